Source: an optimization exercise on an open RTL-to-GDS flow (aim: small area). Production flows keep margins and buffers that such runs may drop. Where RTL was checked, it was by simulation tests only, not by an equivalence proof against the original. The runs stand in the order in which they began. Some may have run side by side, so a run need not build on the results above it, and the first need not be the original design. Some runs may be left out. An edit can pass the tests and still lose a function that they never use. No functional check of the RTL was part of runs 17 to 20 and 23. The clock port is modelled as an ideal driver; clocking choices that lean on that would not hold on a real chip. Power and IR drop assume default switching activity.

==> design.v <==
`timescale 1ns / 1ps
module mac(
    input [7:0] in,
    input [7:0] w,
    input [15:0] b,
    output [15:0] out
    );
assign out = w * in + b;
endmodule
`timescale 1ns / 1ps
module shift_mac_l1
(
  input clk,
  input [15:0] data_in,
  output [15:0] data_out
);
reg [15:0] holding_register;
always @ (posedge clk)
  holding_register <= data_in;
assign data_out = holding_register;
endmodule
`timescale 1ns / 1ps
module shift_row_l1
(
  input clk,
  input [7:0] data_in,
  output [8*DEPTH-1:0] data_out
);
parameter DEPTH = 2412;
reg [8*DEPTH-1:0] holding_register;
always @ (posedge clk)
  holding_register <= {holding_register[8*DEPTH-9:0], data_in};
assign data_out = holding_register;
endmodule
`timescale 1ns / 1ps
module conv_l1(
    	input clk,
    	input reset,
    	input [7:0] pxl_in,
		input [7:0] kernel_00, input [7:0] kernel_01, input [7:0] kernel_02,
		input [7:0] kernel_10, input [7:0] kernel_11, input [7:0] kernel_12,
		input [7:0] kernel_20, input [7:0] kernel_21, input [7:0] kernel_22,
    	output [15:0] pxl_out,
		output valid
    );
	localparam ROW = 1200;	 
	localparam COL = 6;	 
	localparam DEPTH = 2*ROW + 2*COL;	 
	wire [8*DEPTH-1:0] line;
	shift_row_l1 #(.DEPTH(DEPTH)) sr(clk, pxl_in, line);
	wire [7:0] x00 = line[8*(2*ROW+2*COL)-1 -: 8];
	wire [7:0] x01 = line[8*(2*ROW+COL)-1 -: 8];
	wire [7:0] x02 = line[8*(2*ROW)-1 -: 8];
	wire [7:0] x10 = line[8*(ROW+2*COL)-1 -: 8];
	wire [7:0] x11 = line[8*(ROW+COL)-1 -: 8];
	wire [7:0] x12 = line[8*ROW-1 -: 8];
	wire [7:0] x20 = line[8*(2*COL)-1 -: 8];
	wire [7:0] x21 = line[8*COL-1 -: 8];
	wire [7:0] x22 = pxl_in;
	wire [15:0] p00, p01, p02, p10, p11, p12, p20, p21, p22;
	mac m00(x00, kernel_00, 16'd0, p00);
	mac m01(x01, kernel_01, p00, p01);
	mac m02(x02, kernel_02, p01, p02);
	mac m10(x10, kernel_10, p02, p10);
	mac m11(x11, kernel_11, p10, p11);
	mac m12(x12, kernel_12, p11, p12);
	mac m20(x20, kernel_20, p12, p20);
	mac m21(x21, kernel_21, p20, p21);
	mac m22(x22, kernel_22, p21, p22);
	assign pxl_out = p22;
	reg [10:0] counter1;	 
	reg [1:0] counter2;	 
	always @(posedge clk) begin
		if (reset) begin
			counter1 <= 0;
			counter2 <= 0; end
		else if (counter1 == 11'd1199) begin
			counter1 <= 0;
			if (counter2 != 2'd2)
				counter2 <= counter2 + 1; end
		else
			counter1 <= counter1 + 1;
	end
	assign valid = (counter2 == 2'd2) && (counter1 >= 11'd12);
endmodule
==> run.sh <==
#!/bin/bash
# synth_recipe.tcl (not shown) runs the flow's synth.tcl, then flattens the netlist and writes it again
# the make line also repeats each setting of config.mk as NAME=value (left out here)
make -C /OpenROAD-flow-scripts/flow DESIGN_CONFIG=/design/flow/config.mk WORK_HOME=/design/flow/orfs CLKGATE_MAP_FILE= SYNTH_SCRIPT=/design/flow/synth_recipe.tcl finish
==> config.mk <==
export PLATFORM = sky130hd
export DESIGN_NAME = conv_l1
export DESIGN_NICKNAME = conv_l1
export VERILOG_FILES = /design/flow/design.v
export SDC_FILE = /design/flow/constraint.sdc
export NUM_CORES = 8
export LEC_CHECK = 0
export CAP_MARGIN = 20
export CORE_MARGIN = 2
export CORE_UTILIZATION = 50
export PLACE_DENSITY = 0.6
export SLEW_MARGIN = 20
==> constraint.sdc <==
create_clock -name core_clock -period 12.0 [get_ports {clk}]
set_input_delay 2.4000 -clock core_clock [delete_from_list [all_inputs] [get_ports {clk}]]
set_output_delay 2.4000 -clock core_clock [all_outputs]
set_load 0.01 [all_outputs]
==> impl_metrics.tcl, run 1 <==
set metrics [dict create \
    cts_tree "built" \
    netlist-cell-type-count 34 \
    period_needed_ps 11920 \
    finalHoldViolations 0 \
    clk_pin_slew_ps 60 \
    core_sq_mm 0.8113 \
    grt_overflow 0 \
    routed_wl_um 460800 \
    finClkSkew_ps 121.4 \
    p_comb_frac 0.081 \
    pre_cts_ws_ps -1320 \
    status "timing/DRC/antenna clean" \
    drt_pre_antenna_iters 5 \
    vias 138581 \
    grt_antenna_before_repair 45 \
    design_area_sq_mm 0.4835 \
    start_kind "input pin" \
    r2r_slack_ps 10450 \
    crit_path_start "kernel_10[6]" \
    cpMostUsedCell "fa_1" \
    grt_max_degree 24 \
    placed_cell_area_sq_mm 0.4225 \
    synth_cells 21409 \
    cp_max_fo 3 \
    synthToLayoutAreaGrowth_pct 18.97 \
    port_buffers 98 \
    start_util 0.5009 \
    power.share.sequential 0.492 \
    hold_class "flip-flop to flip-flop" \
    crit_type "input pin to output pin" \
    relSlewSlack 0.4087 \
    power.total_mw 130.6 \
    whs_path_depth 0 \
    slew_viol_final 0 \
    slowest_delay_ps 660 \
    powerDensity_mw_per_mm2 270.1 \
    drv_cap 0 \
    fillers 59496 \
    peakVddDrop_v 0.001141 \
    pwr-share-clk 0.428 \
    nNetsFinal 24308 \
    crit_end "pxl_out[15]" \
    num_io_pins 99 \
    dieArea_sq_mm 0.8200 \
    r2r_end "counter2[1]$_SDFFE_PP0P_" \
    ys_warn_count 2 \
    chipHeight_um 905.5 \
    cp.depth 25 \
    rsz0062_at_grt "yes" \
    synth_top_family_by_area "adder cells" \
    crit_family "adder cells" \
    arrival_ps 9520 \
    cp.buffers_inverters 7 \
    rows 331 \
    reg2reg_depth 6 \
    cp.required_ps 9600 \
    avgViaCountPerCell 3.882 \
    holdWs_ps 208.6 \
    clock_latency_ps 1240 \
    hpwlAfterDp_um 239200 \
    intPower_mw 103.3 \
    numCtsBuffers 1757 \
    ys_seq_area_frac 0.9512 \
    netlist_area_sq_mm 0.4064 \
    grt_pass1_vias 143451 \
    syn_area_per_cell_sq_um 18.98 \
    p_sw_mw 27.22 \
    grt.total_usage 0.1149 \
    synthAdderAreaFrac 0.03307 \
    rr_startpoint "counter1[0]$_SDFF_PP0_" \
    synth_seq_cells 19309 \
    cts.sinks 19309 \
    max_freq_mhz 83.90 \
    synth_simple_gate_area_share 0.008270 \
    p_leak_nw 197.5 \
    synth_compound_area_frac 0.0004095 \
    fin_ws_ps 80.96 \
    clockBufferDepth 5 \
    dieWidth_um 905.5 \
    timing.final.crit_share 0.9933 \
    drive_above_1_share 0.1350 \
    synth_mux_area_frac 0 \
    antenna_left 0 \
    htreeDepth 7 \
    drt_iter0_markers 5322 \
    grt_pass1_wl_um 761800 \
    routabilityCongestion 0.7507 \
    route.detailed.wl_per_inst_um 12.91 \
    drc 0 \
    slowest_stage "fa_2" \
    worst_pin_slew_ps 885.8 \
    root_buffer "clkbuf_16" \
    synth_xor_area_frac 0.001035 \
    end_kind "output pin" \
    switching_share 0.2085 \
    setup_viol 0 \
]
[final cells by class]
cell class | instances | area [sq um] | share of cell area
Tap cell | 10822 | 13540 | 0.02801
Timing Repair Buffer | 299 | 2765 | 0.005719
Multi-Input combinational cell | 1453 | 18070 | 0.03738
Clock buffer | 2490 | 51220 | 0.1060
Clock inverter | 666 | 8860 | 0.01833
Inverter | 645 | 2424 | 0.005013
Antenna cell | 15 | 37.54 | 0.00007764
Sequential cell | 19309 | 386600 | 0.7995
[cell usage in the layout, fill, tap and decap left out, types with 16 or more instances in the layout]
master      synthesis  layout
nor2_1             24      21
clkbuf_1            1     302
inv_6               0      27
nand2_1           196     179
clkinv_2            0     330
buf_6               0      51
inv_2               0      60
and2_1            387     347
buf_2               1      24
clkbuf_16           0    1774
ha_1              239     222
clkinvlp_4          0      71
dfxtp_1         19309   19309
clkbuf_8            0     414
buf_12              0      25
bufinv_16           0     195
inv_1             645     584
fa_1              522     442
buf_4               0     143
fa_2                0      80
ha_4                0      16
xnor2_1            39      39
clkinv_4            0      20
and2_4              0      40
[through the flow]
step	TNS (ps)	utilization	std cells
4_1_cts	-104.4	0.5956	35681
6_report	0	0.5959	35699
3_5_place_dp	-9388	0.5208	32495
5_1_grt	-462.7	0.5959	35688
3_3_place_gp	-10470	0.5208	32495
2_1_floorplan	0	-	21409
[power groups by stage]
stage	clock network (mW)	registers (mW)	logic (mW)
after floorplan	0	65.6	4.60
after global placement	0	65.6	9.30
after detailed placement	0	65.6	9.05
after CTS	57.5	64.2	9.81
after global routing	60.2	64.1	11.6
final	55.8	64.2	10.5
[cell usage after synthesis]
library cell / instances / share of area
nor2b_1: 2 / 0.000031
nand2_1: 196 / 0.0018
a21oi_1: 3 / 0.000037
xor2_1: 9 / 0.00019
ha_1: 239 / 0.0074
nand2b_2: 1 / 0.000022
o21bai_1: 1 / 0.000018
dfxtp_1: 19309 / 0.95
nor4_2: 1 / 0.000031
nand4_1: 3 / 0.000046
o21ai_0: 3 / 0.000037
and2_1: 387 / 0.0060
buf_2: 1 / 0.000012
xnor2_1: 39 / 0.00084
or3_1: 1 / 0.000015
clkbuf_1: 1 / 0.0000092
inv_1: 645 / 0.0060
a211oi_1: 1 / 0.000018
a21boi_0: 1 / 0.000018
o41ai_4: 1 / 0.000068
nor4_1: 2 / 0.000031
nand3_1: 3 / 0.000037
nand2b_1: 2 / 0.000031
nor2_1: 24 / 0.00022
o32ai_2: 1 / 0.000040
o31ai_1: 1 / 0.000018
and4_1: 1 / 0.000022
o21a_1: 2 / 0.000037
a21oi_2: 2 / 0.000043
a21o_1: 2 / 0.000037
o21ai_2: 1 / 0.000022
and3_1: 1 / 0.000015
o22ai_1: 1 / 0.000015
fa_1: 522 / 0.026
[worst min path at each step]
stage,start,end,slack [ps]
5_1_grt,sr.holding_register[10439]$_DFF_P_,sr.holding_register[10447]$_DFF_P_,210
3_3_place_gp,sr.holding_register[585]$_DFF_P_,sr.holding_register[593]$_DFF_P_,310
2_1_floorplan,sr.holding_register[9992]$_DFF_P_,sr.holding_register[10000]$_DFF_P_,310
3_5_place_dp,sr.holding_register[10918]$_DFF_P_,sr.holding_register[10926]$_DFF_P_,310
6_report,sr.holding_register[18971]$_DFF_P_,sr.holding_register[18979]$_DFF_P_,210
4_1_cts,sr.holding_register[18971]$_DFF_P_,sr.holding_register[18979]$_DFF_P_,190
[state kept, by name (all words and copies together), names as in the netlist]
name and count:
sr.holding_register 19296, counter1 11, counter2 2
[cell families (layout without fill, tap and decap cells)]
logic type | Yosys count | in the layout
AOI/OAI and AO/OA | 20 | 20
adders and majority gates | 761 | 761
buffers and inverters | 647 | 4100
other | 0 | 15
xor gates and xnor gates | 48 | 48
and+or+nand+nor | 624 | 624
DFF | 19309 | 19309
[per-layer routing]
metal | GRT usage | vias up | routed length, um | share of wire
met5 | 0 | - | 12 | 0.000026
met4 | 0.05431 | 2 | 16760 | 0.036
met3 | 0.03047 | 1435 | 22060 | 0.048
met2 | 0.1455 | 2067 | 167800 | 0.36
met1 | 0.1803 | 65272 | 254200 | 0.55
li1 | - | 69805 | - | -
[worst register-to-register path, delay by kind of cell, from the launching register on]
family	cells	cell delay [ps]
AND/OR/NAND/NOR	4	640
flip-flops	1	400
adder cells (fa/ha/maj)	1	230
AO/OA/AOI/OAI	1	200
[what timing repair did]
action                                  CTS  global route
resized for setup                       462           174
endpoints found under the setup margin   11            10
buffers inserted                         36            14
pin swaps                               164           139
hold buffers                              0             0
--- run 2: outline of the changes from run 1 ---
design.v: 85 -> 2919 lines; modules unchanged: 0
  fa_cell: new, 10 lines
  conv_l1: edited, 50 -> 2905 lines, shown in part
  removed: mac, shift_mac_l1, shift_row_l1
==> module fa_cell as of run 2 <==
module fa_cell(
    input a,
    input b,
    input c,
    output s,
    output co
    );
assign s = a ^ b ^ c;
assign co = (a & b) | (a & c) | (b & c);
endmodule
==> module conv_l1, changes in run 2, first 87 of 2897 lines <==
@@ -11,8 +11,9 @@
 	localparam ROW = 1200;	 
 	localparam COL = 6;	 
 	localparam DEPTH = 2*ROW + 2*COL;	 
-	wire [8*DEPTH-1:0] line;
-	shift_row_l1 #(.DEPTH(DEPTH)) sr(clk, pxl_in, line);
+	reg [8*DEPTH-1:0] line;
+	always @(posedge clk)
+		line <= {line[8*DEPTH-9:0], pxl_in};
 	wire [7:0] x00 = line[8*(2*ROW+2*COL)-1 -: 8];
 	wire [7:0] x01 = line[8*(2*ROW+COL)-1 -: 8];
 	wire [7:0] x02 = line[8*(2*ROW)-1 -: 8];
@@ -21,18 +22,2872 @@
 	wire [7:0] x12 = line[8*ROW-1 -: 8];
 	wire [7:0] x20 = line[8*(2*COL)-1 -: 8];
 	wire [7:0] x21 = line[8*COL-1 -: 8];
-	wire [7:0] x22 = pxl_in;
-	wire [15:0] p00, p01, p02, p10, p11, p12, p20, p21, p22;
-	mac m00(x00, kernel_00, 16'd0, p00);
-	mac m01(x01, kernel_01, p00, p01);
-	mac m02(x02, kernel_02, p01, p02);
-	mac m10(x10, kernel_10, p02, p10);
-	mac m11(x11, kernel_11, p10, p11);
-	mac m12(x12, kernel_12, p11, p12);
-	mac m20(x20, kernel_20, p12, p20);
-	mac m21(x21, kernel_21, p20, p21);
-	mac m22(x22, kernel_22, p21, p22);
-	assign pxl_out = p22;
+	wire [15:0] sum;
+	assign pxl_out = sum;
+	wire pp1;
+	wire pp3;
+	wire pp5;
+	wire pp7;
+	wire pp9;
+	wire pp11;
+	wire pp13;
+	wire pp15;
+	wire pp17;
+	wire pp19;
+	wire pp21;
+	wire pp23;
+	wire pp25;
+	wire pp27;
+	wire pp29;
+	wire pp31;
+	wire pp33;
+	wire pp35;
+	wire pp37;
+	wire pp39;
+	wire pp41;
+	wire pp43;
+	wire pp45;
+	wire pp47;
+	wire pp49;
+	wire pp51;
+	wire pp53;
+	wire pp55;
+	wire pp57;
+	wire pp59;
+	wire pp61;
+	wire pp63;
+	wire pp65;
+	wire pp67;
+	wire pp69;
+	wire pp71;
+	wire pp73;
+	wire pp75;
+	wire pp77;
+	wire pp79;
+	wire pp81;
+	wire pp83;
+	wire pp85;
+	wire pp87;
+	wire pp89;
+	wire pp91;
+	wire pp93;
+	wire pp95;
+	wire pp97;
+	wire pp99;
+	wire pp101;
+	wire pp103;
+	wire pp105;
+	wire pp107;
+	wire pp109;
+	wire pp111;
+	wire pp113;
--- a/config.mk
+++ b/config.mk
@@ -10,3 +10,4 @@
 export CORE_UTILIZATION = 50
 export PLACE_DENSITY = 0.6
 export SLEW_MARGIN = 20
+export SYNTH_HIERARCHICAL = 1
==> impl_metrics.tcl, run 2 <==
set metrics [dict create \
    status "timing/DRC/antenna clean" \
    port_buffers 98 \
    ys_warn_count 7 \
    synth_cells 20694 \
    cts_tree "built" \
    peakVddDrop_v 0.0009538 \
    synthTopCellsByCount "dfxtp_1 (19,309), nand2_1 (581), fa_1 (555)" \
    power.total_mw 129.5 \
    max_freq_mhz 85.02 \
    layout_common_cells "dfxtp_1 (19,309), clkbuf_16 (1,760), nand2_1 (569)" \
    crit_type "input pin to output pin" \
    routabilityCongestion 0.7718 \
    hpwlAfterDp_um 253800 \
    num_io_pins 99 \
    root_buffer "clkbuf_16" \
    synth_flop_cell "dfxtp_1" \
    finalHoldViolations 0 \
    cp.required_ps 9600 \
    core_sq_mm 0.7986 \
    grt.total_usage 0.1195 \
    grt_max_degree 18 \
    period_needed_ps 11760 \
    powerDensity_mw_per_mm2 271.6 \
    numCtsBuffers 1741 \
    drt_pre_antenna_iters 4 \
    vias 134671 \
    grt_antenna_before_repair 47 \
    grt_overflow 0 \
    yosysTopAreaCell "dfxtp_1" \
    routed_wl_um 477000 \
    finClkSkew_ps 118.6 \
    end_kind "output pin" \
    netlist_area_sq_mm 0.4010 \
    syn_area_per_cell_sq_um 19.38 \
    clockBufferDepth 5 \
    drc 0 \
    timing.final.crit_share 0.9802 \
    grt_pass1_vias 137213 \
    netlist-cell-type-count 37 \
    cp_max_fo 7 \
    cts.sinks 19309 \
    final_common_cell "dfxtp_1" \
    worst_pin_slew_ps 818.7 \
    drt_iter0_markers 5558 \
    p_leak_nw 189.4 \
    dieWidth_um 899.6 \
    multiInputGateArea_sq_mm 0.01435 \
    post-route-util 0.5969 \
    fin_setup_tns_ps 0 \
    drive_above_1_share 0.1349 \
    dieArea_sq_mm 0.8093 \
    largest_reg_flops 19296 \
    fillers 58200 \
    yosys.area.top_type_share 0.9639 \
    clock_latency_ps 1230 \
    holdWs_ps 226.5 \
    synthToLayoutAreaGrowth_pct 18.86 \
    start_util 0.5022 \
    synth_area_leaders "dfxtp_1 (96%), fa_1 (2.8%), nand2_1 (0.54%), clkbuf_1 (0.13%), inv_1 (0.029%)" \
    largestRegisters "line (19296), counter1 (11), counter2 (2)" \
    arrival_ps 9360 \
    ys_seq_area_frac 0.9639 \
    slew_viol_final 0 \
    synth_enable_flop_cells 0 \
    antenna_left 0 \
    clk_pin_slew_ps 60 \
    chipHeight_um 899.6 \
    nNetsFinal 23248 \
    route.detailed.wl_per_inst_um 13.81 \
    start_kind "input pin" \
    synthArstFlopShare 0 \
    synth_seq_cells 19309 \
    largest-register "line" \
    grt_pass1_wl_um 762500 \
    htreeDepth 7 \
    rsz0062_at_grt "yes" \
    avgViaCountPerCell 3.900 \
    rows 328 \
    regArea_sq_mm 0.3866 \
    drv_cap 0 \
    synth_most_common_cell "dfxtp_1" \
    hold_class "flip-flop to flip-flop" \
    setup_viol 0 \
    relSlewSlack 0.4534 \
]
-- run 2: kinds of logic (layout without fill, tap and decap cells) --
family / after synthesis / count (layout) / share of synthesized area
XOR/XNOR: 10 / 10 / 0.0002184
flip-flops: 19309 / 19309 / 0.9639
buffers and inverters: 178 / 3440 / 0.001678
AO/OA/AOI/OAI: 16 / 16 / 0.0002777
other: 1 / 18 / 0.000009351
multiplexers: 2 / 2 / 0.00004992
AND/OR/NAND/NOR: 614 / 614 / 0.005915
adder cells (fa/ha/maj): 564 / 564 / 0.02799
-- run 2: routing by layer --
metal	track usage	share of wire	wire, um
met1	0.1870	0.55	262500
met5	0	0.000027	13
met4	0.05300	0.034	16230
met3	0.02980	0.040	19210
met2	0.1551	0.38	179100
-- run 2: power by group --
part           leakage [nW]  switching (mW)  internal, mW  total (mW)
clock                  29.3            21.8          33.5        55.3
sequential              156          0.0314          64.2        64.2
combinational          4.56            5.21          4.79        10.0
total                   189            27.0           102         129
-- run 2: what timing repair did --
action,CTS,global route
resized for setup,366,47
setup buffers,8,1
cloned,0,0
hold buffers,0,0
endpoints found under the setup margin,7,4
pin swaps,130,61
-- run 2: path summary, 6_finish.rpt --
path                                    to  cells after the start  slack [ps]              startpoint
setup / recovery               pxl_out[15]                     23         240               pxl_in[7]
hold / removal          line[9233]$_DFF_P_                      0         230      line[9225]$_DFF_P_
setup reg to reg  counter2[1]$_SDFFE_PP0P_                      4       10350  counter1[8]$_SDFF_PP0_
hold reg to reg         line[9233]$_DFF_P_                      0         230      line[9225]$_DFF_P_
-- run 2: cell type report --
| cell class | count | area share |
|---|---|---|
| Clock buffer | 2509 | 0.1074 |
| Sequential cell | 19309 | 0.8109 |
| Antenna cell | 11 | 0.00005775 |
| Tap cell | 10560 | 0.02772 |
| Inverter | 31 | 0.0002441 |
| Multi-Input combinational cell | 1213 | 0.03011 |
| Timing Repair Buffer | 306 | 0.006620 |
| Clock inverter | 594 | 0.01691 |
-- run 2: Yosys stat by module, one instance, submodules excluded --
module,cells inside,flip-flops and latches,copies in the design
conv_l1,20142,19309,1
fa_cell,1,0,552
-- run 2: critical path, cell delays in order --
cell and delay [ps]:
clkdlybuf4s50_1 470, buf_4 160, buf_4 170, nand2_1 90
fa_1 520, fa_1 530, fa_1 660, fa_1 470
fa_1 540, fa_1 440, fa_1 390, fa_1 480
fa_1 500, inv_1 40, ha_1 280, buf_4 150
o21a_1 190, o31ai_4 70, buf_4 170, a21oi_2 60
xnor2_2 280, buf_6 170, buf_4 110
-- run 2: metrics by stage --
stage               cells  cell area, sq um  worst slack, ps
floorplan           20700            401100            550.4
global placement    31416            416800            -1563
detailed placement  31416            416800            -1515
CTS                 34521            476600           0.6688
global route        34525            476700          -0.5738
finish              34533            476700            238.0
==> inputs of run 3 (changes only) <==
==> flow/run.sh (new file) <==
#!/bin/bash
# The standard layout (standard.sh), with clock tree synthesis told to use
# larger sink clusters of clkbuf_16 and no dummy loads.
set -euo pipefail
export CTS_ARGS="-sink_clustering_enable -repair_clock_nets -dont_use_dummy_load -sink_clustering_size ${CTS_SIZE:-40} -sink_clustering_max_diameter ${CTS_DIAM:-45} -buf_list sky130_fd_sc_hd__clkbuf_16"
bash standard.sh > standard.log 2>&1
==> standard.sh (new file) <==
#!/bin/bash
# synth_recipe.tcl (not shown) runs the flow's synth.tcl, then flattens the netlist and writes it again
# the make line also repeats each setting of config.mk as NAME=value (left out here)
make -C /OpenROAD-flow-scripts/flow DESIGN_CONFIG=/design/flow/config.mk WORK_HOME=/design/flow/orfs CLKGATE_MAP_FILE= SYNTH_SCRIPT=/design/flow/synth_recipe.tcl "${@:-finish}"
removed: run.sh
==> impl_metrics.tcl, run 3 <==
set metrics [dict create \
    cp.required_ps 9600 \
    rr_startpoint "counter1[8]$_SDFF_PP0_" \
    ys_seq_area_frac 0.9639 \
    power.total_mw 113.6 \
    final_common_cell "dfxtp_1" \
    peakVddDrop_v 0.0009532 \
    dieArea_sq_mm 0.8093 \
    finalHoldViolations 0 \
    slew_viol_final 0 \
    numCtsBuffers 1412 \
    root_buffer "clkbuf_16" \
    ys_warn_count 7 \
    cts_tree "built" \
    hpwlAfterDp_um 253800 \
    synthToLayoutAreaGrowth_pct 12.89 \
    worst_hold_path.endpoint "line[1380]$_DFF_P_" \
    worst_pin_slew_ps 835.0 \
    drv_cap 0 \
    drive_above_1_share 0.08334 \
    r2r_slack_ps 10330 \
    grt_antenna_before_repair 54 \
    synth_most_common_cell "dfxtp_1" \
    grt_pass1_wl_um 737300 \
    end_kind "output pin" \
    clk_pin_slew_ps 70 \
    dieWidth_um 899.6 \
    start_kind "input pin" \
    drc 0 \
    post-route-util 0.5669 \
    powerDensity_mw_per_mm2 251.0 \
    finClkSkew_ps 124.8 \
    netlist-cell-type-count 37 \
    drt_iter0_markers 5669 \
    port_buffers 98 \
    synth_seq_cells 19309 \
    netlist_area_sq_mm 0.4010 \
    synthTopCellsByCount "dfxtp_1 (19,309), nand2_1 (581), fa_1 (555)" \
    nNetsFinal 22919 \
    path_cells "clkdlybuf4s50_1, buf_4, buf_4, nand2_1, fa_1, fa_1, fa_1, fa_1, fa_1, fa_2, fa_1, fa_1, fa_1, inv_1, ha_1, o21a_1, o31ai_4, buf_4, a211o_1, nand3_4, buf_4, buf_4" \
    synth_area_leaders "dfxtp_1 (96%), fa_1 (2.8%), nand2_1 (0.54%), clkbuf_1 (0.13%), inv_1 (0.029%)" \
    grt_max_degree 32 \
    slowest_stage "fa_2" \
    rows 328 \
    max_freq_mhz 85.04 \
    syn_area_per_cell_sq_um 19.38 \
    synthArstFlopShare 0 \
    period_needed_ps 11760 \
    routabilityCongestion 0.7718 \
    layout_common_cells "dfxtp_1 (19,309), clkbuf_16 (1,412), nand2_1 (569)" \
    slowest_delay_ps 590 \
    grt.total_usage 0.1162 \
    timing.final.crit_share 0.9799 \
    avgViaCountPerCell 3.964 \
    holdWs_ps 229.6 \
    chipHeight_um 899.6 \
    holdCritStartpoint "line[1372]$_DFF_P_" \
    grt_pass1_vias 131632 \
    route.detailed.wl_per_inst_um 14.10 \
    whs_path_depth 0 \
    largest_reg_flops 19296 \
    pre_cts_ws_ps -1515 \
    drt_pre_antenna_iters 5 \
    p_leak_nw 177.5 \
    cpMostUsedCell "fa_1" \
    largest-register "line" \
    htreeDepth 7 \
    synth_flop_cell "dfxtp_1" \
    vias 130215 \
    fillers 60258 \
    relSlewSlack 0.4426 \
    largestRegisters "line (19296), counter1 (11), counter2 (2)" \
    r2r_end "counter2[1]$_SDFFE_PP0P_" \
    yosys.area.top_type_share 0.9639 \
    reg2reg_depth 4 \
    crit_type "input pin to output pin" \
    fin_ws_ps 241.5 \
    routed_wl_um 463300 \
    core_sq_mm 0.7986 \
    grt_overflow 0 \
    status "timing/DRC/antenna clean" \
    start_util 0.5022 \
    cp_max_fo 7 \
    ctsHoldBuffers 0 \
    rsz0062_at_grt "no" \
    clock_latency_ps 1210 \
    design_area_sq_mm 0.4528 \
    setup_viol 0 \
    placed_cell_area_sq_mm 0.4168 \
    synth_enable_flop_cells 0 \
    cts.sinks 19309 \
    clockBufferDepth 5 \
    arrival_ps 9360 \
    antenna_left 0 \
    synth_cells 20694 \
    yosysTopAreaCell "dfxtp_1" \
    num_io_pins 99 \
    hold_class "flip-flop to flip-flop" \
]
## run 3: layer usage
layer  up-vias  track usage  wire length, um
met4         4      0.05083            17080
met3      1355      0.02937            20290
met2      1893       0.1498           170500
met5         -            0               23
li1      65545            -                -
met1     61418       0.1827           255400
## run 3: Yosys stat by module, one instance, submodules excluded
module | copies in the design | flip-flops and latches | cells | area, sq um
conv_l1 | 1 | 19309 | 20142 | 390000
fa_cell | 552 | 0 | 1 | 20.02
## run 3: worst max-delay path by stage
stage | from | to | slack (ps) | cells past startpoint
3_3_place_gp | kernel_22[0] | pxl_out[12] | -1560 | 26
3_5_place_dp | kernel_22[0] | pxl_out[12] | -1510 | 25
2_1_floorplan | kernel_00[0] | pxl_out[13] | 550 | 22
5_1_grt | kernel_20[2] | pxl_out[13] | 0.5 | 25
6_report | pxl_in[7] | pxl_out[14] | 240 | 22
4_1_cts | kernel_10[7] | pxl_out[14] | 0.7 | 21
## run 3: cell families after synthesis
| family | share of synthesized area |
|---|---|
| other | 0.000009351 |
| buffers and inverters | 0.001678 |
| adders and majority gates | 0.02799 |
| AOI/OAI and AO/OA | 0.0002777 |
| muxes | 0.00004992 |
| xor gates and xnor gates | 0.0002184 |
| DFF | 0.9639 |
| and+or+nand+nor | 0.005915 |
## run 3: repair_timing
action	in CTS	in global routing
setup endpoints to repair	7	4
buffers inserted	8	1
pin swaps	130	55
cloned	0	0
gates resized for setup	366	50
## run 3: worst max-delay path, delay by kind of cell
family,cells,cell delay [ps]
compound gates,3,550
buf+inv,7,1230
simple gates,2,210
fa+ha+maj,10,4940
## run 3: through the flow
stage	TNS [ps]	instances
3_3_place_gp	-7060	31416
4_1_cts	0	32830
2_1_floorplan	0	20700
5_1_grt	0	32835
6_report	0	32846
3_5_place_dp	-6719	31416
## run 3: area by class of cell
cell class                      instances  area (sq um)  share of cell area
Clock buffer                         1412         35330             0.07804
Inverter                               31         116.4           0.0002570
Sequential cell                     19309        386600              0.8538
Timing Repair Buffer                  306          3149            0.006956
Multi-Input combinational cell       1213         14360             0.03171
Antenna cell                           15         37.54          0.00008291
Tap cell                            10560         13210             0.02918
## run 3: power breakdown
part           internal (mW)  switching, mW  leakage [nW]
Sequential              64.1         0.0311           156
Clock                   20.7           18.8          17.4
Combinational           4.79           5.20          4.57
Total                   89.6           24.0           178
==> inputs of run 4 (changes only) <==
==> flow/run.sh (replaced) <==
#!/bin/bash
# The standard layout (standard.sh), with clock tree synthesis told to use
# larger sink clusters of clkbuf_16 and no dummy loads.
set -euo pipefail
export CTS_ARGS="-sink_clustering_enable -repair_clock_nets -dont_use_dummy_load -sink_clustering_size ${CTS_SIZE:-35} -sink_clustering_max_diameter ${CTS_DIAM:-60} -buf_list sky130_fd_sc_hd__clkbuf_16"
bash standard.sh > standard.log 2>&1
==> impl_metrics.tcl, run 4 <==
set metrics [dict create \
    status "timing/DRC/antenna clean" \
    holdCritStartpoint "line[20]$_DFF_P_" \
    rr_startpoint "counter1[8]$_SDFF_PP0_" \
    drt_pre_antenna_iters 5 \
    path_cells "clkdlybuf4s15_2, buf_12, buf_4, nand2_1, fa_1, fa_2, fa_2, fa_1, fa_2, fa_2, fa_2, fa_2, fa_2, inv_2, ha_4, inv_2, fa_2, nor2b_2, o21a_1, nor2_2, fa_2, xnor2_4, buf_6, buf_6" \
    synth_seq_cells 19309 \
    chipHeight_um 899.6 \
    whs_path_depth 0 \
    hold_class "flip-flop to flip-flop" \
    layout_common_cells "dfxtp_1 (19,309), clkbuf_16 (742), nand2_1 (569)" \
    rows 328 \
    grt_max_degree 36 \
    syn_area_per_cell_sq_um 19.38 \
    ctsHoldBuffers 0 \
    root_buffer "clkbuf_16" \
    intPower_mw 80.01 \
    route.detailed.wl_per_inst_um 13.92 \
    pre_cts_ws_ps -1515 \
    end_kind "output pin" \
    netlist_area_sq_mm 0.4010 \
    drive_above_1_share 0.05453 \
    numCtsBuffers 742 \
    synthAdderAreaFrac 0.02799 \
    htreeDepth 6 \
    ys_warn_count 7 \
    largest_reg_flops 19296 \
    ys_seq_area_frac 0.9639 \
    yosys.area.top_type_share 0.9639 \
    drt_iter0_markers 6018 \
    relSlewSlack 0.4461 \
    synth_xor_area_frac 0.0002184 \
    grt_overflow 0 \
    synth_flop_cell "dfxtp_1" \
    fin_ws_ps 234.3 \
    largestRegisters "line (19296), counter1 (11), counter2 (2)" \
    pwr-share-clk 0.274 \
    clock_latency_ps 1110 \
    r2r_slack_ps 10310 \
    r2r_end "counter2[1]$_SDFFE_PP0P_" \
    antenna_left 0 \
    worst_pin_slew_ps 829.7 \
    holdWs_ps 202.7 \
    grt_pass1_vias 123901 \
    largest-register "line" \
    peakVddDrop_v 0.0009525 \
    grt_antenna_before_repair 51 \
    drc 0 \
    crit_type "input pin to output pin" \
    synth_cells 20694 \
    synth_enable_flop_cells 0 \
    grt_pass1_wl_um 707400 \
    synth_most_common_cell "dfxtp_1" \
    setup_viol 0 \
    start_kind "input pin" \
    synth_mux_area_frac 0.00004992 \
    fillers 61746 \
    cp.required_ps 9600 \
    cp_max_fo 5 \
    p_comb_frac 0.098 \
    port_buffers 98 \
    start_util 0.5022 \
    timing.final.crit_share 0.9805 \
    cts_tree "built" \
    dieWidth_um 899.6 \
    synth_simple_gate_area_share 0.005915 \
    worst_hold_path.endpoint "line[28]$_DFF_P_" \
    period_needed_ps 11770 \
    core_sq_mm 0.7986 \
    clockBufferDepth 4 \
    p_sw_mw 22.08 \
    finalHoldViolations 0 \
    grt.total_usage 0.1094 \
    slew_viol_final 0 \
    power.share.sequential 0.628 \
    slowest_delay_ps 650 \
    clk_pin_slew_ps 100 \
    powerDensity_mw_per_mm2 234.2 \
    routabilityCongestion 0.7718 \
    netlist-cell-type-count 37 \
    power.total_mw 102.1 \
    cpMostUsedCell "fa_2" \
    arrival_ps 9370 \
    rsz0062_at_grt "no" \
    reg2reg_depth 4 \
    synthArstFlopShare 0 \
    num_io_pins 99 \
    switching_share 0.2163 \
    vias 126008 \
    yosysTopAreaCell "dfxtp_1" \
    finClkSkew_ps 129.8 \
    p_leak_nw 169.3 \
    drv_cap 0 \
    dieArea_sq_mm 0.8093 \
    hpwlAfterDp_um 253800 \
    post-route-util 0.5459 \
    slowest_stage "fa_2" \
    cts.sinks 19309 \
    synth_compound_area_frac 0.0002777 \
    max_freq_mhz 84.99 \
    synthToLayoutAreaGrowth_pct 8.711 \
    final_common_cell "dfxtp_1" \
    nNetsFinal 22249 \
    synthTopCellsByCount "dfxtp_1 (19,309), nand2_1 (581), fa_1 (555)" \
    avgViaCountPerCell 3.916 \
    synth_top_family_by_area "adder cells" \
    routed_wl_um 447900 \
    synth_area_leaders "dfxtp_1 (96%), fa_1 (2.8%), nand2_1 (0.54%), clkbuf_1 (0.13%), inv_1 (0.029%)" \
]
## run 4: per-layer routing
layer  track usage  part of all wire
met1        0.1815              0.57
met2        0.1445              0.36
met3       0.01941             0.036
met4       0.03125             0.031
met5             0          0.000033
## run 4: final cells by class
cell class	instances	area (sq um)	area share
tap	10560	13210	0.03031
clock buffer	742	18570	0.04259
timing repair buffer	306	3156	0.007238
inverter	31	116.4	0.0002669
antenna	14	35.03	0.00008036
multi-input combinational	1213	14340	0.03289
sequential	19309	386600	0.8866
## run 4: through the flow
step / area (sq um) / setup TNS, ps / std cells
2_1_floorplan: 401100 / 0 / 20700
3_3_place_gp: 416800 / -7060 / 31416
3_5_place_dp: 416800 / -6719 / 31416
4_1_cts: 435900 / 0 / 32160
5_1_grt: 436000 / 0 / 32166
6_report: 436000 / 0 / 32175
## run 4: power groups by stage
| stage | combinational, mW | sequential (mW) | clock [mW] |
|---|---|---|---|
| 4_1_cts | 10.8 | 64.1 | 29.2 |
| 6_report | 10.0 | 64.1 | 27.9 |
| 5_1_grt | 10.9 | 64.2 | 31.4 |
| 2_1_floorplan | 2.62 | 65.6 | 0 |
| 3_3_place_gp | 9.89 | 65.6 | 0 |
| 3_5_place_dp | 9.82 | 65.6 | 0 |
## run 4: worst max path at each step
| stage | from | endpoint | slack (ps) |
|---|---|---|---|
| after floorplan | kernel_00[0] | pxl_out[13] | 550 |
| after global placement | kernel_22[0] | pxl_out[12] | -1560 |
| after detailed placement | kernel_22[0] | pxl_out[12] | -1510 |
| after CTS | kernel_10[7] | pxl_out[14] | 0.7 |
| after global routing | kernel_10[6] | pxl_out[14] | 1 |
| final | kernel_21[1] | pxl_out[13] | 230 |
## run 4: timing repair
action,in CTS,in global routing
resized for setup,366,36
setup buffers,8,1
setup endpoints to repair,7,4
pin swaps,128,44
## run 4: logic make-up after synthesis
kind of cell | after synthesis
fa+ha+maj | 564
mux | 2
simple gates | 614
buf+inv | 178
flops | 19309
compound gates | 16
xor+xnor | 10
other cells | 1
## run 4: Yosys stat by module (local to each module, per instance)
module,cells inside,copies in the design,cell area (sq um)
conv_l1,20142,1,390000
fa_cell,1,552,20.02
## run 4: worst max-delay path, delay by kind of cell
family                   cells  cell delay, ps
adder cells (fa/ha/maj)     12            5410
buffers and inverters        7             830
AND/OR/NAND/NOR              3             280
XOR/XNOR                     1             270
AO/OA/AOI/OAI                1             140
==> inputs of run 5 (changes only) <==
==> flow/run.sh (replaced) <==
#!/bin/bash
# The standard layout (standard.sh), with clock tree synthesis told to use
# larger sink clusters of clkbuf_16 and no dummy loads.
set -euo pipefail
export CTS_ARGS="-sink_clustering_enable -repair_clock_nets -dont_use_dummy_load -sink_clustering_size ${CTS_SIZE:-35} -sink_clustering_max_diameter ${CTS_DIAM:-60} -buf_list sky130_fd_sc_hd__buf_12"
bash standard.sh > standard.log 2>&1
--- a/config.mk
+++ b/config.mk
@@ -7,7 +7,7 @@
 export LEC_CHECK = 0
 export CAP_MARGIN = 20
 export CORE_MARGIN = 2
-export CORE_UTILIZATION = 50
-export PLACE_DENSITY = 0.6
+export CORE_UTILIZATION = 60
+export PLACE_DENSITY = 0.75
 export SLEW_MARGIN = 20
 export SYNTH_HIERARCHICAL = 1
==> impl_metrics.tcl, run 5 <==
set metrics [dict create \
    status "timing/DRC/antenna clean" \
    grt_max_degree 36 \
    cts.sinks 19309 \
    synth_mux_area_frac 0.00004992 \
    port_buffers 98 \
    synth_most_common_cell "dfxtp_1" \
    layout_common_cells "dfxtp_1 (19,309), buf_12 (744), nand2_1 (573)" \
    clockBufferDepth 4 \
    routabilityCongestion 0.7940 \
    nNetsFinal 22203 \
    rows 300 \
    post-route-util 0.6437 \
    core_sq_mm 0.6666 \
    drt_pre_antenna_iters 4 \
    clock_latency_ps 990 \
    slowest_stage "fa_2" \
    max_freq_mhz 84.80 \
    syn_area_per_cell_sq_um 19.38 \
    powerDensity_mw_per_mm2 234.1 \
    peakVddDrop_v 0.0009588 \
    cp.depth 22 \
    synth_enable_flop_cells 0 \
    slowest_delay_ps 670 \
    timing.final.crit_share 0.9827 \
    hold_class "flip-flop to flip-flop" \
    synth_compound_area_frac 0.0002777 \
    cts_tree "built" \
    largest_reg_flops 19296 \
    cpMostUsedCell "fa_1" \
    grt.total_usage 0.1327 \
    p_leak_nw 166.6 \
    vias 125319 \
    dieArea_sq_mm 0.6750 \
    root_buffer "buf_12" \
    cp.buffers_inverters 7 \
    arrival_ps 9390 \
    cp.required_ps 9600 \
    yosysTopAreaCell "dfxtp_1" \
    grt_overflow 0 \
    drc 0 \
    ctsHoldBuffers 0 \
    slew_viol_final 0 \
    largestRegisters "line (19296), counter1 (11), counter2 (2)" \
    grt_antenna_before_repair 35 \
    yosys.area.top_type_share 0.9639 \
    grt_pass1_wl_um 711900 \
    grt_pass1_vias 125660 \
    synth_area_leaders "dfxtp_1 (96%), fa_1 (2.8%), nand2_1 (0.54%), clkbuf_1 (0.13%), inv_1 (0.029%)" \
    period_needed_ps 11790 \
    placed_cells 29770 \
    synth_cells 20694 \
    dieWidth_um 821.6 \
    num_io_pins 99 \
    whs_path_depth 0 \
    netlist_area_sq_mm 0.4010 \
    crit_type "input pin to output pin" \
    finalHoldViolations 0 \
    rsz0062_at_grt "no" \
    relSlewSlack 0.4343 \
    start_util 0.6016 \
    synth_simple_gate_area_share 0.005915 \
    synth_flop_cell "dfxtp_1" \
    ys_warn_count 7 \
    synthAdderAreaFrac 0.02799 \
    clk_pin_slew_ps 80 \
    finClkSkew_ps 88.97 \
    path_cells "clkdlybuf4s50_1, buf_4, nand2_1, fa_1, fa_2, fa_2, fa_1, fa_1, fa_1, fa_1, fa_1, inv_2, ha_4, inv_2, fa_2, nor2b_2, o21a_1, nor2_1, fa_2, inv_2, buf_12, buf_2" \
    avgViaCountPerCell 4.113 \
    synthToLayoutAreaGrowth_pct 7.005 \
    antenna_left 0 \
    route.detailed.wl_per_inst_um 14.86 \
    cp_max_fo 8 \
    netlist-cell-type-count 37 \
    drv_cap 0 \
    synthArstFlopShare 0 \
    start_kind "input pin" \
    hpwlAfterDp_um 257900 \
    largest-register "line" \
    chipHeight_um 821.6 \
    synth_top_family_by_area "adder cells" \
    final_common_cell "dfxtp_1" \
    drive_above_1_share 0.05131 \
    synth_xor_area_frac 0.0002184 \
    setup_viol 0 \
    synthTopCellsByCount "dfxtp_1 (19,309), nand2_1 (581), fa_1 (555)" \
    routed_wl_um 452800 \
    numCtsBuffers 697 \
    end_kind "output pin" \
    crit_family "adder cells" \
    holdWs_ps 246.9 \
    pre_cts_ws_ps -1640 \
    htreeDepth 6 \
    finalNonFillerCells 30472 \
    drt_iter0_markers 5842 \
    reg2reg_depth 4 \
    power.total_mw 100.5 \
    worst_pin_slew_ps 847.4 \
    synth_seq_cells 19309 \
    ys_seq_area_frac 0.9639 \
    fin_ws_ps 208.0 \
]
==> run 5: cell counts after synthesis <==
Identical to the previous run, type by type.
==> run 5: kinds of logic (layout without fill, tap and decap cells) <==
group / after synthesis / after routing
AND/OR/NAND/NOR: 614 / 614
adder cells (fa/ha/maj): 564 / 564
multiplexers: 2 / 2
flip-flops: 19309 / 19309
buffers and inverters: 178 / 1033
XOR/XNOR: 10 / 10
other: 1 / 15
AO/OA/AOI/OAI: 16 / 16
==> run 5: area by class of cell <==
class                      count  area [sq um]
sequential                 19309        386600
fill                       44924        237500
multi-input combinational   1213         14280
clock buffer                 697         13950
tap                         8909         11150
timing repair buffer         305          3072
inverter                      31         116.4
antenna                        8         20.02
==> run 5: worst paths after layout <==
check / startpoint / end / slack [ps]
setup / recovery: pxl_in[6] / pxl_out[12] / 210
hold / removal: line[9755]$_DFF_P_ / line[9763]$_DFF_P_ / 250
setup reg to reg: counter1[8]$_SDFF_PP0_ / counter2[1]$_SDFFE_PP0P_ / 10280
hold reg to reg: line[9755]$_DFF_P_ / line[9763]$_DFF_P_ / 250
==> run 5: routing by layer <==
| layer | vias up | GRT usage | part of all wire | wire [um] |
|---|---|---|---|---|
| li1 | 64067 | - | - | - |
| met1 | 59326 | 0.2179 | 0.56 | 252500 |
| met5 | - | 0 | 0.000057 | 26 |
| met2 | 1136 | 0.1830 | 0.38 | 172900 |
| met3 | 786 | 0.02172 | 0.034 | 15580 |
| met4 | 4 | 0.03428 | 0.026 | 11760 |
==> run 5: power by group <==
group	switching, mW	internal [mW]	leakage [nW]
registers	0.0304	64.1	156
logic	5.35	4.95	4.48
clock network	17.0	9.08	6.55
==> run 5: per-module statistics from Yosys (local to each module, per instance) <==
module	cell area (sq um)	flops+latches	cells inside	copies in the design
fa_cell	20.02	0	1	552
conv_l1	390000	19309	20142	1
==> run 5: timing repair <==
item,in CTS,in global routing
gates resized for setup,343,27
setup buffers,8,0
setup endpoints to repair,6,6
pin swaps,102,51
==> run 5: stage by stage <==
stage | cell area (sq um) | setup TNS [ps]
after floorplan | 401100 | 0
after CTS | 429100 | 0
after detailed placement | 414800 | -8032
after global placement | 414800 | -8049
after global routing | 429100 | 0
final | 429100 | 0
==> inputs of run 6 (changes only) <==
--- a/config.mk
+++ b/config.mk
@@ -7,7 +7,7 @@
 export LEC_CHECK = 0
 export CAP_MARGIN = 20
 export CORE_MARGIN = 2
-export CORE_UTILIZATION = 60
-export PLACE_DENSITY = 0.75
+export CORE_UTILIZATION = 50
+export PLACE_DENSITY = 0.6
 export SLEW_MARGIN = 20
 export SYNTH_HIERARCHICAL = 1
==> impl_metrics.tcl, run 6 <==
set metrics [dict create \
    vias 125939 \
    synth_area_leaders "dfxtp_1 (96%), fa_1 (2.8%), nand2_1 (0.54%), clkbuf_1 (0.13%), inv_1 (0.029%)" \
    numCtsBuffers 742 \
    synth_most_common_cell "dfxtp_1" \
    num_io_pins 99 \
    reg2reg_depth 4 \
    end_kind "output pin" \
    worst_pin_slew_ps 846.5 \
    cp.buffers_inverters 8 \
    crit_type "input pin to output pin" \
    status "timing/DRC/antenna clean" \
    grt_antenna_before_repair 51 \
    rsz0062_at_grt "no" \
    p_leak_nw 167.1 \
    fin_setup_tns_ps 0 \
    netlist_area_sq_mm 0.4010 \
    grt_pass1_wl_um 707000 \
    grt_pass1_vias 123841 \
    cp.depth 23 \
    root_buffer "buf_12" \
    grt.total_usage 0.1094 \
    syn_area_per_cell_sq_um 19.38 \
    grt_max_degree 36 \
    arrival_ps 9370 \
    synthToLayoutAreaGrowth_pct 7.786 \
    synth_seq_cells 19309 \
    clock_latency_ps 1050 \
    grt_overflow 0 \
    routed_wl_um 447100 \
    clockBufferDepth 4 \
    holdWs_ps 189.9 \
    hpwlAfterDp_um 253800 \
    max_freq_mhz 84.98 \
    placed_cells 31416 \
    synth_cells 20694 \
    nNetsFinal 22249 \
    slowest_delay_ps 630 \
    antenna_left 0 \
    yosysTopAreaCell "dfxtp_1" \
    synth_enable_flop_cells 0 \
    peakVddDrop_v 0.0009522 \
    rows 328 \
    core_sq_mm 0.7986 \
    finalNonFillerCells 32177 \
    netlist-cell-type-count 37 \
    cp.required_ps 9600 \
    dieWidth_um 899.6 \
    port_buffers 98 \
    drv_cap 0 \
    hold_class "flip-flop to flip-flop" \
    largestRegisters "line (19296), counter1 (11), counter2 (2)" \
    slowest_stage "fa_2" \
    synth_flop_cell "dfxtp_1" \
    routabilityCongestion 0.7718 \
    route.detailed.wl_per_inst_um 13.90 \
    cp_max_fo 7 \
    ys_seq_area_frac 0.9639 \
    yosys.area.top_type_share 0.9639 \
    timing.final.crit_share 0.9806 \
    start_util 0.5022 \
    ys_warn_count 7 \
    cts_tree "built" \
    start_kind "input pin" \
    crit_family "adder cells" \
    slew_viol_final 0 \
    finClkSkew_ps 142.4 \
    powerDensity_mw_per_mm2 233.5 \
    whs_path_depth 0 \
    final_common_cell "dfxtp_1" \
    placed_cell_area_sq_mm 0.4168 \
    drive_above_1_share 0.05453 \
    largest_reg_flops 19296 \
    period_needed_ps 11770 \
    synthTopCellsByCount "dfxtp_1 (19,309), nand2_1 (581), fa_1 (555)" \
    chipHeight_um 899.6 \
    drt_pre_antenna_iters 5 \
    power.total_mw 100.9 \
    path_cells "clkdlybuf4s50_1, buf_6, nand2_1, fa_2, fa_2, fa_2, fa_1, fa_2, fa_1, fa_1, fa_1, fa_1, inv_1, ha_1, nor2b_2, buf_4, buf_4, o31ai_4, buf_4, a21oi_2, xnor2_2, buf_6, buf_4" \
    dieArea_sq_mm 0.8093 \
    design_area_sq_mm 0.4323 \
    ctsHoldBuffers 0 \
    avgViaCountPerCell 3.914 \
    finalHoldViolations 0 \
    synthArstFlopShare 0 \
    drc 0 \
    layout_common_cells "dfxtp_1 (19,309), buf_12 (788), nand2_1 (569)" \
    setup_viol 0 \
    largest-register "line" \
    cts.sinks 19309 \
    htreeDepth 6 \
    clk_pin_slew_ps 110 \
    cpMostUsedCell "fa_1" \
    drt_iter0_markers 5924 \
    relSlewSlack 0.4349 \
    fillers 62168 \
]
run 6: cell counts after synthesis:
No cell type changed its count.
run 6: area by class of cell:
class / count / area, sq um / share of cell area
diodes: 16 / 40.04 / 0.00009262
clock buffers: 742 / 14850 / 0.03436
inverters: 31 / 116.4 / 0.0002692
multi-input cells: 1213 / 14340 / 0.03317
flip-flops and latches: 19309 / 386600 / 0.8942
well taps: 10560 / 13210 / 0.03057
repair buffers: 306 / 3156 / 0.007300
run 6: routing by layer:
metal  wire [um]  track usage  part of all wire
met5          15            0          0.000034
met4       13300      0.03128             0.030
met3       16210      0.01937             0.036
met2      163000       0.1443              0.36
met1      254500       0.1816              0.57
run 6: worst register-to-register path: stages (launching register included):
cell	delay (ps)
dfxtp_1	380
or4_4	570
nor4_4	340
nor2_1	70
a211oi_1	220
run 6: final timing paths:
check | start | endpoint | slack, ps
worst min-delay path | line[20]$_DFF_P_ | line[28]$_DFF_P_ | 190
worst max-delay path | kernel_10[6] | pxl_out[15] | 230
worst max register to register | counter1[8]$_SDFF_PP0_ | counter2[1]$_SDFFE_PP0P_ | 10310
worst min register to register | line[20]$_DFF_P_ | line[28]$_DFF_P_ | 190
run 6: Yosys stat by module (local to each module, per instance):
module | copies in the design | cells inside
fa_cell | 552 | 1
conv_l1 | 1 | 20142
run 6: what timing repair did:
item | CTS | global route
setup endpoints to repair | 7 | 4
pin swaps | 128 | 44
setup buffers | 8 | 1
resized for setup | 366 | 36
run 6: cells by family (layout without fill, tap and decap cells):
logic type,count (synthesis),in the layout,share of synthesized area
other cells,1,23,0.000009351
fa+ha+maj,564,564,0.02799
flops,19309,19309,0.9639
xor+xnor,10,10,0.0002184
compound gates,16,16,0.0002777
mux,2,2,0.00004992
simple gates,614,614,0.005915
buf+inv,178,1079,0.001678
run 6: stage by stage:
step	worst slack [ps]	utilization
6_report	233.2	0.5413
5_1_grt	0.0008882	0.5412
4_1_cts	0.6688	0.5411
3_5_place_dp	-1515	0.5219
3_3_place_gp	-1563	0.5219
2_1_floorplan	550.4	-
run 6: power breakdown:
group	internal (mW)	leakage, nW	switching [mW]
clock	9.63	6.97	17.1
sequential	64.1	156	0.0313
combinational	4.79	4.56	5.24
==> inputs of run 7 (changes only) <==
==> flow/run.sh (replaced) <==
#!/bin/bash
# The standard layout (standard.sh) with a leaner clock tree: clock tree
# synthesis builds sink clusters of buf_12 without dummy loads, then
# post_cts.tcl resizes each leaf buffer to the smallest that keeps the
# flip-flop clock-pin slew under LEAF_SLEW_PS.
set -euo pipefail
here=$(cd "$(dirname "$0")" && pwd)
export CTS_ARGS="-sink_clustering_enable -repair_clock_nets -dont_use_dummy_load -sink_clustering_size 35 -sink_clustering_max_diameter 60 -buf_list sky130_fd_sc_hd__buf_12"
export POST_CTS_TCL="$here/post_cts.tcl"
export LEAF_SLEW_PS=120
bash standard.sh > standard.log 2>&1
==> flow/leafsize.tcl (new file) <==
# Resize each clock-tree leaf buffer (one that drives only flip-flop clock
# pins) to the smallest of the candidate buffers (listed by rising area) that
# keeps the slew at its flip-flops' clock pins at most target_ps; if none
# does, to the candidate with the lowest slew.
proc leaf_worst_slew {sinks} {
  set w 0
  foreach pin $sinks {
    foreach q {slew_max_rise slew_max_fall} {
      set s [get_property $pin $q]
      if {$s > $w} { set w $s }
    }
  }
  return $w
}

proc leaf_resize {target_ps cands} {
  set target [expr {$target_ps / 1000.0}]
  set block [ord::get_db_block]
  set n 0
  set before 0.0
  set after 0.0
  foreach inst [$block getInsts] {
    if {![string match "clkbuf_*" [$inst getName]]} continue
    set out ""
    foreach it [$inst getITerms] { if {[$it isOutputSignal]} { set out [$it getNet] } }
    if {$out eq "" || $out eq "NULL"} continue
    set leaf 1
    foreach it [$out getITerms] {
      if {[$it isOutputSignal]} continue
      if {![string match "*__df*" [[[$it getInst] getMaster] getName]]} { set leaf 0; break }
    }
    if {!$leaf} continue
    set sinks [get_pins -of_objects [get_nets [$out getName]] -filter "direction==input"]
    if {[llength $sinks] == 0} continue
    set m [$inst getMaster]
    set before [expr {$before + [$m getWidth] * [$m getHeight] / 1e6}]
    set iname [$inst getName]
    set chosen ""
    set best ""
    set bestw 1e9
    foreach c $cands {
      replace_cell [get_cells $iname] $c
      set w [leaf_worst_slew $sinks]
      if {$w <= $target} { set chosen $c; break }
      if {$w < $bestw} { set bestw $w; set best $c }
    }
    if {$chosen eq ""} { set chosen $best; replace_cell [get_cells $iname] $chosen }
    set m [$inst getMaster]
    set after [expr {$after + [$m getWidth] * [$m getHeight] / 1e6}]
    incr n
  }
  puts [format "leaf_resize: %d leaf buffers, area %.1f -> %.1f um2" $n $before $after]
}
==> flow/post_cts.tcl (new file) <==
# Runs at the end of ORFS's CTS step (POST_CTS_TCL): resize the clock-tree
# leaf buffers to the smallest that keeps the flip-flop clock-pin slew low.
source [file join [file dirname [info script]] leafsize.tcl]
set_propagated_clock [all_clocks]
estimate_parasitics -placement
leaf_resize $::env(LEAF_SLEW_PS) {sky130_fd_sc_hd__buf_2 sky130_fd_sc_hd__buf_4 sky130_fd_sc_hd__buf_6 sky130_fd_sc_hd__buf_8 sky130_fd_sc_hd__buf_12 sky130_fd_sc_hd__clkbuf_16 sky130_fd_sc_hd__buf_16}
detailed_placement
check_placement -verbose
--- a/config.mk
+++ b/config.mk
@@ -7,7 +7,7 @@
 export LEC_CHECK = 0
 export CAP_MARGIN = 20
 export CORE_MARGIN = 2
-export CORE_UTILIZATION = 50
-export PLACE_DENSITY = 0.6
+export CORE_UTILIZATION = 60
+export PLACE_DENSITY = 0.75
 export SLEW_MARGIN = 20
 export SYNTH_HIERARCHICAL = 1
==> impl_metrics.tcl, run 7 <==
set metrics [dict create \
    rows 300 \
    drv_cap 0 \
    grt_pass1_wl_um 712600 \
    pwr-share-clk 0.258 \
    worst_pin_slew_ps 853.8 \
    design_area_sq_mm 0.4293 \
    start_kind "input pin" \
    fin_setup_tns_ps 0 \
    route.detailed.wl_per_inst_um 14.87 \
    status "timing/DRC/antenna clean" \
    start_util 0.6016 \
    cts.sinks 19309 \
    yosysTopAreaCell "dfxtp_1" \
    antenna_left 0 \
    synthTopCellsByCount "dfxtp_1 (19,309), nand2_1 (581), fa_1 (555)" \
    final_common_cell "dfxtp_1" \
    largest_reg_flops 19296 \
    cp.required_ps 9600 \
    hold_class "flip-flop to flip-flop" \
    reg2reg_depth 4 \
    placed_cells 29770 \
    drc 0 \
    slew_viol_final 0 \
    dieArea_sq_mm 0.6750 \
    chipHeight_um 821.6 \
    routabilityCongestion 0.7940 \
    synth_enable_flop_cells 0 \
    synth_most_common_cell "dfxtp_1" \
    largestRegisters "line (19296), counter1 (11), counter2 (2)" \
    p_sw_mw 22.23 \
    pre_cts_ws_ps -1640 \
    clk_pin_slew_ps 110 \
    yosys.area.top_type_share 0.9639 \
    port_buffers 98 \
    synthToLayoutAreaGrowth_pct 7.037 \
    dieWidth_um 821.6 \
    timing.final.crit_share 0.9816 \
    cp_max_fo 8 \
    avgViaCountPerCell 4.112 \
    layout_common_cells "dfxtp_1 (19,309), nand2_1 (573), buf_12 (548)" \
    crit_type "input pin to output pin" \
    period_needed_ps 11780 \
    intPower_mw 78.04 \
    top_layer_used "met5" \
    grt.total_usage 0.1328 \
    routed_wl_um 453300 \
    drt_iter0_markers 5859 \
    syn_area_per_cell_sq_um 19.38 \
    finalHoldViolations 0 \
    drive_above_1_share 0.05131 \
    largest-register "line" \
    synth_seq_cells 19309 \
    ys_seq_area_frac 0.9639 \
    core_sq_mm 0.6666 \
    hpwlAfterDp_um 257900 \
    relSlewSlack 0.4300 \
    power.total_mw 100.3 \
    post-route-util 0.6439 \
    grt_pass1_vias 125715 \
    finClkSkew_ps 109.1 \
    arrival_ps 9380 \
    end_kind "output pin" \
    clock_latency_ps 1090 \
    holdWs_ps 224.2 \
    ys_warn_count 7 \
    powerDensity_mw_per_mm2 233.6 \
    cts_tree "built" \
    finalNonFillerCells 30473 \
    wl_met2_um 173100 \
    switching_share 0.2217 \
    grt_overflow 0 \
    wl_met3_um 15780 \
    netlist-cell-type-count 37 \
    p_leak_nw 166.8 \
    synthArstFlopShare 0 \
    p_comb_frac 0.103 \
    grt_antenna_before_repair 35 \
    placed_cell_area_sq_mm 0.4148 \
    vias 125297 \
    power.share.sequential 0.640 \
    synth_flop_cell "dfxtp_1" \
    drt_pre_antenna_iters 5 \
    whs_path_depth 0 \
    num_io_pins 99 \
    max_freq_mhz 84.90 \
    met1_length_um 252700 \
    synth_cells 20694 \
    netlist_area_sq_mm 0.4010 \
    setup_viol 0 \
    synth_area_leaders "dfxtp_1 (96%), fa_1 (2.8%), nand2_1 (0.54%), clkbuf_1 (0.13%), inv_1 (0.029%)" \
    rsz0062_at_grt "no" \
    grt_max_degree 36 \
    fin_ws_ps 221.1 \
    nNetsFinal 22203 \
    peakVddDrop_v 0.0009651 \
]
run 7: path summary, 6_finish.rpt:
check / startpoint / endpoint / slack, ps
worst max register to register: counter1[8]$_SDFF_PP0_ / counter2[1]$_SDFFE_PP0P_ / 10300
worst min register to register: line[13651]$_DFF_P_ / line[13659]$_DFF_P_ / 220
worst max-delay path: pxl_in[6] / pxl_out[12] / 220
worst min-delay path: line[13651]$_DFF_P_ / line[13659]$_DFF_P_ / 220
run 7: modules after synthesis, one instance, submodules excluded:
module / flip-flops and latches / times used / cells inside
fa_cell: 0 / 552 / 1
conv_l1: 19309 / 1 / 20142
run 7: cell families after synthesis:
logic type	synth area share
buf+inv	0.001678
simple gates	0.005915
compound gates	0.0002777
mux	0.00004992
fa+ha+maj	0.02799
flops	0.9639
xor+xnor	0.0002184
other cells	0.000009351
run 7: layout make-up:
type,count,area [sq um]
clock buffer,697,14080
inverter,31,116.4
fill,44912,237400
multi-input combinational,1213,14280
timing repair buffer,305,3072
tap,8909,11150
sequential,19309,386600
antenna,9,22.52
run 7: layer usage:
layer | track usage | vias up
met4 | 0.03418 | 4
met5 | 0 | -
met1 | 0.2180 | 59313
met2 | 0.1833 | 1132
li1 | - | 64068
met3 | 0.02177 | 780
run 7: worst max-delay path, stage by stage:
cell,delay (ps)
clkdlybuf4s50_1,490
buf_4,190
nand2_1,90
fa_1,520
fa_2,680
fa_2,520
fa_1,570
fa_1,440
fa_1,560
fa_1,460
fa_1,510
inv_2,90
ha_4,130
inv_2,30
fa_2,380
nor2b_2,140
o21a_1,130
nor2_1,50
fa_2,640
inv_2,80
buf_12,120
buf_2,130
run 7: power groups by stage:
stage	clock network [mW]	logic, mW	registers (mW)
finish	25.8	10.3	64.1
global route	28.8	11.1	64.2
detailed placement	0	9.60	65.6
global placement	0	9.73	65.6
floorplan	0	2.62	65.6
==> inputs of run 8 (changes only) <==
--- a/flow/run.sh
+++ b/flow/run.sh
@@ -8,4 +8,5 @@
 export CTS_ARGS="-sink_clustering_enable -repair_clock_nets -dont_use_dummy_load -sink_clustering_size 35 -sink_clustering_max_diameter 60 -buf_list sky130_fd_sc_hd__buf_12"
 export POST_CTS_TCL="$here/post_cts.tcl"
 export LEAF_SLEW_PS=120
+export IO_CONSTRAINTS="$here/io.tcl"
 bash standard.sh > standard.log 2>&1
==> flow/io.tcl (new file) <==
# All ports on one stretch of the left edge, next to each other, so the
# adder tree and the pixel taps gather there instead of spreading over the die.
set die [[ord::get_db_block] getDieArea]
set h [expr {[$die dy] / 1000.0}]
set lo [expr {int($h / 2 - 60)}]
set hi [expr {int($h / 2 + 60)}]
set_io_pin_constraint -pin_names [get_ports *] -region left:$lo-$hi
==> impl_metrics.tcl, run 8 <==
set metrics [dict create \
    rows 300 \
    synth_area_leaders "dfxtp_1 (96%), fa_1 (2.8%), nand2_1 (0.54%), clkbuf_1 (0.13%), inv_1 (0.029%)" \
    netlist-cell-type-count 37 \
    start_util 0.6016 \
    synth_seq_cells 19309 \
    status "aborted with a tool error" \
    synth_enable_flop_cells 0 \
    netlist_area_sq_mm 0.4010 \
    synth_flop_cell "dfxtp_1" \
    toolErrorMsg "[ERROR PPL-0111] 1 constraint(s) does not have available slots for the pins." \
    yosysTopAreaCell "dfxtp_1" \
    ys_warn_count 7 \
    synth_cells 20694 \
    yosys.area.top_type_share 0.9639 \
    chipHeight_um 821.6 \
    synthArstFlopShare 0 \
    syn_area_per_cell_sq_um 19.38 \
    dieWidth_um 821.6 \
    ys_seq_area_frac 0.9639 \
    synthTopCellsByCount "dfxtp_1 (19,309), nand2_1 (581), fa_1 (555)" \
    stop_stage "3_2_place_iop" \
    synth_most_common_cell "dfxtp_1" \
]
[run 8: cell counts after synthesis]
Identical to the previous run, type by type.
[run 8: kinds of logic after synthesis]
kind of cell / Yosys count / share of synthesized area
other cells: 1 / 0.000009351
simple gates: 614 / 0.005915
buf+inv: 178 / 0.001678
xor+xnor: 10 / 0.0002184
fa+ha+maj: 564 / 0.02799
compound gates: 16 / 0.0002777
mux: 2 / 0.00004992
flops: 19309 / 0.9639
[run 8: modules after synthesis (local to each module, per instance)]
module	cells inside	flip-flops and latches
fa_cell	1	0
conv_l1	20142	19309
==> inputs of run 9 (changes only) <==
==> flow/io.tcl (replaced) <==
# All ports on one stretch of the left edge, next to each other, so the
# adder tree and the pixel taps gather there instead of spreading over the die.
set die [[ord::get_db_block] getDieArea]
set h [expr {[$die dy] / 1000.0}]
set lo [expr {int($h / 2 - 85)}]
set hi [expr {int($h / 2 + 85)}]
set_io_pin_constraint -pin_names [get_ports *] -region left:$lo-$hi
==> impl_metrics.tcl, run 9 <==
set metrics [dict create \
    clk_pin_slew_ps 110 \
    largest-register "line" \
    cts.sinks 19309 \
    ys_seq_area_frac 0.9639 \
    start_util 0.6016 \
    setup_viol 0 \
    peakVddDrop_v 0.001791 \
    grt_max_degree 36 \
    slew_viol_final 0 \
    layout_common_cells "dfxtp_1 (19,309), nand2_1 (581), buf_12 (531)" \
    synthTopCellsByCount "dfxtp_1 (19,309), nand2_1 (581), fa_1 (555)" \
    slowest_stage "fa_2" \
    dieWidth_um 821.6 \
    synth_area_leaders "dfxtp_1 (96%), fa_1 (2.8%), nand2_1 (0.54%), clkbuf_1 (0.13%), inv_1 (0.029%)" \
    finalHoldViolations 0 \
    drt_pre_antenna_iters 5 \
    status "timing/DRC/antenna clean" \
    relSlewSlack 0.2115 \
    cp.required_ps 9600 \
    routabilityCongestion 0.7794 \
    crit_type "input pin to output pin" \
    synth_seq_cells 19309 \
    synth_most_common_cell "dfxtp_1" \
    synthArstFlopShare 0 \
    finClkSkew_ps 130.5 \
    cp_max_fo 4 \
    power.total_mw 96.15 \
    chipHeight_um 821.6 \
    port_buffers 98 \
    netlist-cell-type-count 37 \
    yosys.area.top_type_share 0.9639 \
    synth_cells 20694 \
    route.detailed.wl_per_inst_um 14.43 \
    num_io_pins 99 \
    start_kind "input pin" \
    synthToLayoutAreaGrowth_pct 6.977 \
    clock_latency_ps 1080 \
    grt_pass1_wl_um 696100 \
    finalNonFillerCells 30476 \
    cpMostUsedCell "fa_1" \
    grt.total_usage 0.1284 \
    core_sq_mm 0.6666 \
    largest_reg_flops 19296 \
    antenna_left 0 \
    placed_cells 29743 \
    crit_family "adder cells" \
    p_leak_nw 166.8 \
    max_freq_mhz 84.37 \
    grt_antenna_before_repair 27 \
    synth_enable_flop_cells 0 \
    routed_wl_um 439900 \
    ys_warn_count 7 \
    timing.final.crit_share 0.9878 \
    powerDensity_mw_per_mm2 224.1 \
    dieArea_sq_mm 0.6750 \
    avgViaCountPerCell 4.097 \
    grt_overflow 0 \
    vias 124865 \
    rsz0062_at_grt "yes" \
    drc 0 \
    drive_above_1_share 0.04924 \
    holdWs_ps 220.9 \
    cp.buffers_inverters 7 \
    drv_cap 0 \
    slowest_delay_ps 620 \
    cts_tree "built" \
    rows 300 \
    largestRegisters "line (19296), counter1 (11), counter2 (2)" \
    worst_pin_slew_ps 1181 \
    drt_iter0_markers 6084 \
    final_common_cell "dfxtp_1" \
    hold_class "flip-flop to flip-flop" \
    nNetsFinal 22194 \
    end_kind "output pin" \
    hpwlAfterDp_um 247500 \
    yosysTopAreaCell "dfxtp_1" \
    synth_flop_cell "dfxtp_1" \
    netlist_area_sq_mm 0.4010 \
    path_cells "clkdlybuf4s50_1, buf_4, buf_6, buf_4, nand2_1, fa_1, fa_2, fa_1, fa_1, fa_1, fa_2, fa_1, fa_2, buf_12, fa_2, inv_1, ha_1, o21a_1, o31ai_2, a21oi_2, xnor2_2, buf_2" \
    arrival_ps 9450 \
    grt_pass1_vias 124103 \
    syn_area_per_cell_sq_um 19.38 \
    period_needed_ps 11850 \
]
-- run 9: metrics by stage --
stage / setup TNS (ps) / setup WS (ps) / util / area [sq um]
2_1_floorplan: 0 / 550.4 / - / 401100
3_3_place_gp: -5433 / -1184 / 0.6215 / 414300
3_5_place_dp: -5491 / -1178 / 0.6215 / 414300
5_1_grt: -64.59 / -29.02 / 0.6435 / 429000
6_report: 0 / 147.0 / 0.6436 / 429000
-- run 9: modules after synthesis, one instance, submodules excluded --
| module | flops+latches | copies in the design |
|---|---|---|
| conv_l1 | 19309 | 1 |
| fa_cell | 0 | 552 |
-- run 9: cell type report --
cell class	instances	area (sq um)
Antenna cell	21	52.55
Timing Repair Buffer	293	2865
Sequential cell	19309	386600
Clock buffer	700	14040
Tap cell	8909	11150
Inverter	31	116.4
Fill cell	45058	237600
Multi-Input combinational cell	1213	14250
-- run 9: kinds of logic (layout without fill, tap and decap cells) --
family	count (synthesis)	in the layout	synth area share
flip-flops	19309	19309	0.9639
AND/OR/NAND/NOR	614	614	0.005915
adder cells (fa/ha/maj)	564	564	0.02799
buffers and inverters	178	1024	0.001678
AO/OA/AOI/OAI	16	16	0.0002777
XOR/XNOR	10	10	0.0002184
multiplexers	2	2	0.00004992
other	1	28	0.000009351
-- run 9: worst paths after layout --
kind	from	endpoint	slack [ps]	depth (start not counted)
worst max-delay path	kernel_02[5]	pxl_out[15]	150	22
worst min-delay path	line[332]$_DFF_P_	line[340]$_DFF_P_	220	0
worst max register to register	counter1[8]$_SDFF_PP0_	counter2[1]$_SDFFE_PP0P_	10360	4
worst min register to register	line[332]$_DFF_P_	line[340]$_DFF_P_	220	0
-- run 9: metal layers --
metal,routed length [um],vias up,track usage
met2,160500,1101,0.1701
met1,252700,58948,0.2181
met5,108,-,0
li1,-,64043,-
met4,10790,16,0.02913
met3,15870,757,0.02222
-- run 9: power breakdown --
group	switching [mW]	internal (mW)
registers	0.0324	64.1
clock network	16.8	8.96
logic	3.13	3.11
==> inputs of run 10 (changes only) <==
--- a/flow/run.sh
+++ b/flow/run.sh
@@ -9,4 +9,5 @@
 export POST_CTS_TCL="$here/post_cts.tcl"
 export LEAF_SLEW_PS=120
 export IO_CONSTRAINTS="$here/io.tcl"
+export BUFFER_PORTS_ARGS="-buffer_cell sky130_fd_sc_hd__buf_2"
 bash standard.sh > standard.log 2>&1
==> impl_metrics.tcl, run 10 <==
set metrics [dict create \
    grt_max_degree 36 \
    timing.final.crit_share 0.9851 \
    synth_simple_gate_area_share 0.005915 \
    switching_share 0.2125 \
    yosysTopAreaCell "dfxtp_1" \
    r2r_slack_ps 10360 \
    grt_pass1_wl_um 707100 \
    slowest_delay_ps 650 \
    netlist_area_sq_mm 0.4010 \
    finalNonFillerCells 30418 \
    power.share.sequential 0.670 \
    synth_cells 20694 \
    clock_latency_ps 1000 \
    cpMostUsedCell "fa_1" \
    placed_cell_area_sq_mm 0.4132 \
    largestRegisters "line (19296), counter1 (11), counter2 (2)" \
    p_sw_mw 20.33 \
    grt_antenna_before_repair 40 \
    dieArea_sq_mm 0.6750 \
    drt_pre_antenna_iters 5 \
    synthAdderAreaFrac 0.02799 \
    cp.depth 23 \
    port_buffers 98 \
    chipHeight_um 821.6 \
    pwr-share-clk 0.270 \
    nNetsFinal 22140 \
    cp_max_fo 4 \
    grt.total_usage 0.1304 \
    finClkSkew_ps 126.9 \
    synthToLayoutAreaGrowth_pct 6.614 \
    synth_top_family_by_area "adder cells" \
    final_common_cell "dfxtp_1" \
    arrival_ps 9420 \
    drv_cap 0 \
    status "timing/DRC/antenna clean" \
    peakVddDrop_v 0.001544 \
    synthTopCellsByCount "dfxtp_1 (19,309), nand2_1 (581), fa_1 (555)" \
    worst_pin_slew_ps 1017 \
    finalHoldViolations 0 \
    synth_mux_area_frac 0.00004992 \
    start_util 0.6016 \
    crit_path_start "kernel_01[1]" \
    routabilityCongestion 0.8155 \
    slew_viol_final 0 \
    layout_common_cells "dfxtp_1 (19,309), nand2_1 (580), fa_1 (526)" \
    hpwlAfterDp_um 250600 \
    synth_area_leaders "dfxtp_1 (96%), fa_1 (2.8%), nand2_1 (0.54%), clkbuf_1 (0.13%), inv_1 (0.029%)" \
    powerDensity_mw_per_mm2 223.8 \
    path_cells "buf_2, buf_4, nand2_1, fa_1, fa_2, fa_1, fa_1, fa_1, fa_1, fa_2, fa_1, fa_1, fa_1, inv_1, ha_2, inv_1, fa_2, nor2b_2, o21a_1, nor2_1, fa_2, xnor2_2, buf_2" \
    placed_cells 29692 \
    synth_seq_cells 19309 \
    cp.required_ps 9600 \
    cp.buffers_inverters 5 \
    synth_flop_cell "dfxtp_1" \
    r2r_end "counter2[1]$_SDFFE_PP0P_" \
    grt_pass1_vias 125086 \
    intPower_mw 75.36 \
    period_needed_ps 11820 \
    ys_seq_area_frac 0.9639 \
    largest_reg_flops 19296 \
    holdWs_ps 211.4 \
    cts.sinks 19309 \
    route.detailed.wl_per_inst_um 14.64 \
    design_area_sq_mm 0.4276 \
    synth_most_common_cell "dfxtp_1" \
    core_sq_mm 0.6666 \
    end_kind "output pin" \
    hold_class "flip-flop to flip-flop" \
    num_io_pins 99 \
    drt_iter0_markers 6120 \
    dieWidth_um 821.6 \
    synth_enable_flop_cells 0 \
    routed_wl_um 445400 \
    crit_family "adder cells" \
    p_comb_frac 0.059 \
    max_freq_mhz 84.59 \
    rr_startpoint "counter1[8]$_SDFF_PP0_" \
    relSlewSlack 0.3209 \
    drive_above_1_share 0.04546 \
    p_leak_nw 166.1 \
    slowest_stage "fa_2" \
    setup_viol 0 \
    post-route-util 0.6414 \
    grt_busiest_layer "met1" \
    fillers 45187 \
    drc 0 \
    start_kind "input pin" \
    largest-register "line" \
    reg2reg_depth 4 \
    syn_area_per_cell_sq_um 19.38 \
    grt.met3_usage 0.02168 \
    grt_overflow 0 \
    rows 300 \
    crit_end "pxl_out[13]" \
    synth_xor_area_frac 0.0002184 \
    cts_tree "built" \
    crit_type "input pin to output pin" \
    avgViaCountPerCell 4.106 \
    vias 124904 \
    clk_pin_slew_ps 120 \
    netlist-cell-type-count 37 \
    yosys.area.top_type_share 0.9639 \
    grt_use_met1 0.2183 \
    synthArstFlopShare 0 \
    use_met2 0.1764 \
    synth_compound_area_frac 0.0002777 \
    antenna_left 0 \
    ys_warn_count 7 \
]
## run 10: cell counts after synthesis
No cell type changed its count.
## run 10: per-stage QoR
stage | TNS [ps] | power, mW | setup slack [ps]
detailed placement | -1941 | 71.03 | -526.1
global placement | -1958 | 71.14 | -500.8
global route | -7.180 | 99.17 | -7.180
finish | 0 | 95.69 | 178.5
floorplan | 0 | 68.22 | 550.4
## run 10: worst register-to-register path, stage by stage, from the launching register on
cell and delay (ps):
dfxtp_1 380, or4_4 570, nor4_4 320, nor2_1 70, a211oi_1 210
## run 10: area by class of cell
class,instances,area [sq um],share of cell area
Inverter,31,116.4,0.0002721
Multi-Input combinational cell,1213,13930,0.03259
Sequential cell,19309,386600,0.9041
Antenna cell,17,42.54,0.00009950
Timing Repair Buffer,230,1633,0.003819
Tap cell,8909,11150,0.02607
Clock buffer,709,14140,0.03308
## run 10: logic make-up (layout without fill, tap and decap cells)
kind of cell,count (synthesis),in the layout
buf+inv,178,970
fa+ha+maj,564,564
compound gates,16,16
other cells,1,24
mux,2,2
flops,19309,19309
xor+xnor,10,10
simple gates,614,614
## run 10: power by group through the flow
| stage | Sequential, mW | Combinational (mW) | Clock, mW |
|---|---|---|---|
| 2_1_floorplan | 65.6 | 2.62 | 0 |
| 3_3_place_gp | 65.6 | 5.51 | 0 |
| 3_5_place_dp | 65.6 | 5.40 | 0 |
| 5_1_grt | 64.2 | 6.15 | 28.9 |
| 6_report | 64.1 | 5.69 | 25.9 |
## run 10: worst min path at each step
stage,startpoint,end,slack (ps),depth (start not counted)
6_report,line[1409]$_DFF_P_,line[1417]$_DFF_P_,210,0
5_1_grt,line[1409]$_DFF_P_,line[1417]$_DFF_P_,200,0
3_5_place_dp,line[10265]$_DFF_P_,line[10273]$_DFF_P_,310,0
3_3_place_gp,line[14779]$_DFF_P_,line[14787]$_DFF_P_,310,0
2_1_floorplan,line[9992]$_DFF_P_,line[10000]$_DFF_P_,310,0
## run 10: metal layers
layer | vias up | share of wire
li1 | 63978 | -
met1 | 59002 | 0.56
met2 | 1111 | 0.37
met3 | 797 | 0.037
met4 | 16 | 0.025
met5 | - | 0.00026
## run 10: modules after synthesis, one instance, submodules excluded
module / area [sq um] / cells inside / flops+latches
conv_l1: 390000 / 20142 / 19309
fa_cell: 20.02 / 1 / 0
==> inputs of run 11 (changes only) <==
--- a/config.mk
+++ b/config.mk
@@ -8,6 +8,7 @@
 export CAP_MARGIN = 20
 export CORE_MARGIN = 2
 export CORE_UTILIZATION = 60
+export GPL_TIMING_DRIVEN = 0
 export PLACE_DENSITY = 0.75
 export SLEW_MARGIN = 20
 export SYNTH_HIERARCHICAL = 1
==> impl_metrics.tcl, run 11 <==
set metrics [dict create \
    status "timing/DRC/antenna clean" \
    fillers 45185 \
    grt_antenna_before_repair 37 \
    pwr-share-clk 0.270 \
    yosys.area.top_type_share 0.9639 \
    power.total_mw 95.72 \
    r2r_slack_ps 10370 \
    largest-register "line" \
    yosysTopAreaCell "dfxtp_1" \
    peakVddDrop_v 0.001340 \
    drt_iter0_markers 6075 \
    r2r_end "counter2[1]$_SDFFE_PP0P_" \
    grt_pass1_wl_um 694800 \
    intPower_mw 75.36 \
    largest_reg_flops 19296 \
    layout_common_cells "dfxtp_1 (19,309), nand2_1 (581), fa_1 (533)" \
    synth_seq_cells 19309 \
    rows 300 \
    largestRegisters "line (19296), counter1 (11), counter2 (2)" \
    rr_startpoint "counter1[8]$_SDFF_PP0_" \
    netlist_area_sq_mm 0.4010 \
    port_buffers 25 \
    rsz0062_at_grt "no" \
    vias 124484 \
    dieWidth_um 821.6 \
    slew_viol_final 0 \
    finalNonFillerCells 30344 \
    synthArstFlopShare 0 \
    ys_warn_count 7 \
    grt_overflow 0 \
    synth_xor_area_frac 0.0002184 \
    final_common_cell "dfxtp_1" \
    routabilityCongestion 0.7906 \
    relSlewSlack 0.2201 \
    num_io_pins 99 \
    holdCritStartpoint "line[18029]$_DFF_P_" \
    hold_class "flip-flop to flip-flop" \
    finClkSkew_ps 114.6 \
    period_needed_ps 11780 \
    clock_latency_ps 1080 \
    switching_share 0.2127 \
    synth_top_family_by_area "adder cells" \
    synth_compound_area_frac 0.0002777 \
    end_kind "output pin" \
    timing.final.crit_share 0.9818 \
    power.share.sequential 0.670 \
    synth_cells 20694 \
    powerDensity_mw_per_mm2 224.3 \
    start_util 0.6016 \
    route.detailed.wl_per_inst_um 14.23 \
    synth_most_common_cell "dfxtp_1" \
    max_freq_mhz 84.88 \
    pre_cts_ws_ps -763.1 \
    synthAdderAreaFrac 0.02799 \
    synth_mux_area_frac 0.00004992 \
    synth_enable_flop_cells 0 \
    core_sq_mm 0.6666 \
    crit_type "input pin to output pin" \
    setup_viol 0 \
    reg2reg_depth 4 \
    finalHoldViolations 0 \
    drt_pre_antenna_iters 5 \
    p_leak_nw 165.5 \
    nNetsFinal 22066 \
    synthTopCellsByCount "dfxtp_1 (19,309), nand2_1 (581), fa_1 (555)" \
    synth_flop_cell "dfxtp_1" \
    drive_above_1_share 0.03815 \
    dieArea_sq_mm 0.6750 \
    synth_area_leaders "dfxtp_1 (96%), fa_1 (2.8%), nand2_1 (0.54%), clkbuf_1 (0.13%), inv_1 (0.029%)" \
    cts.sinks 19309 \
    worst_hold_path.endpoint "line[18037]$_DFF_P_" \
    post-route-util 0.6401 \
    netlist-cell-type-count 37 \
    antenna_left 0 \
    grt_max_degree 36 \
    whs_path_depth 0 \
    worst_pin_slew_ps 1170 \
    synthToLayoutAreaGrowth_pct 6.404 \
    design_area_sq_mm 0.4267 \
    placed_cell_area_sq_mm 0.4123 \
    fin_setup_tns_ps 0 \
    arrival_ps 9380 \
    avgViaCountPerCell 4.102 \
    grt.total_usage 0.1263 \
    ys_seq_area_frac 0.9639 \
    cp.required_ps 9600 \
    synth_simple_gate_area_share 0.005915 \
    holdWs_ps 222.1 \
    clk_pin_slew_ps 110 \
    p_comb_frac 0.060 \
    drv_cap 0 \
    syn_area_per_cell_sq_um 19.38 \
    fin_ws_ps 218.2 \
    cts_tree "built" \
    chipHeight_um 821.6 \
    drc 0 \
    grt_pass1_vias 126293 \
    placed_cells 29634 \
    start_kind "input pin" \
    hpwlAfterDp_um 234900 \
    p_sw_mw 20.35 \
    cp_max_fo 8 \
    routed_wl_um 431900 \
]
-- run 11: power groups by stage --
stage               Combinational (mW)  Clock, mW  Sequential (mW)
finish                            5.77       25.8             64.1
global route                      6.25       28.8             64.2
detailed placement                5.41          0             65.6
global placement                  5.43          0             65.6
floorplan                         2.62          0             65.6
-- run 11: logic make-up after synthesis --
family                     after synthesis
adders and majority gates              564
AOI/OAI and AO/OA                       16
DFF                                  19309
buffers and inverters                  178
muxes                                    2
and+or+nand+nor                        614
other                                    1
xor gates and xnor gates                10
-- run 11: worst max path at each step --
stage,startpoint,end,cells after the start
floorplan,kernel_00[0],pxl_out[13],22
global placement,kernel_02[0],pxl_out[12],23
detailed placement,kernel_02[0],pxl_out[12],23
global route,kernel_02[7],pxl_out[15],19
finish,kernel_02[7],pxl_out[15],20
-- run 11: final cells by class --
class	count	area (sq um)	share of cell area
Sequential cell	19309	386600	0.9059
Timing Repair Buffer	27	147.6	0.0003460
Buffer	140	734.5	0.001721
Inverter	31	116.4	0.0002727
Tap cell	8909	11150	0.02612
Multi-Input combinational cell	1213	13900	0.03258
Antenna cell	17	42.54	0.00009969
Clock buffer	698	14080	0.03300
-- run 11: per-layer routing --
layer	vias to the layer above	wire length (um)	GRT usage
met5	-	170	0
met2	1130	159900	0.1704
met1	58723	242700	0.2084
met4	28	11210	0.03144
li1	63793	-	-
met3	810	17930	0.02488
-- run 11: modules after synthesis, one instance, submodules excluded --
| module | cells | copies in the design |
|---|---|---|
| conv_l1 | 20142 | 1 |
| fa_cell | 1 | 552 |
-- run 11: worst max-delay path, stage by stage --
cell and delay (ps):
clkbuf_1 730, nand2_1 170, fa_1 540, fa_1 620, fa_1 440, fa_1 530
fa_1 540, fa_1 560, fa_1 480, fa_1 530, inv_1 40, ha_1 170
inv_1 150, fa_2 390, nor2b_4 70, buf_4 130, o31ai_1 340, a21oi_1 180
xnor2_1 180, buf_2 160
==> inputs of run 12 (changes only) <==
--- a/flow/run.sh
+++ b/flow/run.sh
@@ -5,7 +5,7 @@
 # flip-flop clock-pin slew under LEAF_SLEW_PS.
 set -euo pipefail
 here=$(cd "$(dirname "$0")" && pwd)
-export CTS_ARGS="-sink_clustering_enable -repair_clock_nets -dont_use_dummy_load -sink_clustering_size 35 -sink_clustering_max_diameter 60 -buf_list sky130_fd_sc_hd__buf_12"
+export CTS_ARGS="-sink_clustering_enable -repair_clock_nets -dont_use_dummy_load -sink_clustering_size 35 -sink_clustering_max_diameter 70 -buf_list sky130_fd_sc_hd__buf_12"
 export POST_CTS_TCL="$here/post_cts.tcl"
 export LEAF_SLEW_PS=120
 export IO_CONSTRAINTS="$here/io.tcl"
--- a/config.mk
+++ b/config.mk
@@ -7,8 +7,8 @@
 export LEC_CHECK = 0
 export CAP_MARGIN = 20
 export CORE_MARGIN = 2
-export CORE_UTILIZATION = 60
+export CORE_UTILIZATION = 70
 export GPL_TIMING_DRIVEN = 0
-export PLACE_DENSITY = 0.75
+export PLACE_DENSITY = 0.85
 export SLEW_MARGIN = 20
 export SYNTH_HIERARCHICAL = 1
==> impl_metrics.tcl, run 12 <==
set metrics [dict create \
    status "aborted with a tool error" \
    stop_stage "4_1_cts" \
    toolErrorMsg "[ERROR DPL-0033] detailed placement checks failed during check placement." \
    synth_area_leaders "dfxtp_1 (96%), fa_1 (2.8%), nand2_1 (0.54%), clkbuf_1 (0.13%), inv_1 (0.029%)" \
    routabilityCongestion 0.8388 \
    placed_cell_area_sq_mm 0.4106 \
    ys_warn_count 7 \
    synth_top_family_by_area "adder cells" \
    synth_xor_area_frac 0.0002184 \
    synthArstFlopShare 0 \
    netlist-cell-type-count 37 \
    synth_cells 20694 \
    netlist_area_sq_mm 0.4010 \
    synthAdderAreaFrac 0.02799 \
    rows 278 \
    yosys.area.top_type_share 0.9639 \
    synth_flop_cell "dfxtp_1" \
    synth_simple_gate_area_share 0.005915 \
    synth_mux_area_frac 0.00004992 \
    synth_seq_cells 19309 \
    ys_seq_area_frac 0.9639 \
    synthTopCellsByCount "dfxtp_1 (19,309), nand2_1 (581), fa_1 (555)" \
    port_buffers 25 \
    synth_enable_flop_cells 0 \
    hpwlAfterDp_um 313300 \
    cts.sinks 19309 \
    dieWidth_um 760.9 \
    num_io_pins 99 \
    yosysTopAreaCell "dfxtp_1" \
    syn_area_per_cell_sq_um 19.38 \
    synth_most_common_cell "dfxtp_1" \
    start_util 0.7013 \
    pre_cts_ws_ps -757.3 \
    placed_cells 28285 \
    synth_compound_area_frac 0.0002777 \
    chipHeight_um 760.9 \
]
==> run 12: cells by family after synthesis <==
group                    Yosys count
flip-flops                     19309
AND/OR/NAND/NOR                  614
adder cells (fa/ha/maj)          564
buffers and inverters            178
AO/OA/AOI/OAI                     16
XOR/XNOR                          10
multiplexers                       2
other                              1
==> run 12: worst max path at each step <==
stage,startpoint,to,slack [ps]
2_1_floorplan,kernel_00[0],pxl_out[13],550
3_3_place_gp,kernel_10[3],pxl_out[13],-710
3_5_place_dp,kernel_10[3],pxl_out[13],-760
==> run 12: modules after synthesis, one instance, submodules excluded <==
module   copies in the design  flops+latches
conv_l1                     1          19309
fa_cell                   552              0
==> run 12: power by group through the flow <==
stage | Clock (mW) | Combinational, mW | Sequential [mW]
global placement | 0 | 5.12 | 65.6
detailed placement | 0 | 5.09 | 65.6
floorplan | 0 | 2.62 | 65.6
==> inputs of run 13 (changes only) <==
==> flow/run.sh (replaced) <==
#!/bin/bash
# The standard layout (standard.sh) with a leaner clock tree: clock tree
# synthesis builds sink clusters of buf_12 without dummy loads, then
# post_cts.tcl resizes each leaf buffer to the smallest that keeps the
# flip-flop clock-pin slew under LEAF_SLEW_PS.
set -euo pipefail
here=$(cd "$(dirname "$0")" && pwd)
export CTS_ARGS="-sink_clustering_enable -repair_clock_nets -dont_use_dummy_load -sink_clustering_size 35 -sink_clustering_max_diameter 70 -buf_list sky130_fd_sc_hd__buf_12 -tree_buf sky130_fd_sc_hd__buf_4"
export POST_CTS_TCL="$here/post_cts.tcl"
export LEAF_SLEW_PS=118
export IO_CONSTRAINTS="$here/io.tcl"
export BUFFER_PORTS_ARGS="-buffer_cell sky130_fd_sc_hd__buf_2"
bash standard.sh > standard.log 2>&1
--- a/config.mk
+++ b/config.mk
@@ -7,8 +7,8 @@
 export LEC_CHECK = 0
 export CAP_MARGIN = 20
 export CORE_MARGIN = 2
-export CORE_UTILIZATION = 70
+export CORE_UTILIZATION = 60
 export GPL_TIMING_DRIVEN = 0
-export PLACE_DENSITY = 0.85
+export PLACE_DENSITY = 0.75
 export SLEW_MARGIN = 20
 export SYNTH_HIERARCHICAL = 1
==> impl_metrics.tcl, run 13 <==
set metrics [dict create \
    grt_max_degree 36 \
    peakVddDrop_v 0.001341 \
    port_buffers 25 \
    synthToLayoutAreaGrowth_pct 6.431 \
    powerDensity_mw_per_mm2 222.2 \
    synth_area_leaders "dfxtp_1 (96%), fa_1 (2.8%), nand2_1 (0.54%), clkbuf_1 (0.13%), inv_1 (0.029%)" \
    grt.total_usage 0.1252 \
    cts.sinks 19309 \
    drv_cap 0 \
    syn_area_per_cell_sq_um 19.38 \
    synth_flop_cell "dfxtp_1" \
    arrival_ps 9380 \
    synth_most_common_cell "dfxtp_1" \
    placed_cell_area_sq_mm 0.4123 \
    yosys.area.top_type_share 0.9639 \
    cp.required_ps 9600 \
    crit_type "input pin to output pin" \
    end_kind "output pin" \
    drc 0 \
    finClkSkew_ps 193.8 \
    timing.final.crit_share 0.9818 \
    dieWidth_um 821.6 \
    p_sw_mw 19.91 \
    final_common_cell "dfxtp_1" \
    period_needed_ps 11780 \
    routed_wl_um 427500 \
    core_sq_mm 0.6666 \
    dieArea_sq_mm 0.6750 \
    largestRegisters "line (19296), counter1 (11), counter2 (2)" \
    start_util 0.6016 \
    worst_pin_slew_ps 1174 \
    cpMostUsedCell "fa_1" \
    slowest_delay_ps 740 \
    antenna_left 0 \
    design_area_sq_mm 0.4268 \
    setup_viol 0 \
    synthArstFlopShare 0 \
    drt_iter0_markers 6394 \
    netlist-cell-type-count 37 \
    ys_seq_area_frac 0.9639 \
    num_io_pins 99 \
    crit_family "adder cells" \
    slew_viol_final 0 \
    cts_tree "built" \
    largest_reg_flops 19296 \
    cp_max_fo 8 \
    start_kind "input pin" \
    finalNonFillerCells 30298 \
    p_leak_nw 165.8 \
    nNetsFinal 22004 \
    power.total_mw 94.84 \
    slowest_stage "clkbuf_1" \
    synth_cells 20694 \
    avgViaCountPerCell 4.104 \
    power.share.sequential 0.677 \
    largest-register "line" \
    grt_pass1_vias 125759 \
    cp.buffers_inverters 3 \
    switching_share 0.2100 \
    yosysTopAreaCell "dfxtp_1" \
    hold_class "flip-flop to flip-flop" \
    relSlewSlack 0.2165 \
    finalHoldViolations 0 \
    netlist_area_sq_mm 0.4010 \
    chipHeight_um 821.6 \
    p_comb_frac 0.061 \
    rsz0062_at_grt "no" \
    pwr-share-clk 0.262 \
    route.detailed.wl_per_inst_um 14.11 \
    layout_common_cells "dfxtp_1 (19,307), nand2_1 (581), fa_1 (533)" \
    intPower_mw 74.92 \
    vias 124330 \
    grt_antenna_before_repair 41 \
    synthTopCellsByCount "dfxtp_1 (19,309), nand2_1 (581), fa_1 (555)" \
    placed_cells 29634 \
    grt_overflow 0 \
    clk_pin_slew_ps 120 \
    status "timing/DRC/antenna clean" \
    clock_latency_ps 1430 \
    synth_seq_cells 19309 \
    path_cells "clkbuf_1, nand2_1, fa_1, fa_1, fa_1, fa_1, fa_1, fa_1, fa_1, fa_1, fa_1, fa_1, inv_1, ha_1, o21a_1, o31ai_1, a211o_1, nand3_1, buf_2" \
    synth_enable_flop_cells 0 \
    holdWs_ps 141.4 \
    hpwlAfterDp_um 234900 \
    rows 300 \
    drt_pre_antenna_iters 5 \
    grt_pass1_wl_um 690500 \
    drive_above_1_share 0.03577 \
    max_freq_mhz 84.88 \
    routabilityCongestion 0.7906 \
    ys_warn_count 7 \
]
[run 13: cell counts after synthesis]
No cell type changed its count.
[run 13: layout make-up]
cell class,instances,area (sq um)
sequential,19309,386600
fill,45167,239800
clock buffer,643,14180
multi-input combinational,1213,13900
tap,8909,11150
buffer,133,704.4
timing repair buffer,27,147.6
inverter,31,116.4
antenna,33,82.58
[run 13: worst paths after layout]
kind                                              from                        to  slack (ps)  cells past startpoint
worst max-delay path                      kernel_02[7]               pxl_out[14]         220                     19
worst min-delay path                line[8759]$_DFF_P_        line[8767]$_DFF_P_         140                      0
worst max register to register  counter1[8]$_SDFF_PP0_  counter2[1]$_SDFFE_PP0P_       10370                      4
worst min register to register      line[8759]$_DFF_P_        line[8767]$_DFF_P_         140                      0
[run 13: per-layer routing]
| metal | global-route usage | part of all wire | vias up |
|---|---|---|---|
| met5 | 0 | 0.00053 | - |
| met4 | 0.02893 | 0.024 | 38 |
| met3 | 0.02434 | 0.041 | 736 |
| met2 | 0.1685 | 0.37 | 1037 |
| met1 | 0.2082 | 0.57 | 58852 |
| li1 | - | - | 63667 |
[run 13: stage by stage]
step | worst slack [ps] | utilization | TNS (ps)
detailed placement | -763.1 | 0.6185 | -3536
global placement | -709.2 | 0.6185 | -3333
floorplan | 550.4 | - | 0
finish | 218.8 | 0.6403 | 0
global route | 6.828 | 0.6402 | 0
[run 13: power groups by stage]
stage	clock network [mW]	registers, mW	logic, mW
after floorplan	0	65.6	2.62
after global routing	27.9	64.2	6.25
after detailed placement	0	65.6	5.41
after global placement	0	65.6	5.43
final	24.9	64.2	5.79
[run 13: per-module statistics from Yosys (local to each module, per instance)]
module   cells  area (sq um)  times used
conv_l1  20142        390000           1
fa_cell      1         20.02         552
[run 13: kinds of logic (layout without fill, tap and decap cells)]
family	Yosys count	in the layout	synth area share
simple gates	614	614	0.005915
buf+inv	178	834	0.001678
other cells	1	40	0.000009351
xor+xnor	10	10	0.0002184
mux	2	2	0.00004992
flops	19309	19309	0.9639
compound gates	16	16	0.0002777
fa+ha+maj	564	564	0.02799
==> inputs of run 14 (changes only) <==
==> flow/run.sh (replaced) <==
#!/bin/bash
# The standard layout (standard.sh) with a leaner clock tree: clock tree
# synthesis builds sink clusters of buf_12 without dummy loads, then
# post_cts.tcl resizes each leaf buffer to the smallest that keeps the
# flip-flop clock-pin slew under LEAF_SLEW_PS.
set -euo pipefail
here=$(cd "$(dirname "$0")" && pwd)
export CTS_ARGS="-sink_clustering_enable -repair_clock_nets -dont_use_dummy_load -sink_clustering_size 35 -sink_clustering_max_diameter 70 -buf_list sky130_fd_sc_hd__buf_12"
export POST_CTS_TCL="$here/post_cts.tcl"
export LEAF_SLEW_PS=120
export IO_CONSTRAINTS="$here/io.tcl"
export BUFFER_PORTS_ARGS="-buffer_cell sky130_fd_sc_hd__buf_2"
bash standard.sh > standard.log 2>&1
==> impl_metrics.tcl, run 14 <==
set metrics [dict create \
    status "timing/DRC/antenna clean" \
    yosys.area.top_type_share 0.9639 \
    top_layer_used "met5" \
    route.detailed.wl_per_inst_um 14.14 \
    fillers 45175 \
    met1_length_um 241900 \
    holdWs_ps 234.5 \
    nNetsFinal 22011 \
    rsz0062_at_grt "no" \
    num_io_pins 99 \
    layout_common_cells "dfxtp_1 (19,309), nand2_1 (581), fa_1 (533)" \
    hpwlAfterDp_um 234900 \
    clock_latency_ps 1060 \
    power.total_mw 95.36 \
    start_util 0.6016 \
    slew_viol_final 0 \
    largest_reg_flops 19296 \
    rows 300 \
    largestRegisters "line (19296), counter1 (11), counter2 (2)" \
    chipHeight_um 821.6 \
    drv_cap 0 \
    end_kind "output pin" \
    grt_overflow 0 \
    vias 124232 \
    final_common_cell "dfxtp_1" \
    drive_above_1_share 0.03567 \
    hold_class "flip-flop to flip-flop" \
    dieArea_sq_mm 0.6750 \
    yosysTopAreaCell "dfxtp_1" \
    clk_pin_slew_ps 120 \
    wl_met2_um 158600 \
    finClkSkew_ps 113.1 \
    synthArstFlopShare 0 \
    worst_pin_slew_ps 1160 \
    largest-register "line" \
    synth_enable_flop_cells 0 \
    period_needed_ps 11850 \
    ys_seq_area_frac 0.9639 \
    finalHoldViolations 0 \
    crit_type "input pin to output pin" \
    powerDensity_mw_per_mm2 223.5 \
    synthTopCellsByCount "dfxtp_1 (19,309), nand2_1 (581), fa_1 (555)" \
    p_leak_nw 165.5 \
    grt.total_usage 0.1254 \
    peakVddDrop_v 0.001340 \
    synth_cells 20694 \
    netlist-cell-type-count 37 \
    drt_iter0_markers 6484 \
    synth_seq_cells 19309 \
    max_freq_mhz 84.36 \
    port_buffers 25 \
    grt_pass1_wl_um 691200 \
    wl_met3_um 17330 \
    arrival_ps 9450 \
    syn_area_per_cell_sq_um 19.38 \
    netlist_area_sq_mm 0.4010 \
    fin_setup_tns_ps 0 \
    routabilityCongestion 0.7906 \
    cts.sinks 19309 \
    synth_most_common_cell "dfxtp_1" \
    drc 0 \
    dieWidth_um 821.6 \
    drt_pre_antenna_iters 7 \
    ys_warn_count 7 \
    routed_wl_um 428300 \
    grt_pass1_vias 125873 \
    grt_max_degree 36 \
    synth_area_leaders "dfxtp_1 (96%), fa_1 (2.8%), nand2_1 (0.54%), clkbuf_1 (0.13%), inv_1 (0.029%)" \
    setup_viol 0 \
    synth_flop_cell "dfxtp_1" \
    relSlewSlack 0.2264 \
    cp_max_fo 8 \
    avgViaCountPerCell 4.101 \
    antenna_left 0 \
    synthToLayoutAreaGrowth_pct 6.383 \
    timing.final.crit_share 0.9879 \
    cp.required_ps 9600 \
    start_kind "input pin" \
    core_sq_mm 0.6666 \
    grt_antenna_before_repair 37 \
    cts_tree "built" \
]
-- run 14: cell types whose count changed in the layout (fill, tap and decap cells not counted), sizes merged --
| cell | previous run | this run |
|---|---|---|
| buf | 211 | 416 |
| clkbuf | 592 | 394 |
| diode | 33 | 19 |
-- run 14: layout make-up --
cell class / count / area [sq um] / area share
Timing Repair Buffer: 27 / 147.6 / 0.0003461
Multi-Input combinational cell: 1213 / 13900 / 0.03259
Buffer: 140 / 734.5 / 0.001721
Clock buffer: 643 / 13990 / 0.03280
Tap cell: 8909 / 11150 / 0.02613
Inverter: 31 / 116.4 / 0.0002727
Sequential cell: 19309 / 386600 / 0.9060
Antenna cell: 19 / 47.55 / 0.0001114
-- run 14: critical path: stages --
cell and delay (ps):
clkbuf_1 780, nand2_1 170, fa_1 510, fa_1 470, fa_1 560, fa_1 460, fa_1 450, fa_1 480
fa_1 470, fa_1 520, fa_1 460, fa_1 610, inv_1 70, ha_1 270, o21a_1 110, o31ai_1 100
a211o_1 300, nand3_1 110, buf_2 150
-- run 14: power by group --
group | internal, mW | switching (mW)
sequential | 64.1 | 0.0202
combinational | 2.28 | 3.52
clock | 8.82 | 16.6
total | 75.2 | 20.1
-- run 14: per-layer routing --
layer  global-route usage  vias up
li1                     -    63683
met1               0.2083    58739
met2               0.1689     1058
met3              0.02471      724
met4              0.02872       28
met5                    0        -
-- run 14: per-module statistics from Yosys, one instance, submodules excluded --
module	times used	cells inside	cell area, sq um
conv_l1	1	20142	390000
fa_cell	552	1	20.02
-- run 14: path summary, 6_finish.rpt --
kind / startpoint / endpoint / slack [ps] / depth (start not counted)
worst max-delay path: kernel_02[7] / pxl_out[14] / 150 / 19
worst max register to register: counter1[8]$_SDFF_PP0_ / counter2[1]$_SDFFE_PP0P_ / 10370 / 4
worst min register to register: line[9000]$_DFF_P_ / line[9008]$_DFF_P_ / 230 / 0
worst min-delay path: line[9000]$_DFF_P_ / line[9008]$_DFF_P_ / 230 / 0
-- run 14: stage by stage --
| stage | cell area (sq um) | instances | utilization | setup slack, ps |
|---|---|---|---|---|
| floorplan | 401100 | 20700 | - | 550.4 |
| global placement | 412300 | 29634 | 0.6185 | -709.2 |
| detailed placement | 412300 | 29634 | 0.6185 | -763.1 |
| global route | 426600 | 30274 | 0.6399 | 6.828 |
| finish | 426600 | 30291 | 0.6400 | 145.6 |
-- run 14: cell families after synthesis --
| kind of cell | synth area share |
|---|---|
| muxes | 0.00004992 |
| xor gates and xnor gates | 0.0002184 |
| and+or+nand+nor | 0.005915 |
| AOI/OAI and AO/OA | 0.0002777 |
| adders and majority gates | 0.02799 |
| other | 0.000009351 |
| DFF | 0.9639 |
| buffers and inverters | 0.001678 |
==> inputs of run 15 (changes only) <==
--- a/flow/run.sh
+++ b/flow/run.sh
@@ -5,7 +5,7 @@
 # flip-flop clock-pin slew under LEAF_SLEW_PS.
 set -euo pipefail
 here=$(cd "$(dirname "$0")" && pwd)
-export CTS_ARGS="-sink_clustering_enable -repair_clock_nets -dont_use_dummy_load -sink_clustering_size 35 -sink_clustering_max_diameter 70 -buf_list sky130_fd_sc_hd__buf_12"
+export CTS_ARGS="-sink_clustering_enable -repair_clock_nets -dont_use_dummy_load -sink_clustering_size 35 -sink_clustering_max_diameter 70 -buf_list sky130_fd_sc_hd__buf_12 -tree_buf sky130_fd_sc_hd__buf_8"
 export POST_CTS_TCL="$here/post_cts.tcl"
 export LEAF_SLEW_PS=120
 export IO_CONSTRAINTS="$here/io.tcl"
==> impl_metrics.tcl, run 15 <==
set metrics [dict create \
    p_sw_mw 20.05 \
    cp_max_fo 8 \
    cts.sinks 19309 \
    largest-register "line" \
    switching_share 0.2110 \
    p_comb_frac 0.061 \
    design_area_sq_mm 0.4264 \
    fillers 45207 \
    synth_flop_cell "dfxtp_1" \
    drv_cap 0 \
    multiInputGateArea_sq_mm 0.01390 \
    netlist-cell-type-count 37 \
    wl_met3_um 17770 \
    cp.required_ps 9600 \
    synth_simple_gate_area_share 0.005915 \
    slowest_stage "clkbuf_1" \
    netlist_area_sq_mm 0.4010 \
    drt_iter0_markers 6364 \
    placed_cell_area_sq_mm 0.4123 \
    peakVddDrop_v 0.001340 \
    grt_pass1_wl_um 690900 \
    clk_pin_slew_ps 120 \
    synth_area_leaders "dfxtp_1 (96%), fa_1 (2.8%), nand2_1 (0.54%), clkbuf_1 (0.13%), inv_1 (0.029%)" \
    whs_path_depth 0 \
    timing.final.crit_share 0.9849 \
    fin_setup_tns_ps 0 \
    grt_max_degree 36 \
    vias 124299 \
    p_leak_nw 165.5 \
    finClkSkew_ps 139.1 \
    power.share.sequential 0.675 \
    grt_antenna_before_repair 37 \
    ys_warn_count 7 \
    synth_seq_cells 19309 \
    crit_type "input pin to output pin" \
    cts_tree "built" \
    yosysTopAreaCell "dfxtp_1" \
    rsz0062_at_grt "no" \
    hold_class "flip-flop to flip-flop" \
    synth_top_family_by_area "adder cells" \
    syn_area_per_cell_sq_um 19.38 \
    ys_seq_area_frac 0.9639 \
    r2r_slack_ps 10370 \
    drive_above_1_share 0.03567 \
    holdCritStartpoint "line[9024]$_DFF_P_" \
    core_sq_mm 0.6666 \
    routabilityCongestion 0.7906 \
    rr_startpoint "counter1[8]$_SDFF_PP0_" \
    period_needed_ps 11820 \
    route.detailed.wl_per_inst_um 14.12 \
    max_freq_mhz 84.61 \
    setup_viol 0 \
    synth_compound_area_frac 0.0002777 \
    start_kind "input pin" \
    largestRegisters "line (19296), counter1 (11), counter2 (2)" \
    synth_enable_flop_cells 0 \
    grt_overflow 0 \
    path_cells "clkbuf_1, nand2_1, fa_1, fa_1, fa_1, fa_1, fa_1, fa_1, fa_1, fa_1, inv_1, ha_1, inv_1, fa_2, nor2b_4, buf_4, o31ai_1, a21oi_1, xnor2_1, buf_2" \
    drc 0 \
    synthToLayoutAreaGrowth_pct 6.331 \
    antenna_left 0 \
    synthAdderAreaFrac 0.02799 \
    arrival_ps 9420 \
    status "timing/DRC/antenna clean" \
    synth_most_common_cell "dfxtp_1" \
    synth_mux_area_frac 0.00004992 \
    relSlewSlack 0.2250 \
    wl_met2_um 158400 \
    rows 300 \
    post-route-util 0.6397 \
    end_kind "output pin" \
    holdWs_ps 206.1 \
    synthArstFlopShare 0 \
    avgViaCountPerCell 4.104 \
    clock_latency_ps 1170 \
    worst_pin_slew_ps 1162 \
    dieArea_sq_mm 0.6750 \
    final_common_cell "dfxtp_1" \
    grt_pass1_vias 125808 \
    met1_length_um 241400 \
    r2r_end "counter2[1]$_SDFFE_PP0P_" \
    slowest_delay_ps 760 \
    synthTopCellsByCount "dfxtp_1 (19,309), nand2_1 (581), fa_1 (555)" \
    yosys.area.top_type_share 0.9639 \
    start_util 0.6016 \
    synth_xor_area_frac 0.0002184 \
    cpMostUsedCell "fa_1" \
    grt.total_usage 0.1253 \
    worst_hold_path.endpoint "line[9032]$_DFF_P_" \
    chipHeight_um 821.6 \
    drt_pre_antenna_iters 6 \
    top_layer_used "met5" \
    routed_wl_um 427800 \
    dieWidth_um 821.6 \
    synth_cells 20694 \
    nNetsFinal 22011 \
    powerDensity_mw_per_mm2 222.7 \
    pwr-share-clk 0.264 \
    hpwlAfterDp_um 234900 \
    layout_common_cells "dfxtp_1 (19,309), nand2_1 (581), fa_1 (533)" \
    finalHoldViolations 0 \
    reg2reg_depth 4 \
    intPower_mw 74.94 \
    port_buffers 25 \
    slew_viol_final 0 \
    largest_reg_flops 19296 \
    regArea_sq_mm 0.3866 \
    num_io_pins 99 \
]
run 15: cell counts after synthesis:
Identical to the previous run, type by type.
run 15: per-stage QoR:
step / total power [mW] / std cells / worst slack, ps
floorplan: 68.22 / 20700 / 550.4
detailed placement: 71.03 / 29634 / -763.1
finish: 94.99 / 30290 / 181.0
global placement: 71.04 / 29634 / -709.2
global route: 98.48 / 30274 / 6.828
run 15: layer usage:
metal,vias up,global-route usage
met5,-,0
met4,32,0.02827
met2,1074,0.1688
met3,726,0.02501
met1,58809,0.2082
li1,63658,-
run 15: cell families after synthesis:
logic type / count (synthesis)
flops: 19309
compound gates: 16
buf+inv: 178
xor+xnor: 10
other cells: 1
fa+ha+maj: 564
mux: 2
simple gates: 614
run 15: worst max path at each step:
stage             endpoint          from
2_1_floorplan  pxl_out[13]  kernel_00[0]
3_3_place_gp   pxl_out[12]  kernel_02[0]
3_5_place_dp   pxl_out[12]  kernel_02[0]
5_1_grt        pxl_out[15]  kernel_02[7]
6_report       pxl_out[15]  kernel_02[7]
run 15: worst max-delay path: cells and delay by family:
| kind | cells | cell delay, ps |
|---|---|---|
| AOI/OAI and AO/OA | 2 | 520 |
| xor gates and xnor gates | 1 | 180 |
| adders and majority gates | 10 | 4800 |
| buffers and inverters | 5 | 1240 |
| and+or+nand+nor | 2 | 240 |
run 15: per-module statistics from Yosys, one instance, submodules excluded:
module / flip-flops and latches / copies in the design / area, sq um / cells inside
fa_cell: 0 / 552 / 20.02 / 1
conv_l1: 19309 / 1 / 390000 / 20142
run 15: power by group through the flow:
stage	combinational (mW)	sequential (mW)	clock [mW]
after floorplan	2.62	65.6	0
after global routing	6.25	64.2	28.1
after global placement	5.43	65.6	0
after detailed placement	5.41	65.6	0
final	5.77	64.1	25.1
run 15: cell type report:
cell class / count / share of cell area
Sequential cell: 19309 / 0.9065
Multi-Input combinational cell: 1213 / 0.03260
Timing Repair Buffer: 27 / 0.0003462
Inverter: 31 / 0.0002729
Buffer: 140 / 0.001722
Antenna cell: 18 / 0.0001056
Clock buffer: 643 / 0.03233
Tap cell: 8909 / 0.02614
==> inputs of run 16 (changes only) <==
--- a/flow/run.sh
+++ b/flow/run.sh
@@ -9,5 +9,6 @@
 export POST_CTS_TCL="$here/post_cts.tcl"
 export LEAF_SLEW_PS=120
 export IO_CONSTRAINTS="$here/io.tcl"
+export POST_GLOBAL_ROUTE_TCL="$here/post_grt.tcl"
 export BUFFER_PORTS_ARGS="-buffer_cell sky130_fd_sc_hd__buf_2"
 bash standard.sh > standard.log 2>&1
--- a/flow/post_cts.tcl
+++ b/flow/post_cts.tcl
@@ -6,3 +6,5 @@
 leaf_resize $::env(LEAF_SLEW_PS) {sky130_fd_sc_hd__buf_2 sky130_fd_sc_hd__buf_4 sky130_fd_sc_hd__buf_6 sky130_fd_sc_hd__buf_8 sky130_fd_sc_hd__buf_12 sky130_fd_sc_hd__clkbuf_16 sky130_fd_sc_hd__buf_16}
 detailed_placement
 check_placement -verbose
+source [file join [file dirname [info script]] report_leaf.tcl]
+report_leaf_slews [file join $::env(LOG_DIR) leaf_cts.txt]
==> flow/post_grt.tcl (new file) <==
source [file join [file dirname [info script]] report_leaf.tcl]
report_leaf_slews [file join $::env(LOG_DIR) leaf_grt.txt]
==> flow/report_leaf.tcl (new file) <==
# Report, per clock-tree leaf net, the worst flip-flop clock-pin slew (ps)
# with the parasitics estimated at this point of the flow.
proc report_leaf_slews {file} {
  set f [open $file w]
  foreach inst [[ord::get_db_block] getInsts] {
    if {![string match "clkbuf_*" [$inst getName]]} continue
    set out ""
    foreach it [$inst getITerms] { if {[$it isOutputSignal]} { set out [$it getNet] } }
    if {$out eq "" || $out eq "NULL"} continue
    set sinks [get_pins -of_objects [get_nets [$out getName]] -filter "direction==input"]
    set w 0
    foreach pin $sinks {
      foreach q {slew_max_rise slew_max_fall} { set s [get_property $pin $q]; if {$s > $w} { set w $s } }
    }
    puts $f "[$out getName] [[$inst getMaster] getName] [llength $sinks] [format %.2f [expr {$w*1000}]]"
  }
  close $f
}
==> impl_metrics.tcl, run 16 <==
set metrics [dict create \
    drv_cap 0 \
    cp.buffers_inverters 5 \
    antenna_left 0 \
    synthToLayoutAreaGrowth_pct 6.331 \
    crit_path_start "kernel_02[7]" \
    nNetsFinal 22011 \
    largestRegisters "line (19296), counter1 (11), counter2 (2)" \
    synth_seq_cells 19309 \
    synth_most_common_cell "dfxtp_1" \
    netlist_area_sq_mm 0.4010 \
    rr_startpoint "counter1[8]$_SDFF_PP0_" \
    grt.total_usage 0.1253 \
    clock_latency_ps 1170 \
    arrival_ps 9420 \
    cts_tree "built" \
    port_buffers 25 \
    finalHoldViolations 0 \
    synth_area_leaders "dfxtp_1 (96%), fa_1 (2.8%), nand2_1 (0.54%), clkbuf_1 (0.13%), inv_1 (0.029%)" \
    vias 124299 \
    yosys.area.top_type_share 0.9639 \
    max_freq_mhz 84.61 \
    drt_iter0_markers 6364 \
    num_io_pins 99 \
    powerDensity_mw_per_mm2 222.7 \
    avgViaCountPerCell 4.104 \
    final_common_cell "dfxtp_1" \
    worst_pin_slew_ps 1162 \
    p_leak_nw 165.5 \
    ys_seq_area_frac 0.9639 \
    end_kind "output pin" \
    finClkSkew_ps 139.1 \
    timing.final.crit_share 0.9849 \
    layout_common_cells "dfxtp_1 (19,309), nand2_1 (581), fa_1 (533)" \
    start_kind "input pin" \
    chipHeight_um 821.6 \
    grt_pass1_wl_um 690900 \
    drt_pre_antenna_iters 6 \
    hold_class "flip-flop to flip-flop" \
    syn_area_per_cell_sq_um 19.38 \
    drive_above_1_share 0.03567 \
    holdWs_ps 206.1 \
    route.detailed.wl_per_inst_um 14.12 \
    synth_flop_cell "dfxtp_1" \
    cp.required_ps 9600 \
    cp_max_fo 8 \
    drc 0 \
    clk_pin_slew_ps 120 \
    netlist-cell-type-count 37 \
    largest-register "line" \
    fin_setup_tns_ps 0 \
    core_sq_mm 0.6666 \
    grt_pass1_vias 125808 \
    dieArea_sq_mm 0.6750 \
    synth_enable_flop_cells 0 \
    wl_met2_um 158400 \
    slowest_stage "clkbuf_1" \
    start_util 0.6016 \
    ys_warn_count 7 \
    slew_viol_final 0 \
    top_layer_used "met5" \
    synth_cells 20694 \
    slowest_delay_ps 760 \
    synthTopCellsByCount "dfxtp_1 (19,309), nand2_1 (581), fa_1 (555)" \
    synthArstFlopShare 0 \
    relSlewSlack 0.2250 \
    grt_max_degree 36 \
    cts.sinks 19309 \
    crit_family "adder cells" \
    dieWidth_um 821.6 \
    period_needed_ps 11820 \
    largest_reg_flops 19296 \
    rows 300 \
    routed_wl_um 427800 \
    peakVddDrop_v 0.001340 \
    path_cells "clkbuf_1, nand2_1, fa_1, fa_1, fa_1, fa_1, fa_1, fa_1, fa_1, fa_1, inv_1, ha_1, inv_1, fa_2, nor2b_4, buf_4, o31ai_1, a21oi_1, xnor2_1, buf_2" \
    hpwlAfterDp_um 234900 \
    routabilityCongestion 0.7906 \
    grt_overflow 0 \
    met1_length_um 241400 \
    grt_antenna_before_repair 37 \
    wl_met3_um 17770 \
    cpMostUsedCell "fa_1" \
    holdCritStartpoint "line[9024]$_DFF_P_" \
    setup_viol 0 \
    yosysTopAreaCell "dfxtp_1" \
    status "timing/DRC/antenna clean" \
    crit_type "input pin to output pin" \
]
[run 16: cell counts after synthesis]
No cell type changed its count.
[run 16: metal layers]
metal  vias to the layer above  GRT usage
met4                        32    0.02827
met5                         -          0
met1                     58809     0.2082
met2                      1074     0.1688
li1                      63658          -
met3                       726    0.02501
[run 16: worst paths after layout]
path                                            endpoint  depth (start not counted)  slack, ps
worst max-delay path                         pxl_out[15]                         20        180
worst min-delay path                  line[9032]$_DFF_P_                          0        210
worst max register to register  counter2[1]$_SDFFE_PP0P_                          4      10370
worst min register to register        line[9032]$_DFF_P_                          0        210
[run 16: through the flow]
step	power (mW)	area [sq um]	worst slack (ps)	std cells	utilization
floorplan	68.22	401100	550.4	20700	-
global placement	71.04	412300	-709.2	29634	0.6185
detailed placement	71.03	412300	-763.1	29634	0.6185
finish	94.99	426400	181.0	30290	0.6397
[run 16: cell families (layout without fill, tap and decap cells)]
| family | count (synthesis) | after routing | share of synthesized area |
|---|---|---|---|
| mux | 2 | 2 | 0.00004992 |
| simple gates | 614 | 614 | 0.005915 |
| buf+inv | 178 | 841 | 0.001678 |
| compound gates | 16 | 16 | 0.0002777 |
| other cells | 1 | 25 | 0.000009351 |
| fa+ha+maj | 564 | 564 | 0.02799 |
| xor+xnor | 10 | 10 | 0.0002184 |
| flops | 19309 | 19309 | 0.9639 |
[run 16: modules after synthesis, one instance, submodules excluded]
module,cell area [sq um],flip-flops and latches,times used,cells
fa_cell,20.02,0,552,1
conv_l1,390000,19309,1,20142
[run 16: area by class of cell]
| type | instances | area [sq um] |
|---|---|---|
| Sequential cell | 19309 | 386600 |
| Multi-Input combinational cell | 1213 | 13900 |
| Fill cell | 45207 | 240200 |
| Inverter | 31 | 116.4 |
| Buffer | 140 | 734.5 |
| Timing Repair Buffer | 27 | 147.6 |
| Antenna cell | 18 | 45.04 |
| Clock buffer | 643 | 13790 |
| Tap cell | 8909 | 11150 |
[run 16: worst register-to-register path, stage by stage (launching register included)]
cell      delay [ps]
dfxtp_1          380
or4_4            580
nor4_4           330
nor2_1            70
a211oi_1         200
[run 16: report_power, final]
| part | switching, mW | internal (mW) |
|---|---|---|
| sequential | 0.0201 | 64.1 |
| combinational | 3.49 | 2.27 |
| clock | 16.5 | 8.54 |
| total | 20.0 | 74.9 |
==> inputs of run 17 (changes only) <==
==> design.v (replaced) <==
`timescale 1ns / 1ps
module fa_cell(
    input a,
    input b,
    input c,
    output s,
    output co
    );
assign s = a ^ b ^ c;
assign co = (a & b) | (a & c) | (b & c);
endmodule
module sel_cell(
    input a,
    input x,
    input b,
    input y,
    input c,
    input z,
    output y_n
    );
assign y_n = ~((a & x) | (b & y) | (c & z));
endmodule
`timescale 1ns / 1ps
`timescale 1ns / 1ps
`timescale 1ns / 1ps
module conv_l1(
    	input clk,
    	input reset,
    	input [7:0] pxl_in,
		input [7:0] kernel_00, input [7:0] kernel_01, input [7:0] kernel_02,
		input [7:0] kernel_10, input [7:0] kernel_11, input [7:0] kernel_12,
		input [7:0] kernel_20, input [7:0] kernel_21, input [7:0] kernel_22,
    	output [15:0] pxl_out,
		output valid
    );
	localparam ROW = 1200;	 
	localparam COL = 6;	 
	localparam DEPTH = 2*ROW + 2*COL;	 
	reg [8*DEPTH-1:0] line;
	always @(posedge clk)
		line <= {line[8*DEPTH-9:0], pxl_in};
	wire [7:0] x00 = line[8*(2*ROW+2*COL)-1 -: 8];
	wire [7:0] x01 = line[8*(2*ROW+COL)-1 -: 8];
	wire [7:0] x02 = line[8*(2*ROW)-1 -: 8];
	wire [7:0] x10 = line[8*(ROW+2*COL)-1 -: 8];
	wire [7:0] x11 = line[8*(ROW+COL)-1 -: 8];
	wire [7:0] x12 = line[8*ROW-1 -: 8];
	wire [7:0] x20 = line[8*(2*COL)-1 -: 8];
	wire [7:0] x21 = line[8*COL-1 -: 8];
	wire [15:0] sum;
	assign pxl_out = sum;
	wire c1;
	wire c2;
	wire c3;
	wire c4;
	wire c5;
	wire c6;
	wire c7;
	wire c8;
	wire sa9;
	wire sb10;
	wire sc11;
	wire pp12;
	wire pp14;
	wire pp16;
	wire pp18;
	wire pp20;
	wire pp22;
	wire pp24;
	wire pp26;
	wire pp28;
	wire sa30;
	wire sb31;
	wire sc32;
	wire pp33;
	wire pp35;
	wire pp37;
	wire pp39;
	wire pp41;
	wire pp43;
	wire pp45;
	wire pp47;
	wire pp49;
	wire sa51;
	wire sb52;
	wire sc53;
	wire pp54;
	wire pp56;
	wire pp58;
	wire pp60;
	wire pp62;
	wire pp64;
	wire pp66;
	wire pp68;
	wire pp70;
	wire sa72;
	wire sb73;
	wire sc74;
	wire pp75;
	wire pp77;
	wire pp79;
	wire pp81;
	wire pp83;
	wire pp85;
	wire pp87;
	wire pp89;
	wire pp91;
	wire sa93;
	wire sb94;
	wire sc95;
	wire pp96;
	wire pp98;
	wire pp100;
	wire pp102;
	wire pp104;
	wire pp106;
	wire pp108;
	wire pp110;
	wire pp112;
	wire sa114;
	wire sb115;
	wire sc116;
	wire pp117;
	wire pp119;
	wire pp121;
	wire pp123;
	wire pp125;
	wire pp127;
	wire pp129;
	wire pp131;
	wire pp133;
	wire sa135;
	wire sb136;
	wire sc137;
	wire pp138;
	wire pp140;
	wire pp142;
	wire pp144;
	wire pp146;
	wire pp148;
	wire pp150;
	wire pp152;
	wire pp154;
	wire sa156;
	wire sb157;
	wire sc158;
	wire pp159;
	wire pp161;
	wire pp163;
	wire pp165;
	wire pp167;
	wire pp169;
	wire pp171;
	wire pp173;
	wire pp175;
	wire c177;
	wire c178;
	wire c179;
	wire c180;
	wire c181;
	wire c182;
	wire c183;
	wire c184;
	wire sa185;
	wire sb186;
	wire sc187;
	wire pp188;
	wire pp190;
	wire pp192;
	wire pp194;
	wire pp196;
	wire pp198;
	wire pp200;
	wire pp202;
	wire pp204;
	wire sa206;
	wire sb207;
	wire sc208;
	wire pp209;
	wire pp211;
	wire pp213;
	wire pp215;
	wire pp217;
	wire pp219;
	wire pp221;
	wire pp223;
	wire pp225;
	wire sa227;
	wire sb228;
	wire sc229;
	wire pp230;
	wire pp232;
	wire pp234;
	wire pp236;
	wire pp238;
	wire pp240;
	wire pp242;
	wire pp244;
	wire pp246;
	wire sa248;
	wire sb249;
	wire sc250;
	wire pp251;
	wire pp253;
	wire pp255;
	wire pp257;
	wire pp259;
	wire pp261;
	wire pp263;
	wire pp265;
	wire pp267;
	wire sa269;
	wire sb270;
	wire sc271;
	wire pp272;
	wire pp274;
	wire pp276;
	wire pp278;
	wire pp280;
	wire pp282;
	wire pp284;
	wire pp286;
	wire pp288;
	wire sa290;
	wire sb291;
	wire sc292;
	wire pp293;
	wire pp295;
	wire pp297;
	wire pp299;
	wire pp301;
	wire pp303;
	wire pp305;
	wire pp307;
	wire pp309;
	wire sa311;
	wire sb312;
	wire sc313;
	wire pp314;
	wire pp316;
	wire pp318;
	wire pp320;
	wire pp322;
	wire pp324;
	wire pp326;
	wire pp328;
	wire pp330;
	wire sa332;
	wire sb333;
	wire sc334;
	wire pp335;
	wire pp337;
	wire pp339;
	wire pp341;
	wire pp343;
	wire pp345;
	wire pp347;
	wire pp349;
	wire pp351;
	wire c353;
	wire c354;
	wire c355;
	wire c356;
	wire c357;
	wire c358;
	wire c359;
	wire c360;
	wire sa361;
	wire sb362;
	wire sc363;
	wire pp364;
	wire pp366;
	wire pp368;
	wire pp370;
	wire pp372;
	wire pp374;
	wire pp376;
	wire pp378;
	wire pp380;
	wire sa382;
	wire sb383;
	wire sc384;
	wire pp385;
	wire pp387;
	wire pp389;
	wire pp391;
	wire pp393;
	wire pp395;
	wire pp397;
	wire pp399;
	wire pp401;
	wire sa403;
	wire sb404;
	wire sc405;
	wire pp406;
	wire pp408;
	wire pp410;
	wire pp412;
	wire pp414;
	wire pp416;
	wire pp418;
	wire pp420;
	wire pp422;
	wire sa424;
	wire sb425;
	wire sc426;
	wire pp427;
	wire pp429;
	wire pp431;
	wire pp433;
	wire pp435;
	wire pp437;
	wire pp439;
	wire pp441;
	wire pp443;
	wire sa445;
	wire sb446;
	wire sc447;
	wire pp448;
	wire pp450;
	wire pp452;
	wire pp454;
	wire pp456;
	wire pp458;
	wire pp460;
	wire pp462;
	wire pp464;
	wire sa466;
	wire sb467;
	wire sc468;
	wire pp469;
	wire pp471;
	wire pp473;
	wire pp475;
	wire pp477;
	wire pp479;
	wire pp481;
	wire pp483;
	wire pp485;
	wire sa487;
	wire sb488;
	wire sc489;
	wire pp490;
	wire pp492;
	wire pp494;
	wire pp496;
	wire pp498;
	wire pp500;
	wire pp502;
	wire pp504;
	wire pp506;
	wire sa508;
	wire sb509;
	wire sc510;
	wire pp511;
	wire pp513;
	wire pp515;
	wire pp517;
	wire pp519;
	wire pp521;
	wire pp523;
	wire pp525;
	wire pp527;
	wire c529;
	wire c530;
	wire c531;
	wire c532;
	wire c533;
	wire c534;
	wire c535;
	wire c536;
	wire sa537;
	wire sb538;
	wire sc539;
	wire pp540;
	wire pp542;
	wire pp544;
	wire pp546;
	wire pp548;
	wire pp550;
	wire pp552;
	wire pp554;
	wire pp556;
	wire sa558;
	wire sb559;
	wire sc560;
	wire pp561;
	wire pp563;
	wire pp565;
	wire pp567;
	wire pp569;
	wire pp571;
	wire pp573;
	wire pp575;
	wire pp577;
	wire sa579;
	wire sb580;
	wire sc581;
	wire pp582;
	wire pp584;
	wire pp586;
	wire pp588;
	wire pp590;
	wire pp592;
	wire pp594;
	wire pp596;
	wire pp598;
	wire sa600;
	wire sb601;
	wire sc602;
	wire pp603;
	wire pp605;
	wire pp607;
	wire pp609;
	wire pp611;
	wire pp613;
	wire pp615;
	wire pp617;
	wire pp619;
	wire sa621;
	wire sb622;
	wire sc623;
	wire pp624;
	wire pp626;
	wire pp628;
	wire pp630;
	wire pp632;
	wire pp634;
	wire pp636;
	wire pp638;
	wire pp640;
	wire sa642;
	wire sb643;
	wire sc644;
	wire pp645;
	wire pp647;
	wire pp649;
	wire pp651;
	wire pp653;
	wire pp655;
	wire pp657;
	wire pp659;
	wire pp661;
	wire sa663;
	wire sb664;
	wire sc665;
	wire pp666;
	wire pp668;
	wire pp670;
	wire pp672;
	wire pp674;
	wire pp676;
	wire pp678;
	wire pp680;
	wire pp682;
	wire sa684;
	wire sb685;
	wire sc686;
	wire pp687;
	wire pp689;
	wire pp691;
	wire pp693;
	wire pp695;
	wire pp697;
	wire pp699;
	wire pp701;
	wire pp703;
	wire pp705;
	wire pp707;
	wire pp709;
	wire pp711;
	wire pp713;
	wire pp715;
	wire pp717;
	wire pp719;
	wire pp721;
	wire pp723;
	wire pp725;
	wire pp727;
	wire pp729;
	wire pp731;
	wire pp733;
	wire pp735;
	wire pp737;
	wire pp739;
	wire pp741;
	wire pp743;
	wire pp745;
	wire pp747;
	wire pp749;
	wire pp751;
	wire pp753;
	wire pp755;
	wire pp757;
	wire pp759;
	wire pp761;
	wire pp763;
	wire pp765;
	wire pp767;
	wire pp769;
	wire pp771;
	wire pp773;
	wire pp775;
	wire pp777;
	wire pp779;
	wire pp781;
	wire pp783;
	wire pp785;
	wire pp787;
	wire pp789;
	wire pp791;
	wire pp793;
	wire pp795;
	wire pp797;
	wire pp799;
	wire pp801;
	wire pp803;
	wire pp805;
	wire pp807;
	wire pp809;
	wire pp811;
	wire pp813;
	wire pp815;
	wire pp817;
	wire pp819;
	wire pp821;
	wire pp823;
	wire pp825;
	wire pp827;
	wire pp829;
	wire pp831;
	wire s833;
	wire c834;
	wire s837;
	wire c838;
	wire s841;
	wire c842;
	wire s845;
	wire c846;
	wire s849;
	wire c850;
	wire s853;
	wire c854;
	wire s857;
	wire c858;
	wire s861;
	wire c862;
	wire s865;
	wire c866;
	wire s869;
	wire c870;
	wire s873;
	wire c874;
	wire s877;
	wire c878;
	wire s881;
	wire c882;
	wire s885;
	wire c886;
	wire s889;
	wire c890;
	wire s893;
	wire c894;
	wire s897;
	wire c898;
	wire s901;
	wire c902;
	wire s905;
	wire c906;
	wire s909;
	wire c910;
	wire s913;
	wire c914;
	wire s917;
	wire c918;
	wire s921;
	wire c922;
	wire s925;
	wire c926;
	wire s929;
	wire c930;
	wire s933;
	wire c934;
	wire s937;
	wire c938;
	wire s941;
	wire c942;
	wire s945;
	wire c946;
	wire s949;
	wire c950;
	wire s953;
	wire c954;
	wire s957;
	wire c958;
	wire s961;
	wire c962;
	wire s965;
	wire c966;
	wire s969;
	wire c970;
	wire s973;
	wire c974;
	wire s977;
	wire c978;
	wire s981;
	wire c982;
	wire s985;
	wire c986;
	wire s989;
	wire c990;
	wire s993;
	wire c994;
	wire s997;
	wire c998;
	wire s1001;
	wire c1002;
	wire s1005;
	wire c1006;
	wire s1009;
	wire c1010;
	wire s1013;
	wire c1014;
	wire s1017;
	wire c1018;
	wire s1021;
	wire c1022;
	wire s1025;
	wire c1026;
	wire s1029;
	wire c1030;
	wire s1033;
	wire c1034;
	wire s1037;
	wire c1038;
	wire s1041;
	wire c1042;
	wire s1045;
	wire c1046;
	wire s1049;
	wire c1050;
	wire s1053;
	wire c1054;
	wire s1057;
	wire c1058;
	wire s1061;
	wire c1062;
	wire s1065;
	wire c1066;
	wire s1069;
	wire c1070;
	wire s1073;
	wire c1074;
	wire s1077;
	wire c1078;
	wire s1081;
	wire c1082;
	wire s1085;
	wire c1086;
	wire s1089;
	wire c1090;
	wire s1093;
	wire c1094;
	wire s1097;
	wire c1098;
	wire s1101;
	wire c1102;
	wire s1105;
	wire c1106;
	wire s1109;
	wire c1110;
	wire s1113;
	wire c1114;
	wire s1117;
	wire c1118;
	wire s1121;
	wire c1122;
	wire s1125;
	wire c1126;
	wire s1129;
	wire c1130;
	wire s1133;
	wire c1134;
	wire s1137;
	wire c1138;
	wire s1141;
	wire c1142;
	wire s1145;
	wire c1146;
	wire s1149;
	wire c1150;
	wire s1153;
	wire c1154;
	wire s1157;
	wire c1158;
	wire s1161;
	wire c1162;
	wire s1165;
	wire c1166;
	wire s1169;
	wire c1170;
	wire s1173;
	wire c1174;
	wire s1177;
	wire c1178;
	wire s1181;
	wire c1182;
	wire s1185;
	wire c1186;
	wire s1189;
	wire c1190;
	wire s1193;
	wire c1194;
	wire s1197;
	wire c1198;
	wire s1201;
	wire c1202;
	wire s1205;
	wire c1206;
	wire s1209;
	wire c1210;
	wire s1213;
	wire c1214;
	wire s1217;
	wire c1218;
	wire s1221;
	wire c1222;
	wire s1225;
	wire c1226;
	wire s1229;
	wire c1230;
	wire s1233;
	wire c1234;
	wire s1237;
	wire c1238;
	wire s1241;
	wire c1242;
	wire s1245;
	wire c1246;
	wire s1249;
	wire c1250;
	wire s1253;
	wire c1254;
	wire s1257;
	wire c1258;
	wire s1261;
	wire c1262;
	wire s1265;
	wire c1266;
	wire s1269;
	wire c1270;
	wire s1273;
	wire c1274;
	wire s1277;
	wire c1278;
	wire s1281;
	wire c1282;
	wire s1285;
	wire c1286;
	wire s1289;
	wire c1290;
	wire s1293;
	wire c1294;
	wire s1297;
	wire c1298;
	wire s1301;
	wire c1302;
	wire s1305;
	wire c1306;
	wire s1309;
	wire c1310;
	wire s1313;
	wire c1314;
	wire s1317;
	wire c1318;
	wire s1321;
	wire c1322;
	wire s1325;
	wire c1326;
	wire s1329;
	wire c1330;
	wire s1333;
	wire c1334;
	wire s1337;
	wire c1338;
	wire s1341;
	wire c1342;
	wire s1345;
	wire c1346;
	wire s1349;
	wire c1350;
	wire s1353;
	wire c1354;
	wire s1357;
	wire c1358;
	wire s1361;
	wire c1362;
	wire s1365;
	wire c1366;
	wire s1369;
	wire c1370;
	wire s1373;
	wire c1374;
	wire s1377;
	wire c1378;
	wire s1381;
	wire c1382;
	wire s1385;
	wire c1386;
	wire s1389;
	wire c1390;
	wire s1393;
	wire c1394;
	wire s1397;
	wire c1398;
	wire s1401;
	wire c1402;
	wire s1405;
	wire c1406;
	wire s1409;
	wire c1410;
	wire s1413;
	wire c1414;
	wire s1417;
	wire c1418;
	wire s1421;
	wire c1422;
	wire s1425;
	wire c1426;
	wire s1429;
	wire c1430;
	wire s1433;
	wire c1434;
	wire s1437;
	wire c1438;
	wire s1441;
	wire c1442;
	wire s1445;
	wire c1446;
	wire s1449;
	wire c1450;
	wire s1453;
	wire c1454;
	wire s1457;
	wire c1458;
	wire s1461;
	wire c1462;
	wire s1465;
	wire c1466;
	wire s1469;
	wire c1470;
	wire s1473;
	wire c1474;
	wire s1477;
	wire c1478;
	wire s1481;
	wire c1482;
	wire s1485;
	wire c1486;
	wire s1489;
	wire c1490;
	wire s1493;
	wire c1494;
	wire s1497;
	wire c1498;
	wire s1501;
	wire c1502;
	wire s1505;
	wire c1506;
	wire s1509;
	wire c1510;
	wire s1513;
	wire c1514;
	wire s1517;
	wire c1518;
	wire s1521;
	wire c1522;
	wire s1525;
	wire c1526;
	wire s1529;
	wire c1530;
	wire s1533;
	wire c1534;
	wire s1537;
	wire c1538;
	wire s1541;
	wire c1542;
	wire s1545;
	wire c1546;
	wire s1549;
	wire c1550;
	wire s1553;
	wire c1554;
	wire s1557;
	wire c1558;
	wire s1561;
	wire c1562;
	wire s1565;
	wire c1566;
	wire s1569;
	wire c1570;
	wire s1573;
	wire c1574;
	wire s1577;
	wire c1578;
	wire s1581;
	wire c1582;
	wire s1585;
	wire c1586;
	wire s1589;
	wire c1590;
	wire s1593;
	wire c1594;
	wire s1597;
	wire c1598;
	wire s1601;
	wire c1602;
	wire s1605;
	wire c1606;
	wire s1609;
	wire c1610;
	wire s1613;
	wire c1614;
	wire s1617;
	wire c1618;
	wire s1621;
	wire c1622;
	wire s1625;
	wire c1626;
	wire s1629;
	wire c1630;
	wire s1633;
	wire c1634;
	wire s1637;
	wire c1638;
	wire s1641;
	wire c1642;
	wire s1645;
	wire c1646;
	wire s1649;
	wire c1650;
	wire s1653;
	wire c1654;
	wire s1657;
	wire c1658;
	wire s1661;
	wire c1662;
	wire s1665;
	wire c1666;
	wire s1669;
	wire c1670;
	wire s1673;
	wire c1674;
	wire s1677;
	wire c1678;
	wire s1681;
	wire c1682;
	wire s1685;
	wire c1686;
	wire s1689;
	wire c1690;
	wire s1693;
	wire c1694;
	wire s1697;
	wire c1698;
	wire s1701;
	wire c1702;
	wire s1705;
	wire c1706;
	wire s1709;
	wire c1710;
	wire s1713;
	wire c1714;
	wire s1717;
	wire c1718;
	wire s1721;
	wire c1722;
	wire s1725;
	wire c1726;
	wire s1729;
	wire c1730;
	wire s1733;
	wire c1734;
	wire s1737;
	wire c1738;
	wire s1741;
	wire c1742;
	wire s1745;
	wire c1746;
	wire s1749;
	wire c1750;
	wire s1753;
	wire c1754;
	wire s1757;
	wire c1758;
	wire s1761;
	wire c1762;
	wire s1765;
	wire c1766;
	wire s1769;
	wire c1770;
	wire s1773;
	wire c1774;
	wire s1777;
	wire c1778;
	wire s1781;
	wire c1782;
	wire s1785;
	wire c1786;
	wire s1789;
	wire c1790;
	wire s1793;
	wire c1794;
	wire s1797;
	wire c1798;
	wire s1801;
	wire c1802;
	wire s1805;
	wire c1806;
	wire s1809;
	wire c1810;
	wire s1813;
	wire c1814;
	wire s1817;
	wire c1818;
	wire s1821;
	wire c1822;
	wire s1825;
	wire c1826;
	wire s1829;
	wire c1830;
	wire s1833;
	wire c1834;
	wire s1837;
	wire c1838;
	wire s1841;
	wire c1842;
	wire s1845;
	wire c1846;
	wire s1849;
	wire c1850;
	wire s1853;
	wire c1854;
	wire s1857;
	wire c1858;
	wire s1861;
	wire c1862;
	wire s1865;
	wire c1866;
	wire s1869;
	wire c1870;
	wire s1873;
	wire c1874;
	wire s1877;
	wire c1878;
	wire s1881;
	wire c1882;
	wire s1885;
	wire c1886;
	wire s1889;
	wire c1890;
	wire s1893;
	wire c1894;
	wire s1897;
	wire c1898;
	wire s1901;
	wire c1902;
	wire s1905;
	wire c1906;
	wire s1909;
	wire c1910;
	wire s1913;
	wire c1914;
	wire s1917;
	wire c1918;
	wire s1921;
	wire c1922;
	wire s1925;
	wire c1926;
	wire s1929;
	wire c1930;
	wire s1933;
	wire c1934;
	wire s1937;
	wire c1938;
	wire s1941;
	wire c1942;
	wire s1945;
	wire c1946;
	wire s1949;
	wire c1950;
	wire s1953;
	wire c1954;
	wire s1957;
	wire c1958;
	wire s1961;
	wire c1962;
	wire s1965;
	wire c1966;
	wire s1969;
	wire c1970;
	wire s1973;
	wire c1974;
	wire s1977;
	wire c1978;
	wire s1981;
	wire c1982;
	wire s1985;
	wire c1986;
	wire s1989;
	wire c1990;
	wire s1993;
	wire c1994;
	wire s1997;
	wire c1998;
	wire s2001;
	wire c2002;
	wire s2005;
	wire c2006;
	wire s2009;
	wire c2010;
	wire s2013;
	wire c2014;
	wire s2017;
	wire c2018;
	wire s2021;
	wire c2022;
	wire s2025;
	wire c2026;
	wire s2029;
	wire c2030;
	wire s2033;
	wire c2034;
	wire s2037;
	wire c2038;
	wire s2041;
	wire c2042;
	wire s2045;
	wire c2046;
	wire s2049;
	wire c2050;
	wire s2053;
	wire c2054;
	wire s2057;
	wire c2058;
	wire s2061;
	wire c2062;
	wire s2065;
	wire c2066;
	wire s2069;
	wire c2070;
	wire s2073;
	wire c2074;
	wire s2077;
	wire c2078;
	wire s2081;
	wire c2082;
	wire s2085;
	wire c2086;
	wire s2089;
	wire c2090;
	wire s2093;
	wire c2094;
	wire s2097;
	wire c2098;
	wire s2101;
	wire c2102;
	wire s2105;
	wire c2106;
	wire s2109;
	wire c2110;
	wire s2113;
	wire c2114;
	wire s2117;
	wire c2118;
	wire s2121;
	wire c2122;
	wire s2125;
	wire c2126;
	wire s2129;
	wire c2130;
	wire s2133;
	wire c2134;
	wire s2137;
	wire c2138;
	wire s2141;
	wire c2142;
	wire s2145;
	wire c2146;
	wire [8:0] s_x00_x01;
	assign s_x00_x01[0] = x00[0] ^ x01[0];
	assign c1 = x00[0] & x01[0];
	fa_cell f2(x00[1], x01[1], c1, s_x00_x01[1], c2);
	fa_cell f3(x00[2], x01[2], c2, s_x00_x01[2], c3);
	fa_cell f4(x00[3], x01[3], c3, s_x00_x01[3], c4);
	fa_cell f5(x00[4], x01[4], c4, s_x00_x01[4], c5);
	fa_cell f6(x00[5], x01[5], c5, s_x00_x01[5], c6);
	fa_cell f7(x00[6], x01[6], c6, s_x00_x01[6], c7);
	fa_cell f8(x00[7], x01[7], c7, s_x00_x01[7], c8);
	assign s_x00_x01[8] = c8;
	assign sa9 = kernel_00[0] & ~kernel_01[0];
	assign sb10 = ~kernel_00[0] & kernel_01[0];
	assign sc11 = kernel_00[0] & kernel_01[0];
	sel_cell m12(sa9, x00[0], sb10, x01[0], sc11, s_x00_x01[0], pp12);
	sel_cell m14(sa9, x00[1], sb10, x01[1], sc11, s_x00_x01[1], pp14);
	sel_cell m16(sa9, x00[2], sb10, x01[2], sc11, s_x00_x01[2], pp16);
	sel_cell m18(sa9, x00[3], sb10, x01[3], sc11, s_x00_x01[3], pp18);
	sel_cell m20(sa9, x00[4], sb10, x01[4], sc11, s_x00_x01[4], pp20);
	sel_cell m22(sa9, x00[5], sb10, x01[5], sc11, s_x00_x01[5], pp22);
	sel_cell m24(sa9, x00[6], sb10, x01[6], sc11, s_x00_x01[6], pp24);
	sel_cell m26(sa9, x00[7], sb10, x01[7], sc11, s_x00_x01[7], pp26);
	assign pp28 = ~(sc11 & s_x00_x01[8]);
	assign sa30 = kernel_00[1] & ~kernel_01[1];
	assign sb31 = ~kernel_00[1] & kernel_01[1];
	assign sc32 = kernel_00[1] & kernel_01[1];
	sel_cell m33(sa30, x00[0], sb31, x01[0], sc32, s_x00_x01[0], pp33);
	sel_cell m35(sa30, x00[1], sb31, x01[1], sc32, s_x00_x01[1], pp35);
	sel_cell m37(sa30, x00[2], sb31, x01[2], sc32, s_x00_x01[2], pp37);
	sel_cell m39(sa30, x00[3], sb31, x01[3], sc32, s_x00_x01[3], pp39);
	sel_cell m41(sa30, x00[4], sb31, x01[4], sc32, s_x00_x01[4], pp41);
	sel_cell m43(sa30, x00[5], sb31, x01[5], sc32, s_x00_x01[5], pp43);
	sel_cell m45(sa30, x00[6], sb31, x01[6], sc32, s_x00_x01[6], pp45);
	sel_cell m47(sa30, x00[7], sb31, x01[7], sc32, s_x00_x01[7], pp47);
	assign pp49 = ~(sc32 & s_x00_x01[8]);
	assign sa51 = kernel_00[2] & ~kernel_01[2];
	assign sb52 = ~kernel_00[2] & kernel_01[2];
	assign sc53 = kernel_00[2] & kernel_01[2];
	sel_cell m54(sa51, x00[0], sb52, x01[0], sc53, s_x00_x01[0], pp54);
	sel_cell m56(sa51, x00[1], sb52, x01[1], sc53, s_x00_x01[1], pp56);
	sel_cell m58(sa51, x00[2], sb52, x01[2], sc53, s_x00_x01[2], pp58);
	sel_cell m60(sa51, x00[3], sb52, x01[3], sc53, s_x00_x01[3], pp60);
	sel_cell m62(sa51, x00[4], sb52, x01[4], sc53, s_x00_x01[4], pp62);
	sel_cell m64(sa51, x00[5], sb52, x01[5], sc53, s_x00_x01[5], pp64);
	sel_cell m66(sa51, x00[6], sb52, x01[6], sc53, s_x00_x01[6], pp66);
	sel_cell m68(sa51, x00[7], sb52, x01[7], sc53, s_x00_x01[7], pp68);
	assign pp70 = ~(sc53 & s_x00_x01[8]);
	assign sa72 = kernel_00[3] & ~kernel_01[3];
	assign sb73 = ~kernel_00[3] & kernel_01[3];
	assign sc74 = kernel_00[3] & kernel_01[3];
	sel_cell m75(sa72, x00[0], sb73, x01[0], sc74, s_x00_x01[0], pp75);
	sel_cell m77(sa72, x00[1], sb73, x01[1], sc74, s_x00_x01[1], pp77);
	sel_cell m79(sa72, x00[2], sb73, x01[2], sc74, s_x00_x01[2], pp79);
	sel_cell m81(sa72, x00[3], sb73, x01[3], sc74, s_x00_x01[3], pp81);
	sel_cell m83(sa72, x00[4], sb73, x01[4], sc74, s_x00_x01[4], pp83);
	sel_cell m85(sa72, x00[5], sb73, x01[5], sc74, s_x00_x01[5], pp85);
	sel_cell m87(sa72, x00[6], sb73, x01[6], sc74, s_x00_x01[6], pp87);
	sel_cell m89(sa72, x00[7], sb73, x01[7], sc74, s_x00_x01[7], pp89);
	assign pp91 = ~(sc74 & s_x00_x01[8]);
	assign sa93 = kernel_00[4] & ~kernel_01[4];
	assign sb94 = ~kernel_00[4] & kernel_01[4];
	assign sc95 = kernel_00[4] & kernel_01[4];
	sel_cell m96(sa93, x00[0], sb94, x01[0], sc95, s_x00_x01[0], pp96);
	sel_cell m98(sa93, x00[1], sb94, x01[1], sc95, s_x00_x01[1], pp98);
	sel_cell m100(sa93, x00[2], sb94, x01[2], sc95, s_x00_x01[2], pp100);
	sel_cell m102(sa93, x00[3], sb94, x01[3], sc95, s_x00_x01[3], pp102);
	sel_cell m104(sa93, x00[4], sb94, x01[4], sc95, s_x00_x01[4], pp104);
	sel_cell m106(sa93, x00[5], sb94, x01[5], sc95, s_x00_x01[5], pp106);
	sel_cell m108(sa93, x00[6], sb94, x01[6], sc95, s_x00_x01[6], pp108);
	sel_cell m110(sa93, x00[7], sb94, x01[7], sc95, s_x00_x01[7], pp110);
	assign pp112 = ~(sc95 & s_x00_x01[8]);
	assign sa114 = kernel_00[5] & ~kernel_01[5];
	assign sb115 = ~kernel_00[5] & kernel_01[5];
	assign sc116 = kernel_00[5] & kernel_01[5];
	sel_cell m117(sa114, x00[0], sb115, x01[0], sc116, s_x00_x01[0], pp117);
	sel_cell m119(sa114, x00[1], sb115, x01[1], sc116, s_x00_x01[1], pp119);
	sel_cell m121(sa114, x00[2], sb115, x01[2], sc116, s_x00_x01[2], pp121);
	sel_cell m123(sa114, x00[3], sb115, x01[3], sc116, s_x00_x01[3], pp123);
	sel_cell m125(sa114, x00[4], sb115, x01[4], sc116, s_x00_x01[4], pp125);
	sel_cell m127(sa114, x00[5], sb115, x01[5], sc116, s_x00_x01[5], pp127);
	sel_cell m129(sa114, x00[6], sb115, x01[6], sc116, s_x00_x01[6], pp129);
	sel_cell m131(sa114, x00[7], sb115, x01[7], sc116, s_x00_x01[7], pp131);
	assign pp133 = ~(sc116 & s_x00_x01[8]);
	assign sa135 = kernel_00[6] & ~kernel_01[6];
	assign sb136 = ~kernel_00[6] & kernel_01[6];
	assign sc137 = kernel_00[6] & kernel_01[6];
	sel_cell m138(sa135, x00[0], sb136, x01[0], sc137, s_x00_x01[0], pp138);
	sel_cell m140(sa135, x00[1], sb136, x01[1], sc137, s_x00_x01[1], pp140);
	sel_cell m142(sa135, x00[2], sb136, x01[2], sc137, s_x00_x01[2], pp142);
	sel_cell m144(sa135, x00[3], sb136, x01[3], sc137, s_x00_x01[3], pp144);
	sel_cell m146(sa135, x00[4], sb136, x01[4], sc137, s_x00_x01[4], pp146);
	sel_cell m148(sa135, x00[5], sb136, x01[5], sc137, s_x00_x01[5], pp148);
	sel_cell m150(sa135, x00[6], sb136, x01[6], sc137, s_x00_x01[6], pp150);
	sel_cell m152(sa135, x00[7], sb136, x01[7], sc137, s_x00_x01[7], pp152);
	assign pp154 = ~(sc137 & s_x00_x01[8]);
	assign sa156 = kernel_00[7] & ~kernel_01[7];
	assign sb157 = ~kernel_00[7] & kernel_01[7];
	assign sc158 = kernel_00[7] & kernel_01[7];
	sel_cell m159(sa156, x00[0], sb157, x01[0], sc158, s_x00_x01[0], pp159);
	sel_cell m161(sa156, x00[1], sb157, x01[1], sc158, s_x00_x01[1], pp161);
	sel_cell m163(sa156, x00[2], sb157, x01[2], sc158, s_x00_x01[2], pp163);
	sel_cell m165(sa156, x00[3], sb157, x01[3], sc158, s_x00_x01[3], pp165);
	sel_cell m167(sa156, x00[4], sb157, x01[4], sc158, s_x00_x01[4], pp167);
	sel_cell m169(sa156, x00[5], sb157, x01[5], sc158, s_x00_x01[5], pp169);
	sel_cell m171(sa156, x00[6], sb157, x01[6], sc158, s_x00_x01[6], pp171);
	sel_cell m173(sa156, x00[7], sb157, x01[7], sc158, s_x00_x01[7], pp173);
	assign pp175 = ~(sc158 & s_x00_x01[8]);
	wire [8:0] s_x02_x10;
	assign s_x02_x10[0] = x02[0] ^ x10[0];
	assign c177 = x02[0] & x10[0];
	fa_cell f178(x02[1], x10[1], c177, s_x02_x10[1], c178);
	fa_cell f179(x02[2], x10[2], c178, s_x02_x10[2], c179);
	fa_cell f180(x02[3], x10[3], c179, s_x02_x10[3], c180);
	fa_cell f181(x02[4], x10[4], c180, s_x02_x10[4], c181);
	fa_cell f182(x02[5], x10[5], c181, s_x02_x10[5], c182);
	fa_cell f183(x02[6], x10[6], c182, s_x02_x10[6], c183);
	fa_cell f184(x02[7], x10[7], c183, s_x02_x10[7], c184);
	assign s_x02_x10[8] = c184;
	assign sa185 = kernel_02[0] & ~kernel_10[0];
	assign sb186 = ~kernel_02[0] & kernel_10[0];
	assign sc187 = kernel_02[0] & kernel_10[0];
	sel_cell m188(sa185, x02[0], sb186, x10[0], sc187, s_x02_x10[0], pp188);
	sel_cell m190(sa185, x02[1], sb186, x10[1], sc187, s_x02_x10[1], pp190);
	sel_cell m192(sa185, x02[2], sb186, x10[2], sc187, s_x02_x10[2], pp192);
	sel_cell m194(sa185, x02[3], sb186, x10[3], sc187, s_x02_x10[3], pp194);
	sel_cell m196(sa185, x02[4], sb186, x10[4], sc187, s_x02_x10[4], pp196);
	sel_cell m198(sa185, x02[5], sb186, x10[5], sc187, s_x02_x10[5], pp198);
	sel_cell m200(sa185, x02[6], sb186, x10[6], sc187, s_x02_x10[6], pp200);
	sel_cell m202(sa185, x02[7], sb186, x10[7], sc187, s_x02_x10[7], pp202);
	assign pp204 = ~(sc187 & s_x02_x10[8]);
	assign sa206 = kernel_02[1] & ~kernel_10[1];
	assign sb207 = ~kernel_02[1] & kernel_10[1];
	assign sc208 = kernel_02[1] & kernel_10[1];
	sel_cell m209(sa206, x02[0], sb207, x10[0], sc208, s_x02_x10[0], pp209);
	sel_cell m211(sa206, x02[1], sb207, x10[1], sc208, s_x02_x10[1], pp211);
	sel_cell m213(sa206, x02[2], sb207, x10[2], sc208, s_x02_x10[2], pp213);
	sel_cell m215(sa206, x02[3], sb207, x10[3], sc208, s_x02_x10[3], pp215);
	sel_cell m217(sa206, x02[4], sb207, x10[4], sc208, s_x02_x10[4], pp217);
	sel_cell m219(sa206, x02[5], sb207, x10[5], sc208, s_x02_x10[5], pp219);
	sel_cell m221(sa206, x02[6], sb207, x10[6], sc208, s_x02_x10[6], pp221);
	sel_cell m223(sa206, x02[7], sb207, x10[7], sc208, s_x02_x10[7], pp223);
	assign pp225 = ~(sc208 & s_x02_x10[8]);
	assign sa227 = kernel_02[2] & ~kernel_10[2];
	assign sb228 = ~kernel_02[2] & kernel_10[2];
	assign sc229 = kernel_02[2] & kernel_10[2];
	sel_cell m230(sa227, x02[0], sb228, x10[0], sc229, s_x02_x10[0], pp230);
	sel_cell m232(sa227, x02[1], sb228, x10[1], sc229, s_x02_x10[1], pp232);
	sel_cell m234(sa227, x02[2], sb228, x10[2], sc229, s_x02_x10[2], pp234);
	sel_cell m236(sa227, x02[3], sb228, x10[3], sc229, s_x02_x10[3], pp236);
	sel_cell m238(sa227, x02[4], sb228, x10[4], sc229, s_x02_x10[4], pp238);
	sel_cell m240(sa227, x02[5], sb228, x10[5], sc229, s_x02_x10[5], pp240);
	sel_cell m242(sa227, x02[6], sb228, x10[6], sc229, s_x02_x10[6], pp242);
	sel_cell m244(sa227, x02[7], sb228, x10[7], sc229, s_x02_x10[7], pp244);
	assign pp246 = ~(sc229 & s_x02_x10[8]);
	assign sa248 = kernel_02[3] & ~kernel_10[3];
	assign sb249 = ~kernel_02[3] & kernel_10[3];
	assign sc250 = kernel_02[3] & kernel_10[3];
	sel_cell m251(sa248, x02[0], sb249, x10[0], sc250, s_x02_x10[0], pp251);
	sel_cell m253(sa248, x02[1], sb249, x10[1], sc250, s_x02_x10[1], pp253);
	sel_cell m255(sa248, x02[2], sb249, x10[2], sc250, s_x02_x10[2], pp255);
	sel_cell m257(sa248, x02[3], sb249, x10[3], sc250, s_x02_x10[3], pp257);
	sel_cell m259(sa248, x02[4], sb249, x10[4], sc250, s_x02_x10[4], pp259);
	sel_cell m261(sa248, x02[5], sb249, x10[5], sc250, s_x02_x10[5], pp261);
	sel_cell m263(sa248, x02[6], sb249, x10[6], sc250, s_x02_x10[6], pp263);
	sel_cell m265(sa248, x02[7], sb249, x10[7], sc250, s_x02_x10[7], pp265);
	assign pp267 = ~(sc250 & s_x02_x10[8]);
	assign sa269 = kernel_02[4] & ~kernel_10[4];
	assign sb270 = ~kernel_02[4] & kernel_10[4];
	assign sc271 = kernel_02[4] & kernel_10[4];
	sel_cell m272(sa269, x02[0], sb270, x10[0], sc271, s_x02_x10[0], pp272);
	sel_cell m274(sa269, x02[1], sb270, x10[1], sc271, s_x02_x10[1], pp274);
	sel_cell m276(sa269, x02[2], sb270, x10[2], sc271, s_x02_x10[2], pp276);
	sel_cell m278(sa269, x02[3], sb270, x10[3], sc271, s_x02_x10[3], pp278);
	sel_cell m280(sa269, x02[4], sb270, x10[4], sc271, s_x02_x10[4], pp280);
	sel_cell m282(sa269, x02[5], sb270, x10[5], sc271, s_x02_x10[5], pp282);
	sel_cell m284(sa269, x02[6], sb270, x10[6], sc271, s_x02_x10[6], pp284);
	sel_cell m286(sa269, x02[7], sb270, x10[7], sc271, s_x02_x10[7], pp286);
	assign pp288 = ~(sc271 & s_x02_x10[8]);
	assign sa290 = kernel_02[5] & ~kernel_10[5];
	assign sb291 = ~kernel_02[5] & kernel_10[5];
	assign sc292 = kernel_02[5] & kernel_10[5];
	sel_cell m293(sa290, x02[0], sb291, x10[0], sc292, s_x02_x10[0], pp293);
	sel_cell m295(sa290, x02[1], sb291, x10[1], sc292, s_x02_x10[1], pp295);
	sel_cell m297(sa290, x02[2], sb291, x10[2], sc292, s_x02_x10[2], pp297);
	sel_cell m299(sa290, x02[3], sb291, x10[3], sc292, s_x02_x10[3], pp299);
	sel_cell m301(sa290, x02[4], sb291, x10[4], sc292, s_x02_x10[4], pp301);
	sel_cell m303(sa290, x02[5], sb291, x10[5], sc292, s_x02_x10[5], pp303);
	sel_cell m305(sa290, x02[6], sb291, x10[6], sc292, s_x02_x10[6], pp305);
	sel_cell m307(sa290, x02[7], sb291, x10[7], sc292, s_x02_x10[7], pp307);
	assign pp309 = ~(sc292 & s_x02_x10[8]);
	assign sa311 = kernel_02[6] & ~kernel_10[6];
	assign sb312 = ~kernel_02[6] & kernel_10[6];
	assign sc313 = kernel_02[6] & kernel_10[6];
	sel_cell m314(sa311, x02[0], sb312, x10[0], sc313, s_x02_x10[0], pp314);
	sel_cell m316(sa311, x02[1], sb312, x10[1], sc313, s_x02_x10[1], pp316);
	sel_cell m318(sa311, x02[2], sb312, x10[2], sc313, s_x02_x10[2], pp318);
	sel_cell m320(sa311, x02[3], sb312, x10[3], sc313, s_x02_x10[3], pp320);
	sel_cell m322(sa311, x02[4], sb312, x10[4], sc313, s_x02_x10[4], pp322);
	sel_cell m324(sa311, x02[5], sb312, x10[5], sc313, s_x02_x10[5], pp324);
	sel_cell m326(sa311, x02[6], sb312, x10[6], sc313, s_x02_x10[6], pp326);
	sel_cell m328(sa311, x02[7], sb312, x10[7], sc313, s_x02_x10[7], pp328);
	assign pp330 = ~(sc313 & s_x02_x10[8]);
	assign sa332 = kernel_02[7] & ~kernel_10[7];
	assign sb333 = ~kernel_02[7] & kernel_10[7];
	assign sc334 = kernel_02[7] & kernel_10[7];
	sel_cell m335(sa332, x02[0], sb333, x10[0], sc334, s_x02_x10[0], pp335);
	sel_cell m337(sa332, x02[1], sb333, x10[1], sc334, s_x02_x10[1], pp337);
	sel_cell m339(sa332, x02[2], sb333, x10[2], sc334, s_x02_x10[2], pp339);
	sel_cell m341(sa332, x02[3], sb333, x10[3], sc334, s_x02_x10[3], pp341);
	sel_cell m343(sa332, x02[4], sb333, x10[4], sc334, s_x02_x10[4], pp343);
	sel_cell m345(sa332, x02[5], sb333, x10[5], sc334, s_x02_x10[5], pp345);
	sel_cell m347(sa332, x02[6], sb333, x10[6], sc334, s_x02_x10[6], pp347);
	sel_cell m349(sa332, x02[7], sb333, x10[7], sc334, s_x02_x10[7], pp349);
	assign pp351 = ~(sc334 & s_x02_x10[8]);
	wire [8:0] s_x11_x12;
	assign s_x11_x12[0] = x11[0] ^ x12[0];
	assign c353 = x11[0] & x12[0];
	fa_cell f354(x11[1], x12[1], c353, s_x11_x12[1], c354);
	fa_cell f355(x11[2], x12[2], c354, s_x11_x12[2], c355);
	fa_cell f356(x11[3], x12[3], c355, s_x11_x12[3], c356);
	fa_cell f357(x11[4], x12[4], c356, s_x11_x12[4], c357);
	fa_cell f358(x11[5], x12[5], c357, s_x11_x12[5], c358);
	fa_cell f359(x11[6], x12[6], c358, s_x11_x12[6], c359);
	fa_cell f360(x11[7], x12[7], c359, s_x11_x12[7], c360);
	assign s_x11_x12[8] = c360;
	assign sa361 = kernel_11[0] & ~kernel_12[0];
	assign sb362 = ~kernel_11[0] & kernel_12[0];
	assign sc363 = kernel_11[0] & kernel_12[0];
	sel_cell m364(sa361, x11[0], sb362, x12[0], sc363, s_x11_x12[0], pp364);
	sel_cell m366(sa361, x11[1], sb362, x12[1], sc363, s_x11_x12[1], pp366);
	sel_cell m368(sa361, x11[2], sb362, x12[2], sc363, s_x11_x12[2], pp368);
	sel_cell m370(sa361, x11[3], sb362, x12[3], sc363, s_x11_x12[3], pp370);
	sel_cell m372(sa361, x11[4], sb362, x12[4], sc363, s_x11_x12[4], pp372);
	sel_cell m374(sa361, x11[5], sb362, x12[5], sc363, s_x11_x12[5], pp374);
	sel_cell m376(sa361, x11[6], sb362, x12[6], sc363, s_x11_x12[6], pp376);
	sel_cell m378(sa361, x11[7], sb362, x12[7], sc363, s_x11_x12[7], pp378);
	assign pp380 = ~(sc363 & s_x11_x12[8]);
	assign sa382 = kernel_11[1] & ~kernel_12[1];
	assign sb383 = ~kernel_11[1] & kernel_12[1];
	assign sc384 = kernel_11[1] & kernel_12[1];
	sel_cell m385(sa382, x11[0], sb383, x12[0], sc384, s_x11_x12[0], pp385);
	sel_cell m387(sa382, x11[1], sb383, x12[1], sc384, s_x11_x12[1], pp387);
	sel_cell m389(sa382, x11[2], sb383, x12[2], sc384, s_x11_x12[2], pp389);
	sel_cell m391(sa382, x11[3], sb383, x12[3], sc384, s_x11_x12[3], pp391);
	sel_cell m393(sa382, x11[4], sb383, x12[4], sc384, s_x11_x12[4], pp393);
	sel_cell m395(sa382, x11[5], sb383, x12[5], sc384, s_x11_x12[5], pp395);
	sel_cell m397(sa382, x11[6], sb383, x12[6], sc384, s_x11_x12[6], pp397);
	sel_cell m399(sa382, x11[7], sb383, x12[7], sc384, s_x11_x12[7], pp399);
	assign pp401 = ~(sc384 & s_x11_x12[8]);
	assign sa403 = kernel_11[2] & ~kernel_12[2];
	assign sb404 = ~kernel_11[2] & kernel_12[2];
	assign sc405 = kernel_11[2] & kernel_12[2];
	sel_cell m406(sa403, x11[0], sb404, x12[0], sc405, s_x11_x12[0], pp406);
	sel_cell m408(sa403, x11[1], sb404, x12[1], sc405, s_x11_x12[1], pp408);
	sel_cell m410(sa403, x11[2], sb404, x12[2], sc405, s_x11_x12[2], pp410);
	sel_cell m412(sa403, x11[3], sb404, x12[3], sc405, s_x11_x12[3], pp412);
	sel_cell m414(sa403, x11[4], sb404, x12[4], sc405, s_x11_x12[4], pp414);
	sel_cell m416(sa403, x11[5], sb404, x12[5], sc405, s_x11_x12[5], pp416);
	sel_cell m418(sa403, x11[6], sb404, x12[6], sc405, s_x11_x12[6], pp418);
	sel_cell m420(sa403, x11[7], sb404, x12[7], sc405, s_x11_x12[7], pp420);
	assign pp422 = ~(sc405 & s_x11_x12[8]);
	assign sa424 = kernel_11[3] & ~kernel_12[3];
	assign sb425 = ~kernel_11[3] & kernel_12[3];
	assign sc426 = kernel_11[3] & kernel_12[3];
	sel_cell m427(sa424, x11[0], sb425, x12[0], sc426, s_x11_x12[0], pp427);
	sel_cell m429(sa424, x11[1], sb425, x12[1], sc426, s_x11_x12[1], pp429);
	sel_cell m431(sa424, x11[2], sb425, x12[2], sc426, s_x11_x12[2], pp431);
	sel_cell m433(sa424, x11[3], sb425, x12[3], sc426, s_x11_x12[3], pp433);
	sel_cell m435(sa424, x11[4], sb425, x12[4], sc426, s_x11_x12[4], pp435);
	sel_cell m437(sa424, x11[5], sb425, x12[5], sc426, s_x11_x12[5], pp437);
	sel_cell m439(sa424, x11[6], sb425, x12[6], sc426, s_x11_x12[6], pp439);
	sel_cell m441(sa424, x11[7], sb425, x12[7], sc426, s_x11_x12[7], pp441);
	assign pp443 = ~(sc426 & s_x11_x12[8]);
	assign sa445 = kernel_11[4] & ~kernel_12[4];
	assign sb446 = ~kernel_11[4] & kernel_12[4];
	assign sc447 = kernel_11[4] & kernel_12[4];
	sel_cell m448(sa445, x11[0], sb446, x12[0], sc447, s_x11_x12[0], pp448);
	sel_cell m450(sa445, x11[1], sb446, x12[1], sc447, s_x11_x12[1], pp450);
	sel_cell m452(sa445, x11[2], sb446, x12[2], sc447, s_x11_x12[2], pp452);
	sel_cell m454(sa445, x11[3], sb446, x12[3], sc447, s_x11_x12[3], pp454);
	sel_cell m456(sa445, x11[4], sb446, x12[4], sc447, s_x11_x12[4], pp456);
	sel_cell m458(sa445, x11[5], sb446, x12[5], sc447, s_x11_x12[5], pp458);
	sel_cell m460(sa445, x11[6], sb446, x12[6], sc447, s_x11_x12[6], pp460);
	sel_cell m462(sa445, x11[7], sb446, x12[7], sc447, s_x11_x12[7], pp462);
	assign pp464 = ~(sc447 & s_x11_x12[8]);
	assign sa466 = kernel_11[5] & ~kernel_12[5];
	assign sb467 = ~kernel_11[5] & kernel_12[5];
	assign sc468 = kernel_11[5] & kernel_12[5];
	sel_cell m469(sa466, x11[0], sb467, x12[0], sc468, s_x11_x12[0], pp469);
	sel_cell m471(sa466, x11[1], sb467, x12[1], sc468, s_x11_x12[1], pp471);
	sel_cell m473(sa466, x11[2], sb467, x12[2], sc468, s_x11_x12[2], pp473);
	sel_cell m475(sa466, x11[3], sb467, x12[3], sc468, s_x11_x12[3], pp475);
	sel_cell m477(sa466, x11[4], sb467, x12[4], sc468, s_x11_x12[4], pp477);
	sel_cell m479(sa466, x11[5], sb467, x12[5], sc468, s_x11_x12[5], pp479);
	sel_cell m481(sa466, x11[6], sb467, x12[6], sc468, s_x11_x12[6], pp481);
	sel_cell m483(sa466, x11[7], sb467, x12[7], sc468, s_x11_x12[7], pp483);
	assign pp485 = ~(sc468 & s_x11_x12[8]);
	assign sa487 = kernel_11[6] & ~kernel_12[6];
	assign sb488 = ~kernel_11[6] & kernel_12[6];
	assign sc489 = kernel_11[6] & kernel_12[6];
	sel_cell m490(sa487, x11[0], sb488, x12[0], sc489, s_x11_x12[0], pp490);
	sel_cell m492(sa487, x11[1], sb488, x12[1], sc489, s_x11_x12[1], pp492);
	sel_cell m494(sa487, x11[2], sb488, x12[2], sc489, s_x11_x12[2], pp494);
	sel_cell m496(sa487, x11[3], sb488, x12[3], sc489, s_x11_x12[3], pp496);
	sel_cell m498(sa487, x11[4], sb488, x12[4], sc489, s_x11_x12[4], pp498);
	sel_cell m500(sa487, x11[5], sb488, x12[5], sc489, s_x11_x12[5], pp500);
	sel_cell m502(sa487, x11[6], sb488, x12[6], sc489, s_x11_x12[6], pp502);
	sel_cell m504(sa487, x11[7], sb488, x12[7], sc489, s_x11_x12[7], pp504);
	assign pp506 = ~(sc489 & s_x11_x12[8]);
	assign sa508 = kernel_11[7] & ~kernel_12[7];
	assign sb509 = ~kernel_11[7] & kernel_12[7];
	assign sc510 = kernel_11[7] & kernel_12[7];
	sel_cell m511(sa508, x11[0], sb509, x12[0], sc510, s_x11_x12[0], pp511);
	sel_cell m513(sa508, x11[1], sb509, x12[1], sc510, s_x11_x12[1], pp513);
	sel_cell m515(sa508, x11[2], sb509, x12[2], sc510, s_x11_x12[2], pp515);
	sel_cell m517(sa508, x11[3], sb509, x12[3], sc510, s_x11_x12[3], pp517);
	sel_cell m519(sa508, x11[4], sb509, x12[4], sc510, s_x11_x12[4], pp519);
	sel_cell m521(sa508, x11[5], sb509, x12[5], sc510, s_x11_x12[5], pp521);
	sel_cell m523(sa508, x11[6], sb509, x12[6], sc510, s_x11_x12[6], pp523);
	sel_cell m525(sa508, x11[7], sb509, x12[7], sc510, s_x11_x12[7], pp525);
	assign pp527 = ~(sc510 & s_x11_x12[8]);
	wire [8:0] s_x20_x21;
	assign s_x20_x21[0] = x20[0] ^ x21[0];
	assign c529 = x20[0] & x21[0];
	fa_cell f530(x20[1], x21[1], c529, s_x20_x21[1], c530);
	fa_cell f531(x20[2], x21[2], c530, s_x20_x21[2], c531);
	fa_cell f532(x20[3], x21[3], c531, s_x20_x21[3], c532);
	fa_cell f533(x20[4], x21[4], c532, s_x20_x21[4], c533);
	fa_cell f534(x20[5], x21[5], c533, s_x20_x21[5], c534);
	fa_cell f535(x20[6], x21[6], c534, s_x20_x21[6], c535);
	fa_cell f536(x20[7], x21[7], c535, s_x20_x21[7], c536);
	assign s_x20_x21[8] = c536;
	assign sa537 = kernel_20[0] & ~kernel_21[0];
	assign sb538 = ~kernel_20[0] & kernel_21[0];
	assign sc539 = kernel_20[0] & kernel_21[0];
	sel_cell m540(sa537, x20[0], sb538, x21[0], sc539, s_x20_x21[0], pp540);
	sel_cell m542(sa537, x20[1], sb538, x21[1], sc539, s_x20_x21[1], pp542);
	sel_cell m544(sa537, x20[2], sb538, x21[2], sc539, s_x20_x21[2], pp544);
	sel_cell m546(sa537, x20[3], sb538, x21[3], sc539, s_x20_x21[3], pp546);
	sel_cell m548(sa537, x20[4], sb538, x21[4], sc539, s_x20_x21[4], pp548);
	sel_cell m550(sa537, x20[5], sb538, x21[5], sc539, s_x20_x21[5], pp550);
	sel_cell m552(sa537, x20[6], sb538, x21[6], sc539, s_x20_x21[6], pp552);
	sel_cell m554(sa537, x20[7], sb538, x21[7], sc539, s_x20_x21[7], pp554);
	assign pp556 = ~(sc539 & s_x20_x21[8]);
	assign sa558 = kernel_20[1] & ~kernel_21[1];
	assign sb559 = ~kernel_20[1] & kernel_21[1];
	assign sc560 = kernel_20[1] & kernel_21[1];
	sel_cell m561(sa558, x20[0], sb559, x21[0], sc560, s_x20_x21[0], pp561);
	sel_cell m563(sa558, x20[1], sb559, x21[1], sc560, s_x20_x21[1], pp563);
	sel_cell m565(sa558, x20[2], sb559, x21[2], sc560, s_x20_x21[2], pp565);
	sel_cell m567(sa558, x20[3], sb559, x21[3], sc560, s_x20_x21[3], pp567);
	sel_cell m569(sa558, x20[4], sb559, x21[4], sc560, s_x20_x21[4], pp569);
	sel_cell m571(sa558, x20[5], sb559, x21[5], sc560, s_x20_x21[5], pp571);
	sel_cell m573(sa558, x20[6], sb559, x21[6], sc560, s_x20_x21[6], pp573);
	sel_cell m575(sa558, x20[7], sb559, x21[7], sc560, s_x20_x21[7], pp575);
	assign pp577 = ~(sc560 & s_x20_x21[8]);
	assign sa579 = kernel_20[2] & ~kernel_21[2];
	assign sb580 = ~kernel_20[2] & kernel_21[2];
	assign sc581 = kernel_20[2] & kernel_21[2];
	sel_cell m582(sa579, x20[0], sb580, x21[0], sc581, s_x20_x21[0], pp582);
	sel_cell m584(sa579, x20[1], sb580, x21[1], sc581, s_x20_x21[1], pp584);
	sel_cell m586(sa579, x20[2], sb580, x21[2], sc581, s_x20_x21[2], pp586);
	sel_cell m588(sa579, x20[3], sb580, x21[3], sc581, s_x20_x21[3], pp588);
	sel_cell m590(sa579, x20[4], sb580, x21[4], sc581, s_x20_x21[4], pp590);
	sel_cell m592(sa579, x20[5], sb580, x21[5], sc581, s_x20_x21[5], pp592);
	sel_cell m594(sa579, x20[6], sb580, x21[6], sc581, s_x20_x21[6], pp594);
	sel_cell m596(sa579, x20[7], sb580, x21[7], sc581, s_x20_x21[7], pp596);
	assign pp598 = ~(sc581 & s_x20_x21[8]);
	assign sa600 = kernel_20[3] & ~kernel_21[3];
	assign sb601 = ~kernel_20[3] & kernel_21[3];
	assign sc602 = kernel_20[3] & kernel_21[3];
	sel_cell m603(sa600, x20[0], sb601, x21[0], sc602, s_x20_x21[0], pp603);
	sel_cell m605(sa600, x20[1], sb601, x21[1], sc602, s_x20_x21[1], pp605);
	sel_cell m607(sa600, x20[2], sb601, x21[2], sc602, s_x20_x21[2], pp607);
	sel_cell m609(sa600, x20[3], sb601, x21[3], sc602, s_x20_x21[3], pp609);
	sel_cell m611(sa600, x20[4], sb601, x21[4], sc602, s_x20_x21[4], pp611);
	sel_cell m613(sa600, x20[5], sb601, x21[5], sc602, s_x20_x21[5], pp613);
	sel_cell m615(sa600, x20[6], sb601, x21[6], sc602, s_x20_x21[6], pp615);
	sel_cell m617(sa600, x20[7], sb601, x21[7], sc602, s_x20_x21[7], pp617);
	assign pp619 = ~(sc602 & s_x20_x21[8]);
	assign sa621 = kernel_20[4] & ~kernel_21[4];
	assign sb622 = ~kernel_20[4] & kernel_21[4];
	assign sc623 = kernel_20[4] & kernel_21[4];
	sel_cell m624(sa621, x20[0], sb622, x21[0], sc623, s_x20_x21[0], pp624);
	sel_cell m626(sa621, x20[1], sb622, x21[1], sc623, s_x20_x21[1], pp626);
	sel_cell m628(sa621, x20[2], sb622, x21[2], sc623, s_x20_x21[2], pp628);
	sel_cell m630(sa621, x20[3], sb622, x21[3], sc623, s_x20_x21[3], pp630);
	sel_cell m632(sa621, x20[4], sb622, x21[4], sc623, s_x20_x21[4], pp632);
	sel_cell m634(sa621, x20[5], sb622, x21[5], sc623, s_x20_x21[5], pp634);
	sel_cell m636(sa621, x20[6], sb622, x21[6], sc623, s_x20_x21[6], pp636);
	sel_cell m638(sa621, x20[7], sb622, x21[7], sc623, s_x20_x21[7], pp638);
	assign pp640 = ~(sc623 & s_x20_x21[8]);
	assign sa642 = kernel_20[5] & ~kernel_21[5];
	assign sb643 = ~kernel_20[5] & kernel_21[5];
	assign sc644 = kernel_20[5] & kernel_21[5];
	sel_cell m645(sa642, x20[0], sb643, x21[0], sc644, s_x20_x21[0], pp645);
	sel_cell m647(sa642, x20[1], sb643, x21[1], sc644, s_x20_x21[1], pp647);
	sel_cell m649(sa642, x20[2], sb643, x21[2], sc644, s_x20_x21[2], pp649);
	sel_cell m651(sa642, x20[3], sb643, x21[3], sc644, s_x20_x21[3], pp651);
	sel_cell m653(sa642, x20[4], sb643, x21[4], sc644, s_x20_x21[4], pp653);
	sel_cell m655(sa642, x20[5], sb643, x21[5], sc644, s_x20_x21[5], pp655);
	sel_cell m657(sa642, x20[6], sb643, x21[6], sc644, s_x20_x21[6], pp657);
	sel_cell m659(sa642, x20[7], sb643, x21[7], sc644, s_x20_x21[7], pp659);
	assign pp661 = ~(sc644 & s_x20_x21[8]);
	assign sa663 = kernel_20[6] & ~kernel_21[6];
	assign sb664 = ~kernel_20[6] & kernel_21[6];
	assign sc665 = kernel_20[6] & kernel_21[6];
	sel_cell m666(sa663, x20[0], sb664, x21[0], sc665, s_x20_x21[0], pp666);
	sel_cell m668(sa663, x20[1], sb664, x21[1], sc665, s_x20_x21[1], pp668);
	sel_cell m670(sa663, x20[2], sb664, x21[2], sc665, s_x20_x21[2], pp670);
	sel_cell m672(sa663, x20[3], sb664, x21[3], sc665, s_x20_x21[3], pp672);
	sel_cell m674(sa663, x20[4], sb664, x21[4], sc665, s_x20_x21[4], pp674);
	sel_cell m676(sa663, x20[5], sb664, x21[5], sc665, s_x20_x21[5], pp676);
	sel_cell m678(sa663, x20[6], sb664, x21[6], sc665, s_x20_x21[6], pp678);
	sel_cell m680(sa663, x20[7], sb664, x21[7], sc665, s_x20_x21[7], pp680);
	assign pp682 = ~(sc665 & s_x20_x21[8]);
	assign sa684 = kernel_20[7] & ~kernel_21[7];
	assign sb685 = ~kernel_20[7] & kernel_21[7];
	assign sc686 = kernel_20[7] & kernel_21[7];
	sel_cell m687(sa684, x20[0], sb685, x21[0], sc686, s_x20_x21[0], pp687);
	sel_cell m689(sa684, x20[1], sb685, x21[1], sc686, s_x20_x21[1], pp689);
	sel_cell m691(sa684, x20[2], sb685, x21[2], sc686, s_x20_x21[2], pp691);
	sel_cell m693(sa684, x20[3], sb685, x21[3], sc686, s_x20_x21[3], pp693);
	sel_cell m695(sa684, x20[4], sb685, x21[4], sc686, s_x20_x21[4], pp695);
	sel_cell m697(sa684, x20[5], sb685, x21[5], sc686, s_x20_x21[5], pp697);
	sel_cell m699(sa684, x20[6], sb685, x21[6], sc686, s_x20_x21[6], pp699);
	sel_cell m701(sa684, x20[7], sb685, x21[7], sc686, s_x20_x21[7], pp701);
	assign pp703 = ~(sc686 & s_x20_x21[8]);
	assign pp705 = ~(kernel_22[0] & pxl_in[0]);
	assign pp707 = ~(kernel_22[0] & pxl_in[1]);
	assign pp709 = ~(kernel_22[0] & pxl_in[2]);
	assign pp711 = ~(kernel_22[0] & pxl_in[3]);
	assign pp713 = ~(kernel_22[0] & pxl_in[4]);
	assign pp715 = ~(kernel_22[0] & pxl_in[5]);
	assign pp717 = ~(kernel_22[0] & pxl_in[6]);
	assign pp719 = ~(kernel_22[0] & pxl_in[7]);
	assign pp721 = ~(kernel_22[1] & pxl_in[0]);
	assign pp723 = ~(kernel_22[1] & pxl_in[1]);
	assign pp725 = ~(kernel_22[1] & pxl_in[2]);
	assign pp727 = ~(kernel_22[1] & pxl_in[3]);
	assign pp729 = ~(kernel_22[1] & pxl_in[4]);
	assign pp731 = ~(kernel_22[1] & pxl_in[5]);
	assign pp733 = ~(kernel_22[1] & pxl_in[6]);
	assign pp735 = ~(kernel_22[1] & pxl_in[7]);
	assign pp737 = ~(kernel_22[2] & pxl_in[0]);
	assign pp739 = ~(kernel_22[2] & pxl_in[1]);
	assign pp741 = ~(kernel_22[2] & pxl_in[2]);
	assign pp743 = ~(kernel_22[2] & pxl_in[3]);
	assign pp745 = ~(kernel_22[2] & pxl_in[4]);
	assign pp747 = ~(kernel_22[2] & pxl_in[5]);
	assign pp749 = ~(kernel_22[2] & pxl_in[6]);
	assign pp751 = ~(kernel_22[2] & pxl_in[7]);
	assign pp753 = ~(kernel_22[3] & pxl_in[0]);
	assign pp755 = ~(kernel_22[3] & pxl_in[1]);
	assign pp757 = ~(kernel_22[3] & pxl_in[2]);
	assign pp759 = ~(kernel_22[3] & pxl_in[3]);
	assign pp761 = ~(kernel_22[3] & pxl_in[4]);
	assign pp763 = ~(kernel_22[3] & pxl_in[5]);
	assign pp765 = ~(kernel_22[3] & pxl_in[6]);
	assign pp767 = ~(kernel_22[3] & pxl_in[7]);
	assign pp769 = ~(kernel_22[4] & pxl_in[0]);
	assign pp771 = ~(kernel_22[4] & pxl_in[1]);
	assign pp773 = ~(kernel_22[4] & pxl_in[2]);
	assign pp775 = ~(kernel_22[4] & pxl_in[3]);
	assign pp777 = ~(kernel_22[4] & pxl_in[4]);
	assign pp779 = ~(kernel_22[4] & pxl_in[5]);
	assign pp781 = ~(kernel_22[4] & pxl_in[6]);
	assign pp783 = ~(kernel_22[4] & pxl_in[7]);
	assign pp785 = ~(kernel_22[5] & pxl_in[0]);
	assign pp787 = ~(kernel_22[5] & pxl_in[1]);
	assign pp789 = ~(kernel_22[5] & pxl_in[2]);
	assign pp791 = ~(kernel_22[5] & pxl_in[3]);
	assign pp793 = ~(kernel_22[5] & pxl_in[4]);
	assign pp795 = ~(kernel_22[5] & pxl_in[5]);
	assign pp797 = ~(kernel_22[5] & pxl_in[6]);
	assign pp799 = ~(kernel_22[5] & pxl_in[7]);
	assign pp801 = ~(kernel_22[6] & pxl_in[0]);
	assign pp803 = ~(kernel_22[6] & pxl_in[1]);
	assign pp805 = ~(kernel_22[6] & pxl_in[2]);
	assign pp807 = ~(kernel_22[6] & pxl_in[3]);
	assign pp809 = ~(kernel_22[6] & pxl_in[4]);
	assign pp811 = ~(kernel_22[6] & pxl_in[5]);
	assign pp813 = ~(kernel_22[6] & pxl_in[6]);
	assign pp815 = ~(kernel_22[6] & pxl_in[7]);
	assign pp817 = ~(kernel_22[7] & pxl_in[0]);
	assign pp819 = ~(kernel_22[7] & pxl_in[1]);
	assign pp821 = ~(kernel_22[7] & pxl_in[2]);
	assign pp823 = ~(kernel_22[7] & pxl_in[3]);
	assign pp825 = ~(kernel_22[7] & pxl_in[4]);
	assign pp827 = ~(kernel_22[7] & pxl_in[5]);
	assign pp829 = ~(kernel_22[7] & pxl_in[6]);
	assign pp831 = ~(kernel_22[7] & pxl_in[7]);
	fa_cell f834(pp705, pp12, pp188, s833, c834);
	fa_cell f838(pp364, pp540, s833, s837, c838);
	fa_cell f842(pp707, pp721, pp14, s841, c842);
	fa_cell f846(pp33, pp190, pp209, s845, c846);
	fa_cell f850(pp366, pp385, pp542, s849, c850);
	fa_cell f854(pp561, c834, s841, s853, c854);
	fa_cell f858(s845, s849, c838, s857, c858);
	fa_cell f862(s853, s857, 1'b1, s861, c862);
	fa_cell f866(pp709, pp723, pp737, s865, c866);
	fa_cell f870(pp16, pp35, pp54, s869, c870);
	fa_cell f874(pp192, pp211, pp230, s873, c874);
	fa_cell f878(pp368, pp387, pp406, s877, c878);
	fa_cell f882(pp544, pp563, pp582, s881, c882);
	fa_cell f886(s865, c842, c846, s885, c886);
	fa_cell f890(c850, s869, s873, s889, c890);
	fa_cell f894(s877, s881, c854, s893, c894);
	fa_cell f898(s885, s889, c858, s897, c898);
	fa_cell f902(s893, c862, s897, s901, c902);
	fa_cell f906(pp711, pp725, pp739, s905, c906);
	fa_cell f910(pp753, pp18, pp37, s909, c910);
	fa_cell f914(pp56, pp75, pp194, s913, c914);
	fa_cell f918(pp213, pp232, pp251, s917, c918);
	fa_cell f922(pp370, pp389, pp408, s921, c922);
	fa_cell f926(pp427, pp546, pp565, s925, c926);
	fa_cell f930(pp584, pp603, c866, s929, c930);
	fa_cell f934(s905, c870, c874, s933, c934);
	fa_cell f938(c878, c882, s909, s937, c938);
	fa_cell f942(s913, s917, s921, s941, c942);
	fa_cell f946(s925, s929, c886, s945, c946);
	fa_cell f950(c890, s933, s937, s949, c950);
	fa_cell f954(s941, c894, s945, s953, c954);
	fa_cell f958(s949, c898, s953, s957, c958);
	fa_cell f962(c902, s957, 1'b1, s961, c962);
	fa_cell f966(pp713, pp727, pp741, s965, c966);
	fa_cell f970(pp755, pp769, pp39, s969, c970);
	fa_cell f974(pp58, pp77, pp96, s973, c974);
	fa_cell f978(pp215, pp234, pp253, s977, c978);
	fa_cell f982(pp272, pp391, pp410, s981, c982);
	fa_cell f986(pp429, pp448, pp567, s985, c986);
	fa_cell f990(pp586, pp605, pp624, s989, c990);
	fa_cell f994(pp20, pp196, pp372, s993, c994);
	fa_cell f998(pp548, c906, s965, s997, c998);
	fa_cell f1002(c910, c914, c918, s1001, c1002);
	fa_cell f1006(c922, c926, s969, s1005, c1006);
	fa_cell f1010(s973, s977, s981, s1009, c1010);
	fa_cell f1014(s985, s989, c930, s1013, c1014);
	fa_cell f1018(s993, s997, c934, s1017, c1018);
	fa_cell f1022(c938, c942, s1001, s1021, c1022);
	fa_cell f1026(s1005, s1009, s1013, s1025, c1026);
	fa_cell f1030(c946, s1017, c950, s1029, c1030);
	fa_cell f1034(s1021, s1025, c954, s1033, c1034);
	fa_cell f1038(s1029, c958, s1033, s1037, c1038);
	fa_cell f1042(c962, s1037, 1'b1, s1041, c1042);
	fa_cell f1046(pp715, pp729, pp743, s1045, c1046);
	fa_cell f1050(pp757, pp771, pp785, s1049, c1050);
	fa_cell f1054(pp60, pp79, pp98, s1053, c1054);
	fa_cell f1058(pp117, pp236, pp255, s1057, c1058);
	fa_cell f1062(pp274, pp293, pp412, s1061, c1062);
	fa_cell f1066(pp431, pp450, pp469, s1065, c1066);
	fa_cell f1070(pp588, pp607, pp626, s1069, c1070);
	fa_cell f1074(pp645, pp41, pp217, s1073, c1074);
	fa_cell f1078(pp393, pp569, c966, s1077, c1078);
	fa_cell f1082(s1045, s1049, c970, s1081, c1082);
	fa_cell f1086(c974, c978, c982, s1085, c1086);
	fa_cell f1090(c986, c990, pp22, s1089, c1090);
	fa_cell f1094(pp198, pp374, pp550, s1093, c1094);
	fa_cell f1098(c994, s1053, s1057, s1097, c1098);
	fa_cell f1102(s1061, s1065, s1069, s1101, c1102);
	fa_cell f1106(s1073, c998, s1077, s1105, c1106);
	fa_cell f1110(c1002, c1006, c1010, s1109, c1110);
	fa_cell f1114(s1081, s1085, c1014, s1113, c1114);
	fa_cell f1118(s1089, s1093, s1097, s1117, c1118);
	fa_cell f1122(s1101, s1105, c1018, s1121, c1122);
	fa_cell f1126(c1022, s1109, c1026, s1125, c1126);
	fa_cell f1130(s1113, s1117, s1121, s1129, c1130);
	fa_cell f1134(c1030, s1125, c1034, s1133, c1134);
	fa_cell f1138(s1129, c1038, s1133, s1137, c1138);
	fa_cell f1142(c1042, s1137, 1'b1, s1141, c1142);
	fa_cell f1146(pp717, pp731, pp745, s1145, c1146);
	fa_cell f1150(pp759, pp773, pp787, s1149, c1150);
	fa_cell f1154(pp801, pp81, pp100, s1153, c1154);
	fa_cell f1158(pp119, pp138, pp257, s1157, c1158);
	fa_cell f1162(pp276, pp295, pp314, s1161, c1162);
	fa_cell f1166(pp433, pp452, pp471, s1165, c1166);
	fa_cell f1170(pp490, pp609, pp628, s1169, c1170);
	fa_cell f1174(pp647, pp666, pp62, s1173, c1174);
	fa_cell f1178(pp238, pp414, pp590, s1177, c1178);
	fa_cell f1182(c1046, c1050, s1145, s1181, c1182);
	fa_cell f1186(s1149, c1054, c1058, s1185, c1186);
	fa_cell f1190(c1062, c1066, c1070, s1189, c1190);
	fa_cell f1194(pp43, pp219, pp395, s1193, c1194);
	fa_cell f1198(pp571, c1074, s1153, s1197, c1198);
	fa_cell f1202(s1157, s1161, s1165, s1201, c1202);
	fa_cell f1206(s1169, c1078, s1173, s1205, c1206);
	fa_cell f1210(s1177, s1181, c1082, s1209, c1210);
	fa_cell f1214(c1086, pp24, pp200, s1213, c1214);
	fa_cell f1218(pp376, pp552, c1090, s1217, c1218);
	fa_cell f1222(c1094, c1098, c1102, s1221, c1222);
	fa_cell f1226(s1185, s1189, s1193, s1225, c1226);
	fa_cell f1230(s1197, s1201, c1106, s1229, c1230);
	fa_cell f1234(s1205, c1110, s1209, s1233, c1234);
	fa_cell f1238(c1114, s1213, s1217, s1237, c1238);
	fa_cell f1242(c1118, s1221, s1225, s1241, c1242);
	fa_cell f1246(s1229, c1122, s1233, s1245, c1246);
	fa_cell f1250(c1126, s1237, s1241, s1249, c1250);
	fa_cell f1254(c1130, s1245, c1134, s1253, c1254);
	fa_cell f1258(s1249, c1138, s1253, s1257, c1258);
	fa_cell f1262(c1142, s1257, 1'b1, s1261, c1262);
	fa_cell f1266(pp719, pp733, pp747, s1265, c1266);
	fa_cell f1270(pp761, pp775, pp789, s1269, c1270);
	fa_cell f1274(pp803, pp817, pp102, s1273, c1274);
	fa_cell f1278(pp121, pp140, pp159, s1277, c1278);
	fa_cell f1282(pp278, pp297, pp316, s1281, c1282);
	fa_cell f1286(pp335, pp454, pp473, s1285, c1286);
	fa_cell f1290(pp492, pp511, pp630, s1289, c1290);
	fa_cell f1294(pp649, pp668, pp687, s1293, c1294);
	fa_cell f1298(pp83, pp259, pp435, s1297, c1298);
	fa_cell f1302(pp611, c1146, c1150, s1301, c1302);
	fa_cell f1306(s1265, s1269, c1154, s1305, c1306);
	fa_cell f1310(c1158, c1162, c1166, s1309, c1310);
	fa_cell f1314(c1170, pp64, pp240, s1313, c1314);
	fa_cell f1318(pp416, pp592, c1174, s1317, c1318);
	fa_cell f1322(c1178, s1273, s1277, s1321, c1322);
	fa_cell f1326(s1281, s1285, s1289, s1325, c1326);
	fa_cell f1330(s1293, s1297, c1182, s1329, c1330);
	fa_cell f1334(s1301, c1186, c1190, s1333, c1334);
	fa_cell f1338(pp45, pp221, pp397, s1337, c1338);
	fa_cell f1342(pp573, c1194, c1198, s1341, c1342);
	fa_cell f1346(c1202, s1305, s1309, s1345, c1346);
	fa_cell f1350(c1206, s1313, s1317, s1349, c1350);
	fa_cell f1354(s1321, s1325, s1329, s1353, c1354);
	fa_cell f1358(c1210, pp26, pp202, s1357, c1358);
	fa_cell f1362(pp378, pp554, c1214, s1361, c1362);
	fa_cell f1366(c1218, c1222, s1333, s1365, c1366);
	fa_cell f1370(c1226, s1337, s1341, s1369, c1370);
	fa_cell f1374(s1345, c1230, s1349, s1373, c1374);
	fa_cell f1378(s1353, c1234, c1238, s1377, c1378);
	fa_cell f1382(s1357, s1361, s1365, s1381, c1382);
	fa_cell f1386(c1242, s1369, s1373, s1385, c1386);
	fa_cell f1390(c1246, s1377, s1381, s1389, c1390);
	fa_cell f1394(c1250, s1385, s1389, s1393, c1394);
	fa_cell f1398(c1254, s1393, c1258, s1397, c1398);
	fa_cell f1402(c1262, s1397, 1'b1, s1401, c1402);
	fa_cell f1406(pp735, pp749, pp763, s1405, c1406);
	fa_cell f1410(pp777, pp791, pp805, s1409, c1410);
	fa_cell f1414(pp819, pp123, pp142, s1413, c1414);
	fa_cell f1418(pp161, pp299, pp318, s1417, c1418);
	fa_cell f1422(pp337, pp475, pp494, s1421, c1422);
	fa_cell f1426(pp513, pp651, pp670, s1425, c1426);
	fa_cell f1430(pp689, pp104, pp280, s1429, c1430);
	fa_cell f1434(pp456, pp632, c1266, s1433, c1434);
	fa_cell f1438(c1270, s1405, s1409, s1437, c1438);
	fa_cell f1442(c1274, c1278, c1282, s1441, c1442);
	fa_cell f1446(c1286, c1290, c1294, s1445, c1446);
	fa_cell f1450(pp85, pp261, pp437, s1449, c1450);
	fa_cell f1454(pp613, c1298, s1413, s1453, c1454);
	fa_cell f1458(s1417, s1421, s1425, s1457, c1458);
	fa_cell f1462(c1302, s1429, s1433, s1461, c1462);
	fa_cell f1466(s1437, c1306, c1310, s1465, c1466);
	fa_cell f1470(pp66, pp242, pp418, s1469, c1470);
	fa_cell f1474(pp594, c1314, c1318, s1473, c1474);
	fa_cell f1478(c1322, c1326, s1441, s1477, c1478);
	fa_cell f1482(s1445, s1449, s1453, s1481, c1482);
	fa_cell f1486(s1457, c1330, s1461, s1485, c1486);
	fa_cell f1490(pp28, pp204, pp380, s1489, c1490);
	fa_cell f1494(pp556, c1334, pp47, s1493, c1494);
	fa_cell f1498(pp223, pp399, pp575, s1497, c1498);
	fa_cell f1502(c1338, c1342, c1346, s1501, c1502);
	fa_cell f1506(s1465, c1350, s1469, s1505, c1506);
	fa_cell f1510(s1473, s1477, s1481, s1509, c1510);
	fa_cell f1514(c1354, s1485, c1358, s1513, c1514);
	fa_cell f1518(c1362, s1489, c1366, s1517, c1518);
	fa_cell f1522(s1493, s1497, c1370, s1521, c1522);
	fa_cell f1526(s1501, c1374, s1505, s1525, c1526);
	fa_cell f1530(s1509, c1378, s1513, s1529, c1530);
	fa_cell f1534(c1382, s1517, s1521, s1533, c1534);
	fa_cell f1538(c1386, s1525, s1529, s1537, c1538);
	fa_cell f1542(c1390, s1533, s1537, s1541, c1542);
	fa_cell f1546(c1394, s1541, c1398, s1545, c1546);
	fa_cell f1550(pp751, pp765, pp779, s1549, c1550);
	fa_cell f1554(pp793, pp807, pp821, s1553, c1554);
	fa_cell f1558(pp144, pp163, pp320, s1557, c1558);
	fa_cell f1562(pp339, pp496, pp515, s1561, c1562);
	fa_cell f1566(pp672, pp691, pp125, s1565, c1566);
	fa_cell f1570(pp301, pp477, pp653, s1569, c1570);
	fa_cell f1574(c1406, c1410, s1549, s1573, c1574);
	fa_cell f1578(s1553, c1414, c1418, s1577, c1578);
	fa_cell f1582(c1422, c1426, pp106, s1581, c1582);
	fa_cell f1586(pp282, pp458, pp634, s1585, c1586);
	fa_cell f1590(c1430, s1557, s1561, s1589, c1590);
	fa_cell f1594(c1434, s1565, s1569, s1593, c1594);
	fa_cell f1598(c1438, s1573, c1442, s1597, c1598);
	fa_cell f1602(c1446, pp87, pp263, s1601, c1602);
	fa_cell f1606(pp439, pp615, c1450, s1605, c1606);
	fa_cell f1610(c1454, c1458, s1577, s1609, c1610);
	fa_cell f1614(s1581, s1585, s1589, s1613, c1614);
	fa_cell f1618(c1462, s1593, pp49, s1617, c1618);
	fa_cell f1622(pp225, pp401, pp577, s1621, c1622);
	fa_cell f1626(c1466, pp68, pp244, s1625, c1626);
	fa_cell f1630(pp420, pp596, c1470, s1629, c1630);
	fa_cell f1634(c1474, c1478, s1597, s1633, c1634);
	fa_cell f1638(s1601, s1605, c1482, s1637, c1638);
	fa_cell f1642(s1609, s1613, c1486, s1641, c1642);
	fa_cell f1646(c1490, c1494, c1498, s1645, c1646);
	fa_cell f1650(s1617, s1621, c1502, s1649, c1650);
	fa_cell f1654(c1506, s1625, s1629, s1653, c1654);
	fa_cell f1658(s1633, c1510, s1637, s1657, c1658);
	fa_cell f1662(s1641, c1514, c1518, s1661, c1662);
	fa_cell f1666(s1645, c1522, s1649, s1665, c1666);
	fa_cell f1670(c1526, s1653, s1657, s1669, c1670);
	fa_cell f1674(c1530, s1661, c1534, s1673, c1674);
	fa_cell f1678(s1665, s1669, c1538, s1677, c1678);
	fa_cell f1682(s1673, c1542, s1677, s1681, c1682);
	fa_cell f1686(pp767, pp781, pp795, s1685, c1686);
	fa_cell f1690(pp809, pp823, pp165, s1689, c1690);
	fa_cell f1694(pp341, pp517, pp693, s1693, c1694);
	fa_cell f1698(pp146, pp322, pp498, s1697, c1698);
	fa_cell f1702(pp674, c1550, c1554, s1701, c1702);
	fa_cell f1706(s1685, c1558, c1562, s1705, c1706);
	fa_cell f1710(pp127, pp303, pp479, s1709, c1710);
	fa_cell f1714(pp655, c1566, c1570, s1713, c1714);
	fa_cell f1718(s1689, s1693, s1697, s1717, c1718);
	fa_cell f1722(c1574, s1701, c1578, s1721, c1722);
	fa_cell f1726(pp108, pp284, pp460, s1725, c1726);
	fa_cell f1730(pp636, c1582, c1586, s1729, c1730);
	fa_cell f1734(c1590, s1705, c1594, s1733, c1734);
	fa_cell f1738(s1709, s1713, s1717, s1737, c1738);
	fa_cell f1742(pp70, pp246, pp422, s1741, c1742);
	fa_cell f1746(pp598, c1598, pp89, s1745, c1746);
	fa_cell f1750(pp265, pp441, pp617, s1749, c1750);
	fa_cell f1754(c1602, c1606, c1610, s1753, c1754);
	fa_cell f1758(s1721, s1725, s1729, s1757, c1758);
	fa_cell f1762(c1614, s1733, c1618, s1761, c1762);
	fa_cell f1766(c1622, s1737, c1626, s1765, c1766);
	fa_cell f1770(c1630, s1741, c1634, s1769, c1770);
	fa_cell f1774(s1745, s1749, c1638, s1773, c1774);
	fa_cell f1778(s1753, s1757, c1642, s1777, c1778);
	fa_cell f1782(c1646, s1761, c1650, s1781, c1782);
	fa_cell f1786(c1654, s1765, s1769, s1785, c1786);
	fa_cell f1790(c1658, s1773, s1777, s1789, c1790);
	fa_cell f1794(c1662, c1666, s1781, s1793, c1794);
	fa_cell f1798(s1785, c1670, s1789, s1797, c1798);
	fa_cell f1802(c1674, s1793, s1797, s1801, c1802);
	fa_cell f1806(c1678, s1801, 1'b1, s1805, c1806);
	fa_cell f1810(pp783, pp797, pp811, s1809, c1810);
	fa_cell f1814(pp825, pp167, pp343, s1813, c1814);
	fa_cell f1818(pp519, pp695, c1686, s1817, c1818);
	fa_cell f1822(s1809, c1690, c1694, s1821, c1822);
	fa_cell f1826(pp148, pp324, pp500, s1825, c1826);
	fa_cell f1830(pp676, c1698, c1702, s1829, c1830);
	fa_cell f1834(s1813, s1817, c1706, s1833, c1834);
	fa_cell f1838(pp129, pp305, pp481, s1837, c1838);
	fa_cell f1842(pp657, c1710, c1714, s1841, c1842);
	fa_cell f1846(s1821, c1718, s1825, s1845, c1846);
	fa_cell f1850(s1829, pp91, pp267, s1849, c1850);
	fa_cell f1854(pp443, pp619, c1722, s1853, c1854);
	fa_cell f1858(pp110, pp286, pp462, s1857, c1858);
	fa_cell f1862(pp638, c1726, c1730, s1861, c1862);
	fa_cell f1866(s1833, c1734, s1837, s1865, c1866);
	fa_cell f1870(s1841, c1738, s1845, s1869, c1870);
	fa_cell f1874(c1742, c1746, c1750, s1873, c1874);
	fa_cell f1878(s1849, c1754, s1853, s1877, c1878);
	fa_cell f1882(c1758, s1857, s1861, s1881, c1882);
	fa_cell f1886(s1865, c1762, s1869, s1885, c1886);
	fa_cell f1890(c1766, c1770, s1873, s1889, c1890);
	fa_cell f1894(c1774, s1877, s1881, s1893, c1894);
	fa_cell f1898(c1778, c1782, s1885, s1897, c1898);
	fa_cell f1902(c1786, s1889, s1893, s1901, c1902);
	fa_cell f1906(c1790, c1794, s1897, s1905, c1906);
	fa_cell f1910(s1901, c1798, s1905, s1909, c1910);
	fa_cell f1914(c1802, s1909, 1'b1, s1913, c1914);
	fa_cell f1918(pp799, pp813, pp827, s1917, c1918);
	fa_cell f1922(c1810, s1917, pp169, s1921, c1922);
	fa_cell f1926(pp345, pp521, pp697, s1925, c1926);
	fa_cell f1930(c1814, c1818, c1822, s1929, c1930);
	fa_cell f1934(pp150, pp326, pp502, s1933, c1934);
	fa_cell f1938(pp678, c1826, c1830, s1937, c1938);
	fa_cell f1942(s1921, s1925, pp112, s1941, c1942);
	fa_cell f1946(pp288, pp464, pp640, s1945, c1946);
	fa_cell f1950(c1834, pp131, pp307, s1949, c1950);
	fa_cell f1954(pp483, pp659, c1838, s1953, c1954);
	fa_cell f1958(c1842, s1929, c1846, s1957, c1958);
	fa_cell f1962(s1933, s1937, c1850, s1961, c1962);
	fa_cell f1966(c1854, c1858, c1862, s1965, c1966);
	fa_cell f1970(s1941, s1945, c1866, s1969, c1970);
	fa_cell f1974(s1949, s1953, c1870, s1973, c1974);
	fa_cell f1978(s1957, c1874, s1961, s1977, c1978);
	fa_cell f1982(c1878, c1882, s1965, s1981, c1982);
	fa_cell f1986(s1969, c1886, s1973, s1985, c1986);
	fa_cell f1990(c1890, s1977, c1894, s1989, c1990);
	fa_cell f1994(s1981, c1898, s1985, s1993, c1994);
	fa_cell f1998(c1902, s1989, c1906, s1997, c1998);
	fa_cell f2002(s1993, c1910, s1997, s2001, c2002);
	fa_cell f2006(pp815, pp829, c1918, s2005, c2006);
	fa_cell f2010(s2005, pp171, pp347, s2009, c2010);
	fa_cell f2014(pp523, pp699, c1922, s2013, c2014);
	fa_cell f2018(c1926, pp133, pp309, s2017, c2018);
	fa_cell f2022(pp485, pp661, c1930, s2021, c2022);
	fa_cell f2026(pp152, pp328, pp504, s2025, c2026);
	fa_cell f2030(pp680, c1934, c1938, s2029, c2030);
	fa_cell f2034(s2009, s2013, c1942, s2033, c2034);
	fa_cell f2038(c1946, c1950, c1954, s2037, c2038);
	fa_cell f2042(s2017, s2021, c1958, s2041, c2042);
	fa_cell f2046(s2025, s2029, c1962, s2045, c2046);
	fa_cell f2050(c1966, s2033, c1970, s2049, c2050);
	fa_cell f2054(s2037, c1974, s2041, s2053, c2054);
	fa_cell f2058(c1978, s2045, c1982, s2057, c2058);
	fa_cell f2062(s2049, c1986, s2053, s2061, c2062);
	fa_cell f2066(c1990, s2057, c1994, s2065, c2066);
	fa_cell f2070(s2061, c1998, s2065, s2069, c2070);
	fa_cell f2074(pp831, c2006, pp154, s2073, c2074);
	fa_cell f2078(pp330, pp506, pp682, s2077, c2078);
	fa_cell f2082(pp173, pp349, pp525, s2081, c2082);
	fa_cell f2086(pp701, c2010, c2014, s2085, c2086);
	fa_cell f2090(c2018, c2022, c2026, s2089, c2090);
	fa_cell f2094(s2073, s2077, c2030, s2093, c2094);
	fa_cell f2098(s2081, s2085, c2034, s2097, c2098);
	fa_cell f2102(c2038, c2042, s2089, s2101, c2102);
	fa_cell f2106(s2093, c2046, s2097, s2105, c2106);
	fa_cell f2110(c2050, c2054, s2101, s2109, c2110);
	fa_cell f2114(c2058, s2105, c2062, s2113, c2114);
	fa_cell f2118(s2109, c2066, s2113, s2117, c2118);
	fa_cell f2122(pp175, pp351, pp527, s2121, c2122);
	fa_cell f2126(pp703, c2074, c2078, s2125, c2126);
	fa_cell f2130(c2082, c2086, s2121, s2129, c2130);
	fa_cell f2134(c2090, s2125, c2094, s2133, c2134);
	fa_cell f2138(s2129, c2098, c2102, s2137, c2138);
	fa_cell f2142(s2133, c2106, c2110, s2141, c2142);
	fa_cell f2146(s2137, c2114, s2141, s2145, c2146);
	wire g8 = ~(c1402 | s1545);
	wire p8 = c1402 ^ s1545;
	wire g9 = ~(s1681 | c1546);
	wire p9 = s1681 ^ c1546;
	wire g10 = ~(c1682 | s1805);
	wire p10 = c1682 ^ s1805;
	wire g11 = ~(c1806 | s1913);
	wire p11 = c1806 ^ s1913;
	wire g12 = ~(c1914 | s2001);
	wire p12 = c1914 ^ s2001;
	wire g13 = ~(c2002 | s2069);
	wire p13 = c2002 ^ s2069;
	wire g14 = ~(c2070 | s2117);
	wire p14 = c2070 ^ s2117;
	wire g15 = ~(c2118 | s2145);
	wire p15 = c2118 ^ s2145;
	wire G0_9 = g9 | (p9 & g8);
	wire P0_9 = p9 & p8;
	wire G0_11 = g11 | (p11 & g10);
	wire P0_11 = p11 & p10;
	wire G0_13 = g13 | (p13 & g12);
	wire P0_13 = p13 & p12;
	wire G0_15 = g15 | (p15 & g14);
	wire P0_15 = p15 & p14;
	wire G1_10 = g10 | (p10 & G0_9);
	wire P1_10 = p10 & P0_9;
	wire G1_11 = G0_11 | (P0_11 & G0_9);
	wire P1_11 = P0_11 & P0_9;
	wire G1_14 = g14 | (p14 & G0_13);
	wire P1_14 = p14 & P0_13;
	wire G1_15 = G0_15 | (P0_15 & G0_13);
	wire P1_15 = P0_15 & P0_13;
	wire G2_12 = g12 | (p12 & G1_11);
	wire P2_12 = p12 & P1_11;
	wire G2_13 = G0_13 | (P0_13 & G1_11);
	wire P2_13 = P0_13 & P1_11;
	wire G2_14 = G1_14 | (P1_14 & G1_11);
	wire P2_14 = P1_14 & P1_11;
	wire G2_15 = G1_15 | (P1_15 & G1_11);
	wire P2_15 = P1_15 & P1_11;
	assign sum[0] = ~s837;
	assign sum[1] = ~s861;
	assign sum[2] = ~s901;
	assign sum[3] = ~s961;
	assign sum[4] = ~s1041;
	assign sum[5] = ~s1141;
	assign sum[6] = ~s1261;
	assign sum[7] = ~s1401;
	assign sum[8] = p8;
	assign sum[9] = p9 ^ g8;
	assign sum[10] = p10 ^ G0_9;
	assign sum[11] = p11 ^ G1_10;
	assign sum[12] = p12 ^ G1_11;
	assign sum[13] = p13 ^ G2_12;
	assign sum[14] = p14 ^ G2_13;
	assign sum[15] = p15 ^ G2_14;
	reg [10:0] counter1;	 
	reg [1:0] counter2;	 
	always @(posedge clk) begin
		if (reset) begin
			counter1 <= 0;
			counter2 <= 0; end
		else if (counter1 == 11'd1199) begin
			counter1 <= 0;
			if (counter2 != 2'd2)
				counter2 <= counter2 + 1; end
		else
			counter1 <= counter1 + 1;
	end
	assign valid = (counter2 == 2'd2) && (counter1 >= 11'd12);
endmodule
--- a/flow/run.sh
+++ b/flow/run.sh
@@ -9,6 +9,5 @@
 export POST_CTS_TCL="$here/post_cts.tcl"
 export LEAF_SLEW_PS=120
 export IO_CONSTRAINTS="$here/io.tcl"
-export POST_GLOBAL_ROUTE_TCL="$here/post_grt.tcl"
 export BUFFER_PORTS_ARGS="-buffer_cell sky130_fd_sc_hd__buf_2"
 bash standard.sh > standard.log 2>&1
--- a/flow/post_cts.tcl
+++ b/flow/post_cts.tcl
@@ -6,5 +6,3 @@
 leaf_resize $::env(LEAF_SLEW_PS) {sky130_fd_sc_hd__buf_2 sky130_fd_sc_hd__buf_4 sky130_fd_sc_hd__buf_6 sky130_fd_sc_hd__buf_8 sky130_fd_sc_hd__buf_12 sky130_fd_sc_hd__clkbuf_16 sky130_fd_sc_hd__buf_16}
 detailed_placement
 check_placement -verbose
-source [file join [file dirname [info script]] report_leaf.tcl]
-report_leaf_slews [file join $::env(LOG_DIR) leaf_cts.txt]
removed: flow/post_grt.tcl
removed: flow/report_leaf.tcl
==> impl_metrics.tcl, run 17 <==
set metrics [dict create \
    num_io_pins 99 \
    synthToLayoutAreaGrowth_pct 6.474 \
    cp_max_fo 8 \
    placed_cell_area_sq_mm 0.4095 \
    crit_type "input pin to output pin" \
    use_met2 0.1772 \
    grt_pass1_wl_um 703400 \
    pwr-share-clk 0.266 \
    p_sw_mw 19.61 \
    intPower_mw 75.03 \
    synthTopCellsByCount "dfxtp_1 (19,309), fa_1 (360), a222oi_1 (256)" \
    largestRegisters "line (19296), counter1 (11), counter2 (2)" \
    peakVddDrop_v 0.001475 \
    p_comb_frac 0.057 \
    drive_above_1_share 0.04157 \
    cpMostUsedCell "fa_1" \
    syn_area_per_cell_sq_um 19.66 \
    vias 125151 \
    synth_enable_flop_cells 0 \
    synth_seq_cells 19309 \
    power.total_mw 94.64 \
    netlist-cell-type-count 32 \
    ys_seq_area_frac 0.9710 \
    max_freq_mhz 80.83 \
    cp.required_ps 9600 \
    chipHeight_um 818.5 \
    grt.total_usage 0.1297 \
    yosysTopAreaCell "dfxtp_1" \
    timing.final.crit_share 1.031 \
    grt.met3_usage 0.02455 \
    finalNonFillerCells 29767 \
    holdCritStartpoint "line[8639]$_DFF_P_" \
    power.share.sequential 0.678 \
    synth_compound_area_frac 0.006717 \
    clk_pin_slew_ps 120 \
    slowest_stage "fa_1" \
    slowest_delay_ps 650 \
    dieArea_sq_mm 0.6700 \
    synth_most_common_cell "dfxtp_1" \
    antenna_left 0 \
    nNetsFinal 21482 \
    failed_checks "negative setup slack" \
    fin_ws_ps -371.4 \
    grt_max_degree 36 \
    holdWs_ps 204.4 \
    yosys.area.top_type_share 0.9710 \
    cts_tree "built" \
    synthAdderAreaFrac 0.01851 \
    end_kind "output pin" \
    r2r_end "counter1[3]$_SDFF_PP0_" \
    netlist_area_sq_mm 0.3981 \
    rsz0062_at_grt "yes" \
    hpwlAfterDp_um 240100 \
    largest-register "line" \
    drt_iter0_markers 8169 \
    synth_area_leaders "dfxtp_1 (97%), fa_1 (1.8%), a222oi_1 (0.64%), nor2b_1 (0.10%), nand2_1 (0.097%)" \
    rr_startpoint "counter1[6]$_SDFF_PP0_" \
    routed_wl_um 441500 \
    start_util 0.6012 \
    layout_common_cells "dfxtp_1 (19,293), clkbuf_16 (291), fa_1 (289)" \
    period_needed_ps 12370 \
    drc 0 \
    grt_antenna_before_repair 35 \
    path_cells "buf_2, nor2b_1, a222oi_1, fa_1, fa_1, fa_1, fa_1, fa_1, fa_1, fa_1, fa_1, fa_1, fa_2, inv_2, ha_4, inv_2, fa_2, nor2b_4, o21a_1, nor2_2, fa_2, inv_2, buf_6" \
    avgViaCountPerCell 4.204 \
    port_buffers 89 \
    rows 299 \
    synth_simple_gate_area_share 0.002977 \
    grt_busiest_layer "met1" \
    largest_reg_flops 19296 \
    design_area_sq_mm 0.4238 \
    finClkSkew_ps 142.3 \
    finalHoldViolations 0 \
    grt_overflow 0 \
    drv_cap 0 \
    synth_flop_cell "dfxtp_1" \
    synth_cells 20251 \
    r2r_slack_ps 10520 \
    synth_top_family_by_area "adder cells" \
    worst_hold_path.endpoint "line[8647]$_DFF_P_" \
    routabilityCongestion 0.8376 \
    worst_pin_slew_ps 1152 \
    final_common_cell "dfxtp_1" \
    p_leak_nw 165.5 \
    hold_class "flip-flop to flip-flop" \
    core_sq_mm 0.6622 \
    grt_pass1_vias 125943 \
    switching_share 0.2072 \
    grt_use_met1 0.2116 \
    reg2reg_depth 4 \
    slew_viol_final 0 \
    fillers 44403 \
    dieWidth_um 818.5 \
    powerDensity_mw_per_mm2 223.3 \
    synth_xor_area_frac 0.0002420 \
    clock_latency_ps 1180 \
    status "complete, but fails checks" \
    setup_viol 6 \
    arrival_ps 9970 \
    synth_mux_area_frac 0 \
    start_kind "input pin" \
    whs_path_depth 0 \
    ys_warn_count 7 \
    synthArstFlopShare 0 \
    route.detailed.wl_per_inst_um 14.83 \
    relSlewSlack 0.2306 \
    drt_pre_antenna_iters 11 \
    placed_cells 29087 \
    cts.sinks 19309 \
]
==> run 17: cell types whose count changed in the layout (fill, tap and decap cells not counted), moves of 53 or more <==
cell / change
a222oi_1: +256
nor2b_1: +63
nand2_1: -478
fa_1: -244
clkbuf_1: -53
buf_2: +69
==> run 17: power by group through the flow <==
stage	Sequential (mW)	Combinational (mW)	Clock, mW
global route	64.2	5.82	28.1
global placement	65.6	4.58	0
floorplan	65.6	2.32	0
finish	64.1	5.35	25.1
detailed placement	65.6	4.53	0
==> run 17: worst max path at each step <==
stage,start,end,slack (ps),cells after the start
after global routing,line[9592]$_DFF_P_,pxl_out[12],-610,24
after floorplan,kernel_01[0],pxl_out[13],660,21
final,kernel_00[1],pxl_out[12],-370,23
after global placement,kernel_12[3],pxl_out[13],-970,22
after detailed placement,kernel_11[4],pxl_out[13],-740,22
==> run 17: critical path, delay by kind of cell <==
family	cells	cell delay (ps)
adder cells (fa/ha/maj)	13	5970
AND/OR/NAND/NOR	3	770
buffers and inverters	5	380
AO/OA/AOI/OAI	2	430
==> run 17: modules after synthesis (local to each module, per instance) <==
module    copies in the design  cells inside
conv_l1                      1         19638
fa_cell                    357             1
sel_cell                   256             1
==> run 17: cell type report <==
type / instances / area [sq um] / share of cell area
Multi-Input combinational cell: 897 / 11600 / 0.02737
Clock buffer: 642 / 13760 / 0.03246
Buffer: 22 / 86.33 / 0.0002037
Antenna cell: 13 / 32.53 / 0.00007675
Sequential cell: 19309 / 386600 / 0.9121
Inverter: 30 / 112.6 / 0.0002657
Timing Repair Buffer: 125 / 743.2 / 0.001753
Tap cell: 8729 / 10920 / 0.02577
==> run 17: through the flow <==
step | setup slack [ps] | util | setup TNS (ps)
2_1_floorplan | 659.6 | - | 0
5_1_grt | -606.2 | 0.6400 | -3285
3_5_place_dp | -735.1 | 0.6185 | -3576
6_report | -371.4 | 0.6401 | -1865
3_3_place_gp | -966.6 | 0.6184 | -4789
==> run 17: cell families (layout without fill, tap and decap cells) <==
group / after synthesis / after routing
simple gates: 235 / 235
xor+xnor: 11 / 11
buf+inv: 52 / 819
other cells: 1 / 21
flops: 19309 / 19309
compound gates: 270 / 270
fa+ha+maj: 373 / 373
==> run 17: metal layers <==
metal	wire, um	up-vias
met4	13210	24
li1	-	63655
met3	19960	797
met5	163	-
met1	242600	59194
met2	165600	1481
==> run 18: too many edits to list; what changed since run 17 <==
design.v: 2081 -> 2262 lines; modules unchanged: 2
  conv_l1: edited, 2056 -> 2237 lines, shown in part
==> module conv_l1, changes in run 18, first 133 of 2676 lines <==
@@ -24,29 +24,36 @@
 	wire [7:0] x21 = line[8*COL-1 -: 8];
 	wire [15:0] sum;
 	assign pxl_out = sum;
-	wire c1;
-	wire c2;
-	wire c3;
-	wire c4;
-	wire c5;
-	wire c6;
-	wire c7;
-	wire c8;
-	wire sa9;
-	wire sb10;
-	wire sc11;
-	wire pp12;
-	wire pp14;
-	wire pp16;
-	wire pp18;
-	wire pp20;
-	wire pp22;
-	wire pp24;
-	wire pp26;
-	wire pp28;
-	wire sa30;
-	wire sb31;
-	wire sc32;
+	wire sa1;
+	wire sb2;
+	wire sc3;
+	wire sa4;
+	wire sb5;
+	wire sc6;
+	wire sa7;
+	wire sb8;
+	wire sc9;
+	wire sa10;
+	wire sb11;
+	wire sc12;
+	wire sa13;
+	wire sb14;
+	wire sc15;
+	wire sa16;
+	wire sb17;
+	wire sc18;
+	wire sa19;
+	wire sb20;
+	wire sc21;
+	wire sa22;
+	wire sb23;
+	wire sc24;
+	wire c25;
+	wire c26;
+	wire c27;
+	wire c28;
+	wire pp29;
+	wire pp31;
 	wire pp33;
 	wire pp35;
 	wire pp37;
@@ -56,21 +63,18 @@
 	wire pp45;
 	wire pp47;
 	wire pp49;
-	wire sa51;
-	wire sb52;
-	wire sc53;
-	wire pp54;
-	wire pp56;
-	wire pp58;
-	wire pp60;
-	wire pp62;
-	wire pp64;
-	wire pp66;
-	wire pp68;
-	wire pp70;
-	wire sa72;
-	wire sb73;
-	wire sc74;
+	wire pp51;
+	wire pp53;
+	wire pp55;
+	wire pp57;
+	wire pp59;
+	wire pp61;
+	wire pp63;
+	wire pp65;
+	wire pp67;
+	wire pp69;
+	wire pp71;
+	wire pp73;
 	wire pp75;
 	wire pp77;
 	wire pp79;
@@ -80,21 +84,20 @@
 	wire pp87;
 	wire pp89;
 	wire pp91;
-	wire sa93;
-	wire sb94;
-	wire sc95;
-	wire pp96;
-	wire pp98;
-	wire pp100;
-	wire pp102;
-	wire pp104;
-	wire pp106;
-	wire pp108;
-	wire pp110;
-	wire pp112;
-	wire sa114;
-	wire sb115;
-	wire sc116;
+	wire pp93;
+	wire pp95;
+	wire pp97;
+	wire pp99;
+	wire pp101;
+	wire pp103;
+	wire pp105;
+	wire pp107;
+	wire c109;
+	wire c110;
+	wire c111;
+	wire c112;
+	wire pp113;
+	wire pp115;
 	wire pp117;
 	wire pp119;
 	wire pp121;
@@ -104,21 +107,18 @@
 	wire pp129;
 	wire pp131;
--- a/flow/run.sh
+++ b/flow/run.sh
@@ -7,7 +7,7 @@
 here=$(cd "$(dirname "$0")" && pwd)
 export CTS_ARGS="-sink_clustering_enable -repair_clock_nets -dont_use_dummy_load -sink_clustering_size 35 -sink_clustering_max_diameter 70 -buf_list sky130_fd_sc_hd__buf_12 -tree_buf sky130_fd_sc_hd__buf_8"
 export POST_CTS_TCL="$here/post_cts.tcl"
-export LEAF_SLEW_PS=120
+export LEAF_SLEW_PS=119
 export IO_CONSTRAINTS="$here/io.tcl"
 export BUFFER_PORTS_ARGS="-buffer_cell sky130_fd_sc_hd__buf_2"
 bash standard.sh > standard.log 2>&1
--- a/config.mk
+++ b/config.mk
@@ -10,5 +10,6 @@
 export CORE_UTILIZATION = 60
 export GPL_TIMING_DRIVEN = 0
 export PLACE_DENSITY = 0.75
+export SETUP_SLACK_MARGIN = 0.2
 export SLEW_MARGIN = 20
 export SYNTH_HIERARCHICAL = 1
==> impl_metrics.tcl, run 18 <==
set metrics [dict create \
    netlist-cell-type-count 36 \
    final_common_cell "dfxtp_1" \
    routabilityCongestion 0.8171 \
    clk_pin_slew_ps 110 \
    synth_flop_cell "dfxtp_1" \
    finalHoldViolations 0 \
    crit_type "input pin to output pin" \
    drive_above_1_share 0.04534 \
    routed_wl_um 430800 \
    drv_cap 0 \
    chipHeight_um 819.4 \
    cts_tree "built" \
    fillers 44469 \
    route.detailed.wl_per_inst_um 14.36 \
    finalNonFillerCells 30006 \
    grt_pass1_vias 125379 \
    grt.total_usage 0.1263 \
    num_io_pins 99 \
    hpwlAfterDp_um 229600 \
    cp.buffers_inverters 3 \
    rsz0062_at_grt "yes" \
    slowest_stage "a222oi_1" \
    status "timing/DRC/antenna clean" \
    start_kind "input pin" \
    slew_viol_final 0 \
    grt_max_degree 36 \
    cts.sinks 19309 \
    powerDensity_mw_per_mm2 221.4 \
    drc 0 \
    setup_viol 0 \
    worst_pin_slew_ps 1103 \
    slowest_delay_ps 990 \
    synth_cells 20330 \
    crit_family "adder cells" \
    avgViaCountPerCell 4.182 \
    grt_pass1_wl_um 693700 \
    placed_cells 29311 \
    rows 299 \
    clock_latency_ps 1170 \
    period_needed_ps 11660 \
    path_cells "buf_2, nor2b_2, a222oi_1, fa_1, fa_2, fa_2, fa_2, fa_2, fa_2, fa_2, fa_1, inv_2, ha_4, nand2_2, o21ai_2, a41oi_2, fa_2, xnor2_2, buf_2" \
    synthArstFlopShare 0 \
    drt_iter0_markers 8403 \
    relSlewSlack 0.2650 \
    finClkSkew_ps 151.1 \
    synth_area_leaders "dfxtp_1 (97%), fa_1 (1.9%), a222oi_1 (0.64%), nand2_1 (0.13%), nor2b_1 (0.10%)" \
    core_sq_mm 0.6625 \
    cpMostUsedCell "fa_2" \
    multiInputGateArea_sq_mm 0.01254 \
    dieWidth_um 819.4 \
    ys_warn_count 7 \
    end_kind "output pin" \
    synthTopCellsByCount "dfxtp_1 (19,309), fa_1 (384), a222oi_1 (256)" \
    start_util 0.6020 \
    regArea_sq_mm 0.3866 \
    fin_ws_ps 339.1 \
    layout_common_cells "dfxtp_1 (19,283), clkbuf_16 (371), fa_1 (301)" \
    antenna_left 0 \
    largest_reg_flops 19296 \
    dieArea_sq_mm 0.6713 \
    grt_antenna_before_repair 39 \
    arrival_ps 9260 \
    largest-register "line" \
    cp.required_ps 9600 \
    largestRegisters "line (19296), counter1 (11), counter2 (2)" \
    p_leak_nw 165.9 \
    nNetsFinal 21594 \
    fin_setup_tns_ps 0 \
    vias 125479 \
    netlist_area_sq_mm 0.3989 \
    synth_enable_flop_cells 0 \
    syn_area_per_cell_sq_um 19.62 \
    hold_class "flip-flop to flip-flop" \
    cp_max_fo 8 \
    timing.final.crit_share 0.9717 \
    grt_overflow 0 \
    yosysTopAreaCell "dfxtp_1" \
    holdWs_ps 186.4 \
    port_buffers 90 \
    synth_most_common_cell "dfxtp_1" \
    max_freq_mhz 85.76 \
    synthToLayoutAreaGrowth_pct 6.667 \
    peakVddDrop_v 0.001856 \
    pre_cts_ws_ps -548.5 \
    yosys.area.top_type_share 0.9691 \
    ys_seq_area_frac 0.9691 \
    power.total_mw 94.22 \
    drt_pre_antenna_iters 12 \
    synth_seq_cells 19309 \
]
==> run 18: changes by cell type in the layout (fill, tap and decap cells not counted), moves of 11 or more <==
cell,previous run,this run
buf_12,261,183
buf_4,32,45
clkbuf_1,21,10
clkbuf_16,291,371
fa_1,289,301
fa_2,71,83
nand2_1,103,134
nor2b_1,63,24
nor2b_2,1,40
==> run 18: layout make-up <==
class | count | share of cell area
Sequential cell | 19309 | 0.9087
Clock buffer | 642 | 0.03322
Multi-Input combinational cell | 967 | 0.02947
Tap cell | 8879 | 0.02611
Timing Repair Buffer | 133 | 0.001867
Inverter | 35 | 0.0003088
Buffer | 19 | 0.0002000
Antenna cell | 22 | 0.0001294
==> run 18: stage by stage <==
stage	utilization	instance area, sq um
floorplan	-	398900
global placement	0.6195	410500
detailed placement	0.6196	410500
global route	0.6421	425400
finish	0.6422	425500
==> run 18: cell families after synthesis <==
kind of cell,share of synthesized area
buffers and inverters,0.0005835
adders and majority gates,0.01993
AOI/OAI and AO/OA,0.006785
xor gates and xnor gates,0.0003513
other,0.000009401
and+or+nand+nor,0.003240
DFF,0.9691
==> run 18: where the power goes <==
part	switching, mW	internal, mW	leakage (nW)
registers	0.0265	64.1	156
clock network	16.5	8.69	6.90
logic	2.59	2.24	3.46
total	19.2	75.1	166
==> run 18: metal layers <==
metal | vias to the layer above | track usage | wire, um
met5 | - | 0 | 191
met4 | 32 | 0.03287 | 11790
met3 | 801 | 0.02455 | 20110
met2 | 1421 | 0.1686 | 158300
met1 | 59294 | 0.2097 | 240500
li1 | 63931 | - | -
==> run 18: path summary, 6_finish.rpt <==
check | from | end | slack [ps] | cells past startpoint
worst max-delay path | kernel_00[6] | pxl_out[13] | 340 | 19
worst min-delay path | line[18259]$_DFF_P_ | line[18267]$_DFF_P_ | 190 | 0
worst max register to register | counter1[0]$_SDFF_PP0_ | counter1[10]$_SDFF_PP0_ | 10400 | 5
worst min register to register | line[18259]$_DFF_P_ | line[18267]$_DFF_P_ | 190 | 0
==> run 18: Yosys stat by module (local to each module, per instance) <==
module / copies in the design / flip-flops and latches / cells
conv_l1: 1 / 19309 / 19694
fa_cell: 380 / 0 / 1
sel_cell: 256 / 0 / 1
==> inputs of run 19 (changes only) <==
--- a/config.mk
+++ b/config.mk
@@ -10,6 +10,6 @@
 export CORE_UTILIZATION = 60
 export GPL_TIMING_DRIVEN = 0
 export PLACE_DENSITY = 0.75
-export SETUP_SLACK_MARGIN = 0.2
+export SETUP_SLACK_MARGIN = 0.1
 export SLEW_MARGIN = 20
 export SYNTH_HIERARCHICAL = 1
==> impl_metrics.tcl, run 19 <==
set metrics [dict create \
    fin_ws_ps 256.1 \
    cts_tree "built" \
    drc 0 \
    period_needed_ps 11740 \
    routed_wl_um 430800 \
    cp.required_ps 9600 \
    drt_pre_antenna_iters 13 \
    peakVddDrop_v 0.001859 \
    port_buffers 90 \
    p_sw_mw 19.12 \
    layout_common_cells "dfxtp_1 (19,286), clkbuf_16 (371), fa_1 (312)" \
    grt_pass1_vias 125379 \
    setup_viol 0 \
    power.total_mw 94.00 \
    netlist_area_sq_mm 0.3989 \
    max_freq_mhz 85.15 \
    chipHeight_um 819.4 \
    yosysTopAreaCell "dfxtp_1" \
    synth_seq_cells 19309 \
    ys_seq_area_frac 0.9691 \
    end_kind "output pin" \
    arrival_ps 9340 \
    largestRegisters "line (19296), counter1 (11), counter2 (2)" \
    route.detailed.wl_per_inst_um 14.36 \
    clock_latency_ps 1170 \
    cts.sinks 19309 \
    start_util 0.6020 \
    synth_flop_cell "dfxtp_1" \
    routabilityCongestion 0.8171 \
    intPower_mw 74.88 \
    dieWidth_um 819.4 \
    start_kind "input pin" \
    yosys.area.top_type_share 0.9691 \
    netlist-cell-type-count 36 \
    synthArstFlopShare 0 \
    num_io_pins 99 \
    clk_pin_slew_ps 110 \
    synthToLayoutAreaGrowth_pct 6.625 \
    power.share.sequential 0.682 \
    pre_cts_ws_ps -548.5 \
    finalHoldViolations 0 \
    pwr-share-clk 0.269 \
    dieArea_sq_mm 0.6713 \
    slew_viol_final 0 \
    nNetsFinal 21587 \
    post-route-util 0.6419 \
    drv_cap 0 \
    syn_area_per_cell_sq_um 19.62 \
    rows 299 \
    vias 125392 \
    largest-register "line" \
    status "timing/DRC/antenna clean" \
    relSlewSlack 0.2617 \
    synth_most_common_cell "dfxtp_1" \
    grt_overflow 0 \
    synth_cells 20330 \
    p_comb_frac 0.049 \
    core_sq_mm 0.6625 \
    ys_warn_count 7 \
    drt_iter0_markers 8276 \
    grt.total_usage 0.1263 \
    p_leak_nw 165.9 \
    grt_antenna_before_repair 39 \
    final_common_cell "dfxtp_1" \
    avgViaCountPerCell 4.180 \
    drive_above_1_share 0.04327 \
    timing.final.crit_share 0.9787 \
    switching_share 0.2034 \
    synthTopCellsByCount "dfxtp_1 (19,309), fa_1 (384), a222oi_1 (256)" \
    rsz0062_at_grt "no" \
    largest_reg_flops 19296 \
    crit_type "input pin to output pin" \
    fillers 44484 \
    grt_pass1_wl_um 693700 \
    powerDensity_mw_per_mm2 221.0 \
    antenna_left 0 \
    synth_area_leaders "dfxtp_1 (97%), fa_1 (1.9%), a222oi_1 (0.64%), nand2_1 (0.13%), nor2b_1 (0.10%)" \
    grt_max_degree 36 \
    hpwlAfterDp_um 229600 \
    worst_pin_slew_ps 1107 \
    synth_enable_flop_cells 0 \
    cp_max_fo 8 \
    finClkSkew_ps 144.8 \
    hold_class "flip-flop to flip-flop" \
]
[run 19: cell counts after synthesis]
Identical to the previous run, type by type.
[run 19: final cells by class]
cell class                 count  area, sq um  area share
inverter                      35        131.4   0.0003089
timing repair buffer         125        721.9    0.001697
multi-input combinational    967        12450     0.02928
sequential                 19309       386600      0.9090
buffer                        20        87.58   0.0002059
clock buffer                 642        14130     0.03323
antenna                       22        55.05   0.0001294
tap                         8879        11110     0.02612
[run 19: final timing paths]
check	from	endpoint	slack, ps	cells past startpoint
worst max-delay path	kernel_02[0]	pxl_out[12]	260	20
worst min-delay path	line[18259]$_DFF_P_	line[18267]$_DFF_P_	190	0
worst max register to register	counter1[0]$_SDFF_PP0_	counter1[10]$_SDFF_PP0_	10410	5
worst min register to register	line[18259]$_DFF_P_	line[18267]$_DFF_P_	190	0
[run 19: cells by family (layout without fill, tap and decap cells)]
logic type      Yosys count  after routing  synth area share
buf+inv                  61            822         0.0005835
simple gates            261            261          0.003240
fa+ha+maj               405            405           0.01993
other cells               1             30       0.000009401
xor+xnor                 16             16         0.0003513
flops                 19309          19309            0.9691
compound gates          277            277          0.006785
[run 19: Yosys stat by module, one instance, submodules excluded]
| module | copies in the design | flip-flops and latches | cell area (sq um) |
|---|---|---|---|
| conv_l1 | 1 | 19309 | 388700 |
| fa_cell | 380 | 0 | 20.02 |
| sel_cell | 256 | 0 | 10.01 |
[run 19: power groups by stage]
stage | Combinational, mW | Clock (mW) | Sequential [mW]
2_1_floorplan | 2.36 | 0 | 65.6
3_3_place_gp | 4.01 | 0 | 65.6
3_5_place_dp | 3.94 | 0 | 65.6
5_1_grt | 5.10 | 28.2 | 64.2
6_report | 4.60 | 25.2 | 64.2
[run 19: routing by layer]
layer | vias up | routed length, um | GRT usage
li1 | 63926 | - | -
met1 | 59209 | 240300 | 0.2097
met2 | 1419 | 158300 | 0.1686
met3 | 806 | 20170 | 0.02455
met4 | 32 | 11860 | 0.03287
met5 | - | 195 | 0
[run 19: metrics by stage]
step           std cells  TNS [ps]  instance area [sq um]  hold WS, ps
3_3_place_gp       29306     -2065                 410500        309.5
2_1_floorplan      20337         0                 398900        309.6
6_report           29999         0                 425300        192.6
3_5_place_dp       29311     -1907                 410500        312.1
5_1_grt            29982         0                 425300        180.2
[run 19: critical path, stage by stage]
cell	delay [ps]
buf_2	100
nor2b_1	710
a222oi_1	320
fa_2	490
fa_1	600
fa_1	480
fa_1	510
fa_2	390
fa_2	390
fa_1	520
fa_2	510
fa_1	530
inv_2	50
ha_4	270
a21oi_4	130
o21ai_2	80
a41oi_2	190
fa_2	480
inv_1	60
buf_2	120
==> inputs of run 20 (changes only) <==
--- a/flow/run.sh
+++ b/flow/run.sh
@@ -5,7 +5,7 @@
 # flip-flop clock-pin slew under LEAF_SLEW_PS.
 set -euo pipefail
 here=$(cd "$(dirname "$0")" && pwd)
-export CTS_ARGS="-sink_clustering_enable -repair_clock_nets -dont_use_dummy_load -sink_clustering_size 35 -sink_clustering_max_diameter 70 -buf_list sky130_fd_sc_hd__buf_12 -tree_buf sky130_fd_sc_hd__buf_8"
+export CTS_ARGS="-sink_clustering_enable -repair_clock_nets -dont_use_dummy_load -sink_clustering_size 33 -sink_clustering_max_diameter 80 -buf_list sky130_fd_sc_hd__buf_12 -tree_buf sky130_fd_sc_hd__buf_4"
 export POST_CTS_TCL="$here/post_cts.tcl"
 export LEAF_SLEW_PS=119
 export IO_CONSTRAINTS="$here/io.tcl"
==> impl_metrics.tcl, run 20 <==
set metrics [dict create \
    finalNonFillerCells 30018 \
    grt_antenna_before_repair 45 \
    synth_top_family_by_area "adder cells" \
    slew_viol_final 0 \
    max_freq_mhz 82.58 \
    start_kind "flip-flop" \
    synthArstFlopShare 0 \
    final_common_cell "dfxtp_1" \
    finClkSkew_ps 253.7 \
    pre_cts_ws_ps -548.5 \
    placed_cell_area_sq_mm 0.4105 \
    synth_simple_gate_area_share 0.003240 \
    grt_max_degree 34 \
    period_needed_ps 12110 \
    yosys.area.top_type_share 0.9691 \
    post-route-util 0.6391 \
    synth_compound_area_frac 0.006785 \
    crit_type "flip-flop to output pin" \
    dieArea_sq_mm 0.6713 \
    fin_ws_ps -109.2 \
    synth_enable_flop_cells 0 \
    ys_seq_area_frac 0.9691 \
    netlist-cell-type-count 36 \
    synth_cells 20330 \
    avgViaCountPerCell 4.181 \
    route.detailed.wl_per_inst_um 14.33 \
    peakVddDrop_v 0.001671 \
    ys_warn_count 7 \
    failed_checks "negative setup slack" \
    hpwlAfterDp_um 229600 \
    drv_cap 0 \
    rows 299 \
    synth_area_leaders "dfxtp_1 (97%), fa_1 (1.9%), a222oi_1 (0.64%), nand2_1 (0.13%), nor2b_1 (0.10%)" \
    synthTopCellsByCount "dfxtp_1 (19,309), fa_1 (384), a222oi_1 (256)" \
    power.share.sequential 0.684 \
    cts_tree "built" \
    routed_wl_um 430200 \
    setup_viol 4 \
    drc 0 \
    switching_share 0.2067 \
    worst_pin_slew_ps 1202 \
    cp.required_ps 9600 \
    fillers 44639 \
    largest_reg_flops 19296 \
    largest-register "line" \
    synth_xor_area_frac 0.0003513 \
    placed_cells 29311 \
    clock_latency_ps 1540 \
    syn_area_per_cell_sq_um 19.62 \
    yosysTopAreaCell "dfxtp_1" \
    start_util 0.6020 \
    p_sw_mw 19.37 \
    p_comb_frac 0.053 \
    dieWidth_um 819.4 \
    finalHoldViolations 0 \
    hold_class "flip-flop to flip-flop" \
    vias 125503 \
    status "complete, but fails checks" \
    antenna_left 0 \
    clk_pin_slew_ps 110 \
    end_kind "output pin" \
    synthToLayoutAreaGrowth_pct 6.156 \
    drt_iter0_markers 7980 \
    grt_pass1_wl_um 693500 \
    nNetsFinal 21599 \
    powerDensity_mw_per_mm2 221.3 \
    grt_pass1_vias 125730 \
    p_leak_nw 164.9 \
    synth_mux_area_frac 0 \
    netlist_area_sq_mm 0.3989 \
    grt.total_usage 0.1265 \
    core_sq_mm 0.6625 \
    drt_pre_antenna_iters 14 \
    num_io_pins 99 \
    cts.sinks 19309 \
    drive_above_1_share 0.04060 \
    synth_flop_cell "dfxtp_1" \
    synth_most_common_cell "dfxtp_1" \
    synthAdderAreaFrac 0.01993 \
    pwr-share-clk 0.263 \
    layout_common_cells "dfxtp_1 (19,293), buf_12 (550), fa_1 (339)" \
    relSlewSlack 0.1988 \
    routabilityCongestion 0.8171 \
    port_buffers 90 \
    design_area_sq_mm 0.4234 \
    arrival_ps 9710 \
    rsz0062_at_grt "yes" \
    synth_seq_cells 19309 \
    chipHeight_um 819.4 \
    grt_overflow 0 \
    largestRegisters "line (19296), counter1 (11), counter2 (2)" \
    cp_max_fo 4 \
    intPower_mw 74.34 \
    timing.final.crit_share 1.009 \
]
-- run 20: changes by cell type in the layout (fill, tap and decap cells not counted), moves of 4 or more --
cell	before	now
fa_1	312	339
dfxtp_1	19286	19293
diode_2	22	29
buf_12	183	550
fa_2	72	45
nor2b_2	23	0
buf_4	39	85
buf_2	98	94
clkbuf_16	371	35
nor2b_1	41	64
clkbuf_1	11	23
dfxtp_4	12	4
clkbuf_2	7	0
buf_8	71	2
-- run 20: layout make-up --
class / count / area (sq um) / area share
buffer: 25 / 97.59 / 0.0002305
timing repair buffer: 113 / 649.4 / 0.001534
antenna: 29 / 72.57 / 0.0001714
clock buffer: 661 / 12470 / 0.02945
sequential: 19309 / 386600 / 0.9130
multi-input combinational: 967 / 12320 / 0.02910
tap: 8879 / 11110 / 0.02624
inverter: 35 / 131.4 / 0.0003103
-- run 20: final timing paths --
| check | cells past startpoint | slack [ps] | start | endpoint |
|---|---|---|---|---|
| hold / removal | 0 | 80 | line[80]$_DFF_P_ | line[88]$_DFF_P_ |
| setup reg to reg | 5 | 10390 | counter1[0]$_SDFF_PP0_ | counter1[10]$_SDFF_PP0_ |
| setup / recovery | 22 | -110 | line[19288]$_DFF_P_ | pxl_out[13] |
| hold reg to reg | 0 | 80 | line[80]$_DFF_P_ | line[88]$_DFF_P_ |
-- run 20: routing by layer --
layer	track usage	up-vias	wire, um
li1	-	63898	-
met1	0.2090	59310	239700
met3	0.02647	844	20310
met2	0.1688	1401	158000
met4	0.03197	50	11940
met5	0	-	312
-- run 20: worst max-delay path, stage by stage, from the launching register on --
cell,delay [ps]
dfxtp_4,370
ha_4,150
fa_2,330
fa_2,360
fa_2,450
buf_6,140
a222oi_1,920
fa_2,650
fa_2,610
fa_2,460
fa_2,520
fa_2,410
fa_2,580
fa_2,490
fa_1,520
inv_2,50
ha_4,280
nand2_2,60
o21ai_2,140
a41oi_2,60
fa_2,400
xnor2_2,180
buf_2,160
-- run 20: metrics by stage --
stage	power (mW)	TNS, ps	hold slack, ps
6_report	93.71	-337.3	75.68
3_5_place_dp	69.56	-1907	312.1
5_1_grt	97.24	-2020	60.00
2_1_floorplan	67.97	0	309.6
3_3_place_gp	69.62	-2065	309.5
-- run 20: cells by family after synthesis --
group / Yosys count
compound gates: 277
xor+xnor: 16
fa+ha+maj: 405
buf+inv: 61
flops: 19309
other cells: 1
simple gates: 261
-- run 20: modules after synthesis, one instance, submodules excluded --
module | cell area (sq um) | cells inside | times used
conv_l1 | 388700 | 19694 | 1
fa_cell | 20.02 | 1 | 380
sel_cell | 10.01 | 1 | 256
-- run 20: power groups by stage --
stage	Combinational [mW]	Clock, mW	Sequential, mW
final	4.96	24.6	64.1
after global routing	5.45	27.6	64.2
after global placement	4.01	0	65.6
after floorplan	2.36	0	65.6
after detailed placement	3.94	0	65.6
==> inputs of run 21 (changes only) <==
--- a/design.v
+++ b/design.v
@@ -1824,347 +1824,347 @@
 	fa_cell f946(pp433, pp609, pp617, s945, c946);
 	fa_cell f950(pp625, c906, c910, s949, c950);
 	fa_cell f954(c914, s933, s937, s953, c954);
-	fa_cell f958(s941, s945, s949, s957, c958);
-	fa_cell f962(c918, s953, c922, s961, c962);
+	fa_cell f958(s941, s945, c918, s957, c958);
+	fa_cell f962(s949, s953, c922, s961, c962);
 	fa_cell f966(s957, s961, c926, s965, c966);
 	fa_cell f970(pp775, pp789, pp803, s969, c970);
 	fa_cell f974(pp817, c930, s969, s973, c974);
-	fa_cell f978(pp35, pp43, pp51, s977, c978);
-	fa_cell f982(pp59, pp227, pp235, s981, c982);
-	fa_cell f986(pp243, pp251, pp419, s985, c986);
-	fa_cell f990(pp427, pp435, pp443, s989, c990);
-	fa_cell f994(pp611, pp619, pp627, s993, c994);
-	fa_cell f998(pp635, s973, c934, s997, c998);
+	fa_cell f978(pp43, pp51, pp59, s977, c978);
+	fa_cell f982(pp235, pp243, pp251, s981, c982);
+	fa_cell f986(pp427, pp435, pp443, s985, c986);
+	fa_cell f990(pp619, pp627, pp635, s989, c990);
+	fa_cell f994(s973, pp35, pp227, s993, c994);
+	fa_cell f998(pp419, pp611, c934, s997, c998);
 	fa_cell f1002(c938, c942, c946, s1001, c1002);
 	fa_cell f1006(s977, s981, s985, s1005, c1006);
 	fa_cell f1010(s989, s993, c950, s1009, c1010);
-	fa_cell f1014(s997, s1001, c954, s1013, c1014);
+	fa_cell f1014(c954, s997, s1001, s1013, c1014);
 	fa_cell f1018(s1005, c958, s1009, s1017, c1018);
 	fa_cell f1022(s1013, c962, s1017, s1021, c1022);
 	fa_cell f1026(c966, s1021, 1'b1, s1025, c1026);
 	fa_cell f1030(pp777, pp791, pp805, s1029, c1030);
 	fa_cell f1034(pp819, pp833, c970, s1033, c1034);
-	fa_cell f1038(s1029, pp37, pp45, s1037, c1038);
+	fa_cell f1038(s1029, s1033, c974, s1037, c1038);
 	fa_cell f1042(pp53, pp61, pp69, s1041, c1042);
-	fa_cell f1046(pp113, pp229, pp237, s1045, c1046);
-	fa_cell f1050(pp245, pp253, pp261, s1049, c1050);
-	fa_cell f1054(pp305, pp421, pp429, s1053, c1054);
-	fa_cell f1058(pp437, pp445, pp453, s1057, c1058);
-	fa_cell f1062(pp497, pp613, pp621, s1061, c1062);
-	fa_cell f1066(pp629, pp637, pp645, s1065, c1066);
-	fa_cell f1070(pp689, s1033, c974, s1069, c1070);
+	fa_cell f1046(pp113, pp245, pp253, s1045, c1046);
+	fa_cell f1050(pp261, pp305, pp437, s1049, c1050);
+	fa_cell f1054(pp445, pp453, pp497, s1053, c1054);
+	fa_cell f1058(pp629, pp637, pp645, s1057, c1058);
+	fa_cell f1062(pp689, pp37, pp229, s1061, c1062);
+	fa_cell f1066(pp421, pp613, pp45, s1065, c1066);
+	fa_cell f1070(pp237, pp429, pp621, s1069, c1070);
 	fa_cell f1074(c978, c982, c986, s1073, c1074);
-	fa_cell f1078(c990, c994, s1037, s1077, c1078);
-	fa_cell f1082(s1041, s1045, s1049, s1081, c1082);
-	fa_cell f1086(s1053, s1057, s1061, s1085, c1086);
+	fa_cell f1078(c990, s1037, s1041, s1077, c1078);
+	fa_cell f1082(s1045, s1049, s1053, s1081, c1082);
+	fa_cell f1086(s1057, s1061, c994, s1085, c1086);
 	fa_cell f1090(s1065, s1069, c998, s1089, c1090);
-	fa_cell f1094(c1002, s1073, c1006, s1093, c1094);
+	fa_cell f1094(c1002, c1006, s1073, s1093, c1094);
 	fa_cell f1098(s1077, s1081, s1085, s1097, c1098);
-	fa_cell f1102(c1010, c1014, s1089, s1101, c1102);
+	fa_cell f1102(c1010, s1089, c1014, s1101, c1102);
 	fa_cell f1106(s1093, s1097, c1018, s1105, c1106);
 	fa_cell f1110(s1101, c1022, s1105, s1109, c1110);
 	fa_cell f1114(pp779, pp793, pp807, s1113, c1114);
 	fa_cell f1118(pp821, pp835, pp849, s1117, c1118);
 	fa_cell f1122(c1030, s1113, s1117, s1121, c1122);
-	fa_cell f1126(pp47, pp55, pp63, s1125, c1126);
-	fa_cell f1130(pp71, pp79, pp115, s1129, c1130);
-	fa_cell f1134(pp123, pp239, pp247, s1133, c1134);
-	fa_cell f1138(pp255, pp263, pp271, s1137, c1138);
-	fa_cell f1142(pp307, pp315, pp431, s1141, c1142);
-	fa_cell f1146(pp439, pp447, pp455, s1145, c1146);
-	fa_cell f1150(pp463, pp499, pp507, s1149, c1150);
-	fa_cell f1154(pp623, pp631, pp639, s1153, c1154);
-	fa_cell f1158(pp647, pp655, pp691, s1157, c1158);
-	fa_cell f1162(pp699, c1034, s1121, s1161, c1162);
+	fa_cell f1126(c1034, pp63, pp71, s1125, c1126);
+	fa_cell f1130(pp79, pp115, pp123, s1129, c1130);
+	fa_cell f1134(pp255, pp263, pp271, s1133, c1134);
+	fa_cell f1138(pp307, pp315, pp447, s1137, c1138);
+	fa_cell f1142(pp455, pp463, pp499, s1141, c1142);
+	fa_cell f1146(pp507, pp639, pp647, s1145, c1146);
+	fa_cell f1150(pp655, pp691, pp699, s1149, c1150);
+	fa_cell f1154(s1121, pp47, pp239, s1153, c1154);
+	fa_cell f1158(pp431, pp623, pp55, s1157, c1158);
+	fa_cell f1162(pp247, pp439, pp631, s1161, c1162);
 	fa_cell f1166(c1038, c1042, c1046, s1165, c1166);
 	fa_cell f1170(c1050, c1054, c1058, s1169, c1170);
-	fa_cell f1174(c1062, c1066, s1125, s1173, c1174);
-	fa_cell f1178(s1129, s1133, s1137, s1177, c1178);
-	fa_cell f1182(s1141, s1145, s1149, s1181, c1182);
-	fa_cell f1186(s1153, s1157, c1070, s1185, c1186);
-	fa_cell f1190(s1161, c1074, s1165, s1189, c1190);
-	fa_cell f1194(s1169, c1078, c1082, s1193, c1194);
-	fa_cell f1198(c1086, s1173, s1177, s1197, c1198);
+	fa_cell f1174(s1125, s1129, s1133, s1173, c1174);
+	fa_cell f1178(s1137, s1141, s1145, s1177, c1178);
+	fa_cell f1182(s1149, c1062, s1153, s1181, c1182);
+	fa_cell f1186(c1066, c1070, s1157, s1185, c1186);
+	fa_cell f1190(s1161, c1074, c1078, s1189, c1190);
+	fa_cell f1194(c1082, s1165, s1169, s1193, c1194);
+	fa_cell f1198(s1173, s1177, c1086, s1197, c1198);
 	fa_cell f1202(s1181, s1185, c1090, s1201, c1202);
-	fa_cell f1206(c1094, s1189, c1098, s1205, c1206);
-	fa_cell f1210(s1193, s1197, s1201, s1209, c1210);
-	fa_cell f1214(c1102, s1205, c1106, s1213, c1214);
+	fa_cell f1206(c1094, s1189, s1193, s1205, c1206);
+	fa_cell f1210(s1197, c1098, c1102, s1209, c1210);
+	fa_cell f1214(s1201, s1205, c1106, s1213, c1214);
 	fa_cell f1218(s1209, s1213, 1'b1, s1217, c1218);
 	fa_cell f1222(pp781, pp795, pp809, s1221, c1222);
 	fa_cell f1226(pp823, pp837, pp851, s1225, c1226);
 	fa_cell f1230(pp865, c1114, c1118, s1229, c1230);
-	fa_cell f1234(s1221, s1225, pp57, s1233, c1234);
-	fa_cell f1238(pp65, pp73, pp81, s1237, c1238);
+	fa_cell f1234(s1221, s1225, s1229, s1233, c1234);
+	fa_cell f1238(c1122, pp73, pp81, s1237, c1238);
 	fa_cell f1242(pp89, pp117, pp125, s1241, c1242);
-	fa_cell f1246(pp133, pp249, pp257, s1245, c1246);
-	fa_cell f1250(pp265, pp273, pp281, s1249, c1250);
-	fa_cell f1254(pp309, pp317, pp325, s1253, c1254);
-	fa_cell f1258(pp441, pp449, pp457, s1257, c1258);
-	fa_cell f1262(pp465, pp473, pp501, s1261, c1262);
-	fa_cell f1266(pp509, pp517, pp633, s1265, c1266);
-	fa_cell f1270(pp641, pp649, pp657, s1269, c1270);
-	fa_cell f1274(pp665, pp693, pp701, s1273, c1274);
-	fa_cell f1278(pp709, s1229, c1122, s1277, c1278);
+	fa_cell f1246(pp133, pp265, pp273, s1245, c1246);
+	fa_cell f1250(pp281, pp309, pp317, s1249, c1250);
+	fa_cell f1254(pp325, pp457, pp465, s1253, c1254);
+	fa_cell f1258(pp473, pp501, pp509, s1257, c1258);
+	fa_cell f1262(pp517, pp649, pp657, s1261, c1262);
+	fa_cell f1266(pp665, pp693, pp701, s1265, c1266);
+	fa_cell f1270(pp709, pp57, pp249, s1269, c1270);
+	fa_cell f1274(pp441, pp633, pp65, s1273, c1274);
+	fa_cell f1278(pp257, pp449, pp641, s1277, c1278);
 	fa_cell f1282(c1126, c1130, c1134, s1281, c1282);
 	fa_cell f1286(c1138, c1142, c1146, s1285, c1286);
-	fa_cell f1290(c1150, c1154, c1158, s1289, c1290);
-	fa_cell f1294(s1233, s1237, s1241, s1293, c1294);
-	fa_cell f1298(s1245, s1249, s1253, s1297, c1298);
-	fa_cell f1302(s1257, s1261, s1265, s1301, c1302);
-	fa_cell f1306(s1269, s1273, c1162, s1305, c1306);
+	fa_cell f1290(c1150, s1233, s1237, s1289, c1290);
+	fa_cell f1294(s1241, s1245, s1249, s1293, c1294);
+	fa_cell f1298(s1253, s1257, s1261, s1297, c1298);
+	fa_cell f1302(s1265, c1154, s1269, s1301, c1302);
+	fa_cell f1306(c1158, c1162, s1273, s1305, c1306);
 	fa_cell f1310(s1277, c1166, c1170, s1309, c1310);
-	fa_cell f1314(s1281, s1285, s1289, s1313, c1314);
-	fa_cell f1318(c1174, c1178, c1182, s1317, c1318);
-	fa_cell f1322(s1293, s1297, s1301, s1321, c1322);
+	fa_cell f1314(c1174, c1178, s1281, s1313, c1314);
+	fa_cell f1318(s1285, s1289, s1293, s1317, c1318);
+	fa_cell f1322(s1297, c1182, s1301, s1321, c1322);
 	fa_cell f1326(c1186, s1305, c1190, s1325, c1326);
-	fa_cell f1330(c1194, s1309, s1313, s1329, c1330);
-	fa_cell f1334(c1198, s1317, s1321, s1333, c1334);
-	fa_cell f1338(c1202, c1206, s1325, s1337, c1338);
+	fa_cell f1330(s1309, c1194, s1313, s1329, c1330);
+	fa_cell f1334(s1317, c1198, s1321, s1333, c1334);
+	fa_cell f1338(c1202, s1325, c1206, s1337, c1338);
 	fa_cell f1342(s1329, s1333, c1210, s1341, c1342);
 	fa_cell f1346(s1337, c1214, s1341, s1345, c1346);
 	fa_cell f1350(pp783, pp797, pp811, s1349, c1350);
 	fa_cell f1354(pp825, pp839, pp853, s1353, c1354);
 	fa_cell f1358(pp867, pp881, c1222, s1357, c1358);
 	fa_cell f1362(c1226, s1349, s1353, s1361, c1362);
-	fa_cell f1366(pp67, pp75, pp83, s1365, c1366);
-	fa_cell f1370(pp91, pp99, pp119, s1369, c1370);
-	fa_cell f1374(pp127, pp135, pp143, s1373, c1374);
-	fa_cell f1378(pp259, pp267, pp275, s1377, c1378);
-	fa_cell f1382(pp283, pp291, pp311, s1381, c1382);
-	fa_cell f1386(pp319, pp327, pp335, s1385, c1386);
-	fa_cell f1390(pp451, pp459, pp467, s1389, c1390);
-	fa_cell f1394(pp475, pp483, pp503, s1393, c1394);
-	fa_cell f1398(pp511, pp519, pp527, s1397, c1398);
-	fa_cell f1402(pp643, pp651, pp659, s1401, c1402);
-	fa_cell f1406(pp667, pp675, pp695, s1405, c1406);
-	fa_cell f1410(pp703, pp711, pp719, s1409, c1410);
-	fa_cell f1414(c1230, s1357, s1361, s1413, c1414);
+	fa_cell f1366(c1230, s1357, pp83, s1365, c1366);
+	fa_cell f1370(pp91, pp99, pp127, s1369, c1370);
+	fa_cell f1374(pp135, pp143, pp275, s1373, c1374);
+	fa_cell f1378(pp283, pp291, pp319, s1377, c1378);
+	fa_cell f1382(pp327, pp335, pp467, s1381, c1382);
+	fa_cell f1386(pp475, pp483, pp511, s1385, c1386);
+	fa_cell f1390(pp519, pp527, pp659, s1389, c1390);
+	fa_cell f1394(pp667, pp675, pp703, s1393, c1394);
+	fa_cell f1398(pp711, pp719, s1361, s1397, c1398);
+	fa_cell f1402(pp67, pp259, pp451, s1401, c1402);
+	fa_cell f1406(pp643, pp75, pp119, s1405, c1406);
+	fa_cell f1410(pp267, pp311, pp459, s1409, c1410);
+	fa_cell f1414(pp503, pp651, pp695, s1413, c1414);
 	fa_cell f1418(c1234, c1238, c1242, s1417, c1418);
 	fa_cell f1422(c1246, c1250, c1254, s1421, c1422);
 	fa_cell f1426(c1258, c1262, c1266, s1425, c1426);
-	fa_cell f1430(c1270, c1274, s1365, s1429, c1430);
-	fa_cell f1434(s1369, s1373, s1377, s1433, c1434);
-	fa_cell f1438(s1381, s1385, s1389, s1437, c1438);
-	fa_cell f1442(s1393, s1397, s1401, s1441, c1442);
-	fa_cell f1446(s1405, s1409, c1278, s1445, c1446);
+	fa_cell f1430(s1365, s1369, s1373, s1429, c1430);
+	fa_cell f1434(s1377, s1381, s1385, s1433, c1434);
+	fa_cell f1438(s1389, s1393, s1397, s1437, c1438);
+	fa_cell f1442(c1270, s1401, c1274, s1441, c1442);
+	fa_cell f1446(c1278, s1405, s1409, s1445, c1446);
 	fa_cell f1450(s1413, c1282, c1286, s1449, c1450);
-	fa_cell f1454(c1290, s1417, s1421, s1453, c1454);
-	fa_cell f1458(s1425, c1294, c1298, s1457, c1458);
-	fa_cell f1462(c1302, s1429, s1433, s1461, c1462);
-	fa_cell f1466(s1437, s1441, c1306, s1465, c1466);
-	fa_cell f1470(s1445, c1310, c1314, s1469, c1470);
-	fa_cell f1474(c1318, s1449, s1453, s1473, c1474);
-	fa_cell f1478(c1322, s1457, s1461, s1477, c1478);
-	fa_cell f1482(s1465, c1326, c1330, s1481, c1482);
-	fa_cell f1486(s1469, s1473, c1334, s1485, c1486);
+	fa_cell f1454(c1290, c1294, c1298, s1453, c1454);
+	fa_cell f1458(s1417, s1421, s1425, s1457, c1458);
+	fa_cell f1462(s1429, s1433, s1437, s1461, c1462);
+	fa_cell f1466(c1302, c1306, s1441, s1465, c1466);
+	fa_cell f1470(s1445, c1310, s1449, s1469, c1470);
+	fa_cell f1474(c1314, c1318, s1453, s1473, c1474);
+	fa_cell f1478(s1457, s1461, c1322, s1477, c1478);
+	fa_cell f1482(s1465, c1326, s1469, s1481, c1482);
+	fa_cell f1486(c1330, s1473, c1334, s1485, c1486);
 	fa_cell f1490(s1477, c1338, s1481, s1489, c1490);
 	fa_cell f1494(s1485, c1342, s1489, s1493, c1494);
 	fa_cell f1498(pp799, pp813, pp827, s1497, c1498);
 	fa_cell f1502(pp841, pp855, pp869, s1501, c1502);
 	fa_cell f1506(pp883, c1350, c1354, s1505, c1506);
-	fa_cell f1510(s1497, s1501, pp77, s1509, c1510);
-	fa_cell f1514(pp85, pp93, pp101, s1513, c1514);
-	fa_cell f1518(pp121, pp129, pp137, s1517, c1518);
-	fa_cell f1522(pp145, pp153, pp269, s1521, c1522);
-	fa_cell f1526(pp277, pp285, pp293, s1525, c1526);
-	fa_cell f1530(pp313, pp321, pp329, s1529, c1530);
-	fa_cell f1534(pp337, pp345, pp461, s1533, c1534);
-	fa_cell f1538(pp469, pp477, pp485, s1537, c1538);
-	fa_cell f1542(pp505, pp513, pp521, s1541, c1542);
-	fa_cell f1546(pp529, pp537, pp653, s1545, c1546);
-	fa_cell f1550(pp661, pp669, pp677, s1549, c1550);
-	fa_cell f1554(pp697, pp705, pp713, s1553, c1554);
-	fa_cell f1558(pp721, pp729, c1358, s1557, c1558);
-	fa_cell f1562(s1505, c1362, c1366, s1561, c1562);
-	fa_cell f1566(c1370, c1374, c1378, s1565, c1566);
-	fa_cell f1570(c1382, c1386, c1390, s1569, c1570);
-	fa_cell f1574(c1394, c1398, c1402, s1573, c1574);
-	fa_cell f1578(c1406, c1410, s1509, s1577, c1578);
-	fa_cell f1582(s1513, s1517, s1521, s1581, c1582);
-	fa_cell f1586(s1525, s1529, s1533, s1585, c1586);
-	fa_cell f1590(s1537, s1541, s1545, s1589, c1590);
-	fa_cell f1594(s1549, s1553, s1557, s1593, c1594);
-	fa_cell f1598(c1414, c1418, c1422, s1597, c1598);
-	fa_cell f1602(c1426, s1561, s1565, s1601, c1602);
-	fa_cell f1606(s1569, s1573, c1430, s1605, c1606);
-	fa_cell f1610(c1434, c1438, c1442, s1609, c1610);
-	fa_cell f1614(s1577, s1581, s1585, s1613, c1614);
-	fa_cell f1618(s1589, c1446, s1593, s1617, c1618);
-	fa_cell f1622(c1450, c1454, c1458, s1621, c1622);
-	fa_cell f1626(s1597, s1601, c1462, s1625, c1626);
-	fa_cell f1630(s1605, s1609, s1613, s1629, c1630);
-	fa_cell f1634(c1466, s1617, c1470, s1633, c1634);
-	fa_cell f1638(c1474, s1621, c1478, s1637, c1638);
-	fa_cell f1642(s1625, s1629, c1482, s1641, c1642);
-	fa_cell f1646(s1633, c1486, s1637, s1645, c1646);
-	fa_cell f1650(s1641, c1490, s1645, s1649, c1650);
+	fa_cell f1510(s1497, s1501, c1358, s1509, c1510);
+	fa_cell f1514(s1505, c1362, pp93, s1513, c1514);
+	fa_cell f1518(pp101, pp137, pp145, s1517, c1518);
+	fa_cell f1522(pp153, pp285, pp293, s1521, c1522);
+	fa_cell f1526(pp329, pp337, pp345, s1525, c1526);
+	fa_cell f1530(pp477, pp485, pp521, s1529, c1530);
+	fa_cell f1534(pp529, pp537, pp669, s1533, c1534);
+	fa_cell f1538(pp677, pp713, pp721, s1537, c1538);
+	fa_cell f1542(pp729, pp77, pp121, s1541, c1542);
+	fa_cell f1546(pp269, pp313, pp461, s1545, c1546);
+	fa_cell f1550(pp505, pp653, pp697, s1549, c1550);
+	fa_cell f1554(pp85, pp129, pp277, s1553, c1554);
+	fa_cell f1558(pp321, pp469, pp513, s1557, c1558);
+	fa_cell f1562(pp661, pp705, s1509, s1561, c1562);
+	fa_cell f1566(c1366, c1370, c1374, s1565, c1566);
+	fa_cell f1570(c1378, c1382, c1386, s1569, c1570);
+	fa_cell f1574(c1390, c1394, c1398, s1573, c1574);
+	fa_cell f1578(s1513, s1517, s1521, s1577, c1578);
+	fa_cell f1582(s1525, s1529, s1533, s1581, c1582);
+	fa_cell f1586(s1537, c1402, s1541, s1585, c1586);
+	fa_cell f1590(s1545, s1549, c1406, s1589, c1590);
+	fa_cell f1594(c1410, c1414, s1553, s1593, c1594);
+	fa_cell f1598(s1557, c1418, c1422, s1597, c1598);
+	fa_cell f1602(c1426, s1561, c1430, s1601, c1602);
+	fa_cell f1606(c1434, s1565, s1569, s1605, c1606);
+	fa_cell f1610(s1573, c1438, s1577, s1609, c1610);
+	fa_cell f1614(s1581, c1442, s1585, s1613, c1614);
+	fa_cell f1618(c1446, s1589, s1593, s1617, c1618);
+	fa_cell f1622(c1450, c1454, s1597, s1621, c1622);
+	fa_cell f1626(c1458, s1601, s1605, s1625, c1626);
+	fa_cell f1630(c1462, s1609, c1466, s1629, c1630);
+	fa_cell f1634(s1613, s1617, c1470, s1633, c1634);
+	fa_cell f1638(s1621, c1474, s1625, s1637, c1638);
+	fa_cell f1642(c1478, s1629, c1482, s1641, c1642);
+	fa_cell f1646(s1633, s1637, c1486, s1645, c1646);
+	fa_cell f1650(c1490, s1641, s1645, s1649, c1650);
 	fa_cell f1654(pp815, pp829, pp843, s1653, c1654);
 	fa_cell f1658(pp857, pp871, pp885, s1657, c1658);
 	fa_cell f1662(c1498, c1502, s1653, s1661, c1662);
-	fa_cell f1666(s1657, pp87, pp95, s1665, c1666);
-	fa_cell f1670(pp103, pp131, pp139, s1669, c1670);
-	fa_cell f1674(pp147, pp155, pp163, s1673, c1674);
-	fa_cell f1678(pp279, pp287, pp295, s1677, c1678);
-	fa_cell f1682(pp323, pp331, pp339, s1681, c1682);
-	fa_cell f1686(pp347, pp355, pp471, s1685, c1686);
-	fa_cell f1690(pp479, pp487, pp515, s1689, c1690);
-	fa_cell f1694(pp523, pp531, pp539, s1693, c1694);
-	fa_cell f1698(pp547, pp663, pp671, s1697, c1698);
-	fa_cell f1702(pp679, pp707, pp715, s1701, c1702);
-	fa_cell f1706(pp723, pp731, pp739, s1705, c1706);
-	fa_cell f1710(c1506, s1661, c1510, s1709, c1710);
+	fa_cell f1666(s1657, c1506, pp103, s1665, c1666);
+	fa_cell f1670(pp147, pp155, pp163, s1669, c1670);
+	fa_cell f1674(pp295, pp339, pp347, s1673, c1674);
+	fa_cell f1678(pp355, pp487, pp531, s1677, c1678);
+	fa_cell f1682(pp539, pp547, pp679, s1681, c1682);
+	fa_cell f1686(pp723, pp731, pp739, s1685, c1686);
+	fa_cell f1690(s1661, pp87, pp131, s1689, c1690);
+	fa_cell f1694(pp279, pp323, pp471, s1693, c1694);
+	fa_cell f1698(pp515, pp663, pp707, s1697, c1698);
+	fa_cell f1702(pp95, pp139, pp287, s1701, c1702);
+	fa_cell f1706(pp331, pp479, pp523, s1705, c1706);
+	fa_cell f1710(pp671, pp715, c1510, s1709, c1710);
 	fa_cell f1714(c1514, c1518, c1522, s1713, c1714);
 	fa_cell f1718(c1526, c1530, c1534, s1717, c1718);
-	fa_cell f1722(c1538, c1542, c1546, s1721, c1722);
-	fa_cell f1726(c1550, c1554, s1665, s1725, c1726);
-	fa_cell f1730(s1669, s1673, s1677, s1729, c1730);
-	fa_cell f1734(s1681, s1685, s1689, s1733, c1734);
-	fa_cell f1738(s1693, s1697, s1701, s1737, c1738);
-	fa_cell f1742(s1705, c1558, c1562, s1741, c1742);
-	fa_cell f1746(c1566, c1570, c1574, s1745, c1746);
-	fa_cell f1750(s1709, s1713, s1717, s1749, c1750);
-	fa_cell f1754(s1721, c1578, c1582, s1753, c1754);
-	fa_cell f1758(c1586, c1590, s1725, s1757, c1758);
-	fa_cell f1762(s1729, s1733, s1737, s1761, c1762);
-	fa_cell f1766(c1594, c1598, c1602, s1765, c1766);
-	fa_cell f1770(c1606, c1610, s1741, s1769, c1770);
-	fa_cell f1774(s1745, s1749, c1614, s1773, c1774);
-	fa_cell f1778(s1753, s1757, s1761, s1777, c1778);
-	fa_cell f1782(c1618, c1622, c1626, s1781, c1782);
-	fa_cell f1786(s1765, s1769, c1630, s1785, c1786);
-	fa_cell f1790(s1773, s1777, c1634, s1789, c1790);
-	fa_cell f1794(c1638, s1781, s1785, s1793, c1794);
-	fa_cell f1798(c1642, s1789, c1646, s1797, c1798);
-	fa_cell f1802(s1793, c1650, 1'b1, s1801, c1802);
+	fa_cell f1722(c1538, s1665, s1669, s1721, c1722);
+	fa_cell f1726(s1673, s1677, s1681, s1725, c1726);
+	fa_cell f1730(s1685, c1542, c1546, s1729, c1730);
+	fa_cell f1734(c1550, s1689, s1693, s1733, c1734);
+	fa_cell f1738(s1697, c1554, c1558, s1737, c1738);
+	fa_cell f1742(s1701, s1705, c1562, s1741, c1742);
+	fa_cell f1746(s1709, c1566, c1570, s1745, c1746);
+	fa_cell f1750(c1574, c1578, c1582, s1749, c1750);
+	fa_cell f1754(s1713, s1717, s1721, s1753, c1754);
+	fa_cell f1758(s1725, c1586, c1590, s1757, c1758);
+	fa_cell f1762(s1729, s1733, c1594, s1761, c1762);
+	fa_cell f1766(s1737, c1598, s1741, s1765, c1766);
+	fa_cell f1770(c1602, s1745, c1606, s1769, c1770);
+	fa_cell f1774(c1610, s1749, s1753, s1773, c1774);
+	fa_cell f1778(c1614, s1757, c1618, s1777, c1778);
+	fa_cell f1782(s1761, c1622, s1765, s1781, c1782);
+	fa_cell f1786(c1626, s1769, s1773, s1785, c1786);
+	fa_cell f1790(c1630, s1777, c1634, s1789, c1790);
+	fa_cell f1794(s1781, c1638, s1785, s1793, c1794);
+	fa_cell f1798(c1642, s1789, s1793, s1797, c1798);
+	fa_cell f1802(c1646, s1797, 1'b1, s1801, c1802);
 	fa_cell f1806(pp831, pp845, pp859, s1805, c1806);
 	fa_cell f1810(pp873, pp887, c1654, s1809, c1810);
-	fa_cell f1814(c1658, s1805, pp97, s1813, c1814);
-	fa_cell f1818(pp105, pp141, pp149, s1817, c1818);
-	fa_cell f1822(pp157, pp165, pp173, s1821, c1822);
-	fa_cell f1826(pp289, pp297, pp333, s1825, c1826);
-	fa_cell f1830(pp341, pp349, pp357, s1829, c1830);
-	fa_cell f1834(pp365, pp481, pp489, s1833, c1834);
-	fa_cell f1838(pp525, pp533, pp541, s1837, c1838);
-	fa_cell f1842(pp549, pp557, pp673, s1841, c1842);
-	fa_cell f1846(pp681, pp717, pp725, s1845, c1846);
-	fa_cell f1850(pp733, pp741, pp749, s1849, c1850);
-	fa_cell f1854(s1809, c1662, c1666, s1853, c1854);
+	fa_cell f1814(c1658, s1805, s1809, s1813, c1814);
+	fa_cell f1818(c1662, pp157, pp165, s1817, c1818);
+	fa_cell f1822(pp173, pp349, pp357, s1821, c1822);
+	fa_cell f1826(pp365, pp541, pp549, s1825, c1826);
+	fa_cell f1830(pp557, pp733, pp741, s1829, c1830);
+	fa_cell f1834(pp749, pp97, pp141, s1833, c1834);
+	fa_cell f1838(pp289, pp333, pp481, s1837, c1838);
+	fa_cell f1842(pp525, pp673, pp717, s1841, c1842);
+	fa_cell f1846(pp105, pp149, pp297, s1845, c1846);
+	fa_cell f1850(pp341, pp489, pp533, s1849, c1850);
+	fa_cell f1854(pp681, pp725, c1666, s1853, c1854);
 	fa_cell f1858(c1670, c1674, c1678, s1857, c1858);
-	fa_cell f1862(c1682, c1686, c1690, s1861, c1862);
-	fa_cell f1866(c1694, c1698, c1702, s1865, c1866);
-	fa_cell f1870(c1706, s1813, s1817, s1869, c1870);
-	fa_cell f1874(s1821, s1825, s1829, s1873, c1874);
-	fa_cell f1878(s1833, s1837, s1841, s1877, c1878);
+	fa_cell f1862(c1682, c1686, s1813, s1861, c1862);
+	fa_cell f1866(s1817, s1821, s1825, s1865, c1866);
+	fa_cell f1870(s1829, c1690, c1694, s1869, c1870);
+	fa_cell f1874(c1698, s1833, s1837, s1873, c1874);
+	fa_cell f1878(s1841, c1702, c1706, s1877, c1878);
 	fa_cell f1882(s1845, s1849, c1710, s1881, c1882);
 	fa_cell f1886(c1714, c1718, c1722, s1885, c1886);
-	fa_cell f1890(s1853, s1857, s1861, s1889, c1890);
-	fa_cell f1894(s1865, c1726, c1730, s1893, c1894);
+	fa_cell f1890(c1726, s1853, s1857, s1889, c1890);
+	fa_cell f1894(s1861, s1865, c1730, s1893, c1894);
 	fa_cell f1898(c1734, c1738, s1869, s1897, c1898);
 	fa_cell f1902(s1873, s1877, c1742, s1901, c1902);
-	fa_cell f1906(c1746, c1750, c1754, s1905, c1906);
-	fa_cell f1910(s1881, s1885, s1889, s1909, c1910);
-	fa_cell f1914(c1758, c1762, s1893, s1913, c1914);
-	fa_cell f1918(s1897, c1766, s1901, s1917, c1918);
-	fa_cell f1922(c1770, c1774, s1905, s1921, c1922);
+	fa_cell f1906(s1881, c1746, c1750, s1905, c1906);
+	fa_cell f1910(c1754, s1885, s1889, s1909, c1910);
+	fa_cell f1914(s1893, c1758, c1762, s1913, c1914);
+	fa_cell f1918(s1897, s1901, c1766, s1917, c1918);
+	fa_cell f1922(c1770, s1905, c1774, s1921, c1922);
 	fa_cell f1926(s1909, c1778, s1913, s1925, c1926);
-	fa_cell f1930(s1917, c1782, c1786, s1929, c1930);
+	fa_cell f1930(c1782, s1917, c1786, s1929, c1930);
 	fa_cell f1934(s1921, s1925, c1790, s1933, c1934);
-	fa_cell f1938(s1929, c1794, s1933, s1937, c1938);
+	fa_cell f1938(c1794, s1929, s1933, s1937, c1938);
 	fa_cell f1942(c1798, s1937, 1'b1, s1941, c1942);
 	fa_cell f1946(pp847, pp861, pp875, s1945, c1946);
 	fa_cell f1950(pp889, c1806, s1945, s1949, c1950);
-	fa_cell f1954(pp107, pp151, pp159, s1953, c1954);
-	fa_cell f1958(pp167, pp175, pp183, s1957, c1958);
-	fa_cell f1962(pp299, pp343, pp351, s1961, c1962);
-	fa_cell f1966(pp359, pp367, pp375, s1965, c1966);
-	fa_cell f1970(pp491, pp535, pp543, s1969, c1970);
-	fa_cell f1974(pp551, pp559, pp567, s1973, c1974);
-	fa_cell f1978(pp683, pp727, pp735, s1977, c1978);
-	fa_cell f1982(pp743, pp751, pp759, s1981, c1982);
-	fa_cell f1986(c1810, s1949, c1814, s1985, c1986);
+	fa_cell f1954(c1810, pp167, pp175, s1953, c1954);
+	fa_cell f1958(pp183, pp359, pp367, s1957, c1958);
+	fa_cell f1962(pp375, pp551, pp559, s1961, c1962);
+	fa_cell f1966(pp567, pp743, pp751, s1965, c1966);
+	fa_cell f1970(pp759, s1949, pp107, s1969, c1970);
+	fa_cell f1974(pp151, pp299, pp343, s1973, c1974);
+	fa_cell f1978(pp491, pp535, pp683, s1977, c1978);
+	fa_cell f1982(pp727, pp159, pp351, s1981, c1982);
+	fa_cell f1986(pp543, pp735, c1814, s1985, c1986);
 	fa_cell f1990(c1818, c1822, c1826, s1989, c1990);
-	fa_cell f1994(c1830, c1834, c1838, s1993, c1994);
-	fa_cell f1998(c1842, c1846, c1850, s1997, c1998);
-	fa_cell f2002(s1953, s1957, s1961, s2001, c2002);
-	fa_cell f2006(s1965, s1969, s1973, s2005, c2006);
-	fa_cell f2010(s1977, s1981, c1854, s2009, c2010);
-	fa_cell f2014(c1858, c1862, c1866, s2013, c2014);
-	fa_cell f2018(s1985, s1989, s1993, s2017, c2018);
-	fa_cell f2022(s1997, c1870, c1874, s2021, c2022);
-	fa_cell f2026(c1878, s2001, s2005, s2025, c2026);
-	fa_cell f2030(c1882, c1886, c1890, s2029, c2030);
-	fa_cell f2034(c1894, s2009, s2013, s2033, c2034);
-	fa_cell f2038(s2017, c1898, s2021, s2037, c2038);
+	fa_cell f1994(c1830, s1953, s1957, s1993, c1994);
+	fa_cell f1998(s1961, s1965, c1834, s1997, c1998);
+	fa_cell f2002(c1838, c1842, s1969, s2001, c2002);
+	fa_cell f2006(s1973, s1977, c1846, s2005, c2006);
+	fa_cell f2010(c1850, s1981, c1854, s2009, c2010);
+	fa_cell f2014(c1858, c1862, s1985, s2013, c2014);
+	fa_cell f2018(c1866, s1989, s1993, s2017, c2018);
+	fa_cell f2022(c1870, c1874, c1878, s2021, c2022);
+	fa_cell f2026(s1997, s2001, s2005, s2025, c2026);
+	fa_cell f2030(c1882, c1886, s2009, s2029, c2030);
+	fa_cell f2034(c1890, s2013, s2017, s2033, c2034);
+	fa_cell f2038(c1894, c1898, s2021, s2037, c2038);
 	fa_cell f2042(s2025, c1902, c1906, s2041, c2042);
-	fa_cell f2046(c1910, s2029, s2033, s2045, c2046);
+	fa_cell f2046(s2029, c1910, s2033, s2045, c2046);
 	fa_cell f2050(c1914, s2037, c1918, s2049, c2050);
-	fa_cell f2054(c1922, s2041, s2045, s2053, c2054);
+	fa_cell f2054(s2041, c1922, s2045, s2053, c2054);
 	fa_cell f2058(c1926, s2049, c1930, s2057, c2058);
 	fa_cell f2062(s2053, c1934, s2057, s2061, c2062);
 	fa_cell f2066(c1938, s2061, 1'b1, s2065, c2066);
 	fa_cell f2070(pp863, pp877, pp891, s2069, c2070);
-	fa_cell f2074(c1946, s2069, pp161, s2073, c2074);
-	fa_cell f2078(pp169, pp177, pp185, s2077, c2078);
-	fa_cell f2082(pp353, pp361, pp369, s2081, c2082);
-	fa_cell f2086(pp377, pp545, pp553, s2085, c2086);
-	fa_cell f2090(pp561, pp569, pp737, s2089, c2090);
-	fa_cell f2094(pp745, pp753, pp761, s2093, c2094);
-	fa_cell f2098(c1950, c1954, c1958, s2097, c2098);
-	fa_cell f2102(c1962, c1966, c1970, s2101, c2102);
-	fa_cell f2106(c1974, c1978, c1982, s2105, c2106);
-	fa_cell f2110(s2073, s2077, s2081, s2109, c2110);
-	fa_cell f2114(s2085, s2089, s2093, s2113, c2114);
+	fa_cell f2074(c1946, s2069, c1950, s2073, c2074);
+	fa_cell f2078(pp177, pp185, pp369, s2077, c2078);
+	fa_cell f2082(pp377, pp561, pp569, s2081, c2082);
+	fa_cell f2086(pp753, pp761, pp161, s2085, c2086);
+	fa_cell f2090(pp353, pp545, pp737, s2089, c2090);
+	fa_cell f2094(pp169, pp361, pp553, s2093, c2094);
+	fa_cell f2098(pp745, c1954, c1958, s2097, c2098);
+	fa_cell f2102(c1962, c1966, s2073, s2101, c2102);
+	fa_cell f2106(s2077, s2081, c1970, s2105, c2106);
+	fa_cell f2110(c1974, c1978, s2085, s2109, c2110);
+	fa_cell f2114(s2089, c1982, s2093, s2113, c2114);
 	fa_cell f2118(c1986, c1990, c1994, s2117, c2118);
-	fa_cell f2122(c1998, s2097, s2101, s2121, c2122);
-	fa_cell f2126(s2105, c2002, c2006, s2125, c2126);
+	fa_cell f2122(s2097, s2101, c1998, s2121, c2122);
+	fa_cell f2126(c2002, c2006, s2105, s2125, c2126);
 	fa_cell f2130(s2109, s2113, c2010, s2129, c2130);
-	fa_cell f2134(c2014, c2018, c2022, s2133, c2134);
-	fa_cell f2138(s2117, s2121, c2026, s2137, c2138);
-	fa_cell f2142(s2125, c2030, s2129, s2141, c2142);
+	fa_cell f2134(c2014, c2018, s2117, s2133, c2134);
+	fa_cell f2138(s2121, c2022, s2125, s2137, c2138);
+	fa_cell f2142(c2026, c2030, s2129, s2141, c2142);
 	fa_cell f2146(c2034, s2133, c2038, s2145, c2146);
 	fa_cell f2150(s2137, c2042, s2141, s2149, c2150);
 	fa_cell f2154(c2046, s2145, c2050, s2153, c2154);
 	fa_cell f2158(s2149, c2054, s2153, s2157, c2158);
 	fa_cell f2162(c2058, s2157, c2062, s2161, c2162);
 	fa_cell f2166(pp879, pp893, c2070, s2165, c2166);
-	fa_cell f2170(pp171, pp179, pp187, s2169, c2170);
-	fa_cell f2174(pp363, pp371, pp379, s2173, c2174);
-	fa_cell f2178(pp555, pp563, pp571, s2177, c2178);
-	fa_cell f2182(pp747, pp755, pp763, s2181, c2182);
-	fa_cell f2186(s2165, c2074, c2078, s2185, c2186);
-	fa_cell f2190(c2082, c2086, c2090, s2189, c2190);
-	fa_cell f2194(c2094, s2169, s2173, s2193, c2194);
-	fa_cell f2198(s2177, s2181, c2098, s2197, c2198);
-	fa_cell f2202(c2102, c2106, s2185, s2201, c2202);
-	fa_cell f2206(s2189, c2110, c2114, s2205, c2206);
-	fa_cell f2210(s2193, c2118, c2122, s2209, c2210);
-	fa_cell f2214(c2126, s2197, s2201, s2213, c2214);
-	fa_cell f2218(s2205, c2130, c2134, s2217, c2218);
-	fa_cell f2222(c2138, s2209, s2213, s2221, c2222);
-	fa_cell f2226(c2142, c2146, s2217, s2225, c2226);
+	fa_cell f2170(s2165, pp187, pp379, s2169, c2170);
+	fa_cell f2174(pp571, pp763, pp171, s2173, c2174);
+	fa_cell f2178(pp363, pp555, pp747, s2177, c2178);
+	fa_cell f2182(pp179, pp371, pp563, s2181, c2182);
+	fa_cell f2186(pp755, c2074, c2078, s2185, c2186);
+	fa_cell f2190(c2082, s2169, c2086, s2189, c2190);
+	fa_cell f2194(c2090, s2173, s2177, s2193, c2194);
+	fa_cell f2198(c2094, s2181, c2098, s2197, c2198);
+	fa_cell f2202(c2102, s2185, c2106, s2201, c2202);
+	fa_cell f2206(c2110, s2189, s2193, s2205, c2206);
+	fa_cell f2210(c2114, c2118, s2197, s2209, c2210);
+	fa_cell f2214(c2122, s2201, c2126, s2213, c2214);
+	fa_cell f2218(s2205, c2130, s2209, s2217, c2218);
+	fa_cell f2222(c2134, c2138, s2213, s2221, c2222);
+	fa_cell f2226(c2142, s2217, c2146, s2225, c2226);
 	fa_cell f2230(s2221, c2150, s2225, s2229, c2230);
 	fa_cell f2234(c2154, s2229, c2158, s2233, c2234);
-	fa_cell f2238(pp895, pp181, pp189, s2237, c2238);
-	fa_cell f2242(pp373, pp381, pp565, s2241, c2242);
-	fa_cell f2246(pp573, pp757, pp765, s2245, c2246);
-	fa_cell f2250(c2166, c2170, c2174, s2249, c2250);
-	fa_cell f2254(c2178, c2182, s2237, s2253, c2254);
-	fa_cell f2258(s2241, s2245, c2186, s2257, c2258);
-	fa_cell f2262(c2190, s2249, c2194, s2261, c2262);
-	fa_cell f2266(s2253, c2198, c2202, s2265, c2266);
-	fa_cell f2270(c2206, s2257, s2261, s2269, c2270);
-	fa_cell f2274(c2210, c2214, s2265, s2273, c2274);
-	fa_cell f2278(s2269, c2218, c2222, s2277, c2278);
-	fa_cell f2282(s2273, c2226, s2277, s2281, c2282);
+	fa_cell f2238(pp895, c2166, pp181, s2237, c2238);
+	fa_cell f2242(pp373, pp565, pp757, s2241, c2242);
+	fa_cell f2246(pp189, pp381, pp573, s2245, c2246);
+	fa_cell f2250(pp765, c2170, c2174, s2249, c2250);
+	fa_cell f2254(c2178, s2237, s2241, s2253, c2254);
+	fa_cell f2258(c2182, s2245, c2186, s2257, c2258);
+	fa_cell f2262(c2190, c2194, s2249, s2261, c2262);
+	fa_cell f2266(s2253, c2198, s2257, s2265, c2266);
+	fa_cell f2270(c2202, c2206, s2261, s2269, c2270);
+	fa_cell f2274(c2210, s2265, c2214, s2273, c2274);
+	fa_cell f2278(s2269, c2218, s2273, s2277, c2278);
+	fa_cell f2282(c2222, c2226, s2277, s2281, c2282);
 	fa_cell f2286(c2230, s2281, 1'b1, s2285, c2286);
 	fa_cell f2290(pp191, pp383, pp575, s2289, c2290);
 	fa_cell f2294(pp767, c2238, c2242, s2293, c2294);
-	fa_cell f2298(c2246, s2289, c2250, s2297, c2298);
-	fa_cell f2302(s2293, c2254, c2258, s2301, c2302);
-	fa_cell f2306(c2262, s2297, c2266, s2305, c2306);
+	fa_cell f2298(s2289, c2246, c2250, s2297, c2298);
+	fa_cell f2302(c2254, s2293, c2258, s2301, c2302);
+	fa_cell f2306(s2297, c2262, c2266, s2305, c2306);
 	fa_cell f2310(s2301, c2270, s2305, s2309, c2310);
-	fa_cell f2314(c2274, c2278, s2309, s2313, c2314);
-	fa_cell f2318(s2313, c2282, 1'b1, s2317, c2318);
+	fa_cell f2314(c2274, s2309, c2278, s2313, c2314);
+	fa_cell f2318(c2282, s2313, 1'b1, s2317, c2318);
 	wire g4 = ~(c1026 | s1109);
 	wire p4 = c1026 ^ s1109;
 	wire g5 = ~(c1110 | s1217);
@@ -2175,8 +2175,8 @@
 	wire p7 = c1346 ^ s1493;
 	wire g8 = ~(c1494 | s1649);
 	wire p8 = c1494 ^ s1649;
-	wire g9 = ~(s1797 | s1801);
-	wire p9 = s1797 ^ s1801;
+	wire g9 = ~(c1650 | s1801);
+	wire p9 = c1650 ^ s1801;
 	wire g10 = ~(c1802 | s1941);
 	wire p10 = c1802 ^ s1941;
 	wire g11 = ~(c1942 | s2065);
--- a/flow/run.sh
+++ b/flow/run.sh
@@ -5,7 +5,7 @@
 # flip-flop clock-pin slew under LEAF_SLEW_PS.
 set -euo pipefail
 here=$(cd "$(dirname "$0")" && pwd)
-export CTS_ARGS="-sink_clustering_enable -repair_clock_nets -dont_use_dummy_load -sink_clustering_size 33 -sink_clustering_max_diameter 80 -buf_list sky130_fd_sc_hd__buf_12 -tree_buf sky130_fd_sc_hd__buf_4"
+export CTS_ARGS="-sink_clustering_enable -repair_clock_nets -dont_use_dummy_load -sink_clustering_size 33 -sink_clustering_max_diameter 80 -buf_list sky130_fd_sc_hd__buf_12 -tree_buf sky130_fd_sc_hd__buf_8"
 export POST_CTS_TCL="$here/post_cts.tcl"
 export LEAF_SLEW_PS=119
 export IO_CONSTRAINTS="$here/io.tcl"
==> impl_metrics.tcl, run 21 <==
set metrics [dict create \
    status "timing/DRC/antenna clean" \
    period_needed_ps 11870 \
    drc 0 \
    switching_share 0.2206 \
    p_comb_frac 0.078 \
    fin_setup_tns_ps 0 \
    worst_pin_slew_ps 1125 \
    largest_reg_flops 19296 \
    finalHoldViolations 0 \
    drv_cap 0 \
    intPower_mw 75.40 \
    grt_pass1_vias 126546 \
    hold_class "flip-flop to flip-flop" \
    relSlewSlack 0.2498 \
    rows 299 \
    largest-register "line" \
    start_util 0.6020 \
    slew_viol_final 0 \
    power.share.sequential 0.663 \
    finalNonFillerCells 30004 \
    syn_area_per_cell_sq_um 19.62 \
    arrival_ps 9470 \
    route.detailed.wl_per_inst_um 14.75 \
    end_kind "output pin" \
    p_leak_nw 165.2 \
    synth_area_leaders "dfxtp_1 (97%), fa_1 (1.9%), a222oi_1 (0.64%), nand2_1 (0.13%), nor2b_1 (0.10%)" \
    grt.total_usage 0.1298 \
    avgViaCountPerCell 4.195 \
    chipHeight_um 819.4 \
    synth_most_common_cell "dfxtp_1" \
    dieWidth_um 819.4 \
    synth_enable_flop_cells 0 \
    finClkSkew_ps 132.2 \
    design_area_sq_mm 0.4243 \
    layout_common_cells "dfxtp_1 (19,286), buf_12 (565), fa_1 (297)" \
    vias 125863 \
    antenna_left 0 \
    drt_pre_antenna_iters 13 \
    timing.final.crit_share 0.9888 \
    drive_above_1_share 0.04530 \
    routed_wl_um 442600 \
    synth_flop_cell "dfxtp_1" \
    post-route-util 0.6404 \
    start_kind "input pin" \
    synthToLayoutAreaGrowth_pct 6.372 \
    synthTopCellsByCount "dfxtp_1 (19,309), fa_1 (384), a222oi_1 (256)" \
    grt_antenna_before_repair 38 \
    core_sq_mm 0.6625 \
    netlist_area_sq_mm 0.3989 \
    port_buffers 90 \
    grt_pass1_wl_um 705700 \
    yosysTopAreaCell "dfxtp_1" \
    largestRegisters "line (19296), counter1 (11), counter2 (2)" \
    clock_latency_ps 1170 \
    synth_seq_cells 19309 \
    netlist-cell-type-count 36 \
    pwr-share-clk 0.259 \
    cp_max_fo 10 \
    synthArstFlopShare 0 \
    yosys.area.top_type_share 0.9691 \
    num_io_pins 99 \
    powerDensity_mw_per_mm2 228.0 \
    max_freq_mhz 84.28 \
    fin_ws_ps 134.7 \
    setup_viol 0 \
    routabilityCongestion 0.8515 \
    placed_cell_area_sq_mm 0.4105 \
    p_sw_mw 21.34 \
    crit_type "input pin to output pin" \
    grt_max_degree 34 \
    synth_cells 20330 \
    cts_tree "built" \
    nNetsFinal 21593 \
    pre_cts_ws_ps -1313 \
    ys_warn_count 7 \
    placed_cells 29307 \
    clk_pin_slew_ps 120 \
    cp.required_ps 9600 \
    cts.sinks 19309 \
    hpwlAfterDp_um 238000 \
    drt_iter0_markers 8220 \
    dieArea_sq_mm 0.6713 \
    ys_seq_area_frac 0.9691 \
    peakVddDrop_v 0.001727 \
    grt_overflow 0 \
    rsz0062_at_grt "yes" \
    final_common_cell "dfxtp_1" \
]
run 21: cell types whose count changed in the layout (fill, tap and decap cells not counted), moves of 8 or more:
cell,delta
buf_12,+15
buf_2,-9
buf_4,-61
buf_8,+72
clkbuf_1,-15
clkbuf_16,-13
diode_2,-8
fa_1,-42
fa_2,+42
nor2b_1,-25
nor2b_2,+22
run 21: final timing paths:
| check | start | to | slack [ps] | cells past startpoint |
|---|---|---|---|---|
| max | kernel_11[3] | pxl_out[12] | 130 | 20 |
| min | line[8763]$_DFF_P_ | line[8771]$_DFF_P_ | 220 | 0 |
| min reg2reg | line[8763]$_DFF_P_ | line[8771]$_DFF_P_ | 220 | 0 |
| max reg2reg | counter1[0]$_SDFF_PP0_ | counter1[8]$_SDFF_PP0_ | 10450 | 4 |
run 21: through the flow:
step	power, mW	hold WS [ps]
3_5_place_dp	71.07	312.1
3_3_place_gp	71.06	309.7
5_1_grt	100.2	207.4
2_1_floorplan	68.15	309.6
6_report	96.74	221.7
run 21: cell families after synthesis:
logic type,count (synthesis),synth area share
adder cells (fa/ha/maj),405,0.01993
buffers and inverters,61,0.0005835
AND/OR/NAND/NOR,261,0.003240
other,1,0.000009401
AO/OA/AOI/OAI,277,0.006785
XOR/XNOR,16,0.0003513
flip-flops,19309,0.9691
run 21: metal layers:
metal  vias up  global-route usage  wire [um]  share of wire
met5         -                   0        126        0.00028
met3       853             0.02338      18520          0.042
met2      1508              0.1771     166100           0.38
li1      63908                   -          -              -
met1     59572              0.2121     244300           0.55
met4        22             0.03661      13500          0.031
run 21: layout make-up:
| type | instances | area, sq um |
|---|---|---|
| flip-flops and latches | 19309 | 386600 |
| multi-input cells | 967 | 12620 |
| fillers | 44561 | 238300 |
| inverters | 35 | 131.4 |
| clock buffers | 666 | 12930 |
| diodes | 21 | 52.55 |
| well taps | 8879 | 11110 |
| repair buffers | 110 | 704.4 |
| plain buffers | 17 | 142.6 |
run 21: critical path, cell delays in order:
cell,delay (ps)
buf_2,150
and2_1,370
a222oi_1,740
fa_1,580
fa_1,470
fa_2,480
fa_1,510
fa_2,370
fa_2,350
fa_1,510
fa_1,450
fa_1,530
inv_2,50
ha_4,300
nand2_4,60
o21ai_2,150
a41oi_2,60
fa_2,740
inv_2,60
buf_6,120
run 21: power groups by stage:
stage,Clock [mW],Sequential [mW],Combinational [mW]
floorplan,0,65.6,2.54
global placement,0,65.6,5.44
detailed placement,0,65.6,5.45
global route,28.1,64.2,7.99
finish,25.1,64.1,7.53
run 21: modules after synthesis, one instance, submodules excluded:
module    flops+latches  copies in the design
sel_cell              0                   256
conv_l1           19309                     1
fa_cell               0                   380
==> inputs of run 22 (changes only) <==
--- a/design.v
+++ b/design.v
@@ -2245,18 +2245,14 @@
 	assign sum[13] = p13 ^ G3_12;
 	assign sum[14] = p14 ^ G3_13;
 	assign sum[15] = p15 ^ G3_14;
-	reg [10:0] counter1;	 
-	reg [1:0] counter2;	 
+	reg [11:0] count;
 	always @(posedge clk) begin
-		if (reset) begin
-			counter1 <= 0;
-			counter2 <= 0; end
-		else if (counter1 == 11'd1199) begin
-			counter1 <= 0;
-			if (counter2 != 2'd2)
-				counter2 <= counter2 + 1; end
+		if (reset)
+			count <= 0;
+		else if (count == 12'd3599)
+			count <= 12'd2400;
 		else
-			counter1 <= counter1 + 1;
+			count <= count + 1;
 	end
-	assign valid = (counter2 == 2'd2) && (counter1 >= 11'd12);
+	assign valid = (count >= 12'd2412);
 endmodule
==> impl_metrics.tcl, run 22 <==
set metrics [dict create \
    routed_wl_um 449800 \
    whs_path_depth 0 \
    synth_enable_flop_cells 0 \
    clock_latency_ps 1170 \
    start_util 0.6019 \
    num_io_pins 99 \
    end_kind "output pin" \
    setup_viol 0 \
    status "timing/DRC/antenna clean" \
    synthTopCellsByCount "dfxtp_1 (19,308), fa_1 (384), a222oi_1 (256)" \
    synth_most_common_cell "dfxtp_1" \
    ys_seq_area_frac 0.9692 \
    drt_iter0_markers 7970 \
    cts_tree "built" \
    final_common_cell "dfxtp_1" \
    max_freq_mhz 84.32 \
    synth_area_leaders "dfxtp_1 (97%), fa_1 (1.9%), a222oi_1 (0.64%), nand2_1 (0.13%), nor2b_1 (0.10%)" \
    drive_above_1_share 0.04578 \
    relSlewSlack 0.2460 \
    worst_pin_slew_ps 1131 \
    slew_viol_final 0 \
    yosys.area.top_type_share 0.9692 \
    cp.required_ps 9600 \
    cp_max_fo 8 \
    grt_antenna_before_repair 33 \
    avgViaCountPerCell 4.196 \
    power.total_mw 94.12 \
    hold_class "flip-flop to flip-flop" \
    powerDensity_mw_per_mm2 221.9 \
    chipHeight_um 819.3 \
    synth_seq_cells 19308 \
    period_needed_ps 11860 \
    netlist-cell-type-count 34 \
    rr_startpoint "count[0]$_SDFF_PP0_" \
    p_leak_nw 165.2 \
    routabilityCongestion 0.8376 \
    finalHoldViolations 0 \
    drv_cap 0 \
    nNetsFinal 21612 \
    largest-register "line" \
    dieWidth_um 819.3 \
    r2r_end "count[4]$_SDFF_PP0_" \
    grt_pass1_wl_um 715400 \
    netlist_area_sq_mm 0.3988 \
    route.detailed.wl_per_inst_um 14.98 \
    timing.final.crit_share 0.9883 \
    vias 125976 \
    grt_overflow 0 \
    synth_flop_cell "dfxtp_1" \
    peakVddDrop_v 0.001075 \
    core_sq_mm 0.6625 \
    arrival_ps 9460 \
    largestRegisters "line (19296), count (12)" \
    drc 0 \
    r2r_slack_ps 10360 \
    reg2reg_depth 5 \
    start_kind "input pin" \
    yosysTopAreaCell "dfxtp_1" \
    synthToLayoutAreaGrowth_pct 6.350 \
    port_buffers 90 \
    worst_hold_path.endpoint "line[13337]$_DFF_P_" \
    holdWs_ps 231.5 \
    largest_reg_flops 19296 \
    grt.total_usage 0.1325 \
    cts.sinks 19308 \
    hpwlAfterDp_um 244400 \
    syn_area_per_cell_sq_um 19.62 \
    rsz0062_at_grt "yes" \
    dieArea_sq_mm 0.6712 \
    finClkSkew_ps 106.8 \
    grt_pass1_vias 125802 \
    synthArstFlopShare 0 \
    grt_max_degree 34 \
    holdCritStartpoint "line[13329]$_DFF_P_" \
    rows 299 \
    crit_type "input pin to output pin" \
    ys_warn_count 7 \
    drt_pre_antenna_iters 10 \
    clk_pin_slew_ps 120 \
    synth_cells 20329 \
    antenna_left 0 \
    layout_common_cells "dfxtp_1 (19,286), buf_12 (568), fa_1 (320)" \
]
run 22: worst max path at each step:
stage,to,start,slack (ps),cells after the start
finish,pxl_out[12],kernel_02[4],140,20
global route,pxl_out[12],line[88]$_DFF_P_,70,20
detailed placement,pxl_out[13],pxl_in[5],-740,22
global placement,pxl_out[15],pxl_in[5],-720,22
floorplan,pxl_out[13],pxl_in[7],510,20
run 22: cell type report:
type / count / area [sq um]
flip-flops and latches: 19308 / 386600
fillers: 44668 / 238400
clock buffers: 669 / 12930
multi-input cells: 971 / 12500
well taps: 8879 / 11110
repair buffers: 127 / 755.7
inverters: 32 / 120.1
plain buffers: 17 / 95.09
diodes: 20 / 50.05
run 22: cells by family (layout without fill, tap and decap cells):
| logic type | count (synthesis) | in the layout | synth area share |
|---|---|---|---|
| AO/OA/AOI/OAI | 277 | 277 | 0.006777 |
| AND/OR/NAND/NOR | 266 | 266 | 0.003209 |
| XOR/XNOR | 16 | 16 | 0.0003514 |
| flip-flops | 19308 | 19308 | 0.9692 |
| other | 1 | 28 | 0.000009403 |
| buffers and inverters | 57 | 845 | 0.0005459 |
| adder cells (fa/ha/maj) | 404 | 404 | 0.01990 |
run 22: modules after synthesis (local to each module, per instance):
module / cells inside / flops+latches
sel_cell: 1 / 0
fa_cell: 1 / 0
conv_l1: 19693 / 19308
run 22: critical path: stages:
cell and delay, ps:
buf_2 150, nor2b_2 650, a222oi_1 260, fa_1 450, fa_1 800, fa_1 500, fa_1 500, fa_2 410
fa_2 390, fa_1 510, fa_2 470, fa_1 540, inv_2 50, ha_4 240, a21oi_4 130, o21ai_1 90
a41oi_1 220, fa_2 490, inv_1 70, buf_2 120
run 22: through the flow:
step | cell area [sq um] | TNS (ps) | utilization | worst slack [ps] | cells
floorplan | 398800 | 0 | - | 505.6 | 20336
global placement | 410400 | -2914 | 0.6194 | -724.3 | 29305
detailed placement | 410500 | -2823 | 0.6196 | -740.7 | 29320
global route | 424100 | 0 | 0.6401 | 72.29 | 30008
finish | 424100 | 0 | 0.6402 | 140.4 | 30023
run 22: layer usage:
layer | global-route usage | up-vias | routed length, um
li1 | - | 63981 | -
met1 | 0.2186 | 59666 | 249500
met2 | 0.1794 | 1450 | 167600
met3 | 0.02341 | 857 | 19170
met4 | 0.03585 | 22 | 13380
met5 | 0 | - | 128
run 22: report_power, final:
group / switching (mW) / leakage [nW] / internal, mW
registers: 0.0292 / 156 / 64.1
logic: 2.80 / 3.53 / 2.11
clock network: 16.8 / 6.12 / 8.28
==> inputs of run 23 (changes only) <==
--- a/design.v
+++ b/design.v
@@ -1273,6 +1273,16 @@
 	wire c2314;
 	wire s2317;
 	wire c2318;
+	wire s2321;
+	wire c2322;
+	wire s2325;
+	wire c2326;
+	wire s2329;
+	wire c2330;
+	wire s2333;
+	wire c2334;
+	wire s2337;
+	wire c2338;
 	assign sa1 = kernel_00[0] & ~kernel_01[0];
 	assign sb2 = ~kernel_00[0] & kernel_01[0];
 	assign sc3 = kernel_00[0] & kernel_01[0];
@@ -1863,336 +1873,329 @@
 	fa_cell f1102(c1010, s1089, c1014, s1101, c1102);
 	fa_cell f1106(s1093, s1097, c1018, s1105, c1106);
 	fa_cell f1110(s1101, c1022, s1105, s1109, c1110);
-	fa_cell f1114(pp779, pp793, pp807, s1113, c1114);
-	fa_cell f1118(pp821, pp835, pp849, s1117, c1118);
-	fa_cell f1122(c1030, s1113, s1117, s1121, c1122);
-	fa_cell f1126(c1034, pp63, pp71, s1125, c1126);
-	fa_cell f1130(pp79, pp115, pp123, s1129, c1130);
-	fa_cell f1134(pp255, pp263, pp271, s1133, c1134);
-	fa_cell f1138(pp307, pp315, pp447, s1137, c1138);
-	fa_cell f1142(pp455, pp463, pp499, s1141, c1142);
-	fa_cell f1146(pp507, pp639, pp647, s1145, c1146);
-	fa_cell f1150(pp655, pp691, pp699, s1149, c1150);
-	fa_cell f1154(s1121, pp47, pp239, s1153, c1154);
-	fa_cell f1158(pp431, pp623, pp55, s1157, c1158);
-	fa_cell f1162(pp247, pp439, pp631, s1161, c1162);
-	fa_cell f1166(c1038, c1042, c1046, s1165, c1166);
-	fa_cell f1170(c1050, c1054, c1058, s1169, c1170);
-	fa_cell f1174(s1125, s1129, s1133, s1173, c1174);
-	fa_cell f1178(s1137, s1141, s1145, s1177, c1178);
-	fa_cell f1182(s1149, c1062, s1153, s1181, c1182);
-	fa_cell f1186(c1066, c1070, s1157, s1185, c1186);
-	fa_cell f1190(s1161, c1074, c1078, s1189, c1190);
-	fa_cell f1194(c1082, s1165, s1169, s1193, c1194);
-	fa_cell f1198(s1173, s1177, c1086, s1197, c1198);
-	fa_cell f1202(s1181, s1185, c1090, s1201, c1202);
-	fa_cell f1206(c1094, s1189, s1193, s1205, c1206);
-	fa_cell f1210(s1197, c1098, c1102, s1209, c1210);
-	fa_cell f1214(s1201, s1205, c1106, s1213, c1214);
-	fa_cell f1218(s1209, s1213, 1'b1, s1217, c1218);
-	fa_cell f1222(pp781, pp795, pp809, s1221, c1222);
-	fa_cell f1226(pp823, pp837, pp851, s1225, c1226);
-	fa_cell f1230(pp865, c1114, c1118, s1229, c1230);
-	fa_cell f1234(s1221, s1225, s1229, s1233, c1234);
-	fa_cell f1238(c1122, pp73, pp81, s1237, c1238);
-	fa_cell f1242(pp89, pp117, pp125, s1241, c1242);
-	fa_cell f1246(pp133, pp265, pp273, s1245, c1246);
-	fa_cell f1250(pp281, pp309, pp317, s1249, c1250);
-	fa_cell f1254(pp325, pp457, pp465, s1253, c1254);
-	fa_cell f1258(pp473, pp501, pp509, s1257, c1258);
-	fa_cell f1262(pp517, pp649, pp657, s1261, c1262);
-	fa_cell f1266(pp665, pp693, pp701, s1265, c1266);
-	fa_cell f1270(pp709, pp57, pp249, s1269, c1270);
-	fa_cell f1274(pp441, pp633, pp65, s1273, c1274);
-	fa_cell f1278(pp257, pp449, pp641, s1277, c1278);
-	fa_cell f1282(c1126, c1130, c1134, s1281, c1282);
-	fa_cell f1286(c1138, c1142, c1146, s1285, c1286);
-	fa_cell f1290(c1150, s1233, s1237, s1289, c1290);
-	fa_cell f1294(s1241, s1245, s1249, s1293, c1294);
-	fa_cell f1298(s1253, s1257, s1261, s1297, c1298);
-	fa_cell f1302(s1265, c1154, s1269, s1301, c1302);
-	fa_cell f1306(c1158, c1162, s1273, s1305, c1306);
-	fa_cell f1310(s1277, c1166, c1170, s1309, c1310);
-	fa_cell f1314(c1174, c1178, s1281, s1313, c1314);
-	fa_cell f1318(s1285, s1289, s1293, s1317, c1318);
-	fa_cell f1322(s1297, c1182, s1301, s1321, c1322);
-	fa_cell f1326(c1186, s1305, c1190, s1325, c1326);
-	fa_cell f1330(s1309, c1194, s1313, s1329, c1330);
-	fa_cell f1334(s1317, c1198, s1321, s1333, c1334);
-	fa_cell f1338(c1202, s1325, c1206, s1337, c1338);
-	fa_cell f1342(s1329, s1333, c1210, s1341, c1342);
-	fa_cell f1346(s1337, c1214, s1341, s1345, c1346);
-	fa_cell f1350(pp783, pp797, pp811, s1349, c1350);
-	fa_cell f1354(pp825, pp839, pp853, s1353, c1354);
-	fa_cell f1358(pp867, pp881, c1222, s1357, c1358);
-	fa_cell f1362(c1226, s1349, s1353, s1361, c1362);
-	fa_cell f1366(c1230, s1357, pp83, s1365, c1366);
-	fa_cell f1370(pp91, pp99, pp127, s1369, c1370);
-	fa_cell f1374(pp135, pp143, pp275, s1373, c1374);
-	fa_cell f1378(pp283, pp291, pp319, s1377, c1378);
-	fa_cell f1382(pp327, pp335, pp467, s1381, c1382);
-	fa_cell f1386(pp475, pp483, pp511, s1385, c1386);
-	fa_cell f1390(pp519, pp527, pp659, s1389, c1390);
-	fa_cell f1394(pp667, pp675, pp703, s1393, c1394);
-	fa_cell f1398(pp711, pp719, s1361, s1397, c1398);
-	fa_cell f1402(pp67, pp259, pp451, s1401, c1402);
-	fa_cell f1406(pp643, pp75, pp119, s1405, c1406);
-	fa_cell f1410(pp267, pp311, pp459, s1409, c1410);
-	fa_cell f1414(pp503, pp651, pp695, s1413, c1414);
-	fa_cell f1418(c1234, c1238, c1242, s1417, c1418);
-	fa_cell f1422(c1246, c1250, c1254, s1421, c1422);
-	fa_cell f1426(c1258, c1262, c1266, s1425, c1426);
-	fa_cell f1430(s1365, s1369, s1373, s1429, c1430);
-	fa_cell f1434(s1377, s1381, s1385, s1433, c1434);
-	fa_cell f1438(s1389, s1393, s1397, s1437, c1438);
-	fa_cell f1442(c1270, s1401, c1274, s1441, c1442);
-	fa_cell f1446(c1278, s1405, s1409, s1445, c1446);
-	fa_cell f1450(s1413, c1282, c1286, s1449, c1450);
-	fa_cell f1454(c1290, c1294, c1298, s1453, c1454);
-	fa_cell f1458(s1417, s1421, s1425, s1457, c1458);
-	fa_cell f1462(s1429, s1433, s1437, s1461, c1462);
-	fa_cell f1466(c1302, c1306, s1441, s1465, c1466);
-	fa_cell f1470(s1445, c1310, s1449, s1469, c1470);
-	fa_cell f1474(c1314, c1318, s1453, s1473, c1474);
-	fa_cell f1478(s1457, s1461, c1322, s1477, c1478);
-	fa_cell f1482(s1465, c1326, s1469, s1481, c1482);
-	fa_cell f1486(c1330, s1473, c1334, s1485, c1486);
-	fa_cell f1490(s1477, c1338, s1481, s1489, c1490);
-	fa_cell f1494(s1485, c1342, s1489, s1493, c1494);
-	fa_cell f1498(pp799, pp813, pp827, s1497, c1498);
-	fa_cell f1502(pp841, pp855, pp869, s1501, c1502);
-	fa_cell f1506(pp883, c1350, c1354, s1505, c1506);
-	fa_cell f1510(s1497, s1501, c1358, s1509, c1510);
-	fa_cell f1514(s1505, c1362, pp93, s1513, c1514);
-	fa_cell f1518(pp101, pp137, pp145, s1517, c1518);
-	fa_cell f1522(pp153, pp285, pp293, s1521, c1522);
-	fa_cell f1526(pp329, pp337, pp345, s1525, c1526);
-	fa_cell f1530(pp477, pp485, pp521, s1529, c1530);
-	fa_cell f1534(pp529, pp537, pp669, s1533, c1534);
-	fa_cell f1538(pp677, pp713, pp721, s1537, c1538);
-	fa_cell f1542(pp729, pp77, pp121, s1541, c1542);
-	fa_cell f1546(pp269, pp313, pp461, s1545, c1546);
-	fa_cell f1550(pp505, pp653, pp697, s1549, c1550);
-	fa_cell f1554(pp85, pp129, pp277, s1553, c1554);
-	fa_cell f1558(pp321, pp469, pp513, s1557, c1558);
-	fa_cell f1562(pp661, pp705, s1509, s1561, c1562);
-	fa_cell f1566(c1366, c1370, c1374, s1565, c1566);
-	fa_cell f1570(c1378, c1382, c1386, s1569, c1570);
-	fa_cell f1574(c1390, c1394, c1398, s1573, c1574);
-	fa_cell f1578(s1513, s1517, s1521, s1577, c1578);
-	fa_cell f1582(s1525, s1529, s1533, s1581, c1582);
-	fa_cell f1586(s1537, c1402, s1541, s1585, c1586);
-	fa_cell f1590(s1545, s1549, c1406, s1589, c1590);
-	fa_cell f1594(c1410, c1414, s1553, s1593, c1594);
-	fa_cell f1598(s1557, c1418, c1422, s1597, c1598);
-	fa_cell f1602(c1426, s1561, c1430, s1601, c1602);
-	fa_cell f1606(c1434, s1565, s1569, s1605, c1606);
-	fa_cell f1610(s1573, c1438, s1577, s1609, c1610);
-	fa_cell f1614(s1581, c1442, s1585, s1613, c1614);
-	fa_cell f1618(c1446, s1589, s1593, s1617, c1618);
-	fa_cell f1622(c1450, c1454, s1597, s1621, c1622);
-	fa_cell f1626(c1458, s1601, s1605, s1625, c1626);
-	fa_cell f1630(c1462, s1609, c1466, s1629, c1630);
-	fa_cell f1634(s1613, s1617, c1470, s1633, c1634);
-	fa_cell f1638(s1621, c1474, s1625, s1637, c1638);
-	fa_cell f1642(c1478, s1629, c1482, s1641, c1642);
-	fa_cell f1646(s1633, s1637, c1486, s1645, c1646);
-	fa_cell f1650(c1490, s1641, s1645, s1649, c1650);
-	fa_cell f1654(pp815, pp829, pp843, s1653, c1654);
-	fa_cell f1658(pp857, pp871, pp885, s1657, c1658);
-	fa_cell f1662(c1498, c1502, s1653, s1661, c1662);
-	fa_cell f1666(s1657, c1506, pp103, s1665, c1666);
-	fa_cell f1670(pp147, pp155, pp163, s1669, c1670);
-	fa_cell f1674(pp295, pp339, pp347, s1673, c1674);
-	fa_cell f1678(pp355, pp487, pp531, s1677, c1678);
-	fa_cell f1682(pp539, pp547, pp679, s1681, c1682);
-	fa_cell f1686(pp723, pp731, pp739, s1685, c1686);
-	fa_cell f1690(s1661, pp87, pp131, s1689, c1690);
-	fa_cell f1694(pp279, pp323, pp471, s1693, c1694);
-	fa_cell f1698(pp515, pp663, pp707, s1697, c1698);
-	fa_cell f1702(pp95, pp139, pp287, s1701, c1702);
-	fa_cell f1706(pp331, pp479, pp523, s1705, c1706);
-	fa_cell f1710(pp671, pp715, c1510, s1709, c1710);
-	fa_cell f1714(c1514, c1518, c1522, s1713, c1714);
-	fa_cell f1718(c1526, c1530, c1534, s1717, c1718);
-	fa_cell f1722(c1538, s1665, s1669, s1721, c1722);
-	fa_cell f1726(s1673, s1677, s1681, s1725, c1726);
-	fa_cell f1730(s1685, c1542, c1546, s1729, c1730);
-	fa_cell f1734(c1550, s1689, s1693, s1733, c1734);
-	fa_cell f1738(s1697, c1554, c1558, s1737, c1738);
-	fa_cell f1742(s1701, s1705, c1562, s1741, c1742);
-	fa_cell f1746(s1709, c1566, c1570, s1745, c1746);
-	fa_cell f1750(c1574, c1578, c1582, s1749, c1750);
-	fa_cell f1754(s1713, s1717, s1721, s1753, c1754);
-	fa_cell f1758(s1725, c1586, c1590, s1757, c1758);
-	fa_cell f1762(s1729, s1733, c1594, s1761, c1762);
-	fa_cell f1766(s1737, c1598, s1741, s1765, c1766);
-	fa_cell f1770(c1602, s1745, c1606, s1769, c1770);
-	fa_cell f1774(c1610, s1749, s1753, s1773, c1774);
-	fa_cell f1778(c1614, s1757, c1618, s1777, c1778);
-	fa_cell f1782(s1761, c1622, s1765, s1781, c1782);
-	fa_cell f1786(c1626, s1769, s1773, s1785, c1786);
-	fa_cell f1790(c1630, s1777, c1634, s1789, c1790);
-	fa_cell f1794(s1781, c1638, s1785, s1793, c1794);
-	fa_cell f1798(c1642, s1789, s1793, s1797, c1798);
-	fa_cell f1802(c1646, s1797, 1'b1, s1801, c1802);
-	fa_cell f1806(pp831, pp845, pp859, s1805, c1806);
-	fa_cell f1810(pp873, pp887, c1654, s1809, c1810);
-	fa_cell f1814(c1658, s1805, s1809, s1813, c1814);
-	fa_cell f1818(c1662, pp157, pp165, s1817, c1818);
-	fa_cell f1822(pp173, pp349, pp357, s1821, c1822);
-	fa_cell f1826(pp365, pp541, pp549, s1825, c1826);
-	fa_cell f1830(pp557, pp733, pp741, s1829, c1830);
-	fa_cell f1834(pp749, pp97, pp141, s1833, c1834);
-	fa_cell f1838(pp289, pp333, pp481, s1837, c1838);
-	fa_cell f1842(pp525, pp673, pp717, s1841, c1842);
-	fa_cell f1846(pp105, pp149, pp297, s1845, c1846);
-	fa_cell f1850(pp341, pp489, pp533, s1849, c1850);
-	fa_cell f1854(pp681, pp725, c1666, s1853, c1854);
-	fa_cell f1858(c1670, c1674, c1678, s1857, c1858);
-	fa_cell f1862(c1682, c1686, s1813, s1861, c1862);
-	fa_cell f1866(s1817, s1821, s1825, s1865, c1866);
-	fa_cell f1870(s1829, c1690, c1694, s1869, c1870);
-	fa_cell f1874(c1698, s1833, s1837, s1873, c1874);
-	fa_cell f1878(s1841, c1702, c1706, s1877, c1878);
-	fa_cell f1882(s1845, s1849, c1710, s1881, c1882);
-	fa_cell f1886(c1714, c1718, c1722, s1885, c1886);
-	fa_cell f1890(c1726, s1853, s1857, s1889, c1890);
-	fa_cell f1894(s1861, s1865, c1730, s1893, c1894);
-	fa_cell f1898(c1734, c1738, s1869, s1897, c1898);
-	fa_cell f1902(s1873, s1877, c1742, s1901, c1902);
-	fa_cell f1906(s1881, c1746, c1750, s1905, c1906);
-	fa_cell f1910(c1754, s1885, s1889, s1909, c1910);
-	fa_cell f1914(s1893, c1758, c1762, s1913, c1914);
-	fa_cell f1918(s1897, s1901, c1766, s1917, c1918);
-	fa_cell f1922(c1770, s1905, c1774, s1921, c1922);
-	fa_cell f1926(s1909, c1778, s1913, s1925, c1926);
-	fa_cell f1930(c1782, s1917, c1786, s1929, c1930);
-	fa_cell f1934(s1921, s1925, c1790, s1933, c1934);
-	fa_cell f1938(c1794, s1929, s1933, s1937, c1938);
-	fa_cell f1942(c1798, s1937, 1'b1, s1941, c1942);
-	fa_cell f1946(pp847, pp861, pp875, s1945, c1946);
-	fa_cell f1950(pp889, c1806, s1945, s1949, c1950);
-	fa_cell f1954(c1810, pp167, pp175, s1953, c1954);
-	fa_cell f1958(pp183, pp359, pp367, s1957, c1958);
-	fa_cell f1962(pp375, pp551, pp559, s1961, c1962);
-	fa_cell f1966(pp567, pp743, pp751, s1965, c1966);
-	fa_cell f1970(pp759, s1949, pp107, s1969, c1970);
-	fa_cell f1974(pp151, pp299, pp343, s1973, c1974);
-	fa_cell f1978(pp491, pp535, pp683, s1977, c1978);
-	fa_cell f1982(pp727, pp159, pp351, s1981, c1982);
-	fa_cell f1986(pp543, pp735, c1814, s1985, c1986);
-	fa_cell f1990(c1818, c1822, c1826, s1989, c1990);
-	fa_cell f1994(c1830, s1953, s1957, s1993, c1994);
-	fa_cell f1998(s1961, s1965, c1834, s1997, c1998);
-	fa_cell f2002(c1838, c1842, s1969, s2001, c2002);
-	fa_cell f2006(s1973, s1977, c1846, s2005, c2006);
-	fa_cell f2010(c1850, s1981, c1854, s2009, c2010);
-	fa_cell f2014(c1858, c1862, s1985, s2013, c2014);
-	fa_cell f2018(c1866, s1989, s1993, s2017, c2018);
-	fa_cell f2022(c1870, c1874, c1878, s2021, c2022);
-	fa_cell f2026(s1997, s2001, s2005, s2025, c2026);
-	fa_cell f2030(c1882, c1886, s2009, s2029, c2030);
-	fa_cell f2034(c1890, s2013, s2017, s2033, c2034);
-	fa_cell f2038(c1894, c1898, s2021, s2037, c2038);
-	fa_cell f2042(s2025, c1902, c1906, s2041, c2042);
-	fa_cell f2046(s2029, c1910, s2033, s2045, c2046);
-	fa_cell f2050(c1914, s2037, c1918, s2049, c2050);
-	fa_cell f2054(s2041, c1922, s2045, s2053, c2054);
-	fa_cell f2058(c1926, s2049, c1930, s2057, c2058);
-	fa_cell f2062(s2053, c1934, s2057, s2061, c2062);
-	fa_cell f2066(c1938, s2061, 1'b1, s2065, c2066);
-	fa_cell f2070(pp863, pp877, pp891, s2069, c2070);
-	fa_cell f2074(c1946, s2069, c1950, s2073, c2074);
-	fa_cell f2078(pp177, pp185, pp369, s2077, c2078);
-	fa_cell f2082(pp377, pp561, pp569, s2081, c2082);
-	fa_cell f2086(pp753, pp761, pp161, s2085, c2086);
-	fa_cell f2090(pp353, pp545, pp737, s2089, c2090);
-	fa_cell f2094(pp169, pp361, pp553, s2093, c2094);
-	fa_cell f2098(pp745, c1954, c1958, s2097, c2098);
-	fa_cell f2102(c1962, c1966, s2073, s2101, c2102);
-	fa_cell f2106(s2077, s2081, c1970, s2105, c2106);
-	fa_cell f2110(c1974, c1978, s2085, s2109, c2110);
-	fa_cell f2114(s2089, c1982, s2093, s2113, c2114);
-	fa_cell f2118(c1986, c1990, c1994, s2117, c2118);
-	fa_cell f2122(s2097, s2101, c1998, s2121, c2122);
-	fa_cell f2126(c2002, c2006, s2105, s2125, c2126);
-	fa_cell f2130(s2109, s2113, c2010, s2129, c2130);
-	fa_cell f2134(c2014, c2018, s2117, s2133, c2134);
-	fa_cell f2138(s2121, c2022, s2125, s2137, c2138);
-	fa_cell f2142(c2026, c2030, s2129, s2141, c2142);
-	fa_cell f2146(c2034, s2133, c2038, s2145, c2146);
-	fa_cell f2150(s2137, c2042, s2141, s2149, c2150);
-	fa_cell f2154(c2046, s2145, c2050, s2153, c2154);
-	fa_cell f2158(s2149, c2054, s2153, s2157, c2158);
-	fa_cell f2162(c2058, s2157, c2062, s2161, c2162);
-	fa_cell f2166(pp879, pp893, c2070, s2165, c2166);
-	fa_cell f2170(s2165, pp187, pp379, s2169, c2170);
-	fa_cell f2174(pp571, pp763, pp171, s2173, c2174);
-	fa_cell f2178(pp363, pp555, pp747, s2177, c2178);
-	fa_cell f2182(pp179, pp371, pp563, s2181, c2182);
-	fa_cell f2186(pp755, c2074, c2078, s2185, c2186);
-	fa_cell f2190(c2082, s2169, c2086, s2189, c2190);
-	fa_cell f2194(c2090, s2173, s2177, s2193, c2194);
-	fa_cell f2198(c2094, s2181, c2098, s2197, c2198);
-	fa_cell f2202(c2102, s2185, c2106, s2201, c2202);
-	fa_cell f2206(c2110, s2189, s2193, s2205, c2206);
-	fa_cell f2210(c2114, c2118, s2197, s2209, c2210);
-	fa_cell f2214(c2122, s2201, c2126, s2213, c2214);
-	fa_cell f2218(s2205, c2130, s2209, s2217, c2218);
-	fa_cell f2222(c2134, c2138, s2213, s2221, c2222);
-	fa_cell f2226(c2142, s2217, c2146, s2225, c2226);
-	fa_cell f2230(s2221, c2150, s2225, s2229, c2230);
-	fa_cell f2234(c2154, s2229, c2158, s2233, c2234);
-	fa_cell f2238(pp895, c2166, pp181, s2237, c2238);
-	fa_cell f2242(pp373, pp565, pp757, s2241, c2242);
-	fa_cell f2246(pp189, pp381, pp573, s2245, c2246);
-	fa_cell f2250(pp765, c2170, c2174, s2249, c2250);
-	fa_cell f2254(c2178, s2237, s2241, s2253, c2254);
-	fa_cell f2258(c2182, s2245, c2186, s2257, c2258);
-	fa_cell f2262(c2190, c2194, s2249, s2261, c2262);
-	fa_cell f2266(s2253, c2198, s2257, s2265, c2266);
-	fa_cell f2270(c2202, c2206, s2261, s2269, c2270);
-	fa_cell f2274(c2210, s2265, c2214, s2273, c2274);
-	fa_cell f2278(s2269, c2218, s2273, s2277, c2278);
-	fa_cell f2282(c2222, c2226, s2277, s2281, c2282);
-	fa_cell f2286(c2230, s2281, 1'b1, s2285, c2286);
-	fa_cell f2290(pp191, pp383, pp575, s2289, c2290);
-	fa_cell f2294(pp767, c2238, c2242, s2293, c2294);
-	fa_cell f2298(s2289, c2246, c2250, s2297, c2298);
-	fa_cell f2302(c2254, s2293, c2258, s2301, c2302);
-	fa_cell f2306(s2297, c2262, c2266, s2305, c2306);
-	fa_cell f2310(s2301, c2270, s2305, s2309, c2310);
-	fa_cell f2314(c2274, s2309, c2278, s2313, c2314);
-	fa_cell f2318(c2282, s2313, 1'b1, s2317, c2318);
-	wire g4 = ~(c1026 | s1109);
-	wire p4 = c1026 ^ s1109;
-	wire g5 = ~(c1110 | s1217);
-	wire p5 = c1110 ^ s1217;
-	wire g6 = ~(c1218 | s1345);
-	wire p6 = c1218 ^ s1345;
-	wire g7 = ~(c1346 | s1493);
-	wire p7 = c1346 ^ s1493;
-	wire g8 = ~(c1494 | s1649);
-	wire p8 = c1494 ^ s1649;
-	wire g9 = ~(c1650 | s1801);
-	wire p9 = c1650 ^ s1801;
-	wire g10 = ~(c1802 | s1941);
-	wire p10 = c1802 ^ s1941;
-	wire g11 = ~(c1942 | s2065);
-	wire p11 = c1942 ^ s2065;
-	wire g12 = ~(c2066 | s2161);
-	wire p12 = c2066 ^ s2161;
-	wire g13 = ~(s2233 | c2162);
-	wire p13 = s2233 ^ c2162;
-	wire g14 = ~(s2285 | c2234);
-	wire p14 = s2285 ^ c2234;
-	wire g15 = ~(c2286 | s2317);
-	wire p15 = c2286 ^ s2317;
-	wire G0_5 = g5 | (p5 & g4);
-	wire P0_5 = p5 & p4;
-	wire G0_7 = g7 | (p7 & g6);
-	wire P0_7 = p7 & p6;
+	fa_cell f1114(c1026, s1109, 1'b1, s1113, c1114);
+	fa_cell f1118(pp779, pp793, pp807, s1117, c1118);
+	fa_cell f1122(pp821, pp835, pp849, s1121, c1122);
+	fa_cell f1126(c1030, s1117, s1121, s1125, c1126);
+	fa_cell f1130(c1034, pp63, pp71, s1129, c1130);
+	fa_cell f1134(pp79, pp115, pp123, s1133, c1134);
+	fa_cell f1138(pp255, pp263, pp271, s1137, c1138);
+	fa_cell f1142(pp307, pp315, pp447, s1141, c1142);
+	fa_cell f1146(pp455, pp463, pp499, s1145, c1146);
+	fa_cell f1150(pp507, pp639, pp647, s1149, c1150);
+	fa_cell f1154(pp655, pp691, pp699, s1153, c1154);
+	fa_cell f1158(s1125, pp47, pp239, s1157, c1158);
+	fa_cell f1162(pp431, pp623, pp55, s1161, c1162);
+	fa_cell f1166(pp247, pp439, pp631, s1165, c1166);
+	fa_cell f1170(c1038, c1042, c1046, s1169, c1170);
+	fa_cell f1174(c1050, c1054, c1058, s1173, c1174);
+	fa_cell f1178(s1129, s1133, s1137, s1177, c1178);
+	fa_cell f1182(s1141, s1145, s1149, s1181, c1182);
+	fa_cell f1186(s1153, c1062, s1157, s1185, c1186);
+	fa_cell f1190(c1066, c1070, s1161, s1189, c1190);
+	fa_cell f1194(s1165, c1074, c1078, s1193, c1194);
+	fa_cell f1198(c1082, s1169, s1173, s1197, c1198);
+	fa_cell f1202(s1177, s1181, c1086, s1201, c1202);
+	fa_cell f1206(s1185, s1189, c1090, s1205, c1206);
+	fa_cell f1210(c1094, s1193, s1197, s1209, c1210);
+	fa_cell f1214(s1201, c1098, c1102, s1213, c1214);
+	fa_cell f1218(s1205, s1209, c1106, s1217, c1218);
+	fa_cell f1222(s1213, s1217, c1110, s1221, c1222);
+	fa_cell f1226(c1114, s1221, 1'b1, s1225, c1226);
+	fa_cell f1230(pp781, pp795, pp809, s1229, c1230);
+	fa_cell f1234(pp823, pp837, pp851, s1233, c1234);
+	fa_cell f1238(pp865, c1118, c1122, s1237, c1238);
+	fa_cell f1242(s1229, s1233, s1237, s1241, c1242);
+	fa_cell f1246(c1126, pp73, pp81, s1245, c1246);
+	fa_cell f1250(pp89, pp117, pp125, s1249, c1250);
+	fa_cell f1254(pp133, pp265, pp273, s1253, c1254);
+	fa_cell f1258(pp281, pp309, pp317, s1257, c1258);
+	fa_cell f1262(pp325, pp457, pp465, s1261, c1262);
+	fa_cell f1266(pp473, pp501, pp509, s1265, c1266);
+	fa_cell f1270(pp517, pp649, pp657, s1269, c1270);
+	fa_cell f1274(pp665, pp693, pp701, s1273, c1274);
+	fa_cell f1278(pp709, pp57, pp249, s1277, c1278);
+	fa_cell f1282(pp441, pp633, pp65, s1281, c1282);
+	fa_cell f1286(pp257, pp449, pp641, s1285, c1286);
+	fa_cell f1290(c1130, c1134, c1138, s1289, c1290);
+	fa_cell f1294(c1142, c1146, c1150, s1293, c1294);
+	fa_cell f1298(c1154, s1241, s1245, s1297, c1298);
+	fa_cell f1302(s1249, s1253, s1257, s1301, c1302);
+	fa_cell f1306(s1261, s1265, s1269, s1305, c1306);
+	fa_cell f1310(s1273, c1158, s1277, s1309, c1310);
+	fa_cell f1314(c1162, c1166, s1281, s1313, c1314);
+	fa_cell f1318(s1285, c1170, c1174, s1317, c1318);
+	fa_cell f1322(c1178, c1182, s1289, s1321, c1322);
+	fa_cell f1326(s1293, s1297, s1301, s1325, c1326);
+	fa_cell f1330(s1305, c1186, s1309, s1329, c1330);
+	fa_cell f1334(c1190, s1313, c1194, s1333, c1334);
+	fa_cell f1338(s1317, c1198, s1321, s1337, c1338);
+	fa_cell f1342(s1325, c1202, s1329, s1341, c1342);
+	fa_cell f1346(c1206, s1333, c1210, s1345, c1346);
+	fa_cell f1350(s1337, s1341, c1214, s1349, c1350);
+	fa_cell f1354(s1345, c1218, s1349, s1353, c1354);
+	fa_cell f1358(c1222, s1353, c1226, s1357, c1358);
+	fa_cell f1362(pp783, pp797, pp811, s1361, c1362);
+	fa_cell f1366(pp825, pp839, pp853, s1365, c1366);
+	fa_cell f1370(pp867, pp881, c1230, s1369, c1370);
+	fa_cell f1374(c1234, s1361, s1365, s1373, c1374);
+	fa_cell f1378(c1238, s1369, pp83, s1377, c1378);
+	fa_cell f1382(pp91, pp99, pp127, s1381, c1382);
+	fa_cell f1386(pp135, pp143, pp275, s1385, c1386);
+	fa_cell f1390(pp283, pp291, pp319, s1389, c1390);
+	fa_cell f1394(pp327, pp335, pp467, s1393, c1394);
+	fa_cell f1398(pp475, pp483, pp511, s1397, c1398);
+	fa_cell f1402(pp519, pp527, pp659, s1401, c1402);
+	fa_cell f1406(pp667, pp675, pp703, s1405, c1406);
+	fa_cell f1410(pp711, pp719, s1373, s1409, c1410);
+	fa_cell f1414(pp67, pp259, pp451, s1413, c1414);
+	fa_cell f1418(pp643, pp75, pp119, s1417, c1418);
+	fa_cell f1422(pp267, pp311, pp459, s1421, c1422);
+	fa_cell f1426(pp503, pp651, pp695, s1425, c1426);
+	fa_cell f1430(c1242, c1246, c1250, s1429, c1430);
+	fa_cell f1434(c1254, c1258, c1262, s1433, c1434);
+	fa_cell f1438(c1266, c1270, c1274, s1437, c1438);
+	fa_cell f1442(s1377, s1381, s1385, s1441, c1442);
+	fa_cell f1446(s1389, s1393, s1397, s1445, c1446);
+	fa_cell f1450(s1401, s1405, s1409, s1449, c1450);
+	fa_cell f1454(c1278, s1413, c1282, s1453, c1454);
+	fa_cell f1458(c1286, s1417, s1421, s1457, c1458);
+	fa_cell f1462(s1425, c1290, c1294, s1461, c1462);
+	fa_cell f1466(c1298, c1302, c1306, s1465, c1466);
+	fa_cell f1470(s1429, s1433, s1437, s1469, c1470);
+	fa_cell f1474(s1441, s1445, s1449, s1473, c1474);
+	fa_cell f1478(c1310, c1314, s1453, s1477, c1478);
+	fa_cell f1482(s1457, c1318, s1461, s1481, c1482);
+	fa_cell f1486(c1322, c1326, s1465, s1485, c1486);
+	fa_cell f1490(s1469, s1473, c1330, s1489, c1490);
+	fa_cell f1494(s1477, c1334, s1481, s1493, c1494);
+	fa_cell f1498(c1338, s1485, c1342, s1497, c1498);
+	fa_cell f1502(s1489, c1346, s1493, s1501, c1502);
+	fa_cell f1506(s1497, c1350, s1501, s1505, c1506);
+	fa_cell f1510(c1354, s1505, c1358, s1509, c1510);
+	fa_cell f1514(pp799, pp813, pp827, s1513, c1514);
+	fa_cell f1518(pp841, pp855, pp869, s1517, c1518);
+	fa_cell f1522(pp883, c1362, c1366, s1521, c1522);
+	fa_cell f1526(s1513, s1517, c1370, s1525, c1526);
+	fa_cell f1530(s1521, c1374, pp93, s1529, c1530);
+	fa_cell f1534(pp101, pp137, pp145, s1533, c1534);
+	fa_cell f1538(pp153, pp285, pp293, s1537, c1538);
+	fa_cell f1542(pp329, pp337, pp345, s1541, c1542);
+	fa_cell f1546(pp477, pp485, pp521, s1545, c1546);
+	fa_cell f1550(pp529, pp537, pp669, s1549, c1550);
+	fa_cell f1554(pp677, pp713, pp721, s1553, c1554);
+	fa_cell f1558(pp729, pp77, pp121, s1557, c1558);
+	fa_cell f1562(pp269, pp313, pp461, s1561, c1562);
+	fa_cell f1566(pp505, pp653, pp697, s1565, c1566);
+	fa_cell f1570(pp85, pp129, pp277, s1569, c1570);
+	fa_cell f1574(pp321, pp469, pp513, s1573, c1574);
+	fa_cell f1578(pp661, pp705, s1525, s1577, c1578);
+	fa_cell f1582(c1378, c1382, c1386, s1581, c1582);
+	fa_cell f1586(c1390, c1394, c1398, s1585, c1586);
+	fa_cell f1590(c1402, c1406, c1410, s1589, c1590);
+	fa_cell f1594(s1529, s1533, s1537, s1593, c1594);
+	fa_cell f1598(s1541, s1545, s1549, s1597, c1598);
+	fa_cell f1602(s1553, c1414, s1557, s1601, c1602);
+	fa_cell f1606(s1561, s1565, c1418, s1605, c1606);
+	fa_cell f1610(c1422, c1426, s1569, s1609, c1610);
+	fa_cell f1614(s1573, c1430, c1434, s1613, c1614);
+	fa_cell f1618(c1438, s1577, c1442, s1617, c1618);
+	fa_cell f1622(c1446, s1581, s1585, s1621, c1622);
+	fa_cell f1626(s1589, c1450, s1593, s1625, c1626);
+	fa_cell f1630(s1597, c1454, s1601, s1629, c1630);
+	fa_cell f1634(c1458, s1605, s1609, s1633, c1634);
+	fa_cell f1638(c1462, c1466, s1613, s1637, c1638);
+	fa_cell f1642(c1470, s1617, s1621, s1641, c1642);
+	fa_cell f1646(c1474, s1625, c1478, s1645, c1646);
+	fa_cell f1650(s1629, s1633, c1482, s1649, c1650);
+	fa_cell f1654(s1637, c1486, s1641, s1653, c1654);
+	fa_cell f1658(c1490, s1645, c1494, s1657, c1658);
+	fa_cell f1662(s1649, s1653, c1498, s1661, c1662);
+	fa_cell f1666(c1502, s1657, s1661, s1665, c1666);
+	fa_cell f1670(c1506, s1665, 1'b1, s1669, c1670);
+	fa_cell f1674(pp815, pp829, pp843, s1673, c1674);
+	fa_cell f1678(pp857, pp871, pp885, s1677, c1678);
+	fa_cell f1682(c1514, c1518, s1673, s1681, c1682);
+	fa_cell f1686(s1677, c1522, pp103, s1685, c1686);
+	fa_cell f1690(pp147, pp155, pp163, s1689, c1690);
+	fa_cell f1694(pp295, pp339, pp347, s1693, c1694);
+	fa_cell f1698(pp355, pp487, pp531, s1697, c1698);
+	fa_cell f1702(pp539, pp547, pp679, s1701, c1702);
+	fa_cell f1706(pp723, pp731, pp739, s1705, c1706);
+	fa_cell f1710(s1681, pp87, pp131, s1709, c1710);
+	fa_cell f1714(pp279, pp323, pp471, s1713, c1714);
+	fa_cell f1718(pp515, pp663, pp707, s1717, c1718);
+	fa_cell f1722(pp95, pp139, pp287, s1721, c1722);
+	fa_cell f1726(pp331, pp479, pp523, s1725, c1726);
+	fa_cell f1730(pp671, pp715, c1526, s1729, c1730);
+	fa_cell f1734(c1530, c1534, c1538, s1733, c1734);
+	fa_cell f1738(c1542, c1546, c1550, s1737, c1738);
+	fa_cell f1742(c1554, s1685, s1689, s1741, c1742);
+	fa_cell f1746(s1693, s1697, s1701, s1745, c1746);
+	fa_cell f1750(s1705, c1558, c1562, s1749, c1750);
+	fa_cell f1754(c1566, s1709, s1713, s1753, c1754);
+	fa_cell f1758(s1717, c1570, c1574, s1757, c1758);
+	fa_cell f1762(s1721, s1725, c1578, s1761, c1762);
+	fa_cell f1766(s1729, c1582, c1586, s1765, c1766);
+	fa_cell f1770(c1590, c1594, c1598, s1769, c1770);
+	fa_cell f1774(s1733, s1737, s1741, s1773, c1774);
+	fa_cell f1778(s1745, c1602, c1606, s1777, c1778);
+	fa_cell f1782(s1749, s1753, c1610, s1781, c1782);
+	fa_cell f1786(s1757, c1614, s1761, s1785, c1786);
+	fa_cell f1790(c1618, s1765, c1622, s1789, c1790);
+	fa_cell f1794(c1626, s1769, s1773, s1793, c1794);
+	fa_cell f1798(c1630, s1777, c1634, s1797, c1798);
+	fa_cell f1802(s1781, c1638, s1785, s1801, c1802);
+	fa_cell f1806(c1642, s1789, s1793, s1805, c1806);
+	fa_cell f1810(c1646, s1797, c1650, s1809, c1810);
+	fa_cell f1814(s1801, c1654, s1805, s1813, c1814);
+	fa_cell f1818(c1658, s1809, s1813, s1817, c1818);
+	fa_cell f1822(c1662, s1817, c1666, s1821, c1822);
+	fa_cell f1826(pp831, pp845, pp859, s1825, c1826);
+	fa_cell f1830(pp873, pp887, c1674, s1829, c1830);
+	fa_cell f1834(c1678, s1825, s1829, s1833, c1834);
+	fa_cell f1838(c1682, pp157, pp165, s1837, c1838);
+	fa_cell f1842(pp173, pp349, pp357, s1841, c1842);
+	fa_cell f1846(pp365, pp541, pp549, s1845, c1846);
+	fa_cell f1850(pp557, pp733, pp741, s1849, c1850);
+	fa_cell f1854(pp749, pp97, pp141, s1853, c1854);
+	fa_cell f1858(pp289, pp333, pp481, s1857, c1858);
+	fa_cell f1862(pp525, pp673, pp717, s1861, c1862);
+	fa_cell f1866(pp105, pp149, pp297, s1865, c1866);
+	fa_cell f1870(pp341, pp489, pp533, s1869, c1870);
+	fa_cell f1874(pp681, pp725, c1686, s1873, c1874);
+	fa_cell f1878(c1690, c1694, c1698, s1877, c1878);
+	fa_cell f1882(c1702, c1706, s1833, s1881, c1882);
+	fa_cell f1886(s1837, s1841, s1845, s1885, c1886);
+	fa_cell f1890(s1849, c1710, c1714, s1889, c1890);
+	fa_cell f1894(c1718, s1853, s1857, s1893, c1894);
+	fa_cell f1898(s1861, c1722, c1726, s1897, c1898);
+	fa_cell f1902(s1865, s1869, c1730, s1901, c1902);
+	fa_cell f1906(c1734, c1738, c1742, s1905, c1906);
+	fa_cell f1910(c1746, s1873, s1877, s1909, c1910);
+	fa_cell f1914(s1881, s1885, c1750, s1913, c1914);
+	fa_cell f1918(c1754, c1758, s1889, s1917, c1918);
+	fa_cell f1922(s1893, s1897, c1762, s1921, c1922);
+	fa_cell f1926(s1901, c1766, c1770, s1925, c1926);
+	fa_cell f1930(c1774, s1905, s1909, s1929, c1930);
+	fa_cell f1934(s1913, c1778, c1782, s1933, c1934);
+	fa_cell f1938(s1917, s1921, c1786, s1937, c1938);
+	fa_cell f1942(c1790, s1925, c1794, s1941, c1942);
+	fa_cell f1946(s1929, c1798, s1933, s1945, c1946);
+	fa_cell f1950(c1802, s1937, c1806, s1949, c1950);
+	fa_cell f1954(s1941, s1945, c1810, s1953, c1954);
+	fa_cell f1958(c1814, s1949, s1953, s1957, c1958);
+	fa_cell f1962(c1818, s1957, 1'b1, s1961, c1962);
+	fa_cell f1966(pp847, pp861, pp875, s1965, c1966);
+	fa_cell f1970(pp889, c1826, s1965, s1969, c1970);
+	fa_cell f1974(c1830, pp167, pp175, s1973, c1974);
+	fa_cell f1978(pp183, pp359, pp367, s1977, c1978);
+	fa_cell f1982(pp375, pp551, pp559, s1981, c1982);
+	fa_cell f1986(pp567, pp743, pp751, s1985, c1986);
+	fa_cell f1990(pp759, s1969, pp107, s1989, c1990);
+	fa_cell f1994(pp151, pp299, pp343, s1993, c1994);
+	fa_cell f1998(pp491, pp535, pp683, s1997, c1998);
+	fa_cell f2002(pp727, pp159, pp351, s2001, c2002);
+	fa_cell f2006(pp543, pp735, c1834, s2005, c2006);
+	fa_cell f2010(c1838, c1842, c1846, s2009, c2010);
+	fa_cell f2014(c1850, s1973, s1977, s2013, c2014);
+	fa_cell f2018(s1981, s1985, c1854, s2017, c2018);
+	fa_cell f2022(c1858, c1862, s1989, s2021, c2022);
+	fa_cell f2026(s1993, s1997, c1866, s2025, c2026);
+	fa_cell f2030(c1870, s2001, c1874, s2029, c2030);
+	fa_cell f2034(c1878, c1882, s2005, s2033, c2034);
+	fa_cell f2038(c1886, s2009, s2013, s2037, c2038);
+	fa_cell f2042(c1890, c1894, c1898, s2041, c2042);
+	fa_cell f2046(s2017, s2021, s2025, s2045, c2046);
+	fa_cell f2050(c1902, c1906, s2029, s2049, c2050);
+	fa_cell f2054(c1910, s2033, s2037, s2053, c2054);
+	fa_cell f2058(c1914, c1918, s2041, s2057, c2058);
+	fa_cell f2062(s2045, c1922, c1926, s2061, c2062);
+	fa_cell f2066(s2049, c1930, s2053, s2065, c2066);
+	fa_cell f2070(c1934, s2057, c1938, s2069, c2070);
+	fa_cell f2074(s2061, c1942, s2065, s2073, c2074);
+	fa_cell f2078(c1946, s2069, c1950, s2077, c2078);
+	fa_cell f2082(s2073, c1954, s2077, s2081, c2082);
+	fa_cell f2086(c1958, s2081, 1'b1, s2085, c2086);
+	fa_cell f2090(pp863, pp877, pp891, s2089, c2090);
+	fa_cell f2094(c1966, s2089, c1970, s2093, c2094);
+	fa_cell f2098(pp177, pp185, pp369, s2097, c2098);
+	fa_cell f2102(pp377, pp561, pp569, s2101, c2102);
+	fa_cell f2106(pp753, pp761, pp161, s2105, c2106);
+	fa_cell f2110(pp353, pp545, pp737, s2109, c2110);
+	fa_cell f2114(pp169, pp361, pp553, s2113, c2114);
+	fa_cell f2118(pp745, c1974, c1978, s2117, c2118);
+	fa_cell f2122(c1982, c1986, s2093, s2121, c2122);
+	fa_cell f2126(s2097, s2101, c1990, s2125, c2126);
+	fa_cell f2130(c1994, c1998, s2105, s2129, c2130);
+	fa_cell f2134(s2109, c2002, s2113, s2133, c2134);
+	fa_cell f2138(c2006, c2010, c2014, s2137, c2138);
+	fa_cell f2142(s2117, s2121, c2018, s2141, c2142);
+	fa_cell f2146(c2022, c2026, s2125, s2145, c2146);
+	fa_cell f2150(s2129, s2133, c2030, s2149, c2150);
+	fa_cell f2154(c2034, c2038, s2137, s2153, c2154);
+	fa_cell f2158(s2141, c2042, s2145, s2157, c2158);
+	fa_cell f2162(c2046, c2050, s2149, s2161, c2162);
+	fa_cell f2166(c2054, s2153, c2058, s2165, c2166);
+	fa_cell f2170(s2157, c2062, s2161, s2169, c2170);
+	fa_cell f2174(c2066, s2165, c2070, s2173, c2174);
+	fa_cell f2178(s2169, c2074, s2173, s2177, c2178);
+	fa_cell f2182(c2078, s2177, c2082, s2181, c2182);
+	fa_cell f2186(pp879, pp893, c2090, s2185, c2186);
+	fa_cell f2190(s2185, pp187, pp379, s2189, c2190);
+	fa_cell f2194(pp571, pp763, pp171, s2193, c2194);
+	fa_cell f2198(pp363, pp555, pp747, s2197, c2198);
+	fa_cell f2202(pp179, pp371, pp563, s2201, c2202);
+	fa_cell f2206(pp755, c2094, c2098, s2205, c2206);
+	fa_cell f2210(c2102, s2189, c2106, s2209, c2210);
+	fa_cell f2214(c2110, s2193, s2197, s2213, c2214);
+	fa_cell f2218(c2114, s2201, c2118, s2217, c2218);
+	fa_cell f2222(c2122, s2205, c2126, s2221, c2222);
+	fa_cell f2226(c2130, s2209, s2213, s2225, c2226);
+	fa_cell f2230(c2134, c2138, s2217, s2229, c2230);
+	fa_cell f2234(c2142, s2221, c2146, s2233, c2234);
+	fa_cell f2238(s2225, c2150, s2229, s2237, c2238);
+	fa_cell f2242(c2154, c2158, s2233, s2241, c2242);
+	fa_cell f2246(c2162, s2237, c2166, s2245, c2246);
+	fa_cell f2250(s2241, c2170, s2245, s2249, c2250);
+	fa_cell f2254(c2174, s2249, c2178, s2253, c2254);
+	fa_cell f2258(pp895, c2186, pp181, s2257, c2258);
+	fa_cell f2262(pp373, pp565, pp757, s2261, c2262);
+	fa_cell f2266(pp189, pp381, pp573, s2265, c2266);
+	fa_cell f2270(pp765, c2190, c2194, s2269, c2270);
+	fa_cell f2274(c2198, s2257, s2261, s2273, c2274);
+	fa_cell f2278(c2202, s2265, c2206, s2277, c2278);
+	fa_cell f2282(c2210, c2214, s2269, s2281, c2282);
+	fa_cell f2286(s2273, c2218, s2277, s2285, c2286);
+	fa_cell f2290(c2222, c2226, s2281, s2289, c2290);
+	fa_cell f2294(c2230, s2285, c2234, s2293, c2294);
+	fa_cell f2298(s2289, c2238, s2293, s2297, c2298);
+	fa_cell f2302(c2242, c2246, s2297, s2301, c2302);
+	fa_cell f2306(c2250, s2301, 1'b1, s2305, c2306);
+	fa_cell f2310(pp191, pp383, pp575, s2309, c2310);
+	fa_cell f2314(pp767, c2258, c2262, s2313, c2314);
+	fa_cell f2318(s2309, c2266, c2270, s2317, c2318);
+	fa_cell f2322(c2274, s2313, c2278, s2321, c2322);
+	fa_cell f2326(s2317, c2282, c2286, s2325, c2326);
+	fa_cell f2330(s2321, c2290, s2325, s2329, c2330);
+	fa_cell f2334(c2294, s2329, c2298, s2333, c2334);
+	fa_cell f2338(c2302, s2333, 1'b1, s2337, c2338);
+	wire g8 = ~(s1669 | c1510);
+	wire p8 = s1669 ^ c1510;
+	wire g9 = ~(c1670 | s1821);
+	wire p9 = c1670 ^ s1821;
+	wire g10 = ~(c1822 | s1961);
+	wire p10 = c1822 ^ s1961;
+	wire g11 = ~(c1962 | s2085);
+	wire p11 = c1962 ^ s2085;
+	wire g12 = ~(c2086 | s2181);
+	wire p12 = c2086 ^ s2181;
+	wire g13 = ~(s2253 | c2182);
+	wire p13 = s2253 ^ c2182;
+	wire g14 = ~(s2305 | c2254);
+	wire p14 = s2305 ^ c2254;
+	wire g15 = ~(c2306 | s2337);
+	wire p15 = c2306 ^ s2337;
 	wire G0_9 = g9 | (p9 & g8);
 	wire P0_9 = p9 & p8;
 	wire G0_11 = g11 | (p11 & g10);
@@ -2201,10 +2204,6 @@
 	wire P0_13 = p13 & p12;
 	wire G0_15 = g15 | (p15 & g14);
 	wire P0_15 = p15 & p14;
-	wire G1_6 = g6 | (p6 & G0_5);
-	wire P1_6 = p6 & P0_5;
-	wire G1_7 = G0_7 | (P0_7 & G0_5);
-	wire P1_7 = P0_7 & P0_5;
 	wire G1_10 = g10 | (p10 & G0_9);
 	wire P1_10 = p10 & P0_9;
 	wire G1_11 = G0_11 | (P0_11 & G0_9);
@@ -2213,38 +2212,30 @@
 	wire P1_14 = p14 & P0_13;
 	wire G1_15 = G0_15 | (P0_15 & G0_13);
 	wire P1_15 = P0_15 & P0_13;
-	wire G2_8 = g8 | (p8 & G1_7);
-	wire P2_8 = p8 & P1_7;
-	wire G2_9 = G0_9 | (P0_9 & G1_7);
-	wire P2_9 = P0_9 & P1_7;
-	wire G2_10 = G1_10 | (P1_10 & G1_7);
-	wire P2_10 = P1_10 & P1_7;
-	wire G2_11 = G1_11 | (P1_11 & G1_7);
-	wire P2_11 = P1_11 & P1_7;
-	wire G3_12 = g12 | (p12 & G2_11);
-	wire P3_12 = p12 & P2_11;
-	wire G3_13 = G0_13 | (P0_13 & G2_11);
-	wire P3_13 = P0_13 & P2_11;
-	wire G3_14 = G1_14 | (P1_14 & G2_11);
-	wire P3_14 = P1_14 & P2_11;
-	wire G3_15 = G1_15 | (P1_15 & G2_11);
-	wire P3_15 = P1_15 & P2_11;
+	wire G2_12 = g12 | (p12 & G1_11);
+	wire P2_12 = p12 & P1_11;
+	wire G2_13 = G0_13 | (P0_13 & G1_11);
+	wire P2_13 = P0_13 & P1_11;
+	wire G2_14 = G1_14 | (P1_14 & G1_11);
+	wire P2_14 = P1_14 & P1_11;
+	wire G2_15 = G1_15 | (P1_15 & G1_11);
+	wire P2_15 = P1_15 & P1_11;
 	assign sum[0] = ~s901;
 	assign sum[1] = ~s925;
 	assign sum[2] = ~s965;
 	assign sum[3] = ~s1025;
-	assign sum[4] = p4;
-	assign sum[5] = p5 ^ g4;
-	assign sum[6] = p6 ^ G0_5;
-	assign sum[7] = p7 ^ G1_6;
-	assign sum[8] = p8 ^ G1_7;
-	assign sum[9] = p9 ^ G2_8;
-	assign sum[10] = p10 ^ G2_9;
-	assign sum[11] = p11 ^ G2_10;
-	assign sum[12] = p12 ^ G2_11;
-	assign sum[13] = p13 ^ G3_12;
-	assign sum[14] = p14 ^ G3_13;
-	assign sum[15] = p15 ^ G3_14;
+	assign sum[4] = ~s1113;
+	assign sum[5] = ~s1225;
+	assign sum[6] = ~s1357;
+	assign sum[7] = ~s1509;
+	assign sum[8] = p8;
+	assign sum[9] = p9 ^ g8;
+	assign sum[10] = p10 ^ G0_9;
+	assign sum[11] = p11 ^ G1_10;
+	assign sum[12] = p12 ^ G1_11;
+	assign sum[13] = p13 ^ G2_12;
+	assign sum[14] = p14 ^ G2_13;
+	assign sum[15] = p15 ^ G2_14;
 	reg [11:0] count;
 	always @(posedge clk) begin
 		if (reset)
==> impl_metrics.tcl, run 23 <==
set metrics [dict create \
    status "timing/DRC/antenna clean" \
    wl_met2_um 166800 \
    final_common_cell "dfxtp_1" \
    routed_wl_um 441200 \
    synthTopCellsByCount "dfxtp_1 (19,308), fa_1 (388), a222oi_1 (256)" \
    slowest_stage "a222oi_1" \
    finalNonFillerCells 30002 \
    layout_common_cells "dfxtp_1 (19,283), buf_12 (575), fa_1 (309)" \
    grt_overflow 0 \
    rows 299 \
    max_freq_mhz 84.03 \
    placed_cells 29298 \
    p_leak_nw 165.4 \
    vias 125866 \
    rsz0062_at_grt "yes" \
    fin_setup_tns_ps 0 \
    synth_flop_cell "dfxtp_1" \
    synth_most_common_cell "dfxtp_1" \
    pre_cts_ws_ps -1107 \
    wl_met3_um 18200 \
    r2r_slack_ps 10450 \
    grt.total_usage 0.1303 \
    grt_antenna_before_repair 30 \
    synthArstFlopShare 0 \
    dieArea_sq_mm 0.6712 \
    met1_length_um 244100 \
    chipHeight_um 819.2 \
    yosys.area.top_type_share 0.9693 \
    ys_seq_area_frac 0.9693 \
    slew_viol_final 0 \
    finalHoldViolations 0 \
    multiInputGateArea_sq_mm 0.01265 \
    hpwlAfterDp_um 236600 \
    fillers 44614 \
    cts_tree "built" \
    drv_cap 0 \
    syn_area_per_cell_sq_um 19.63 \
    synth_enable_flop_cells 0 \
    num_io_pins 99 \
    arrival_ps 9500 \
    drt_iter0_markers 7845 \
    powerDensity_mw_per_mm2 223.6 \
    top_layer_used "met5" \
    synth_area_leaders "dfxtp_1 (97%), fa_1 (1.9%), a222oi_1 (0.64%), nand2_1 (0.12%), nor2b_1 (0.10%)" \
    crit_end "pxl_out[14]" \
    cpMostUsedCell "fa_2" \
    largest_reg_flops 19296 \
    end_kind "output pin" \
    routabilityCongestion 0.8442 \
    cts.sinks 19308 \
    start_kind "input pin" \
    core_sq_mm 0.6625 \
    fin_ws_ps 99.08 \
    netlist_area_sq_mm 0.3988 \
    reg2reg_depth 5 \
    setup_viol 0 \
    netlist-cell-type-count 32 \
    cp.depth 17 \
    drive_above_1_share 0.04859 \
    synthToLayoutAreaGrowth_pct 6.440 \
    drt_pre_antenna_iters 11 \
    antenna_left 0 \
    cp_max_fo 8 \
    rr_startpoint "count[0]$_SDFF_PP0_" \
    r2r_end "count[7]$_SDFF_PP0_" \
    dieWidth_um 819.2 \
    period_needed_ps 11900 \
    route.detailed.wl_per_inst_um 14.70 \
    grt_max_degree 34 \
    path_cells "buf_2, nor2b_2, a222oi_1, fa_1, fa_2, fa_1, fa_1, fa_2, fa_2, fa_2, fa_2, fa_2, nor2b_4, o31a_1, or4_4, nand3_4, buf_6" \
    crit_type "input pin to output pin" \
    clk_pin_slew_ps 110 \
    cp.required_ps 9600 \
    nNetsFinal 21604 \
    grt_pass1_vias 126331 \
    relSlewSlack 0.09399 \
    yosysTopAreaCell "dfxtp_1" \
    largestRegisters "line (19296), count (12)" \
    hold_class "flip-flop to flip-flop" \
    drc 0 \
    largest-register "line" \
    synth_cells 20311 \
    synth_seq_cells 19308 \
    crit_path_start "kernel_20[6]" \
    peakVddDrop_v 0.001183 \
    timing.final.crit_share 0.9917 \
    finClkSkew_ps 125.9 \
    worst_pin_slew_ps 1359 \
    regArea_sq_mm 0.3866 \
    ys_warn_count 7 \
    grt_pass1_wl_um 708400 \
    clock_latency_ps 1140 \
    port_buffers 90 \
    slowest_delay_ps 1050 \
    start_util 0.6019 \
    cp.buffers_inverters 2 \
    avgViaCountPerCell 4.195 \
    crit_family "adder cells" \
]
run 23: cell type report:
type | instances | share of cell area
well taps | 8879 | 0.02617
inverters | 28 | 0.0002535
repair buffers | 144 | 0.002282
flip-flops and latches | 19308 | 0.9108
diodes | 7 | 0.00004127
plain buffers | 18 | 0.0003655
clock buffers | 662 | 0.03029
multi-input cells | 956 | 0.02981
run 23: worst min path at each step:
stage / start / end / slack (ps) / depth (start not counted)
after floorplan: line[9992]$_DFF_P_ / line[10000]$_DFF_P_ / 310 / 0
after global placement: line[38]$_DFF_P_ / line[46]$_DFF_P_ / 310 / 0
after detailed placement: line[10093]$_DFF_P_ / line[10101]$_DFF_P_ / 310 / 0
after global routing: line[8651]$_DFF_P_ / line[8659]$_DFF_P_ / 220 / 0
final: line[11060]$_DFF_P_ / line[11068]$_DFF_P_ / 210 / 0
run 23: where the power goes:
| part | switching, mW | internal, mW |
|---|---|---|
| Clock | 16.7 | 8.25 |
| Combinational | 3.25 | 2.58 |
| Sequential | 0.0271 | 64.1 |
| Total | 20.0 | 74.9 |
run 23: metrics by stage:
step,area [sq um],utilization,hold WS (ps),power [mW]
floorplan,398800,-,309.6,68.12
detailed placement,410400,0.6195,312.1,70.45
global route,424400,0.6406,215.7,98.51
finish,424500,0.6406,213.4,94.91
global placement,410400,0.6194,309.7,70.54
run 23: kinds of logic (layout without fill, tap and decap cells):
logic type      count (synthesis)  in the layout  synth area share
buf+inv                        55            852         0.0005334
other cells                     1             16       0.000009404
fa+ha+maj                     404            404           0.01998
simple gates                  261            261          0.003229
flops                       19308          19308            0.9693
compound gates                268            268          0.006639
xor+xnor                       14             14         0.0003075
run 23: layer usage:
layer / up-vias / track usage
li1: 63920 / -
met1: 59643 / 0.2147
met2: 1448 / 0.1780
met3: 831 / 0.02256
met4: 24 / 0.03378
met5: - / 0
run 23: modules after synthesis (local to each module, per instance):
| module | area (sq um) | cells |
|---|---|---|
| sel_cell | 10.01 | 1 |
| fa_cell | 20.02 | 1 |
| conv_l1 | 388500 | 19670 |
==> inputs of run 24 (changes only) <==
==> design.v: back to that of run 22 <==
--- a/flow/run.sh
+++ b/flow/run.sh
@@ -7,7 +7,8 @@
 here=$(cd "$(dirname "$0")" && pwd)
 export CTS_ARGS="-sink_clustering_enable -repair_clock_nets -dont_use_dummy_load -sink_clustering_size 33 -sink_clustering_max_diameter 80 -buf_list sky130_fd_sc_hd__buf_12 -tree_buf sky130_fd_sc_hd__buf_8"
 export POST_CTS_TCL="$here/post_cts.tcl"
-export LEAF_SLEW_PS=119
+export LEAF_SLEW_PS=118
 export IO_CONSTRAINTS="$here/io.tcl"
+export MIN_CLK_ROUTING_LAYER=met2
 export BUFFER_PORTS_ARGS="-buffer_cell sky130_fd_sc_hd__buf_2"
 bash standard.sh > standard.log 2>&1
--- a/flow/post_cts.tcl
+++ b/flow/post_cts.tcl
@@ -6,3 +6,5 @@
 leaf_resize $::env(LEAF_SLEW_PS) {sky130_fd_sc_hd__buf_2 sky130_fd_sc_hd__buf_4 sky130_fd_sc_hd__buf_6 sky130_fd_sc_hd__buf_8 sky130_fd_sc_hd__buf_12 sky130_fd_sc_hd__clkbuf_16 sky130_fd_sc_hd__buf_16}
 detailed_placement
 check_placement -verbose
+source [file join [file dirname [info script]] report_leaf.tcl]
+report_leaf_slews [file join $::env(LOG_DIR) leaf_cts.txt]
==> flow/report_leaf.tcl (new file) <==
# Report, per clock-tree leaf net, the worst flip-flop clock-pin slew (ps)
# with the parasitics estimated at this point of the flow.
proc report_leaf_slews {file} {
  set f [open $file w]
  foreach inst [[ord::get_db_block] getInsts] {
    if {![string match "clkbuf_*" [$inst getName]]} continue
    set out ""
    foreach it [$inst getITerms] { if {[$it isOutputSignal]} { set out [$it getNet] } }
    if {$out eq "" || $out eq "NULL"} continue
    set sinks [get_pins -of_objects [get_nets [$out getName]] -filter "direction==input"]
    set w 0
    foreach pin $sinks {
      foreach q {slew_max_rise slew_max_fall} { set s [get_property $pin $q]; if {$s > $w} { set w $s } }
    }
    puts $f "[$out getName] [[$inst getMaster] getName] [llength $sinks] [format %.2f [expr {$w*1000}]]"
  }
  close $f
}
==> impl_metrics.tcl, run 24 <==
set metrics [dict create \
    status "timing/DRC/antenna clean" \
    finClkSkew_ps 111.6 \
    final_common_cell "dfxtp_1" \
    finalHoldViolations 0 \
    synth_enable_flop_cells 0 \
    setup_viol 0 \
    synth_cells 20329 \
    core_sq_mm 0.6625 \
    synthArstFlopShare 0 \
    holdWs_ps 237.2 \
    drv_cap 0 \
    fin_setup_tns_ps 0 \
    fillers 44650 \
    clock_latency_ps 1160 \
    layout_common_cells "dfxtp_1 (19,286), buf_12 (551), fa_1 (327)" \
    arrival_ps 9500 \
    netlist_area_sq_mm 0.3988 \
    multiInputGateArea_sq_mm 0.01246 \
    largestRegisters "line (19296), count (12)" \
    reg2reg_depth 5 \
    start_util 0.6019 \
    rsz0062_at_grt "yes" \
    r2r_slack_ps 10360 \
    grt.total_usage 0.1325 \
    grt_pass1_wl_um 715600 \
    dieArea_sq_mm 0.6712 \
    synth_flop_cell "dfxtp_1" \
    drt_pre_antenna_iters 13 \
    synthTopCellsByCount "dfxtp_1 (19,308), fa_1 (384), a222oi_1 (256)" \
    end_kind "output pin" \
    relSlewSlack 0.2149 \
    synth_area_leaders "dfxtp_1 (97%), fa_1 (1.9%), a222oi_1 (0.64%), nand2_1 (0.13%), nor2b_1 (0.10%)" \
    synthAdderAreaFrac 0.01990 \
    grt_overflow 0 \
    intPower_mw 74.56 \
    netlist-cell-type-count 34 \
    power.total_mw 94.15 \
    cp.required_ps 9600 \
    hpwlAfterDp_um 244400 \
    synth_mux_area_frac 0 \
    synth_compound_area_frac 0.006777 \
    drt_iter0_markers 7915 \
    yosys.area.top_type_share 0.9692 \
    p_comb_frac 0.053 \
    largest_reg_flops 19296 \
    grt_max_degree 34 \
    synth_xor_area_frac 0.0003514 \
    power.share.sequential 0.681 \
    slew_viol_final 0 \
    ys_seq_area_frac 0.9692 \
    switching_share 0.2081 \
    synthToLayoutAreaGrowth_pct 6.367 \
    grt_antenna_before_repair 34 \
    peakVddDrop_v 0.001069 \
    cts_tree "built" \
    clk_pin_slew_ps 110 \
    routabilityCongestion 0.8376 \
    crit_end "pxl_out[13]" \
    syn_area_per_cell_sq_um 19.62 \
    route.detailed.wl_per_inst_um 14.97 \
    r2r_end "count[4]$_SDFF_PP0_" \
    max_freq_mhz 84.02 \
    drive_above_1_share 0.04539 \
    crit_path_start "kernel_02[3]" \
    routed_wl_um 449500 \
    vias 125415 \
    yosysTopAreaCell "dfxtp_1" \
    powerDensity_mw_per_mm2 221.9 \
    ys_warn_count 7 \
    synth_most_common_cell "dfxtp_1" \
    regArea_sq_mm 0.3866 \
    port_buffers 90 \
    grt_pass1_vias 124316 \
    avgViaCountPerCell 4.178 \
    rows 299 \
    pwr-share-clk 0.266 \
    synth_top_family_by_area "adder cells" \
    dieWidth_um 819.3 \
    synth_simple_gate_area_share 0.003209 \
    worst_pin_slew_ps 1175 \
    cp_max_fo 8 \
    antenna_left 0 \
    cts.sinks 19308 \
    nNetsFinal 21616 \
    period_needed_ps 11900 \
    timing.final.crit_share 0.9918 \
    p_sw_mw 19.59 \
    num_io_pins 99 \
    p_leak_nw 165.3 \
    synth_seq_cells 19308 \
    rr_startpoint "count[0]$_SDFF_PP0_" \
    drc 0 \
    largest-register "line" \
    start_kind "input pin" \
    chipHeight_um 819.3 \
    hold_class "flip-flop to flip-flop" \
    crit_type "input pin to output pin" \
]
[run 24: cells by family (layout without fill, tap and decap cells)]
logic type,count (synthesis),in the layout
buffers and inverters,57,849
and+or+nand+nor,266,266
DFF,19308,19308
AOI/OAI and AO/OA,277,277
adders and majority gates,404,404
other,1,22
xor gates and xnor gates,16,16
[run 24: worst max-delay path, stage by stage]
cell	delay [ps]
buf_2	200
nor2b_2	640
a222oi_1	270
fa_1	470
fa_1	790
fa_1	500
fa_1	500
fa_2	400
fa_2	380
fa_1	510
fa_2	470
fa_1	540
inv_2	50
ha_4	300
nand2_1	70
o21ai_1	170
a41oi_2	60
fa_2	380
xnor2_2	200
buf_2	160
[run 24: routing by layer]
layer / up-vias / share of wire / routed length (um) / track usage
met1: 59761 / 0.56 / 250100 / 0.2186
met3: 121 / 0.040 / 18150 / 0.02341
met4: 26 / 0.0074 / 3315 / 0.006717
li1: 63989 / - / - / -
met2: 1518 / 0.40 / 177800 / 0.1930
met5: - / 0.00032 / 144 / 0
[run 24: worst min path at each step]
stage                                to  slack, ps  cells after the start           startpoint
floorplan           line[10000]$_DFF_P_        310                      0   line[9992]$_DFF_P_
global placement     line[9685]$_DFF_P_        310                      0   line[9677]$_DFF_P_
detailed placement  line[10366]$_DFF_P_        310                      0  line[10358]$_DFF_P_
global route         line[1147]$_DFF_P_        240                      0   line[1139]$_DFF_P_
finish              line[12970]$_DFF_P_        240                      0  line[12962]$_DFF_P_
[run 24: cell type report]
cell class / count / share of cell area
timing repair buffer: 131 / 0.001870
tap: 8879 / 0.02619
clock buffer: 669 / 0.03067
multi-input combinational: 971 / 0.02938
sequential: 19308 / 0.9113
buffer: 17 / 0.0002153
antenna: 14 / 0.00008259
inverter: 32 / 0.0002832
[run 24: modules after synthesis (local to each module, per instance)]
module | area, sq um | copies in the design | cells
conv_l1 | 388600 | 1 | 19693
fa_cell | 20.02 | 380 | 1
sel_cell | 10.01 | 256 | 1
[run 24: power by group through the flow]
| stage | logic (mW) | clock network, mW | registers (mW) |
|---|---|---|---|
| finish | 4.99 | 25.0 | 64.1 |
| global route | 5.50 | 28.1 | 64.1 |
| detailed placement | 4.44 | 0 | 65.6 |
| global placement | 4.53 | 0 | 65.6 |
| floorplan | 2.61 | 0 | 65.6 |
[run 24: per-stage QoR]
stage	utilization	setup WS, ps	instance area (sq um)	instances
final	0.6403	98.06	424200	30021
after floorplan	-	505.6	398800	20336
after detailed placement	0.6196	-740.7	410500	29320
after global placement	0.6194	-724.3	410400	29305
after global routing	0.6402	45.05	424200	30012
==> inputs of run 25 (changes only) <==
--- a/flow/post_cts.tcl
+++ b/flow/post_cts.tcl
@@ -6,5 +6,3 @@
 leaf_resize $::env(LEAF_SLEW_PS) {sky130_fd_sc_hd__buf_2 sky130_fd_sc_hd__buf_4 sky130_fd_sc_hd__buf_6 sky130_fd_sc_hd__buf_8 sky130_fd_sc_hd__buf_12 sky130_fd_sc_hd__clkbuf_16 sky130_fd_sc_hd__buf_16}
 detailed_placement
 check_placement -verbose
-source [file join [file dirname [info script]] report_leaf.tcl]
-report_leaf_slews [file join $::env(LOG_DIR) leaf_cts.txt]
removed: flow/report_leaf.tcl
==> impl_metrics.tcl, run 25 <==
set metrics [dict create \
    intPower_mw 74.56 \
    syn_area_per_cell_sq_um 19.62 \
    grt_pass1_wl_um 715600 \
    synthArstFlopShare 0 \
    drive_above_1_share 0.04539 \
    pwr-share-clk 0.266 \
    max_freq_mhz 84.02 \
    crit_family "adder cells" \
    drt_iter0_markers 7915 \
    wl_met3_um 18150 \
    cp.buffers_inverters 3 \
    grt_overflow 0 \
    synthToLayoutAreaGrowth_pct 6.367 \
    drc 0 \
    cpMostUsedCell "fa_1" \
    cp.depth 20 \
    wl_met2_um 177800 \
    r2r_slack_ps 10360 \
    antenna_left 0 \
    status "timing/DRC/antenna clean" \
    drt_pre_antenna_iters 13 \
    yosys.area.top_type_share 0.9692 \
    p_leak_nw 165.3 \
    chipHeight_um 819.3 \
    fin_setup_tns_ps 0 \
    holdWs_ps 237.2 \
    placed_cells 29320 \
    grt.total_usage 0.1325 \
    routed_wl_um 449500 \
    timing.final.crit_share 0.9918 \
    start_kind "input pin" \
    p_comb_frac 0.053 \
    route.detailed.wl_per_inst_um 14.97 \
    period_needed_ps 11900 \
    cp.required_ps 9600 \
    synth_enable_flop_cells 0 \
    netlist_area_sq_mm 0.3988 \
    ys_seq_area_frac 0.9692 \
    dieWidth_um 819.3 \
    port_buffers 90 \
    largestRegisters "line (19296), count (12)" \
    grt_max_degree 34 \
    power.share.sequential 0.681 \
    grt_antenna_before_repair 34 \
    routabilityCongestion 0.8376 \
    powerDensity_mw_per_mm2 221.9 \
    rsz0062_at_grt "yes" \
    slowest_stage "fa_1" \
    power.total_mw 94.15 \
    slew_viol_final 0 \
    r2r_end "count[4]$_SDFF_PP0_" \
    setup_viol 0 \
    post-route-util 0.6403 \
    rows 299 \
    num_io_pins 99 \
    worst_pin_slew_ps 1175 \
    fillers 44650 \
    clk_pin_slew_ps 110 \
    drv_cap 0 \
    top_layer_used "met5" \
    hold_class "flip-flop to flip-flop" \
    crit_type "input pin to output pin" \
    reg2reg_depth 5 \
    cts_tree "built" \
    netlist-cell-type-count 34 \
    cp_max_fo 8 \
    synth_seq_cells 19308 \
    synth_flop_cell "dfxtp_1" \
    slowest_delay_ps 790 \
    relSlewSlack 0.2149 \
    finalHoldViolations 0 \
    pre_cts_ws_ps -740.7 \
    hpwlAfterDp_um 244400 \
    final_common_cell "dfxtp_1" \
    yosysTopAreaCell "dfxtp_1" \
    met1_length_um 250100 \
    avgViaCountPerCell 4.178 \
    path_cells "buf_2, nor2b_2, a222oi_1, fa_1, fa_1, fa_1, fa_1, fa_2, fa_2, fa_1, fa_2, fa_1, inv_2, ha_4, nand2_1, o21ai_1, a41oi_2, fa_2, xnor2_2, buf_2" \
    design_area_sq_mm 0.4242 \
    synth_cells 20329 \
    core_sq_mm 0.6625 \
    arrival_ps 9500 \
    crit_end "pxl_out[13]" \
    finalNonFillerCells 30021 \
    largest-register "line" \
    synthTopCellsByCount "dfxtp_1 (19,308), fa_1 (384), a222oi_1 (256)" \
    clock_latency_ps 1160 \
    end_kind "output pin" \
    rr_startpoint "count[0]$_SDFF_PP0_" \
    start_util 0.6019 \
    ys_warn_count 7 \
    finClkSkew_ps 111.6 \
    layout_common_cells "dfxtp_1 (19,286), buf_12 (551), fa_1 (327)" \
    grt_pass1_vias 124316 \
    p_sw_mw 19.59 \
    vias 125415 \
    largest_reg_flops 19296 \
    dieArea_sq_mm 0.6712 \
    nNetsFinal 21616 \
    synth_most_common_cell "dfxtp_1" \
    switching_share 0.2081 \
    fin_ws_ps 98.06 \
    crit_path_start "kernel_02[3]" \
    synth_area_leaders "dfxtp_1 (97%), fa_1 (1.9%), a222oi_1 (0.64%), nand2_1 (0.13%), nor2b_1 (0.10%)" \
    peakVddDrop_v 0.001069 \
    placed_cell_area_sq_mm 0.4105 \
    cts.sinks 19308 \
]
[run 25: cell counts after synthesis]
Identical to the previous run, type by type.
[run 25: power groups by stage]
stage / Clock [mW] / Sequential [mW] / Combinational, mW
floorplan: 0 / 65.6 / 2.61
global placement: 0 / 65.6 / 4.53
detailed placement: 0 / 65.6 / 4.44
global route: 28.1 / 64.1 / 5.50
finish: 25.0 / 64.1 / 4.99
[run 25: area by class of cell]
| type | count | area [sq um] | share of cell area |
|---|---|---|---|
| antenna | 14 | 35.03 | 0.00008259 |
| buffer | 17 | 91.34 | 0.0002153 |
| clock buffer | 669 | 13010 | 0.03067 |
| inverter | 32 | 120.1 | 0.0002832 |
| multi-input combinational | 971 | 12460 | 0.02938 |
| sequential | 19308 | 386600 | 0.9113 |
| tap | 8879 | 11110 | 0.02619 |
| timing repair buffer | 131 | 793.3 | 0.001870 |
[run 25: Yosys stat by module, one instance, submodules excluded]
module / cells inside / copies in the design / flops+latches
conv_l1: 19693 / 1 / 19308
fa_cell: 1 / 380 / 0
sel_cell: 1 / 256 / 0
[run 25: per-layer routing]
metal	global-route usage	vias up
met5	0	-
met4	0.006717	26
met3	0.02341	121
met2	0.1930	1518
met1	0.2186	59761
li1	-	63989
[run 25: worst min path at each step]
stage | start | endpoint | slack [ps] | cells after the start
2_1_floorplan | line[9992]$_DFF_P_ | line[10000]$_DFF_P_ | 310 | 0
3_3_place_gp | line[9677]$_DFF_P_ | line[9685]$_DFF_P_ | 310 | 0
3_5_place_dp | line[10358]$_DFF_P_ | line[10366]$_DFF_P_ | 310 | 0
5_1_grt | line[1139]$_DFF_P_ | line[1147]$_DFF_P_ | 240 | 0
6_report | line[12962]$_DFF_P_ | line[12970]$_DFF_P_ | 240 | 0
[run 25: cells by family (layout without fill, tap and decap cells)]
logic type / after synthesis / after routing / share of synthesized area
AOI/OAI and AO/OA: 277 / 277 / 0.006777
and+or+nand+nor: 266 / 266 / 0.003209
buffers and inverters: 57 / 849 / 0.0005459
xor gates and xnor gates: 16 / 16 / 0.0003514
DFF: 19308 / 19308 / 0.9692
other: 1 / 22 / 0.000009403
adders and majority gates: 404 / 404 / 0.01990
==> inputs of run 26 (changes only) <==
--- a/flow/run.sh
+++ b/flow/run.sh
@@ -10,5 +10,5 @@
 export LEAF_SLEW_PS=118
 export IO_CONSTRAINTS="$here/io.tcl"
 export MIN_CLK_ROUTING_LAYER=met2
-export BUFFER_PORTS_ARGS="-buffer_cell sky130_fd_sc_hd__buf_2"
+export BUFFER_PORTS_ARGS="-buffer_cell sky130_fd_sc_hd__buf_1"
 bash standard.sh > standard.log 2>&1
==> impl_metrics.tcl, run 26 <==
set metrics [dict create \
    clock_latency_ps 1140 \
    max_freq_mhz 84.44 \
    hpwlAfterDp_um 245300 \
    worst_pin_slew_ps 1329 \
    grt_pass1_wl_um 714300 \
    synth_seq_cells 19308 \
    switching_share 0.2089 \
    holdWs_ps 223.4 \
    placed_cells 29325 \
    core_sq_mm 0.6625 \
    crit_family "adder cells" \
    syn_area_per_cell_sq_um 19.62 \
    p_comb_frac 0.056 \
    rsz0062_at_grt "yes" \
    synthTopCellsByCount "dfxtp_1 (19,308), fa_1 (384), a222oi_1 (256)" \
    drc 0 \
    power.total_mw 94.42 \
    vias 125321 \
    p_leak_nw 165.2 \
    route.detailed.wl_per_inst_um 14.97 \
    grt.total_usage 0.1322 \
    ys_warn_count 7 \
    cp.depth 20 \
    yosys.area.top_type_share 0.9692 \
    synth_flop_cell "dfxtp_1" \
    drt_iter0_markers 7587 \
    cp_max_fo 5 \
    antenna_left 0 \
    grt_pass1_vias 124972 \
    routed_wl_um 449600 \
    fin_ws_ps 157.4 \
    nNetsFinal 21632 \
    arrival_ps 9440 \
    ys_seq_area_frac 0.9692 \
    crit_path_start "kernel_01[7]" \
    rr_startpoint "count[0]$_SDFF_PP0_" \
    pwr-share-clk 0.265 \
    cts_tree "built" \
    slowest_delay_ps 880 \
    end_kind "output pin" \
    cts.sinks 19308 \
    finalNonFillerCells 30046 \
    intPower_mw 74.69 \
    grt_antenna_before_repair 32 \
    synth_enable_flop_cells 0 \
    dieArea_sq_mm 0.6712 \
    powerDensity_mw_per_mm2 222.5 \
    slew_viol_final 0 \
    post-route-util 0.6404 \
    drive_above_1_share 0.04266 \
    power.share.sequential 0.679 \
    hold_class "flip-flop to flip-flop" \
    drt_pre_antenna_iters 11 \
    reg2reg_depth 5 \
    avgViaCountPerCell 4.171 \
    period_needed_ps 11840 \
    finalHoldViolations 0 \
    p_sw_mw 19.73 \
    grt_overflow 0 \
    synthToLayoutAreaGrowth_pct 6.396 \
    relSlewSlack 0.1140 \
    final_common_cell "dfxtp_1" \
    peakVddDrop_v 0.001791 \
    drv_cap 0 \
    start_kind "input pin" \
    rows 299 \
    synthArstFlopShare 0 \
    port_buffers 90 \
    r2r_end "count[0]$_SDFF_PP0_" \
    slowest_stage "a222oi_1" \
    largestRegisters "line (19296), count (12)" \
    synth_most_common_cell "dfxtp_1" \
    num_io_pins 99 \
    chipHeight_um 819.3 \
    largest-register "line" \
    dieWidth_um 819.3 \
    timing.final.crit_share 0.9869 \
    placed_cell_area_sq_mm 0.4104 \
    pre_cts_ws_ps -787.7 \
    setup_viol 0 \
    start_util 0.6019 \
    routabilityCongestion 0.8396 \
    crit_end "pxl_out[12]" \
    clk_pin_slew_ps 110 \
    synth_cells 20329 \
    yosysTopAreaCell "dfxtp_1" \
    r2r_slack_ps 10470 \
    cp.buffers_inverters 4 \
    fin_setup_tns_ps 0 \
    largest_reg_flops 19296 \
    crit_type "input pin to output pin" \
    finClkSkew_ps 134.2 \
    layout_common_cells "dfxtp_1 (19,288), buf_12 (545), fa_1 (317)" \
    design_area_sq_mm 0.4243 \
    path_cells "clkbuf_2, and2_4, a222oi_1, fa_1, fa_1, fa_1, fa_1, fa_2, fa_2, fa_2, fa_2, fa_1, inv_2, ha_4, a21oi_4, o21ai_2, a41oi_2, fa_2, inv_2, buf_6" \
    netlist-cell-type-count 34 \
    grt_max_degree 34 \
    cp.required_ps 9600 \
    status "timing/DRC/antenna clean" \
    netlist_area_sq_mm 0.3988 \
    synth_area_leaders "dfxtp_1 (97%), fa_1 (1.9%), a222oi_1 (0.64%), nand2_1 (0.13%), nor2b_1 (0.10%)" \
]
==> run 26: changes by cell type in the layout (fill, tap and decap cells not counted), moves of 10 or more <==
cell     before  now
fa_1        327  317
buf_2        89   21
buf_1         0   71
nor2b_1      18   37
fa_2         57   67
nor2b_2      40   21
==> run 26: power by group through the flow <==
stage | Combinational [mW] | Sequential (mW) | Clock [mW]
after floorplan | 2.61 | 65.6 | 0
after global placement | 4.26 | 65.6 | 0
after detailed placement | 4.20 | 65.6 | 0
after global routing | 5.77 | 64.1 | 28.1
final | 5.26 | 64.1 | 25.0
==> run 26: worst min-delay path by stage <==
stage | cells past startpoint | end | from | slack, ps
floorplan | 0 | line[10000]$_DFF_P_ | line[9992]$_DFF_P_ | 310
global placement | 0 | line[84]$_DFF_P_ | line[76]$_DFF_P_ | 310
detailed placement | 0 | line[10002]$_DFF_P_ | line[9994]$_DFF_P_ | 310
global route | 0 | line[18781]$_DFF_P_ | line[18773]$_DFF_P_ | 220
finish | 0 | line[18781]$_DFF_P_ | line[18773]$_DFF_P_ | 220
==> run 26: cell families (layout without fill, tap and decap cells) <==
group,Yosys count,count (layout),share of synthesized area
flip-flops,19308,19308,0.9692
adder cells (fa/ha/maj),404,404,0.01990
AO/OA/AOI/OAI,277,277,0.006777
XOR/XNOR,16,16,0.0003514
buffers and inverters,57,865,0.0005459
AND/OR/NAND/NOR,266,266,0.003209
other,1,31,0.000009403
==> run 26: worst reg2reg max path, cell delays in order, from the launching register on <==
cell      delay, ps
dfxtp_1         370
ha_1            230
and3_1          240
nand3_1         190
nand2b_1        310
nor2_1           70
==> run 26: layout make-up <==
class	instances	area, sq um
antenna	23	57.56
tap	8879	11110
buffer	25	205.2
clock buffer	669	13010
timing repair buffer	139	765.7
inverter	32	120.1
multi-input combinational	971	12480
fill	44537	238200
sequential	19308	386600
==> run 26: modules after synthesis, one instance, submodules excluded <==
| module | cell area [sq um] | cells | copies in the design |
|---|---|---|---|
| sel_cell | 10.01 | 1 | 256 |
| conv_l1 | 388600 | 19693 | 1 |
| fa_cell | 20.02 | 1 | 380 |
==> run 26: routing by layer <==
layer	track usage	up-vias	share of wire
met5	0	-	0.00033
li1	-	64004	-
met4	0.004809	22	0.0048
met3	0.02446	85	0.041
met1	0.2156	59761	0.55
met2	0.1953	1449	0.40
==> inputs of run 27 (changes only) <==
==> flow/run.sh (replaced) <==
#!/bin/bash
# The standard layout (standard.sh), run with these changes:
# - clock tree synthesis builds sink clusters of 33 flip-flops driven by
#   buf_12, with buf_8 above them and no dummy loads; post_cts.tcl then
#   resizes each leaf buffer to the smallest that keeps the flip-flop
#   clock-pin slew under LEAF_SLEW_PS (estimated after placement);
# - io.tcl puts all ports next to each other on the left edge;
# - every port gets a buf_2 as its port buffer (resized later as needed);
# - clock nets may be routed from met2 up.
# ORFS writes each step's full log under orfs/logs; make's own output goes
# to standard.log.
set -euo pipefail
here=$(cd "$(dirname "$0")" && pwd)
export CTS_ARGS="-sink_clustering_enable -repair_clock_nets -dont_use_dummy_load -sink_clustering_size 33 -sink_clustering_max_diameter 80 -buf_list sky130_fd_sc_hd__buf_12 -tree_buf sky130_fd_sc_hd__buf_8"
export POST_CTS_TCL="$here/post_cts.tcl"
export LEAF_SLEW_PS=118
export IO_CONSTRAINTS="$here/io.tcl"
export MIN_CLK_ROUTING_LAYER=met2
export BUFFER_PORTS_ARGS="-buffer_cell sky130_fd_sc_hd__buf_2"
bash standard.sh > standard.log 2>&1
==> impl_metrics.tcl, run 27 <==
set metrics [dict create \
    status "timing/DRC/antenna clean" \
    netlist_area_sq_mm 0.3988 \
    grt_pass1_wl_um 715600 \
    routabilityCongestion 0.8376 \
    rows 299 \
    start_kind "input pin" \
    drt_pre_antenna_iters 13 \
    largest-register "line" \
    synth_cells 20329 \
    synth_area_leaders "dfxtp_1 (97%), fa_1 (1.9%), a222oi_1 (0.64%), nand2_1 (0.13%), nor2b_1 (0.10%)" \
    p_leak_nw 165.3 \
    relSlewSlack 0.2149 \
    synthToLayoutAreaGrowth_pct 6.367 \
    synth_enable_flop_cells 0 \
    fillers 44650 \
    ys_warn_count 7 \
    layout_common_cells "dfxtp_1 (19,286), buf_12 (551), fa_1 (327)" \
    synth_seq_cells 19308 \
    setup_viol 0 \
    ys_seq_area_frac 0.9692 \
    post-route-util 0.6403 \
    chipHeight_um 819.3 \
    period_needed_ps 11900 \
    port_buffers 90 \
    synthTopCellsByCount "dfxtp_1 (19,308), fa_1 (384), a222oi_1 (256)" \
    finalHoldViolations 0 \
    hpwlAfterDp_um 244400 \
    hold_class "flip-flop to flip-flop" \
    powerDensity_mw_per_mm2 221.9 \
    route.detailed.wl_per_inst_um 14.97 \
    largestRegisters "line (19296), count (12)" \
    synthArstFlopShare 0 \
    holdWs_ps 237.2 \
    max_freq_mhz 84.02 \
    end_kind "output pin" \
    final_common_cell "dfxtp_1" \
    antenna_left 0 \
    grt_antenna_before_repair 34 \
    dieArea_sq_mm 0.6712 \
    drc 0 \
    crit_type "input pin to output pin" \
    cp_max_fo 8 \
    slew_viol_final 0 \
    clock_latency_ps 1160 \
    rsz0062_at_grt "yes" \
    vias 125415 \
    finalNonFillerCells 30021 \
    grt_overflow 0 \
    crit_path_start "kernel_02[3]" \
    rr_startpoint "count[0]$_SDFF_PP0_" \
    timing.final.crit_share 0.9918 \
    grt_max_degree 34 \
    drive_above_1_share 0.04539 \
    syn_area_per_cell_sq_um 19.62 \
    holdCritStartpoint "line[12962]$_DFF_P_" \
    grt_pass1_vias 124316 \
    drt_iter0_markers 7915 \
    cp.required_ps 9600 \
    clk_pin_slew_ps 110 \
    grt.total_usage 0.1325 \
    worst_pin_slew_ps 1175 \
    synth_most_common_cell "dfxtp_1" \
    nNetsFinal 21616 \
    num_io_pins 99 \
    r2r_slack_ps 10360 \
    start_util 0.6019 \
    cts.sinks 19308 \
    finClkSkew_ps 111.6 \
    yosysTopAreaCell "dfxtp_1" \
    largest_reg_flops 19296 \
    synth_flop_cell "dfxtp_1" \
    netlist-cell-type-count 34 \
    yosys.area.top_type_share 0.9692 \
    dieWidth_um 819.3 \
    arrival_ps 9500 \
    routed_wl_um 449500 \
    placed_cells 29320 \
    drv_cap 0 \
    avgViaCountPerCell 4.178 \
    cts_tree "built" \
    peakVddDrop_v 0.001069 \
    core_sq_mm 0.6625 \
]
run 27: cell counts after synthesis:
Identical to the previous run, type by type.
run 27: worst paths after layout:
path	endpoint	cells after the start
setup / recovery	pxl_out[13]	20
hold / removal	line[12970]$_DFF_P_	0
hold reg to reg	line[12970]$_DFF_P_	0
setup reg to reg	count[4]$_SDFF_PP0_	5
run 27: layout make-up:
class | instances | area (sq um) | share of cell area
sequential | 19308 | 386600 | 0.9113
inverter | 32 | 120.1 | 0.0002832
buffer | 17 | 91.34 | 0.0002153
clock buffer | 669 | 13010 | 0.03067
tap | 8879 | 11110 | 0.02619
antenna | 14 | 35.03 | 0.00008259
timing repair buffer | 131 | 793.3 | 0.001870
multi-input combinational | 971 | 12460 | 0.02938
run 27: report_power, final:
group          internal [mW]  switching [mW]  total (mW)
Clock                   8.32            16.7        25.0
Combinational           2.15            2.84        4.99
Sequential              64.1          0.0291        64.1
run 27: metrics by stage:
step                worst slack [ps]  power [mW]  TNS (ps)  instance area [sq um]
global route                   45.05       97.73         0                 424200
global placement              -724.3       70.15     -2914                 410400
floorplan                      505.6       68.21         0                 398800
finish                         98.06       94.15         0                 424200
detailed placement            -740.7       70.07     -2823                 410500
run 27: Yosys stat by module, one instance, submodules excluded:
module	cells	copies in the design	cell area [sq um]
conv_l1	19693	1	388600
fa_cell	1	380	20.02
sel_cell	1	256	10.01
run 27: layer usage:
| metal | up-vias | GRT usage | share of wire |
|---|---|---|---|
| met5 | - | 0 | 0.00032 |
| met4 | 26 | 0.006717 | 0.0074 |
| li1 | 63989 | - | - |
| met1 | 59761 | 0.2186 | 0.56 |
| met2 | 1518 | 0.1930 | 0.40 |
| met3 | 121 | 0.02341 | 0.040 |
run 27: kinds of logic after synthesis:
family                     synth area share
buffers and inverters             0.0005459
and+or+nand+nor                    0.003209
xor gates and xnor gates          0.0003514
adders and majority gates           0.01990
DFF                                  0.9692
other                           0.000009403
AOI/OAI and AO/OA                  0.006777
run 27: worst max-delay path, cell delays in order:
cell and delay [ps]:
buf_2 200, nor2b_2 640, a222oi_1 270, fa_1 470, fa_1 790, fa_1 500, fa_1 500, fa_2 400
fa_2 380, fa_1 510, fa_2 470, fa_1 540, inv_2 50, ha_4 300, nand2_1 70, o21ai_1 170
a41oi_2 60, fa_2 380, xnor2_2 200, buf_2 160
==> inputs of run 28 (changes only) <==
--- a/config.mk
+++ b/config.mk
@@ -7,9 +7,9 @@
 export LEC_CHECK = 0
 export CAP_MARGIN = 20
 export CORE_MARGIN = 2
-export CORE_UTILIZATION = 60
+export CORE_UTILIZATION = 55
 export GPL_TIMING_DRIVEN = 0
-export PLACE_DENSITY = 0.75
+export PLACE_DENSITY = 0.7
 export SETUP_SLACK_MARGIN = 0.1
 export SLEW_MARGIN = 20
 export SYNTH_HIERARCHICAL = 1
==> impl_metrics.tcl, run 28 <==
set metrics [dict create \
    grt_pass1_vias 124272 \
    holdCritStartpoint "line[17681]$_DFF_P_" \
    finalNonFillerCells 30711 \
    port_buffers 90 \
    cts_tree "built" \
    fillers 52740 \
    r2r_end "count[4]$_SDFF_PP0_" \
    drv_cap 0 \
    reg2reg_depth 5 \
    num_io_pins 99 \
    status "timing/DRC/antenna clean" \
    rows 312 \
    intPower_mw 75.04 \
    pwr-share-clk 0.261 \
    largest-register "line" \
    drt_pre_antenna_iters 13 \
    timing.final.crit_share 0.9891 \
    cp.required_ps 9600 \
    regArea_sq_mm 0.3866 \
    crit_type "input pin to output pin" \
    period_needed_ps 11870 \
    clk_pin_slew_ps 120 \
    power.total_mw 95.86 \
    worst_hold_path.endpoint "line[17689]$_DFF_P_" \
    grt_antenna_before_repair 39 \
    synth_most_common_cell "dfxtp_1" \
    antenna_left 0 \
    switching_share 0.2172 \
    layout_common_cells "dfxtp_1 (19,292), buf_12 (529), fa_1 (335)" \
    ys_seq_area_frac 0.9692 \
    end_kind "output pin" \
    vias 125734 \
    setup_viol 0 \
    routabilityCongestion 0.7991 \
    drt_iter0_markers 7881 \
    synthArstFlopShare 0 \
    grt_overflow 0 \
    finClkSkew_ps 165.8 \
    slew_viol_final 0 \
    routed_wl_um 432900 \
    multiInputGateArea_sq_mm 0.01244 \
    synthToLayoutAreaGrowth_pct 6.574 \
    synth_cells 20329 \
    start_kind "input pin" \
    arrival_ps 9470 \
    post-route-util 0.5885 \
    synth_flop_cell "dfxtp_1" \
    p_comb_frac 0.070 \
    largest_reg_flops 19296 \
    syn_area_per_cell_sq_um 19.62 \
    rsz0062_at_grt "yes" \
    start_util 0.5522 \
    grt_pass1_wl_um 696000 \
    finalHoldViolations 0 \
    relSlewSlack 0.1185 \
    synth_seq_cells 19308 \
    synthTopCellsByCount "dfxtp_1 (19,308), fa_1 (384), a222oi_1 (256)" \
    powerDensity_mw_per_mm2 225.5 \
    yosysTopAreaCell "dfxtp_1" \
    nNetsFinal 21598 \
    core_sq_mm 0.7222 \
    yosys.area.top_type_share 0.9692 \
    grt_max_degree 34 \
    ys_warn_count 7 \
    dieWidth_um 855.5 \
    dieArea_sq_mm 0.7319 \
    p_sw_mw 20.82 \
    grt.total_usage 0.1165 \
    drc 0 \
    final_common_cell "dfxtp_1" \
    worst_pin_slew_ps 1322 \
    hpwlAfterDp_um 236100 \
    max_freq_mhz 84.26 \
    r2r_slack_ps 10520 \
    route.detailed.wl_per_inst_um 14.10 \
    clock_latency_ps 1190 \
    placed_cells 30015 \
    hold_class "flip-flop to flip-flop" \
    power.share.sequential 0.669 \
    avgViaCountPerCell 4.094 \
    cp_max_fo 8 \
    rr_startpoint "count[0]$_SDFF_PP0_" \
    synth_area_leaders "dfxtp_1 (97%), fa_1 (1.9%), a222oi_1 (0.64%), nand2_1 (0.13%), nor2b_1 (0.10%)" \
    peakVddDrop_v 0.001912 \
    p_leak_nw 165.2 \
    cts.sinks 19308 \
    chipHeight_um 855.5 \
    netlist-cell-type-count 34 \
    largestRegisters "line (19296), count (12)" \
    holdWs_ps 189.6 \
    drive_above_1_share 0.04330 \
    synth_enable_flop_cells 0 \
    whs_path_depth 0 \
    netlist_area_sq_mm 0.3988 \
]
[run 28: cell counts after synthesis]
No cell type changed its count.
[run 28: worst max-delay path by stage]
stage | slack, ps | end | start
after detailed placement | -1110 | pxl_out[13] | kernel_22[0]
final | 130 | pxl_out[13] | kernel_10[4]
after floorplan | 510 | pxl_out[13] | pxl_in[7]
after global placement | -1160 | pxl_out[13] | kernel_22[0]
after global routing | 70 | pxl_out[13] | kernel_20[7]
[run 28: power by group through the flow]
stage / Combinational [mW] / Clock [mW] / Sequential [mW]
2_1_floorplan: 2.61 / 0 / 65.6
3_3_place_gp: 5.74 / 0 / 65.6
3_5_place_dp: 5.66 / 0 / 65.6
5_1_grt: 7.17 / 28.2 / 64.1
6_report: 6.71 / 25.0 / 64.1
[run 28: cells by family (layout without fill, tap and decap cells)]
| family | Yosys count | after routing | share of synthesized area |
|---|---|---|---|
| flops | 19308 | 19308 | 0.9692 |
| fa+ha+maj | 404 | 404 | 0.01990 |
| compound gates | 277 | 277 | 0.006777 |
| simple gates | 266 | 267 | 0.003209 |
| buf+inv | 57 | 830 | 0.0005459 |
| xor+xnor | 16 | 16 | 0.0003514 |
| other cells | 1 | 32 | 0.000009403 |
[run 28: routing by layer]
metal | routed length [um] | part of all wire | GRT usage
met1 | 242400 | 0.56 | 0.1917
met2 | 168700 | 0.39 | 0.1683
met3 | 19210 | 0.044 | 0.02261
met4 | 2485 | 0.0057 | 0.004731
met5 | 154 | 0.00036 | 0
[run 28: stage by stage]
stage	worst slack (ps)	TNS [ps]	cell area, sq um
6_report	131.3	0	425000
3_5_place_dp	-1113	-4563	411300
3_3_place_gp	-1156	-4908	411300
2_1_floorplan	505.6	0	398800
5_1_grt	70.21	0	425000
[run 28: per-module statistics from Yosys, one instance, submodules excluded]
module    cells  flip-flops and latches
conv_l1   19693                   19308
fa_cell       1                       0
sel_cell      1                       0
[run 28: area by class of cell]
class                           count  share of cell area
Buffer                             17           0.0002414
Antenna cell                       24           0.0001413
Sequential cell                 19308              0.9095
Multi-Input combinational cell    972             0.02927
Timing Repair Buffer              114            0.001528
Inverter                           32           0.0002826
Clock buffer                      667             0.03085
Tap cell                         9577             0.02819
[run 28: worst max-delay path, stage by stage]
cell and delay (ps):
buf_2 100, nor2b_1 830, a222oi_1 230, fa_1 490
fa_1 730, fa_2 540, fa_1 480, fa_2 360
fa_2 350, fa_1 500, fa_1 440, fa_1 560
inv_2 50, ha_4 300, nand2_4 60, o21ai_2 150
a41oi_2 60, fa_2 410, xnor2_4 260, buf_6 160
==> inputs of run 29 (changes only) <==
--- a/config.mk
+++ b/config.mk
@@ -7,9 +7,9 @@
 export LEC_CHECK = 0
 export CAP_MARGIN = 20
 export CORE_MARGIN = 2
-export CORE_UTILIZATION = 55
+export CORE_UTILIZATION = 64
 export GPL_TIMING_DRIVEN = 0
-export PLACE_DENSITY = 0.7
+export PLACE_DENSITY = 0.8
 export SETUP_SLACK_MARGIN = 0.1
 export SLEW_MARGIN = 20
 export SYNTH_HIERARCHICAL = 1
==> impl_metrics.tcl, run 29 <==
set metrics [dict create \
    antenna_left 0 \
    cp.required_ps 9600 \
    netlist_area_sq_mm 0.3988 \
    clock_latency_ps 1180 \
    start_kind "input pin" \
    synth_xor_area_frac 0.0003514 \
    largest-register "line" \
    netlist-cell-type-count 34 \
    grt_overflow 0 \
    grt.total_usage 0.1595 \
    grt_antenna_before_repair 33 \
    synthToLayoutAreaGrowth_pct 6.276 \
    ys_warn_count 7 \
    synthAdderAreaFrac 0.01990 \
    timing.final.crit_share 0.9918 \
    synth_enable_flop_cells 0 \
    route.detailed.wl_per_inst_um 17.11 \
    routabilityCongestion 0.8452 \
    rsz0062_at_grt "no" \
    period_needed_ps 11900 \
    reg2reg_depth 5 \
    hold_class "flip-flop to flip-flop" \
    relSlewSlack 0.2627 \
    cp_max_fo 8 \
    grt_pass1_wl_um 788200 \
    num_io_pins 99 \
    path_cells "buf_2, nor2b_2, a222oi_1, fa_1, fa_2, fa_2, fa_2, fa_2, fa_2, fa_1, fa_2, fa_1, inv_1, ha_4, nand2_1, o21ai_1, a41oi_2, fa_2, inv_1, buf_2" \
    ys_seq_area_frac 0.9692 \
    setup_viol 0 \
    crit_family "adder cells" \
    routed_wl_um 503300 \
    yosysTopAreaCell "dfxtp_1" \
    synth_mux_area_frac 0 \
    drc 0 \
    p_leak_nw 165.5 \
    largestRegisters "line (19296), count (12)" \
    fillers 37517 \
    dieWidth_um 793.4 \
    drive_above_1_share 0.04425 \
    holdCritStartpoint "line[745]$_DFF_P_" \
    avgViaCountPerCell 4.304 \
    start_util 0.6431 \
    synth_cells 20329 \
    worst_hold_path.endpoint "line[753]$_DFF_P_" \
    finClkSkew_ps 161.0 \
    synth_top_family_by_area "adder cells" \
    synth_most_common_cell "dfxtp_1" \
    cts_tree "built" \
    powerDensity_mw_per_mm2 222.9 \
    cts.sinks 19308 \
    r2r_end "count[9]$_SDFF_PP0_" \
    hpwlAfterDp_um 256000 \
    synth_compound_area_frac 0.006777 \
    port_buffers 90 \
    holdWs_ps 181.1 \
    clk_pin_slew_ps 120 \
    slowest_stage "nor2b_2" \
    nNetsFinal 21596 \
    synth_flop_cell "dfxtp_1" \
    r2r_slack_ps 10420 \
    fin_ws_ps 98.38 \
    max_freq_mhz 84.02 \
    grt_pass1_vias 132038 \
    drv_cap 0 \
    pre_cts_ws_ps -770.2 \
    dieArea_sq_mm 0.6295 \
    slew_viol_final 0 \
    core_sq_mm 0.6201 \
    yosys.area.top_type_share 0.9692 \
    slowest_delay_ps 710 \
    rows 289 \
    synthArstFlopShare 0 \
    synth_simple_gate_area_share 0.003209 \
    grt_max_degree 34 \
    drt_pre_antenna_iters 13 \
    arrival_ps 9500 \
    vias 126585 \
    finalHoldViolations 0 \
    chipHeight_um 793.4 \
    largest_reg_flops 19296 \
    end_kind "output pin" \
    worst_pin_slew_ps 1106 \
    synth_area_leaders "dfxtp_1 (97%), fa_1 (1.9%), a222oi_1 (0.64%), nand2_1 (0.13%), nor2b_1 (0.10%)" \
    final_common_cell "dfxtp_1" \
    drt_iter0_markers 8433 \
    rr_startpoint "count[0]$_SDFF_PP0_" \
    synthTopCellsByCount "dfxtp_1 (19,308), fa_1 (384), a222oi_1 (256)" \
    cpMostUsedCell "fa_2" \
    status "timing/DRC/antenna clean" \
    peakVddDrop_v 0.001783 \
    layout_common_cells "dfxtp_1 (19,286), buf_12 (434), fa_1 (323)" \
    syn_area_per_cell_sq_um 19.62 \
    whs_path_depth 0 \
    crit_type "input pin to output pin" \
    cp.buffers_inverters 4 \
    synth_seq_cells 19308 \
]
-- run 29: cell types whose count changed in the layout (fill, tap and decap cells not counted), sizes merged --
cell / previous run / this run
clkbuf: 65 / 165
diode: 24 / 8
and2: 33 / 32
buf: 733 / 632
-- run 29: through the flow --
step	TNS [ps]	utilization	area (sq um)	std cells	power (mW)
2_1_floorplan	0	-	398800	20336	68.21
3_3_place_gp	-3409	0.6606	409700	28719	70.06
3_5_place_dp	-3001	0.6608	409800	28735	70.01
5_1_grt	0	0.6834	423800	29405	97.65
6_report	0	0.6835	423800	29409	94.48
-- run 29: kinds of logic after synthesis --
| logic type | after synthesis |
|---|---|
| adder cells (fa/ha/maj) | 404 |
| flip-flops | 19308 |
| XOR/XNOR | 16 |
| other | 1 |
| AO/OA/AOI/OAI | 277 |
| AND/OR/NAND/NOR | 266 |
| buffers and inverters | 57 |
-- run 29: final cells by class --
cell class / count / area (sq um) / area share
antenna: 8 / 20.02 / 0.00004723
buffer: 17 / 105.1 / 0.0002480
clock buffer: 666 / 13560 / 0.03200
inverter: 32 / 120.1 / 0.0002834
multi-input combinational: 971 / 12430 / 0.02933
sequential: 19308 / 386600 / 0.9121
tap: 8293 / 10380 / 0.02448
timing repair buffer: 114 / 649.4 / 0.001532
-- run 29: power breakdown --
part	leakage (nW)	internal, mW	switching, mW
registers	156	64.1	0.0292
clock network	6.50	8.56	17.0
logic	3.45	1.99	2.77
total	166	74.6	19.8
-- run 29: layer usage --
layer,up-vias,part of all wire,track usage
met2,1478,0.45,0.2579
met4,36,0.0056,0.006807
met5,-,0.00044,0
li1,63923,-,-
met3,141,0.034,0.02342
met1,61007,0.51,0.2448
-- run 29: modules after synthesis, one instance, submodules excluded --
| module | cells inside | flops+latches | copies in the design | cell area [sq um] |
|---|---|---|---|---|
| conv_l1 | 19693 | 19308 | 1 | 388600 |
| fa_cell | 1 | 0 | 380 | 20.02 |
| sel_cell | 1 | 0 | 256 | 10.01 |
-- run 29: how the worst max path moves through the flow --
stage / from / to / slack (ps) / depth (start not counted)
3_5_place_dp: pxl_in[5] / pxl_out[12] / -770 / 22
5_1_grt: kernel_22[1] / pxl_out[12] / 100 / 20
3_3_place_gp: kernel_01[7] / pxl_out[12] / -850 / 20
2_1_floorplan: pxl_in[7] / pxl_out[13] / 510 / 20
6_report: kernel_02[5] / pxl_out[12] / 100 / 20
-- run 29: worst register-to-register path, cell delays in order, from the launching register on --
cell and delay (ps):
dfxtp_1 390, ha_1 240, and3_1 250, nand3_1 200, nand2b_1 310, nor2_1 90
==> inputs of run 30 (changes only) <==
--- a/config.mk
+++ b/config.mk
@@ -7,9 +7,10 @@
 export LEC_CHECK = 0
 export CAP_MARGIN = 20
 export CORE_MARGIN = 2
-export CORE_UTILIZATION = 64
+export CORE_UTILIZATION = 60
 export GPL_TIMING_DRIVEN = 0
-export PLACE_DENSITY = 0.8
+export PLACE_DENSITY = 0.75
 export SETUP_SLACK_MARGIN = 0.1
 export SLEW_MARGIN = 20
 export SYNTH_HIERARCHICAL = 1
+export TNS_END_PERCENT = 10
==> impl_metrics.tcl, run 30 <==
set metrics [dict create \
    rr_startpoint "count[0]$_SDFF_PP0_" \
    synthArstFlopShare 0 \
    rows 299 \
    pre_cts_ws_ps -740.7 \
    fin_ws_ps -50.56 \
    cp.required_ps 9600 \
    syn_area_per_cell_sq_um 19.62 \
    synth_area_leaders "dfxtp_1 (97%), fa_1 (1.9%), a222oi_1 (0.64%), nand2_1 (0.13%), nor2b_1 (0.10%)" \
    num_io_pins 99 \
    hold_class "flip-flop to flip-flop" \
    arrival_ps 9650 \
    crit_type "input pin to output pin" \
    ys_warn_count 7 \
    cp.buffers_inverters 4 \
    drt_iter0_markers 8009 \
    nNetsFinal 21603 \
    drv_cap 0 \
    finalHoldViolations 0 \
    vias 125346 \
    timing.final.crit_share 1.004 \
    worst_pin_slew_ps 1260 \
    ys_seq_area_frac 0.9692 \
    reg2reg_depth 5 \
    grt_max_degree 34 \
    crit_path_start "kernel_10[7]" \
    yosysTopAreaCell "dfxtp_1" \
    post-route-util 0.6400 \
    period_needed_ps 12050 \
    cts.sinks 19308 \
    drt_pre_antenna_iters 12 \
    synth_top_family_by_area "adder cells" \
    slowest_delay_ps 910 \
    dieWidth_um 819.3 \
    design_area_sq_mm 0.4240 \
    failed_checks "negative setup slack" \
    slew_viol_final 0 \
    finClkSkew_ps 114.0 \
    r2r_slack_ps 10360 \
    crit_end "pxl_out[12]" \
    synth_enable_flop_cells 0 \
    placed_cell_area_sq_mm 0.4105 \
    final_common_cell "dfxtp_1" \
    largestRegisters "line (19296), count (12)" \
    layout_common_cells "dfxtp_1 (19,287), buf_12 (551), fa_1 (331)" \
    routed_wl_um 449200 \
    rsz0062_at_grt "yes" \
    peakVddDrop_v 0.001039 \
    cts_tree "built" \
    netlist-cell-type-count 34 \
    route.detailed.wl_per_inst_um 14.97 \
    grt.total_usage 0.1324 \
    synth_mux_area_frac 0 \
    p_leak_nw 165.2 \
    met1_length_um 250300 \
    cp_max_fo 8 \
    synth_xor_area_frac 0.0003514 \
    powerDensity_mw_per_mm2 221.7 \
    clk_pin_slew_ps 110 \
    synth_simple_gate_area_share 0.003209 \
    drive_above_1_share 0.04414 \
    setup_viol 2 \
    largest_reg_flops 19296 \
    grt_pass1_wl_um 715100 \
    dieArea_sq_mm 0.6712 \
    r2r_end "count[4]$_SDFF_PP0_" \
    synth_compound_area_frac 0.006777 \
    start_kind "input pin" \
    synth_most_common_cell "dfxtp_1" \
    synthTopCellsByCount "dfxtp_1 (19,308), fa_1 (384), a222oi_1 (256)" \
    largest-register "line" \
    chipHeight_um 819.3 \
    clock_latency_ps 1160 \
    port_buffers 90 \
    routabilityCongestion 0.8376 \
    top_layer_used "met5" \
    slowest_stage "nor2b_1" \
    hpwlAfterDp_um 244400 \
    crit_family "adder cells" \
    wl_met2_um 177700 \
    synth_cells 20329 \
    max_freq_mhz 82.98 \
    synth_flop_cell "dfxtp_1" \
    antenna_left 0 \
    wl_met3_um 17950 \
    synth_seq_cells 19308 \
    cp.depth 20 \
    end_kind "output pin" \
    path_cells "buf_2, nor2b_1, a222oi_1, fa_1, fa_1, fa_1, fa_1, fa_2, fa_2, fa_1, fa_2, fa_1, inv_1, ha_4, nand2_1, o21ai_1, a41oi_2, fa_2, inv_1, buf_2" \
    netlist_area_sq_mm 0.3988 \
    synthToLayoutAreaGrowth_pct 6.325 \
    synthAdderAreaFrac 0.01990 \
    avgViaCountPerCell 4.177 \
    relSlewSlack 0.1597 \
    status "complete, but fails checks" \
    core_sq_mm 0.6625 \
    start_util 0.6019 \
    grt_overflow 0 \
    drc 0 \
    grt_pass1_vias 124276 \
    cpMostUsedCell "fa_1" \
    yosys.area.top_type_share 0.9692 \
    grt_antenna_before_repair 33 \
]
run 30: changes by cell type in the layout (fill, tap and decap cells not counted), moves of 3 or more:
cell,change
diode_2,+9
clkbuf_16,-118
fa_1,+8
buf_4,+3
and2_1,-3
clkbuf_4,+5
buf_12,+117
and2_2,+3
nor2b_1,+3
fa_2,-8
buf_2,-3
run 30: Yosys stat by module, one instance, submodules excluded:
| module | cells | cell area, sq um |
|---|---|---|
| conv_l1 | 19693 | 388600 |
| sel_cell | 1 | 10.01 |
| fa_cell | 1 | 20.02 |
run 30: final cells by class:
| class | instances | area (sq um) |
|---|---|---|
| plain buffers | 17 | 88.84 |
| diodes | 17 | 42.54 |
| multi-input cells | 971 | 12410 |
| repair buffers | 118 | 679.4 |
| inverters | 32 | 120.1 |
| well taps | 8879 | 11110 |
| fillers | 44670 | 238500 |
| clock buffers | 669 | 13010 |
| flip-flops and latches | 19308 | 386600 |
run 30: per-layer routing:
| metal | up-vias | GRT usage |
|---|---|---|
| li1 | 63972 | - |
| met2 | 1456 | 0.1927 |
| met3 | 106 | 0.02347 |
| met5 | - | 0 |
| met4 | 20 | 0.006887 |
| met1 | 59792 | 0.2185 |
run 30: kinds of logic after synthesis:
family                   count (synthesis)
XOR/XNOR                                16
AO/OA/AOI/OAI                          277
buffers and inverters                   57
AND/OR/NAND/NOR                        266
other                                    1
adder cells (fa/ha/maj)                404
flip-flops                           19308
run 30: worst min-delay path by stage:
stage,startpoint,end,slack [ps],cells past startpoint
finish,line[12962]$_DFF_P_,line[12970]$_DFF_P_,240,0
global route,line[1139]$_DFF_P_,line[1147]$_DFF_P_,240,0
detailed placement,line[10358]$_DFF_P_,line[10366]$_DFF_P_,310,0
global placement,line[9677]$_DFF_P_,line[9685]$_DFF_P_,310,0
floorplan,line[9992]$_DFF_P_,line[10000]$_DFF_P_,310,0
run 30: power breakdown:
| part | internal (mW) | leakage, nW | switching [mW] |
|---|---|---|---|
| Clock | 8.32 | 6.17 | 16.7 |
| Sequential | 64.1 | 156 | 0.0297 |
| Combinational | 2.05 | 3.45 | 2.77 |
run 30: stage by stage:
step           cells  setup TNS (ps)  total power, mW  hold slack [ps]
6_report       30011          -66.55            94.00            235.1
5_1_grt        30000          -26.11            97.61            243.6
3_5_place_dp   29320           -2823            70.07            312.1
3_3_place_gp   29305           -2914            70.15            309.6
2_1_floorplan  20336               0            68.21            309.6

what the ideal ports hide:
The results above use ideal ports. As a check the final layouts listed here were re-extracted and re-timed, cells and wires unchanged. Step 1 assumes that a clkbuf_16 drives the clock port and a buf_2 every other input. Step 2 moves the port delays by t, midway between the first and last clock arrival at a register: inputs arrive t later, outputs are due t later. That takes back most of the time a late clock gives input paths. a / b / c = no drivers / after step 1 / after step 2; a / b = the first two.
run | t, ns | setup WS [ns] | worst setup path at the end
run 1 | 1.329 | 0.081 / -0.158 / -0.158 | input to output
run 2 | 1.315 | 0.238 / 0.017 / 0.017 | input to output
run 3 | 1.301 | 0.241 / 0.058 / 0.058 | input to output
run 4 | 1.200 | 0.234 / -0.026 / -0.026 | input to output
run 5 | 1.111 | 0.208 / 0.032 / 0.032 | input to output
run 6 | 1.137 | 0.233 / 0.005 / 0.005 | input to output
run 7 | 1.127 | 0.221 / 0.034 / 0.034 | input to output
run 9 | 1.116 | 0.147 / 0.043 / 0.043 | input to output
run 10 | 1.085 | 0.179 / -0.053 / -0.053 | input to output
run 11 | 1.103 | 0.218 / 0.151 / 0.151 | input to output
run 13 | 1.433 | 0.219 / 0.174 / 0.174 | input to output
run 14 | 1.105 | 0.146 / 0.117 / 0.117 | input to output
run 15 | 1.197 | 0.181 / 0.153 / 0.153 | input to output
run 16 | 1.197 | 0.181 / 0.153 / 0.153 | input to output
run 17 | 1.171 | -0.371 / -0.549 / -0.549 | input to output
run 18 | 1.163 | 0.339 / 0.193 / 0.193 | input to output
run 19 | 1.165 | 0.256 / 0.099 / 0.099 | input to output
run 20 | 1.469 | -0.109 / -0.207 / -0.145 | input to output
run 21 | 1.192 | 0.135 / 0.033 / 0.033 | input to output
run 22 | 1.174 | 0.140 / 0.028 / 0.028 | input to output
run 23 | 1.185 | 0.099 / 0.035 / 0.035 | input to output
run 24 | 1.161 | 0.098 / 0.037 / 0.037 | input to output
run 25 | 1.161 | 0.098 / 0.037 / 0.037 | input to output
run 26 | 1.136 | 0.157 / 0.005 / 0.005 | input to output
run 27 | 1.161 | 0.098 / 0.037 / 0.037 | input to output
run 28 | 1.169 | 0.131 / 0.037 / 0.037 | input to output
run 29 | 1.166 | 0.098 / 0.043 / 0.043 | input to output
run 30 | 1.164 | -0.051 / -0.114 / -0.114 | input to output
Met with ideal ports but missed after step 2: setup timing in run 1, run 4 and run 10. The setup slack of run 4, which loses most, moves by -0.260 ns with the drivers and by -0.260 ns with both steps.
